What follows belongs to an exercise in optimizing a design on an open flow for small area, a short achievable clock period and few clock cycles per item; a production flow would make more cautious choices.
RTL that was checked went through simulation tests only; none was proved equivalent to the original.
Runs are listed by start time; runs that overlapped did not see each other's results, and the first one shown may already differ from the original design.
Some runs may be left out. An edit can pass the tests and still lose a function that they never use.
Function not checked in runs 4 to 7, 9, 19, 35 to 39, 44 and 45: the RTL went through the layout flow alone.

<file path="flow/run.sh">
#!/bin/bash
# synth_recipe.tcl (not shown) runs the flow's synth.tcl, then flattens the netlist and writes it again
# the make line also repeats each setting of config.mk as NAME=value (left out here)
make -C /OpenROAD-flow-scripts/flow DESIGN_CONFIG=/design/flow/config.mk WORK_HOME=/design/flow/orfs CLKGATE_MAP_FILE= SYNTH_SCRIPT=/design/flow/synth_recipe.tcl finish
</file>
<file path="flow/config.mk">
export PLATFORM = sky130hd
export DESIGN_NAME = div_avalon
export DESIGN_NICKNAME = div_avalon
export VERILOG_FILES = /design/flow/design.v
export SDC_FILE = /design/flow/constraint.sdc
export NUM_CORES = 4
export LEC_CHECK = 0
export CAP_MARGIN = 20
export CORE_MARGIN = 2
export CORE_UTILIZATION = 40
export SLEW_MARGIN = 20
</file>
<file path="flow/constraint.sdc">
create_clock -name core_clock -period 5.0 [get_ports {clk}]
set_input_delay 1.0000 -clock core_clock [delete_from_list [all_inputs] [get_ports {clk}]]
set_output_delay 1.0000 -clock core_clock [all_outputs]
set_load 0.01 [all_outputs]
</file>
<file path="flow/design.v">
module div 
	#(
		parameter W=32,
					 CBIT=6		 
	 )
	(
		input wire clk, reset, str_trg,
		input wire [W-1:0] dvsr, dvnd,
		output reg ready, done_trg,
		output wire [W-1:0] quo,rmd
	);
	localparam [1:0]
		idle = 2'b00,
		op = 2'b01,
		last = 2'b10,
		done = 2'b11;
	reg [1:0] state_reg, state_next;
	reg [W-1:0] rh_reg, rh_next, rl_reg, rl_next, rh_tmp, d_reg, d_next;
	reg [CBIT-1:0] n_reg, n_next;
	reg q_bit, start;
	always @ (posedge clk, posedge reset)
		if (reset)
		begin
			state_reg<=idle;
			rh_reg<=0;
			rl_reg<=0;
			d_reg<=0;
			n_reg<=0;
		end
		else
		begin
			state_reg<=state_next;
			rh_reg<=rh_next;
			rl_reg<=rl_next;
			d_reg<=d_next;
			n_reg<=n_next;
		end
		always @*
		begin
			start = str_trg;
			state_next = state_reg;
			ready = 1'b0;
			done_trg = 1'b0;
			rh_next = rh_reg;
			rl_next = rl_reg;
			d_next = d_reg;
			n_next = n_reg;
			case (state_reg)
				idle:
				begin
					ready = 1'b1;
					if (start)
					begin
						rh_next = 0;
						rl_next = dvnd;   
						d_next = dvsr;    
						n_next = W+1;     
						state_next = op;
					end
				end
				op:
				begin
					rl_next  = {rl_reg[W-2:0], q_bit};
					rh_next = {rh_tmp[W-2:0], rl_reg[W-1]};
					n_next = n_reg-1;
					if (n_next==1)
						state_next = last;
				end
				last:  
				begin
					rl_next = {rl_reg[W-2:0], q_bit};
					rh_next = rh_tmp;
					state_next = done;
				end
				done:
				begin
					done_trg = 1'b1;
					state_next = idle;
				end
				default: state_next = idle;
			endcase
		end
		always @*
			if (rh_reg >= d_reg)
			begin
				rh_tmp = rh_reg - d_reg;
				q_bit=1'b1;
			end
			else
			begin
				rh_tmp = rh_reg;
				q_bit = 1'b0;
			end
		assign quo = rl_reg;
		assign rmd = rh_reg;
endmodule
module div_avalon
	#(
		parameter W     = 32,
				  CBIT  = 6		 
	 )
	(
		input wire clk, reset,
		input wire [2:0] div_address,
		input wire div_chipselect,
		input wire div_write,
		input wire [W-1:0] div_writedata,
		output wire [W-1:0] div_readdata,
		output wire div_irq,
		output wire div_rdy
	);
    localparam [2:0]
        SET_DIVIDEND  = 3'h0,
        SET_DIVISOR   = 3'h1,
        START         = 3'h2,
        GET_QUOTIENT  = 3'h3,
        GET_REMAINDER = 3'h4,
        GET_READY     = 3'h5,
        DONE_TRG      = 3'h6;
	wire div_start, div_ready, set_done_trg, clr_done_trg;
	reg [W-1:0] dvnd_reg, dvsr_reg;
	reg done_trg_reg;
	wire [W-1:0] quo, rmd;
	wire wr_en, wr_dvnd, wr_dvsr;
	div #(.W(32), .CBIT(6)) d1
		 ( .clk(clk), .reset(reset), .str_trg(div_start), .dvsr(dvsr_reg), .dvnd(dvnd_reg),   
		   .ready(div_ready), .done_trg(set_done_trg), .quo(quo), .rmd(rmd));         
	always @ (posedge clk, posedge reset)
	begin
		if (reset)
		begin
			dvnd_reg <= 0;
			dvsr_reg <= 0;
			done_trg_reg <= 0;
		end
		else
		begin
			if (wr_dvnd)
				dvnd_reg <= div_writedata;
			if (wr_dvsr)
				dvsr_reg <= div_writedata;
			if (set_done_trg)
				done_trg_reg <= 1'b1;
			else if (clr_done_trg)
				done_trg_reg <= 1'b0;
		end
	end
	assign wr_en = div_write & div_chipselect;
	assign wr_dvnd = (div_address == SET_DIVIDEND) & wr_en;
	assign wr_dvsr = (div_address == SET_DIVISOR) & wr_en;
	assign div_start = (div_address == START) & wr_en;
	assign clr_done_trg = (div_address == DONE_TRG) & wr_en;
	assign div_readdata = (div_address == GET_QUOTIENT) ? quo :
								 (div_address == GET_REMAINDER) ? rmd :
								 (div_address == GET_READY) ? {31'b0, div_ready} : {31'b0, done_trg_reg};
	assign div_rdy = div_ready;
	assign div_irq = done_trg_reg;
endmodule
</file>
==> results.sh, run 1 <==
export IMPL_die_y_um=156
export IMPL_required_ns=4.00
export IMPL_clk_path_buf_depth=2
export IMPL_synth_area_um2=9280
export IMPL_status="finished clean"
export IMPL_worstSetupPathType="primary input to output port"
export IMPL_netlist_instances=923
export IMPL_path_cells="clkdlybuf4s50_1 -> inv_1 -> nor3_2 -> buf_4 -> a22o_1 -> clkdlybuf4s50_1"
export IMPL_fillers=2128
export IMPL_htree_num_levels=4
export IMPL_timing_final_crit_share_pct=81.0
export IMPL_hold_violations=0
export IMPL_port_buffers=72
export IMPL_endpoint_kind="output port"
export IMPL_synth_seq_cells=169
export IMPL_num_nets_final=1052
export IMPL_drc=0
export IMPL_start_kind="primary input"
export IMPL_yosys_cell_types_count=64
export IMPL_yosysTopAreaCellShare_pct=45.6
export IMPL_io_pins=73
export IMPL_antenna_found_initial=0
export IMPL_synth_avg_cell_area_um2=10.1
export IMPL_syn2layout_area_growth_pct=17.3
export IMPL_drt_wl_total_mm=22.7
export IMPL_grt_pass1_vias=6754
export IMPL_synth_edf_count=0
export IMPL_crit_top_cell="clkdlybuf4s50_1"
export IMPL_postSynthNetCount=1001
export IMPL_crit_path_top_delay_cell="clkdlybuf4s50_1"
export IMPL_rsz0062_at_grt="false"
export IMPL_post_cts_buffers=0
export IMPL_vias_per_cell=5.55
export IMPL_drive_gt1_share_pct=13.0
export IMPL_min_path_type="flop to flop"
export IMPL_synthTopCellsByCount="dfrtp_1 (169), nand2_1 (115), o21ai_0 (98)"
export IMPL_ys_flop_type="dfrtp_1"
export IMPL_grt_first_pass_wirelength_mm=36.9
export IMPL_cap_violations=0
export IMPL_fin_area_um2=10900
export IMPL_cts_buffers=17
export IMPL_synth_most_common_cell="dfrtp_1"
export IMPL_cp_top_family="buffers and inverters"
export IMPL_drv_slew=0
export IMPL_antennaDiodeCount=0
export IMPL_die_area_um2=24400
export IMPL_timing_fmax_mhz=247
export IMPL_timing_critical_path_buf_inv=4
export IMPL_relSlewSlack_pct=38.7
export IMPL_cts_resized=0
export IMPL_clk_pin_slew_ns=0.07
export IMPL_grt_total_usage_pct=19.3
export IMPL_ys_warn_count=2
export IMPL_yosys_area_top_type="dfrtp_1"
export IMPL_crit_arrival_ns=3.05
export IMPL_rows=55
export IMPL_cts_sinks=169
export IMPL_drtPass1Iterations=4
export IMPL_die_width_um=156
export IMPL_insertion_delay_ns=0.44
export IMPL_initialDrtViolationCount=413
export IMPL_initial_core_util_pct=40.8
export IMPL_synth_async_reset_ratio_pct=100
export IMPL_wl_per_cell_um=17.8
export IMPL_grt_max_degree=170
export IMPL_core_area_um2=22700
export IMPL_place_congestion=0.897
export IMPL_dpl_cell_area_um2=10300
export IMPL_vias=7063
export IMPL_synth_area_leaders="dfrtp_1 (46%), mux2_2 (8.3%), o21ai_0 (5.3%)"
export IMPL_holdBufCountCts=0
export IMPL_synth_seq_area_share_pct=45.6
export IMPL_setup_tns_ns=0
export IMPL_overflow=0
export IMPL_cts_tree="yes"
export IMPL_fin_skew_ns=0.0135
export IMPL_worstPathMaxFanout=16
export IMPL_slowest_delay_ns=0.65
export IMPL_dpl_hpwl_mm=15.4
export IMPL_root_buffer="clkbuf_16"
export IMPL_worstMarginPinSlew_ns=0.920
export IMPL_setup_viol=0
export IMPL_fin_crit_ns=4.05
export IMPL_detail_route_antenna_nets=0
## metal layers
metal	track usage, %	vias up	share of wire, %
li1	-	3428	-
met1	27.4	3487	50
met2	30.3	128	45
met3	3.88	20	3.9
met4	4.85	0	1.3
met5	0	-	0
## worst reg2reg max path, delay by kind of cell (launching register included)
kind	cells	cell delay [ns]
flip-flops	1	0.39
AND/OR/NAND/NOR	3	0.58
AO/OA/AOI/OAI	5	1.35
buffers and inverters	2	0.48
adder cells (fa/ha/maj)	2	0.61
multiplexers	1	0.33
## final cells by class
type | count | area, um^2 | share of cell area [%]
sequential | 169 | 4230 | 38.9
inverter | 51 | 195 | 1.79
multi-input combinational | 646 | 4660 | 42.8
timing repair buffer | 89 | 861 | 7.91
tap | 285 | 357 | 3.28
clock buffer | 19 | 443 | 4.07
clock inverter | 13 | 144 | 1.32
## worst paths after layout
check | from | cells after the start | slack [ns] | endpoint
min in group asynchronous | reset | 3 | 1.16 | d1.rl_reg[6]
max reg2reg | d1.rh_reg[0] | 13 | 1.14 | d1.rh_reg[7]
min | dvsr_reg[4] | 2 | 0.47 | d1.d_reg[4]
max in group asynchronous | reset | 3 | 3.15 | dvnd_reg[26]
min reg2reg | dvsr_reg[4] | 2 | 0.47 | d1.d_reg[4]
max | div_address[2] | 6 | 0.95 | div_readdata[11]
## kinds of logic (layout without fill, tap and decap cells)
group                      after synthesis  after routing  share of synthesized area (%)
AOI/OAI and AO/OA                      260            260                           18.6
muxes                                  114            114                           13.2
adders and majority gates               39             39                           5.34
DFF                                    169            169                           45.6
buffers and inverters                  108            172                           4.55
xor gates and xnor gates                29             29                           2.74
and+or+nand+nor                        204            204                           9.97
## cells in the final DEF, fill, tap and decap left out, types with 5 or more instances in the layout
cell type        count
dfrtp_1            169
buf_4               16
xnor2_1             16
ha_1                37
o21ai_0             98
clkdlybuf4s50_1     72
o221ai_1            13
nand2_1            115
clkbuf_16           17
a21o_1              16
a22oi_1             11
a22o_1              33
mux2i_1             44
clkinvlp_4           5
o31a_1               5
xor2_1              13
mux2_2              68
inv_1               50
and3_1               8
o21ai_1              9
nand3_1             11
nor2_1              23
a21oi_1             30
a221o_1              6
o211ai_1             5
a31oi_1              7
nand4_1              8
nand2b_1             6
nor3_1               6
## metrics by stage
step / utilization, % / hold WS [ns] / cells / setup slack, ns
global placement: 45.3 / 0.458 / 1240 / 1.00
finish: 47.9 / 0.474 / 1272 / 0.950
global route: 47.9 / 0.510 / 1272 / 0.867
CTS: 47.9 / 0.475 / 1272 / 0.961
detailed placement: 45.3 / 0.467 / 1240 / 0.993
floorplan: - / 0.446 / 923 / 1.85
Testbench counts, summed over its fixed seeds: cycles 81,920, items 2,048.
Power of run 1 is not shown: the default activity estimate is doubtful for this run.
==> run 2: changes to the inputs <==
==> flow/design.v (replaced) <==
module div
	#(
		parameter W=32
	 )
	(
		input wire clk, reset, str_trg,
		input wire [W-1:0] dvsr, dvnd,
		output wire ready,
		output reg done_trg,
		output wire [W-1:0] quo, rmd
	);
	function [5:0] clz32;
		input [31:0] x;
		integer i;
		begin
			clz32 = 6'd32;
			for (i = 0; i < 32; i = i + 1)
				if (x[i]) clz32 = 6'd31 - i[5:0];
		end
	endfunction
	reg        busy_reg;
	reg [4:0]  n_reg;
	reg [W-1:0] r_reg, q_reg, d_reg;
	wire [5:0] ca = clz32(dvnd);
	wire [5:0] cd = clz32(dvsr);
	wire       dz = (dvsr == 0);
	wire [5:0] p  = cd - ca;
	wire       imm = dz | (ca > cd);
	wire [W:0] diff = {1'b0, r_reg} - {1'b0, d_reg};
	wire       ge = ~diff[W];
	wire       last = (n_reg == 0);
	always @(posedge clk, posedge reset)
		if (reset)
			busy_reg <= 1'b0;
		else if (str_trg)
			busy_reg <= ~imm;
		else if (last)
			busy_reg <= 1'b0;
	always @(posedge clk)
	begin
		if (str_trg)
		begin
			n_reg <= p[4:0];
			d_reg <= dvsr << p[4:0];
		end
		else
		begin
			n_reg <= n_reg - 1'b1;
			d_reg <= d_reg >> 1;
		end
		if (str_trg)
			r_reg <= dvnd;
		else if (busy_reg & ge)
			r_reg <= diff[W-1:0];
		if (str_trg)
			q_reg <= {W{dz}};
		else if (busy_reg)
			q_reg <= {q_reg[W-2:0], ge};
	end
	always @*
		done_trg = str_trg ? imm : (busy_reg & last);
	assign ready = ~busy_reg;
	assign quo = q_reg;
	assign rmd = r_reg;
endmodule
module div_avalon
	#(
		parameter W     = 32,
				  CBIT  = 6
	 )
	(
		input wire clk, reset,
		input wire [2:0] div_address,
		input wire div_chipselect,
		input wire div_write,
		input wire [W-1:0] div_writedata,
		output wire [W-1:0] div_readdata,
		output wire div_irq,
		output wire div_rdy
	);
	wire div_start, div_ready, set_done_trg, clr_done_trg;
	reg [W-1:0] dvnd_reg, dvsr_reg;
	reg done_trg_reg;
	wire [W-1:0] quo, rmd;
	wire wr_en, wr_dvnd, wr_dvsr;
	div #(.W(32)) d1
		 ( .clk(clk), .reset(reset), .str_trg(div_start), .dvsr(dvsr_reg), .dvnd(dvnd_reg),
		   .ready(div_ready), .done_trg(set_done_trg), .quo(quo), .rmd(rmd));
	always @(posedge clk)
	begin
		if (wr_dvnd)
			dvnd_reg <= div_writedata;
		if (wr_dvsr)
			dvsr_reg <= div_writedata;
	end
	always @(posedge clk, posedge reset)
		if (reset)
			done_trg_reg <= 1'b0;
		else if (set_done_trg)
			done_trg_reg <= 1'b1;
		else if (clr_done_trg)
			done_trg_reg <= 1'b0;
	assign wr_en = div_write & div_chipselect;
	assign wr_dvnd = (div_address == 3'h0) & wr_en;
	assign wr_dvsr = (div_address == 3'h1) & wr_en;
	assign div_start = (div_address == 3'h2) & wr_en & div_ready;
	assign clr_done_trg = (div_address == 3'h6) & wr_en;
	assign div_readdata = (div_address == 3'h3) ? quo :
						  (div_address == 3'h4) ? rmd :
						  {31'b0, (div_address == 3'h5) ? div_ready : done_trg_reg};
	assign div_rdy = div_ready;
	assign div_irq = done_trg_reg;
endmodule
==> results.sh, run 2 <==
export IMPL_synth_avg_cell_area_um2=10.2
export IMPL_vias_per_cell=5.64
export IMPL_pre_cts_slack_ns=0.360
export IMPL_synth_area_leaders="edfxtp_1 (38%), dfxtp_1 (7.3%), ha_1 (5.4%)"
export IMPL_final_cell_mix="edfxtp_1 (128), nand2_1 (90), a21oi_1 (76), nor2_1 (75), clkdlybuf4s50_1 (72)"
export IMPL_yosys_cell_types_count=68
export IMPL_synth_seq_cells=167
export IMPL_num_nets_final=1151
export IMPL_synthTopCellsByCount="edfxtp_1 (128), nand2_1 (90), nor2_1 (79)"
export IMPL_r2r_start="dvsr_reg[5]"
export IMPL_core_area_um2=25100
export IMPL_cts_buffers=17
export IMPL_drt_wl_total_mm=27.0
export IMPL_cts_tree="yes"
export IMPL_initialDrtViolationCount=687
export IMPL_required_ns=5.30
export IMPL_fin_area_um2=12000
export IMPL_ys_warn_count=2
export IMPL_synth_seq_area_share_pct=45.4
export IMPL_place_congestion=0.922
export IMPL_fin_crit_ns=4.64
export IMPL_antennaDiodeCount=0
export IMPL_worst_r2r_cell_count=16
export IMPL_finalWorstSetupSlack_ns=0.360
export IMPL_post_cts_buffers=0
export IMPL_final_common_cell="edfxtp_1"
export IMPL_cts_sinks=167
export IMPL_grt_total_usage_pct=21.0
export IMPL_holdBufCountCts=0
export IMPL_synth_top_family_by_area="compound AO/OA/AOI/OAI gates"
export IMPL_synth_async_reset_ratio_pct=1.20
export IMPL_worstPathMaxFanout=20
export IMPL_grt_max_degree=47
export IMPL_overflow=0
export IMPL_die_area_um2=26800
export IMPL_syn2layout_area_growth_pct=17.5
export IMPL_timing_fmax_mhz=216
export IMPL_rsz0062_at_grt="false"
export IMPL_min_path_type="flop to flop"
export IMPL_start_kind="flop"
export IMPL_netlist_instances=998
export IMPL_yosys_area_top_type="edfxtp_1"
export IMPL_relSlewSlack_pct=31.8
export IMPL_hold_violations=0
export IMPL_grt_pass1_vias=7606
export IMPL_synth_area_um2=10200
export IMPL_worstMarginPinSlew_ns=1.02
export IMPL_synth_most_common_cell="edfxtp_1"
export IMPL_yosysTopAreaCellShare_pct=37.7
export IMPL_wl_per_cell_um=19.2
export IMPL_setup_viol=0
export IMPL_dpl_hpwl_mm=20.6
export IMPL_synth_fa_ha_area_share_pct=5.79
export IMPL_crit_start="dvsr_reg[5]"
export IMPL_grt_first_pass_wirelength_mm=43.1
export IMPL_synth_mux_area_share_pct=8.05
export IMPL_reg2reg_to="d1.d_reg[28]"
export IMPL_clk_pin_slew_ns=0.07
export IMPL_vias=7941
export IMPL_synth_edf_count=128
export IMPL_rows=58
export IMPL_drive_gt1_share_pct=9.64
export IMPL_port_buffers=72
export IMPL_endpoint_kind="flop"
export IMPL_setup_tns_ns=0
export IMPL_htree_num_levels=4
export IMPL_cap_violations=0
export IMPL_die_width_um=164
export IMPL_synthSimpleGateAreaFrac_pct=11.8
export IMPL_clk_path_buf_depth=2
export IMPL_crit_path_end="d1.d_reg[28]"
export IMPL_drc=0
export IMPL_postSynthNetCount=1083
export IMPL_antenna_found_initial=0
export IMPL_ys_flop_type="edfxtp_1"
export IMPL_io_pins=73
export IMPL_fin_hold_ws_ns=0.466
export IMPL_cts_resized=0
export IMPL_rrSetupSlack_ns=0.36
export IMPL_fin_skew_ns=0.00635
export IMPL_status="finished clean"
export IMPL_crit_arrival_ns=4.94
export IMPL_detail_route_antenna_nets=0
export IMPL_timing_final_crit_share_pct=92.8
export IMPL_drtPass1Iterations=5
export IMPL_initial_core_util_pct=40.6
export IMPL_die_y_um=164
export IMPL_insertion_delay_ns=0.43
export IMPL_synth_xor_area_share_pct=2.83
export IMPL_worstSetupPathType="flop to flop"
export IMPL_synth_compound_area_share_pct=22.0
export IMPL_root_buffer="clkbuf_16"
export IMPL_drv_slew=0
export IMPL_dpl_cell_area_um2=11400
## run 2: cell families after synthesis
family                   count (synthesis)
AO/OA/AOI/OAI                          329
XOR/XNOR                                33
adder cells (fa/ha/maj)                 46
buffers and inverters                  107
flip-flops                             167
multiplexers                            59
AND/OR/NAND/NOR                        257
## run 2: per-layer routing
metal  global-route usage [%]  share of wire [%]  up-vias
li1                         -                  -     3883
met1                     31.1                 50     3802
met2                     31.3                 43      223
met3                     3.38                4.3       33
met4                     6.58                2.1        0
met5                        0                  0        -
## run 2: area by class of cell
| class | count | area [um^2] |
|---|---|---|
| clock buffer | 17 | 425 |
| clock inverter | 15 | 190 |
| fill | 2398 | 13100 |
| inverter | 61 | 229 |
| multi-input combinational | 724 | 5200 |
| sequential | 167 | 4630 |
| tap | 330 | 413 |
| timing repair buffer | 95 | 893 |
## run 2: through the flow
step,util (%),cells
floorplan,-,998
global placement,45.3,1377
detailed placement,45.3,1377
CTS,47.8,1409
global route,47.8,1409
finish,47.8,1409
## run 2: worst min-delay path by stage
| stage | slack, ns | startpoint | cells after the start | to |
|---|---|---|---|---|
| 2_1_floorplan | 0.43 | d1.d_reg[5] | 2 | d1.d_reg[4] |
| 3_3_place_gp | 0.45 | d1.d_reg[5] | 2 | d1.d_reg[4] |
| 3_5_place_dp | 0.45 | d1.n_reg[0] | 1 | d1.n_reg[0] |
| 4_1_cts | 0.47 | d1.n_reg[0] | 1 | d1.n_reg[0] |
| 5_1_grt | 0.49 | d1.d_reg[5] | 2 | d1.d_reg[4] |
| 6_report | 0.47 | d1.d_reg[5] | 2 | d1.d_reg[4] |
## run 2: worst max-delay path, cell delays in order, from the launching register on
cell,delay [ns]
edfxtp_1,0.49
nor2_1,0.13
o31ai_1,0.08
a211oi_1,0.27
o31ai_1,0.09
a211oi_1,0.25
o31ai_1,0.11
a211oi_1,0.24
nor3_1,0.08
o31a_1,0.29
fa_2,0.89
buf_4,0.30
mux4_2,0.55
mux2i_1,0.22
mux2i_1,0.17
a211oi_1,0.27
a21oi_1,0.06
Testbench counts for the RTL of run 2, summed over its fixed seeds: cycles 24,255, items 2,048.
Power of run 2 is not shown: the default activity estimate is doubtful for this run.
==> run 3: changes to the inputs <==
--- a/flow/config.mk
+++ b/flow/config.mk
@@ -10,2 +10,3 @@
 export CORE_UTILIZATION = 40
+export SETUP_SLACK_MARGIN = 2.2
 export SLEW_MARGIN = 20
==> results.sh, run 3 <==
export IMPL_worstHoldEndpoint="d1.d_reg[4]"
export IMPL_root_buffer="clkbuf_16"
export IMPL_clk_pin_slew_ns=0.07
export IMPL_cap_violations=0
export IMPL_insertion_delay_ns=0.44
export IMPL_rsz0062_at_grt="true"
export IMPL_yosys_area_top_type="edfxtp_1"
export IMPL_grt_total_usage_pct=23.5
export IMPL_ys_flop_type="edfxtp_1"
export IMPL_min_path_type="flop to flop"
export IMPL_status="finished clean"
export IMPL_io_pins=73
export IMPL_worstSetupPathType="flop to flop"
export IMPL_drtPass1Iterations=6
export IMPL_postSynthNetCount=1083
export IMPL_synth_area_um2=10200
export IMPL_grt_pass1_vias=8525
export IMPL_final_common_cell="edfxtp_1"
export IMPL_grt_max_degree=49
export IMPL_detail_route_antenna_nets=0
export IMPL_fin_util_pct=56.6
export IMPL_vias_per_cell=5.86
export IMPL_r2r_start="dvnd_reg[0]"
export IMPL_synth_avg_cell_area_um2=10.2
export IMPL_hold_start="d1.d_reg[5]"
export IMPL_die_width_um=164
export IMPL_setup_viol=0
export IMPL_clk_path_buf_depth=2
export IMPL_fin_crit_ns=4.40
export IMPL_drv_slew=0
export IMPL_netlist_instances=998
export IMPL_overflow=0
export IMPL_drt_wl_total_mm=33.1
export IMPL_cts_buffers=17
export IMPL_endpoint_kind="flop"
export IMPL_synth_async_reset_ratio_pct=1.20
export IMPL_yosys_cell_types_count=68
export IMPL_initialDrtViolationCount=773
export IMPL_die_area_um2=26800
export IMPL_initial_core_util_pct=40.6
export IMPL_vias=9042
export IMPL_die_y_um=164
export IMPL_antennaDiodeCount=0
export IMPL_hold_depth=2
export IMPL_crit_arrival_ns=4.71
export IMPL_synth_edf_count=128
export IMPL_relSlewSlack_pct=47.2
export IMPL_cts_tree="yes"
export IMPL_start_kind="flop"
export IMPL_cts_sinks=167
export IMPL_fin_skew_ns=0.0110
export IMPL_synth_area_leaders="edfxtp_1 (38%), dfxtp_1 (7.3%), ha_1 (5.4%)"
export IMPL_synth_seq_cells=167
export IMPL_grt_first_pass_wirelength_mm=48.1
export IMPL_ys_warn_count=2
export IMPL_num_nets_final=1284
export IMPL_port_buffers=72
export IMPL_drive_gt1_share_pct=31.2
export IMPL_synthTopCellsByCount="edfxtp_1 (128), nand2_1 (90), nor2_1 (79)"
export IMPL_timing_final_crit_share_pct=88.0
export IMPL_antenna_found_initial=0
export IMPL_required_ns=5.31
export IMPL_final_cell_mix="edfxtp_1 (128), buf_4 (85), nand2_1 (83), nor2_1 (68), a21oi_1 (61)"
export IMPL_wl_per_cell_um=21.5
export IMPL_synth_seq_area_share_pct=45.4
export IMPL_hold_violations=0
export IMPL_drc=0
export IMPL_core_area_um2=25100
export IMPL_rows=58
export IMPL_reg2reg_to="d1.d_reg[30]"
export IMPL_synth_most_common_cell="edfxtp_1"
export IMPL_htree_num_levels=4
export IMPL_setup_tns_ns=0
export IMPL_place_congestion=0.918
export IMPL_dpl_hpwl_mm=20.4
export IMPL_worst_r2r_cell_count=20
export IMPL_syn2layout_area_growth_pct=39.4
export IMPL_worstMarginPinSlew_ns=0.788
export IMPL_worstPathMaxFanout=6
export IMPL_yosysTopAreaCellShare_pct=37.7
export IMPL_timing_fmax_mhz=227
export IMPL_rrSetupSlack_ns=0.60
-- run 3: cell counts after synthesis --
No cell type changed its count.
-- run 3: worst max-delay path by stage --
stage,slack (ns),cells after the start,endpoint,from
2_1_floorplan,1.25,18,d1.d_reg[25],dvsr_reg[0]
3_3_place_gp,0.20,17,d1.d_reg[28],dvsr_reg[0]
3_5_place_dp,0.12,19,d1.d_reg[28],dvnd_reg[1]
4_1_cts,0.77,20,d1.d_reg[30],dvnd_reg[0]
5_1_grt,0.40,19,d1.d_reg[25],dvsr_reg[0]
6_report,0.60,20,d1.d_reg[30],dvnd_reg[0]
-- run 3: cell families after synthesis --
group                      Yosys count  synth area share, %
adders and majority gates           46                 5.79
AOI/OAI and AO/OA                  329                 22.0
buffers and inverters              107                 4.10
and+or+nand+nor                    257                 11.8
muxes                               59                 8.05
DFF                                167                 45.4
xor gates and xnor gates            33                 2.83
-- run 3: critical path: stages (launching register included) --
cell      delay (ns)
edfxtp_1        0.43
nor2b_4         0.15
o21bai_1        0.15
a21oi_1         0.08
o21ai_1         0.15
a21oi_2         0.09
or3_1           0.40
a21oi_2         0.21
o211a_1         0.22
o32ai_2         0.08
ha_2            0.20
inv_2           0.07
fa_2            0.46
buf_12          0.16
buf_12          0.13
mux2_4          0.32
a22o_4          0.28
mux2i_4         0.24
a21oi_1         0.14
a211oi_1        0.24
a21oi_1         0.06
-- run 3: final cells by class --
| type | instances | area, um^2 |
|---|---|---|
| repair buffers | 224 | 2330 |
| well taps | 330 | 413 |
| multi-input cells | 728 | 6060 |
| clock buffers | 24 | 482 |
| inverters | 61 | 230 |
| fillers | 2123 | 10900 |
| clock inverters | 8 | 73.8 |
| flip-flops and latches | 167 | 4630 |
-- run 3: routing by layer --
metal | vias to the layer above | track usage [%] | wire, um
li1 | 4170 | - | -
met1 | 4442 | 32.3 | 14400
met2 | 366 | 37.3 | 15600
met3 | 64 | 3.66 | 1910
met4 | 0 | 9.49 | 1190
met5 | - | 0 | 0
-- run 3: per-stage QoR --
| stage | area [um^2] | std cells | worst slack, ns | hold WS (ns) |
|---|---|---|---|---|
| 6_report | 14200 | 1542 | 0.601 | 0.469 |
| 5_1_grt | 14200 | 1542 | 0.399 | 0.483 |
| 4_1_cts | 13200 | 1489 | 0.770 | 0.474 |
| 3_5_place_dp | 11500 | 1376 | 0.117 | 0.463 |
| 3_3_place_gp | 11500 | 1376 | 0.202 | 0.449 |
| 2_1_floorplan | 10400 | 998 | 1.25 | 0.425 |
-- run 3: repair_timing --
action                                 CTS  global route
hold buffers                             0             0
resized for setup                      248           126
setup endpoints to repair              200           153
pin swaps                               51            74
gates cloned                            12             3
endpoints found under the hold margin    0             0
setup buffers                           69            50
Power of run 3 is not shown: the default activity estimate is doubtful for this run.
==> run 4: changes to the inputs <==
--- a/flow/design.v
+++ b/flow/design.v
@@ -7,2 +7,3 @@
 		input wire [W-1:0] dvsr, dvnd,
+		input wire [5:0] cd, ca,
 		output wire ready,
@@ -11,11 +12,2 @@
 	);
-	function [5:0] clz32;
-		input [31:0] x;
-		integer i;
-		begin
-			clz32 = 6'd32;
-			for (i = 0; i < 32; i = i + 1)
-				if (x[i]) clz32 = 6'd31 - i[5:0];
-		end
-	endfunction
 	reg        busy_reg;
@@ -23,5 +15,3 @@
 	reg [W-1:0] r_reg, q_reg, d_reg;
-	wire [5:0] ca = clz32(dvnd);
-	wire [5:0] cd = clz32(dvsr);
-	wire       dz = (dvsr == 0);
+	wire       dz = cd[5];
 	wire [5:0] p  = cd - ca;
@@ -82,2 +72,3 @@
 	reg [W-1:0] dvnd_reg, dvsr_reg;
+	reg [5:0] ca_reg, cd_reg;
 	reg done_trg_reg;
@@ -85,4 +76,13 @@
 	wire wr_en, wr_dvnd, wr_dvsr;
+	reg [5:0] wclz;
+	integer i;
+	always @*
+	begin
+		wclz = 6'd32;
+		for (i = 0; i < W; i = i + 1)
+			if (div_writedata[i]) wclz = 6'd31 - i[5:0];
+	end
 	div #(.W(32)) d1
 		 ( .clk(clk), .reset(reset), .str_trg(div_start), .dvsr(dvsr_reg), .dvnd(dvnd_reg),
+		   .cd(cd_reg), .ca(ca_reg),
 		   .ready(div_ready), .done_trg(set_done_trg), .quo(quo), .rmd(rmd));
@@ -91,5 +91,11 @@
 		if (wr_dvnd)
+		begin
 			dvnd_reg <= div_writedata;
+			ca_reg <= wclz;
+		end
 		if (wr_dvsr)
+		begin
 			dvsr_reg <= div_writedata;
+			cd_reg <= wclz;
+		end
 	end
--- a/flow/config.mk
+++ b/flow/config.mk
@@ -10,3 +10,2 @@
 export CORE_UTILIZATION = 40
-export SETUP_SLACK_MARGIN = 2.2
 export SLEW_MARGIN = 20
==> results.sh, run 4 <==
export IMPL_drive_gt1_share_pct=7.99
export IMPL_cp_top_family="buffers and inverters"
export IMPL_yosys_area_top_type="edfxtp_1"
export IMPL_timing_final_crit_share_pct=80.4
export IMPL_die_area_um2=26400
export IMPL_grt_total_usage_pct=19.2
export IMPL_cap_violations=0
export IMPL_grt_max_degree=67
export IMPL_final_common_cell="edfxtp_1"
export IMPL_required_ns=4.00
export IMPL_setup_tns_ns=0
export IMPL_drv_slew=0
export IMPL_reg2reg_to="d1.r_reg[31]"
export IMPL_dp_cells=1343
export IMPL_cts_resized=0
export IMPL_path_cells="clkdlybuf4s50_1 -> nand2b_1 -> nor2_2 -> buf_4 -> a22o_1 -> clkdlybuf4s50_1"
export IMPL_hold_depth=2
export IMPL_synthTopCellsByCount="edfxtp_1 (140), nand2_1 (86), nor2_1 (85)"
export IMPL_root_buffer="clkbuf_16"
export IMPL_synth_edf_count=140
export IMPL_detail_route_antenna_nets=0
export IMPL_timing_fmax_mhz=249
export IMPL_ys_flop_type="edfxtp_1"
export IMPL_die_width_um=162
export IMPL_cts_buffers=17
export IMPL_netlist_instances=974
export IMPL_core_area_um2=24500
export IMPL_slowest_delay_ns=0.68
export IMPL_fillers=2304
export IMPL_synth_async_reset_ratio_pct=1.12
export IMPL_crit_top_cell="clkdlybuf4s50_1"
export IMPL_place_congestion=0.887
export IMPL_synth_avg_cell_area_um2=10.3
export IMPL_endpoint_kind="output port"
export IMPL_synthSimpleGateAreaFrac_pct=10.9
export IMPL_synth_area_leaders="edfxtp_1 (42%), dfxtp_1 (7.4%), ha_1 (5.5%)"
export IMPL_insertion_delay_ns=0.43
export IMPL_relSlewSlack_pct=40.6
export IMPL_vias_per_cell=5.46
export IMPL_rsz0062_at_grt="false"
export IMPL_min_path_type="flop to flop"
export IMPL_ys_warn_count=2
export IMPL_seqCellArea_um2=4990
export IMPL_overflow=0
export IMPL_status="finished clean"
export IMPL_io_pins=73
export IMPL_holdBufCountCts=0
export IMPL_drtPass1Iterations=5
export IMPL_worstMarginPinSlew_ns=0.891
export IMPL_worstPathMaxFanout=31
export IMPL_yosysTopAreaCellShare_pct=41.9
export IMPL_synth_area_um2=10000
export IMPL_r2r_start="d1.r_reg[0]"
export IMPL_fin_skew_ns=0.0138
export IMPL_postSynthNetCount=1059
export IMPL_worstSetupPathType="primary input to output port"
export IMPL_grt_pass1_vias=7284
export IMPL_worstHoldEndpoint="d1.d_reg[5]"
export IMPL_timing_critical_path_buf_inv=3
export IMPL_antenna_found_initial=0
export IMPL_crit_arrival_ns=3.02
export IMPL_fin_cells=1375
export IMPL_synth_mux_area_share_pct=5.77
export IMPL_clk_path_buf_depth=2
export IMPL_worst_r2r_cell_count=13
export IMPL_rows=57
export IMPL_synth_xor_area_share_pct=3.05
export IMPL_grt_first_pass_wirelength_mm=39.2
export IMPL_fin_crit_ns=4.02
export IMPL_rrSetupSlack_ns=1.11
export IMPL_clk_pin_slew_ns=0.06
export IMPL_drt_wl_total_mm=24.7
export IMPL_antennaDiodeCount=0
export IMPL_post_cts_buffers=0
export IMPL_port_buffers=72
export IMPL_initialDrtViolationCount=513
export IMPL_dpl_hpwl_mm=18.3
export IMPL_cts_tree="yes"
export IMPL_synth_compound_area_share_pct=20.4
export IMPL_synth_top_family_by_area="compound AO/OA/AOI/OAI gates"
export IMPL_setup_viol=0
export IMPL_synth_fa_ha_area_share_pct=5.88
export IMPL_cts_sinks=179
export IMPL_vias=7502
export IMPL_synth_seq_cells=179
export IMPL_initial_core_util_pct=41.1
export IMPL_hold_start="d1.d_reg[6]"
export IMPL_die_y_um=162
export IMPL_crit_path_top_delay_cell="clkdlybuf4s50_1"
export IMPL_num_nets_final=1123
export IMPL_wl_per_cell_um=18.0
export IMPL_start_kind="primary input"
export IMPL_multiInputGateArea_um2=4720
export IMPL_drc=0
export IMPL_synth_most_common_cell="edfxtp_1"
export IMPL_yosys_cell_types_count=62
export IMPL_htree_num_levels=4
export IMPL_final_cell_mix="edfxtp_1 (140), nand2_1 (86), a21oi_1 (82), nor2_1 (81), clkdlybuf4s50_1 (72)"
export IMPL_syn2layout_area_growth_pct=17.4
export IMPL_hold_violations=0
export IMPL_synth_seq_area_share_pct=49.7
## run 4: cell count changes in the layout (fill, tap and decap cells not counted), moves of 16 or more
cell	previous run	this run
mux4_2	18	2
clkdlybuf4s50_1	37	72
o21ai_1	21	2
buf_6	33	0
mux2i_1	17	41
buf_4	85	18
o21ai_0	31	66
buf_12	19	0
a21oi_1	61	82
buf_2	32	0
## run 4: cell type report
| class | count | area share (%) |
|---|---|---|
| Tap cell | 324 | 3.44 |
| Sequential cell | 179 | 42.3 |
| Inverter | 61 | 1.94 |
| Clock buffer | 18 | 3.64 |
| Multi-Input combinational cell | 689 | 40.1 |
| Clock inverter | 14 | 1.33 |
| Timing Repair Buffer | 90 | 7.26 |
## run 4: worst max-delay path by stage
stage	from	to	slack [ns]	cells past startpoint
after global placement	div_address[1]	div_readdata[31]	1.01	6
after CTS	div_address[2]	div_readdata[20]	0.98	6
after detailed placement	div_address[2]	div_readdata[20]	0.98	6
after global routing	d1.r_reg[0]	d1.r_reg[31]	0.81	13
after floorplan	d1.r_reg[0]	d1.r_reg[0]	0.65	12
final	div_address[2]	div_readdata[20]	0.98	6
## run 4: cell families (layout without fill, tap and decap cells)
kind of cell	Yosys count	count (layout)
buffers and inverters	106	183
and+or+nand+nor	242	242
DFF	179	179
muxes	54	54
adders and majority gates	46	46
AOI/OAI and AO/OA	312	312
xor gates and xnor gates	35	35
## run 4: routing by layer
metal / wire length, um / GRT usage (%)
met5: 0 / 0
met4: 232 / 4.47
met3: 1110 / 2.72
met2: 11200 / 29.9
met1: 12200 / 28.4
## run 4: tightest hold or removal path, cell delays in order, from the launching register on
cell	delay (ns)
dfxtp_1	0.33
nand2_1	0.06
o31ai_1	0.05
## run 4: metrics by stage
step	utilization (%)	instance area [um^2]	setup WS, ns	hold WS (ns)
floorplan	-	10100	0.648	0.424
global placement	45.7	11200	1.01	0.448
detailed placement	45.7	11200	0.975	0.460
CTS	48.1	11800	0.975	0.470
global route	48.2	11800	0.808	0.498
finish	48.2	11800	0.981	0.468
Power of run 4 is not shown: the default activity estimate is doubtful for this run.
==> run 5: changes to the inputs <==
--- a/flow/config.mk
+++ b/flow/config.mk
@@ -10,2 +10,3 @@
 export CORE_UTILIZATION = 40
+export SETUP_SLACK_MARGIN = 1.8
 export SLEW_MARGIN = 20
==> results.sh, run 5 <==
export IMPL_final_common_cell="edfxtp_1"
export IMPL_hold_violations=0
export IMPL_clk_pin_slew_ns=0.06
export IMPL_drv_slew=0
export IMPL_die_width_um=162
export IMPL_crit_start="d1.busy_reg"
export IMPL_grt_first_pass_wirelength_mm=40.8
export IMPL_die_area_um2=26400
export IMPL_timing_fmax_mhz=305
export IMPL_cts_sinks=179
export IMPL_synth_async_reset_ratio_pct=1.12
export IMPL_place_congestion=0.885
export IMPL_synth_seq_cells=179
export IMPL_fin_crit_ns=3.28
export IMPL_insertion_delay_ns=0.43
export IMPL_grt_max_degree=59
export IMPL_overflow=0
export IMPL_cts_buffers=17
export IMPL_core_area_um2=24500
export IMPL_worstMarginPinSlew_ns=0.674
export IMPL_initialDrtViolationCount=523
export IMPL_vias=7775
export IMPL_cap_violations=0
export IMPL_start_kind="flop"
export IMPL_htree_num_levels=4
export IMPL_crit_arrival_ns=2.28
export IMPL_final_cell_mix="edfxtp_1 (140), nand2_1 (85), nor2_1 (81), a21oi_1 (80), o21ai_0 (64)"
export IMPL_yosys_area_top_type="edfxtp_1"
export IMPL_antennaDiodeCount=0
export IMPL_status="finished clean"
export IMPL_syn2layout_area_growth_pct=20.8
export IMPL_yosysTopAreaCellShare_pct=41.9
export IMPL_holdBufCountCts=0
export IMPL_synth_seq_area_share_pct=49.7
export IMPL_die_y_um=162
export IMPL_port_buffers=72
export IMPL_worstSetupPathType="flop to output port"
export IMPL_setup_tns_ns=0
export IMPL_worstPathMaxFanout=5
export IMPL_use_met1_pct=29.2
export IMPL_postSynthNetCount=1059
export IMPL_wl_per_cell_um=19.4
export IMPL_hold_start="d1.d_reg[7]"
export IMPL_drive_gt1_share_pct=13.0
export IMPL_drc=0
export IMPL_synth_area_um2=10000
export IMPL_grt_use_met3_pct=3.26
export IMPL_root_buffer="clkbuf_16"
export IMPL_netlist_instances=974
export IMPL_synthTopCellsByCount="edfxtp_1 (140), nand2_1 (86), nor2_1 (85)"
export IMPL_vias_per_cell=5.57
export IMPL_synth_area_leaders="edfxtp_1 (42%), dfxtp_1 (7.4%), ha_1 (5.5%)"
export IMPL_grt_total_usage_pct=20.2
export IMPL_top_usage_layer="met2"
export IMPL_relSlewSlack_pct=55.1
export IMPL_setup_viol=0
export IMPL_required_ns=4.00
export IMPL_io_pins=73
export IMPL_ys_flop_type="edfxtp_1"
export IMPL_grt_pass1_vias=7328
export IMPL_use_met2_pct=31.2
export IMPL_ys_warn_count=2
export IMPL_initial_core_util_pct=41.1
export IMPL_drt_wl_total_mm=27.1
export IMPL_cts_tree="yes"
export IMPL_synth_avg_cell_area_um2=10.3
export IMPL_clk_path_buf_depth=2
export IMPL_rsz0062_at_grt="true"
export IMPL_rows=57
export IMPL_r2r_start="d1.r_reg[0]"
export IMPL_detail_route_antenna_nets=0
export IMPL_drtPass1Iterations=5
export IMPL_fin_skew_ns=0.0127
export IMPL_timing_final_crit_share_pct=65.6
export IMPL_num_nets_final=1145
export IMPL_endpoint_kind="output port"
export IMPL_min_path_type="flop to flop"
export IMPL_antenna_found_initial=0
export IMPL_yosys_cell_types_count=62
export IMPL_synth_most_common_cell="edfxtp_1"
export IMPL_synth_edf_count=140
export IMPL_dpl_hpwl_mm=18.4
-- run 5: cell type report --
cell class	count	area, um^2
clock inverter	12	130
sequential	179	4990
clock buffer	20	447
inverter	61	229
multi-input combinational	691	4840
tap	324	405
fill	2267	12300
timing repair buffer	110	1090
-- run 5: layer usage --
metal	up-vias	share of wire, %
li1	3776	-
met3	35	4.7
met5	-	0
met4	0	3.2
met1	3781	47
met2	183	45
-- run 5: final timing paths --
kind | endpoint | slack [ns] | cells after the start
setup / recovery | div_readdata[0] | 1.72 | 6
hold / removal | d1.d_reg[6] | 0.46 | 2
setup reg to reg | d1.r_reg[23] | 1.81 | 14
hold reg to reg | d1.d_reg[6] | 0.46 | 2
max in group asynchronous | d1.busy_reg | 4.14 | 2
min in group asynchronous | done_trg_reg | 0.75 | 2
-- run 5: critical path, stage by stage, from the launching register on --
cell	delay, ns
dfrtp_1	0.50
inv_1	0.33
mux2i_1	0.12
o21ai_0	0.20
nand2_1	0.07
o21ai_0	0.07
clkdlybuf4s50_1	0.56
-- run 5: through the flow --
step                      hold WS [ns]  util, %  cell area, um^2  setup WS [ns]  std cells
after floorplan                  0.424        -            10100           1.79        974
after global placement           0.451     45.8            11200           1.00       1343
after detailed placement         0.451     45.8            11200          0.955       1343
after CTS                        0.465     48.9            12000           1.75       1388
after global routing             0.473     49.6            12100           1.66       1397
final                            0.464     49.6            12100           1.72       1397
-- run 5: repair_timing --
action / in CTS / in global routing
setup buffers: 10 / 5
endpoints found under the setup margin: 77 / 63
pin swaps: 6 / 10
resized for setup: 115 / 15
gates cloned: 3 / 4
-- run 5: logic make-up (layout without fill, tap and decap cells) --
logic type | after synthesis | count (layout) | share of synthesized area, %
AOI/OAI and AO/OA | 312 | 312 | 20.4
xor gates and xnor gates | 35 | 36 | 3.05
adders and majority gates | 46 | 46 | 5.88
buffers and inverters | 106 | 203 | 4.29
DFF | 179 | 179 | 49.7
muxes | 54 | 54 | 5.77
and+or+nand+nor | 242 | 243 | 10.9
Power of run 5 is not shown: the default activity estimate is doubtful for this run.
==> run 6: changes to the inputs <==
--- a/flow/config.mk
+++ b/flow/config.mk
@@ -10,3 +10,3 @@
 export CORE_UTILIZATION = 40
-export SETUP_SLACK_MARGIN = 1.8
+export SETUP_SLACK_MARGIN = 2.3
 export SLEW_MARGIN = 20
==> results.sh, run 6 <==
export IMPL_status="finished clean"
export IMPL_grt_pass1_vias=7798
export IMPL_htree_num_levels=4
export IMPL_required_ns=5.15
export IMPL_postSynthNetCount=1059
export IMPL_hold_start="d1.d_reg[5]"
export IMPL_synth_edf_count=140
export IMPL_min_path_type="flop to flop"
export IMPL_grt_max_degree=52
export IMPL_yosys_cell_types_count=62
export IMPL_timing_final_crit_share_pct=65.3
export IMPL_slowest_delay_ns=0.40
export IMPL_ys_flop_type="edfxtp_1"
export IMPL_io_pins=73
export IMPL_cts_buffers=17
export IMPL_place_congestion=0.890
export IMPL_r2r_start="d1.r_reg[0]"
export IMPL_endpoint_kind="flop"
export IMPL_vias=8178
export IMPL_synth_seq_cells=179
export IMPL_crit_path_top_delay_cell="o211ai_1"
export IMPL_holdBufCountCts=0
export IMPL_cts_tree="yes"
export IMPL_die_width_um=162
export IMPL_overflow=0
export IMPL_timing_fmax_mhz=306
export IMPL_rsz0062_at_grt="true"
export IMPL_rows=57
export IMPL_grt_total_usage_pct=21.7
export IMPL_die_area_um2=26400
export IMPL_num_nets_final=1209
export IMPL_crit_start="d1.r_reg[0]"
export IMPL_vias_per_cell=5.60
export IMPL_synth_area_um2=10000
export IMPL_synthTopCellsByCount="edfxtp_1 (140), nand2_1 (86), nor2_1 (85)"
export IMPL_synth_seq_area_share_pct=49.7
export IMPL_setup_viol=0
export IMPL_cp_top_family="compound AO/OA/AOI/OAI gates"
export IMPL_clk_path_buf_depth=2
export IMPL_start_kind="flop"
export IMPL_die_y_um=162
export IMPL_clk_pin_slew_ns=0.07
export IMPL_timing_critical_path_buf_inv=3
export IMPL_worstSetupPathType="flop to flop"
export IMPL_setup_tns_ns=0
export IMPL_insertion_delay_ns=0.44
export IMPL_syn2layout_area_growth_pct=34.1
export IMPL_cts_sinks=179
export IMPL_core_area_um2=24500
export IMPL_synth_area_leaders="edfxtp_1 (42%), dfxtp_1 (7.4%), ha_1 (5.5%)"
export IMPL_cap_violations=0
export IMPL_drive_gt1_share_pct=27.1
export IMPL_yosys_area_top_type="edfxtp_1"
export IMPL_yosysTopAreaCellShare_pct=41.9
export IMPL_port_buffers=72
export IMPL_crit_arrival_ns=3.41
export IMPL_drv_slew=0
export IMPL_hold_violations=0
export IMPL_drt_wl_total_mm=29.3
export IMPL_dpl_hpwl_mm=18.3
export IMPL_wl_per_cell_um=20.1
export IMPL_fillers=2109
export IMPL_worstPathMaxFanout=8
export IMPL_antenna_found_initial=0
export IMPL_synth_most_common_cell="edfxtp_1"
export IMPL_antennaDiodeCount=0
export IMPL_initialDrtViolationCount=759
export IMPL_fin_skew_ns=0.0130
export IMPL_worstMarginPinSlew_ns=0.699
export IMPL_drc=0
export IMPL_netlist_instances=974
export IMPL_drtPass1Iterations=5
export IMPL_fin_crit_ns=3.27
export IMPL_final_common_cell="edfxtp_1"
export IMPL_root_buffer="clkbuf_16"
export IMPL_initial_core_util_pct=41.1
export IMPL_synth_avg_cell_area_um2=10.3
export IMPL_grt_first_pass_wirelength_mm=43.5
export IMPL_detail_route_antenna_nets=0
export IMPL_synth_async_reset_ratio_pct=1.12
export IMPL_ys_warn_count=2
export IMPL_path_cells="inv_1 -> ha_2 -> fa_2 -> nor2b_2 -> o31a_1 -> o2111ai_2 -> o211ai_1 -> a21oi_2 -> o21ai_2 -> o311ai_2 -> o2bb2ai_4 -> a21boi_4 -> buf_6 -> clkbuf_16"
export IMPL_relSlewSlack_pct=53.2
export IMPL_final_cell_mix="edfxtp_1 (140), nand2_1 (82), nor2_1 (75), a21oi_1 (62), inv_1 (59)"
-- run 6: timing repair --
item,4_1_cts,5_1_grt
setup endpoints to repair,162,112
buffers inserted,43,28
gates cloned,9,5
pin swaps,48,49
gates resized for setup,248,109
-- run 6: kinds of logic (layout without fill, tap and decap cells) --
group	after synthesis	after routing	synth area share, %
buffers and inverters	106	266	4.29
XOR/XNOR	35	37	3.05
flip-flops	179	179	49.7
AND/OR/NAND/NOR	242	243	10.9
multiplexers	54	54	5.77
AO/OA/AOI/OAI	312	312	20.4
adder cells (fa/ha/maj)	46	46	5.88
-- run 6: tightest hold or removal path, delay by kind of cell, from the launching register on --
family	cells	cell delay (ns)
and+or+nand+nor	1	0.05
DFF	1	0.33
AOI/OAI and AO/OA	1	0.05
-- run 6: path summary, 6_finish.rpt --
kind | cells after the start | to | slack, ns
max in group asynchronous | 2 | done_trg_reg | 4.13
min in group asynchronous | 2 | d1.busy_reg | 0.76
max reg2reg | 14 | d1.r_reg[12] | 1.73
max | 14 | d1.r_reg[12] | 1.73
min reg2reg | 2 | d1.d_reg[4] | 0.46
min | 2 | d1.d_reg[4] | 0.46
-- run 6: area by class of cell --
type	instances	area, um^2	area share (%)
multi-input cells	692	5470	40.6
flip-flops and latches	179	4990	37.1
clock inverters	11	129	0.957
clock buffers	21	450	3.34
inverters	61	231	1.72
repair buffers	173	1790	13.3
well taps	324	405	3.01
-- run 6: stage by stage --
stage               util, %  hold slack [ns]  cell area, um^2  setup slack, ns  std cells
floorplan                 -            0.424            10200             1.79        974
global placement       46.0            0.445            11300             1.00       1344
detailed placement     46.0            0.450            11300            0.946       1344
CTS                    51.9            0.458            12700             1.73       1428
global route           55.1            0.476            13500             1.65       1461
finish                 55.1            0.459            13500             1.73       1461
-- run 6: routing by layer --
layer,share of wire [%],wire (um),vias up,GRT usage (%)
li1,-,-,3906,-
met1,46,13500,3959,30.7
met2,46,13500,261,34.6
met3,5.4,1580,52,3.39
met4,2.5,741,0,6.07
met5,0,0,-,0
Power of run 6 is not shown: the default activity estimate is doubtful for this run.
==> run 7: changes to the inputs <==
--- a/flow/config.mk
+++ b/flow/config.mk
@@ -10,3 +10,3 @@
 export CORE_UTILIZATION = 40
-export SETUP_SLACK_MARGIN = 2.3
+export SETUP_SLACK_MARGIN = 2.6
 export SLEW_MARGIN = 20
==> results.sh, run 7 <==
export IMPL_start_kind="flop"
export IMPL_root_buffer="clkbuf_16"
export IMPL_min_path_type="flop to flop"
export IMPL_syn2layout_area_growth_pct=47.4
export IMPL_htree_num_levels=4
export IMPL_grt_pass1_vias=8408
export IMPL_slowest_delay_ns=0.38
export IMPL_cap_violations=0
export IMPL_timing_fmax_mhz=318
export IMPL_grt_first_pass_wirelength_mm=47.5
export IMPL_antennaDiodeCount=0
export IMPL_hold_violations=0
export IMPL_rsz0062_at_grt="true"
export IMPL_ys_flop_type="edfxtp_1"
export IMPL_num_nets_final=1272
export IMPL_cts_buffers=17
export IMPL_crit_top_cell="buf_4"
export IMPL_worstSetupPathType="flop to flop"
export IMPL_synth_seq_cells=179
export IMPL_crit_arrival_ns=3.34
export IMPL_cts_sinks=179
export IMPL_grt_total_usage_pct=23.7
export IMPL_synth_area_leaders="edfxtp_1 (42%), dfxtp_1 (7.4%), ha_1 (5.5%)"
export IMPL_vias_per_cell=5.70
export IMPL_vias=8687
export IMPL_initialDrtViolationCount=985
export IMPL_io_pins=73
export IMPL_yosysTopAreaCellShare_pct=41.9
export IMPL_path_cells="inv_1 -> ha_2 -> fa_2 -> nor2b_4 -> o31a_1 -> o2111ai_2 -> o211ai_1 -> buf_4 -> a21oi_4 -> o21ai_4 -> o311ai_4 -> o2bb2ai_4 -> a21boi_4 -> buf_4 -> buf_12"
export IMPL_die_area_um2=26400
export IMPL_synth_avg_cell_area_um2=10.3
export IMPL_multiInputGateArea_um2=6130
export IMPL_setup_viol=0
export IMPL_synth_most_common_cell="edfxtp_1"
export IMPL_status="finished clean"
export IMPL_drt_wl_total_mm=32.8
export IMPL_drive_gt1_share_pct=38.5
export IMPL_final_common_cell="edfxtp_1"
export IMPL_worstMarginPinSlew_ns=0.567
export IMPL_port_buffers=72
export IMPL_fin_skew_ns=0.0172
export IMPL_finalWorstSetupSlack_ns=1.85
export IMPL_pre_cts_slack_ns=0.906
export IMPL_synth_edf_count=140
export IMPL_timing_final_crit_share_pct=63.0
export IMPL_fin_crit_ns=3.15
export IMPL_rows=57
export IMPL_antenna_found_initial=0
export IMPL_clk_path_buf_depth=2
export IMPL_cts_tree="yes"
export IMPL_yosys_cell_types_count=62
export IMPL_worstPathMaxFanout=16
export IMPL_detail_route_antenna_nets=0
export IMPL_wl_per_cell_um=21.5
export IMPL_dpl_hpwl_mm=18.5
export IMPL_place_congestion=0.891
export IMPL_synth_area_um2=10000
export IMPL_synth_async_reset_ratio_pct=1.12
export IMPL_drv_slew=0
export IMPL_synthTopCellsByCount="edfxtp_1 (140), nand2_1 (86), nor2_1 (85)"
export IMPL_synth_seq_area_share_pct=49.7
export IMPL_initial_core_util_pct=41.1
export IMPL_final_cell_mix="edfxtp_1 (140), buf_4 (83), nand2_1 (70), nor2_1 (67), inv_1 (58)"
export IMPL_crit_path_top_delay_cell="edfxtp_1"
export IMPL_fillers=1891
export IMPL_grt_max_degree=43
export IMPL_core_area_um2=24500
export IMPL_clk_pin_slew_ns=0.07
export IMPL_insertion_delay_ns=0.44
export IMPL_seqCellArea_um2=5000
export IMPL_overflow=0
export IMPL_die_y_um=162
export IMPL_ys_warn_count=2
export IMPL_yosys_area_top_type="edfxtp_1"
export IMPL_relSlewSlack_pct=61.8
export IMPL_required_ns=5.19
export IMPL_setup_tns_ns=0
export IMPL_drtPass1Iterations=5
export IMPL_drc=0
export IMPL_postSynthNetCount=1059
export IMPL_netlist_instances=974
export IMPL_die_width_um=162
export IMPL_endpoint_kind="flop"
==> run 7: cell types whose count changed in the layout (fill, tap and decap cells not counted), sizes merged <==
cell	previous run	this run
dlymetal6s2s	2	6
clkinv	4	2
clkinvlp	2	6
buf	129	203
inv	64	69
clkbuf	27	17
clkdlybuf4s50	27	16
nand2b	15	16
bufinv	2	1
bufbuf	1	0
==> run 7: area by class of cell <==
class	count	share of cell area, %
Multi-Input combinational cell	693	41.4
Sequential cell	179	33.8
Timing Repair Buffer	233	16.3
Clock buffer	17	2.87
Tap cell	324	2.74
Inverter	61	1.68
Clock inverter	15	0.997
Timing Repair inverter	2	0.194
==> run 7: per-stage QoR <==
step / cell area (um^2) / hold WS [ns] / util, % / std cells
2_1_floorplan: 10300 / 0.424 / - / 974
3_3_place_gp: 11300 / 0.450 / 46.3 / 1340
3_5_place_dp: 11300 / 0.452 / 46.3 / 1340
4_1_cts: 13900 / 0.467 / 56.8 / 1481
5_1_grt: 14800 / 0.502 / 60.5 / 1524
6_report: 14800 / 0.468 / 60.5 / 1524
==> run 7: kinds of logic after synthesis <==
family,count (synthesis),synth area share (%)
simple gates,242,10.9
mux,54,5.77
compound gates,312,20.4
fa+ha+maj,46,5.88
xor+xnor,35,3.05
buf+inv,106,4.29
flops,179,49.7
==> run 7: repair_timing <==
| item | 4_1_cts | 5_1_grt |
|---|---|---|
| buffers inserted | 96 | 43 |
| cloned | 13 | 0 |
| hold endpoints to repair | 0 | 0 |
| hold buffers | 0 | 0 |
| endpoints found under the setup margin | 246 | 157 |
| gates resized for setup | 429 | 140 |
| pin swaps | 80 | 97 |
==> run 7: worst max-delay path: cells and delay by family, from the launching register on <==
kind,cells,cell delay [ns]
AOI/OAI and AO/OA,8,1.50
adders and majority gates,2,0.40
DFF,1,0.38
buffers and inverters,4,0.54
and+or+nand+nor,1,0.05
==> run 7: path summary, 6_finish.rpt <==
kind / start / to / slack, ns / cells after the start
setup / recovery: d1.r_reg[0] / d1.r_reg[31] / 1.85 / 15
hold / removal: d1.d_reg[28] / d1.d_reg[27] / 0.47 / 2
setup reg to reg: d1.r_reg[0] / d1.r_reg[31] / 1.85 / 15
hold reg to reg: d1.d_reg[28] / d1.d_reg[27] / 0.47 / 2
max in group asynchronous: reset / d1.busy_reg / 4.10 / 2
min in group asynchronous: reset / done_trg_reg / 0.78 / 2
==> run 7: layer usage <==
| metal | track usage, % | up-vias | routed length, um |
|---|---|---|---|
| met4 | 9.01 | 0 | 1160 |
| met3 | 3.34 | 77 | 1790 |
| met1 | 32.5 | 4225 | 14300 |
| li1 | - | 4038 | - |
| met5 | 0 | - | 0 |
| met2 | 38.3 | 347 | 15600 |
Power of run 7 is not shown: the default activity estimate is doubtful for this run.
==> run 8: changes to the inputs <==
--- a/flow/design.v
+++ b/flow/design.v
@@ -18,4 +18,24 @@
 	wire       imm = dz | (ca > cd);
-	wire [W:0] diff = {1'b0, r_reg} - {1'b0, d_reg};
-	wire       ge = ~diff[W];
+	reg [W-1:0] G, P, Gn, Pn;
+	integer i, s;
+	always @*
+	begin
+		G = r_reg & ~d_reg;
+		P = r_reg ^ ~d_reg;
+		G[0] = G[0] | P[0];
+		P[0] = 1'b0;
+		for (s = 1; s < W; s = s * 2)
+		begin
+			Gn = G; Pn = P;
+			for (i = 0; i < W; i = i + 1)
+				if (i & s)
+				begin
+					Gn[i] = G[i] | (P[i] & G[(i & ~(s-1)) - 1]);
+					Pn[i] = P[i] & P[(i & ~(s-1)) - 1];
+				end
+			G = Gn; P = Pn;
+		end
+	end
+	wire [W-1:0] diff = r_reg ^ ~d_reg ^ {G[W-2:0], 1'b1};
+	wire       ge = G[W-1];
 	wire       last = (n_reg == 0);
@@ -43,3 +63,3 @@
 		else if (busy_reg & ge)
-			r_reg <= diff[W-1:0];
+			r_reg <= diff;
 		if (str_trg)
--- a/flow/config.mk
+++ b/flow/config.mk
@@ -10,3 +10,3 @@
 export CORE_UTILIZATION = 40
-export SETUP_SLACK_MARGIN = 2.6
+export SETUP_SLACK_MARGIN = 1.8
 export SLEW_MARGIN = 20
==> results.sh, run 8 <==
export IMPL_netlist_instances=900
export IMPL_rows=57
export IMPL_cts_buffers=17
export IMPL_use_met1_pct=27.8
export IMPL_io_pins=73
export IMPL_rsz0062_at_grt="true"
export IMPL_synth_avg_cell_area_um2=10.9
export IMPL_multiInputGateArea_um2=4630
export IMPL_synth_edf_count=140
export IMPL_drt_wl_total_mm=24.8
export IMPL_grt_total_usage_pct=19.1
export IMPL_dpl_hpwl_mm=17.4
export IMPL_grt_first_pass_wirelength_mm=37.9
export IMPL_start_kind="flop"
export IMPL_relSlewSlack_pct=54.5
export IMPL_detail_route_antenna_nets=0
export IMPL_timing_final_crit_share_pct=66.3
export IMPL_fin_crit_ns=3.32
export IMPL_hold_violations=0
export IMPL_setup_tns_ns=0
export IMPL_yosys_cell_types_count=63
export IMPL_cts_tree="yes"
export IMPL_endpoint_kind="flop"
export IMPL_root_buffer="clkbuf_16"
export IMPL_syn2layout_area_growth_pct=21.6
export IMPL_die_width_um=161
export IMPL_num_nets_final=1071
export IMPL_drtPass1Iterations=7
export IMPL_yosys_area_top_type="edfxtp_1"
export IMPL_initial_core_util_pct=40.6
export IMPL_ys_flop_type="edfxtp_1"
export IMPL_finalWorstSetupSlack_ns=1.68
export IMPL_insertion_delay_ns=0.43
export IMPL_vias_per_cell=5.40
export IMPL_antenna_found_initial=0
export IMPL_die_y_um=161
export IMPL_cts_sinks=179
export IMPL_initialDrtViolationCount=534
export IMPL_vias=7123
export IMPL_synth_area_leaders="edfxtp_1 (43%), dfxtp_1 (7.5%), ha_1 (5.5%)"
export IMPL_overflow=0
export IMPL_synthTopCellsByCount="edfxtp_1 (140), nand2_1 (72), inv_1 (66)"
export IMPL_ys_warn_count=2
export IMPL_top_usage_layer="met2"
export IMPL_fillers=2207
export IMPL_htree_num_levels=4
export IMPL_synth_seq_cells=179
export IMPL_use_met2_pct=29.2
export IMPL_min_path_type="flop to flop"
export IMPL_synth_area_um2=9850
export IMPL_synth_most_common_cell="edfxtp_1"
export IMPL_fin_cells=1320
export IMPL_crit_arrival_ns=3.51
export IMPL_antennaDiodeCount=0
export IMPL_worstSetupPathType="flop to flop"
export IMPL_postSynthNetCount=988
export IMPL_timing_fmax_mhz=302
export IMPL_grt_pass1_vias=6884
export IMPL_pre_cts_slack_ns=0.928
export IMPL_wl_per_cell_um=18.8
export IMPL_status="finished clean"
export IMPL_drc=0
export IMPL_grt_use_met3_pct=2.87
export IMPL_core_area_um2=24200
export IMPL_die_area_um2=25900
export IMPL_synth_seq_area_share_pct=50.7
export IMPL_required_ns=5.20
export IMPL_place_congestion=0.837
export IMPL_holdBufCountCts=0
export IMPL_worstMarginPinSlew_ns=0.681
export IMPL_dp_cells=1264
export IMPL_drv_slew=0
export IMPL_yosysTopAreaCellShare_pct=42.7
export IMPL_grt_max_degree=91
export IMPL_port_buffers=72
export IMPL_seqCellArea_um2=4990
export IMPL_fin_skew_ns=0.0123
export IMPL_clk_pin_slew_ns=0.07
export IMPL_clk_path_buf_depth=2
export IMPL_final_common_cell="edfxtp_1"
export IMPL_synth_async_reset_ratio_pct=1.12
export IMPL_drive_gt1_share_pct=12.9
export IMPL_final_cell_mix="edfxtp_1 (140), nand2_1 (72), inv_1 (65), o21ai_0 (57), nor2_1 (55)"
export IMPL_cap_violations=0
export IMPL_setup_viol=0
export IMPL_worstPathMaxFanout=6
-- run 8: cell types whose count changed after synthesis, sizes merged, moves of 6 or more --
cell	previous run	this run
nor2	85	57
a21oi	82	56
nand2	86	73
mux2i	41	52
mux4	2	10
nand2b	14	6
o21ai	68	60
mux2	11	4
a221o	6	0
-- run 8: repair_timing --
action,4_1_cts,5_1_grt
resized for setup,64,34
pin swaps,3,18
setup buffers,9,11
cloned,1,3
endpoints found under the setup margin,70,88
-- run 8: cells by family (layout without fill, tap and decap cells) --
| family | Yosys count | after routing | share of synthesized area (%) |
|---|---|---|---|
| adders and majority gates | 49 | 49 | 6.68 |
| muxes | 66 | 66 | 8.03 |
| xor gates and xnor gates | 31 | 31 | 2.76 |
| DFF | 179 | 179 | 50.7 |
| buffers and inverters | 112 | 208 | 4.51 |
| AOI/OAI and AO/OA | 267 | 267 | 18.2 |
| and+or+nand+nor | 196 | 196 | 9.10 |
-- run 8: critical path, stage by stage, from the launching register on --
cell	delay [ns]
edfxtp_1	0.43
ha_1	0.36
o21ai_2	0.20
a21oi_4	0.05
o41a_4	0.38
a311o_2	0.47
buf_6	0.14
a21oi_4	0.15
a311oi_2	0.13
nand4_1	0.13
and3b_2	0.23
a21boi_4	0.06
buf_4	0.17
clkbuf_16	0.16
-- run 8: final timing paths --
check                      slack (ns)  depth (start not counted)      endpoint        start
hold reg to reg                  0.46                          2   d1.d_reg[6]  d1.d_reg[7]
max in group asynchronous        4.13                          2  done_trg_reg        reset
hold / removal                   0.46                          2   d1.d_reg[6]  d1.d_reg[7]
min in group asynchronous        0.76                          2   d1.busy_reg        reset
setup / recovery                 1.68                         13   d1.r_reg[8]  d1.r_reg[3]
setup reg to reg                 1.68                         13   d1.r_reg[8]  d1.r_reg[3]
-- run 8: layout make-up --
| cell class | count | area share [%] |
|---|---|---|
| Clock buffer | 21 | 3.68 |
| Clock inverter | 11 | 1.16 |
| Inverter | 66 | 2.07 |
| Multi-Input combinational cell | 609 | 38.6 |
| Sequential cell | 179 | 41.7 |
| Tap cell | 324 | 3.39 |
| Timing Repair Buffer | 110 | 9.35 |
-- run 8: metrics by stage --
| step | hold WS [ns] | utilization [%] | area (um^2) |
|---|---|---|---|
| after floorplan | 0.425 | - | 9920 |
| after global placement | 0.441 | 45.4 | 11000 |
| after detailed placement | 0.451 | 45.4 | 11000 |
| after CTS | 0.469 | 48.2 | 11700 |
| after global routing | 0.477 | 49.4 | 12000 |
| final | 0.460 | 49.4 | 12000 |
-- run 8: per-layer routing --
layer	vias to the layer above	wire length, um
li1	3486	-
met1	3434	12200
met2	178	11100
met3	25	1030
met4	0	459
met5	-	0
Testbench counts for the RTL of run 8, summed over its fixed seeds: cycles 24,255, items 2,048.
Power of run 8 is not shown: the default activity estimate is doubtful for this run.
==> run 9: changes to the inputs <==
--- a/flow/design.v
+++ b/flow/design.v
@@ -12,5 +12,6 @@
 	);
-	reg        busy_reg;
+	reg        busy_reg, fix_reg;
 	reg [4:0]  n_reg;
-	reg [W-1:0] r_reg, q_reg, d_reg;
+	reg [W:0]  r_reg;	 
+	reg [W-1:0] q_reg, d_reg;
 	wire       dz = cd[5];
@@ -18,3 +19,5 @@
 	wire       imm = dz | (ca > cd);
-	reg [W-1:0] G, P, Gn, Pn;
+	wire       neg = r_reg[W];
+	wire [W:0] b = {1'b0, d_reg} ^ {(W+1){~neg}};
+	reg [W:0] G, P, Gn, Pn;
 	integer i, s;
@@ -22,10 +25,10 @@
 	begin
-		G = r_reg & ~d_reg;
-		P = r_reg ^ ~d_reg;
-		G[0] = G[0] | P[0];
+		G = r_reg & b;
+		P = r_reg ^ b;
+		G[0] = G[0] | (P[0] & ~neg);
 		P[0] = 1'b0;
-		for (s = 1; s < W; s = s * 2)
+		for (s = 1; s <= W; s = s * 2)
 		begin
 			Gn = G; Pn = P;
-			for (i = 0; i < W; i = i + 1)
+			for (i = 0; i <= W; i = i + 1)
 				if (i & s)
@@ -38,4 +41,4 @@
 	end
-	wire [W-1:0] diff = r_reg ^ ~d_reg ^ {G[W-2:0], 1'b1};
-	wire       ge = G[W-1];
+	wire [W:0] sum = r_reg ^ b ^ {G[W-1:0], ~neg};
+	wire       qb = ~sum[W];
 	wire       last = (n_reg == 0);
@@ -43,7 +46,21 @@
 		if (reset)
+		begin
 			busy_reg <= 1'b0;
+			fix_reg <= 1'b0;
+		end
 		else if (str_trg)
+		begin
 			busy_reg <= ~imm;
-		else if (last)
+			fix_reg <= 1'b0;
+		end
+		else if (fix_reg)
+		begin
 			busy_reg <= 1'b0;
+			fix_reg <= 1'b0;
+		end
+		else if (busy_reg & last)
+		begin
+			busy_reg <= ~qb;
+			fix_reg <= ~qb;
+		end
 	always @(posedge clk)
@@ -51,25 +68,23 @@
 		if (str_trg)
-		begin
 			n_reg <= p[4:0];
+		else
+			n_reg <= n_reg - 1'b1;
+		if (str_trg)
 			d_reg <= dvsr << p[4:0];
-		end
-		else
-		begin
-			n_reg <= n_reg - 1'b1;
+		else if (busy_reg & ~last)
 			d_reg <= d_reg >> 1;
-		end
 		if (str_trg)
-			r_reg <= dvnd;
-		else if (busy_reg & ge)
-			r_reg <= diff;
+			r_reg <= {1'b0, dvnd};
+		else if (busy_reg)
+			r_reg <= sum;
 		if (str_trg)
 			q_reg <= {W{dz}};
-		else if (busy_reg)
-			q_reg <= {q_reg[W-2:0], ge};
+		else if (busy_reg & ~fix_reg)
+			q_reg <= {q_reg[W-2:0], qb};
 	end
 	always @*
-		done_trg = str_trg ? imm : (busy_reg & last);
+		done_trg = str_trg ? imm : (fix_reg | (busy_reg & last & qb));
 	assign ready = ~busy_reg;
 	assign quo = q_reg;
-	assign rmd = r_reg;
+	assign rmd = r_reg[W-1:0];
 endmodule
--- a/flow/config.mk
+++ b/flow/config.mk
@@ -9,3 +9,4 @@
 export CORE_MARGIN = 2
-export CORE_UTILIZATION = 40
+export CORE_UTILIZATION = 60
+export CTS_BUF_LIST = sky130_fd_sc_hd__clkbuf_4 sky130_fd_sc_hd__clkbuf_8
 export SETUP_SLACK_MARGIN = 1.8
==> results.sh, run 9 <==
export IMPL_required_ns=4.00
export IMPL_hold_violations=0
export IMPL_rows=48
export IMPL_synth_avg_cell_area_um2=11.1
export IMPL_r2r_start="d1.r_reg[32]"
export IMPL_die_width_um=137
export IMPL_timing_fmax_mhz=312
export IMPL_yosys_cell_types_count=70
export IMPL_yosys_area_top_type="edfxtp_1"
export IMPL_fin_hold_ws_ns=0.480
export IMPL_fillers=1264
export IMPL_drtPass1Iterations=7
export IMPL_rsz0062_at_grt="true"
export IMPL_io_pins=73
export IMPL_num_nets_final=1115
export IMPL_endpoint_kind="output port"
export IMPL_core_area_um2=17300
export IMPL_antenna_found_initial=0
export IMPL_die_y_um=137
export IMPL_crit_path_top_delay_cell="dlygate4sd2_1"
export IMPL_root_buffer="clkbuf_8"
export IMPL_start_kind="primary input"
export IMPL_crit_start="div_address[2]"
export IMPL_cts_sinks=181
export IMPL_cts_buffers=17
export IMPL_ys_flop_type="edfxtp_1"
export IMPL_drc=0
export IMPL_fin_crit_ns=3.21
export IMPL_htree_num_levels=4
export IMPL_synth_area_um2=10600
export IMPL_drt_wl_total_mm=26.9
export IMPL_synth_edf_count=172
export IMPL_grt_pass1_vias=7726
export IMPL_initialDrtViolationCount=705
export IMPL_crit_top_cell="buf_6"
export IMPL_timing_final_crit_share_pct=64.1
export IMPL_slowest_delay_ns=0.28
export IMPL_setup_tns_ns=0
export IMPL_syn2layout_area_growth_pct=15.9
export IMPL_final_cell_mix="edfxtp_1 (172), a21oi_1 (80), nand2_1 (76), nor2_1 (73), xnor2_1 (45)"
export IMPL_netlist_instances=954
export IMPL_yosysTopAreaCellShare_pct=48.6
export IMPL_place_congestion=0.938
export IMPL_ys_warn_count=2
export IMPL_dpl_hpwl_mm=19.1
export IMPL_synthTopCellsByCount="edfxtp_1 (172), a21oi_1 (82), nand2_1 (78)"
export IMPL_cap_violations=0
export IMPL_synth_area_leaders="edfxtp_1 (49%), ha_1 (4.9%), mux2i_1 (4.2%)"
export IMPL_postSynthNetCount=1041
export IMPL_drv_slew=0
export IMPL_hold_start="d1.n_reg[0]"
export IMPL_largest_reg_flops=33
export IMPL_clk_pin_slew_ns=0.11
export IMPL_cp_top_family="buffers and inverters"
export IMPL_overflow=0
export IMPL_cts_tree="yes"
export IMPL_timing_critical_path_buf_inv=5
export IMPL_min_path_type="flop to flop"
export IMPL_worstMarginPinSlew_ns=0.574
export IMPL_die_area_um2=18800
export IMPL_status="finished clean"
export IMPL_grt_max_degree=45
export IMPL_synth_most_common_cell="edfxtp_1"
export IMPL_synth_seq_area_share_pct=50.5
export IMPL_vias=7916
export IMPL_detail_route_antenna_nets=0
export IMPL_setup_viol=0
export IMPL_synth_async_reset_ratio_pct=1.66
export IMPL_port_buffers=72
export IMPL_fin_skew_ns=0.0168
export IMPL_relSlewSlack_pct=61.6
export IMPL_worstPathMaxFanout=8
export IMPL_grt_total_usage_pct=29.6
export IMPL_drive_gt1_share_pct=14.2
export IMPL_insertion_delay_ns=0.47
export IMPL_clk_path_buf_depth=2
export IMPL_initial_core_util_pct=61.4
export IMPL_grt_first_pass_wirelength_mm=41.4
export IMPL_wl_per_cell_um=21.3
export IMPL_vias_per_cell=6.26
export IMPL_worstSetupPathType="primary input to output port"
export IMPL_crit_arrival_ns=2.21
export IMPL_synth_seq_cells=181
export IMPL_path_cells="buf_6 -> nor3b_4 -> buf_6 -> buf_4 -> buf_8 -> a22o_1 -> dlygate4sd2_1"
export IMPL_final_common_cell="edfxtp_1"
export IMPL_antennaDiodeCount=0
[run 9: cell types whose count changed after synthesis, moves of 19 or more]
| cell | previous run | this run |
|---|---|---|
| dfxtp_1 | 37 | 6 |
| xnor2_1 | 19 | 47 |
| inv_1 | 66 | 41 |
| o21ai_0 | 59 | 36 |
| a21oi_1 | 55 | 82 |
| nor2_1 | 57 | 76 |
| edfxtp_1 | 140 | 172 |
[run 9: metrics by stage]
step                      instance area, um^2  util, %  std cells  setup slack (ns)
final                                   12300     71.2       1265              1.79
after global routing                    12300     71.2       1265              1.74
after CTS                               12300     70.8       1260              1.70
after detailed placement                11600     67.2       1220             0.944
after global placement                  11600     67.2       1220              1.02
after floorplan                         10700        -        954              1.80
[run 9: worst paths after layout]
| check | cells past startpoint | slack [ns] | to |
|---|---|---|---|
| worst max-delay path | 7 | 1.79 | div_readdata[10] |
| worst min register to register | 1 | 0.48 | d1.n_reg[0] |
| max in group asynchronous | 2 | 4.19 | d1.busy_reg |
| worst min-delay path | 1 | 0.48 | d1.n_reg[0] |
| worst max register to register | 11 | 1.94 | d1.busy_reg |
| min in group asynchronous | 2 | 0.68 | done_trg_reg |
[run 9: cell families (layout without fill, tap and decap cells)]
| logic type | Yosys count | after routing | share of synthesized area [%] |
|---|---|---|---|
| AO/OA/AOI/OAI | 287 | 287 | 19.0 |
| AND/OR/NAND/NOR | 226 | 227 | 9.69 |
| flip-flops | 181 | 181 | 50.5 |
| buffers and inverters | 93 | 177 | 3.50 |
| multiplexers | 63 | 63 | 6.57 |
| XOR/XNOR | 56 | 57 | 4.69 |
| adder cells (fa/ha/maj) | 48 | 48 | 6.08 |
[run 9: repair_timing]
item	4_1_cts	5_1_grt
cloned	5	1
endpoints found under the hold margin	0	0
hold buffers	0	0
buffers inserted	4	4
gates resized for setup	74	48
setup endpoints to repair	103	63
pin swaps	2	7
[run 9: layer usage]
metal,global-route usage [%],vias up,part of all wire (%)
met5,0,-,0
met4,8.42,0,2.2
met3,6.30,42,6.5
met2,48.1,299,49
met1,40.4,3853,43
li1,-,3722,-
[run 9: area by class of cell]
type | count | area [um^2] | area share (%)
clock buffers | 17 | 234 | 1.90
clock inverters | 14 | 215 | 1.75
inverters | 42 | 166 | 1.35
multi-input cells | 682 | 5060 | 41.1
flip-flops and latches | 181 | 5360 | 43.5
well taps | 225 | 282 | 2.29
repair buffers | 104 | 996 | 8.09
[run 9: worst reg2reg max path, cell delays in order (launching register included)]
cell,delay [ns]
dfxtp_4,0.39
buf_12,0.16
xor2_1,0.18
fa_1,0.43
nor2b_2,0.19
o2111ai_2,0.19
a21bo_4,0.29
a211oi_4,0.34
o21ai_2,0.15
a32oi_4,0.34
a21oi_2,0.10
o22a_1,0.18
Power of run 9 is not shown: the default activity estimate is doubtful for this run.
==> run 10: changes to the inputs <==
--- a/flow/design.v
+++ b/flow/design.v
@@ -12,6 +12,5 @@
 	);
-	reg        busy_reg, fix_reg;
+	reg        busy_reg;
 	reg [4:0]  n_reg;
-	reg [W:0]  r_reg;	 
-	reg [W-1:0] q_reg, d_reg;
+	reg [W-1:0] r_reg, q_reg, d_reg;
 	wire       dz = cd[5];
@@ -19,5 +18,3 @@
 	wire       imm = dz | (ca > cd);
-	wire       neg = r_reg[W];
-	wire [W:0] b = {1'b0, d_reg} ^ {(W+1){~neg}};
-	reg [W:0] G, P, Gn, Pn;
+	reg [W-1:0] G, P, Gn, Pn;
 	integer i, s;
@@ -25,10 +22,10 @@
 	begin
-		G = r_reg & b;
-		P = r_reg ^ b;
-		G[0] = G[0] | (P[0] & ~neg);
+		G = r_reg & ~d_reg;
+		P = r_reg ^ ~d_reg;
+		G[0] = G[0] | P[0];
 		P[0] = 1'b0;
-		for (s = 1; s <= W; s = s * 2)
+		for (s = 1; s < W; s = s * 2)
 		begin
 			Gn = G; Pn = P;
-			for (i = 0; i <= W; i = i + 1)
+			for (i = 0; i < W; i = i + 1)
 				if (i & s)
@@ -41,4 +38,4 @@
 	end
-	wire [W:0] sum = r_reg ^ b ^ {G[W-1:0], ~neg};
-	wire       qb = ~sum[W];
+	wire [W-1:0] diff = r_reg ^ ~d_reg ^ {G[W-2:0], 1'b1};
+	wire       ge = G[W-1];
 	wire       last = (n_reg == 0);
@@ -46,21 +43,7 @@
 		if (reset)
-		begin
 			busy_reg <= 1'b0;
-			fix_reg <= 1'b0;
-		end
 		else if (str_trg)
-		begin
 			busy_reg <= ~imm;
-			fix_reg <= 1'b0;
-		end
-		else if (fix_reg)
-		begin
+		else if (last)
 			busy_reg <= 1'b0;
-			fix_reg <= 1'b0;
-		end
-		else if (busy_reg & last)
-		begin
-			busy_reg <= ~qb;
-			fix_reg <= ~qb;
-		end
 	always @(posedge clk)
@@ -68,23 +51,25 @@
 		if (str_trg)
+		begin
 			n_reg <= p[4:0];
+			d_reg <= dvsr << p[4:0];
+		end
 		else
+		begin
 			n_reg <= n_reg - 1'b1;
+			d_reg <= d_reg >> 1;
+		end
 		if (str_trg)
-			d_reg <= dvsr << p[4:0];
-		else if (busy_reg & ~last)
-			d_reg <= d_reg >> 1;
-		if (str_trg)
-			r_reg <= {1'b0, dvnd};
-		else if (busy_reg)
-			r_reg <= sum;
+			r_reg <= dvnd;
+		else if (busy_reg & ge)
+			r_reg <= diff;
 		if (str_trg)
 			q_reg <= {W{dz}};
-		else if (busy_reg & ~fix_reg)
-			q_reg <= {q_reg[W-2:0], qb};
+		else if (busy_reg)
+			q_reg <= {q_reg[W-2:0], ge};
 	end
 	always @*
-		done_trg = str_trg ? imm : (fix_reg | (busy_reg & last & qb));
+		done_trg = str_trg ? imm : (busy_reg & last);
 	assign ready = ~busy_reg;
 	assign quo = q_reg;
-	assign rmd = r_reg[W-1:0];
+	assign rmd = r_reg;
 endmodule
--- a/flow/config.mk
+++ b/flow/config.mk
@@ -9,5 +9,5 @@
 export CORE_MARGIN = 2
-export CORE_UTILIZATION = 60
+export CORE_UTILIZATION = 70
 export CTS_BUF_LIST = sky130_fd_sc_hd__clkbuf_4 sky130_fd_sc_hd__clkbuf_8
-export SETUP_SLACK_MARGIN = 1.8
+export SETUP_SLACK_MARGIN = 2.0
 export SLEW_MARGIN = 20
==> results.sh, run 10 <==
export IMPL_status="finished clean"
export IMPL_insertion_delay_ns=0.50
export IMPL_synth_async_reset_ratio_pct=1.12
export IMPL_hold_start="d1.d_reg[6]"
export IMPL_start_kind="flop"
export IMPL_hold_depth=2
export IMPL_core_area_um2=13800
export IMPL_port_buffers=72
export IMPL_cts_sinks=179
export IMPL_antennaDiodeCount=0
export IMPL_cap_violations=0
export IMPL_drive_gt1_share_pct=22.9
export IMPL_cts_buffers=17
export IMPL_setup_viol=0
export IMPL_die_y_um=123
export IMPL_synth_edf_count=140
export IMPL_vias_per_cell=7.02
export IMPL_path_cells="inv_1 -> ha_2 -> fa_2 -> nand2b_4 -> a21oi_4 -> o41a_4 -> a311o_2 -> a21oi_4 -> a311oi_2 -> nand4_1 -> and3b_2 -> a21boi_4 -> buf_4 -> clkbuf_16"
export IMPL_initialDrtViolationCount=1207
export IMPL_synth_seq_cells=179
export IMPL_wl_per_cell_um=25.1
export IMPL_syn2layout_area_growth_pct=22.5
export IMPL_antenna_found_initial=0
export IMPL_drc=0
export IMPL_relSlewSlack_pct=55.8
export IMPL_drv_slew=0
export IMPL_final_common_cell="edfxtp_1"
export IMPL_setup_tns_ns=0
export IMPL_worstPathMaxFanout=8
export IMPL_worstHoldEndpoint="d1.d_reg[5]"
export IMPL_yosysTopAreaCellShare_pct=42.7
export IMPL_rows=43
export IMPL_dpl_hpwl_mm=17.7
export IMPL_yosys_area_top_type="edfxtp_1"
export IMPL_timing_final_crit_share_pct=67.2
export IMPL_synth_seq_area_share_pct=50.7
export IMPL_synth_area_um2=9850
export IMPL_crit_path_top_delay_cell="edfxtp_1"
export IMPL_initial_core_util_pct=71.2
export IMPL_ys_flop_type="edfxtp_1"
export IMPL_drt_wl_total_mm=30.0
export IMPL_grt_first_pass_wirelength_mm=42.0
export IMPL_htree_num_levels=4
export IMPL_endpoint_kind="flop"
export IMPL_synth_area_leaders="edfxtp_1 (43%), dfxtp_1 (7.5%), ha_1 (5.5%)"
export IMPL_slowest_delay_ns=0.37
export IMPL_num_nets_final=1092
export IMPL_place_congestion=0.924
export IMPL_die_area_um2=15000
export IMPL_worstSetupPathType="flop to flop"
export IMPL_timing_fmax_mhz=298
export IMPL_io_pins=73
export IMPL_grt_max_degree=65
export IMPL_yosys_cell_types_count=63
export IMPL_netlist_instances=900
export IMPL_postSynthNetCount=988
export IMPL_cts_tree="yes"
export IMPL_overflow=0
export IMPL_synth_avg_cell_area_um2=10.9
export IMPL_clk_path_buf_depth=2
export IMPL_rrSetupSlack_ns=1.64
export IMPL_die_width_um=123
export IMPL_ys_warn_count=2
export IMPL_synthTopCellsByCount="edfxtp_1 (140), nand2_1 (72), inv_1 (66)"
export IMPL_fin_crit_ns=3.36
export IMPL_grt_total_usage_pct=37.8
export IMPL_crit_arrival_ns=3.58
export IMPL_r2r_start="d1.r_reg[0]"
export IMPL_hold_violations=0
export IMPL_reg2reg_to="d1.r_reg[28]"
export IMPL_worst_r2r_cell_count=14
export IMPL_crit_top_cell="a21oi_4"
export IMPL_fin_skew_ns=0.0180
export IMPL_synth_most_common_cell="edfxtp_1"
export IMPL_worstMarginPinSlew_ns=0.663
export IMPL_grt_pass1_vias=7619
export IMPL_vias=8403
export IMPL_root_buffer="clkbuf_8"
export IMPL_clk_pin_slew_ns=0.11
export IMPL_final_cell_mix="edfxtp_1 (140), nand2_1 (70), inv_1 (63), nor2_1 (54), a21oi_1 (46)"
export IMPL_rsz0062_at_grt="true"
export IMPL_detail_route_antenna_nets=0
export IMPL_drtPass1Iterations=8
export IMPL_min_path_type="flop to flop"
export IMPL_required_ns=5.22
==> run 10: cell families (layout without fill, tap and decap cells) <==
logic type / Yosys count / in the layout / share of synthesized area [%]
simple gates: 196 / 196 / 9.10
flops: 179 / 179 / 50.7
fa+ha+maj: 49 / 49 / 6.68
compound gates: 267 / 267 / 18.2
xor+xnor: 31 / 31 / 2.76
buf+inv: 112 / 229 / 4.51
mux: 66 / 66 / 8.03
==> run 10: timing repair <==
action / CTS / global route
pin swaps: 16 / 44
buffers inserted: 27 / 8
endpoints found under the setup margin: 107 / 109
cloned: 5 / 3
hold buffers: 0 / 0
resized for setup: 217 / 66
==> run 10: how the worst max path moves through the flow <==
stage              startpoint  depth (start not counted)               to  slack [ns]
2_1_floorplan     d1.r_reg[0]                         12      d1.r_reg[0]        1.69
3_3_place_gp   div_address[2]                          6  div_readdata[0]        0.92
3_5_place_dp   div_address[2]                          6  div_readdata[0]        0.90
4_1_cts           d1.r_reg[0]                         15     d1.r_reg[19]        1.77
5_1_grt          d1.r_reg[21]                         11     d1.r_reg[28]        1.55
6_report          d1.r_reg[0]                         14     d1.r_reg[28]        1.64
==> run 10: area by class of cell <==
cell class                 instances  area (um^2)
sequential                       179         4990
tap                              180          225
clock inverter                    15          150
inverter                          66          250
timing repair buffer             131         1310
multi-input combinational        609         4900
fill                             603         1760
clock buffer                      17          234
==> run 10: critical path, delay by kind of cell (launching register included) <==
kind	cells	cell delay [ns]
DFF	1	0.37
AOI/OAI and AO/OA	6	1.10
and+or+nand+nor	3	0.64
adders and majority gates	2	0.52
buffers and inverters	3	0.44
==> run 10: per-layer routing <==
metal | wire, um | up-vias | global-route usage [%]
met1 | 10700 | 4010 | 48.3
met4 | 1540 | 0 | 14.5
met3 | 3330 | 173 | 10.3
met2 | 14400 | 668 | 61.9
li1 | - | 3552 | -
met5 | 0 | - | 0
==> run 10: stage by stage <==
step                      util [%]  hold slack [ns]  std cells  area, um^2  worst slack, ns
after floorplan                  -            0.425        900        9920             1.69
after global placement        78.3            0.449       1122       10800            0.921
after detailed placement      78.3            0.448       1122       10800            0.901
after CTS                     84.4            0.461       1186       11700             1.77
after global routing          87.3            0.496       1197       12100             1.55
final                         87.3            0.456       1197       12100             1.64
Testbench counts for the RTL of run 10, summed over its fixed seeds: cycles 24,255, items 2,048.
Power of run 10 is not shown: the default activity estimate is doubtful for this run.
==> run 11: changes to the inputs <==
--- a/flow/config.mk
+++ b/flow/config.mk
@@ -9,5 +9,5 @@
 export CORE_MARGIN = 2
-export CORE_UTILIZATION = 70
+export CORE_UTILIZATION = 60
 export CTS_BUF_LIST = sky130_fd_sc_hd__clkbuf_4 sky130_fd_sc_hd__clkbuf_8
-export SETUP_SLACK_MARGIN = 2.0
+export SETUP_SLACK_MARGIN = 1.8
 export SLEW_MARGIN = 20
==> results.sh, run 11 <==
export IMPL_overflow=0
export IMPL_synth_seq_area_share_pct=50.7
export IMPL_fin_skew_ns=0.0189
export IMPL_syn2layout_area_growth_pct=18.6
export IMPL_status="finished clean"
export IMPL_synth_async_reset_ratio_pct=1.12
export IMPL_synth_most_common_cell="edfxtp_1"
export IMPL_hold_violations=0
export IMPL_synth_area_um2=9850
export IMPL_crit_arrival_ns=3.49
export IMPL_synth_compound_area_share_pct=18.2
export IMPL_die_width_um=132
export IMPL_port_buffers=72
export IMPL_synth_xor_area_share_pct=2.76
export IMPL_crit_path_end="d1.r_reg[14]"
export IMPL_cts_tree="yes"
export IMPL_synth_top_family_by_area="compound AO/OA/AOI/OAI gates"
export IMPL_synth_mux_area_share_pct=8.03
export IMPL_final_cell_mix="edfxtp_1 (140), nand2_1 (72), inv_1 (65), o21ai_0 (56), nor2_1 (54)"
export IMPL_synth_fa_ha_area_share_pct=6.68
export IMPL_initialDrtViolationCount=593
export IMPL_grt_pass1_vias=7065
export IMPL_reg2reg_to="d1.r_reg[14]"
export IMPL_initial_core_util_pct=61.8
export IMPL_synthSimpleGateAreaFrac_pct=9.10
export IMPL_clk_pin_slew_ns=0.09
export IMPL_antenna_found_initial=0
export IMPL_cts_sinks=179
export IMPL_htree_num_levels=4
export IMPL_worstMarginPinSlew_ns=0.665
export IMPL_final_common_cell="edfxtp_1"
export IMPL_slowest_delay_ns=0.35
export IMPL_drv_slew=0
export IMPL_endpoint_kind="flop"
export IMPL_multiInputGateArea_um2=4620
export IMPL_seqCellArea_um2=4990
export IMPL_place_congestion=0.910
export IMPL_drtPass1Iterations=8
export IMPL_required_ns=5.20
export IMPL_dp_cells=1158
export IMPL_ys_warn_count=2
export IMPL_die_y_um=132
export IMPL_yosys_area_top_type="edfxtp_1"
export IMPL_root_buffer="clkbuf_8"
export IMPL_wl_per_cell_um=20.1
export IMPL_drc=0
export IMPL_drt_wl_total_mm=24.6
export IMPL_cts_buffers=17
export IMPL_worst_r2r_cell_count=14
export IMPL_crit_path_top_delay_cell="edfxtp_1"
export IMPL_hold_depth=2
export IMPL_grt_total_usage_pct=28.1
export IMPL_die_area_um2=17500
export IMPL_path_cells="inv_1 -> ha_2 -> fa_2 -> nand2b_4 -> a21oi_4 -> o41a_4 -> a311o_2 -> a21oi_4 -> a311oi_2 -> nand4_1 -> and3b_2 -> a21boi_4 -> buf_6 -> clkbuf_16"
export IMPL_detail_route_antenna_nets=0
export IMPL_crit_start="d1.r_reg[0]"
export IMPL_fin_cells=1220
export IMPL_synth_seq_cells=179
export IMPL_setup_viol=0
export IMPL_rsz0062_at_grt="true"
export IMPL_synth_edf_count=140
export IMPL_io_pins=73
export IMPL_synth_avg_cell_area_um2=10.9
export IMPL_dpl_hpwl_mm=17.4
export IMPL_synthTopCellsByCount="edfxtp_1 (140), nand2_1 (72), inv_1 (66)"
export IMPL_vias=7471
export IMPL_synth_area_leaders="edfxtp_1 (43%), dfxtp_1 (7.5%), ha_1 (5.5%)"
export IMPL_netlist_instances=900
export IMPL_fin_crit_ns=3.29
export IMPL_antennaDiodeCount=0
export IMPL_timing_final_crit_share_pct=65.8
export IMPL_vias_per_cell=6.12
export IMPL_min_path_type="flop to flop"
export IMPL_crit_top_cell="a21oi_4"
export IMPL_clk_path_buf_depth=2
export IMPL_cap_violations=0
export IMPL_core_area_um2=15900
export IMPL_rows=46
export IMPL_grt_first_pass_wirelength_mm=37.7
export IMPL_yosysTopAreaCellShare_pct=42.7
export IMPL_num_nets_final=1079
export IMPL_fillers=1122
export IMPL_yosys_cell_types_count=63
export IMPL_r2r_start="d1.r_reg[0]"
export IMPL_ys_flop_type="edfxtp_1"
export IMPL_worstSetupPathType="flop to flop"
export IMPL_insertion_delay_ns=0.49
export IMPL_timing_fmax_mhz=304
export IMPL_drive_gt1_share_pct=14.3
export IMPL_relSlewSlack_pct=55.7
export IMPL_postSynthNetCount=988
export IMPL_rrSetupSlack_ns=1.71
export IMPL_start_kind="flop"
export IMPL_worstPathMaxFanout=6
export IMPL_setup_tns_ns=0
export IMPL_grt_max_degree=65
==> run 11: cell families (layout without fill, tap and decap cells) <==
kind of cell             Yosys count  count (layout)
AO/OA/AOI/OAI                    267             267
AND/OR/NAND/NOR                  196             196
flip-flops                       179             179
buffers and inverters            112             216
multiplexers                      66              66
adder cells (fa/ha/maj)           49              49
XOR/XNOR                          31              31
==> run 11: how the worst min path moves through the flow <==
stage,from,slack [ns],end
detailed placement,d1.d_reg[6],0.46,d1.d_reg[5]
global route,d1.d_reg[5],0.48,d1.d_reg[4]
floorplan,d1.d_reg[5],0.43,d1.d_reg[4]
global placement,d1.d_reg[6],0.46,d1.d_reg[5]
CTS,d1.d_reg[5],0.47,d1.d_reg[4]
finish,d1.d_reg[5],0.47,d1.d_reg[4]
==> run 11: layout make-up <==
class | instances | area share [%]
clock buffer | 18 | 2.07
clock inverter | 14 | 1.11
inverter | 66 | 2.12
multi-input combinational | 609 | 39.6
sequential | 179 | 42.8
tap | 216 | 2.31
timing repair buffer | 118 | 10.0
==> run 11: critical path: cells and delay by family, from the launching register on <==
family          cells  cell delay, ns
compound gates      6            1.16
fa+ha+maj           2            0.51
simple gates        3            0.61
flops               1            0.35
buf+inv             3            0.37
==> run 11: metal layers <==
metal,routed length [um],track usage (%)
met5,0,0
met4,758,11.2
met3,1590,4.27
met2,11500,44.6
met1,10700,39.0
==> run 11: stage by stage <==
| stage | hold slack, ns | utilization [%] | setup WS, ns | cell area (um^2) |
|---|---|---|---|---|
| 6_report | 0.472 | 73.2 | 1.71 | 11700 |
| 5_1_grt | 0.480 | 73.2 | 1.63 | 11700 |
| 4_1_cts | 0.473 | 72.1 | 1.65 | 11500 |
| 3_5_place_dp | 0.460 | 68.1 | 0.890 | 10900 |
| 3_3_place_gp | 0.456 | 68.1 | 0.925 | 10900 |
| 2_1_floorplan | 0.425 | - | 1.69 | 9920 |
==> run 11: what timing repair did <==
| item | 4_1_cts | 5_1_grt |
|---|---|---|
| gates cloned | 4 | 2 |
| buffers inserted | 15 | 9 |
| setup endpoints to repair | 86 | 63 |
| pin swaps | 6 | 7 |
| hold buffers | 0 | 0 |
| resized for setup | 71 | 25 |
Power of run 11 is not shown: the default activity estimate is doubtful for this run.
==> run 12: changes to the inputs <==
==> flow/flow/run.sh (new file) <==
#!/bin/bash
# Standard layout, with the port buffers made from buf_2 cells instead of
# the slow delay-buffer cells buffer_ports picks on its own.
set -euo pipefail
export BUFFER_PORTS_ARGS="-buffer_cell sky130_fd_sc_hd__buf_2"
bash standard.sh > standard.log 2>&1
==> flow/standard.sh (new file) <==
#!/bin/bash
# synth_recipe.tcl (not shown) runs the flow's synth.tcl, then flattens the netlist and writes it again
# the make line also repeats each setting of config.mk as NAME=value (left out here)
make -C /OpenROAD-flow-scripts/flow DESIGN_CONFIG=/design/flow/config.mk WORK_HOME=/design/flow/orfs CLKGATE_MAP_FILE= SYNTH_SCRIPT=/design/flow/synth_recipe.tcl "${@:-finish}"
removed: flow/run.sh
==> results.sh, run 12 <==
export IMPL_status="finished clean"
export IMPL_setup_viol=0
export IMPL_synth_area_um2=9850
export IMPL_grt_max_degree=65
export IMPL_endpoint_kind="flop"
export IMPL_grt_pass1_vias=7103
export IMPL_synth_async_reset_ratio_pct=1.12
export IMPL_yosysTopAreaCellShare_pct=42.7
export IMPL_postSynthNetCount=988
export IMPL_fin_hold_ws_ns=0.373
export IMPL_synth_area_leaders="edfxtp_1 (43%), dfxtp_1 (7.5%), ha_1 (5.5%)"
export IMPL_timing_final_crit_share_pct=65.9
export IMPL_rows=46
export IMPL_crit_path_top_delay_cell="edfxtp_1"
export IMPL_final_cell_mix="edfxtp_1 (140), nand2_1 (72), buf_2 (72), inv_1 (64), o21ai_0 (57)"
export IMPL_final_common_cell="edfxtp_1"
export IMPL_synth_avg_cell_area_um2=10.9
export IMPL_vias=7494
export IMPL_num_nets_final=1073
export IMPL_reg2reg_to="d1.r_reg[6]"
export IMPL_cts_sinks=179
export IMPL_die_width_um=132
export IMPL_min_path_type="primary input to asynchronous set/reset pin"
export IMPL_synth_most_common_cell="edfxtp_1"
export IMPL_syn2layout_area_growth_pct=15.0
export IMPL_insertion_delay_ns=0.46
export IMPL_synth_seq_cells=179
export IMPL_antennaDiodeCount=0
export IMPL_vias_per_cell=6.17
export IMPL_worstMarginPinSlew_ns=0.748
export IMPL_ys_flop_type="edfxtp_1"
export IMPL_dpl_hpwl_mm=17.8
export IMPL_r2r_start="d1.r_reg[0]"
export IMPL_die_y_um=132
export IMPL_slowest_delay_ns=0.37
export IMPL_drt_wl_total_mm=24.9
export IMPL_antenna_found_initial=0
export IMPL_overflow=0
export IMPL_drv_slew=0
export IMPL_grt_total_usage_pct=28.3
export IMPL_fin_skew_ns=0.0127
export IMPL_crit_arrival_ns=3.48
export IMPL_required_ns=5.18
export IMPL_rsz0062_at_grt="true"
export IMPL_fin_area_um2=11300
export IMPL_drc=0
export IMPL_ys_warn_count=2
export IMPL_synth_seq_area_share_pct=50.7
export IMPL_core_area_um2=15900
export IMPL_worstPathMaxFanout=6
export IMPL_htree_num_levels=4
export IMPL_cts_buffers=17
export IMPL_rrSetupSlack_ns=1.70
export IMPL_drive_gt1_share_pct=20.1
export IMPL_io_pins=73
export IMPL_worst_r2r_cell_count=15
export IMPL_cp_top_family="compound AO/OA/AOI/OAI gates"
export IMPL_port_buffers=72
export IMPL_wl_per_cell_um=20.5
export IMPL_timing_critical_path_buf_inv=4
export IMPL_place_congestion=0.932
export IMPL_detail_route_antenna_nets=0
export IMPL_cap_violations=0
export IMPL_fin_crit_ns=3.30
export IMPL_synthTopCellsByCount="edfxtp_1 (140), nand2_1 (72), inv_1 (66)"
export IMPL_hold_violations=0
export IMPL_worstSetupPathType="flop to flop"
export IMPL_initialDrtViolationCount=793
export IMPL_clk_pin_slew_ns=0.09
export IMPL_initial_core_util_pct=61.8
export IMPL_path_cells="inv_2 -> ha_4 -> fa_2 -> nand2b_4 -> a21oi_4 -> o41a_4 -> a311o_2 -> buf_6 -> a21oi_2 -> a311oi_2 -> nand4_1 -> and3b_2 -> a21boi_4 -> buf_12 -> buf_8"
export IMPL_yosys_cell_types_count=63
export IMPL_dpl_cell_area_um2=10500
export IMPL_cts_tree="yes"
export IMPL_setup_tns_ns=0
export IMPL_synth_edf_count=140
export IMPL_grt_first_pass_wirelength_mm=38.2
export IMPL_clk_path_buf_depth=2
export IMPL_relSlewSlack_pct=49.9
export IMPL_root_buffer="clkbuf_8"
export IMPL_drtPass1Iterations=7
export IMPL_netlist_instances=900
export IMPL_start_kind="flop"
export IMPL_timing_fmax_mhz=303
export IMPL_die_area_um2=17500
export IMPL_yosys_area_top_type="edfxtp_1"
run 12: routing by layer:
layer	share of wire, %	global-route usage [%]	vias to the layer above	routed length (um)
li1	-	-	3500	-
met1	45	41.1	3691	11100
met2	47	44.7	277	11700
met3	6.8	4.81	26	1680
met4	1.5	7.19	0	363
met5	0	0	-	0
run 12: worst reg2reg max path, stage by stage (launching register included):
cell and delay [ns]:
edfxtp_1 0.37, inv_2 0.06, ha_4 0.15, fa_2 0.33, nand2b_4 0.16, a21oi_4 0.14
o41a_4 0.15, a311o_2 0.24, buf_6 0.12, a21oi_2 0.06, a311oi_2 0.35, nand4_1 0.16
and3b_2 0.27, a21boi_4 0.20, buf_12 0.15, buf_8 0.12
run 12: what timing repair did:
| item | in CTS | in global routing |
|---|---|---|
| endpoints found under the setup margin | 56 | 56 |
| hold buffers | 0 | 0 |
| setup buffers | 14 | 9 |
| pin swaps | 8 | 7 |
| gates cloned | 2 | 0 |
| resized for setup | 11 | 20 |
run 12: worst max-delay path by stage:
stage | endpoint | start | slack, ns | cells past startpoint
6_report | d1.r_reg[6] | d1.r_reg[0] | 1.70 | 15
3_3_place_gp | d1.r_reg[0] | d1.r_reg[0] | 1.29 | 13
5_1_grt | d1.r_reg[6] | d1.r_reg[0] | 1.61 | 15
2_1_floorplan | d1.r_reg[0] | d1.r_reg[0] | 1.69 | 12
3_5_place_dp | d1.r_reg[1] | d1.r_reg[0] | 1.20 | 13
4_1_cts | d1.r_reg[6] | d1.r_reg[0] | 1.75 | 15
run 12: metrics by stage:
step                      instances  util [%]  setup WS (ns)
final                          1214      71.0           1.70
after floorplan                 900         -           1.69
after CTS                      1205      70.0           1.75
after detailed placement       1157      65.8           1.20
after global placement         1157      65.8           1.29
after global routing           1214      71.0           1.61
run 12: cell families after synthesis:
group                      Yosys count  synth area share, %
and+or+nand+nor                    196                 9.10
AOI/OAI and AO/OA                  267                 18.2
xor gates and xnor gates            31                 2.76
DFF                                179                 50.7
muxes                               66                 8.03
buffers and inverters              112                 4.51
adders and majority gates           49                 6.68
run 12: layout make-up:
class	count	area, um^2
clock buffers	19	249
clock inverters	13	200
fillers	1202	4620
inverters	66	248
multi-input cells	610	4640
flip-flops and latches	179	4990
well taps	216	270
repair buffers	111	723
Power of run 12 is not shown: the default activity estimate is doubtful for this run.
==> run 13: changes to the inputs <==
--- a/flow/config.mk
+++ b/flow/config.mk
@@ -11,2 +11,3 @@
 export CTS_BUF_LIST = sky130_fd_sc_hd__clkbuf_4 sky130_fd_sc_hd__clkbuf_8
+export GPL_TIMING_DRIVEN = 1
 export SETUP_SLACK_MARGIN = 1.8
==> results.sh, run 13 <==
export IMPL_syn2layout_area_growth_pct=15.0
export IMPL_rows=46
export IMPL_initial_core_util_pct=61.8
export IMPL_vias_per_cell=6.17
export IMPL_cts_tree="yes"
export IMPL_fin_crit_ns=3.30
export IMPL_synth_seq_cells=179
export IMPL_port_buffers=72
export IMPL_worstPathMaxFanout=6
export IMPL_netlist_instances=900
export IMPL_drv_slew=0
export IMPL_synth_async_reset_ratio_pct=1.12
export IMPL_cts_sinks=179
export IMPL_htree_num_levels=4
export IMPL_grt_total_usage_pct=28.3
export IMPL_initialDrtViolationCount=793
export IMPL_synthTopCellsByCount="edfxtp_1 (140), nand2_1 (72), inv_1 (66)"
export IMPL_endpoint_kind="flop"
export IMPL_root_buffer="clkbuf_8"
export IMPL_place_congestion=0.932
export IMPL_yosysTopAreaCellShare_pct=42.7
export IMPL_setup_viol=0
export IMPL_synth_area_um2=9850
export IMPL_final_cell_mix="edfxtp_1 (140), nand2_1 (72), buf_2 (72), inv_1 (64), o21ai_0 (57)"
export IMPL_detail_route_antenna_nets=0
export IMPL_worstMarginPinSlew_ns=0.748
export IMPL_synth_seq_area_share_pct=50.7
export IMPL_clk_path_buf_depth=2
export IMPL_fin_hold_ws_ns=0.373
export IMPL_clk_pin_slew_ns=0.09
export IMPL_synth_avg_cell_area_um2=10.9
export IMPL_die_area_um2=17500
export IMPL_overflow=0
export IMPL_worstSetupPathType="flop to flop"
export IMPL_pre_cts_slack_ns=1.20
export IMPL_synth_edf_count=140
export IMPL_cts_buffers=17
export IMPL_cap_violations=0
export IMPL_postSynthNetCount=988
export IMPL_setup_tns_ns=0
export IMPL_relSlewSlack_pct=49.9
export IMPL_ys_flop_type="edfxtp_1"
export IMPL_finalWorstSetupSlack_ns=1.70
export IMPL_min_path_type="primary input to asynchronous set/reset pin"
export IMPL_num_nets_final=1073
export IMPL_fin_skew_ns=0.0127
export IMPL_yosys_area_top_type="edfxtp_1"
export IMPL_final_common_cell="edfxtp_1"
export IMPL_wl_per_cell_um=20.5
export IMPL_die_width_um=132
export IMPL_grt_pass1_vias=7103
export IMPL_required_ns=5.18
export IMPL_dpl_hpwl_mm=17.8
export IMPL_start_kind="flop"
export IMPL_synth_most_common_cell="edfxtp_1"
export IMPL_rsz0062_at_grt="true"
export IMPL_timing_final_crit_share_pct=65.9
export IMPL_crit_arrival_ns=3.48
export IMPL_drc=0
export IMPL_ys_warn_count=2
export IMPL_antennaDiodeCount=0
export IMPL_insertion_delay_ns=0.46
export IMPL_core_area_um2=15900
export IMPL_drt_wl_total_mm=24.9
export IMPL_timing_fmax_mhz=303
export IMPL_antenna_found_initial=0
export IMPL_status="finished clean"
export IMPL_grt_first_pass_wirelength_mm=38.2
export IMPL_drtPass1Iterations=7
export IMPL_vias=7494
export IMPL_drive_gt1_share_pct=20.1
export IMPL_io_pins=73
export IMPL_yosys_cell_types_count=63
export IMPL_synth_area_leaders="edfxtp_1 (43%), dfxtp_1 (7.5%), ha_1 (5.5%)"
export IMPL_die_y_um=132
export IMPL_hold_violations=0
export IMPL_grt_max_degree=65
==> run 13: cell counts after synthesis <==
Identical to the previous run, type by type.
==> run 13: cell families after synthesis <==
| group | synth area share, % |
|---|---|
| flops | 50.7 |
| buf+inv | 4.51 |
| simple gates | 9.10 |
| xor+xnor | 2.76 |
| fa+ha+maj | 6.68 |
| mux | 8.03 |
| compound gates | 18.2 |
==> run 13: final timing paths <==
path	start	endpoint	slack, ns	cells after the start
setup / recovery	d1.r_reg[0]	d1.r_reg[6]	1.70	15
hold / removal	reset	done_trg_reg	0.37	2
setup reg to reg	d1.r_reg[0]	d1.r_reg[6]	1.70	15
hold reg to reg	d1.d_reg[6]	d1.d_reg[5]	0.47	2
max in group asynchronous	reset	d1.busy_reg	4.52	2
min in group core_clock	d1.d_reg[6]	d1.d_reg[5]	0.47	2
==> run 13: what timing repair did <==
| item | CTS | global route |
|---|---|---|
| hold endpoints to repair | 0 | 0 |
| pin swaps | 8 | 7 |
| hold buffers | 0 | 0 |
| cloned | 2 | 0 |
| setup buffers | 14 | 9 |
| resized for setup | 11 | 20 |
| endpoints found under the setup margin | 56 | 56 |
==> run 13: layer usage <==
metal	GRT usage, %	wire length, um	share of wire (%)	up-vias
li1	-	-	-	3500
met1	41.1	11100	45	3691
met2	44.7	11700	47	277
met3	4.81	1680	6.8	26
met4	7.19	363	1.5	0
met5	0	0	0	-
==> run 13: area by class of cell <==
cell class	count	area, um^2
timing repair buffer	111	723
tap	216	270
sequential	179	4990
clock buffer	19	249
fill	1202	4620
clock inverter	13	200
inverter	66	248
multi-input combinational	610	4640
==> run 13: critical path, stage by stage, from the launching register on <==
cell and delay [ns]:
edfxtp_1 0.37, inv_2 0.05, ha_4 0.15, fa_2 0.33, nand2b_4 0.16, a21oi_4 0.14
o41a_4 0.15, a311o_2 0.24, buf_6 0.11, a21oi_2 0.05, a311oi_2 0.35, nand4_1 0.16
and3b_2 0.27, a21boi_4 0.20, buf_12 0.15, buf_8 0.12
==> run 13: stage by stage <==
stage / utilization [%] / cells / instance area [um^2]
floorplan: - / 900 / 9920
global placement: 65.8 / 1157 / 10500
detailed placement: 65.8 / 1157 / 10500
CTS: 70.0 / 1205 / 11200
global route: 71.0 / 1214 / 11300
finish: 71.0 / 1214 / 11300
Power of run 13 is not shown: the default activity estimate is doubtful for this run.
==> run 14: changes to the inputs <==
--- a/flow/config.mk
+++ b/flow/config.mk
@@ -11,4 +11,3 @@
 export CTS_BUF_LIST = sky130_fd_sc_hd__clkbuf_4 sky130_fd_sc_hd__clkbuf_8
-export GPL_TIMING_DRIVEN = 1
-export SETUP_SLACK_MARGIN = 1.8
+export SETUP_SLACK_MARGIN = 2.0
 export SLEW_MARGIN = 20
==> results.sh, run 14 <==
export IMPL_fin_crit_ns=3.20
export IMPL_drive_gt1_share_pct=22.7
export IMPL_cts_tree="yes"
export IMPL_synth_most_common_cell="edfxtp_1"
export IMPL_setup_tns_ns=0
export IMPL_vias=7651
export IMPL_yosys_area_top_type="edfxtp_1"
export IMPL_place_congestion=0.942
export IMPL_cts_sinks=179
export IMPL_drt_wl_total_mm=25.8
export IMPL_worstMarginPinSlew_ns=0.714
export IMPL_drc=0
export IMPL_num_nets_final=1091
export IMPL_die_y_um=132
export IMPL_crit_arrival_ns=3.39
export IMPL_die_width_um=132
export IMPL_insertion_delay_ns=0.47
export IMPL_htree_num_levels=4
export IMPL_overflow=0
export IMPL_hold_violations=0
export IMPL_netlist_instances=900
export IMPL_antennaDiodeCount=0
export IMPL_postSynthNetCount=988
export IMPL_min_path_type="primary input to asynchronous set/reset pin"
export IMPL_grt_total_usage_pct=29.4
export IMPL_io_pins=73
export IMPL_fin_skew_ns=0.0149
export IMPL_ys_flop_type="edfxtp_1"
export IMPL_grt_first_pass_wirelength_mm=39.7
export IMPL_timing_final_crit_share_pct=64.0
export IMPL_yosysTopAreaCellShare_pct=42.7
export IMPL_setup_viol=0
export IMPL_endpoint_kind="flop"
export IMPL_synth_area_leaders="edfxtp_1 (43%), dfxtp_1 (7.5%), ha_1 (5.5%)"
export IMPL_worstSetupPathType="flop to flop"
export IMPL_synth_seq_cells=179
export IMPL_grt_pass1_vias=7326
export IMPL_finalWorstSetupSlack_ns=1.80
export IMPL_rows=46
export IMPL_synthTopCellsByCount="edfxtp_1 (140), nand2_1 (72), inv_1 (66)"
export IMPL_synth_seq_area_share_pct=50.7
export IMPL_vias_per_cell=6.21
export IMPL_initialDrtViolationCount=621
export IMPL_synth_avg_cell_area_um2=10.9
export IMPL_port_buffers=72
export IMPL_ys_warn_count=2
export IMPL_fin_util_pct=72.7
export IMPL_pre_cts_slack_ns=1.22
export IMPL_cap_violations=0
export IMPL_rsz0062_at_grt="true"
export IMPL_timing_fmax_mhz=312
export IMPL_initial_core_util_pct=61.8
export IMPL_required_ns=5.18
export IMPL_clk_pin_slew_ns=0.09
export IMPL_core_area_um2=15900
export IMPL_final_cell_mix="edfxtp_1 (140), nand2_1 (70), buf_2 (69), inv_1 (64)"
export IMPL_clk_path_buf_depth=2
export IMPL_status="finished clean"
export IMPL_wl_per_cell_um=20.9
export IMPL_root_buffer="clkbuf_8"
export IMPL_dpl_hpwl_mm=17.9
export IMPL_worstPathMaxFanout=12
export IMPL_die_area_um2=17500
export IMPL_holdBufCountCts=0
export IMPL_syn2layout_area_growth_pct=17.7
export IMPL_relSlewSlack_pct=52.2
export IMPL_drtPass1Iterations=5
export IMPL_synth_area_um2=9850
export IMPL_yosys_cell_types_count=63
export IMPL_drv_slew=0
export IMPL_detail_route_antenna_nets=0
export IMPL_start_kind="flop"
export IMPL_synth_async_reset_ratio_pct=1.12
export IMPL_synth_edf_count=140
export IMPL_antenna_found_initial=0
export IMPL_final_common_cell="edfxtp_1"
export IMPL_cts_buffers=17
export IMPL_grt_max_degree=65
[run 14: cell counts after synthesis]
No cell type changed its count.
[run 14: critical path, cell delays in order, from the launching register on]
cell      delay (ns)
edfxtp_1        0.35
inv_1           0.05
ha_2            0.16
fa_2            0.35
nand2b_4        0.17
a21oi_4         0.14
o41a_4          0.15
a311o_2         0.22
a21oi_2         0.09
a311oi_2        0.32
nand4_1         0.15
and3b_2         0.29
buf_6           0.13
a21boi_4        0.17
buf_12          0.17
[run 14: metrics by stage]
| step | hold slack (ns) | cell area (um^2) | cells |
|---|---|---|---|
| after floorplan | 0.425 | 9920 | 900 |
| after global placement | 0.447 | 10500 | 1157 |
| after detailed placement | 0.450 | 10500 | 1157 |
| after CTS | 0.351 | 11200 | 1212 |
| after global routing | 0.354 | 11600 | 1232 |
| final | 0.370 | 11600 | 1232 |
[run 14: logic make-up (layout without fill, tap and decap cells)]
| logic type | after synthesis | count (layout) | share of synthesized area, % |
|---|---|---|---|
| adder cells (fa/ha/maj) | 49 | 49 | 6.68 |
| flip-flops | 179 | 179 | 50.7 |
| multiplexers | 66 | 66 | 8.03 |
| AND/OR/NAND/NOR | 196 | 196 | 9.10 |
| AO/OA/AOI/OAI | 267 | 268 | 18.2 |
| XOR/XNOR | 31 | 31 | 2.76 |
| buffers and inverters | 112 | 227 | 4.51 |
[run 14: worst paths after layout]
check	depth (start not counted)	slack (ns)	startpoint	endpoint
max	14	1.80	d1.r_reg[0]	d1.r_reg[1]
min	2	0.37	reset	d1.busy_reg
max reg2reg	14	1.80	d1.r_reg[0]	d1.r_reg[1]
min reg2reg	1	0.47	d1.n_reg[0]	d1.n_reg[0]
max in group asynchronous	2	4.52	reset	done_trg_reg
min in group core_clock	1	0.47	d1.n_reg[0]	d1.n_reg[0]
[run 14: layout make-up]
cell class	instances	area, um^2
Sequential cell	179	4990
Multi-Input combinational cell	610	4710
Fill cell	1127	4350
Timing Repair Buffer	129	1020
Tap cell	216	270
Clock buffer	19	249
Inverter	66	248
Clock inverter	13	100
[run 14: what timing repair did]
item	4_1_cts	5_1_grt
gates cloned	5	2
pin swaps	13	24
resized for setup	37	37
buffers inserted	18	18
endpoints found under the setup margin	99	98
[run 14: metal layers]
metal	wire length (um)	vias up	GRT usage, %
met5	0	-	0
met2	12000	310	45.7
li1	-	3532	-
met3	1730	51	5.73
met1	11400	3758	42.2
met4	683	0	9.24
Power of run 14 is not shown: the default activity estimate is doubtful for this run.
==> run 15: changes to the inputs <==
--- a/flow/config.mk
+++ b/flow/config.mk
@@ -11,3 +11,3 @@
 export CTS_BUF_LIST = sky130_fd_sc_hd__clkbuf_4 sky130_fd_sc_hd__clkbuf_8
-export SETUP_SLACK_MARGIN = 2.0
+export SETUP_SLACK_MARGIN = 1.4
 export SLEW_MARGIN = 20
==> results.sh, run 15 <==
export IMPL_start_kind="flop"
export IMPL_insertion_delay_ns=0.46
export IMPL_place_congestion=0.934
export IMPL_wl_per_cell_um=19.9
export IMPL_grt_total_usage_pct=27.5
export IMPL_root_buffer="clkbuf_8"
export IMPL_num_nets_final=1048
export IMPL_grt_pass1_vias=6832
export IMPL_syn2layout_area_growth_pct=10.4
export IMPL_crit_path_top_delay_cell="fa_4"
export IMPL_fin_skew_ns=0.0178
export IMPL_worstMarginPinSlew_ns=0.983
export IMPL_synth_avg_cell_area_um2=10.9
export IMPL_overflow=0
export IMPL_drc=0
export IMPL_yosys_cell_types_count=63
export IMPL_dpl_hpwl_mm=17.8
export IMPL_die_area_um2=17500
export IMPL_rows=46
export IMPL_r2r_start="cd_reg[0]"
export IMPL_synth_compound_area_share_pct=18.2
export IMPL_synth_most_common_cell="edfxtp_1"
export IMPL_htree_num_levels=4
export IMPL_detail_route_antenna_nets=0
export IMPL_fin_hold_ws_ns=0.376
export IMPL_synth_area_leaders="edfxtp_1 (43%), dfxtp_1 (7.5%), ha_1 (5.5%)"
export IMPL_endpoint_kind="flop"
export IMPL_clk_pin_slew_ns=0.10
export IMPL_min_path_type="primary input to asynchronous set/reset pin"
export IMPL_slowest_delay_ns=1.14
export IMPL_fillers=1218
export IMPL_grt_use_met3_pct=4.96
export IMPL_drive_gt1_share_pct=16.0
export IMPL_drtPass1Iterations=5
export IMPL_clk_path_buf_depth=2
export IMPL_status="finished clean"
export IMPL_synth_seq_cells=179
export IMPL_cap_violations=0
export IMPL_initialDrtViolationCount=707
export IMPL_worstPathMaxFanout=48
export IMPL_final_common_cell="edfxtp_1"
export IMPL_vias_per_cell=6.09
export IMPL_antenna_found_initial=0
export IMPL_worstSetupPathType="flop to flop"
export IMPL_pre_cts_slack_ns=1.15
export IMPL_io_pins=73
export IMPL_die_y_um=132
export IMPL_initial_core_util_pct=61.8
export IMPL_rsz0062_at_grt="true"
export IMPL_grt_first_pass_wirelength_mm=37.3
export IMPL_synth_fa_ha_area_share_pct=6.68
export IMPL_drv_slew=0
export IMPL_grt_max_degree=65
export IMPL_cts_tree="yes"
export IMPL_use_met2_pct=43.4
export IMPL_synth_mux_area_share_pct=8.03
export IMPL_synth_edf_count=140
export IMPL_timing_fmax_mhz=287
export IMPL_use_met1_pct=40.5
export IMPL_finalWorstSetupSlack_ns=1.51
export IMPL_synth_seq_area_share_pct=50.7
export IMPL_drt_wl_total_mm=23.7
export IMPL_crit_start="cd_reg[0]"
export IMPL_ys_warn_count=2
export IMPL_top_usage_layer="met2"
export IMPL_port_buffers=72
export IMPL_synth_area_um2=9850
export IMPL_setup_viol=0
export IMPL_yosysTopAreaCellShare_pct=42.7
export IMPL_synth_top_family_by_area="compound AO/OA/AOI/OAI gates"
export IMPL_relSlewSlack_pct=34.2
export IMPL_fin_crit_ns=3.49
export IMPL_cts_buffers=17
export IMPL_path_cells="inv_1 -> ha_1 -> inv_1 -> fa_4 -> mux4_2 -> a21oi_1 -> mux2_2 -> nor2_1 -> o21ai_0 -> o21ai_0"
export IMPL_setup_tns_ns=0
export IMPL_die_width_um=132
export IMPL_crit_arrival_ns=3.81
export IMPL_synth_xor_area_share_pct=2.76
export IMPL_postSynthNetCount=988
export IMPL_synth_async_reset_ratio_pct=1.12
export IMPL_antennaDiodeCount=0
export IMPL_required_ns=5.32
export IMPL_core_area_um2=15900
export IMPL_vias=7241
export IMPL_synthTopCellsByCount="edfxtp_1 (140), nand2_1 (72), inv_1 (66)"
export IMPL_ys_flop_type="edfxtp_1"
export IMPL_synthSimpleGateAreaFrac_pct=9.10
export IMPL_hold_violations=0
export IMPL_multiInputGateArea_um2=4500
export IMPL_timing_final_crit_share_pct=69.7
export IMPL_final_cell_mix="edfxtp_1 (140), nand2_1 (72), buf_2 (72), inv_1 (66), o21ai_0 (59)"
export IMPL_cts_sinks=179
export IMPL_yosys_area_top_type="edfxtp_1"
export IMPL_netlist_instances=900
export IMPL_seqCellArea_um2=4990
[run 15: layout make-up]
cell class	count	area share, %
well taps	216	2.49
clock inverters	14	1.35
clock buffers	18	2.22
multi-input cells	609	41.4
repair buffers	87	4.38
inverters	66	2.28
flip-flops and latches	179	45.9
[run 15: critical path, delay by kind of cell (launching register included)]
| family | cells | cell delay [ns] |
|---|---|---|
| adder cells (fa/ha/maj) | 2 | 1.28 |
| multiplexers | 2 | 0.67 |
| AND/OR/NAND/NOR | 1 | 0.05 |
| buffers and inverters | 2 | 0.15 |
| flip-flops | 1 | 0.41 |
| AO/OA/AOI/OAI | 3 | 0.77 |
[run 15: stage by stage]
step | util, % | std cells | area (um^2)
floorplan | - | 900 | 9890
global placement | 65.6 | 1156 | 10500
detailed placement | 65.6 | 1156 | 10500
CTS | 68.1 | 1189 | 10900
global route | 68.2 | 1189 | 10900
finish | 68.2 | 1189 | 10900
[run 15: final timing paths]
check / endpoint / slack (ns) / depth (start not counted)
min in group core_clock: d1.d_reg[6] / 0.48 / 2
max in group asynchronous: d1.busy_reg / 4.49 / 2
max: d1.d_reg[29] / 1.51 / 10
min: done_trg_reg / 0.38 / 2
max reg2reg: d1.d_reg[29] / 1.51 / 10
min reg2reg: d1.d_reg[6] / 0.48 / 2
[run 15: metal layers]
metal  routed length, um  share of wire, %  vias up
met2               11000                47      258
met4                 188              0.79        0
met3                1460               6.1       22
met1               11000                46     3512
met5                   0                 0        -
li1                    -                 -     3449
[run 15: logic make-up (layout without fill, tap and decap cells)]
kind of cell,count (synthesis),after routing
AO/OA/AOI/OAI,267,267
AND/OR/NAND/NOR,196,196
flip-flops,179,179
buffers and inverters,112,185
multiplexers,66,66
adder cells (fa/ha/maj),49,49
XOR/XNOR,31,31
[run 15: what timing repair did]
item,CTS,global route
resized for setup,1,3
pin swaps,1,1
setup buffers,1,0
endpoints found under the setup margin,20,41
hold buffers,0,0
Power of run 15 is not shown: the default activity estimate is doubtful for this run.
==> run 16: changes to the inputs <==
--- a/flow/config.mk
+++ b/flow/config.mk
@@ -11,3 +11,3 @@
 export CTS_BUF_LIST = sky130_fd_sc_hd__clkbuf_4 sky130_fd_sc_hd__clkbuf_8
-export SETUP_SLACK_MARGIN = 1.4
+export SETUP_SLACK_MARGIN = 1.1
 export SLEW_MARGIN = 20
==> results.sh, run 16 <==
export IMPL_ys_warn_count=2
export IMPL_port_buffers=72
export IMPL_num_nets_final=1046
export IMPL_netlist_instances=900
export IMPL_post_cts_buffers=0
export IMPL_dpl_hpwl_mm=17.4
export IMPL_worstSetupPathType="flop to flop"
export IMPL_initialDrtViolationCount=695
export IMPL_synth_area_um2=9850
export IMPL_clk_path_buf_depth=2
export IMPL_start_kind="flop"
export IMPL_status="finished clean"
export IMPL_antenna_found_initial=0
export IMPL_drt_wl_total_mm=22.9
export IMPL_setup_tns_ns=0
export IMPL_multiInputGateArea_um2=4490
export IMPL_vias=7124
export IMPL_clk_pin_slew_ns=0.10
export IMPL_cts_tree="yes"
export IMPL_crit_top_cell="a21oi_1"
export IMPL_grt_pass1_vias=6961
export IMPL_initial_core_util_pct=61.8
export IMPL_timing_fmax_mhz=277
export IMPL_ys_flop_type="edfxtp_1"
export IMPL_wl_per_cell_um=19.3
export IMPL_crit_path_top_delay_cell="fa_1"
export IMPL_root_buffer="clkbuf_8"
export IMPL_core_area_um2=15900
export IMPL_crit_arrival_ns=3.79
export IMPL_synth_seq_area_share_pct=50.7
export IMPL_drv_slew=0
export IMPL_detail_route_antenna_nets=0
export IMPL_place_congestion=0.923
export IMPL_antennaDiodeCount=0
export IMPL_grt_first_pass_wirelength_mm=36.8
export IMPL_final_cell_mix="edfxtp_1 (140), nand2_1 (72), buf_2 (72), inv_1 (66), o21ai_0 (59)"
export IMPL_slowest_delay_ns=0.41
export IMPL_htree_num_levels=4
export IMPL_io_pins=73
export IMPL_die_y_um=132
export IMPL_synth_area_leaders="edfxtp_1 (43%), dfxtp_1 (7.5%), ha_1 (5.5%)"
export IMPL_worstMarginPinSlew_ns=1.01
export IMPL_rsz0062_at_grt="false"
export IMPL_setup_viol=0
export IMPL_drc=0
export IMPL_cts_sinks=179
export IMPL_rows=46
export IMPL_cts_buffers=17
export IMPL_synth_async_reset_ratio_pct=1.12
export IMPL_holdBufCountCts=0
export IMPL_worstPathMaxFanout=22
export IMPL_drive_gt1_share_pct=16.0
export IMPL_relSlewSlack_pct=32.7
export IMPL_required_ns=5.18
export IMPL_die_width_um=132
export IMPL_insertion_delay_ns=0.48
export IMPL_vias_per_cell=6.00
export IMPL_endpoint_kind="flop"
export IMPL_fin_crit_ns=3.61
export IMPL_min_path_type="primary input to asynchronous set/reset pin"
export IMPL_postSynthNetCount=988
export IMPL_synth_avg_cell_area_um2=10.9
export IMPL_die_area_um2=17500
export IMPL_timing_final_crit_share_pct=72.2
export IMPL_grt_max_degree=91
export IMPL_syn2layout_area_growth_pct=10.5
export IMPL_yosys_cell_types_count=63
export IMPL_synthTopCellsByCount="edfxtp_1 (140), nand2_1 (72), inv_1 (66)"
export IMPL_yosys_area_top_type="edfxtp_1"
export IMPL_yosysTopAreaCellShare_pct=42.7
export IMPL_fin_hold_ws_ns=0.352
export IMPL_hold_violations=0
export IMPL_drtPass1Iterations=5
export IMPL_grt_total_usage_pct=27.3
export IMPL_fillers=1253
export IMPL_overflow=0
export IMPL_synth_edf_count=140
export IMPL_synth_seq_cells=179
export IMPL_cap_violations=0
export IMPL_fin_skew_ns=0.0206
export IMPL_path_cells="inv_1 -> ha_1 -> fa_1 -> nand2b_1 -> a21oi_1 -> o41a_4 -> a311o_2 -> a21oi_1 -> a311oi_2 -> nand4_1 -> and3b_1 -> a21boi_4 -> buf_12"
export IMPL_final_common_cell="edfxtp_1"
export IMPL_seqCellArea_um2=4990
export IMPL_synth_most_common_cell="edfxtp_1"
[run 16: changes by cell type in the layout (fill, tap and decap cells not counted), sizes merged]
cell      change
inv           -1
clkinv        +2
buf           -2
clkinvlp      -1
[run 16: area by class of cell]
type                    instances  area share [%]
clock buffers                  18            2.22
clock inverters                14            1.52
inverters                      66            2.28
multi-input cells             609            41.3
flip-flops and latches        179            45.9
well taps                     216            2.48
repair buffers                 85            4.32
[run 16: timing repair]
item	in CTS	in global routing
setup endpoints to repair	0	32
gates resized for setup	0	2
hold endpoints to repair	0	0
[run 16: metal layers]
metal	GRT usage, %	vias up	part of all wire [%]
met5	0	-	0
met4	6.82	0	1.4
met3	5.46	27	6.7
met2	42.7	235	46
met1	39.4	3429	46
li1	-	3433	-
[run 16: kinds of logic after synthesis]
family                     count (synthesis)  share of synthesized area (%)
DFF                                      179                           50.7
xor gates and xnor gates                  31                           2.76
AOI/OAI and AO/OA                        267                           18.2
and+or+nand+nor                          196                           9.10
muxes                                     66                           8.03
buffers and inverters                    112                           4.51
adders and majority gates                 49                           6.68
[run 16: critical path: cells and delay by family (launching register included)]
kind	cells	cell delay [ns]
compound gates	6	1.48
fa+ha+maj	2	0.59
buf+inv	2	0.28
flops	1	0.37
simple gates	3	0.58
[run 16: through the flow]
step	util, %	setup WS, ns	std cells	cell area [um^2]
after floorplan	-	1.15	900	9870
after global placement	65.6	1.18	1155	10500
after detailed placement	65.6	1.13	1155	10500
after CTS	68.2	1.10	1187	10900
after global routing	68.3	1.15	1187	10900
final	68.3	1.39	1187	10900
[run 16: path summary, 6_finish.rpt]
path,slack [ns],startpoint,end,cells past startpoint
worst min register to register,0.47,d1.d_reg[6],d1.d_reg[5],2
worst min-delay path,0.35,reset,d1.busy_reg,2
worst max register to register,1.39,d1.r_reg[0],d1.r_reg[15],13
worst max-delay path,1.39,d1.r_reg[0],d1.r_reg[15],13
max in group asynchronous,4.54,reset,done_trg_reg,2
min in group core_clock,0.47,d1.d_reg[6],d1.d_reg[5],2
Power of run 16 is not shown: the default activity estimate is doubtful for this run.
==> run 17: changes to the inputs <==
--- a/flow/config.mk
+++ b/flow/config.mk
@@ -11,3 +11,3 @@
 export CTS_BUF_LIST = sky130_fd_sc_hd__clkbuf_4 sky130_fd_sc_hd__clkbuf_8
-export SETUP_SLACK_MARGIN = 1.1
+export SETUP_SLACK_MARGIN = 1.6
 export SLEW_MARGIN = 20
==> results.sh, run 17 <==
export IMPL_top_usage_layer="met2"
export IMPL_vias_per_cell=5.96
export IMPL_fin_area_um2=11000
export IMPL_port_buffers=72
export IMPL_timing_final_crit_share_pct=65.7
export IMPL_multiInputGateArea_um2=4520
export IMPL_rows=46
export IMPL_root_buffer="clkbuf_8"
export IMPL_drive_gt1_share_pct=17.8
export IMPL_synth_async_reset_ratio_pct=1.12
export IMPL_grt_first_pass_wirelength_mm=37.9
export IMPL_synth_xor_area_share_pct=2.76
export IMPL_synth_compound_area_share_pct=18.2
export IMPL_synthTopCellsByCount="edfxtp_1 (140), nand2_1 (72), inv_1 (66)"
export IMPL_synth_avg_cell_area_um2=10.9
export IMPL_r2r_start="d1.r_reg[0]"
export IMPL_netlist_instances=900
export IMPL_synth_seq_cells=179
export IMPL_setup_viol=0
export IMPL_crit_arrival_ns=3.48
export IMPL_clk_path_buf_depth=2
export IMPL_use_met2_pct=44.2
export IMPL_synth_seq_area_share_pct=50.7
export IMPL_cts_sinks=179
export IMPL_grt_max_degree=65
export IMPL_synth_edf_count=140
export IMPL_crit_start="d1.r_reg[0]"
export IMPL_seqCellArea_um2=4990
export IMPL_cts_tree="yes"
export IMPL_initial_core_util_pct=61.8
export IMPL_synth_top_family_by_area="compound AO/OA/AOI/OAI gates"
export IMPL_min_path_type="primary input to asynchronous set/reset pin"
export IMPL_overflow=0
export IMPL_insertion_delay_ns=0.46
export IMPL_required_ns=5.19
export IMPL_fin_skew_ns=0.0172
export IMPL_vias=7156
export IMPL_cap_violations=0
export IMPL_worstSetupPathType="flop to flop"
export IMPL_slowest_delay_ns=0.46
export IMPL_synth_most_common_cell="edfxtp_1"
export IMPL_worstPathMaxFanout=5
export IMPL_dpl_hpwl_mm=17.6
export IMPL_antennaDiodeCount=0
export IMPL_finalWorstSetupSlack_ns=1.71
export IMPL_drtPass1Iterations=5
export IMPL_crit_path_top_delay_cell="a311o_2"
export IMPL_syn2layout_area_growth_pct=11.8
export IMPL_ys_warn_count=2
export IMPL_initialDrtViolationCount=593
export IMPL_synth_area_um2=9850
export IMPL_grt_use_met3_pct=5.61
export IMPL_wl_per_cell_um=19.7
export IMPL_cp_top_family="compound AO/OA/AOI/OAI gates"
export IMPL_status="finished clean"
export IMPL_core_area_um2=15900
export IMPL_synth_area_leaders="edfxtp_1 (43%), dfxtp_1 (7.5%), ha_1 (5.5%)"
export IMPL_die_area_um2=17500
export IMPL_fin_crit_ns=3.29
export IMPL_yosys_cell_types_count=63
export IMPL_timing_fmax_mhz=304
export IMPL_synthSimpleGateAreaFrac_pct=9.10
export IMPL_timing_critical_path_buf_inv=2
export IMPL_place_congestion=0.917
export IMPL_path_cells="inv_2 -> ha_2 -> fa_2 -> nand2b_4 -> a21oi_2 -> o41a_4 -> a311o_2 -> a211o_1 -> a21oi_4 -> inv_2 -> fa_2 -> xnor2_1 -> o21ai_1"
export IMPL_endpoint_kind="flop"
export IMPL_synth_fa_ha_area_share_pct=6.68
export IMPL_num_nets_final=1059
export IMPL_htree_num_levels=4
export IMPL_drc=0
export IMPL_yosys_area_top_type="edfxtp_1"
export IMPL_rrSetupSlack_ns=1.71
export IMPL_postSynthNetCount=988
export IMPL_die_y_um=132
export IMPL_relSlewSlack_pct=36.3
export IMPL_use_met1_pct=40.7
export IMPL_drt_wl_total_mm=23.7
export IMPL_final_common_cell="edfxtp_1"
export IMPL_fillers=1206
export IMPL_drv_slew=0
export IMPL_detail_route_antenna_nets=0
export IMPL_io_pins=73
export IMPL_setup_tns_ns=0
export IMPL_ys_flop_type="edfxtp_1"
export IMPL_start_kind="flop"
export IMPL_worstMarginPinSlew_ns=0.955
export IMPL_grt_total_usage_pct=27.9
export IMPL_hold_violations=0
export IMPL_dpl_cell_area_um2=10500
export IMPL_cts_buffers=17
export IMPL_final_cell_mix="edfxtp_1 (140), nand2_1 (72), buf_2 (72), inv_1 (64), o21ai_0 (58)"
export IMPL_rsz0062_at_grt="true"
export IMPL_yosysTopAreaCellShare_pct=42.7
export IMPL_synth_mux_area_share_pct=8.03
export IMPL_pre_cts_slack_ns=1.18
export IMPL_clk_pin_slew_ns=0.09
export IMPL_grt_pass1_vias=7103
export IMPL_die_width_um=132
export IMPL_antenna_found_initial=0
[run 17: cell type report]
class                           count  share of cell area [%]
Multi-Input combinational cell    609                    41.0
Clock inverter                     11                    1.15
Sequential cell                   179                    45.4
Timing Repair Buffer               98                    5.22
Tap cell                          216                    2.46
Clock buffer                       21                    2.51
Inverter                           66                    2.25
[run 17: final timing paths]
path	end	cells after the start
setup / recovery	d1.r_reg[17]	13
setup reg to reg	d1.r_reg[17]	13
max in group asynchronous	done_trg_reg	2
hold reg to reg	d1.d_reg[6]	2
hold / removal	d1.busy_reg	2
min in group core_clock	d1.d_reg[6]	2
[run 17: logic make-up (layout without fill, tap and decap cells)]
family	after synthesis	count (layout)
DFF	179	179
muxes	66	66
and+or+nand+nor	196	196
buffers and inverters	112	196
AOI/OAI and AO/OA	267	267
adders and majority gates	49	49
xor gates and xnor gates	31	31
[run 17: timing repair]
action / in CTS / in global routing
cloned: 0 / 0
setup endpoints to repair: 40 / 53
hold buffers: 0 / 0
buffers inserted: 2 / 9
resized for setup: 3 / 9
pin swaps: 3 / 6
[run 17: per-layer routing]
layer | vias to the layer above | routed length [um]
met1 | 3414 | 10800
met5 | - | 0
li1 | 3469 | -
met4 | 0 | 247
met2 | 245 | 11100
met3 | 28 | 1530
[run 17: metrics by stage]
stage	util (%)	cells	hold slack (ns)
6_report	69.0	1200	0.386
5_1_grt	69.0	1200	0.352
4_1_cts	68.4	1191	0.367
3_5_place_dp	65.7	1157	0.448
3_3_place_gp	65.7	1157	0.447
2_1_floorplan	-	900	0.425
[run 17: worst register-to-register path: stages (launching register included)]
cell	delay, ns
edfxtp_1	0.40
inv_2	0.07
ha_2	0.17
fa_2	0.20
nand2b_4	0.12
a21oi_2	0.06
o41a_4	0.39
a311o_2	0.46
a211o_1	0.33
a21oi_4	0.18
inv_2	0.06
fa_2	0.34
xnor2_1	0.16
o21ai_1	0.07
Power of run 17 is not shown: the default activity estimate is doubtful for this run.
==> run 18: changes to the inputs <==
--- a/flow/config.mk
+++ b/flow/config.mk
@@ -9,3 +9,3 @@
 export CORE_MARGIN = 2
-export CORE_UTILIZATION = 60
+export CORE_UTILIZATION = 50
 export CTS_BUF_LIST = sky130_fd_sc_hd__clkbuf_4 sky130_fd_sc_hd__clkbuf_8
==> results.sh, run 18 <==
export IMPL_min_path_type="primary input to asynchronous set/reset pin"
export IMPL_final_common_cell="edfxtp_1"
export IMPL_antennaDiodeCount=0
export IMPL_ys_warn_count=2
export IMPL_synth_seq_area_share_pct=50.7
export IMPL_synth_most_common_cell="edfxtp_1"
export IMPL_rsz0062_at_grt="true"
export IMPL_setup_viol=0
export IMPL_fin_cells=1245
export IMPL_synth_edf_count=140
export IMPL_reg2reg_to="d1.r_reg[17]"
export IMPL_status="finished clean"
export IMPL_die_area_um2=20800
export IMPL_endpoint_kind="flop"
export IMPL_dpl_hpwl_mm=18.5
export IMPL_insertion_delay_ns=0.46
export IMPL_path_cells="inv_1 -> ha_2 -> fa_2 -> nand2b_4 -> a21oi_1 -> o41a_4 -> a311o_2 -> a211o_1 -> a21oi_4 -> inv_1 -> fa_2 -> xnor2_1 -> o21ai_0"
export IMPL_crit_path_top_delay_cell="a311o_2"
export IMPL_wl_per_cell_um=19.7
export IMPL_yosys_cell_types_count=63
export IMPL_fin_crit_ns=3.32
export IMPL_core_area_um2=19400
export IMPL_worstPathMaxFanout=4
export IMPL_relSlewSlack_pct=51.8
export IMPL_overflow=0
export IMPL_required_ns=5.18
export IMPL_initialDrtViolationCount=511
export IMPL_syn2layout_area_growth_pct=12.6
export IMPL_rrSetupSlack_ns=1.68
export IMPL_r2r_start="d1.r_reg[0]"
export IMPL_timing_critical_path_buf_inv=2
export IMPL_cp_top_family="compound AO/OA/AOI/OAI gates"
export IMPL_vias=7089
export IMPL_grt_total_usage_pct=24.2
export IMPL_grt_first_pass_wirelength_mm=38.0
export IMPL_cts_buffers=17
export IMPL_clk_path_buf_depth=2
export IMPL_drc=0
export IMPL_port_buffers=72
export IMPL_detail_route_antenna_nets=0
export IMPL_io_pins=73
export IMPL_synth_area_leaders="edfxtp_1 (43%), dfxtp_1 (7.5%), ha_1 (5.5%)"
export IMPL_fin_skew_ns=0.0167
export IMPL_drtPass1Iterations=7
export IMPL_cts_sinks=179
export IMPL_setup_tns_ns=0
export IMPL_crit_arrival_ns=3.50
export IMPL_timing_fmax_mhz=301
export IMPL_synth_area_um2=9850
export IMPL_dp_cells=1207
export IMPL_die_y_um=144
export IMPL_final_cell_mix="edfxtp_1 (140), nand2_1 (72), buf_2 (72), inv_1 (66), o21ai_0 (59)"
export IMPL_initial_core_util_pct=50.8
export IMPL_drv_slew=0
export IMPL_cap_violations=0
export IMPL_postSynthNetCount=988
export IMPL_drive_gt1_share_pct=17.0
export IMPL_synthTopCellsByCount="edfxtp_1 (140), nand2_1 (72), inv_1 (66)"
export IMPL_antenna_found_initial=0
export IMPL_pre_cts_slack_ns=1.37
export IMPL_hold_violations=0
export IMPL_rows=51
export IMPL_yosys_area_top_type="edfxtp_1"
export IMPL_worstMarginPinSlew_ns=0.716
export IMPL_start_kind="flop"
export IMPL_synth_avg_cell_area_um2=10.9
export IMPL_synth_seq_cells=179
export IMPL_root_buffer="clkbuf_8"
export IMPL_synth_async_reset_ratio_pct=1.12
export IMPL_holdBufCountCts=0
export IMPL_grt_pass1_vias=6891
export IMPL_timing_final_crit_share_pct=66.5
export IMPL_ys_flop_type="edfxtp_1"
export IMPL_htree_num_levels=4
export IMPL_worstSetupPathType="flop to flop"
export IMPL_num_nets_final=1055
export IMPL_worst_r2r_cell_count=13
export IMPL_drt_wl_total_mm=24.5
export IMPL_fin_util_pct=57.2
export IMPL_netlist_instances=900
export IMPL_slowest_delay_ns=0.44
export IMPL_place_congestion=0.873
export IMPL_finalWorstSetupSlack_ns=1.68
export IMPL_yosysTopAreaCellShare_pct=42.7
export IMPL_clk_pin_slew_ns=0.10
export IMPL_cts_tree="yes"
export IMPL_vias_per_cell=5.69
export IMPL_die_width_um=144
export IMPL_grt_max_degree=65
-- run 18: worst register-to-register path: cells and delay by family, from the launching register on --
kind                       cells  cell delay [ns]
AOI/OAI and AO/OA              6             1.52
xor gates and xnor gates       1             0.12
adders and majority gates      3             0.73
buffers and inverters          2             0.15
DFF                            1             0.39
and+or+nand+nor                1             0.13
-- run 18: layout make-up --
type / count / area, um^2
multi-input cells: 609 / 4520
fillers: 1706 / 8310
flip-flops and latches: 179 / 4990
clock buffers: 17 / 234
inverters: 66 / 248
repair buffers: 94 / 542
clock inverters: 15 / 225
well taps: 265 / 332
-- run 18: routing by layer --
layer	vias up	routed length, um	track usage, %
met1	3443	11900	35.9
met3	16	1020	4.24
li1	3450	-	-
met2	180	11200	37.2
met5	-	0	0
met4	0	376	5.98
-- run 18: logic make-up (layout without fill, tap and decap cells) --
family	after synthesis	in the layout	share of synthesized area (%)
compound gates	267	267	18.2
simple gates	196	196	9.10
flops	179	179	50.7
buf+inv	112	192	4.51
mux	66	66	8.03
fa+ha+maj	49	49	6.68
xor+xnor	31	31	2.76
-- run 18: how the worst max path moves through the flow --
stage                startpoint           end  cells past startpoint
detailed placement  d1.r_reg[0]   d1.r_reg[0]                     13
global route        d1.r_reg[0]  d1.r_reg[17]                     13
global placement    d1.r_reg[0]   d1.r_reg[0]                     13
CTS                 d1.r_reg[0]  d1.r_reg[17]                     13
floorplan           d1.r_reg[0]   d1.r_reg[0]                     12
finish              d1.r_reg[0]  d1.r_reg[17]                     13
-- run 18: per-stage QoR --
step                area [um^2]  hold slack (ns)
floorplan                  9890            0.425
global placement          10500            0.448
detailed placement        10500            0.445
CTS                       11000            0.342
global route              11100            0.347
finish                    11100            0.366
-- run 18: timing repair --
item	CTS	global route
buffers inserted	4	2
gates resized for setup	5	6
pin swaps	3	4
setup endpoints to repair	34	41
Power of run 18 is not shown: the default activity estimate is doubtful for this run.
==> run 19: changes to the inputs <==
--- a/flow/design.v
+++ b/flow/design.v
@@ -18,24 +18,4 @@
 	wire       imm = dz | (ca > cd);
-	reg [W-1:0] G, P, Gn, Pn;
-	integer i, s;
-	always @*
-	begin
-		G = r_reg & ~d_reg;
-		P = r_reg ^ ~d_reg;
-		G[0] = G[0] | P[0];
-		P[0] = 1'b0;
-		for (s = 1; s < W; s = s * 2)
-		begin
-			Gn = G; Pn = P;
-			for (i = 0; i < W; i = i + 1)
-				if (i & s)
-				begin
-					Gn[i] = G[i] | (P[i] & G[(i & ~(s-1)) - 1]);
-					Pn[i] = P[i] & P[(i & ~(s-1)) - 1];
-				end
-			G = Gn; P = Pn;
-		end
-	end
-	wire [W-1:0] diff = r_reg ^ ~d_reg ^ {G[W-2:0], 1'b1};
-	wire       ge = G[W-1];
+	wire [W:0] diff = {1'b0, r_reg} - {1'b0, d_reg};
+	wire       ge = ~diff[W];
 	wire       last = (n_reg == 0);
@@ -63,3 +43,3 @@
 		else if (busy_reg & ge)
-			r_reg <= diff;
+			r_reg <= diff[W-1:0];
 		if (str_trg)
--- a/flow/config.mk
+++ b/flow/config.mk
@@ -9,3 +9,3 @@
 export CORE_MARGIN = 2
-export CORE_UTILIZATION = 50
+export CORE_UTILIZATION = 60
 export CTS_BUF_LIST = sky130_fd_sc_hd__clkbuf_4 sky130_fd_sc_hd__clkbuf_8
==> results.sh, run 19 <==
export IMPL_status="finished clean"
export IMPL_worstSetupPathType="flop to flop"
export IMPL_detail_route_antenna_nets=0
export IMPL_crit_arrival_ns=3.47
export IMPL_synth_edf_count=140
export IMPL_clk_pin_slew_ns=0.09
export IMPL_antenna_found_initial=0
export IMPL_relSlewSlack_pct=47.2
export IMPL_synth_seq_cells=179
export IMPL_initial_core_util_pct=61.0
export IMPL_place_congestion=0.917
export IMPL_syn2layout_area_growth_pct=12.6
export IMPL_setup_viol=0
export IMPL_cts_sinks=179
export IMPL_synth_avg_cell_area_um2=10.3
export IMPL_setup_tns_ns=0
export IMPL_rrSetupSlack_ns=1.71
export IMPL_num_nets_final=1132
export IMPL_ys_flop_type="edfxtp_1"
export IMPL_ys_warn_count=2
export IMPL_grt_max_degree=71
export IMPL_netlist_instances=974
export IMPL_drt_wl_total_mm=24.3
export IMPL_postSynthNetCount=1059
export IMPL_vias_per_cell=6.07
export IMPL_rsz0062_at_grt="false"
export IMPL_fin_skew_ns=0.00870
export IMPL_io_pins=73
export IMPL_vias=7767
export IMPL_fin_crit_ns=3.29
export IMPL_wl_per_cell_um=19.0
export IMPL_overflow=0
export IMPL_drv_slew=0
export IMPL_core_area_um2=16500
export IMPL_cts_buffers=17
export IMPL_endpoint_kind="flop"
export IMPL_root_buffer="clkbuf_8"
export IMPL_reg2reg_to="d1.r_reg[28]"
export IMPL_htree_num_levels=4
export IMPL_synthTopCellsByCount="edfxtp_1 (140), nand2_1 (86), nor2_1 (85)"
export IMPL_dpl_hpwl_mm=17.3
export IMPL_die_width_um=133
export IMPL_worst_r2r_cell_count=14
export IMPL_timing_fmax_mhz=304
export IMPL_grt_first_pass_wirelength_mm=38.4
export IMPL_die_area_um2=17800
export IMPL_synth_area_um2=10000
export IMPL_required_ns=5.18
export IMPL_start_kind="flop"
export IMPL_min_path_type="primary input to asynchronous set/reset pin"
export IMPL_grt_pass1_vias=7202
export IMPL_timing_final_crit_share_pct=65.8
export IMPL_r2r_start="d1.r_reg[0]"
export IMPL_yosysTopAreaCellShare_pct=41.9
export IMPL_antennaDiodeCount=0
export IMPL_grt_total_usage_pct=27.9
export IMPL_worstMarginPinSlew_ns=0.791
export IMPL_drc=0
export IMPL_insertion_delay_ns=0.46
export IMPL_clk_path_buf_depth=2
export IMPL_yosys_area_top_type="edfxtp_1"
export IMPL_cts_tree="yes"
export IMPL_rows=47
export IMPL_drive_gt1_share_pct=16.2
export IMPL_final_cell_mix="edfxtp_1 (140), nand2_1 (86), nor2_1 (81), a21oi_1 (81), buf_2 (72)"
export IMPL_synth_most_common_cell="edfxtp_1"
export IMPL_cap_violations=0
export IMPL_initialDrtViolationCount=641
export IMPL_synth_area_leaders="edfxtp_1 (42%), dfxtp_1 (7.4%), ha_1 (5.5%)"
export IMPL_synth_async_reset_ratio_pct=1.12
export IMPL_final_common_cell="edfxtp_1"
export IMPL_port_buffers=72
export IMPL_synth_seq_area_share_pct=49.7
export IMPL_hold_violations=0
export IMPL_worstPathMaxFanout=16
export IMPL_die_y_um=133
export IMPL_yosys_cell_types_count=62
export IMPL_drtPass1Iterations=5
-- run 19: worst max-delay path, cell delays in order, from the launching register on --
cell	delay, ns
edfxtp_1	0.35
inv_1	0.05
ha_1	0.20
fa_2	0.41
nor2b_2	0.13
o31a_1	0.23
o2111ai_2	0.16
o211ai_1	0.37
a21oi_2	0.14
o21ai_2	0.20
o311ai_1	0.12
o2bb2ai_2	0.16
a21boi_4	0.16
buf_4	0.16
buf_16	0.16
-- run 19: per-layer routing --
metal	GRT usage [%]	routed length, um
met1	41.9	11500
met2	42.8	10900
met3	3.73	1480
met4	7.86	439
met5	0	0
-- run 19: layout make-up --
cell class	instances	area, um^2
multi-input cells	689	4750
flip-flops and latches	179	4990
clock buffers	17	234
clock inverters	15	203
repair inverters	1	7.51
fillers	1309	5160
inverters	61	233
repair buffers	98	613
well taps	220	275
-- run 19: how the worst max path moves through the flow --
stage,from,endpoint,slack (ns),cells after the start
3_3_place_gp,d1.r_reg[0],d1.r_reg[0],1.37,13
2_1_floorplan,d1.r_reg[0],d1.r_reg[0],1.61,12
3_5_place_dp,d1.r_reg[0],d1.r_reg[2],1.28,13
6_report,d1.r_reg[0],d1.r_reg[28],1.71,14
4_1_cts,d1.r_reg[0],d1.r_reg[29],1.61,14
5_1_grt,d1.r_reg[0],d1.r_reg[22],1.56,14
-- run 19: per-stage QoR --
stage	util (%)	instances	hold WS [ns]	cell area, um^2	worst slack [ns]
3_3_place_gp	64.9	1237	0.442	10700	1.37
2_1_floorplan	-	974	0.424	10100	1.61
3_5_place_dp	64.9	1237	0.440	10700	1.28
6_report	68.7	1280	0.375	11300	1.71
4_1_cts	68.2	1274	0.355	11200	1.61
5_1_grt	68.7	1280	0.365	11300	1.56
-- run 19: what timing repair did --
| item | CTS | global route |
|---|---|---|
| resized for setup | 7 | 6 |
| hold buffers | 0 | 0 |
| buffers inserted | 3 | 5 |
| cloned | 2 | 1 |
| pin swaps | 3 | 6 |
| setup endpoints to repair | 32 | 46 |
-- run 19: kinds of logic (layout without fill, tap and decap cells) --
group	count (synthesis)	in the layout	share of synthesized area [%]
mux	54	54	5.77
xor+xnor	35	35	3.05
simple gates	242	242	10.9
fa+ha+maj	46	46	5.88
flops	179	179	49.7
compound gates	312	312	20.4
buf+inv	106	192	4.29
Power of run 19 is not shown: the default activity estimate is doubtful for this run.
==> run 20: changes to the inputs <==
--- a/flow/design.v
+++ b/flow/design.v
@@ -18,4 +18,24 @@
 	wire       imm = dz | (ca > cd);
-	wire [W:0] diff = {1'b0, r_reg} - {1'b0, d_reg};
-	wire       ge = ~diff[W];
+	reg [W-1:0] G, P, Gn, Pn;
+	integer i, s;
+	always @*
+	begin
+		G = r_reg & ~d_reg;
+		P = r_reg ^ ~d_reg;
+		G[0] = G[0] | P[0];
+		P[0] = 1'b0;
+		for (s = 1; s < W; s = s * 2)
+		begin
+			Gn = G; Pn = P;
+			for (i = 0; i < W; i = i + 1)
+				if (i & s)
+				begin
+					Gn[i] = G[i] | (P[i] & G[(i & ~(s-1)) - 1]);
+					Pn[i] = P[i] & P[(i & ~(s-1)) - 1];
+				end
+			G = Gn; P = Pn;
+		end
+	end
+	wire [W-1:0] diff = r_reg ^ ~d_reg ^ {G[W-2:0], 1'b1};
+	wire       ge = G[W-1];
 	wire       last = (n_reg == 0);
@@ -43,3 +63,3 @@
 		else if (busy_reg & ge)
-			r_reg <= diff[W-1:0];
+			r_reg <= diff;
 		if (str_trg)
==> flow/flow/run.sh (replaced) <==
#!/bin/bash
# Standard layout, with the port buffers made from buf_1 cells instead of
# the slow delay-buffer cells buffer_ports picks on its own.
set -euo pipefail
export BUFFER_PORTS_ARGS="-buffer_cell sky130_fd_sc_hd__buf_1"
bash standard.sh > standard.log 2>&1
==> results.sh, run 20 <==
export IMPL_synth_avg_cell_area_um2=10.9
export IMPL_vias=7332
export IMPL_vias_per_cell=6.09
export IMPL_worstSetupPathType="flop to flop"
export IMPL_timing_final_crit_share_pct=67.8
export IMPL_setup_viol=0
export IMPL_holdBufCountCts=0
export IMPL_synth_xor_area_share_pct=2.76
export IMPL_r2r_start="d1.r_reg[0]"
export IMPL_die_y_um=132
export IMPL_cts_sinks=179
export IMPL_yosysTopAreaCellShare_pct=42.7
export IMPL_synth_area_leaders="edfxtp_1 (43%), dfxtp_1 (7.5%), ha_1 (5.5%)"
export IMPL_required_ns=5.17
export IMPL_multiInputGateArea_um2=4540
export IMPL_final_cell_mix="edfxtp_1 (140), nand2_1 (72), buf_1 (69), inv_1 (66), o21ai_0 (59)"
export IMPL_drtPass1Iterations=5
export IMPL_synth_seq_cells=179
export IMPL_fin_crit_ns=3.39
export IMPL_relSlewSlack_pct=35.0
export IMPL_initial_core_util_pct=61.8
export IMPL_synth_seq_area_share_pct=50.7
export IMPL_die_width_um=132
export IMPL_root_buffer="clkbuf_8"
export IMPL_yosys_area_top_type="edfxtp_1"
export IMPL_synth_most_common_cell="edfxtp_1"
export IMPL_htree_num_levels=4
export IMPL_synthTopCellsByCount="edfxtp_1 (140), nand2_1 (72), inv_1 (66)"
export IMPL_crit_start="d1.r_reg[0]"
export IMPL_core_area_um2=15900
export IMPL_worstPathMaxFanout=6
export IMPL_final_common_cell="edfxtp_1"
export IMPL_cts_buffers=17
export IMPL_synth_area_um2=9850
export IMPL_endpoint_kind="flop"
export IMPL_start_kind="flop"
export IMPL_rrSetupSlack_ns=1.61
export IMPL_die_area_um2=17500
export IMPL_wl_per_cell_um=20.2
export IMPL_cts_tree="yes"
export IMPL_cap_violations=0
export IMPL_synthSimpleGateAreaFrac_pct=9.10
export IMPL_timing_fmax_mhz=295
export IMPL_rows=46
export IMPL_syn2layout_area_growth_pct=11.9
export IMPL_hold_violations=0
export IMPL_status="finished clean"
export IMPL_clk_path_buf_depth=2
export IMPL_antenna_found_initial=0
export IMPL_synth_async_reset_ratio_pct=1.12
export IMPL_grt_total_usage_pct=28.1
export IMPL_drive_gt1_share_pct=10.9
export IMPL_ys_warn_count=2
export IMPL_postSynthNetCount=988
export IMPL_setup_tns_ns=0
export IMPL_place_congestion=0.880
export IMPL_worst_r2r_cell_count=14
export IMPL_ys_flop_type="edfxtp_1"
export IMPL_grt_max_degree=49
export IMPL_antennaDiodeCount=0
export IMPL_overflow=0
export IMPL_drv_slew=0
export IMPL_detail_route_antenna_nets=0
export IMPL_rsz0062_at_grt="true"
export IMPL_num_nets_final=1063
export IMPL_drc=0
export IMPL_fin_skew_ns=0.0172
export IMPL_fin_cells=1204
export IMPL_synth_fa_ha_area_share_pct=6.68
export IMPL_port_buffers=72
export IMPL_synth_edf_count=140
export IMPL_insertion_delay_ns=0.46
export IMPL_io_pins=73
export IMPL_reg2reg_to="d1.r_reg[31]"
export IMPL_initialDrtViolationCount=645
export IMPL_drt_wl_total_mm=24.3
export IMPL_yosys_cell_types_count=63
export IMPL_min_path_type="primary input to asynchronous set/reset pin"
export IMPL_netlist_instances=900
export IMPL_synth_compound_area_share_pct=18.2
export IMPL_grt_first_pass_wirelength_mm=37.9
export IMPL_fillers=1235
export IMPL_crit_arrival_ns=3.57
export IMPL_clk_pin_slew_ns=0.10
export IMPL_seqCellArea_um2=4990
export IMPL_grt_pass1_vias=7051
export IMPL_synth_top_family_by_area="compound AO/OA/AOI/OAI gates"
export IMPL_synth_mux_area_share_pct=8.03
export IMPL_dp_cells=1157
export IMPL_dpl_hpwl_mm=18.0
export IMPL_worstMarginPinSlew_ns=0.975
==> run 20: cell count changes after synthesis, sizes merged, moves of 11 or more <==
cell   previous run  this run
nor2             85        57
nand2            86        73
a21oi            82        56
mux2i            41        52
==> run 20: worst max-delay path: stages (launching register included) <==
cell and delay [ns]:
edfxtp_1 0.37, inv_1 0.05, ha_1 0.19, fa_2 0.35, nand2b_4 0.15, a21oi_2 0.15, o41a_4 0.17, a311o_2 0.22
a21oi_1 0.11, a311oi_2 0.40, nand4_1 0.18, and3b_2 0.29, buf_4 0.16, a21boi_4 0.16, buf_6 0.16
==> run 20: logic make-up (layout without fill, tap and decap cells) <==
logic type / after synthesis / after routing
fa+ha+maj: 49 / 49
compound gates: 267 / 268
mux: 66 / 66
xor+xnor: 31 / 31
buf+inv: 112 / 199
simple gates: 196 / 196
flops: 179 / 179
==> run 20: timing repair <==
item                                    4_1_cts  5_1_grt
endpoints found under the setup margin       39       84
pin swaps                                     4        7
hold endpoints to repair                      0        0
setup buffers                                 4        8
resized for setup                             9        9
cloned                                        2        1
==> run 20: cell type report <==
| class | instances | area share (%) |
|---|---|---|
| clock buffer | 17 | 2.12 |
| tap | 216 | 2.45 |
| multi-input combinational | 610 | 41.2 |
| inverter | 66 | 2.25 |
| clock inverter | 15 | 1.65 |
| timing repair buffer | 101 | 5.02 |
| sequential | 179 | 45.3 |
==> run 20: how the worst max path moves through the flow <==
stage,end,slack (ns)
floorplan,d1.r_reg[0],1.60
global placement,d1.r_reg[0],1.20
detailed placement,d1.r_reg[0],1.06
CTS,d1.r_reg[8],1.59
global route,d1.r_reg[31],1.54
finish,d1.r_reg[31],1.61
==> run 20: metrics by stage <==
step | utilization, % | worst slack [ns] | hold WS (ns) | cell area [um^2]
after CTS | 68.3 | 1.59 | 0.321 | 10900
after global placement | 65.2 | 1.20 | 0.447 | 10400
after detailed placement | 65.2 | 1.06 | 0.457 | 10400
after floorplan | - | 1.60 | 0.425 | 9890
final | 69.1 | 1.61 | 0.349 | 11000
after global routing | 69.1 | 1.54 | 0.332 | 11000
==> run 20: layer usage <==
metal  share of wire [%]  global-route usage, %  up-vias  routed length, um
li1                    -                      -     3468                  -
met1                  46                   40.2     3579              11200
met2                  47                   44.7      259              11400
met3                 5.7                   5.19       26               1380
met4                 1.5                   7.49        0                354
met5                   0                      0        -                  0
Testbench counts for the RTL of run 20, summed over its fixed seeds: cycles 24,255, items 2,048.
Power of run 20 is not shown: the default activity estimate is doubtful for this run.
==> run 21: changes to the inputs <==
==> flow/flow/run.sh (replaced) <==
#!/bin/bash
# Standard layout, with the port buffers made from buf_2 cells instead of
# the slow delay-buffer cells buffer_ports picks on its own.
set -euo pipefail
export BUFFER_PORTS_ARGS="-buffer_cell sky130_fd_sc_hd__buf_2"
bash standard.sh > standard.log 2>&1
--- a/flow/config.mk
+++ b/flow/config.mk
@@ -11,2 +11,4 @@
 export CTS_BUF_LIST = sky130_fd_sc_hd__clkbuf_4 sky130_fd_sc_hd__clkbuf_8
+export CTS_CLUSTER_DIAMETER = 60
+export CTS_CLUSTER_SIZE = 30
 export SETUP_SLACK_MARGIN = 1.6
==> results.sh, run 21 <==
export IMPL_wl_per_cell_um=19.7
export IMPL_io_pins=73
export IMPL_worstSetupPathType="flop to flop"
export IMPL_final_cell_mix="edfxtp_1 (140), nand2_1 (72), buf_2 (72), inv_1 (64), o21ai_0 (58)"
export IMPL_syn2layout_area_growth_pct=11.8
export IMPL_grt_max_degree=65
export IMPL_synth_async_reset_ratio_pct=1.12
export IMPL_setup_tns_ns=0
export IMPL_fillers=1206
export IMPL_timing_critical_path_buf_inv=2
export IMPL_timing_final_crit_share_pct=65.7
export IMPL_final_common_cell="edfxtp_1"
export IMPL_synth_most_common_cell="edfxtp_1"
export IMPL_required_ns=5.19
export IMPL_synth_seq_cells=179
export IMPL_rows=46
export IMPL_start_kind="flop"
export IMPL_vias=7156
export IMPL_wl_met3_mm=1.53
export IMPL_synth_edf_count=140
export IMPL_r2r_start="d1.r_reg[0]"
export IMPL_holdBufCountCts=0
export IMPL_crit_path_top_delay_cell="a311o_2"
export IMPL_cts_sinks=179
export IMPL_dpl_hpwl_mm=17.6
export IMPL_top_layer="met4"
export IMPL_slowest_delay_ns=0.46
export IMPL_cts_tree="yes"
export IMPL_rrSetupSlack_ns=1.71
export IMPL_relSlewSlack_pct=36.3
export IMPL_clk_pin_slew_ns=0.09
export IMPL_fin_skew_ns=0.0172
export IMPL_worstMarginPinSlew_ns=0.955
export IMPL_port_buffers=72
export IMPL_cp_top_family="compound AO/OA/AOI/OAI gates"
export IMPL_worst_r2r_cell_count=13
export IMPL_clk_path_buf_depth=2
export IMPL_worstPathMaxFanout=5
export IMPL_reg2reg_to="d1.r_reg[17]"
export IMPL_ys_flop_type="edfxtp_1"
export IMPL_htree_num_levels=4
export IMPL_antennaDiodeCount=0
export IMPL_synth_seq_area_share_pct=50.7
export IMPL_insertion_delay_ns=0.46
export IMPL_fin_cells=1200
export IMPL_synthTopCellsByCount="edfxtp_1 (140), nand2_1 (72), inv_1 (66)"
export IMPL_overflow=0
export IMPL_die_area_um2=17500
export IMPL_timing_fmax_mhz=304
export IMPL_rsz0062_at_grt="true"
export IMPL_synth_area_leaders="edfxtp_1 (43%), dfxtp_1 (7.5%), ha_1 (5.5%)"
export IMPL_grt_first_pass_wirelength_mm=37.9
export IMPL_core_area_um2=15900
export IMPL_initial_core_util_pct=61.8
export IMPL_dp_cells=1157
export IMPL_yosys_cell_types_count=63
export IMPL_fin_hold_ws_ns=0.386
export IMPL_endpoint_kind="flop"
export IMPL_grt_pass1_vias=7103
export IMPL_drive_gt1_share_pct=17.8
export IMPL_status="finished clean"
export IMPL_drt_wl_total_mm=23.7
export IMPL_yosysTopAreaCellShare_pct=42.7
export IMPL_initialDrtViolationCount=593
export IMPL_min_path_type="primary input to asynchronous set/reset pin"
export IMPL_path_cells="inv_2 -> ha_2 -> fa_2 -> nand2b_4 -> a21oi_2 -> o41a_4 -> a311o_2 -> a211o_1 -> a21oi_4 -> inv_2 -> fa_2 -> xnor2_1 -> o21ai_1"
export IMPL_hold_violations=0
export IMPL_detail_route_antenna_nets=0
export IMPL_drv_slew=0
export IMPL_drc=0
export IMPL_die_width_um=132
export IMPL_drtPass1Iterations=5
export IMPL_synth_avg_cell_area_um2=10.9
export IMPL_die_y_um=132
export IMPL_fin_crit_ns=3.29
export IMPL_postSynthNetCount=988
export IMPL_synth_area_um2=9850
export IMPL_cts_buffers=17
export IMPL_num_nets_final=1059
export IMPL_wl_met2_mm=11.1
export IMPL_place_congestion=0.917
export IMPL_crit_arrival_ns=3.48
export IMPL_setup_viol=0
export IMPL_ys_warn_count=2
export IMPL_crit_start="d1.r_reg[0]"
export IMPL_root_buffer="clkbuf_8"
export IMPL_yosys_area_top_type="edfxtp_1"
export IMPL_vias_per_cell=5.96
export IMPL_wl_met1_mm=10.8
export IMPL_cap_violations=0
export IMPL_antenna_found_initial=0
export IMPL_netlist_instances=900
export IMPL_grt_total_usage_pct=27.9
export IMPL_fin_util_pct=69.0
-- run 21: changes by cell type in the layout (fill, tap and decap cells not counted), sizes merged --
| cell | previous run | this run |
|---|---|---|
| buf | 97 | 98 |
| clkinvlp | 1 | 4 |
| a21boi | 4 | 3 |
| inv | 77 | 68 |
| clkinv | 1 | 3 |
-- run 21: logic make-up after synthesis --
| kind of cell | share of synthesized area, % |
|---|---|
| and+or+nand+nor | 9.10 |
| xor gates and xnor gates | 2.76 |
| adders and majority gates | 6.68 |
| buffers and inverters | 4.51 |
| muxes | 8.03 |
| DFF | 50.7 |
| AOI/OAI and AO/OA | 18.2 |
-- run 21: repair_timing --
item	in CTS	in global routing
buffers inserted	2	9
pin swaps	3	6
setup endpoints to repair	40	53
resized for setup	3	9
-- run 21: area by class of cell --
cell class / instances / area (um^2) / area share, %
Sequential cell: 179 / 4990 / 45.4
Inverter: 66 / 248 / 2.25
Clock buffer: 21 / 277 / 2.51
Multi-Input combinational cell: 609 / 4520 / 41.0
Tap cell: 216 / 270 / 2.46
Timing Repair Buffer: 98 / 574 / 5.22
Clock inverter: 11 / 126 / 1.15
-- run 21: metal layers --
layer  track usage [%]  up-vias
met5                 0        -
met2              44.2      245
li1                  -     3469
met1              40.7     3414
met4              5.13        0
met3              5.61       28
-- run 21: worst max-delay path by stage --
stage / slack (ns) / to / cells after the start
2_1_floorplan: 1.60 / d1.r_reg[0] / 12
6_report: 1.71 / d1.r_reg[17] / 13
3_5_place_dp: 1.18 / d1.r_reg[0] / 13
5_1_grt: 1.57 / d1.d_reg[22] / 9
4_1_cts: 1.60 / d1.d_reg[27] / 9
3_3_place_gp: 1.32 / d1.r_reg[3] / 13
-- run 21: stage by stage --
stage / worst slack (ns) / cell area (um^2)
finish: 1.71 / 11000
detailed placement: 1.18 / 10500
CTS: 1.60 / 10900
floorplan: 1.60 / 9890
global placement: 1.32 / 10500
global route: 1.57 / 11000
Power of run 21 is not shown: the default activity estimate is doubtful for this run.
==> run 22: changes to the inputs <==
--- a/flow/design.v
+++ b/flow/design.v
@@ -18,2 +18,4 @@
 	wire       imm = dz | (ca > cd);
+	wire [W-1:0] g0 = r_reg & ~d_reg;
+	wire [W-1:0] p0 = r_reg ^ ~d_reg;
 	reg [W-1:0] G, P, Gn, Pn;
@@ -22,5 +24,4 @@
 	begin
-		G = r_reg & ~d_reg;
-		P = r_reg ^ ~d_reg;
-		G[0] = G[0] | P[0];
+		G = g0; P = p0;
+		G[0] = r_reg[0] | ~d_reg[0];
 		P[0] = 1'b0;
@@ -32,3 +33,8 @@
 				begin
-					Gn[i] = G[i] | (P[i] & G[(i & ~(s-1)) - 1]);
+					if (i == 1)
+						Gn[i] = g0[1] | (p0[1] & g0[0]) | (p0[1] & p0[0]);
+					else if (i == s)
+						Gn[i] = g0[i] | (p0[i] & g0[i-1]) | (p0[i] & p0[i-1] & G[i-2]);
+					else
+						Gn[i] = G[i] | (P[i] & G[(i & ~(s-1)) - 1]);
 					Pn[i] = P[i] & P[(i & ~(s-1)) - 1];
@@ -38,3 +44,3 @@
 	end
-	wire [W-1:0] diff = r_reg ^ ~d_reg ^ {G[W-2:0], 1'b1};
+	wire [W-1:0] diff = p0 ^ {G[W-2:0], 1'b1};
 	wire       ge = G[W-1];
--- a/flow/config.mk
+++ b/flow/config.mk
@@ -11,4 +11,2 @@
 export CTS_BUF_LIST = sky130_fd_sc_hd__clkbuf_4 sky130_fd_sc_hd__clkbuf_8
-export CTS_CLUSTER_DIAMETER = 60
-export CTS_CLUSTER_SIZE = 30
 export SETUP_SLACK_MARGIN = 1.6
==> results.sh, run 22 <==
export IMPL_synth_area_um2=9970
export IMPL_drt_wl_total_mm=23.2
export IMPL_die_area_um2=17700
export IMPL_synth_most_common_cell="edfxtp_1"
export IMPL_setup_tns_ns=0
export IMPL_syn2layout_area_growth_pct=11.6
export IMPL_synth_area_leaders="edfxtp_1 (42%), dfxtp_1 (7.4%), ha_1 (5.6%)"
export IMPL_vias=7229
export IMPL_worstSetupPathType="flop to flop"
export IMPL_num_nets_final=1049
export IMPL_yosysTopAreaCellShare_pct=42.2
export IMPL_grt_total_usage_pct=27.0
export IMPL_dpl_hpwl_mm=17.4
export IMPL_synthTopCellsByCount="edfxtp_1 (140), nand2_1 (67), inv_1 (64)"
export IMPL_clk_pin_slew_ns=0.09
export IMPL_die_y_um=133
export IMPL_worstPathMaxFanout=27
export IMPL_ys_warn_count=2
export IMPL_fin_crit_ns=3.28
export IMPL_r2r_start="d1.r_reg[2]"
export IMPL_synth_seq_cells=179
export IMPL_insertion_delay_ns=0.47
export IMPL_overflow=0
export IMPL_hold_violations=0
export IMPL_cts_tree="yes"
export IMPL_port_buffers=72
export IMPL_cts_sinks=179
export IMPL_timing_final_crit_share_pct=65.6
export IMPL_vias_per_cell=6.04
export IMPL_synth_seq_area_share_pct=50.1
export IMPL_grt_max_degree=56
export IMPL_htree_num_levels=4
export IMPL_drive_gt1_share_pct=17.9
export IMPL_place_congestion=0.901
export IMPL_initial_core_util_pct=60.8
export IMPL_rrSetupSlack_ns=1.72
export IMPL_drc=0
export IMPL_postSynthNetCount=982
export IMPL_fin_skew_ns=0.0119
export IMPL_setup_viol=0
export IMPL_worstMarginPinSlew_ns=0.804
export IMPL_endpoint_kind="flop"
export IMPL_wl_per_cell_um=19.4
export IMPL_slowest_delay_ns=0.48
export IMPL_status="finished clean"
export IMPL_path_cells="ha_1 -> o211ai_2 -> a21oi_2 -> o2111a_2 -> o211a_4 -> o21ai_2 -> a31oi_2 -> o21a_1 -> o31a_1 -> buf_8"
export IMPL_rsz0062_at_grt="false"
export IMPL_yosys_cell_types_count=59
export IMPL_reg2reg_to="d1.r_reg[2]"
export IMPL_relSlewSlack_pct=46.2
export IMPL_drtPass1Iterations=5
export IMPL_crit_arrival_ns=3.44
export IMPL_cts_buffers=17
export IMPL_antennaDiodeCount=0
export IMPL_final_cell_mix="edfxtp_1 (140), buf_2 (72), nand2_1 (66), inv_1 (64)"
export IMPL_grt_pass1_vias=6971
export IMPL_netlist_instances=897
export IMPL_min_path_type="primary input to asynchronous set/reset pin"
export IMPL_clk_path_buf_depth=2
export IMPL_yosys_area_top_type="edfxtp_1"
export IMPL_crit_path_top_delay_cell="edfxtp_1"
export IMPL_initialDrtViolationCount=712
export IMPL_start_kind="flop"
export IMPL_worst_r2r_cell_count=10
export IMPL_ys_flop_type="edfxtp_1"
export IMPL_timing_fmax_mhz=305
export IMPL_detail_route_antenna_nets=0
export IMPL_synth_edf_count=140
export IMPL_synth_async_reset_ratio_pct=1.12
export IMPL_final_common_cell="edfxtp_1"
export IMPL_synth_avg_cell_area_um2=11.1
export IMPL_root_buffer="clkbuf_8"
export IMPL_grt_first_pass_wirelength_mm=36.9
export IMPL_rows=47
export IMPL_io_pins=73
export IMPL_required_ns=5.16
export IMPL_cap_violations=0
export IMPL_drv_slew=0
export IMPL_core_area_um2=16400
export IMPL_antenna_found_initial=0
export IMPL_die_width_um=133
## run 22: cell types whose count changed after synthesis, sizes merged, moves of 6 or more
cell    before  now
mux4        10   21
mux2i       52   43
clkbuf      37   30
a21oi       56   62
buf          9   15
nand2       73   67
## run 22: critical path: cells and delay by family (launching register included)
kind,cells,cell delay (ns)
AOI/OAI and AO/OA,8,1.77
adders and majority gates,1,0.42
buffers and inverters,1,0.27
DFF,1,0.48
## run 22: cell type report
| cell class | count | area (um^2) |
|---|---|---|
| clock inverter | 15 | 218 |
| clock buffer | 17 | 234 |
| multi-input combinational | 609 | 4600 |
| timing repair buffer | 93 | 559 |
| sequential | 179 | 4990 |
| fill | 1266 | 5280 |
| tap | 220 | 275 |
| inverter | 64 | 240 |
## run 22: cell families (layout without fill, tap and decap cells)
kind of cell	after synthesis	count (layout)	synth area share [%]
and+or+nand+nor	195	195	8.90
adders and majority gates	46	46	5.85
DFF	179	179	50.1
xor gates and xnor gates	31	31	2.72
muxes	66	66	9.29
AOI/OAI and AO/OA	271	271	18.6
buffers and inverters	109	189	4.49
## run 22: routing by layer
layer | GRT usage, % | part of all wire (%) | wire length (um)
met3 | 4.41 | 5.6 | 1300
met5 | 0 | 0 | 0
met1 | 38.6 | 45 | 10500
met2 | 43.2 | 47 | 11000
met4 | 7.47 | 1.8 | 414
## run 22: worst max-delay path by stage
stage / slack, ns / cells past startpoint / start / endpoint
after floorplan: 1.73 / 5 / div_write / d1.r_reg[0]
after global placement: 1.41 / 5 / div_address[1] / div_readdata[0]
after detailed placement: 1.31 / 5 / div_address[1] / div_readdata[0]
after CTS: 1.64 / 9 / cd_reg[0] / d1.d_reg[24]
after global routing: 1.61 / 10 / d1.r_reg[2] / d1.r_reg[7]
final: 1.72 / 10 / d1.r_reg[2] / d1.r_reg[2]
## run 22: repair_timing
action / 4_1_cts / 5_1_grt
hold buffers: 0 / 0
endpoints found under the setup margin: 62 / 74
pin swaps: 0 / 2
resized for setup: 3 / 4
buffers inserted: 0 / 7
## run 22: stage by stage
step           utilization [%]  cell area (um^2)  std cells  setup slack (ns)  hold slack (ns)
5_1_grt                   67.8             11100       1197              1.61            0.349
2_1_floorplan                -             10000        897              1.73            0.425
3_5_place_dp              64.3             10600       1158              1.31            0.461
6_report                  67.8             11100       1197              1.72            0.368
4_1_cts                   67.2             11000       1190              1.64            0.347
3_3_place_gp              64.3             10600       1158              1.41            0.450
Testbench counts for the RTL of run 22, summed over its fixed seeds: cycles 24,255, items 2,048.
Power of run 22 is not shown: the default activity estimate is doubtful for this run.
==> run 23: changes to the inputs <==
--- a/flow/config.mk
+++ b/flow/config.mk
@@ -11,3 +11,3 @@
 export CTS_BUF_LIST = sky130_fd_sc_hd__clkbuf_4 sky130_fd_sc_hd__clkbuf_8
-export SETUP_SLACK_MARGIN = 1.6
+export SETUP_SLACK_MARGIN = 2.2
 export SLEW_MARGIN = 20
==> results.sh, run 23 <==
export IMPL_port_buffers=72
export IMPL_drt_wl_total_mm=26.5
export IMPL_worstSetupPathType="flop to flop"
export IMPL_min_path_type="primary input to asynchronous set/reset pin"
export IMPL_dpl_hpwl_mm=17.3
export IMPL_rrSetupSlack_ns=1.93
export IMPL_drtPass1Iterations=5
export IMPL_holdBufCountCts=0
export IMPL_ys_warn_count=2
export IMPL_synth_most_common_cell="edfxtp_1"
export IMPL_insertion_delay_ns=0.48
export IMPL_hold_violations=0
export IMPL_pre_cts_slack_ns=1.30
export IMPL_wl_per_cell_um=21.5
export IMPL_postSynthNetCount=982
export IMPL_start_kind="flop"
export IMPL_grt_first_pass_wirelength_mm=40.6
export IMPL_grt_max_degree=55
export IMPL_relSlewSlack_pct=38.6
export IMPL_synth_area_leaders="edfxtp_1 (42%), dfxtp_1 (7.4%), ha_1 (5.6%)"
export IMPL_fin_util_pct=73.1
export IMPL_fin_crit_ns=3.07
export IMPL_vias_per_cell=6.24
export IMPL_htree_num_levels=4
export IMPL_crit_arrival_ns=3.43
export IMPL_final_cell_mix="edfxtp_1 (140), buf_2 (69), nand2_1 (64), inv_1 (62), nor2_1 (58)"
export IMPL_drc=0
export IMPL_dpl_cell_area_um2=10600
export IMPL_clk_pin_slew_ns=0.09
export IMPL_synth_edf_count=140
export IMPL_io_pins=73
export IMPL_yosys_cell_types_count=59
export IMPL_synth_seq_cells=179
export IMPL_antenna_found_initial=0
export IMPL_overflow=0
export IMPL_initialDrtViolationCount=850
export IMPL_rsz0062_at_grt="true"
export IMPL_reg2reg_to="d1.d_reg[24]"
export IMPL_worstPathMaxFanout=5
export IMPL_drive_gt1_share_pct=26.6
export IMPL_die_area_um2=17700
export IMPL_path_cells="inv_1 -> ha_1 -> inv_2 -> fa_4 -> clkbuf_16 -> mux4_2 -> mux2i_2 -> buf_4 -> a211oi_1 -> a211oi_1 -> a21oi_1"
export IMPL_finalWorstSetupSlack_ns=1.93
export IMPL_grt_total_usage_pct=30.3
export IMPL_die_y_um=133
export IMPL_setup_tns_ns=0
export IMPL_synth_async_reset_ratio_pct=1.12
export IMPL_synth_area_um2=9970
export IMPL_initial_core_util_pct=60.8
export IMPL_synthTopCellsByCount="edfxtp_1 (140), nand2_1 (67), inv_1 (64)"
export IMPL_crit_path_top_delay_cell="fa_4"
export IMPL_netlist_instances=897
export IMPL_cts_tree="yes"
export IMPL_status="finished clean"
export IMPL_final_common_cell="edfxtp_1"
export IMPL_synth_seq_area_share_pct=50.1
export IMPL_num_nets_final=1088
export IMPL_cts_sinks=179
export IMPL_cap_violations=0
export IMPL_setup_viol=0
export IMPL_endpoint_kind="flop"
export IMPL_grt_pass1_vias=7407
export IMPL_worst_r2r_cell_count=11
export IMPL_crit_top_cell="a211oi_1"
export IMPL_vias=7710
export IMPL_clk_path_buf_depth=2
export IMPL_required_ns=5.36
export IMPL_fillers=1137
export IMPL_r2r_start="cd_reg[0]"
export IMPL_timing_final_crit_share_pct=61.5
export IMPL_yosysTopAreaCellShare_pct=42.2
export IMPL_antennaDiodeCount=0
export IMPL_drv_slew=0
export IMPL_syn2layout_area_growth_pct=20.2
export IMPL_cts_buffers=17
export IMPL_worstMarginPinSlew_ns=0.918
export IMPL_root_buffer="clkbuf_8"
export IMPL_synth_avg_cell_area_um2=11.1
export IMPL_fin_skew_ns=0.0169
export IMPL_timing_fmax_mhz=325
export IMPL_slowest_delay_ns=0.83
export IMPL_detail_route_antenna_nets=0
export IMPL_ys_flop_type="edfxtp_1"
export IMPL_place_congestion=0.904
export IMPL_rows=47
export IMPL_core_area_um2=16400
export IMPL_yosys_area_top_type="edfxtp_1"
export IMPL_die_width_um=133
export IMPL_fin_area_um2=12000
[run 23: cell counts after synthesis]
Identical to the previous run, type by type.
[run 23: per-layer routing]
layer  vias up  track usage, %  routed length, um
met4         0            8.48                555
li1       3579               -                  -
met1      3770            42.3              11200
met5         -               0                  0
met2       311            49.3              13000
met3        50            5.33               1770
[run 23: kinds of logic (layout without fill, tap and decap cells)]
family,after synthesis,count (layout),share of synthesized area (%)
compound gates,271,274,18.6
xor+xnor,31,31,2.72
fa+ha+maj,46,46,5.85
buf+inv,109,221,4.49
flops,179,179,50.1
mux,66,66,9.29
simple gates,195,198,8.90
[run 23: layout make-up]
cell class | count | area [um^2] | area share (%)
timing repair buffer | 126 | 982 | 8.19
clock buffer | 17 | 234 | 1.95
inverter | 64 | 240 | 2.00
multi-input combinational | 615 | 5150 | 42.9
sequential | 179 | 4990 | 41.7
tap | 220 | 275 | 2.30
clock inverter | 14 | 113 | 0.939
[run 23: how the worst max path moves through the flow]
stage              startpoint                to  slack, ns  cells after the start
2_1_floorplan  div_address[1]  div_readdata[11]       2.08                      5
3_3_place_gp   div_address[1]   div_readdata[0]       1.41                      5
3_5_place_dp   div_address[1]   div_readdata[1]       1.30                      5
4_1_cts             cd_reg[0]      d1.d_reg[27]       1.95                     12
5_1_grt             cd_reg[0]      d1.d_reg[24]       1.83                     11
6_report            cd_reg[0]      d1.d_reg[24]       1.93                     11
[run 23: through the flow]
step           hold slack, ns  instances
2_1_floorplan           0.425        897
3_3_place_gp            0.445       1156
3_5_place_dp            0.448       1156
4_1_cts                 0.358       1223
5_1_grt                 0.363       1235
6_report                0.369       1235
[run 23: critical path: cells and delay by family, from the launching register on]
family,cells,cell delay (ns)
adder cells (fa/ha/maj),2,0.99
multiplexers,2,0.78
AO/OA/AOI/OAI,3,0.36
flip-flops,1,0.39
buffers and inverters,4,0.45
[run 23: repair_timing]
item	CTS	global route
buffers inserted	27	9
setup endpoints to repair	94	96
gates resized for setup	83	36
cloned	9	3
pin swaps	47	21
Power of run 23 is not shown: the default activity estimate is doubtful for this run.
==> run 24: changes to the inputs <==
--- a/flow/config.mk
+++ b/flow/config.mk
@@ -11,3 +11,3 @@
 export CTS_BUF_LIST = sky130_fd_sc_hd__clkbuf_4 sky130_fd_sc_hd__clkbuf_8
-export SETUP_SLACK_MARGIN = 2.2
+export SETUP_SLACK_MARGIN = 1.9
 export SLEW_MARGIN = 20
==> results.sh, run 24 <==
export IMPL_crit_arrival_ns=2.03
export IMPL_worstMarginPinSlew_ns=0.700
export IMPL_cp_top_family="buffers and inverters"
export IMPL_vias_per_cell=6.11
export IMPL_core_area_um2=16400
export IMPL_grt_pass1_vias=6970
export IMPL_cts_tree="yes"
export IMPL_cts_buffers=17
export IMPL_drt_wl_total_mm=24.1
export IMPL_timing_final_crit_share_pct=60.5
export IMPL_die_y_um=133
export IMPL_syn2layout_area_growth_pct=14.4
export IMPL_synth_compound_area_share_pct=18.6
export IMPL_ys_flop_type="edfxtp_1"
export IMPL_synth_seq_area_share_pct=50.1
export IMPL_initialDrtViolationCount=662
export IMPL_drc=0
export IMPL_place_congestion=0.892
export IMPL_yosys_cell_types_count=59
export IMPL_rows=47
export IMPL_synth_top_family_by_area="compound AO/OA/AOI/OAI gates"
export IMPL_setup_tns_ns=0
export IMPL_grt_max_degree=56
export IMPL_detail_route_antenna_nets=0
export IMPL_synth_avg_cell_area_um2=11.1
export IMPL_endpoint_kind="output port"
export IMPL_antennaDiodeCount=0
export IMPL_setup_viol=0
export IMPL_synth_edf_count=140
export IMPL_min_path_type="primary input to asynchronous set/reset pin"
export IMPL_holdBufCountCts=0
export IMPL_root_buffer="clkbuf_8"
export IMPL_synth_area_leaders="edfxtp_1 (42%), dfxtp_1 (7.4%), ha_1 (5.6%)"
export IMPL_ys_warn_count=2
export IMPL_synth_area_um2=9970
export IMPL_yosysTopAreaCellShare_pct=42.2
export IMPL_yosys_area_top_type="edfxtp_1"
export IMPL_final_cell_mix="edfxtp_1 (140), buf_2 (72), nand2_1 (66), inv_1 (64), nor2_1 (58)"
export IMPL_worstSetupPathType="primary input to output port"
export IMPL_die_width_um=133
export IMPL_num_nets_final=1053
export IMPL_cap_violations=0
export IMPL_dpl_hpwl_mm=16.9
export IMPL_fin_cells=1201
export IMPL_synthSimpleGateAreaFrac_pct=8.90
export IMPL_worstPathMaxFanout=31
export IMPL_drv_slew=0
export IMPL_slowest_delay_ns=0.21
export IMPL_clk_path_buf_depth=2
export IMPL_rsz0062_at_grt="true"
export IMPL_wl_per_cell_um=20.1
export IMPL_required_ns=4.00
export IMPL_grt_total_usage_pct=27.5
export IMPL_synth_mux_area_share_pct=9.29
export IMPL_clk_pin_slew_ns=0.09
export IMPL_status="finished clean"
export IMPL_hold_violations=0
export IMPL_drive_gt1_share_pct=21.3
export IMPL_multiInputGateArea_um2=4800
export IMPL_port_buffers=72
export IMPL_final_common_cell="edfxtp_1"
export IMPL_synth_fa_ha_area_share_pct=5.85
export IMPL_cts_sinks=179
export IMPL_path_cells="buf_2 -> nand2b_1 -> nor2_2 -> buf_8 -> a22o_1 -> buf_2"
export IMPL_initial_core_util_pct=60.8
export IMPL_synth_seq_cells=179
export IMPL_seqCellArea_um2=4990
export IMPL_vias=7333
export IMPL_dp_cells=1156
export IMPL_timing_fmax_mhz=330
export IMPL_io_pins=73
export IMPL_antenna_found_initial=0
export IMPL_relSlewSlack_pct=53.2
export IMPL_grt_first_pass_wirelength_mm=37.2
export IMPL_crit_top_cell="buf_2"
export IMPL_htree_num_levels=4
export IMPL_crit_path_top_delay_cell="nand2b_1"
export IMPL_fillers=1199
export IMPL_synth_xor_area_share_pct=2.72
export IMPL_drtPass1Iterations=5
export IMPL_postSynthNetCount=982
export IMPL_timing_critical_path_buf_inv=3
export IMPL_fin_skew_ns=0.00912
export IMPL_netlist_instances=897
export IMPL_die_area_um2=17700
export IMPL_overflow=0
export IMPL_insertion_delay_ns=0.45
export IMPL_synth_most_common_cell="edfxtp_1"
export IMPL_start_kind="primary input"
export IMPL_synth_async_reset_ratio_pct=1.12
export IMPL_fin_crit_ns=3.03
export IMPL_synthTopCellsByCount="edfxtp_1 (140), nand2_1 (67), inv_1 (64)"
==> run 24: kinds of logic after synthesis <==
group / Yosys count
AOI/OAI and AO/OA: 271
and+or+nand+nor: 195
DFF: 179
buffers and inverters: 109
muxes: 66
adders and majority gates: 46
xor gates and xnor gates: 31
==> run 24: layout make-up <==
| type | count | share of cell area [%] |
|---|---|---|
| clock inverters | 14 | 2.36 |
| inverters | 64 | 2.11 |
| flip-flops and latches | 179 | 43.8 |
| repair buffers | 93 | 5.08 |
| well taps | 220 | 2.41 |
| clock buffers | 18 | 2.12 |
| multi-input cells | 613 | 42.1 |
==> run 24: worst reg2reg max path, delay by kind of cell, from the launching register on <==
family                     cells  cell delay [ns]
AOI/OAI and AO/OA              3             0.53
adders and majority gates      2             0.96
buffers and inverters          3             0.27
DFF                            1             0.40
muxes                          2             0.75
==> run 24: timing repair <==
action | CTS | global route
pin swaps | 5 | 14
buffers inserted | 5 | 3
setup endpoints to repair | 87 | 88
gates resized for setup | 12 | 40
gates cloned | 3 | 2
==> run 24: worst paths after layout <==
kind	slack (ns)	cells past startpoint	to	start
min	0.39	2	done_trg_reg	reset
max	1.97	6	div_readdata[25]	div_address[1]
min reg2reg	0.48	2	d1.d_reg[6]	d1.d_reg[7]
max in group asynchronous	4.50	2	d1.busy_reg	reset
min in group core_clock	0.48	2	d1.d_reg[6]	d1.d_reg[7]
max reg2reg	1.98	10	d1.d_reg[24]	cd_reg[0]
==> run 24: stage by stage <==
stage	util, %	setup WS, ns	instance area (um^2)	hold slack (ns)
finish	69.5	1.97	11400	0.389
global route	69.5	1.86	11400	0.369
CTS	68.2	1.90	11200	0.377
detailed placement	64.3	1.29	10500	0.455
global placement	64.3	1.41	10500	0.451
floorplan	-	2.05	10000	0.425
==> run 24: layer usage <==
layer,wire (um),vias up,track usage (%)
met4,447,0,8.30
li1,-,3492,-
met5,0,-,0
met1,10700,3541,39.1
met2,11500,263,44.0
met3,1520,37,4.44
Power of run 24 is not shown: the default activity estimate is doubtful for this run.
==> run 25: changes to the inputs <==
--- a/flow/config.mk
+++ b/flow/config.mk
@@ -11,3 +11,3 @@
 export CTS_BUF_LIST = sky130_fd_sc_hd__clkbuf_4 sky130_fd_sc_hd__clkbuf_8
-export SETUP_SLACK_MARGIN = 1.9
+export SETUP_SLACK_MARGIN = 2.0
 export SLEW_MARGIN = 20
==> results.sh, run 25 <==
export IMPL_seqCellArea_um2=4990
export IMPL_grt_total_usage_pct=28.0
export IMPL_relSlewSlack_pct=52.3
export IMPL_crit_path_top_delay_cell="fa_4"
export IMPL_grt_max_degree=56
export IMPL_antennaDiodeCount=0
export IMPL_synth_edf_count=140
export IMPL_htree_num_levels=4
export IMPL_rows=47
export IMPL_synthTopCellsByCount="edfxtp_1 (140), nand2_1 (67), inv_1 (64)"
export IMPL_yosysTopAreaCellShare_pct=42.2
export IMPL_setup_viol=0
export IMPL_cts_sinks=179
export IMPL_wl_per_cell_um=20.6
export IMPL_fin_skew_ns=0.0123
export IMPL_initialDrtViolationCount=589
export IMPL_multiInputGateArea_um2=4960
export IMPL_worstPathMaxFanout=10
export IMPL_grt_pass1_vias=7092
export IMPL_clk_path_buf_depth=2
export IMPL_yosys_area_top_type="edfxtp_1"
export IMPL_drive_gt1_share_pct=24.2
export IMPL_slowest_delay_ns=0.83
export IMPL_path_cells="inv_1 -> ha_1 -> inv_2 -> fa_4 -> buf_12 -> mux4_2 -> mux2i_2 -> mux2i_1 -> a22oi_2 -> o21ai_0"
export IMPL_ys_flop_type="edfxtp_1"
export IMPL_netlist_instances=897
export IMPL_dpl_hpwl_mm=16.9
export IMPL_synth_seq_cells=179
export IMPL_drc=0
export IMPL_timing_fmax_mhz=336
export IMPL_start_kind="flop"
export IMPL_status="finished clean"
export IMPL_io_pins=73
export IMPL_synth_seq_area_share_pct=50.1
export IMPL_synth_area_um2=9970
export IMPL_syn2layout_area_growth_pct=18.0
export IMPL_grt_first_pass_wirelength_mm=37.9
export IMPL_drtPass1Iterations=5
export IMPL_initial_core_util_pct=60.8
export IMPL_port_buffers=72
export IMPL_cts_buffers=17
export IMPL_final_common_cell="edfxtp_1"
export IMPL_drv_slew=0
export IMPL_overflow=0
export IMPL_synth_area_leaders="edfxtp_1 (42%), dfxtp_1 (7.4%), ha_1 (5.6%)"
export IMPL_place_congestion=0.892
export IMPL_required_ns=5.32
export IMPL_synth_avg_cell_area_um2=11.1
export IMPL_rsz0062_at_grt="true"
export IMPL_insertion_delay_ns=0.45
export IMPL_fillers=1142
export IMPL_worstSetupPathType="flop to flop"
export IMPL_clk_pin_slew_ns=0.10
export IMPL_min_path_type="primary input to asynchronous set/reset pin"
export IMPL_synth_most_common_cell="edfxtp_1"
export IMPL_antenna_found_initial=0
export IMPL_die_y_um=133
export IMPL_die_width_um=133
export IMPL_drt_wl_total_mm=25.1
export IMPL_num_nets_final=1067
export IMPL_synth_async_reset_ratio_pct=1.12
export IMPL_vias=7420
export IMPL_postSynthNetCount=982
export IMPL_cp_top_family="adder cells"
export IMPL_final_cell_mix="edfxtp_1 (140), buf_2 (69), nand2_1 (66), inv_1 (63), nor2_1 (58)"
export IMPL_root_buffer="clkbuf_8"
export IMPL_worstMarginPinSlew_ns=0.711
export IMPL_hold_violations=0
export IMPL_vias_per_cell=6.11
export IMPL_core_area_um2=16400
export IMPL_timing_final_crit_share_pct=59.5
export IMPL_die_area_um2=17700
export IMPL_endpoint_kind="flop"
export IMPL_crit_arrival_ns=3.29
export IMPL_detail_route_antenna_nets=0
export IMPL_fin_crit_ns=2.97
export IMPL_yosys_cell_types_count=59
export IMPL_timing_critical_path_buf_inv=3
export IMPL_ys_warn_count=2
export IMPL_setup_tns_ns=0
export IMPL_cap_violations=0
export IMPL_cts_tree="yes"
-- run 25: worst register-to-register path: stages, from the launching register on --
cell and delay, ns:
edfxtp_1 0.39, inv_1 0.07, ha_1 0.15, inv_2 0.05, fa_4 0.83, buf_12 0.16
mux4_2 0.55, mux2i_2 0.22, mux2i_1 0.12, a22oi_2 0.21, o21ai_0 0.11
-- run 25: metal layers --
| layer | GRT usage (%) | share of wire [%] | vias to the layer above |
|---|---|---|---|
| met4 | 6.03 | 1.6 | 0 |
| met1 | 39.7 | 43 | 3586 |
| met3 | 5.17 | 6.6 | 33 |
| met5 | 0 | 0 | - |
| met2 | 45.6 | 49 | 276 |
| li1 | - | - | 3525 |
-- run 25: final timing paths --
check / from / end / slack (ns) / cells past startpoint
min: reset / done_trg_reg / 0.39 / 2
min in group core_clock: d1.d_reg[7] / d1.d_reg[6] / 0.47 / 2
max in group asynchronous: reset / d1.busy_reg / 4.49 / 2
max reg2reg: cd_reg[0] / d1.d_reg[18] / 2.03 / 10
min reg2reg: d1.d_reg[7] / d1.d_reg[6] / 0.47 / 2
max: cd_reg[0] / d1.d_reg[18] / 2.03 / 10
-- run 25: through the flow --
stage | area (um^2) | util, % | cells | hold WS (ns) | setup slack (ns)
final | 11800 | 71.7 | 1215 | 0.395 | 2.03
after detailed placement | 10500 | 64.3 | 1156 | 0.455 | 1.29
after floorplan | 10000 | - | 897 | 0.425 | 2.05
after global placement | 10500 | 64.3 | 1156 | 0.451 | 1.41
after global routing | 11800 | 71.7 | 1215 | 0.365 | 1.86
after CTS | 11400 | 69.2 | 1205 | 0.377 | 1.96
-- run 25: cell type report --
type | instances | area share [%]
Multi-Input combinational cell | 614 | 42.1
Inverter | 64 | 2.04
Clock buffer | 18 | 2.05
Tap cell | 220 | 2.34
Timing Repair Buffer | 106 | 6.72
Clock inverter | 14 | 2.29
Sequential cell | 179 | 42.4
-- run 25: cell families (layout without fill, tap and decap cells) --
kind of cell             count (synthesis)  in the layout  share of synthesized area (%)
XOR/XNOR                                31             31                           2.72
buffers and inverters                  109            202                           4.49
multiplexers                            66             66                           9.29
AND/OR/NAND/NOR                        195            198                           8.90
AO/OA/AOI/OAI                          271            273                           18.6
flip-flops                             179            179                           50.1
adder cells (fa/ha/maj)                 46             46                           5.85
-- run 25: repair_timing --
item / in CTS / in global routing
gates cloned: 5 / 4
buffers inserted: 12 / 6
hold buffers: 0 / 0
pin swaps: 14 / 16
gates resized for setup: 34 / 63
setup endpoints to repair: 89 / 94
Power of run 25 is not shown: the default activity estimate is doubtful for this run.
==> run 26: changes to the inputs <==
--- a/flow/design.v
+++ b/flow/design.v
@@ -16,32 +16,9 @@
 	wire       dz = cd[5];
-	wire [5:0] p  = cd - ca;
-	wire       imm = dz | (ca > cd);
-	wire [W-1:0] g0 = r_reg & ~d_reg;
-	wire [W-1:0] p0 = r_reg ^ ~d_reg;
-	reg [W-1:0] G, P, Gn, Pn;
-	integer i, s;
-	always @*
-	begin
-		G = g0; P = p0;
-		G[0] = r_reg[0] | ~d_reg[0];
-		P[0] = 1'b0;
-		for (s = 1; s < W; s = s * 2)
-		begin
-			Gn = G; Pn = P;
-			for (i = 0; i < W; i = i + 1)
-				if (i & s)
-				begin
-					if (i == 1)
-						Gn[i] = g0[1] | (p0[1] & g0[0]) | (p0[1] & p0[0]);
-					else if (i == s)
-						Gn[i] = g0[i] | (p0[i] & g0[i-1]) | (p0[i] & p0[i-1] & G[i-2]);
-					else
-						Gn[i] = G[i] | (P[i] & G[(i & ~(s-1)) - 1]);
-					Pn[i] = P[i] & P[(i & ~(s-1)) - 1];
-				end
-			G = Gn; P = Pn;
-		end
-	end
-	wire [W-1:0] diff = p0 ^ {G[W-2:0], 1'b1};
-	wire       ge = G[W-1];
+	wire [5:0] p;
+	wire       cd_ge_ca;
+	div_sub #(.W(6)) sub_p (.a(cd), .b(ca), .diff(p), .ge(cd_ge_ca));
+	wire       imm = dz | ~cd_ge_ca;
+	wire [W-1:0] diff;
+	wire       ge;
+	div_sub #(.W(W)) sub_r (.a(r_reg), .b(d_reg), .diff(diff), .ge(ge));
 	wire       last = (n_reg == 0);
@@ -80,2 +57,40 @@
 	assign rmd = r_reg;
+endmodule
+module div_sub
+	#(
+		parameter W=32
+	 )
+	(
+		input wire [W-1:0] a, b,
+		output wire [W-1:0] diff,
+		output wire ge
+	);
+	wire [W-1:0] g0 = a & ~b;
+	wire [W-1:0] p0 = a ^ ~b;
+	reg [W-1:0] G, P, Gn, Pn;
+	integer i, s;
+	always @*
+	begin
+		G = g0; P = p0;
+		G[0] = a[0] | ~b[0];
+		P[0] = 1'b0;
+		for (s = 1; s < W; s = s * 2)
+		begin
+			Gn = G; Pn = P;
+			for (i = 0; i < W; i = i + 1)
+				if (i & s)
+				begin
+					if (i == 1)
+						Gn[i] = g0[1] | (p0[1] & g0[0]) | (p0[1] & p0[0]);
+					else if (i == s)
+						Gn[i] = g0[i] | (p0[i] & g0[i-1]) | (p0[i] & p0[i-1] & G[i-2]);
+					else
+						Gn[i] = G[i] | (P[i] & G[(i & ~(s-1)) - 1]);
+					Pn[i] = P[i] & P[(i & ~(s-1)) - 1];
+				end
+			G = Gn; P = Pn;
+		end
+	end
+	assign diff = p0 ^ {G[W-2:0], 1'b1};
+	assign ge = G[W-1];
 endmodule
--- a/flow/config.mk
+++ b/flow/config.mk
@@ -11,3 +11,3 @@
 export CTS_BUF_LIST = sky130_fd_sc_hd__clkbuf_4 sky130_fd_sc_hd__clkbuf_8
-export SETUP_SLACK_MARGIN = 2.0
+export SETUP_SLACK_MARGIN = 1.9
 export SLEW_MARGIN = 20
==> results.sh, run 26 <==
export IMPL_status="finished clean"
export IMPL_port_buffers=72
export IMPL_detail_route_antenna_nets=0
export IMPL_grt_pass1_vias=7329
export IMPL_min_path_type="primary input to asynchronous set/reset pin"
export IMPL_grt_use_met3_pct=4.79
export IMPL_fillers=1288
export IMPL_ys_warn_count=4
export IMPL_fin_skew_ns=0.0123
export IMPL_use_met1_pct=42.5
export IMPL_synth_area_um2=9970
export IMPL_synth_seq_area_share_pct=50.1
export IMPL_clk_path_buf_depth=2
export IMPL_netlist_instances=945
export IMPL_path_cells="buf_8 -> inv_2 -> nor3_4 -> buf_6 -> buf_12 -> a22o_1 -> buf_2"
export IMPL_grt_max_degree=87
export IMPL_cts_buffers=17
export IMPL_htree_num_levels=4
export IMPL_drt_wl_total_mm=25.2
export IMPL_rsz0062_at_grt="true"
export IMPL_timing_final_crit_share_pct=61.1
export IMPL_initialDrtViolationCount=789
export IMPL_synthTopCellsByCount="edfxtp_1 (140), nand2_1 (102), nor2_1 (73)"
export IMPL_final_cell_mix="edfxtp_1 (140), nand2_1 (101), nor2_1 (72), buf_2 (70), mux2i_1 (61)"
export IMPL_overflow=0
export IMPL_postSynthNetCount=1026
export IMPL_setup_viol=0
export IMPL_vias=7661
export IMPL_synth_seq_cells=179
export IMPL_crit_arrival_ns=2.06
export IMPL_cts_tree="yes"
export IMPL_vias_per_cell=6.13
export IMPL_timing_fmax_mhz=327
export IMPL_wl_per_cell_um=20.2
export IMPL_worstPathMaxFanout=16
export IMPL_cap_violations=0
export IMPL_initial_core_util_pct=60.7
export IMPL_synth_area_leaders="edfxtp_1 (42%), dfxtp_1 (7.4%), mux2i_1 (6.1%)"
export IMPL_yosys_area_top_type="edfxtp_1"
export IMPL_place_congestion=0.917
export IMPL_worstMarginPinSlew_ns=0.860
export IMPL_worstSetupPathType="primary input to output port"
export IMPL_die_width_um=133
export IMPL_worst_r2r_cell_count=11
export IMPL_holdBufCountCts=0
export IMPL_synth_top_family_by_area="compound AO/OA/AOI/OAI gates"
export IMPL_start_kind="primary input"
export IMPL_fin_crit_ns=3.06
export IMPL_yosys_cell_types_count=67
export IMPL_core_area_um2=16400
export IMPL_drtPass1Iterations=5
export IMPL_use_met2_pct=46.1
export IMPL_required_ns=4.00
export IMPL_endpoint_kind="output port"
export IMPL_slowest_delay_ns=0.28
export IMPL_synth_xor_area_share_pct=3.49
export IMPL_insertion_delay_ns=0.47
export IMPL_clk_pin_slew_ns=0.10
export IMPL_root_buffer="clkbuf_8"
export IMPL_ys_flop_type="edfxtp_1"
export IMPL_rows=47
export IMPL_synth_avg_cell_area_um2=10.5
export IMPL_grt_first_pass_wirelength_mm=39.9
export IMPL_syn2layout_area_growth_pct=12.5
export IMPL_yosysTopAreaCellShare_pct=42.2
export IMPL_final_common_cell="edfxtp_1"
export IMPL_top_usage_layer="met2"
export IMPL_drive_gt1_share_pct=16.1
export IMPL_relSlewSlack_pct=42.6
export IMPL_setup_tns_ns=0
export IMPL_drc=0
export IMPL_synth_async_reset_ratio_pct=1.12
export IMPL_synth_fa_ha_area_share_pct=5.27
export IMPL_crit_path_top_delay_cell="nor3_4"
export IMPL_antenna_found_initial=0
export IMPL_synth_edf_count=140
export IMPL_die_area_um2=17700
export IMPL_synth_mux_area_share_pct=7.96
export IMPL_antennaDiodeCount=0
export IMPL_die_y_um=133
export IMPL_io_pins=73
export IMPL_cts_sinks=179
export IMPL_grt_total_usage_pct=29.3
export IMPL_dpl_hpwl_mm=18.3
export IMPL_num_nets_final=1097
export IMPL_synthSimpleGateAreaFrac_pct=11.6
export IMPL_synth_most_common_cell="edfxtp_1"
export IMPL_hold_violations=0
export IMPL_drv_slew=0
export IMPL_synth_compound_area_share_pct=17.2
run 26: final timing paths:
kind                                start                to  slack [ns]
min reg2reg                  d1.d_reg[29]      d1.d_reg[28]        0.47
max                        div_address[2]  div_readdata[17]        1.94
min in group core_clock      d1.d_reg[29]      d1.d_reg[28]        0.47
max reg2reg                     cd_reg[0]      d1.d_reg[30]        2.04
min                                 reset      done_trg_reg        0.36
max in group asynchronous           reset       d1.busy_reg        4.53
run 26: layer usage:
layer	part of all wire, %	wire [um]	vias up
met2	47	11900	283
met4	1.7	431	0
met3	6.5	1650	43
met1	45	11300	3715
met5	0	0	-
li1	-	-	3620
run 26: repair_timing:
item                                    CTS  global route
pin swaps                                 3             3
setup buffers                             2            12
gates resized for setup                  12            14
gates cloned                              2             0
endpoints found under the setup margin   76            92
run 26: logic make-up (layout without fill, tap and decap cells):
family / after synthesis / in the layout
xor+xnor: 35 / 36
mux: 73 / 73
buf+inv: 105 / 188
compound gates: 252 / 252
fa+ha+maj: 42 / 42
simple gates: 259 / 259
flops: 179 / 179
run 26: area by class of cell:
class	count	area [um^2]	area share [%]
inverter	57	214	1.91
timing repair buffer	99	629	5.61
sequential	179	4990	44.6
multi-input combinational	662	4700	41.9
tap	220	275	2.46
clock buffer	18	241	2.15
clock inverter	14	154	1.37
run 26: through the flow:
step	utilization, %	instances	setup WS, ns	hold WS (ns)	instance area (um^2)
after floorplan	-	945	1.15	0.425	10000
after global placement	64.2	1201	1.73	0.453	10500
after detailed placement	64.2	1201	1.62	0.458	10500
after CTS	67.2	1237	1.80	0.341	11000
after global routing	68.3	1249	1.88	0.349	11200
final	68.3	1249	1.94	0.362	11200
run 26: worst max-delay path, delay by kind of cell:
family | cells | cell delay, ns
buffers and inverters | 5 | 0.60
AND/OR/NAND/NOR | 1 | 0.28
AO/OA/AOI/OAI | 1 | 0.17
Testbench counts for the RTL of run 26, summed over its fixed seeds: cycles 24,255, items 2,048.
Power of run 26 is not shown: the default activity estimate is doubtful for this run.
==> run 27: changes to the inputs <==
--- a/flow/config.mk
+++ b/flow/config.mk
@@ -11,3 +11,3 @@
 export CTS_BUF_LIST = sky130_fd_sc_hd__clkbuf_4 sky130_fd_sc_hd__clkbuf_8
-export SETUP_SLACK_MARGIN = 1.9
+export SETUP_SLACK_MARGIN = 2.3
 export SLEW_MARGIN = 20
==> results.sh, run 27 <==
export IMPL_status="finished clean"
export IMPL_yosysTopAreaCellShare_pct=42.2
export IMPL_synth_top_family_by_area="compound AO/OA/AOI/OAI gates"
export IMPL_fin_area_um2=12300
export IMPL_insertion_delay_ns=0.45
export IMPL_fin_crit_ns=2.97
export IMPL_cap_violations=0
export IMPL_setup_tns_ns=0
export IMPL_vias_per_cell=6.17
export IMPL_fillers=1118
export IMPL_rrSetupSlack_ns=2.04
export IMPL_die_area_um2=17700
export IMPL_setup_viol=0
export IMPL_start_kind="primary input"
export IMPL_antennaDiodeCount=0
export IMPL_synth_avg_cell_area_um2=10.5
export IMPL_cts_sinks=179
export IMPL_synth_mux_area_share_pct=7.96
export IMPL_cts_tree="yes"
export IMPL_netlist_instances=945
export IMPL_synth_edf_count=140
export IMPL_yosys_area_top_type="edfxtp_1"
export IMPL_die_width_um=133
export IMPL_drtPass1Iterations=6
export IMPL_initial_core_util_pct=60.7
export IMPL_min_path_type="primary input to asynchronous set/reset pin"
export IMPL_synth_compound_area_share_pct=17.2
export IMPL_cts_buffers=17
export IMPL_drive_gt1_share_pct=25.3
export IMPL_worst_r2r_cell_count=11
export IMPL_hold_violations=0
export IMPL_root_buffer="clkbuf_8"
export IMPL_synth_area_leaders="edfxtp_1 (42%), dfxtp_1 (7.4%), mux2i_1 (6.1%)"
export IMPL_drv_slew=0
export IMPL_clk_pin_slew_ns=0.10
export IMPL_yosys_cell_types_count=67
export IMPL_grt_max_degree=87
export IMPL_ys_flop_type="edfxtp_1"
export IMPL_vias=8003
export IMPL_grt_total_usage_pct=31.0
export IMPL_fin_skew_ns=0.0147
export IMPL_crit_top_cell="buf_12"
export IMPL_slowest_delay_ns=0.20
export IMPL_fin_hold_ws_ns=0.366
export IMPL_rows=47
export IMPL_worstSetupPathType="primary input to output port"
export IMPL_dpl_cell_area_um2=10600
export IMPL_rsz0062_at_grt="true"
export IMPL_crit_arrival_ns=1.97
export IMPL_required_ns=4.00
export IMPL_relSlewSlack_pct=57.0
export IMPL_die_y_um=133
export IMPL_path_cells="buf_12 -> nor3_4 -> buf_6 -> buf_12 -> buf_12 -> a22o_1 -> buf_2"
export IMPL_overflow=0
export IMPL_htree_num_levels=4
export IMPL_timing_final_crit_share_pct=59.4
export IMPL_synth_seq_cells=179
export IMPL_grt_pass1_vias=7694
export IMPL_wl_per_cell_um=20.9
export IMPL_synth_async_reset_ratio_pct=1.12
export IMPL_clk_path_buf_depth=2
export IMPL_antenna_found_initial=0
export IMPL_synth_seq_area_share_pct=50.1
export IMPL_ys_warn_count=4
export IMPL_synthTopCellsByCount="edfxtp_1 (140), nand2_1 (102), nor2_1 (73)"
export IMPL_detail_route_antenna_nets=0
export IMPL_crit_path_top_delay_cell="nor3_4"
export IMPL_endpoint_kind="output port"
export IMPL_dpl_hpwl_mm=18.4
export IMPL_drc=0
export IMPL_synth_fa_ha_area_share_pct=5.27
export IMPL_final_cell_mix="edfxtp_1 (140), nand2_1 (98), nor2_1 (71), buf_2 (69), inv_1 (55)"
export IMPL_place_congestion=0.938
export IMPL_worstPathMaxFanout=8
export IMPL_worstMarginPinSlew_ns=0.645
export IMPL_num_nets_final=1146
export IMPL_postSynthNetCount=1026
export IMPL_synthSimpleGateAreaFrac_pct=11.6
export IMPL_initialDrtViolationCount=715
export IMPL_io_pins=73
export IMPL_final_common_cell="edfxtp_1"
export IMPL_syn2layout_area_growth_pct=23.0
export IMPL_synth_area_um2=9970
export IMPL_holdBufCountCts=0
export IMPL_grt_first_pass_wirelength_mm=42.1
export IMPL_synth_xor_area_share_pct=3.49
export IMPL_core_area_um2=16400
export IMPL_drt_wl_total_mm=27.1
export IMPL_timing_fmax_mhz=337
export IMPL_synth_most_common_cell="edfxtp_1"
export IMPL_port_buffers=72
[run 27: cell count changes in the layout (fill, tap and decap cells not counted), sizes merged]
cell / change
inv: -1
nor2: +1
clkbuf: -1
bufinv: +1
clkinv: +1
xnor2: +2
buf: +45
or2: +1
[run 27: cell type report]
| cell class | count | area [um^2] | share of cell area, % |
|---|---|---|---|
| well taps | 220 | 275 | 2.25 |
| repair buffers | 144 | 1180 | 9.62 |
| clock buffers | 17 | 234 | 1.91 |
| multi-input cells | 666 | 5170 | 42.2 |
| clock inverters | 15 | 183 | 1.49 |
| flip-flops and latches | 179 | 5000 | 40.8 |
| inverters | 57 | 219 | 1.79 |
[run 27: what timing repair did]
| action | in CTS | in global routing |
|---|---|---|
| setup buffers | 34 | 21 |
| pin swaps | 21 | 29 |
| setup endpoints to repair | 104 | 111 |
| cloned | 8 | 2 |
| gates resized for setup | 76 | 44 |
[run 27: logic make-up after synthesis]
family	Yosys count
AO/OA/AOI/OAI	252
XOR/XNOR	35
adder cells (fa/ha/maj)	42
buffers and inverters	105
flip-flops	179
multiplexers	73
AND/OR/NAND/NOR	259
[run 27: critical path, delay by kind of cell]
family                 cells  cell delay, ns
AO/OA/AOI/OAI              1            0.15
buffers and inverters      5            0.62
AND/OR/NAND/NOR            1            0.20
[run 27: metrics by stage]
step | utilization (%) | std cells | setup slack (ns)
6_report | 74.7 | 1298 | 2.03
3_3_place_gp | 64.3 | 1201 | 1.56
3_5_place_dp | 64.3 | 1201 | 1.53
4_1_cts | 72.2 | 1275 | 2.05
2_1_floorplan | - | 945 | 1.93
5_1_grt | 74.7 | 1298 | 1.97
[run 27: worst paths after layout]
kind	from	endpoint
min in group core_clock	d1.d_reg[29]	d1.d_reg[28]
min	reset	d1.busy_reg
max in group asynchronous	reset	d1.busy_reg
max	div_address[0]	div_readdata[14]
min reg2reg	d1.d_reg[29]	d1.d_reg[28]
max reg2reg	d1.r_reg[14]	d1.r_reg[18]
[run 27: layer usage]
| layer | track usage [%] | routed length [um] | vias up |
|---|---|---|---|
| li1 | - | - | 3732 |
| met1 | 42.5 | 11400 | 3880 |
| met2 | 50.8 | 13000 | 343 |
| met3 | 6.36 | 2020 | 48 |
| met4 | 7.95 | 685 | 0 |
| met5 | 0 | 0 | - |
Power of run 27 is not shown: the default activity estimate is doubtful for this run.
==> run 28: changes to the inputs <==
--- a/flow/config.mk
+++ b/flow/config.mk
@@ -11,3 +11,3 @@
 export CTS_BUF_LIST = sky130_fd_sc_hd__clkbuf_4 sky130_fd_sc_hd__clkbuf_8
-export SETUP_SLACK_MARGIN = 2.3
+export SETUP_SLACK_MARGIN = 2.5
 export SLEW_MARGIN = 20
==> results.sh, run 28 <==
export IMPL_timing_final_crit_share_pct=61.3
export IMPL_antenna_found_initial=0
export IMPL_drive_gt1_share_pct=35.1
export IMPL_setup_viol=0
export IMPL_netlist_instances=945
export IMPL_reg2reg_to="d1.r_reg[30]"
export IMPL_detail_route_antenna_nets=0
export IMPL_r2r_start="d1.r_reg[14]"
export IMPL_die_area_um2=17700
export IMPL_slowest_delay_ns=0.48
export IMPL_postSynthNetCount=1026
export IMPL_ys_flop_type="edfxtp_1"
export IMPL_synth_seq_area_share_pct=50.1
export IMPL_synth_area_leaders="edfxtp_1 (42%), dfxtp_1 (7.4%), mux2i_1 (6.1%)"
export IMPL_root_buffer="clkbuf_8"
export IMPL_grt_pass1_vias=7884
export IMPL_core_area_um2=16400
export IMPL_cts_buffers=17
export IMPL_cts_sinks=179
export IMPL_antennaDiodeCount=0
export IMPL_drc=0
export IMPL_dpl_hpwl_mm=18.2
export IMPL_required_ns=5.34
export IMPL_yosys_area_top_type="edfxtp_1"
export IMPL_final_cell_mix="edfxtp_1 (140), nand2_1 (88), buf_4 (72), buf_2 (69), nor2_1 (63)"
export IMPL_grt_total_usage_pct=32.0
export IMPL_synth_avg_cell_area_um2=10.5
export IMPL_place_congestion=0.940
export IMPL_worst_r2r_cell_count=11
export IMPL_drt_wl_total_mm=31.2
export IMPL_initialDrtViolationCount=1035
export IMPL_htree_num_levels=4
export IMPL_rows=47
export IMPL_status="finished clean"
export IMPL_grt_max_degree=87
export IMPL_timing_fmax_mhz=326
export IMPL_synth_async_reset_ratio_pct=1.12
export IMPL_die_y_um=133
export IMPL_drv_slew=0
export IMPL_synthTopCellsByCount="edfxtp_1 (140), nand2_1 (102), nor2_1 (73)"
export IMPL_cts_tree="yes"
export IMPL_final_common_cell="edfxtp_1"
export IMPL_crit_arrival_ns=3.40
export IMPL_holdBufCountCts=0
export IMPL_worstPathMaxFanout=4
export IMPL_min_path_type="primary input to asynchronous set/reset pin"
export IMPL_clk_pin_slew_ns=0.10
export IMPL_io_pins=73
export IMPL_port_buffers=72
export IMPL_rrSetupSlack_ns=1.93
export IMPL_setup_tns_ns=0
export IMPL_endpoint_kind="flop"
export IMPL_worstSetupPathType="flop to flop"
export IMPL_cap_violations=0
export IMPL_synth_seq_cells=179
export IMPL_initial_core_util_pct=60.7
export IMPL_synth_area_um2=9970
export IMPL_syn2layout_area_growth_pct=35.1
export IMPL_fin_skew_ns=0.0131
export IMPL_clk_path_buf_depth=2
export IMPL_overflow=0
export IMPL_insertion_delay_ns=0.48
export IMPL_start_kind="flop"
export IMPL_num_nets_final=1202
export IMPL_fin_crit_ns=3.07
export IMPL_crit_path_top_delay_cell="or4b_1"
export IMPL_vias=8629
export IMPL_vias_per_cell=6.38
export IMPL_grt_first_pass_wirelength_mm=43.3
export IMPL_path_cells="ha_4 -> and3_4 -> o211ai_1 -> a2111oi_4 -> o211ai_1 -> o211a_1 -> buf_6 -> buf_6 -> nor2b_4 -> or4b_1 -> nand3_1"
export IMPL_die_width_um=133
export IMPL_synth_edf_count=140
export IMPL_synth_most_common_cell="edfxtp_1"
export IMPL_rsz0062_at_grt="true"
export IMPL_yosysTopAreaCellShare_pct=42.2
export IMPL_ys_warn_count=4
export IMPL_wl_per_cell_um=23.0
export IMPL_yosys_cell_types_count=67
export IMPL_hold_violations=0
export IMPL_worstMarginPinSlew_ns=0.643
export IMPL_drtPass1Iterations=12
export IMPL_relSlewSlack_pct=57.2
export IMPL_fillers=884
==> run 28: cell types whose count changed in the layout (fill, tap and decap cells not counted), moves of 12 or more <==
| cell | previous run | this run |
|---|---|---|
| mux2i_1 | 53 | 26 |
| buf_4 | 52 | 72 |
| mux2i_2 | 7 | 19 |
| mux2i_4 | 3 | 18 |
| buf_6 | 6 | 28 |
==> run 28: per-layer routing <==
| metal | share of wire, % | routed length [um] | vias to the layer above | global-route usage, % |
|---|---|---|---|---|
| li1 | - | - | 3842 | - |
| met1 | 39 | 12200 | 4147 | 43.9 |
| met2 | 49 | 15100 | 514 | 51.8 |
| met3 | 7.9 | 2480 | 126 | 5.82 |
| met4 | 4.4 | 1370 | 0 | 10.3 |
| met5 | 0 | 0 | - | 0 |
==> run 28: layout make-up <==
class	count	area, um^2	share of cell area [%]
Timing Repair Buffer	198	1810	13.4
Inverter	57	219	1.63
Sequential cell	179	5000	37.1
Multi-Input combinational cell	668	5760	42.8
Tap cell	220	275	2.04
Clock buffer	18	241	1.79
Clock inverter	13	159	1.18
==> run 28: critical path, delay by kind of cell, from the launching register on <==
| family | cells | cell delay (ns) |
|---|---|---|
| simple gates | 4 | 0.89 |
| fa+ha+maj | 1 | 0.33 |
| flops | 1 | 0.46 |
| buf+inv | 2 | 0.26 |
| compound gates | 4 | 0.99 |
==> run 28: per-stage QoR <==
step / hold slack [ns] / setup WS [ns] / instance area (um^2) / util, % / instances
4_1_cts: 0.346 / 2.11 / 12500 / 76.1 / 1308
3_5_place_dp: 0.456 / 1.33 / 10600 / 64.4 / 1201
5_1_grt: 0.361 / 1.90 / 13500 / 82.1 / 1353
6_report: 0.361 / 1.93 / 13500 / 82.1 / 1353
2_1_floorplan: 0.425 / 1.93 / 10000 / - / 945
3_3_place_gp: 0.443 / 1.42 / 10600 / 64.4 / 1201
==> run 28: kinds of logic after synthesis <==
logic type	after synthesis	synth area share (%)
multiplexers	73	7.96
flip-flops	179	50.1
adder cells (fa/ha/maj)	42	5.27
AO/OA/AOI/OAI	252	17.2
AND/OR/NAND/NOR	259	11.6
XOR/XNOR	35	3.49
buffers and inverters	105	4.33
==> run 28: worst max-delay path by stage <==
stage              startpoint         endpoint  depth (start not counted)
6_report         d1.r_reg[14]     d1.r_reg[30]                         11
5_1_grt          d1.r_reg[13]     d1.r_reg[30]                         11
4_1_cts        div_address[1]  div_readdata[3]                          6
3_5_place_dp      d1.r_reg[2]     d1.r_reg[20]                         10
3_3_place_gp      d1.r_reg[5]     d1.r_reg[23]                         10
2_1_floorplan  div_address[0]      d1.r_reg[0]                          3
==> run 28: repair_timing <==
action / 4_1_cts / 5_1_grt
pin swaps: 59 / 76
resized for setup: 145 / 117
setup endpoints to repair: 153 / 122
cloned: 9 / 5
buffers inserted: 67 / 40
Power of run 28 is not shown: the default activity estimate is doubtful for this run.
==> run 29: changes to the inputs <==
--- a/flow/config.mk
+++ b/flow/config.mk
@@ -11,3 +11,3 @@
 export CTS_BUF_LIST = sky130_fd_sc_hd__clkbuf_4 sky130_fd_sc_hd__clkbuf_8
-export SETUP_SLACK_MARGIN = 2.5
+export SETUP_SLACK_MARGIN = 2.1
 export SLEW_MARGIN = 20
==> results.sh, run 29 <==
export IMPL_initial_core_util_pct=60.7
export IMPL_slowest_delay_ns=0.23
export IMPL_wl_per_cell_um=20.6
export IMPL_rows=47
export IMPL_syn2layout_area_growth_pct=16.0
export IMPL_synth_avg_cell_area_um2=10.5
export IMPL_die_width_um=133
export IMPL_port_buffers=72
export IMPL_initialDrtViolationCount=799
export IMPL_timing_critical_path_buf_inv=4
export IMPL_grt_pass1_vias=7419
export IMPL_synth_area_leaders="edfxtp_1 (42%), dfxtp_1 (7.4%), mux2i_1 (6.1%)"
export IMPL_synth_area_um2=9970
export IMPL_yosys_cell_types_count=67
export IMPL_final_cell_mix="edfxtp_1 (140), nand2_1 (100), nor2_1 (71), buf_2 (69), mux2i_1 (61)"
export IMPL_cp_top_family="buffers and inverters"
export IMPL_grt_first_pass_wirelength_mm=40.4
export IMPL_crit_top_cell="buf_12"
export IMPL_fin_crit_ns=2.90
export IMPL_hold_violations=0
export IMPL_fin_skew_ns=0.0163
export IMPL_final_common_cell="edfxtp_1"
export IMPL_synth_edf_count=140
export IMPL_dpl_cell_area_um2=10600
export IMPL_drtPass1Iterations=8
export IMPL_clk_path_buf_depth=2
export IMPL_fin_util_pct=70.5
export IMPL_worstSetupPathType="primary input to output port"
export IMPL_fillers=1265
export IMPL_core_area_um2=16400
export IMPL_crit_arrival_ns=1.90
export IMPL_setup_tns_ns=0
export IMPL_yosys_area_top_type="edfxtp_1"
export IMPL_crit_path_top_delay_cell="nor3_4"
export IMPL_die_area_um2=17700
export IMPL_drt_wl_total_mm=25.9
export IMPL_required_ns=4.00
export IMPL_detail_route_antenna_nets=0
export IMPL_num_nets_final=1108
export IMPL_timing_final_crit_share_pct=58.1
export IMPL_drv_slew=0
export IMPL_ys_flop_type="edfxtp_1"
export IMPL_cap_violations=0
export IMPL_yosysTopAreaCellShare_pct=42.2
export IMPL_cts_tree="yes"
export IMPL_io_pins=73
export IMPL_root_buffer="clkbuf_8"
export IMPL_place_congestion=0.937
export IMPL_ys_warn_count=4
export IMPL_overflow=0
export IMPL_antennaDiodeCount=0
export IMPL_worstMarginPinSlew_ns=0.833
export IMPL_synth_seq_area_share_pct=50.1
export IMPL_synth_async_reset_ratio_pct=1.12
export IMPL_synthTopCellsByCount="edfxtp_1 (140), nand2_1 (102), nor2_1 (73)"
export IMPL_clk_pin_slew_ns=0.10
export IMPL_worst_r2r_cell_count=10
export IMPL_vias_per_cell=6.14
export IMPL_drc=0
export IMPL_min_path_type="primary input to asynchronous set/reset pin"
export IMPL_synth_seq_cells=179
export IMPL_netlist_instances=945
export IMPL_cts_sinks=179
export IMPL_htree_num_levels=4
export IMPL_worstPathMaxFanout=16
export IMPL_die_y_um=133
export IMPL_antenna_found_initial=0
export IMPL_grt_max_degree=87
export IMPL_setup_viol=0
export IMPL_cts_buffers=17
export IMPL_synth_most_common_cell="edfxtp_1"
export IMPL_postSynthNetCount=1026
export IMPL_start_kind="primary input"
export IMPL_drive_gt1_share_pct=19.4
export IMPL_relSlewSlack_pct=44.5
export IMPL_status="finished clean"
export IMPL_endpoint_kind="output port"
export IMPL_rsz0062_at_grt="true"
export IMPL_cp_depth=6
export IMPL_insertion_delay_ns=0.46
export IMPL_vias=7734
export IMPL_timing_fmax_mhz=344
export IMPL_path_cells="buf_12 -> nor3_4 -> buf_6 -> buf_12 -> a22o_1 -> buf_2"
export IMPL_holdBufCountCts=0
export IMPL_fin_area_um2=11600
export IMPL_grt_total_usage_pct=29.5
export IMPL_dpl_hpwl_mm=18.3
==> run 29: cell count changes in the layout (fill, tap and decap cells not counted), sizes merged <==
cell / change
bufinv: -2
inv: +1
clkbuf: -4
clkinvlp: +2
buf: -88
a21boi: -1
nand2: -1
==> run 29: area by class of cell <==
| type | instances | area, um^2 | area share [%] |
|---|---|---|---|
| repair buffers | 106 | 778 | 6.73 |
| clock buffers | 18 | 241 | 2.09 |
| flip-flops and latches | 179 | 5000 | 43.2 |
| multi-input cells | 666 | 4930 | 42.6 |
| well taps | 220 | 275 | 2.38 |
| clock inverters | 14 | 128 | 1.10 |
| inverters | 57 | 214 | 1.85 |
==> run 29: through the flow <==
| step | hold WS [ns] | worst slack [ns] | instances |
|---|---|---|---|
| after floorplan | 0.425 | 1.93 | 945 |
| after global placement | 0.450 | 1.56 | 1201 |
| after detailed placement | 0.449 | 1.52 | 1201 |
| after CTS | 0.346 | 2.06 | 1250 |
| after global routing | 0.355 | 2.03 | 1260 |
| final | 0.355 | 2.10 | 1260 |
==> run 29: worst paths after layout <==
check,start,endpoint,slack (ns)
setup / recovery,div_address[1],div_readdata[21],2.10
hold / removal,reset,d1.busy_reg,0.36
setup reg to reg,d1.r_reg[2],d1.r_reg[7],2.14
hold reg to reg,d1.d_reg[29],d1.d_reg[28],0.47
max in group asynchronous,reset,d1.busy_reg,4.53
min in group core_clock,d1.d_reg[29],d1.d_reg[28],0.47
==> run 29: repair_timing <==
| item | CTS | global route |
|---|---|---|
| resized for setup | 34 | 33 |
| pin swaps | 8 | 21 |
| endpoints found under the setup margin | 91 | 95 |
| cloned | 4 | 3 |
| buffers inserted | 13 | 7 |
==> run 29: routing by layer <==
metal  GRT usage (%)  wire, um
met1            42.3     11500
met2            48.0     12400
met3            4.75      1630
met4            5.38       331
met5               0         0
==> run 29: cells by family after synthesis <==
| logic type | count (synthesis) | share of synthesized area, % |
|---|---|---|
| simple gates | 259 | 11.6 |
| xor+xnor | 35 | 3.49 |
| flops | 179 | 50.1 |
| buf+inv | 105 | 4.33 |
| compound gates | 252 | 17.2 |
| mux | 73 | 7.96 |
| fa+ha+maj | 42 | 5.27 |
Power of run 29 is not shown: the default activity estimate is doubtful for this run.
==> run 30: changes to the inputs <==
--- a/flow/config.mk
+++ b/flow/config.mk
@@ -9,3 +9,3 @@
 export CORE_MARGIN = 2
-export CORE_UTILIZATION = 60
+export CORE_UTILIZATION = 65
 export CTS_BUF_LIST = sky130_fd_sc_hd__clkbuf_4 sky130_fd_sc_hd__clkbuf_8
==> results.sh, run 30 <==
export IMPL_status="finished clean"
export IMPL_fin_crit_ns=2.96
export IMPL_synth_seq_cells=179
export IMPL_required_ns=4.00
export IMPL_endpoint_kind="output port"
export IMPL_antennaDiodeCount=0
export IMPL_antenna_found_initial=0
export IMPL_multiInputGateArea_um2=4840
export IMPL_wl_per_cell_um=21.5
export IMPL_drc=0
export IMPL_place_congestion=0.975
export IMPL_root_buffer="clkbuf_8"
export IMPL_die_width_um=128
export IMPL_dpl_cell_area_um2=10500
export IMPL_htree_num_levels=4
export IMPL_vias_per_cell=6.42
export IMPL_hold_violations=0
export IMPL_setup_viol=0
export IMPL_ys_warn_count=4
export IMPL_detail_route_antenna_nets=0
export IMPL_worstSetupPathType="primary input to output port"
export IMPL_syn2layout_area_growth_pct=15.8
export IMPL_initialDrtViolationCount=869
export IMPL_synth_async_reset_ratio_pct=1.12
export IMPL_clk_path_buf_depth=2
export IMPL_drive_gt1_share_pct=18.6
export IMPL_drt_wl_total_mm=26.4
export IMPL_die_y_um=128
export IMPL_grt_pass1_vias=7308
export IMPL_cts_sinks=179
export IMPL_cts_tree="yes"
export IMPL_num_nets_final=1108
export IMPL_drv_slew=0
export IMPL_port_buffers=72
export IMPL_grt_max_degree=87
export IMPL_yosys_cell_types_count=67
export IMPL_setup_tns_ns=0
export IMPL_clk_pin_slew_ns=0.11
export IMPL_core_area_um2=15100
export IMPL_fin_area_um2=11500
export IMPL_synth_seq_area_share_pct=50.1
export IMPL_fin_util_pct=76.5
export IMPL_timing_final_crit_share_pct=59.3
export IMPL_final_cell_mix="edfxtp_1 (140), nand2_1 (100), nor2_1 (71), buf_2 (69), mux2i_1 (60)"
export IMPL_cts_buffers=17
export IMPL_final_common_cell="edfxtp_1"
export IMPL_fillers=1022
export IMPL_start_kind="primary input"
export IMPL_relSlewSlack_pct=44.3
export IMPL_insertion_delay_ns=0.48
export IMPL_synth_edf_count=140
export IMPL_min_path_type="primary input to asynchronous set/reset pin"
export IMPL_worstMarginPinSlew_ns=0.836
export IMPL_grt_total_usage_pct=32.3
export IMPL_synth_most_common_cell="edfxtp_1"
export IMPL_vias=7886
export IMPL_ys_flop_type="edfxtp_1"
export IMPL_fin_skew_ns=0.0187
export IMPL_synth_area_leaders="edfxtp_1 (42%), dfxtp_1 (7.4%), mux2i_1 (6.1%)"
export IMPL_timing_fmax_mhz=337
export IMPL_rows=45
export IMPL_overflow=0
export IMPL_worstPathMaxFanout=8
export IMPL_netlist_instances=945
export IMPL_postSynthNetCount=1026
export IMPL_crit_arrival_ns=1.96
export IMPL_synth_avg_cell_area_um2=10.5
export IMPL_cap_violations=0
export IMPL_drtPass1Iterations=6
export IMPL_synth_area_um2=9970
export IMPL_die_area_um2=16300
export IMPL_yosys_area_top_type="edfxtp_1"
export IMPL_yosysTopAreaCellShare_pct=42.2
export IMPL_grt_first_pass_wirelength_mm=40.2
export IMPL_initial_core_util_pct=66.0
export IMPL_io_pins=73
export IMPL_dpl_hpwl_mm=18.0
export IMPL_synthTopCellsByCount="edfxtp_1 (140), nand2_1 (102), nor2_1 (73)"
export IMPL_rsz0062_at_grt="true"
export IMPL_seqCellArea_um2=4990
[run 30: critical path, cell delays in order]
cell    delay [ns]
buf_12        0.11
nor3_4        0.23
buf_6         0.18
buf_12        0.14
a22o_1        0.16
buf_2         0.14
[run 30: routing by layer]
layer / vias up / part of all wire, % / GRT usage, %
met5: - / 0 / 0
met1: 3853 / 42 / 45.2
li1: 3641 / - / -
met2: 351 / 49 / 52.7
met3: 41 / 7.5 / 5.55
met4: 0 / 1.9 / 8.86
[run 30: metrics by stage]
step | cells | setup slack [ns] | hold WS [ns]
final | 1228 | 2.04 | 0.354
after detailed placement | 1169 | 1.59 | 0.459
after global placement | 1169 | 1.63 | 0.445
after global routing | 1228 | 2.00 | 0.333
after floorplan | 945 | 1.93 | 0.425
after CTS | 1216 | 2.06 | 0.346
[run 30: cells by family after synthesis]
logic type	share of synthesized area [%]
xor+xnor	3.49
simple gates	11.6
mux	7.96
buf+inv	4.33
flops	50.1
fa+ha+maj	5.27
compound gates	17.2
[run 30: layout make-up]
| cell class | instances | area share [%] |
|---|---|---|
| timing repair buffer | 108 | 7.43 |
| inverter | 57 | 1.85 |
| tap | 188 | 2.04 |
| sequential | 179 | 43.3 |
| multi-input combinational | 664 | 41.9 |
| clock inverter | 14 | 1.34 |
| clock buffer | 18 | 2.09 |
[run 30: final timing paths]
kind | endpoint | cells past startpoint | slack (ns) | startpoint
hold / removal | done_trg_reg | 2 | 0.35 | reset
setup / recovery | div_readdata[1] | 6 | 2.04 | div_address[1]
max in group asynchronous | d1.busy_reg | 2 | 4.53 | reset
setup reg to reg | d1.r_reg[31] | 10 | 2.10 | d1.r_reg[0]
hold reg to reg | d1.d_reg[0] | 2 | 0.48 | d1.d_reg[1]
min in group core_clock | d1.d_reg[0] | 2 | 0.48 | d1.d_reg[1]
[run 30: timing repair]
action,CTS,global route
gates cloned,5,3
resized for setup,40,19
pin swaps,6,38
hold buffers,0,0
setup endpoints to repair,92,97
buffers inserted,10,9
Power of run 30 is not shown: the default activity estimate is doubtful for this run.
==> run 31: changes to the inputs <==
--- a/flow/config.mk
+++ b/flow/config.mk
@@ -9,5 +9,5 @@
 export CORE_MARGIN = 2
-export CORE_UTILIZATION = 65
+export CORE_UTILIZATION = 60
 export CTS_BUF_LIST = sky130_fd_sc_hd__clkbuf_4 sky130_fd_sc_hd__clkbuf_8
-export SETUP_SLACK_MARGIN = 2.1
+export SETUP_SLACK_MARGIN = 2.0
 export SLEW_MARGIN = 20
==> results.sh, run 31 <==
export IMPL_status="finished clean"
export IMPL_crit_start="div_address[0]"
export IMPL_rows=47
export IMPL_hold_violations=0
export IMPL_fin_util_pct=71.3
export IMPL_final_cell_mix="edfxtp_1 (140), nand2_1 (100), nor2_1 (71), buf_2 (69), mux2i_1 (61)"
export IMPL_path_cells="clkbuf_4 -> nor3_4 -> buf_6 -> clkbuf_16 -> a22o_1 -> buf_2"
export IMPL_synth_seq_area_share_pct=50.1
export IMPL_yosysTopAreaCellShare_pct=42.2
export IMPL_clk_pin_slew_ns=0.11
export IMPL_crit_arrival_ns=2.00
export IMPL_r2r_start="d1.r_reg[21]"
export IMPL_insertion_delay_ns=0.48
export IMPL_netlist_instances=945
export IMPL_synth_most_common_cell="edfxtp_1"
export IMPL_drv_slew=0
export IMPL_pre_cts_slack_ns=1.55
export IMPL_syn2layout_area_growth_pct=17.4
export IMPL_synth_edf_count=140
export IMPL_ys_warn_count=4
export IMPL_worstSetupPathType="primary input to output port"
export IMPL_worst_r2r_cell_count=10
export IMPL_initial_core_util_pct=60.7
export IMPL_grt_use_met3_pct=4.44
export IMPL_drive_gt1_share_pct=18.5
export IMPL_fin_crit_ns=3.00
export IMPL_finalWorstSetupSlack_ns=2.00
export IMPL_htree_num_levels=4
export IMPL_timing_final_crit_share_pct=59.9
export IMPL_io_pins=73
export IMPL_setup_tns_ns=0
export IMPL_start_kind="primary input"
export IMPL_wl_per_cell_um=21.1
export IMPL_cp_depth=6
export IMPL_detail_route_antenna_nets=0
export IMPL_place_congestion=0.876
export IMPL_cts_buffers=17
export IMPL_postSynthNetCount=1026
export IMPL_overflow=0
export IMPL_use_met1_pct=41.6
export IMPL_cts_sinks=179
export IMPL_grt_pass1_vias=7374
export IMPL_slowest_delay_ns=0.19
export IMPL_antennaDiodeCount=0
export IMPL_vias_per_cell=6.19
export IMPL_die_width_um=133
export IMPL_synthTopCellsByCount="edfxtp_1 (140), nand2_1 (102), nor2_1 (73)"
export IMPL_crit_path_end="div_readdata[1]"
export IMPL_port_buffers=72
export IMPL_rrSetupSlack_ns=2.05
export IMPL_grt_first_pass_wirelength_mm=39.7
export IMPL_grt_max_degree=87
export IMPL_yosys_cell_types_count=67
export IMPL_grt_total_usage_pct=29.1
export IMPL_rsz0062_at_grt="true"
export IMPL_reg2reg_to="d1.r_reg[17]"
export IMPL_vias=7823
export IMPL_final_common_cell="edfxtp_1"
export IMPL_clk_path_buf_depth=2
export IMPL_top_usage_layer="met2"
export IMPL_min_path_type="primary input to asynchronous set/reset pin"
export IMPL_antenna_found_initial=0
export IMPL_synth_area_um2=9970
export IMPL_setup_viol=0
export IMPL_num_nets_final=1111
export IMPL_core_area_um2=16400
export IMPL_multiInputGateArea_um2=4870
export IMPL_seqCellArea_um2=4990
export IMPL_use_met2_pct=46.5
export IMPL_drtPass1Iterations=7
export IMPL_cts_tree="yes"
export IMPL_worstPathMaxFanout=8
export IMPL_worstMarginPinSlew_ns=0.845
export IMPL_fillers=1188
export IMPL_fin_skew_ns=0.0215
export IMPL_die_area_um2=17700
export IMPL_synth_async_reset_ratio_pct=1.12
export IMPL_dpl_hpwl_mm=18.1
export IMPL_crit_path_top_delay_cell="buf_6"
export IMPL_endpoint_kind="output port"
export IMPL_cap_violations=0
export IMPL_drc=0
export IMPL_timing_critical_path_buf_inv=4
export IMPL_synth_seq_cells=179
export IMPL_synth_area_leaders="edfxtp_1 (42%), dfxtp_1 (7.4%), mux2i_1 (6.1%)"
export IMPL_required_ns=4.00
export IMPL_die_y_um=133
export IMPL_yosys_area_top_type="edfxtp_1"
export IMPL_initialDrtViolationCount=801
export IMPL_relSlewSlack_pct=43.7
export IMPL_fin_hold_ws_ns=0.343
export IMPL_synth_avg_cell_area_um2=10.5
export IMPL_root_buffer="clkbuf_8"
export IMPL_drt_wl_total_mm=26.7
export IMPL_ys_flop_type="edfxtp_1"
export IMPL_cp_top_family="buffers and inverters"
export IMPL_timing_fmax_mhz=334
run 31: cell count changes in the layout (fill, tap and decap cells not counted), sizes merged, moves of 2 or more:
cell	previous run	this run
bufinv	2	4
buf	107	101
clkbuf	19	27
clkinv	6	3
inv	60	62
clkinvlp	3	1
run 31: how the worst min path moves through the flow:
stage | slack (ns) | startpoint | to
finish | 0.34 | reset | done_trg_reg
global route | 0.34 | reset | done_trg_reg
CTS | 0.33 | reset | done_trg_reg
detailed placement | 0.46 | d1.n_reg[0] | d1.n_reg[0]
global placement | 0.45 | d1.n_reg[0] | d1.n_reg[0]
floorplan | 0.43 | d1.d_reg[1] | d1.d_reg[0]
run 31: logic make-up (layout without fill, tap and decap cells):
family,Yosys count,count (layout),share of synthesized area [%]
AND/OR/NAND/NOR,259,261,11.6
buffers and inverters,105,198,4.33
multiplexers,73,73,7.96
flip-flops,179,179,50.1
AO/OA/AOI/OAI,252,252,17.2
adder cells (fa/ha/maj),42,42,5.27
XOR/XNOR,35,38,3.49
run 31: final cells by class:
class / count / share of cell area (%)
clock buffers: 19 / 2.13
clock inverters: 13 / 1.70
inverters: 57 / 1.83
multi-input cells: 666 / 41.6
flip-flops and latches: 179 / 42.7
well taps: 220 / 2.35
repair buffers: 109 / 7.69
run 31: metrics by stage:
stage | instances | area [um^2]
floorplan | 945 | 10000
global placement | 1200 | 10500
detailed placement | 1200 | 10500
CTS | 1239 | 11200
global route | 1263 | 11700
finish | 1263 | 11700
run 31: repair_timing:
item,CTS,global route
pin swaps,2,7
setup buffers,5,12
gates resized for setup,22,28
hold buffers,0,0
gates cloned,2,12
setup endpoints to repair,85,96
run 31: per-layer routing:
metal	share of wire (%)	wire [um]
met1	44	11700
met2	48	12800
met3	6.6	1770
met4	1.5	408
met5	0	0
Power of run 31 is not shown: the default activity estimate is doubtful for this run.
==> run 32: changes to the inputs <==
--- a/flow/config.mk
+++ b/flow/config.mk
@@ -11,3 +11,3 @@
 export CTS_BUF_LIST = sky130_fd_sc_hd__clkbuf_4 sky130_fd_sc_hd__clkbuf_8
-export SETUP_SLACK_MARGIN = 2.0
+export SETUP_SLACK_MARGIN = 2.2
 export SLEW_MARGIN = 20
==> results.sh, run 32 <==
export IMPL_fin_crit_ns=2.95
export IMPL_die_width_um=133
export IMPL_synth_area_leaders="edfxtp_1 (42%), dfxtp_1 (7.4%), mux2i_1 (6.1%)"
export IMPL_drt_wl_total_mm=26.8
export IMPL_antenna_found_initial=0
export IMPL_die_area_um2=17700
export IMPL_final_cell_mix="edfxtp_1 (140), nand2_1 (100), nor2_1 (71), buf_2 (69)"
export IMPL_grt_max_degree=87
export IMPL_drc=0
export IMPL_crit_path_top_delay_cell="edfxtp_1"
export IMPL_synth_avg_cell_area_um2=10.5
export IMPL_core_area_um2=16400
export IMPL_drive_gt1_share_pct=22.2
export IMPL_timing_fmax_mhz=339
export IMPL_synth_async_reset_ratio_pct=1.12
export IMPL_fin_skew_ns=0.0189
export IMPL_endpoint_kind="flop"
export IMPL_synth_edf_count=140
export IMPL_io_pins=73
export IMPL_num_nets_final=1119
export IMPL_start_kind="flop"
export IMPL_grt_first_pass_wirelength_mm=41.3
export IMPL_cts_buffers=17
export IMPL_root_buffer="clkbuf_8"
export IMPL_final_common_cell="edfxtp_1"
export IMPL_synth_seq_area_share_pct=50.1
export IMPL_fin_cells=1271
export IMPL_min_path_type="primary input to asynchronous set/reset pin"
export IMPL_postSynthNetCount=1026
export IMPL_syn2layout_area_growth_pct=19.3
export IMPL_synthTopCellsByCount="edfxtp_1 (140), nand2_1 (102), nor2_1 (73)"
export IMPL_rsz0062_at_grt="true"
export IMPL_vias_per_cell=6.20
export IMPL_grt_pass1_vias=7638
export IMPL_synth_seq_cells=179
export IMPL_initialDrtViolationCount=965
export IMPL_pre_cts_slack_ns=1.53
export IMPL_vias=7875
export IMPL_required_ns=5.19
export IMPL_synth_most_common_cell="edfxtp_1"
export IMPL_path_cells="ha_4 -> and3_1 -> o211ai_1 -> a2111oi_4 -> o211ai_1 -> o211a_1 -> a21oi_2 -> a21oi_2 -> a21boi_4 -> buf_12 -> clkbuf_16"
export IMPL_antennaDiodeCount=0
export IMPL_htree_num_levels=4
export IMPL_detail_route_antenna_nets=0
export IMPL_crit_arrival_ns=3.15
export IMPL_relSlewSlack_pct=45.0
export IMPL_cp_top_family="compound AO/OA/AOI/OAI gates"
export IMPL_clk_path_buf_depth=2
export IMPL_drtPass1Iterations=6
export IMPL_dpl_hpwl_mm=18.3
export IMPL_slowest_delay_ns=0.48
export IMPL_overflow=0
export IMPL_ys_warn_count=4
export IMPL_cap_violations=0
export IMPL_setup_tns_ns=0
export IMPL_yosys_cell_types_count=67
export IMPL_grt_total_usage_pct=30.5
export IMPL_clk_pin_slew_ns=0.10
export IMPL_insertion_delay_ns=0.47
export IMPL_worstMarginPinSlew_ns=0.825
export IMPL_cp_depth=11
export IMPL_yosysTopAreaCellShare_pct=42.2
export IMPL_status="finished clean"
export IMPL_finalWorstSetupSlack_ns=2.05
export IMPL_dp_cells=1201
export IMPL_rows=47
export IMPL_wl_per_cell_um=21.1
export IMPL_netlist_instances=945
export IMPL_drv_slew=0
export IMPL_place_congestion=0.937
export IMPL_worstPathMaxFanout=8
export IMPL_hold_violations=0
export IMPL_worst_r2r_cell_count=11
export IMPL_port_buffers=72
export IMPL_yosys_area_top_type="edfxtp_1"
export IMPL_fin_util_pct=72.5
export IMPL_setup_viol=0
export IMPL_cts_sinks=179
export IMPL_die_y_um=133
export IMPL_synth_area_um2=9970
export IMPL_timing_critical_path_buf_inv=2
export IMPL_timing_final_crit_share_pct=59.1
export IMPL_initial_core_util_pct=60.7
export IMPL_ys_flop_type="edfxtp_1"
export IMPL_cts_tree="yes"
export IMPL_worstSetupPathType="flop to flop"
==> run 32: changes by cell type in the layout (fill, tap and decap cells not counted), moves of 6 or more <==
cell and delta:
mux2i_2 +6, mux2i_1 -6, ha_4 +11, buf_4 +8
ha_1 -11, clkbuf_16 -6
==> run 32: path summary, 6_finish.rpt <==
kind / from / end / slack, ns
setup / recovery: d1.r_reg[14] / d1.r_reg[18] / 2.05
max in group asynchronous: reset / d1.busy_reg / 4.52
setup reg to reg: d1.r_reg[14] / d1.r_reg[18] / 2.05
hold reg to reg: d1.d_reg[29] / d1.d_reg[28] / 0.47
hold / removal: reset / d1.busy_reg / 0.36
min in group core_clock: d1.d_reg[29] / d1.d_reg[28] / 0.47
==> run 32: final cells by class <==
class / count / area, um^2
multi-input combinational: 666 / 5090
sequential: 179 / 5000
fill: 1178 / 4510
timing repair buffer: 117 / 922
tap: 220 / 275
clock buffer: 17 / 234
inverter: 57 / 214
clock inverter: 15 / 158
==> run 32: cells by family after synthesis <==
group / count (synthesis) / share of synthesized area, %
fa+ha+maj: 42 / 5.27
compound gates: 252 / 17.2
flops: 179 / 50.1
buf+inv: 105 / 4.33
mux: 73 / 7.96
simple gates: 259 / 11.6
xor+xnor: 35 / 3.49
==> run 32: layer usage <==
layer / GRT usage [%] / routed length (um) / vias up
li1: - / - / 3675
met5: 0 / 0 / -
met2: 48.1 / 12500 / 345
met3: 6.09 / 1940 / 55
met1: 42.2 / 11600 / 3800
met4: 10.8 / 753 / 0
==> run 32: stage by stage <==
step	hold WS, ns	area [um^2]
floorplan	0.425	10000
global route	0.343	11900
finish	0.360	11900
detailed placement	0.458	10600
global placement	0.450	10600
CTS	0.333	11500
==> run 32: timing repair <==
| action | 4_1_cts | 5_1_grt |
|---|---|---|
| setup endpoints to repair | 99 | 103 |
| setup buffers | 14 | 15 |
| hold buffers | 0 | 0 |
| cloned | 7 | 2 |
| gates resized for setup | 56 | 34 |
| pin swaps | 24 | 14 |
Power of run 32 is not shown: the default activity estimate is doubtful for this run.
==> run 33: changes to the inputs <==
--- a/flow/config.mk
+++ b/flow/config.mk
@@ -11,3 +11,4 @@
 export CTS_BUF_LIST = sky130_fd_sc_hd__clkbuf_4 sky130_fd_sc_hd__clkbuf_8
-export SETUP_SLACK_MARGIN = 2.2
+export PLACE_DENSITY = 0.75
+export SETUP_SLACK_MARGIN = 2.1
 export SLEW_MARGIN = 20
==> results.sh, run 33 <==
export IMPL_status="finished clean"
export IMPL_grt_first_pass_wirelength_mm=38.4
export IMPL_initial_core_util_pct=60.7
export IMPL_synth_area_leaders="edfxtp_1 (42%), dfxtp_1 (7.4%), mux2i_1 (6.1%)"
export IMPL_rsz0062_at_grt="true"
export IMPL_detail_route_antenna_nets=0
export IMPL_die_y_um=133
export IMPL_netlist_instances=945
export IMPL_antenna_found_initial=0
export IMPL_grt_total_usage_pct=28.1
export IMPL_start_kind="primary input"
export IMPL_synth_area_um2=9970
export IMPL_antennaDiodeCount=0
export IMPL_postSynthNetCount=1026
export IMPL_die_area_um2=17700
export IMPL_ys_warn_count=4
export IMPL_drv_slew=0
export IMPL_use_met2_pct=44.0
export IMPL_place_congestion=0.903
export IMPL_rrSetupSlack_ns=2.11
export IMPL_htree_num_levels=4
export IMPL_endpoint_kind="output port"
export IMPL_fin_skew_ns=0.0139
export IMPL_synth_most_common_cell="edfxtp_1"
export IMPL_grt_use_met3_pct=4.60
export IMPL_relSlewSlack_pct=46.3
export IMPL_hold_violations=0
export IMPL_setup_tns_ns=0
export IMPL_ys_flop_type="edfxtp_1"
export IMPL_holdBufCountCts=0
export IMPL_cts_sinks=179
export IMPL_yosys_cell_types_count=67
export IMPL_worstPathMaxFanout=8
export IMPL_top_usage_layer="met2"
export IMPL_drc=0
export IMPL_core_area_um2=16400
export IMPL_dpl_hpwl_mm=17.0
export IMPL_drtPass1Iterations=5
export IMPL_die_width_um=133
export IMPL_crit_path_top_delay_cell="nor3_4"
export IMPL_num_nets_final=1121
export IMPL_setup_viol=0
export IMPL_clk_path_buf_depth=2
export IMPL_yosysTopAreaCellShare_pct=42.2
export IMPL_wl_per_cell_um=20.1
export IMPL_syn2layout_area_growth_pct=18.0
export IMPL_root_buffer="clkbuf_8"
export IMPL_use_met1_pct=40.6
export IMPL_initialDrtViolationCount=713
export IMPL_rows=47
export IMPL_required_ns=4.00
export IMPL_drt_wl_total_mm=25.6
export IMPL_grt_pass1_vias=7111
export IMPL_min_path_type="primary input to asynchronous set/reset pin"
export IMPL_reg2reg_to="d1.r_reg[4]"
export IMPL_worstMarginPinSlew_ns=0.806
export IMPL_cts_tree="yes"
export IMPL_synth_avg_cell_area_um2=10.5
export IMPL_cts_buffers=17
export IMPL_synth_edf_count=140
export IMPL_io_pins=73
export IMPL_vias=7778
export IMPL_worst_r2r_cell_count=10
export IMPL_timing_final_crit_share_pct=58.8
export IMPL_overflow=0
export IMPL_synth_seq_cells=179
export IMPL_synth_seq_area_share_pct=50.1
export IMPL_worstSetupPathType="primary input to output port"
export IMPL_timing_fmax_mhz=340
export IMPL_vias_per_cell=6.11
export IMPL_crit_arrival_ns=1.94
export IMPL_grt_max_degree=87
export IMPL_insertion_delay_ns=0.47
export IMPL_synthTopCellsByCount="edfxtp_1 (140), nand2_1 (102), nor2_1 (73)"
export IMPL_pre_cts_slack_ns=1.45
export IMPL_clk_pin_slew_ns=0.09
export IMPL_synth_async_reset_ratio_pct=1.12
export IMPL_fin_crit_ns=2.94
export IMPL_r2r_start="d1.r_reg[0]"
export IMPL_final_cell_mix="edfxtp_1 (140), nand2_1 (99), nor2_1 (71), buf_2 (70), mux2i_1 (59)"
export IMPL_cap_violations=0
export IMPL_final_common_cell="edfxtp_1"
export IMPL_port_buffers=72
export IMPL_path_cells="buf_12 -> inv_6 -> nor3_4 -> buf_6 -> clkbuf_16 -> a22o_1 -> buf_2"
export IMPL_slowest_delay_ns=0.18
export IMPL_drive_gt1_share_pct=20.7
export IMPL_yosys_area_top_type="edfxtp_1"
export IMPL_finalWorstSetupSlack_ns=2.06
## run 33: critical path: cells and delay by family
kind / cells / cell delay [ns]
AO/OA/AOI/OAI: 1 / 0.15
buffers and inverters: 5 / 0.60
AND/OR/NAND/NOR: 1 / 0.18
## run 33: per-stage QoR
stage,hold slack [ns],utilization [%],instances,area (um^2)
6_report,0.365,71.7,1273,11800
5_1_grt,0.366,71.7,1273,11800
4_1_cts,0.346,68.7,1249,11300
3_5_place_dp,0.457,64.5,1204,10600
3_3_place_gp,0.447,64.5,1204,10600
2_1_floorplan,0.425,-,945,10000
## run 33: layout make-up
| class | count | area, um^2 |
|---|---|---|
| clock inverter | 12 | 108 |
| multi-input combinational | 665 | 4980 |
| timing repair buffer | 120 | 933 |
| sequential | 179 | 5000 |
| fill | 1172 | 4640 |
| inverter | 57 | 219 |
| clock buffer | 20 | 256 |
| tap | 220 | 275 |
## run 33: routing by layer
layer | up-vias | part of all wire, % | wire, um
li1 | 3667 | - | -
met4 | 0 | 2.1 | 527
met3 | 36 | 5.5 | 1420
met5 | - | 0 | 0
met1 | 3796 | 45 | 11400
met2 | 279 | 48 | 12200
## run 33: kinds of logic (layout without fill, tap and decap cells)
kind of cell / after synthesis / count (layout) / share of synthesized area (%)
flops: 179 / 179 / 50.1
fa+ha+maj: 42 / 42 / 5.27
xor+xnor: 35 / 37 / 3.49
mux: 73 / 73 / 7.96
compound gates: 252 / 253 / 17.2
buf+inv: 105 / 209 / 4.33
simple gates: 259 / 260 / 11.6
## run 33: worst max path at each step
stage,from,endpoint
6_report,div_address[2],div_readdata[4]
2_1_floorplan,div_address[0],d1.r_reg[0]
3_3_place_gp,div_address[0],d1.r_reg[27]
3_5_place_dp,div_address[0],d1.r_reg[22]
4_1_cts,div_address[1],div_readdata[4]
5_1_grt,div_address[2],div_readdata[14]
## run 33: timing repair
action | in CTS | in global routing
cloned | 4 | 6
buffers inserted | 9 | 18
pin swaps | 7 | 24
gates resized for setup | 33 | 41
endpoints found under the setup margin | 96 | 101
Power of run 33 is not shown: the default activity estimate is doubtful for this run.
==> run 34: changes to the inputs <==
--- a/flow/config.mk
+++ b/flow/config.mk
@@ -11,3 +11,3 @@
 export CTS_BUF_LIST = sky130_fd_sc_hd__clkbuf_4 sky130_fd_sc_hd__clkbuf_8
-export PLACE_DENSITY = 0.75
+export PLACE_DENSITY = 0.45
 export SETUP_SLACK_MARGIN = 2.1
==> results.sh, run 34 <==
export IMPL_status="finished clean"
export IMPL_start_kind="primary input"
export IMPL_place_congestion=0.937
export IMPL_yosysTopAreaCellShare_pct=42.2
export IMPL_worstMarginPinSlew_ns=0.833
export IMPL_dpl_hpwl_mm=18.3
export IMPL_postSynthNetCount=1026
export IMPL_grt_max_degree=87
export IMPL_synth_avg_cell_area_um2=10.5
export IMPL_initialDrtViolationCount=799
export IMPL_required_ns=4.00
export IMPL_fin_skew_ns=0.0163
export IMPL_syn2layout_area_growth_pct=16.0
export IMPL_holdBufCountCts=0
export IMPL_synth_seq_cells=179
export IMPL_clk_path_buf_depth=2
export IMPL_worstPathMaxFanout=16
export IMPL_vias_per_cell=6.14
export IMPL_fillers=1265
export IMPL_fin_crit_ns=2.90
export IMPL_synth_async_reset_ratio_pct=1.12
export IMPL_crit_top_cell="buf_12"
export IMPL_wl_per_cell_um=20.6
export IMPL_drive_gt1_share_pct=19.4
export IMPL_rsz0062_at_grt="true"
export IMPL_drv_slew=0
export IMPL_r2r_start="d1.r_reg[2]"
export IMPL_ys_warn_count=4
export IMPL_detail_route_antenna_nets=0
export IMPL_synth_seq_area_share_pct=50.1
export IMPL_netlist_instances=945
export IMPL_cap_violations=0
export IMPL_setup_tns_ns=0
export IMPL_synthTopCellsByCount="edfxtp_1 (140), nand2_1 (102), nor2_1 (73)"
export IMPL_clk_pin_slew_ns=0.10
export IMPL_final_cell_mix="edfxtp_1 (140), nand2_1 (100), nor2_1 (71), buf_2 (69), mux2i_1 (61)"
export IMPL_die_width_um=133
export IMPL_grt_total_usage_pct=29.5
export IMPL_drtPass1Iterations=8
export IMPL_drc=0
export IMPL_num_nets_final=1108
export IMPL_synth_area_leaders="edfxtp_1 (42%), dfxtp_1 (7.4%), mux2i_1 (6.1%)"
export IMPL_grt_first_pass_wirelength_mm=40.4
export IMPL_grt_pass1_vias=7419
export IMPL_crit_start="div_address[1]"
export IMPL_worstSetupPathType="primary input to output port"
export IMPL_synth_area_um2=9970
export IMPL_die_area_um2=17700
export IMPL_timing_final_crit_share_pct=58.1
export IMPL_relSlewSlack_pct=44.5
export IMPL_ys_flop_type="edfxtp_1"
export IMPL_core_area_um2=16400
export IMPL_endpoint_kind="output port"
export IMPL_slowest_delay_ns=0.23
export IMPL_cts_buffers=17
export IMPL_final_common_cell="edfxtp_1"
export IMPL_rows=47
export IMPL_cts_tree="yes"
export IMPL_vias=7734
export IMPL_port_buffers=72
export IMPL_die_y_um=133
export IMPL_io_pins=73
export IMPL_root_buffer="clkbuf_8"
export IMPL_hold_violations=0
export IMPL_antenna_found_initial=0
export IMPL_yosys_area_top_type="edfxtp_1"
export IMPL_crit_path_top_delay_cell="nor3_4"
export IMPL_path_cells="buf_12 -> nor3_4 -> buf_6 -> buf_12 -> a22o_1 -> buf_2"
export IMPL_seqCellArea_um2=5000
export IMPL_drt_wl_total_mm=25.9
export IMPL_timing_fmax_mhz=344
export IMPL_synth_edf_count=140
export IMPL_multiInputGateArea_um2=4930
export IMPL_htree_num_levels=4
export IMPL_cts_sinks=179
export IMPL_insertion_delay_ns=0.46
export IMPL_synth_most_common_cell="edfxtp_1"
export IMPL_setup_viol=0
export IMPL_min_path_type="primary input to asynchronous set/reset pin"
export IMPL_initial_core_util_pct=60.7
export IMPL_antennaDiodeCount=0
export IMPL_overflow=0
export IMPL_yosys_cell_types_count=67
export IMPL_crit_arrival_ns=1.90
[run 34: per-layer routing]
layer	track usage [%]	routed length [um]	vias to the layer above
met3	4.75	1630	23
met5	0	0	-
met2	48.0	12400	274
met1	42.3	11500	3790
met4	5.38	331	0
li1	-	-	3647
[run 34: logic make-up after synthesis]
group	after synthesis	synth area share, %
AOI/OAI and AO/OA	252	17.2
xor gates and xnor gates	35	3.49
adders and majority gates	42	5.27
buffers and inverters	105	4.33
DFF	179	50.1
muxes	73	7.96
and+or+nand+nor	259	11.6
[run 34: area by class of cell]
class / instances / area share [%]
Timing Repair Buffer: 106 / 6.73
Tap cell: 220 / 2.38
Inverter: 57 / 1.85
Clock inverter: 14 / 1.10
Multi-Input combinational cell: 666 / 42.6
Sequential cell: 179 / 43.2
Clock buffer: 18 / 2.09
[run 34: metrics by stage]
stage | util [%] | cell area [um^2] | hold slack, ns | instances | worst slack [ns]
final | 70.5 | 11600 | 0.355 | 1260 | 2.10
after global routing | 70.5 | 11600 | 0.355 | 1260 | 2.03
after CTS | 68.7 | 11300 | 0.346 | 1250 | 2.06
after detailed placement | 64.3 | 10600 | 0.449 | 1201 | 1.52
after global placement | 64.3 | 10600 | 0.450 | 1201 | 1.56
after floorplan | - | 10000 | 0.425 | 945 | 1.93
[run 34: path summary, 6_finish.rpt]
path / endpoint / slack [ns] / cells after the start
max reg2reg: d1.r_reg[7] / 2.14 / 10
min: d1.busy_reg / 0.36 / 2
max: div_readdata[21] / 2.10 / 6
max in group asynchronous: d1.busy_reg / 4.53 / 2
min reg2reg: d1.d_reg[28] / 0.47 / 2
min in group core_clock: d1.d_reg[28] / 0.47 / 2
[run 34: critical path: cells and delay by family]
| kind | cells | cell delay, ns |
|---|---|---|
| AND/OR/NAND/NOR | 1 | 0.23 |
| buffers and inverters | 4 | 0.52 |
| AO/OA/AOI/OAI | 1 | 0.16 |
[run 34: repair_timing]
action                                  CTS  global route
gates cloned                              4             3
pin swaps                                 8            21
setup buffers                            13             7
resized for setup                        34            33
endpoints found under the setup margin   91            95
Power of run 34 is not shown: the default activity estimate is doubtful for this run.
==> run 35: changes to the inputs <==
--- a/flow/design.v
+++ b/flow/design.v
@@ -7,3 +7,4 @@
 		input wire [W-1:0] dvsr, dvnd,
-		input wire [5:0] cd, ca,
+		input wire [5:0] cd,
+		input wire [4:0] ca,
 		output wire ready,
@@ -16,5 +17,5 @@
 	wire       dz = cd[5];
-	wire [5:0] p;
+	wire [4:0] p;
 	wire       cd_ge_ca;
-	div_sub #(.W(6)) sub_p (.a(cd), .b(ca), .diff(p), .ge(cd_ge_ca));
+	div_sub #(.W(5)) sub_p (.a(cd[4:0]), .b(ca), .diff(p), .ge(cd_ge_ca));
 	wire       imm = dz | ~cd_ge_ca;
@@ -113,3 +114,4 @@
 	reg [W-1:0] dvnd_reg, dvsr_reg;
-	reg [5:0] ca_reg, cd_reg;
+	reg [5:0] cd_reg;
+	reg [4:0] ca_reg;
 	reg done_trg_reg;
@@ -134,3 +136,3 @@
 			dvnd_reg <= div_writedata;
-			ca_reg <= wclz;
+			ca_reg <= wclz[5] ? 5'd31 : wclz[4:0];
 		end
--- a/flow/config.mk
+++ b/flow/config.mk
@@ -11,3 +11,2 @@
 export CTS_BUF_LIST = sky130_fd_sc_hd__clkbuf_4 sky130_fd_sc_hd__clkbuf_8
-export PLACE_DENSITY = 0.45
 export SETUP_SLACK_MARGIN = 2.1
==> results.sh, run 35 <==
export IMPL_status="finished clean"
export IMPL_insertion_delay_ns=0.49
export IMPL_r2r_start="d1.r_reg[21]"
export IMPL_fin_skew_ns=0.0212
export IMPL_synthTopCellsByCount="edfxtp_1 (139), nand2_1 (93), mux2i_1 (68), nor2_1 (68), a21oi_1 (66)"
export IMPL_place_congestion=0.919
export IMPL_rsz0062_at_grt="true"
export IMPL_slowest_delay_ns=0.20
export IMPL_io_pins=73
export IMPL_crit_path_top_delay_cell="nor2_4"
export IMPL_die_width_um=132
export IMPL_rows=46
export IMPL_setup_viol=0
export IMPL_grt_first_pass_wirelength_mm=39.8
export IMPL_synth_async_reset_ratio_pct=1.12
export IMPL_rrSetupSlack_ns=2.03
export IMPL_dpl_hpwl_mm=18.1
export IMPL_crit_top_cell="buf_12"
export IMPL_netlist_instances=929
export IMPL_antennaDiodeCount=0
export IMPL_setup_tns_ns=0
export IMPL_clk_path_buf_depth=2
export IMPL_timing_final_crit_share_pct=59.6
export IMPL_fin_crit_ns=2.98
export IMPL_reg2reg_to="d1.r_reg[22]"
export IMPL_cts_tree="yes"
export IMPL_port_buffers=72
export IMPL_start_kind="primary input"
export IMPL_grt_pass1_vias=7255
export IMPL_drt_wl_total_mm=26.4
export IMPL_num_nets_final=1119
export IMPL_yosys_area_top_type="edfxtp_1"
export IMPL_relSlewSlack_pct=54.7
export IMPL_finalWorstSetupSlack_ns=2.02
export IMPL_worst_r2r_cell_count=11
export IMPL_ys_flop_type="edfxtp_1"
export IMPL_drive_gt1_share_pct=21.0
export IMPL_initialDrtViolationCount=720
export IMPL_synth_seq_area_share_pct=50.3
export IMPL_core_area_um2=16000
export IMPL_endpoint_kind="output port"
export IMPL_required_ns=4.00
export IMPL_drc=0
export IMPL_pre_cts_slack_ns=1.63
export IMPL_min_path_type="primary input to asynchronous set/reset pin"
export IMPL_final_common_cell="edfxtp_1"
export IMPL_synth_edf_count=139
export IMPL_root_buffer="clkbuf_8"
export IMPL_hold_violations=0
export IMPL_synth_area_leaders="edfxtp_1 (42%), dfxtp_1 (7.5%), mux2i_1 (6.9%)"
export IMPL_ys_warn_count=4
export IMPL_drv_slew=0
export IMPL_antenna_found_initial=0
export IMPL_drtPass1Iterations=5
export IMPL_overflow=0
export IMPL_cp_top_family="buffers and inverters"
export IMPL_fillers=1155
export IMPL_synth_avg_cell_area_um2=10.6
export IMPL_grt_total_usage_pct=29.5
export IMPL_fin_area_um2=11800
export IMPL_postSynthNetCount=1009
export IMPL_timing_critical_path_buf_inv=4
export IMPL_cap_violations=0
export IMPL_die_y_um=132
export IMPL_synth_area_um2=9880
export IMPL_dpl_cell_area_um2=10500
export IMPL_initial_core_util_pct=61.7
export IMPL_crit_arrival_ns=1.98
export IMPL_htree_num_levels=4
export IMPL_timing_fmax_mhz=336
export IMPL_synth_seq_cells=178
export IMPL_worstMarginPinSlew_ns=0.678
export IMPL_wl_per_cell_um=20.8
export IMPL_worstSetupPathType="primary input to output port"
export IMPL_cts_sinks=178
export IMPL_vias=7711
export IMPL_yosysTopAreaCellShare_pct=42.2
export IMPL_clk_pin_slew_ns=0.10
export IMPL_path_cells="buf_12 -> nand2b_4 -> nor2_4 -> buf_12 -> clkbuf_16 -> a22o_1 -> buf_2"
export IMPL_detail_route_antenna_nets=0
export IMPL_vias_per_cell=6.08
export IMPL_yosys_cell_types_count=69
export IMPL_grt_max_degree=55
export IMPL_syn2layout_area_growth_pct=19.7
export IMPL_cts_buffers=17
export IMPL_die_area_um2=17500
export IMPL_synth_most_common_cell="edfxtp_1"
export IMPL_final_cell_mix="edfxtp_1 (139), nand2_1 (92), mux2i_1 (68), buf_2 (68), nor2_1 (65)"
export IMPL_worstPathMaxFanout=7
==> run 35: cell count changes after synthesis, moves of 5 or more <==
cell | before | now
nor2_1 | 73 | 68
nand2_1 | 102 | 93
a21oi_1 | 57 | 66
o21ai_1 | 11 | 5
mux2i_1 | 61 | 68
==> run 35: worst reg2reg max path, cell delays in order, from the launching register on <==
cell,delay (ns)
edfxtp_1,0.45
ha_4,0.28
and3_1,0.19
and2_1,0.16
a221o_1,0.36
a221oi_2,0.39
a21boi_2,0.12
a21oi_2,0.17
nand2b_4,0.18
a31oi_4,0.10
buf_12,0.17
clkbuf_16,0.17
==> run 35: through the flow <==
stage | utilization, % | std cells | hold slack (ns)
2_1_floorplan | - | 929 | 0.420
3_3_place_gp | 65.9 | 1188 | 0.448
3_5_place_dp | 65.9 | 1188 | 0.455
4_1_cts | 71.1 | 1239 | 0.336
5_1_grt | 73.9 | 1268 | 0.341
6_report | 73.9 | 1268 | 0.355
==> run 35: how the worst max path moves through the flow <==
stage | slack (ns) | depth (start not counted) | to | startpoint
floorplan | 2.13 | 9 | d1.r_reg[0] | d1.r_reg[21]
CTS | 2.05 | 6 | div_readdata[2] | div_address[0]
detailed placement | 1.63 | 5 | d1.q_reg[28] | div_address[1]
global route | 1.97 | 11 | d1.r_reg[14] | d1.r_reg[21]
global placement | 1.79 | 10 | d1.r_reg[28] | d1.r_reg[2]
finish | 2.02 | 7 | div_readdata[13] | div_address[0]
==> run 35: layout make-up <==
type	instances	area [um^2]	share of cell area, %
clock buffer	17	234	1.98
clock inverter	15	219	1.85
inverter	59	221	1.87
multi-input combinational	651	4850	41.0
sequential	178	4960	42.0
tap	216	270	2.29
timing repair buffer	132	1060	8.97
==> run 35: metal layers <==
| layer | vias to the layer above | wire [um] | track usage [%] |
|---|---|---|---|
| met1 | 3732 | 11300 | 41.0 |
| li1 | 3649 | - | - |
| met2 | 297 | 12900 | 48.0 |
| met5 | - | 0 | 0 |
| met4 | 0 | 380 | 6.81 |
| met3 | 33 | 1830 | 6.19 |
==> run 35: timing repair <==
item | CTS | global route
buffers inserted | 14 | 25
hold buffers | 0 | 0
setup endpoints to repair | 88 | 87
gates resized for setup | 31 | 20
cloned | 5 | 4
pin swaps | 12 | 43
==> run 35: cells by family after synthesis <==
family	Yosys count	share of synthesized area (%)
AOI/OAI and AO/OA	261	17.7
and+or+nand+nor	232	10.3
DFF	178	50.3
buffers and inverters	103	4.34
muxes	78	8.43
adders and majority gates	41	5.19
xor gates and xnor gates	36	3.69
Power of run 35 is not shown: the default activity estimate is doubtful for this run.
==> run 36: changes to the inputs <==
--- a/flow/config.mk
+++ b/flow/config.mk
@@ -11,3 +11,3 @@
 export CTS_BUF_LIST = sky130_fd_sc_hd__clkbuf_4 sky130_fd_sc_hd__clkbuf_8
-export SETUP_SLACK_MARGIN = 2.1
+export SETUP_SLACK_MARGIN = 2.0
 export SLEW_MARGIN = 20
==> results.sh, run 36 <==
export IMPL_fillers=1199
export IMPL_worstMarginPinSlew_ns=0.955
export IMPL_top_layer="met4"
export IMPL_syn2layout_area_growth_pct=15.9
export IMPL_drive_gt1_share_pct=18.3
export IMPL_postSynthNetCount=1009
export IMPL_initial_core_util_pct=61.7
export IMPL_num_nets_final=1094
export IMPL_wl_met2_mm=12.1
export IMPL_timing_fmax_mhz=337
export IMPL_final_cell_mix="edfxtp_1 (139), nand2_1 (92), buf_2 (69), nor2_1 (65), mux2i_1 (65)"
export IMPL_rows=46
export IMPL_drc=0
export IMPL_synth_avg_cell_area_um2=10.6
export IMPL_vias=7650
export IMPL_cts_tree="yes"
export IMPL_required_ns=4.00
export IMPL_place_congestion=0.969
export IMPL_start_kind="primary input"
export IMPL_detail_route_antenna_nets=0
export IMPL_root_buffer="clkbuf_8"
export IMPL_final_common_cell="edfxtp_1"
export IMPL_io_pins=73
export IMPL_wl_met3_mm=1.59
export IMPL_synthTopCellsByCount="edfxtp_1 (139), nand2_1 (93), mux2i_1 (68), nor2_1 (68), a21oi_1 (66)"
export IMPL_min_path_type="primary input to asynchronous set/reset pin"
export IMPL_synth_most_common_cell="edfxtp_1"
export IMPL_cap_violations=0
export IMPL_drt_wl_total_mm=25.5
export IMPL_setup_tns_ns=0
export IMPL_rsz0062_at_grt="false"
export IMPL_wl_per_cell_um=20.5
export IMPL_clk_pin_slew_ns=0.09
export IMPL_crit_arrival_ns=1.96
export IMPL_antennaDiodeCount=0
export IMPL_grt_first_pass_wirelength_mm=38.9
export IMPL_status="finished clean"
export IMPL_synth_seq_area_share_pct=50.3
export IMPL_holdBufCountCts=0
export IMPL_dp_cells=1186
export IMPL_dpl_hpwl_mm=17.6
export IMPL_clk_path_buf_depth=2
export IMPL_overflow=0
export IMPL_ys_warn_count=4
export IMPL_die_area_um2=17500
export IMPL_die_y_um=132
export IMPL_drv_slew=0
export IMPL_ys_flop_type="edfxtp_1"
export IMPL_initialDrtViolationCount=838
export IMPL_yosys_area_top_type="edfxtp_1"
export IMPL_hold_violations=0
export IMPL_synth_async_reset_ratio_pct=1.12
export IMPL_fin_cells=1243
export IMPL_port_buffers=72
export IMPL_insertion_delay_ns=0.48
export IMPL_endpoint_kind="output port"
export IMPL_worstSetupPathType="primary input to output port"
export IMPL_fin_area_um2=11500
export IMPL_setup_viol=0
export IMPL_timing_final_crit_share_pct=59.3
export IMPL_synth_seq_cells=178
export IMPL_htree_num_levels=4
export IMPL_relSlewSlack_pct=36.4
export IMPL_die_width_um=132
export IMPL_antenna_found_initial=0
export IMPL_drtPass1Iterations=6
export IMPL_fin_skew_ns=0.00966
export IMPL_cts_buffers=17
export IMPL_synth_edf_count=139
export IMPL_cts_sinks=178
export IMPL_dpl_cell_area_um2=10500
export IMPL_synth_area_leaders="edfxtp_1 (42%), dfxtp_1 (7.5%), mux2i_1 (6.9%)"
export IMPL_wl_met1_mm=11.3
export IMPL_fin_crit_ns=2.96
export IMPL_netlist_instances=929
export IMPL_core_area_um2=16000
export IMPL_synth_area_um2=9880
export IMPL_grt_pass1_vias=7287
export IMPL_grt_max_degree=92
export IMPL_yosys_cell_types_count=69
export IMPL_worstPathMaxFanout=8
export IMPL_yosysTopAreaCellShare_pct=42.2
export IMPL_grt_total_usage_pct=28.5
export IMPL_vias_per_cell=6.15
[run 36: cells by family after synthesis]
logic type / after synthesis / share of synthesized area, %
xor gates and xnor gates: 36 / 3.69
DFF: 178 / 50.3
buffers and inverters: 103 / 4.34
adders and majority gates: 41 / 5.19
muxes: 78 / 8.43
and+or+nand+nor: 232 / 10.3
AOI/OAI and AO/OA: 261 / 17.7
[run 36: timing repair]
action	4_1_cts	5_1_grt
setup buffers	11	7
cloned	2	5
gates resized for setup	17	32
setup endpoints to repair	87	85
pin swaps	5	13
[run 36: final timing paths]
check / end / startpoint / slack (ns) / cells past startpoint
worst max-delay path: div_readdata[1] / div_address[2] / 2.04 / 7
worst min-delay path: d1.busy_reg / reset / 0.36 / 2
worst max register to register: d1.d_reg[31] / cd_reg[1] / 2.09 / 8
worst min register to register: d1.d_reg[26] / d1.d_reg[27] / 0.47 / 2
max in group asynchronous: d1.busy_reg / reset / 4.53 / 2
min in group core_clock: d1.d_reg[26] / d1.d_reg[27] / 0.47 / 2
[run 36: per-layer routing]
layer / vias to the layer above / track usage [%]
li1: 3596 / -
met1: 3676 / 40.7
met2: 318 / 45.0
met3: 60 / 5.54
met4: 0 / 7.83
met5: - / 0
[run 36: worst max-delay path, cell delays in order]
cell and delay (ns):
buf_4 0.16, nand2b_4 0.09, nor2_4 0.04, buf_12 0.14
clkbuf_16 0.16, a22o_1 0.23, buf_2 0.14
[run 36: area by class of cell]
cell class	count	area [um^2]	share of cell area, %
clock buffers	18	241	2.11
clock inverters	14	179	1.56
inverters	59	221	1.93
multi-input cells	650	4740	41.4
flip-flops and latches	178	4970	43.4
well taps	216	270	2.36
repair buffers	108	832	7.26
[run 36: through the flow]
stage | hold slack [ns] | setup slack (ns) | util, %
global placement | 0.442 | 1.73 | 65.5
finish | 0.359 | 2.04 | 71.6
floorplan | 0.420 | 2.01 | -
detailed placement | 0.449 | 1.63 | 65.5
global route | 0.344 | 1.95 | 71.6
CTS | 0.333 | 2.01 | 69.6
Power of run 36 is not shown: the default activity estimate is doubtful for this run.
==> run 37: changes to the inputs <==
--- a/flow/config.mk
+++ b/flow/config.mk
@@ -11,3 +11,3 @@
 export CTS_BUF_LIST = sky130_fd_sc_hd__clkbuf_4 sky130_fd_sc_hd__clkbuf_8
-export SETUP_SLACK_MARGIN = 2.0
+export SETUP_SLACK_MARGIN = 2.2
 export SLEW_MARGIN = 20
==> results.sh, run 37 <==
export IMPL_vias_per_cell=6.33
export IMPL_grt_max_degree=63
export IMPL_drt_wl_total_mm=27.9
export IMPL_holdBufCountCts=0
export IMPL_final_common_cell="edfxtp_1"
export IMPL_wl_per_cell_um=21.9
export IMPL_synth_seq_cells=178
export IMPL_setup_tns_ns=0
export IMPL_overflow=0
export IMPL_final_cell_mix="edfxtp_1 (139), nand2_1 (90), buf_2 (72), nor2_1 (65), mux2i_1 (64)"
export IMPL_grt_total_usage_pct=30.2
export IMPL_synthTopCellsByCount="edfxtp_1 (139), nand2_1 (93), mux2i_1 (68), nor2_1 (68), a21oi_1 (66)"
export IMPL_crit_start="div_address[0]"
export IMPL_synth_edf_count=139
export IMPL_timing_final_crit_share_pct=59.8
export IMPL_drc=0
export IMPL_root_buffer="clkbuf_8"
export IMPL_ys_flop_type="edfxtp_1"
export IMPL_synth_area_leaders="edfxtp_1 (42%), dfxtp_1 (7.5%), mux2i_1 (6.9%)"
export IMPL_crit_arrival_ns=1.99
export IMPL_drtPass1Iterations=12
export IMPL_worstSetupPathType="primary input to output port"
export IMPL_hold_violations=0
export IMPL_yosys_cell_types_count=69
export IMPL_relSlewSlack_pct=51.7
export IMPL_worstMarginPinSlew_ns=0.723
export IMPL_yosysTopAreaCellShare_pct=42.2
export IMPL_num_nets_final=1128
export IMPL_timing_fmax_mhz=335
export IMPL_core_area_um2=16000
export IMPL_vias=8083
export IMPL_io_pins=73
export IMPL_netlist_instances=929
export IMPL_ys_warn_count=4
export IMPL_yosys_area_top_type="edfxtp_1"
export IMPL_cts_buffers=17
export IMPL_status="finished clean"
export IMPL_fin_crit_ns=2.99
export IMPL_cap_violations=0
export IMPL_setup_viol=0
export IMPL_fillers=1107
export IMPL_finalWorstSetupSlack_ns=2.01
export IMPL_rows=46
export IMPL_drv_slew=0
export IMPL_die_y_um=132
export IMPL_synth_area_um2=9880
export IMPL_fin_skew_ns=0.0164
export IMPL_syn2layout_area_growth_pct=22.0
export IMPL_antennaDiodeCount=0
export IMPL_port_buffers=72
export IMPL_worstPathMaxFanout=8
export IMPL_clk_pin_slew_ns=0.08
export IMPL_die_width_um=132
export IMPL_synth_async_reset_ratio_pct=1.12
export IMPL_insertion_delay_ns=0.48
export IMPL_endpoint_kind="output port"
export IMPL_htree_num_levels=4
export IMPL_rsz0062_at_grt="true"
export IMPL_die_area_um2=17500
export IMPL_dpl_hpwl_mm=18.1
export IMPL_min_path_type="primary input to asynchronous set/reset pin"
export IMPL_grt_first_pass_wirelength_mm=40.9
export IMPL_initial_core_util_pct=61.7
export IMPL_detail_route_antenna_nets=0
export IMPL_clk_path_buf_depth=2
export IMPL_drive_gt1_share_pct=23.8
export IMPL_cts_sinks=178
export IMPL_required_ns=4.00
export IMPL_grt_pass1_vias=7510
export IMPL_antenna_found_initial=0
export IMPL_synth_most_common_cell="edfxtp_1"
export IMPL_place_congestion=1.02
export IMPL_cts_tree="yes"
export IMPL_r2r_start="d1.r_reg[26]"
export IMPL_fin_hold_ws_ns=0.390
export IMPL_synth_avg_cell_area_um2=10.6
export IMPL_initialDrtViolationCount=977
export IMPL_pre_cts_slack_ns=1.46
export IMPL_start_kind="primary input"
export IMPL_synth_seq_area_share_pct=50.3
export IMPL_postSynthNetCount=1009
==> run 37: cell counts after synthesis <==
No cell type changed its count.
==> run 37: what timing repair did <==
action | in CTS | in global routing
gates cloned | 6 | 9
setup endpoints to repair | 137 | 99
buffers inserted | 25 | 21
resized for setup | 45 | 55
endpoints found under the hold margin | 0 | 0
pin swaps | 27 | 43
==> run 37: layer usage <==
| metal | vias up | GRT usage [%] | wire length [um] |
|---|---|---|---|
| li1 | 3678 | - | - |
| met4 | 0 | 8.06 | 556 |
| met3 | 58 | 5.19 | 2030 |
| met1 | 3965 | 41.8 | 11700 |
| met2 | 382 | 49.7 | 13600 |
| met5 | - | 0 | 0 |
==> run 37: area by class of cell <==
type                       instances  area (um^2)  area share, %
sequential                       178         4970           41.2
tap                              216          270           2.24
clock buffer                      18          241           2.00
timing repair buffer             140         1200           10.0
clock inverter                    14         91.3          0.758
multi-input combinational        652         5060           42.0
inverter                          59          221           1.84
==> run 37: logic make-up (layout without fill, tap and decap cells) <==
| logic type | count (synthesis) | count (layout) | share of synthesized area, % |
|---|---|---|---|
| and+or+nand+nor | 232 | 233 | 10.3 |
| adders and majority gates | 41 | 41 | 5.19 |
| DFF | 178 | 178 | 50.3 |
| AOI/OAI and AO/OA | 261 | 262 | 17.7 |
| xor gates and xnor gates | 36 | 38 | 3.69 |
| muxes | 78 | 78 | 8.43 |
| buffers and inverters | 103 | 231 | 4.34 |
==> run 37: per-stage QoR <==
stage	cell area, um^2	cells	utilization, %
after floorplan	9990	929	-
after global placement	10500	1184	65.8
after detailed placement	10500	1184	65.8
after CTS	11500	1247	71.7
after global routing	12100	1277	75.3
final	12100	1277	75.3
==> run 37: path summary, 6_finish.rpt <==
check                           depth (start not counted)  slack, ns         endpoint
worst max-delay path                                    7       2.01  div_readdata[1]
worst min-delay path                                    2       0.39     done_trg_reg
worst max register to register                         10       2.13      d1.r_reg[0]
worst min register to register                          2       0.47      d1.d_reg[0]
max in group asynchronous                               2       4.49      d1.busy_reg
min in group core_clock                                 2       0.47      d1.d_reg[0]
==> run 37: critical path, stage by stage <==
cell and delay (ns):
buf_12 0.10, nand2b_4 0.14, nor2_4 0.13, buf_6 0.15, buf_12 0.13, a22o_1 0.18
buf_2 0.15
Power of run 37 is not shown: the default activity estimate is doubtful for this run.
==> run 38: changes to the inputs <==
--- a/flow/design.v
+++ b/flow/design.v
@@ -25,2 +25,12 @@
 	wire       last = (n_reg == 0);
+	reg [W-1:0] sh;
+	integer k;
+	always @*
+	begin
+		sh = dvsr;
+		for (k = 0; k < 5; k = k + 1)
+			sh = ({W{p[k]}} & (sh << (1 << k))) |
+			     ({W{~p[k]}} & sh & ~({W{1'b1}} << (W - (1 << k)))) |
+			     (sh & ({W{1'b1}} << (W - (1 << k))));
+	end
 	always @(posedge clk, posedge reset)
@@ -37,3 +47,3 @@
 			n_reg <= p[4:0];
-			d_reg <= dvsr << p[4:0];
+			d_reg <= sh;
 		end
--- a/flow/config.mk
+++ b/flow/config.mk
@@ -11,3 +11,3 @@
 export CTS_BUF_LIST = sky130_fd_sc_hd__clkbuf_4 sky130_fd_sc_hd__clkbuf_8
-export SETUP_SLACK_MARGIN = 2.2
+export SETUP_SLACK_MARGIN = 2.1
 export SLEW_MARGIN = 20
==> results.sh, run 38 <==
export IMPL_grt_max_degree=72
export IMPL_die_area_um2=17300
export IMPL_synth_seq_cells=178
export IMPL_timing_final_crit_share_pct=58.7
export IMPL_drtPass1Iterations=5
export IMPL_clk_pin_slew_ns=0.10
export IMPL_synth_edf_count=139
export IMPL_syn2layout_area_growth_pct=20.2
export IMPL_port_buffers=72
export IMPL_detail_route_antenna_nets=0
export IMPL_setup_tns_ns=0
export IMPL_rows=46
export IMPL_worstSetupPathType="primary input to output port"
export IMPL_place_congestion=0.893
export IMPL_path_cells="buf_12 -> nor2b_4 -> and2_4 -> a22o_1 -> buf_2"
export IMPL_yosysTopAreaCellShare_pct=42.7
export IMPL_rsz0062_at_grt="true"
export IMPL_worstMarginPinSlew_ns=0.710
export IMPL_timing_critical_path_buf_inv=2
export IMPL_drt_wl_total_mm=26.5
export IMPL_crit_arrival_ns=1.94
export IMPL_fin_area_um2=11700
export IMPL_synthTopCellsByCount="edfxtp_1 (139), mux2i_1 (66), nand2_1 (66)"
export IMPL_vias_per_cell=6.14
export IMPL_yosys_cell_types_count=72
export IMPL_cap_violations=0
export IMPL_start_kind="primary input"
export IMPL_synth_async_reset_ratio_pct=1.12
export IMPL_drc=0
export IMPL_ys_flop_type="edfxtp_1"
export IMPL_core_area_um2=15900
export IMPL_grt_total_usage_pct=29.9
export IMPL_postSynthNetCount=967
export IMPL_io_pins=73
export IMPL_setup_viol=0
export IMPL_rrSetupSlack_ns=2.14
export IMPL_required_ns=4.00
export IMPL_fin_crit_ns=2.94
export IMPL_netlist_instances=887
export IMPL_clk_path_buf_depth=2
export IMPL_status="finished clean"
export IMPL_insertion_delay_ns=0.47
export IMPL_final_common_cell="edfxtp_1"
export IMPL_grt_pass1_vias=7317
export IMPL_die_y_um=132
export IMPL_cts_sinks=178
export IMPL_synth_most_common_cell="edfxtp_1"
export IMPL_cts_buffers=17
export IMPL_cp_top_family="simple AND/OR/NAND/NOR gates"
export IMPL_slowest_delay_ns=0.28
export IMPL_initialDrtViolationCount=627
export IMPL_synth_area_um2=9770
export IMPL_antennaDiodeCount=0
export IMPL_relSlewSlack_pct=52.7
export IMPL_drive_gt1_share_pct=23.6
export IMPL_initial_core_util_pct=61.5
export IMPL_endpoint_kind="output port"
export IMPL_cts_tree="yes"
export IMPL_dpl_hpwl_mm=17.4
export IMPL_dpl_cell_area_um2=10400
export IMPL_synth_seq_area_share_pct=50.8
export IMPL_antenna_found_initial=0
export IMPL_vias=7536
export IMPL_crit_path_top_delay_cell="and2_4"
export IMPL_min_path_type="primary input to asynchronous set/reset pin"
export IMPL_htree_num_levels=4
export IMPL_final_cell_mix="edfxtp_1 (139), buf_2 (69), nand2_1 (65), mux2i_1 (63), nor2_1 (62)"
export IMPL_fin_skew_ns=0.0106
export IMPL_worstPathMaxFanout=8
export IMPL_die_width_um=132
export IMPL_timing_fmax_mhz=341
export IMPL_drv_slew=0
export IMPL_holdBufCountCts=0
export IMPL_wl_per_cell_um=21.6
export IMPL_ys_warn_count=4
export IMPL_synth_avg_cell_area_um2=11.0
export IMPL_root_buffer="clkbuf_8"
export IMPL_grt_first_pass_wirelength_mm=39.9
export IMPL_synth_area_leaders="edfxtp_1 (43%), dfxtp_1 (7.6%), mux2i_1 (6.8%)"
export IMPL_yosys_area_top_type="edfxtp_1"
export IMPL_num_nets_final=1079
export IMPL_overflow=0
export IMPL_hold_violations=0
## run 38: timing repair
action,CTS,global route
gates cloned,7,4
buffers inserted,20,20
setup endpoints to repair,98,116
pin swaps,11,44
resized for setup,38,31
## run 38: kinds of logic (layout without fill, tap and decap cells)
family | count (synthesis) | in the layout | synth area share, %
AO/OA/AOI/OAI | 264 | 264 | 19.0
AND/OR/NAND/NOR | 191 | 194 | 8.82
flip-flops | 178 | 178 | 50.8
buffers and inverters | 99 | 219 | 4.25
multiplexers | 79 | 79 | 8.63
adder cells (fa/ha/maj) | 41 | 41 | 5.25
XOR/XNOR | 35 | 37 | 3.29
## run 38: routing by layer
layer | vias up | share of wire, % | global-route usage (%)
li1 | 3538 | - | -
met1 | 3713 | 44 | 41.2
met2 | 254 | 48 | 48.9
met3 | 31 | 6.0 | 6.13
met4 | 0 | 1.7 | 7.43
met5 | - | 0 | 0
## run 38: final timing paths
path | from | cells after the start | to
hold / removal | reset | 2 | done_trg_reg
hold reg to reg | d1.d_reg[28] | 2 | d1.d_reg[27]
max in group asynchronous | reset | 2 | d1.busy_reg
setup / recovery | div_address[1] | 5 | div_readdata[11]
setup reg to reg | d1.r_reg[14] | 10 | d1.r_reg[10]
min in group core_clock | d1.d_reg[28] | 2 | d1.d_reg[27]
## run 38: final cells by class
| type | instances | area, um^2 |
|---|---|---|
| Clock buffer | 17 | 234 |
| Clock inverter | 15 | 160 |
| Tap cell | 216 | 270 |
| Fill cell | 1100 | 4140 |
| Timing Repair Buffer | 131 | 1020 |
| Inverter | 56 | 210 |
| Sequential cell | 178 | 4970 |
| Multi-Input combinational cell | 615 | 4880 |
## run 38: stage by stage
stage                     util (%)  instances  hold WS, ns  worst slack (ns)
after detailed placement      65.5       1145        0.460              1.21
after global routing          73.9       1228        0.340              2.04
final                         73.9       1228        0.355              2.06
after CTS                     70.9       1204        0.335              2.07
after global placement        65.5       1145        0.454              1.31
after floorplan                  -        887        0.425              2.05
Power of run 38 is not shown: the default activity estimate is doubtful for this run.
==> run 39: changes to the inputs <==
--- a/flow/config.mk
+++ b/flow/config.mk
@@ -11,3 +11,3 @@
 export CTS_BUF_LIST = sky130_fd_sc_hd__clkbuf_4 sky130_fd_sc_hd__clkbuf_8
-export SETUP_SLACK_MARGIN = 2.1
+export SETUP_SLACK_MARGIN = 2.0
 export SLEW_MARGIN = 20
==> results.sh, run 39 <==
export IMPL_htree_num_levels=4
export IMPL_root_buffer="clkbuf_8"
export IMPL_rrSetupSlack_ns=2.07
export IMPL_initialDrtViolationCount=784
export IMPL_use_met2_pct=46.1
export IMPL_holdBufCountCts=0
export IMPL_wl_per_cell_um=20.7
export IMPL_overflow=0
export IMPL_grt_use_met3_pct=5.86
export IMPL_port_buffers=72
export IMPL_cap_violations=0
export IMPL_worstPathMaxFanout=8
export IMPL_min_path_type="primary input to asynchronous set/reset pin"
export IMPL_synth_edf_count=139
export IMPL_grt_total_usage_pct=28.6
export IMPL_synth_area_um2=9770
export IMPL_die_area_um2=17300
export IMPL_insertion_delay_ns=0.46
export IMPL_place_congestion=0.892
export IMPL_grt_pass1_vias=7045
export IMPL_synth_most_common_cell="edfxtp_1"
export IMPL_synth_avg_cell_area_um2=11.0
export IMPL_io_pins=73
export IMPL_vias_per_cell=6.08
export IMPL_die_width_um=132
export IMPL_syn2layout_area_growth_pct=18.1
export IMPL_initial_core_util_pct=61.5
export IMPL_worst_r2r_cell_count=12
export IMPL_setup_viol=0
export IMPL_synth_xor_area_share_pct=3.29
export IMPL_drv_slew=0
export IMPL_dpl_hpwl_mm=17.3
export IMPL_synth_area_leaders="edfxtp_1 (43%), dfxtp_1 (7.6%), mux2i_1 (6.8%)"
export IMPL_rsz0062_at_grt="true"
export IMPL_drc=0
export IMPL_r2r_start="d1.r_reg[8]"
export IMPL_synth_compound_area_share_pct=19.0
export IMPL_num_nets_final=1068
export IMPL_clk_path_buf_depth=2
export IMPL_worstMarginPinSlew_ns=0.968
export IMPL_drtPass1Iterations=5
export IMPL_required_ns=4.00
export IMPL_postSynthNetCount=967
export IMPL_hold_violations=0
export IMPL_fin_skew_ns=0.0151
export IMPL_fin_crit_ns=2.98
export IMPL_timing_fmax_mhz=336
export IMPL_final_cell_mix="edfxtp_1 (139), buf_2 (70), mux2i_1 (66), nand2_1 (65), nor2_1 (62)"
export IMPL_detail_route_antenna_nets=0
export IMPL_die_y_um=132
export IMPL_endpoint_kind="output port"
export IMPL_synthTopCellsByCount="edfxtp_1 (139), mux2i_1 (66), nand2_1 (66)"
export IMPL_ys_flop_type="edfxtp_1"
export IMPL_cts_buffers=17
export IMPL_synth_seq_cells=178
export IMPL_clk_pin_slew_ns=0.10
export IMPL_netlist_instances=887
export IMPL_synth_mux_area_share_pct=8.63
export IMPL_antenna_found_initial=1
export IMPL_status="finished clean"
export IMPL_synth_top_family_by_area="compound AO/OA/AOI/OAI gates"
export IMPL_timing_final_crit_share_pct=59.6
export IMPL_top_usage_layer="met2"
export IMPL_use_met1_pct=39.7
export IMPL_synth_fa_ha_area_share_pct=5.25
export IMPL_grt_max_degree=94
export IMPL_setup_tns_ns=0
export IMPL_synth_async_reset_ratio_pct=1.12
export IMPL_fillers=1160
export IMPL_fin_area_um2=11500
export IMPL_crit_arrival_ns=1.98
export IMPL_yosys_cell_types_count=72
export IMPL_dpl_cell_area_um2=10400
export IMPL_worstSetupPathType="primary input to output port"
export IMPL_cts_sinks=178
export IMPL_ys_warn_count=4
export IMPL_core_area_um2=15900
export IMPL_reg2reg_to="d1.r_reg[11]"
export IMPL_synth_seq_area_share_pct=50.8
export IMPL_vias=7406
export IMPL_grt_first_pass_wirelength_mm=38.2
export IMPL_yosysTopAreaCellShare_pct=42.7
export IMPL_drive_gt1_share_pct=21.9
export IMPL_cts_tree="yes"
export IMPL_yosys_area_top_type="edfxtp_1"
export IMPL_start_kind="primary input"
export IMPL_relSlewSlack_pct=35.5
export IMPL_drt_wl_total_mm=25.2
export IMPL_rows=46
export IMPL_synthSimpleGateAreaFrac_pct=8.82
export IMPL_final_common_cell="edfxtp_1"
run 39: how the worst max path moves through the flow:
stage                   startpoint          endpoint  slack, ns  cells after the start
floorplan           div_address[2]  div_readdata[10]       1.93                      6
global placement    div_address[0]      d1.r_reg[24]       1.82                      6
detailed placement  div_address[0]      d1.r_reg[23]       1.65                      6
CTS                      cd_reg[1]      d1.d_reg[30]       1.95                      8
global route          d1.r_reg[20]      d1.r_reg[11]       1.97                     12
finish              div_address[1]   div_readdata[0]       2.02                      6
run 39: logic make-up after synthesis:
group / count (synthesis)
AOI/OAI and AO/OA: 264
xor gates and xnor gates: 35
adders and majority gates: 41
buffers and inverters: 99
DFF: 178
muxes: 79
and+or+nand+nor: 191
run 39: timing repair:
action | 4_1_cts | 5_1_grt
buffers inserted | 13 | 18
hold endpoints to repair | 0 | 0
pin swaps | 6 | 5
resized for setup | 18 | 30
setup endpoints to repair | 83 | 81
cloned | 4 | 2
run 39: routing by layer:
metal | part of all wire [%] | routed length (um)
met4 | 2.0 | 498
met1 | 44 | 11100
met3 | 6.5 | 1650
met2 | 48 | 12000
met5 | 0 | 0
run 39: area by class of cell:
cell class / instances / area [um^2] / area share [%]
inverters: 56 / 210 / 1.82
clock inverters: 14 / 154 / 1.33
clock buffers: 18 / 241 / 2.09
diodes: 1 / 2.50 / 0.0217
repair buffers: 123 / 918 / 7.96
flip-flops and latches: 178 / 4960 / 43.0
multi-input cells: 612 / 4780 / 41.4
well taps: 216 / 270 / 2.34
run 39: per-stage QoR:
| stage | utilization [%] | hold WS, ns | setup WS [ns] | instances |
|---|---|---|---|---|
| floorplan | - | 0.425 | 1.93 | 887 |
| global placement | 65.6 | 0.444 | 1.82 | 1148 |
| detailed placement | 65.6 | 0.452 | 1.65 | 1148 |
| CTS | 69.9 | 0.351 | 1.95 | 1197 |
| global route | 72.6 | 0.360 | 1.97 | 1217 |
| finish | 72.6 | 0.367 | 2.02 | 1218 |
run 39: worst max-delay path: stages:
cell and delay, ns:
buf_6 0.12, nor2b_4 0.13, and2_4 0.20, clkbuf_16 0.18, a22o_1 0.22, buf_2 0.13
Power of run 39 is not shown: the default activity estimate is doubtful for this run.
==> run 40: changes to the inputs <==
--- a/flow/design.v
+++ b/flow/design.v
@@ -20,3 +20,3 @@
 	div_sub #(.W(5)) sub_p (.a(cd[4:0]), .b(ca), .diff(p), .ge(cd_ge_ca));
-	wire       imm = dz | ~cd_ge_ca;
+	wire       imm = ~dz & ~cd_ge_ca;
 	wire [W-1:0] diff;
@@ -46,3 +46,3 @@
 		begin
-			n_reg <= p[4:0];
+			n_reg <= dz ? 5'd31 : p;
 			d_reg <= sh;
@@ -59,3 +59,3 @@
 		if (str_trg)
-			q_reg <= {W{dz}};
+			q_reg <= {W{1'b0}};
 		else if (busy_reg)
--- a/flow/config.mk
+++ b/flow/config.mk
@@ -11,3 +11,3 @@
 export CTS_BUF_LIST = sky130_fd_sc_hd__clkbuf_4 sky130_fd_sc_hd__clkbuf_8
-export SETUP_SLACK_MARGIN = 2.0
+export SETUP_SLACK_MARGIN = 2.1
 export SLEW_MARGIN = 20
==> results.sh, run 40 <==
export IMPL_crit_path_end="div_readdata[3]"
export IMPL_setup_viol=0
export IMPL_die_width_um=131
export IMPL_initialDrtViolationCount=698
export IMPL_hold_violations=0
export IMPL_synth_seq_area_share_pct=48.1
export IMPL_dpl_hpwl_mm=17.1
export IMPL_clk_pin_slew_ns=0.10
export IMPL_overflow=0
export IMPL_rsz0062_at_grt="true"
export IMPL_worstPathMaxFanout=8
export IMPL_yosys_area_top_type="edfxtp_1"
export IMPL_start_kind="primary input"
export IMPL_drtPass1Iterations=5
export IMPL_grt_pass1_vias=7117
export IMPL_synth_area_um2=9660
export IMPL_fin_skew_ns=0.0160
export IMPL_detail_route_antenna_nets=0
export IMPL_final_cell_mix="edfxtp_1 (107), mux2i_1 (98), nand2_1 (79), nor2_1 (79)"
export IMPL_crit_arrival_ns=1.90
export IMPL_synth_async_reset_ratio_pct=1.12
export IMPL_endpoint_kind="output port"
export IMPL_required_ns=4.00
export IMPL_fin_crit_ns=2.90
export IMPL_status="finished clean"
export IMPL_pre_cts_slack_ns=1.33
export IMPL_place_congestion=0.912
export IMPL_fin_util_pct=72.4
export IMPL_postSynthNetCount=997
export IMPL_synth_seq_cells=178
export IMPL_vias=7550
export IMPL_worst_r2r_cell_count=12
export IMPL_yosys_cell_types_count=72
export IMPL_core_area_um2=15800
export IMPL_ys_flop_type="edfxtp_1"
export IMPL_dpl_cell_area_um2=10200
export IMPL_num_nets_final=1100
export IMPL_synth_most_common_cell="edfxtp_1"
export IMPL_drc=0
export IMPL_worstMarginPinSlew_ns=0.757
export IMPL_rows=46
export IMPL_cts_buffers=17
export IMPL_r2r_start="cd_reg[0]"
export IMPL_worstSetupPathType="primary input to output port"
export IMPL_relSlewSlack_pct=49.1
export IMPL_synth_area_leaders="edfxtp_1 (33%), dfxtp_1 (14%), mux2i_1 (10%)"
export IMPL_syn2layout_area_growth_pct=18.7
export IMPL_antenna_found_initial=0
export IMPL_antennaDiodeCount=0
export IMPL_timing_fmax_mhz=344
export IMPL_ys_warn_count=4
export IMPL_min_path_type="primary input to asynchronous set/reset pin"
export IMPL_io_pins=73
export IMPL_cts_sinks=178
export IMPL_cts_tree="yes"
export IMPL_wl_per_cell_um=20.1
export IMPL_htree_num_levels=4
export IMPL_grt_first_pass_wirelength_mm=38.2
export IMPL_reg2reg_to="d1.d_reg[31]"
export IMPL_finalWorstSetupSlack_ns=2.10
export IMPL_cap_violations=0
export IMPL_die_y_um=131
export IMPL_setup_tns_ns=0
export IMPL_initial_core_util_pct=61.0
export IMPL_grt_max_degree=105
export IMPL_clk_path_buf_depth=2
export IMPL_insertion_delay_ns=0.48
export IMPL_synth_edf_count=107
export IMPL_synth_avg_cell_area_um2=10.5
export IMPL_yosysTopAreaCellShare_pct=33.3
export IMPL_crit_start="div_address[2]"
export IMPL_timing_final_crit_share_pct=58.1
export IMPL_fillers=1141
export IMPL_grt_total_usage_pct=29.7
export IMPL_root_buffer="clkbuf_8"
export IMPL_fin_area_um2=11500
export IMPL_drv_slew=0
export IMPL_netlist_instances=917
export IMPL_rrSetupSlack_ns=2.13
export IMPL_drive_gt1_share_pct=20.7
export IMPL_synthTopCellsByCount="edfxtp_1 (107), mux2i_1 (101), nor2_1 (82)"
export IMPL_vias_per_cell=6.04
export IMPL_port_buffers=72
export IMPL_die_area_um2=17100
export IMPL_drt_wl_total_mm=25.0
export IMPL_final_common_cell="edfxtp_1"
-- run 40: cells by family after synthesis --
family,Yosys count,synth area share (%)
and+or+nand+nor,233,11.1
muxes,104,10.9
xor gates and xnor gates,32,3.37
buffers and inverters,102,4.47
AOI/OAI and AO/OA,227,16.7
DFF,178,48.1
adders and majority gates,41,5.31
-- run 40: worst min-delay path by stage --
| stage | from | endpoint | slack [ns] | depth (start not counted) |
|---|---|---|---|---|
| after detailed placement | d1.d_reg[28] | d1.d_reg[27] | 0.45 | 2 |
| final | reset | d1.busy_reg | 0.37 | 2 |
| after floorplan | d1.d_reg[25] | d1.d_reg[24] | 0.43 | 2 |
| after global routing | reset | d1.busy_reg | 0.35 | 2 |
| after global placement | d1.d_reg[27] | d1.d_reg[26] | 0.45 | 2 |
| after CTS | reset | d1.busy_reg | 0.34 | 2 |
-- run 40: final cells by class --
type	count	area, um^2	area share (%)
multi-input cells	642	4970	43.4
repair buffers	121	963	8.41
flip-flops and latches	178	4650	40.6
clock inverters	14	141	1.23
clock buffers	18	241	2.11
inverters	60	228	1.99
well taps	216	270	2.36
-- run 40: what timing repair did --
item	4_1_cts	5_1_grt
pin swaps	7	13
gates cloned	6	3
hold buffers	0	0
gates resized for setup	23	38
buffers inserted	15	22
setup endpoints to repair	85	85
-- run 40: through the flow --
stage | cells | hold slack [ns]
2_1_floorplan | 917 | 0.425
3_3_place_gp | 1171 | 0.447
3_5_place_dp | 1171 | 0.454
4_1_cts | 1224 | 0.343
5_1_grt | 1249 | 0.350
6_report | 1249 | 0.368
-- run 40: worst max-delay path: stages --
cell and delay [ns]:
buf_12 0.11, nand2b_4 0.16, nor2_4 0.10, buf_6 0.13, clkbuf_16 0.15, a22o_1 0.12
buf_2 0.12
-- run 40: routing by layer --
| layer | GRT usage [%] | share of wire (%) |
|---|---|---|
| met5 | 0 | 0 |
| met4 | 8.51 | 2.3 |
| met3 | 4.85 | 4.8 |
| met2 | 47.8 | 47 |
| met1 | 41.8 | 46 |
Testbench counts for the RTL of run 40, summed over its fixed seeds: cycles 24,255, items 2,048.
Power of run 40 is not shown: the default activity estimate is doubtful for this run.
==> run 41: changes to the inputs <==
--- a/flow/config.mk
+++ b/flow/config.mk
@@ -11,3 +11,4 @@
 export CTS_BUF_LIST = sky130_fd_sc_hd__clkbuf_4 sky130_fd_sc_hd__clkbuf_8
-export SETUP_SLACK_MARGIN = 2.1
+export SETUP_SLACK_MARGIN = 2.0
 export SLEW_MARGIN = 20
+export TNS_END_PERCENT = 10
==> results.sh, run 41 <==
export IMPL_vias_per_cell=5.97
export IMPL_initial_core_util_pct=61.0
export IMPL_top_usage_layer="met2"
export IMPL_status="finished clean"
export IMPL_synth_async_reset_ratio_pct=1.12
export IMPL_grt_total_usage_pct=28.3
export IMPL_root_buffer="clkbuf_8"
export IMPL_drt_wl_total_mm=24.7
export IMPL_cts_buffers=17
export IMPL_fin_crit_ns=3.03
export IMPL_timing_fmax_mhz=330
export IMPL_overflow=0
export IMPL_num_nets_final=1077
export IMPL_synth_seq_area_share_pct=48.1
export IMPL_antenna_found_initial=0
export IMPL_grt_use_met3_pct=4.48
export IMPL_worstSetupPathType="primary input to output port"
export IMPL_drtPass1Iterations=5
export IMPL_setup_viol=0
export IMPL_detail_route_antenna_nets=0
export IMPL_clk_path_buf_depth=2
export IMPL_r2r_start="cd_reg[0]"
export IMPL_synth_area_leaders="edfxtp_1 (33%), dfxtp_1 (14%), mux2i_1 (10%)"
export IMPL_wl_per_cell_um=20.1
export IMPL_clk_pin_slew_ns=0.09
export IMPL_drive_gt1_share_pct=17.2
export IMPL_final_common_cell="edfxtp_1"
export IMPL_drv_slew=0
export IMPL_postSynthNetCount=997
export IMPL_fin_area_um2=11100
export IMPL_grt_first_pass_wirelength_mm=36.4
export IMPL_setup_tns_ns=0
export IMPL_yosys_cell_types_count=72
export IMPL_reg2reg_to="d1.d_reg[31]"
export IMPL_worstMarginPinSlew_ns=0.725
export IMPL_place_congestion=0.952
export IMPL_cap_violations=0
export IMPL_use_met2_pct=45.0
export IMPL_synth_avg_cell_area_um2=10.5
export IMPL_seqCellArea_um2=4650
export IMPL_grt_max_degree=105
export IMPL_ys_flop_type="edfxtp_1"
export IMPL_holdBufCountCts=0
export IMPL_synthTopCellsByCount="edfxtp_1 (107), mux2i_1 (101), nor2_1 (82)"
export IMPL_netlist_instances=917
export IMPL_syn2layout_area_growth_pct=14.9
export IMPL_synth_most_common_cell="edfxtp_1"
export IMPL_worst_r2r_cell_count=12
export IMPL_port_buffers=72
export IMPL_cts_tree="yes"
export IMPL_relSlewSlack_pct=51.3
export IMPL_hold_violations=0
export IMPL_final_cell_mix="edfxtp_1 (107), mux2i_1 (101), nor2_1 (80), nand2_1 (79), dfxtp_1 (69)"
export IMPL_use_met1_pct=41.0
export IMPL_vias=7314
export IMPL_insertion_delay_ns=0.49
export IMPL_initialDrtViolationCount=650
export IMPL_io_pins=73
export IMPL_multiInputGateArea_um2=4760
export IMPL_die_width_um=131
export IMPL_antennaDiodeCount=0
export IMPL_endpoint_kind="output port"
export IMPL_dpl_hpwl_mm=17.2
export IMPL_synth_area_um2=9660
export IMPL_die_area_um2=17100
export IMPL_drc=0
export IMPL_start_kind="primary input"
export IMPL_core_area_um2=15800
export IMPL_rows=46
export IMPL_ys_warn_count=4
export IMPL_dpl_cell_area_um2=10200
export IMPL_worstPathMaxFanout=8
export IMPL_synth_edf_count=107
export IMPL_fin_skew_ns=0.0190
export IMPL_rrSetupSlack_ns=2.12
export IMPL_grt_pass1_vias=6757
export IMPL_yosys_area_top_type="edfxtp_1"
export IMPL_synth_seq_cells=178
export IMPL_die_y_um=131
export IMPL_htree_num_levels=4
export IMPL_crit_arrival_ns=2.03
export IMPL_rsz0062_at_grt="true"
export IMPL_cts_sinks=178
export IMPL_timing_final_crit_share_pct=60.6
export IMPL_yosysTopAreaCellShare_pct=33.3
export IMPL_fillers=1225
export IMPL_min_path_type="primary input to asynchronous set/reset pin"
export IMPL_required_ns=4.00
## run 41: cell counts after synthesis
Identical to the previous run, type by type.
## run 41: routing by layer
layer	vias to the layer above	share of wire (%)
li1	3544	-
met4	0	1.7
met5	-	0
met3	30	5.6
met2	264	47
met1	3476	46
## run 41: how the worst max path moves through the flow
stage	start	endpoint	slack, ns	depth (start not counted)
6_report	div_address[0]	div_readdata[23]	1.97	6
5_1_grt	d1.busy_reg	div_readdata[0]	1.91	4
4_1_cts	div_address[2]	div_readdata[1]	1.83	6
2_1_floorplan	div_write	d1.r_reg[0]	1.69	5
3_5_place_dp	ca_reg[0]	d1.d_reg[31]	1.77	10
3_3_place_gp	div_address[2]	div_readdata[1]	1.82	6
## run 41: final cells by class
type                            count  area share (%)
Clock buffer                       17            2.11
Clock inverter                     15            1.66
Inverter                           60            2.03
Multi-Input combinational cell    639            42.9
Sequential cell                   178            41.9
Tap cell                          216            2.44
Timing Repair Buffer              101            6.93
## run 41: worst max-delay path: stages
cell       delay [ns]
clkbuf_4         0.19
inv_1            0.12
nor2_4           0.23
clkbuf_16        0.21
a22o_1           0.14
buf_2            0.13
## run 41: cells by family after synthesis
kind of cell	after synthesis	synth area share (%)
simple gates	233	11.1
compound gates	227	16.7
flops	178	48.1
mux	104	10.9
buf+inv	102	4.47
fa+ha+maj	41	5.31
xor+xnor	32	3.37
## run 41: metrics by stage
step / utilization [%] / setup WS (ns) / hold slack [ns] / cells
after floorplan: - / 1.69 / 0.425 / 917
after global placement: 64.7 / 1.82 / 0.448 / 1173
after detailed placement: 64.7 / 1.77 / 0.461 / 1173
after CTS: 68.0 / 1.83 / 0.334 / 1210
after global routing: 70.1 / 1.91 / 0.339 / 1226
final: 70.1 / 1.97 / 0.363 / 1226
## run 41: timing repair
action	CTS	global route
buffers inserted	3	10
gates cloned	2	6
gates resized for setup	3	26
endpoints found under the setup margin	82	67
pin swaps	1	4
hold endpoints to repair	0	0
Power of run 41 is not shown: the default activity estimate is doubtful for this run.
==> run 42: changes to the inputs <==
--- a/flow/config.mk
+++ b/flow/config.mk
@@ -11,3 +11,3 @@
 export CTS_BUF_LIST = sky130_fd_sc_hd__clkbuf_4 sky130_fd_sc_hd__clkbuf_8
-export SETUP_SLACK_MARGIN = 2.0
+export SETUP_SLACK_MARGIN = 2.1
 export SLEW_MARGIN = 20
==> results.sh, run 42 <==
export IMPL_setup_viol=0
export IMPL_status="finished clean"
export IMPL_worst_r2r_cell_count=12
export IMPL_min_path_type="primary input to asynchronous set/reset pin"
export IMPL_cts_buffers=17
export IMPL_rsz0062_at_grt="true"
export IMPL_synth_seq_cells=178
export IMPL_postSynthNetCount=997
export IMPL_synthTopCellsByCount="edfxtp_1 (107), mux2i_1 (101), nor2_1 (82)"
export IMPL_final_common_cell="edfxtp_1"
export IMPL_netlist_instances=917
export IMPL_die_y_um=131
export IMPL_grt_first_pass_wirelength_mm=38.2
export IMPL_hold_violations=0
export IMPL_die_width_um=131
export IMPL_htree_num_levels=4
export IMPL_drc=0
export IMPL_worstPathMaxFanout=16
export IMPL_port_buffers=72
export IMPL_cts_tree="yes"
export IMPL_overflow=0
export IMPL_synth_area_um2=9660
export IMPL_cap_violations=0
export IMPL_wl_per_cell_um=20.1
export IMPL_antennaDiodeCount=0
export IMPL_rows=46
export IMPL_die_area_um2=17100
export IMPL_grt_total_usage_pct=29.7
export IMPL_syn2layout_area_growth_pct=18.6
export IMPL_fin_crit_ns=2.91
export IMPL_setup_tns_ns=0
export IMPL_start_kind="primary input"
export IMPL_vias_per_cell=6.08
export IMPL_reg2reg_to="d1.d_reg[31]"
export IMPL_endpoint_kind="output port"
export IMPL_root_buffer="clkbuf_8"
export IMPL_relSlewSlack_pct=49.1
export IMPL_initialDrtViolationCount=622
export IMPL_yosys_area_top_type="edfxtp_1"
export IMPL_drive_gt1_share_pct=20.6
export IMPL_synth_edf_count=107
export IMPL_fin_skew_ns=0.0167
export IMPL_core_area_um2=15800
export IMPL_initial_core_util_pct=61.0
export IMPL_timing_fmax_mhz=344
export IMPL_drtPass1Iterations=5
export IMPL_clk_pin_slew_ns=0.10
export IMPL_ys_flop_type="edfxtp_1"
export IMPL_place_congestion=0.912
export IMPL_required_ns=4.00
export IMPL_clk_path_buf_depth=2
export IMPL_io_pins=73
export IMPL_rrSetupSlack_ns=2.14
export IMPL_dpl_hpwl_mm=17.1
export IMPL_final_cell_mix="edfxtp_1 (107), mux2i_1 (99), nand2_1 (79), nor2_1 (79)"
export IMPL_synth_seq_area_share_pct=48.1
export IMPL_detail_route_antenna_nets=0
export IMPL_yosysTopAreaCellShare_pct=33.3
export IMPL_crit_arrival_ns=1.91
export IMPL_timing_final_crit_share_pct=58.1
export IMPL_worstMarginPinSlew_ns=0.758
export IMPL_drv_slew=0
export IMPL_insertion_delay_ns=0.48
export IMPL_antenna_found_initial=0
export IMPL_cts_sinks=178
export IMPL_grt_pass1_vias=7117
export IMPL_vias=7599
export IMPL_drt_wl_total_mm=25.1
export IMPL_yosys_cell_types_count=72
export IMPL_ys_warn_count=4
export IMPL_r2r_start="cd_reg[0]"
export IMPL_grt_max_degree=105
export IMPL_worstSetupPathType="primary input to output port"
export IMPL_synth_most_common_cell="edfxtp_1"
export IMPL_synth_area_leaders="edfxtp_1 (33%), dfxtp_1 (14%), mux2i_1 (10%)"
export IMPL_synth_async_reset_ratio_pct=1.12
export IMPL_num_nets_final=1100
export IMPL_synth_avg_cell_area_um2=10.5
export IMPL_holdBufCountCts=0
-- run 42: cell counts after synthesis --
Identical to the previous run, type by type.
-- run 42: critical path, stage by stage --
cell,delay [ns]
buf_6,0.12
nand2b_4,0.20
nor2_4,0.06
buf_12,0.15
a22o_1,0.24
buf_2,0.14
-- run 42: worst max-delay path by stage --
stage	from	end	slack, ns	cells after the start
floorplan	div_address[0]	cd_reg[0]	2.11	3
global placement	div_address[1]	div_readdata[26]	1.45	5
detailed placement	div_address[1]	div_readdata[3]	1.33	5
CTS	div_address[2]	div_readdata[26]	2.10	7
global route	cd_reg[0]	d1.d_reg[31]	2.02	12
finish	div_address[1]	div_readdata[11]	2.09	6
-- run 42: layout make-up --
class,count,area (um^2)
fillers,1143,4380
inverters,60,228
clock buffers,18,241
repair buffers,121,956
clock inverters,14,141
multi-input cells,642,4960
flip-flops and latches,178,4650
well taps,216,270
-- run 42: repair_timing --
item,4_1_cts,5_1_grt
gates resized for setup,23,35
buffers inserted,15,22
gates cloned,6,3
pin swaps,7,11
setup endpoints to repair,85,85
-- run 42: metal layers --
layer	routed length, um	GRT usage (%)
met5	0	0
met4	618	8.51
met3	1370	4.85
met2	11800	47.8
met1	11300	41.8
-- run 42: cell families (layout without fill, tap and decap cells) --
logic type	count (synthesis)	count (layout)	synth area share [%]
simple gates	233	236	11.1
compound gates	227	227	16.7
flops	178	178	48.1
mux	104	104	10.9
buf+inv	102	213	4.47
fa+ha+maj	41	41	5.31
xor+xnor	32	34	3.37
-- run 42: metrics by stage --
| step | util (%) | worst slack, ns | instances | cell area (um^2) | hold WS [ns] |
|---|---|---|---|---|---|
| floorplan | - | 2.11 | 917 | 9710 | 0.425 |
| global placement | 64.6 | 1.45 | 1171 | 10200 | 0.447 |
| detailed placement | 64.6 | 1.33 | 1171 | 10200 | 0.454 |
| CTS | 69.5 | 2.10 | 1224 | 11000 | 0.343 |
| global route | 72.3 | 2.02 | 1249 | 11400 | 0.350 |
| finish | 72.3 | 2.09 | 1249 | 11400 | 0.366 |
Power of run 42 is not shown: the default activity estimate is doubtful for this run.
==> run 43: changes to the inputs <==
--- a/flow/config.mk
+++ b/flow/config.mk
@@ -11,4 +11,3 @@
 export CTS_BUF_LIST = sky130_fd_sc_hd__clkbuf_4 sky130_fd_sc_hd__clkbuf_8
-export SETUP_SLACK_MARGIN = 2.1
+export SETUP_SLACK_MARGIN = 2.0
 export SLEW_MARGIN = 20
-export TNS_END_PERCENT = 10
==> results.sh, run 43 <==
export IMPL_status="finished clean"
export IMPL_postSynthNetCount=997
export IMPL_final_cell_mix="edfxtp_1 (107), mux2i_1 (100), nand2_1 (79), nor2_1 (79)"
export IMPL_netlist_instances=917
export IMPL_vias_per_cell=6.00
export IMPL_num_nets_final=1092
export IMPL_cts_sinks=178
export IMPL_worstMarginPinSlew_ns=0.778
export IMPL_start_kind="primary input"
export IMPL_drive_gt1_share_pct=19.5
export IMPL_crit_arrival_ns=1.95
export IMPL_r2r_start="cd_reg[0]"
export IMPL_dpl_hpwl_mm=17.3
export IMPL_die_area_um2=17100
export IMPL_antennaDiodeCount=0
export IMPL_fin_util_pct=70.8
export IMPL_synth_seq_area_share_pct=48.1
export IMPL_multiInputGateArea_um2=4870
export IMPL_worstSetupPathType="primary input to output port"
export IMPL_min_path_type="primary input to asynchronous set/reset pin"
export IMPL_final_common_cell="edfxtp_1"
export IMPL_synthTopCellsByCount="edfxtp_1 (107), mux2i_1 (101), nor2_1 (82)"
export IMPL_yosysTopAreaCellShare_pct=33.3
export IMPL_grt_total_usage_pct=28.6
export IMPL_synth_most_common_cell="edfxtp_1"
export IMPL_hold_violations=0
export IMPL_cts_tree="yes"
export IMPL_slowest_delay_ns=0.24
export IMPL_synth_edf_count=107
export IMPL_drv_slew=0
export IMPL_vias=7445
export IMPL_clk_path_buf_depth=2
export IMPL_htree_num_levels=4
export IMPL_seqCellArea_um2=4650
export IMPL_crit_path_top_delay_cell="a22o_1"
export IMPL_clk_pin_slew_ns=0.09
export IMPL_drc=0
export IMPL_ys_warn_count=4
export IMPL_relSlewSlack_pct=47.8
export IMPL_drtPass1Iterations=5
export IMPL_crit_start="div_address[1]"
export IMPL_rows=46
export IMPL_rsz0062_at_grt="true"
export IMPL_yosys_cell_types_count=72
export IMPL_cap_violations=0
export IMPL_synth_area_leaders="edfxtp_1 (33%), dfxtp_1 (14%), mux2i_1 (10%)"
export IMPL_fin_crit_ns=2.95
export IMPL_detail_route_antenna_nets=0
export IMPL_antenna_found_initial=0
export IMPL_synth_avg_cell_area_um2=10.5
export IMPL_wl_per_cell_um=19.7
export IMPL_synth_async_reset_ratio_pct=1.12
export IMPL_synth_seq_cells=178
export IMPL_syn2layout_area_growth_pct=16.1
export IMPL_root_buffer="clkbuf_8"
export IMPL_holdBufCountCts=0
export IMPL_die_y_um=131
export IMPL_worstPathMaxFanout=8
export IMPL_initial_core_util_pct=61.0
export IMPL_port_buffers=72
export IMPL_timing_fmax_mhz=339
export IMPL_fillers=1163
export IMPL_required_ns=4.00
export IMPL_yosys_area_top_type="edfxtp_1"
export IMPL_ys_flop_type="edfxtp_1"
export IMPL_grt_pass1_vias=6809
export IMPL_place_congestion=0.920
export IMPL_drt_wl_total_mm=24.5
export IMPL_insertion_delay_ns=0.48
export IMPL_cts_buffers=17
export IMPL_core_area_um2=15800
export IMPL_setup_viol=0
export IMPL_grt_first_pass_wirelength_mm=36.7
export IMPL_synth_area_um2=9660
export IMPL_io_pins=73
export IMPL_overflow=0
export IMPL_die_width_um=131
export IMPL_crit_top_cell="buf_4"
export IMPL_initialDrtViolationCount=596
export IMPL_fin_skew_ns=0.0157
export IMPL_timing_final_crit_share_pct=58.9
export IMPL_path_cells="buf_4 -> nand2b_4 -> nor2_4 -> buf_4 -> a22o_1 -> buf_2"
export IMPL_setup_tns_ns=0
export IMPL_endpoint_kind="output port"
export IMPL_grt_max_degree=105
## run 43: changes by cell type in the layout (fill, tap and decap cells not counted), moves of 2 or more
cell,previous run,this run
buf_12,9,6
buf_16,2,0
clkbuf_16,3,1
clkinv_4,3,1
clkinvlp_2,0,2
nand3_4,3,1
## run 43: through the flow
| stage | cell area [um^2] | worst slack [ns] | cells | hold WS (ns) |
|---|---|---|---|---|
| 2_1_floorplan | 9690 | 2.01 | 917 | 0.425 |
| 3_3_place_gp | 10200 | 1.45 | 1172 | 0.448 |
| 3_5_place_dp | 10200 | 1.29 | 1172 | 0.444 |
| 4_1_cts | 10900 | 2.01 | 1221 | 0.341 |
| 5_1_grt | 11200 | 1.96 | 1241 | 0.342 |
| 6_report | 11200 | 2.05 | 1241 | 0.360 |
## run 43: area by class of cell
type	count	area share, %
multi-input combinational	640	43.4
clock buffer	18	2.15
timing repair buffer	115	7.15
inverter	60	2.04
clock inverter	14	1.35
tap	216	2.41
sequential	178	41.5
## run 43: what timing repair did
item | 4_1_cts | 5_1_grt
pin swaps | 6 | 6
setup endpoints to repair | 69 | 48
buffers inserted | 14 | 19
resized for setup | 18 | 27
cloned | 3 | 1
endpoints found under the hold margin | 0 | 0
## run 43: path summary, 6_finish.rpt
check,end,slack (ns),cells past startpoint
max,div_readdata[12],2.05,6
min,d1.busy_reg,0.36,2
max reg2reg,d1.d_reg[31],2.12,12
min reg2reg,d1.d_reg[27],0.47,2
max in group asynchronous,d1.busy_reg,4.52,2
min in group core_clock,d1.d_reg[27],0.47,2
## run 43: logic make-up after synthesis
kind of cell	count (synthesis)	share of synthesized area, %
DFF	178	48.1
muxes	104	10.9
and+or+nand+nor	233	11.1
xor gates and xnor gates	32	3.37
buffers and inverters	102	4.47
adders and majority gates	41	5.31
AOI/OAI and AO/OA	227	16.7
## run 43: metal layers
layer	GRT usage, %	up-vias	routed length, um	part of all wire (%)
li1	-	3577	-	-
met1	41.9	3584	11600	47
met2	44.8	251	11300	46
met3	4.60	33	1200	4.9
met4	7.07	0	348	1.4
met5	0	-	0	0
## run 43: worst max-delay path, delay by kind of cell
kind                   cells  cell delay, ns
AO/OA/AOI/OAI              1            0.24
buffers and inverters      3            0.45
AND/OR/NAND/NOR            2            0.26
Power of run 43 is not shown: the default activity estimate is doubtful for this run.
==> run 44: changes to the inputs <==
--- a/flow/design.v
+++ b/flow/design.v
@@ -15,3 +15,4 @@
 	reg [4:0]  n_reg;
-	reg [W-1:0] r_reg, q_reg, d_reg;
+	reg [W-1:0] r_reg, q_reg;
+	reg [W-1:0] nd_reg;	 
 	wire       dz = cd[5];
@@ -23,3 +24,3 @@
 	wire       ge;
-	div_sub #(.W(W)) sub_r (.a(r_reg), .b(d_reg), .diff(diff), .ge(ge));
+	div_sub #(.W(W)) sub_r (.a(r_reg), .b(~nd_reg), .diff(diff), .ge(ge));
 	wire       last = (n_reg == 0);
@@ -47,3 +48,3 @@
 			n_reg <= dz ? 5'd31 : p;
-			d_reg <= sh;
+			nd_reg <= ~sh;
 		end
@@ -52,3 +53,3 @@
 			n_reg <= n_reg - 1'b1;
-			d_reg <= d_reg >> 1;
+			nd_reg <= {1'b1, nd_reg[W-1:1]};
 		end
==> results.sh, run 44 <==
export IMPL_status="finished clean"
export IMPL_timing_fmax_mhz=324
export IMPL_core_area_um2=15800
export IMPL_postSynthNetCount=998
export IMPL_drive_gt1_share_pct=20.4
export IMPL_overflow=0
export IMPL_synth_seq_cells=178
export IMPL_final_common_cell="edfxtp_1"
export IMPL_crit_top_cell="buf_4"
export IMPL_fin_skew_ns=0.0128
export IMPL_timing_final_crit_share_pct=61.8
export IMPL_htree_num_levels=4
export IMPL_drc=0
export IMPL_synth_async_reset_ratio_pct=1.12
export IMPL_die_width_um=130
export IMPL_antenna_found_initial=0
export IMPL_root_buffer="clkbuf_8"
export IMPL_detail_route_antenna_nets=0
export IMPL_cts_sinks=178
export IMPL_cap_violations=0
export IMPL_finalWorstSetupSlack_ns=1.91
export IMPL_die_area_um2=17000
export IMPL_port_buffers=72
export IMPL_worstPathMaxFanout=13
export IMPL_place_congestion=0.938
export IMPL_relSlewSlack_pct=45.0
export IMPL_grt_pass1_vias=7312
export IMPL_synth_seq_area_share_pct=48.5
export IMPL_min_path_type="primary input to asynchronous set/reset pin"
export IMPL_dpl_hpwl_mm=18.0
export IMPL_synth_area_um2=9580
export IMPL_worstSetupPathType="flop to flop"
export IMPL_rsz0062_at_grt="true"
export IMPL_clk_path_buf_depth=2
export IMPL_die_y_um=130
export IMPL_yosys_cell_types_count=73
export IMPL_start_kind="flop"
export IMPL_required_ns=5.24
export IMPL_rows=46
export IMPL_pre_cts_slack_ns=1.33
export IMPL_cts_buffers=17
export IMPL_synthTopCellsByCount="edfxtp_1 (107), nand2_1 (100), nor2_1 (99)"
export IMPL_drv_slew=0
export IMPL_yosys_area_top_type="edfxtp_1"
export IMPL_drtPass1Iterations=8
export IMPL_netlist_instances=918
export IMPL_grt_total_usage_pct=31.1
export IMPL_synth_most_common_cell="edfxtp_1"
export IMPL_synth_area_leaders="edfxtp_1 (34%), dfxtp_1 (14%), mux2i_1 (9.8%)"
export IMPL_hold_violations=0
export IMPL_path_cells="ha_4 -> a21o_2 -> a31o_2 -> a311oi_2 -> o221ai_2 -> o31ai_4 -> o21ai_2 -> a21oi_2 -> o211ai_1 -> buf_4 -> buf_4 -> buf_12"
export IMPL_ys_warn_count=4
export IMPL_final_cell_mix="edfxtp_1 (107), nand2_1 (100), nor2_1 (97), mux2i_1 (94)"
export IMPL_setup_tns_ns=0
export IMPL_grt_max_degree=95
export IMPL_grt_first_pass_wirelength_mm=39.6
export IMPL_yosysTopAreaCellShare_pct=33.5
export IMPL_setup_viol=0
export IMPL_initial_core_util_pct=60.8
export IMPL_crit_arrival_ns=3.33
export IMPL_insertion_delay_ns=0.47
export IMPL_endpoint_kind="flop"
export IMPL_io_pins=73
export IMPL_antennaDiodeCount=0
export IMPL_fin_area_um2=11300
export IMPL_syn2layout_area_growth_pct=18.4
export IMPL_vias_per_cell=6.24
export IMPL_holdBufCountCts=0
export IMPL_clk_pin_slew_ns=0.09
export IMPL_dpl_cell_area_um2=10200
export IMPL_slowest_delay_ns=0.45
export IMPL_cts_tree="yes"
export IMPL_synth_edf_count=107
export IMPL_wl_per_cell_um=20.7
export IMPL_worstMarginPinSlew_ns=0.819
export IMPL_ys_flop_type="edfxtp_1"
export IMPL_fin_hold_ws_ns=0.368
export IMPL_drt_wl_total_mm=25.8
export IMPL_crit_path_top_delay_cell="edfxtp_1"
export IMPL_fin_crit_ns=3.09
export IMPL_initialDrtViolationCount=692
export IMPL_synth_avg_cell_area_um2=10.4
export IMPL_vias=7776
export IMPL_num_nets_final=1097
run 44: final cells by class:
class | count | area (um^2)
Timing Repair Buffer | 124 | 981
Inverter | 24 | 90.1
Clock buffer | 18 | 241
Sequential cell | 178 | 4650
Clock inverter | 14 | 154
Tap cell | 216 | 270
Fill cell | 1170 | 4420
Multi-Input combinational cell | 672 | 4960
run 44: layer usage:
layer	track usage (%)	wire [um]
met1	43.5	11400
met3	5.86	1570
met5	0	0
met2	49.4	12100
met4	10.1	697
run 44: final timing paths:
| kind | to | cells after the start | startpoint | slack (ns) |
|---|---|---|---|---|
| worst max-delay path | d1.r_reg[13] | 12 | d1.r_reg[17] | 1.91 |
| worst min-delay path | done_trg_reg | 2 | reset | 0.37 |
| min in group core_clock | d1.nd_reg[29] | 2 | d1.nd_reg[30] | 0.46 |
| worst max register to register | d1.r_reg[13] | 12 | d1.r_reg[17] | 1.91 |
| worst min register to register | d1.nd_reg[29] | 2 | d1.nd_reg[30] | 0.46 |
| max in group asynchronous | d1.busy_reg | 2 | reset | 4.51 |
run 44: cells by family after synthesis:
family | Yosys count | synth area share [%]
AO/OA/AOI/OAI | 219 | 16.8
XOR/XNOR | 32 | 2.92
adder cells (fa/ha/maj) | 41 | 5.35
buffers and inverters | 70 | 3.00
flip-flops | 178 | 48.5
multiplexers | 95 | 10.1
AND/OR/NAND/NOR | 283 | 13.4
run 44: through the flow:
stage                     util (%)  cells
after global routing          72.0   1246
after detailed placement      65.0   1174
after CTS                     70.9   1237
after floorplan                  -    918
final                         72.0   1246
after global placement        65.0   1174
run 44: worst max-delay path: cells and delay by family (launching register included):
family,cells,cell delay (ns)
adders and majority gates,1,0.26
DFF,1,0.45
buffers and inverters,3,0.44
AOI/OAI and AO/OA,8,1.69
run 44: what timing repair did:
| action | CTS | global route |
|---|---|---|
| gates cloned | 5 | 2 |
| setup buffers | 26 | 7 |
| pin swaps | 10 | 8 |
| endpoints found under the setup margin | 87 | 93 |
| gates resized for setup | 35 | 18 |
Power of run 44 is not shown: the default activity estimate is doubtful for this run.
==> run 45: changes to the inputs <==
--- a/flow/config.mk
+++ b/flow/config.mk
@@ -11,3 +11,3 @@
 export CTS_BUF_LIST = sky130_fd_sc_hd__clkbuf_4 sky130_fd_sc_hd__clkbuf_8
-export SETUP_SLACK_MARGIN = 2.0
+export SETUP_SLACK_MARGIN = 2.1
 export SLEW_MARGIN = 20
==> results.sh, run 45 <==
export IMPL_required_ns=5.20
export IMPL_synth_area_um2=9580
export IMPL_die_y_um=130
export IMPL_grt_total_usage_pct=31.0
export IMPL_relSlewSlack_pct=49.0
export IMPL_io_pins=73
export IMPL_dpl_hpwl_mm=17.6
export IMPL_syn2layout_area_growth_pct=22.7
export IMPL_rows=46
export IMPL_place_congestion=0.934
export IMPL_drive_gt1_share_pct=23.5
export IMPL_cts_tree="yes"
export IMPL_worstSetupPathType="flop to flop"
export IMPL_ys_warn_count=4
export IMPL_insertion_delay_ns=0.48
export IMPL_antenna_found_initial=0
export IMPL_worst_r2r_cell_count=13
export IMPL_yosys_area_top_type="edfxtp_1"
export IMPL_rrSetupSlack_ns=1.75
export IMPL_clk_pin_slew_ns=0.10
export IMPL_initialDrtViolationCount=711
export IMPL_drt_wl_total_mm=26.4
export IMPL_drtPass1Iterations=5
export IMPL_endpoint_kind="flop"
export IMPL_initial_core_util_pct=60.8
export IMPL_timing_fmax_mhz=308
export IMPL_yosys_cell_types_count=73
export IMPL_setup_viol=0
export IMPL_fin_skew_ns=0.0110
export IMPL_grt_max_degree=64
export IMPL_cts_sinks=178
export IMPL_synth_async_reset_ratio_pct=1.12
export IMPL_wl_per_cell_um=20.8
export IMPL_status="finished clean"
export IMPL_grt_pass1_vias=7337
export IMPL_yosysTopAreaCellShare_pct=33.5
export IMPL_synth_avg_cell_area_um2=10.4
export IMPL_clk_path_buf_depth=2
export IMPL_reg2reg_to="d1.r_reg[19]"
export IMPL_vias_per_cell=6.13
export IMPL_dpl_cell_area_um2=10200
export IMPL_pre_cts_slack_ns=1.39
export IMPL_die_width_um=130
export IMPL_detail_route_antenna_nets=0
export IMPL_cts_buffers=17
export IMPL_timing_final_crit_share_pct=64.9
export IMPL_synthTopCellsByCount="edfxtp_1 (107), nand2_1 (100), nor2_1 (99)"
export IMPL_finalWorstSetupSlack_ns=1.75
export IMPL_postSynthNetCount=998
export IMPL_root_buffer="clkbuf_8"
export IMPL_worstPathMaxFanout=8
export IMPL_grt_first_pass_wirelength_mm=39.7
export IMPL_netlist_instances=918
export IMPL_cap_violations=0
export IMPL_r2r_start="d1.r_reg[4]"
export IMPL_final_common_cell="edfxtp_1"
export IMPL_overflow=0
export IMPL_start_kind="flop"
export IMPL_fin_crit_ns=3.25
export IMPL_num_nets_final=1121
export IMPL_crit_path_end="d1.r_reg[19]"
export IMPL_port_buffers=72
export IMPL_synth_most_common_cell="edfxtp_1"
export IMPL_min_path_type="primary input to asynchronous set/reset pin"
export IMPL_fillers=1114
export IMPL_synth_seq_area_share_pct=48.5
export IMPL_rsz0062_at_grt="true"
export IMPL_synth_seq_cells=178
export IMPL_crit_start="d1.r_reg[4]"
export IMPL_drc=0
export IMPL_hold_violations=0
export IMPL_ys_flop_type="edfxtp_1"
export IMPL_core_area_um2=15800
export IMPL_final_cell_mix="edfxtp_1 (107), nand2_1 (100), nor2_1 (96), mux2i_1 (94), dfxtp_1 (69)"
export IMPL_fin_area_um2=11800
export IMPL_worstMarginPinSlew_ns=0.760
export IMPL_htree_num_levels=4
export IMPL_vias=7784
export IMPL_die_area_um2=17000
export IMPL_synth_edf_count=107
export IMPL_holdBufCountCts=0
export IMPL_setup_tns_ns=0
export IMPL_antennaDiodeCount=0
export IMPL_drv_slew=0
export IMPL_synth_area_leaders="edfxtp_1 (34%), dfxtp_1 (14%), mux2i_1 (9.8%)"
export IMPL_crit_arrival_ns=3.44
## run 45: per-stage QoR
stage | instances | util [%] | hold slack (ns)
floorplan | 918 | - | 0.422
global placement | 1174 | 64.9 | 0.449
detailed placement | 1174 | 64.9 | 0.455
CTS | 1256 | 72.7 | 0.332
global route | 1270 | 74.6 | 0.357
finish | 1270 | 74.6 | 0.365
## run 45: layout make-up
type	count	area, um^2	area share (%)
clock inverter	15	193	1.64
multi-input combinational	670	5040	42.9
sequential	178	4650	39.5
timing repair buffer	150	1280	10.9
inverter	24	92.6	0.787
clock buffer	17	234	1.99
tap	216	270	2.30
## run 45: layer usage
metal  global-route usage [%]  vias up  part of all wire (%)
met4                     8.95        0                   2.3
met2                     50.9      327                    47
met3                     5.29       57                   5.8
li1                         -     3675                     -
met5                        0        -                     0
met1                     43.0     3725                    45
## run 45: worst min-delay path by stage
stage	cells past startpoint	from	end	slack, ns
after floorplan	2	d1.nd_reg[30]	d1.nd_reg[29]	0.42
after global placement	1	d1.n_reg[0]	d1.n_reg[0]	0.45
after detailed placement	1	d1.n_reg[0]	d1.n_reg[0]	0.46
after CTS	2	reset	d1.busy_reg	0.33
after global routing	2	reset	d1.busy_reg	0.36
final	2	reset	d1.busy_reg	0.36
## run 45: critical path: stages (launching register included)
cell and delay (ns):
edfxtp_1 0.46, ha_4 0.32, inv_4 0.04, a2111oi_4 0.40, o2111ai_4 0.23, a2111oi_4 0.32, buf_4 0.18, o31ai_4 0.08
o21ai_2 0.17, a21oi_2 0.09, o211ai_1 0.23, buf_4 0.18, buf_6 0.12, buf_8 0.13
## run 45: what timing repair did
item,in CTS,in global routing
gates cloned,9,0
pin swaps,26,33
resized for setup,59,36
setup endpoints to repair,82,101
setup buffers,41,14
## run 45: kinds of logic (layout without fill, tap and decap cells)
group	Yosys count	after routing	synth area share, %
simple gates	283	283	13.4
fa+ha+maj	41	41	5.35
buf+inv	70	206	3.00
xor+xnor	32	32	2.92
flops	178	178	48.5
mux	95	95	10.1
compound gates	219	219	16.8
Power of run 45 is not shown: the default activity estimate is doubtful for this run.
==> run 46: changes to the inputs <==
--- a/flow/design.v
+++ b/flow/design.v
@@ -15,4 +15,3 @@
 	reg [4:0]  n_reg;
-	reg [W-1:0] r_reg, q_reg;
-	reg [W-1:0] nd_reg;	 
+	reg [W-1:0] r_reg, q_reg, d_reg;
 	wire       dz = cd[5];
@@ -24,3 +23,3 @@
 	wire       ge;
-	div_sub #(.W(W)) sub_r (.a(r_reg), .b(~nd_reg), .diff(diff), .ge(ge));
+	div_sub #(.W(W)) sub_r (.a(r_reg), .b(d_reg), .diff(diff), .ge(ge));
 	wire       last = (n_reg == 0);
@@ -48,3 +47,3 @@
 			n_reg <= dz ? 5'd31 : p;
-			nd_reg <= ~sh;
+			d_reg <= sh;
 		end
@@ -53,3 +52,3 @@
 			n_reg <= n_reg - 1'b1;
-			nd_reg <= {1'b1, nd_reg[W-1:1]};
+			d_reg <= d_reg >> 1;
 		end
--- a/flow/config.mk
+++ b/flow/config.mk
@@ -7,3 +7,3 @@
 export LEC_CHECK = 0
-export CAP_MARGIN = 20
+export CAP_MARGIN = 0
 export CORE_MARGIN = 2
@@ -11,3 +11,3 @@
 export CTS_BUF_LIST = sky130_fd_sc_hd__clkbuf_4 sky130_fd_sc_hd__clkbuf_8
-export SETUP_SLACK_MARGIN = 2.1
-export SLEW_MARGIN = 20
+export SETUP_SLACK_MARGIN = 2.0
+export SLEW_MARGIN = 0
==> results.sh, run 46 <==
export IMPL_synth_area_um2=9660
export IMPL_synth_area_leaders="edfxtp_1 (33%), dfxtp_1 (14%), mux2i_1 (10%)"
export IMPL_endpoint_kind="output port"
export IMPL_synth_edf_count=107
export IMPL_fin_crit_ns=2.95
export IMPL_htree_num_levels=4
export IMPL_synth_compound_area_share_pct=16.7
export IMPL_detail_route_antenna_nets=0
export IMPL_wl_per_cell_um=19.7
export IMPL_synthSimpleGateAreaFrac_pct=11.1
export IMPL_synth_async_reset_ratio_pct=1.12
export IMPL_synth_top_family_by_area="compound AO/OA/AOI/OAI gates"
export IMPL_wl_met1_mm=11.6
export IMPL_required_ns=4.00
export IMPL_netlist_instances=917
export IMPL_seqCellArea_um2=4650
export IMPL_r2r_start="cd_reg[0]"
export IMPL_vias_per_cell=6.00
export IMPL_cts_sinks=178
export IMPL_io_pins=73
export IMPL_drt_wl_total_mm=24.5
export IMPL_cap_violations=0
export IMPL_fillers=1163
export IMPL_grt_first_pass_wirelength_mm=36.7
export IMPL_die_y_um=131
export IMPL_top_layer="met4"
export IMPL_status="finished clean"
export IMPL_core_area_um2=15800
export IMPL_overflow=0
export IMPL_vias=7445
export IMPL_cts_tree="yes"
export IMPL_synth_xor_area_share_pct=3.37
export IMPL_drive_gt1_share_pct=19.5
export IMPL_grt_total_usage_pct=28.6
export IMPL_start_kind="primary input"
export IMPL_grt_pass1_vias=6809
export IMPL_clk_pin_slew_ns=0.09
export IMPL_die_width_um=131
export IMPL_worstPathMaxFanout=8
export IMPL_insertion_delay_ns=0.48
export IMPL_holdBufCountCts=0
export IMPL_worstMarginPinSlew_ns=0.778
export IMPL_synth_mux_area_share_pct=10.9
export IMPL_hold_violations=0
export IMPL_syn2layout_area_growth_pct=16.1
export IMPL_fin_skew_ns=0.0157
export IMPL_timing_fmax_mhz=339
export IMPL_ys_warn_count=4
export IMPL_synth_seq_area_share_pct=48.1
export IMPL_root_buffer="clkbuf_8"
export IMPL_wl_met3_mm=1.20
export IMPL_synth_seq_cells=178
export IMPL_final_common_cell="edfxtp_1"
export IMPL_ys_flop_type="edfxtp_1"
export IMPL_yosys_area_top_type="edfxtp_1"
export IMPL_drtPass1Iterations=5
export IMPL_initialDrtViolationCount=596
export IMPL_cts_buffers=17
export IMPL_relSlewSlack_pct=47.8
export IMPL_antennaDiodeCount=0
export IMPL_multiInputGateArea_um2=4870
export IMPL_initial_core_util_pct=61.0
export IMPL_synthTopCellsByCount="edfxtp_1 (107), mux2i_1 (101), nor2_1 (82)"
export IMPL_drc=0
export IMPL_final_cell_mix="edfxtp_1 (107), mux2i_1 (100), nand2_1 (79), nor2_1 (79)"
export IMPL_wl_met2_mm=11.3
export IMPL_yosysTopAreaCellShare_pct=33.3
export IMPL_yosys_cell_types_count=72
export IMPL_min_path_type="primary input to asynchronous set/reset pin"
export IMPL_drv_slew=0
export IMPL_num_nets_final=1092
export IMPL_synth_fa_ha_area_share_pct=5.31
export IMPL_worstSetupPathType="primary input to output port"
export IMPL_timing_final_crit_share_pct=58.9
export IMPL_dpl_hpwl_mm=17.3
export IMPL_grt_max_degree=105
export IMPL_postSynthNetCount=997
export IMPL_port_buffers=72
export IMPL_crit_start="div_address[1]"
export IMPL_crit_arrival_ns=1.95
export IMPL_clk_path_buf_depth=2
export IMPL_place_congestion=0.920
export IMPL_setup_viol=0
export IMPL_die_area_um2=17100
export IMPL_synth_most_common_cell="edfxtp_1"
export IMPL_setup_tns_ns=0
export IMPL_rows=46
export IMPL_synth_avg_cell_area_um2=10.5
export IMPL_antenna_found_initial=0
export IMPL_rsz0062_at_grt="true"
run 46: cell count changes in the layout (fill, tap and decap cells not counted), sizes merged, moves of 5 or more:
cell | previous run | this run
o22a | 7 | 0
mux2i | 94 | 101
nand2 | 100 | 80
o21a | 4 | 9
o221a | 1 | 8
a31oi | 16 | 7
o211ai | 1 | 17
a21oi | 48 | 41
buf | 150 | 114
inv | 31 | 65
o221ai | 9 | 2
nor2 | 99 | 85
o22ai | 1 | 17
run 46: final timing paths:
path | to | slack, ns | cells after the start
max | div_readdata[12] | 2.05 | 6
min | d1.busy_reg | 0.36 | 2
max reg2reg | d1.d_reg[31] | 2.12 | 12
min reg2reg | d1.d_reg[27] | 0.47 | 2
max in group asynchronous | d1.busy_reg | 4.52 | 2
min in group core_clock | d1.d_reg[27] | 0.47 | 2
run 46: what timing repair did:
item / 4_1_cts / 5_1_grt
resized for setup: 18 / 27
pin swaps: 6 / 6
buffers inserted: 14 / 19
cloned: 3 / 1
setup endpoints to repair: 69 / 48
run 46: per-stage QoR:
step / hold WS [ns] / std cells / area (um^2) / setup slack, ns / utilization, %
2_1_floorplan: 0.425 / 917 / 9690 / 2.01 / -
3_3_place_gp: 0.448 / 1172 / 10200 / 1.45 / 64.6
3_5_place_dp: 0.444 / 1172 / 10200 / 1.29 / 64.6
4_1_cts: 0.341 / 1221 / 10900 / 2.01 / 68.7
5_1_grt: 0.342 / 1241 / 11200 / 1.96 / 70.8
6_report: 0.360 / 1241 / 11200 / 2.05 / 70.8
run 46: layout make-up:
class / instances / area share [%]
clock buffers: 18 / 2.15
clock inverters: 14 / 1.35
inverters: 60 / 2.04
multi-input cells: 640 / 43.4
repair buffers: 115 / 7.15
well taps: 216 / 2.41
flip-flops and latches: 178 / 41.5
run 46: logic make-up after synthesis:
logic type                 after synthesis
and+or+nand+nor                        233
AOI/OAI and AO/OA                      227
DFF                                    178
muxes                                  104
buffers and inverters                  102
adders and majority gates               41
xor gates and xnor gates                32
run 46: worst max-delay path, cell delays in order:
cell and delay, ns:
buf_4 0.15, nand2b_4 0.20, nor2_4 0.06, buf_4 0.16, a22o_1 0.24, buf_2 0.14
run 46: per-layer routing:
layer | up-vias | GRT usage (%)
li1 | 3577 | -
met1 | 3584 | 41.9
met2 | 251 | 44.8
met3 | 33 | 4.60
met4 | 0 | 7.07
met5 | - | 0
Testbench counts for the RTL of run 46, summed over its fixed seeds: cycles 24,255, items 2,048.
Power of run 46 is not shown: the default activity estimate is doubtful for this run.
==> run 47: changes to the inputs <==
--- a/flow/config.mk
+++ b/flow/config.mk
@@ -11,3 +11,3 @@
 export CTS_BUF_LIST = sky130_fd_sc_hd__clkbuf_4 sky130_fd_sc_hd__clkbuf_8
-export SETUP_SLACK_MARGIN = 2.0
+export SETUP_SLACK_MARGIN = 2.1
 export SLEW_MARGIN = 0
==> results.sh, run 47 <==
export IMPL_yosys_area_top_type="edfxtp_1"
export IMPL_worstMarginPinSlew_ns=0.757
export IMPL_antenna_found_initial=0
export IMPL_rrSetupSlack_ns=2.13
export IMPL_fin_hold_ws_ns=0.368
export IMPL_drt_wl_total_mm=25.0
export IMPL_synth_seq_cells=178
export IMPL_die_area_um2=17100
export IMPL_root_buffer="clkbuf_8"
export IMPL_synthTopCellsByCount="edfxtp_1 (107), mux2i_1 (101), nor2_1 (82)"
export IMPL_cap_violations=0
export IMPL_postSynthNetCount=997
export IMPL_rsz0062_at_grt="true"
export IMPL_drtPass1Iterations=5
export IMPL_syn2layout_area_growth_pct=18.7
export IMPL_ys_warn_count=4
export IMPL_port_buffers=72
export IMPL_start_kind="primary input"
export IMPL_drv_slew=0
export IMPL_grt_total_usage_pct=29.7
export IMPL_timing_final_crit_share_pct=58.1
export IMPL_wl_per_cell_um=20.1
export IMPL_core_area_um2=15800
export IMPL_detail_route_antenna_nets=0
export IMPL_fin_area_um2=11500
export IMPL_worstSetupPathType="primary input to output port"
export IMPL_dpl_cell_area_um2=10200
export IMPL_final_common_cell="edfxtp_1"
export IMPL_io_pins=73
export IMPL_num_nets_final=1100
export IMPL_r2r_start="cd_reg[0]"
export IMPL_synth_async_reset_ratio_pct=1.12
export IMPL_grt_first_pass_wirelength_mm=38.2
export IMPL_hold_violations=0
export IMPL_synth_area_leaders="edfxtp_1 (33%), dfxtp_1 (14%), mux2i_1 (10%)"
export IMPL_initial_core_util_pct=61.0
export IMPL_clk_path_buf_depth=2
export IMPL_cts_sinks=178
export IMPL_synth_seq_area_share_pct=48.1
export IMPL_vias=7550
export IMPL_synth_area_um2=9660
export IMPL_initialDrtViolationCount=698
export IMPL_grt_pass1_vias=7117
export IMPL_yosys_cell_types_count=72
export IMPL_drc=0
export IMPL_netlist_instances=917
export IMPL_min_path_type="primary input to asynchronous set/reset pin"
export IMPL_fin_crit_ns=2.90
export IMPL_rows=46
export IMPL_die_y_um=131
export IMPL_fillers=1141
export IMPL_path_cells="buf_12 -> nand2b_4 -> nor2_4 -> buf_6 -> clkbuf_16 -> a22o_1 -> buf_2"
export IMPL_slowest_delay_ns=0.16
export IMPL_pre_cts_slack_ns=1.33
export IMPL_crit_arrival_ns=1.90
export IMPL_required_ns=4.00
export IMPL_worstPathMaxFanout=8
export IMPL_fin_skew_ns=0.0160
export IMPL_crit_path_top_delay_cell="nand2b_4"
export IMPL_endpoint_kind="output port"
export IMPL_clk_pin_slew_ns=0.10
export IMPL_relSlewSlack_pct=49.1
export IMPL_status="finished clean"
export IMPL_cts_buffers=17
export IMPL_grt_max_degree=105
export IMPL_drive_gt1_share_pct=20.7
export IMPL_worst_r2r_cell_count=12
export IMPL_place_congestion=0.912
export IMPL_insertion_delay_ns=0.48
export IMPL_dpl_hpwl_mm=17.1
export IMPL_finalWorstSetupSlack_ns=2.10
export IMPL_yosysTopAreaCellShare_pct=33.3
export IMPL_synth_avg_cell_area_um2=10.5
export IMPL_die_width_um=131
export IMPL_synth_most_common_cell="edfxtp_1"
export IMPL_final_cell_mix="edfxtp_1 (107), mux2i_1 (98), nand2_1 (79), nor2_1 (79)"
export IMPL_htree_num_levels=4
export IMPL_setup_tns_ns=0
export IMPL_setup_viol=0
export IMPL_antennaDiodeCount=0
export IMPL_synth_edf_count=107
export IMPL_ys_flop_type="edfxtp_1"
export IMPL_vias_per_cell=6.04
export IMPL_cts_tree="yes"
export IMPL_overflow=0
export IMPL_timing_fmax_mhz=344
export IMPL_reg2reg_to="d1.d_reg[31]"
## run 47: cell counts after synthesis
Identical to the previous run, type by type.
## run 47: cells by family after synthesis
| group | Yosys count | share of synthesized area (%) |
|---|---|---|
| xor gates and xnor gates | 32 | 3.37 |
| AOI/OAI and AO/OA | 227 | 16.7 |
| and+or+nand+nor | 233 | 11.1 |
| buffers and inverters | 102 | 4.47 |
| adders and majority gates | 41 | 5.31 |
| DFF | 178 | 48.1 |
| muxes | 104 | 10.9 |
## run 47: worst max-delay path by stage
stage | from | endpoint | slack [ns] | cells past startpoint
CTS | div_address[2] | div_readdata[26] | 2.10 | 7
finish | div_address[2] | div_readdata[3] | 2.10 | 7
floorplan | div_address[0] | cd_reg[0] | 2.11 | 3
global placement | div_address[1] | div_readdata[26] | 1.45 | 5
global route | cd_reg[0] | d1.d_reg[31] | 2.02 | 12
detailed placement | div_address[1] | div_readdata[3] | 1.33 | 5
## run 47: cell type report
class	count	area [um^2]	share of cell area, %
multi-input cells	642	4970	43.4
flip-flops and latches	178	4650	40.6
repair buffers	121	963	8.41
well taps	216	270	2.36
clock buffers	18	241	2.11
inverters	60	228	1.99
clock inverters	14	141	1.23
## run 47: what timing repair did
| item | 4_1_cts | 5_1_grt |
|---|---|---|
| pin swaps | 7 | 13 |
| cloned | 6 | 3 |
| gates resized for setup | 23 | 38 |
| setup buffers | 15 | 22 |
| hold buffers | 0 | 0 |
| setup endpoints to repair | 85 | 85 |
## run 47: layer usage
layer  part of all wire, %  vias up  GRT usage (%)
met5                     0        -              0
met4                   2.3        0           8.51
met3                   4.8       48           4.85
met2                    47      222           47.8
met1                    46     3679           41.8
li1                      -     3601              -
## run 47: worst max-delay path, delay by kind of cell
| kind | cells | cell delay, ns |
|---|---|---|
| AND/OR/NAND/NOR | 2 | 0.26 |
| buffers and inverters | 4 | 0.51 |
| AO/OA/AOI/OAI | 1 | 0.12 |
## run 47: stage by stage
step	std cells	util, %
finish	1249	72.4
global route	1249	72.4
CTS	1224	69.5
detailed placement	1171	64.6
global placement	1171	64.6
floorplan	917	-
Power of run 47 is not shown: the default activity estimate is doubtful for this run.
==> run 48: changes to the inputs <==
==> flow/config.mk (replaced) <==
export PLATFORM = sky130hd
export DESIGN_NAME = div_avalon
export DESIGN_NICKNAME = div_avalon
export VERILOG_FILES = /design/flow/design.v
export SDC_FILE = /design/flow/constraint.sdc
export NUM_CORES = 4
export LEC_CHECK = 0
export CAP_MARGIN = 20
export CORE_MARGIN = 2
export CORE_UTILIZATION = 60
export CTS_BUF_LIST = sky130_fd_sc_hd__clkbuf_4 sky130_fd_sc_hd__clkbuf_8 sky130_fd_sc_hd__clkbuf_16
export CTS_CLUSTER_DIAMETER = 200
export CTS_CLUSTER_SIZE = 50
export SETUP_SLACK_MARGIN = 2.0
export SLEW_MARGIN = 20
==> results.sh, run 48 <==
export IMPL_crit_top_cell="buf_4"
export IMPL_synth_most_common_cell="edfxtp_1"
export IMPL_final_cell_mix="edfxtp_1 (107), mux2i_1 (100), nand2_1 (79), nor2_1 (79)"
export IMPL_clk_path_buf_depth=2
export IMPL_io_pins=73
export IMPL_drv_slew=0
export IMPL_core_area_um2=15800
export IMPL_status="finished clean"
export IMPL_wl_per_cell_um=20.1
export IMPL_antennaDiodeCount=0
export IMPL_overflow=0
export IMPL_endpoint_kind="output port"
export IMPL_yosys_area_top_type="edfxtp_1"
export IMPL_netlist_instances=917
export IMPL_rows=46
export IMPL_crit_path_top_delay_cell="nand2b_4"
export IMPL_synthSimpleGateAreaFrac_pct=11.1
export IMPL_hold_violations=0
export IMPL_seqCellArea_um2=4650
export IMPL_vias_per_cell=6.02
export IMPL_min_path_type="primary input to asynchronous set/reset pin"
export IMPL_initialDrtViolationCount=672
export IMPL_yosysTopAreaCellShare_pct=33.3
export IMPL_timing_critical_path_buf_inv=3
export IMPL_dpl_cell_area_um2=10200
export IMPL_rrSetupSlack_ns=2.10
export IMPL_timing_fmax_mhz=339
export IMPL_insertion_delay_ns=0.44
export IMPL_start_kind="primary input"
export IMPL_fin_crit_ns=2.95
export IMPL_initial_core_util_pct=61.0
export IMPL_drtPass1Iterations=5
export IMPL_ys_flop_type="edfxtp_1"
export IMPL_cap_violations=0
export IMPL_final_common_cell="edfxtp_1"
export IMPL_rsz0062_at_grt="true"
export IMPL_num_nets_final=1092
export IMPL_dpl_hpwl_mm=17.3
export IMPL_synth_edf_count=107
export IMPL_worstPathMaxFanout=8
export IMPL_worstMarginPinSlew_ns=0.741
export IMPL_synth_mux_area_share_pct=10.9
export IMPL_synth_area_um2=9660
export IMPL_synth_seq_cells=178
export IMPL_htree_num_levels=4
export IMPL_grt_pass1_vias=6848
export IMPL_synth_avg_cell_area_um2=10.5
export IMPL_cts_sinks=178
export IMPL_postSynthNetCount=997
export IMPL_fillers=1123
export IMPL_fin_skew_ns=0.00870
export IMPL_detail_route_antenna_nets=0
export IMPL_holdBufCountCts=0
export IMPL_syn2layout_area_growth_pct=18.8
export IMPL_crit_arrival_ns=1.95
export IMPL_die_width_um=131
export IMPL_fin_area_um2=11500
export IMPL_cts_buffers=17
export IMPL_synth_fa_ha_area_share_pct=5.31
export IMPL_slowest_delay_ns=0.19
export IMPL_ys_warn_count=4
export IMPL_vias=7474
export IMPL_grt_total_usage_pct=28.8
export IMPL_synthTopCellsByCount="edfxtp_1 (107), mux2i_1 (101), nor2_1 (82)"
export IMPL_synth_async_reset_ratio_pct=1.12
export IMPL_synth_top_family_by_area="compound AO/OA/AOI/OAI gates"
export IMPL_cts_tree="yes"
export IMPL_setup_tns_ns=0
export IMPL_synth_area_leaders="edfxtp_1 (33%), dfxtp_1 (14%), mux2i_1 (10%)"
export IMPL_yosys_cell_types_count=72
export IMPL_drc=0
export IMPL_drt_wl_total_mm=25.0
export IMPL_port_buffers=72
export IMPL_timing_final_crit_share_pct=59.0
export IMPL_relSlewSlack_pct=50.2
export IMPL_clk_pin_slew_ns=0.07
export IMPL_root_buffer="clkbuf_16"
export IMPL_synth_xor_area_share_pct=3.37
export IMPL_path_cells="buf_4 -> nand2b_4 -> nor2_4 -> buf_4 -> a22o_1 -> buf_2"
export IMPL_worstSetupPathType="primary input to output port"
export IMPL_die_y_um=131
export IMPL_drive_gt1_share_pct=19.9
export IMPL_synth_seq_area_share_pct=48.1
export IMPL_required_ns=4.00
export IMPL_cp_top_family="buffers and inverters"
export IMPL_grt_max_degree=105
export IMPL_synth_compound_area_share_pct=16.7
export IMPL_place_congestion=0.920
export IMPL_grt_first_pass_wirelength_mm=36.9
export IMPL_setup_viol=0
export IMPL_multiInputGateArea_um2=4920
export IMPL_antenna_found_initial=0
export IMPL_die_area_um2=17100
==> run 48: path summary, 6_finish.rpt <==
| path | startpoint | cells past startpoint | endpoint |
|---|---|---|---|
| worst max register to register | cd_reg[0] | 12 | d1.d_reg[31] |
| min in group core_clock | d1.d_reg[28] | 2 | d1.d_reg[27] |
| worst min-delay path | reset | 2 | d1.busy_reg |
| worst min register to register | d1.d_reg[28] | 2 | d1.d_reg[27] |
| worst max-delay path | div_address[1] | 6 | div_readdata[3] |
| max in group asynchronous | reset | 2 | d1.busy_reg |
==> run 48: per-layer routing <==
metal	part of all wire, %	track usage [%]	vias to the layer above	wire (um)
met5	0	0	-	0
met4	1.9	8.14	0	472
met1	46	41.9	3584	11500
met3	6.0	4.32	46	1500
met2	46	45.3	255	11500
li1	-	-	3589	-
==> run 48: cell type report <==
class | instances | area share, %
Inverter | 60 | 2.00
Sequential cell | 178 | 40.5
Timing Repair Buffer | 114 | 7.14
Tap cell | 216 | 2.36
Multi-Input combinational cell | 641 | 42.9
Clock buffer | 18 | 3.77
Clock inverter | 14 | 1.32
==> run 48: what timing repair did <==
action,CTS,global route
pin swaps,6,9
gates cloned,3,4
resized for setup,18,32
buffers inserted,14,16
endpoints found under the setup margin,68,45
==> run 48: cells by family after synthesis <==
group	after synthesis
xor gates and xnor gates	32
and+or+nand+nor	233
muxes	104
DFF	178
AOI/OAI and AO/OA	227
adders and majority gates	41
buffers and inverters	102
==> run 48: through the flow <==
step,worst slack (ns),utilization [%],hold slack (ns),instances
3_3_place_gp,1.45,64.6,0.448,1172
3_5_place_dp,1.29,64.6,0.444,1172
2_1_floorplan,2.01,-,0.425,917
5_1_grt,1.97,72.5,0.397,1241
6_report,2.05,72.5,0.404,1241
4_1_cts,2.01,69.9,0.393,1221
Power of run 48 is not shown: the default activity estimate is doubtful for this run.

[re-timing with driven ports]
Ports are ideal in the flow. The routed layouts listed here were re-timed in OpenROAD. Step 1 sets driving cells, clkbuf_16 on the clock port and buf_2 on the other inputs (assumed; they add their load-dependent delay and slew). Step 2 adds t to the input delays and takes it off the output delays; t is the mean of the earliest and latest rising clock arrival at the registers after step 1. Input paths then give back, and output paths get back, about the clock's delay inside the block. Slacks: ideal / step 1 / step 2; pairs: ideal / step 1.
run	t (ns)	slack for setup (ns)	cell pins on the clock port's net
run 1	0.470	0.950 / 0.894 / 0.881	1
run 2	0.471	0.360 / 0.360 / 0.360	1
run 3	0.480	0.601 / 0.601 / 0.601	1
run 4	0.469	0.981 / 0.955 / 0.955	1
run 5	0.480	1.722 / 1.670 / 1.414	1
run 6	0.479	1.734 / 1.734 / 1.734	1
run 7	0.486	1.850 / 1.826 / 1.826	1
run 8	0.476	1.684 / 1.684 / 1.531	1
run 9	0.504	1.795 / 1.761 / 1.411	1
run 10	0.528	1.639 / 1.639 / 1.478	1
run 11	0.516	1.709 / 1.709 / 1.374	1
run 12	0.495	1.703 / 1.703 / 1.465	1
run 13	0.495	1.703 / 1.703 / 1.465	1
run 14	0.504	1.798 / 1.798 / 1.692	1
run 15	0.499	1.514 / 1.514 / 1.514	1
run 16	0.512	1.392 / 1.392 / 1.392	1
run 17	0.488	1.714 / 1.714 / 1.586	1
run 18	0.495	1.677 / 1.677 / 1.610	1
run 19	0.498	1.708 / 1.708 / 1.506	1
run 20	0.491	1.608 / 1.608 / 1.555	1
run 21	0.488	1.714 / 1.714 / 1.586	1
run 22	0.508	1.722 / 1.722 / 1.711	1
run 23	0.510	1.926 / 1.926 / 1.786	1
run 24	0.491	1.974 / 1.950 / 1.736	1
run 25	0.488	2.027 / 1.988 / 1.641	1
run 26	0.504	1.944 / 1.885 / 1.860	1
run 27	0.489	2.028 / 1.975 / 1.930	1
run 28	0.514	1.933 / 1.933 / 1.740	1
run 29	0.500	2.096 / 2.042 / 1.810	1
run 30	0.510	2.035 / 1.989 / 1.700	1
run 31	0.513	2.005 / 1.971 / 1.745	1
run 32	0.502	2.046 / 1.998 / 1.841	1
run 33	0.508	2.061 / 1.985 / 1.926	1
run 34	0.500	2.096 / 2.042 / 1.810	1
run 35	0.515	2.022 / 1.969 / 1.913	1
run 36	0.514	2.037 / 2.003 / 1.733	1
run 37	0.516	2.011 / 1.948 / 1.804	1
run 38	0.511	2.064 / 1.987 / 1.781	1
run 39	0.493	2.020 / 1.984 / 1.671	1
run 40	0.505	2.096 / 2.041 / 1.637	1
run 41	0.518	1.968 / 1.937 / 1.837	1
run 42	0.506	2.093 / 2.037 / 1.636	1
run 43	0.514	2.054 / 2.028 / 1.633	1
run 44	0.506	1.911 / 1.868 / 1.543	1
run 45	0.515	1.755 / 1.755 / 1.750	1
run 46	0.514	2.054 / 2.028 / 1.633	1
run 47	0.505	2.096 / 2.041 / 1.637	1
run 48	0.476	2.052 / 2.027 / 2.008	1
After both steps setup and hold are still met in every run listed.
